This design comes from an exercise in tuning for small area, a short achievable clock period and few clock cycles on the open sky130 flow, not from production work. At most, simulation tests tie the RTL to the original design; equivalence was not proved. Runs are listed by start time; runs that overlapped did not see each other's results, and the first one shown may already differ from the original design. Not every run is shown, and edits may drop behaviour that the tests do not exercise. The RTL of runs 2, 5 to 8 and 16 was laid out without a check of its function. No activity file was given, so power comes from the tool's default toggle rates.

==> flow/design.v <==
`timescale 1ns / 1ps
module conv1_dsp(
    input  wire signed [15:0] A,
    input  wire signed [15:0] B,
    output wire signed [31:0] P
);
    assign P = A * B;
endmodule
`timescale 1ns / 1ps
module conv1_weights_memory(
    input  wire                clk,
    input  wire                rst,
    input  wire                start,
    input  wire        [4: 0]  input_filter,
    output wire signed [15: 0] w0, w1,
    output wire signed [31: 0] b,
    output wire                done
);
    function signed [15:0] weights0_rom;
        input [4:0] i0;
        begin
            case (i0)
                5'd0: weights0_rom = -16'sd551;
                5'd1: weights0_rom = -16'sd35;
                5'd2: weights0_rom = -16'sd460;
                5'd3: weights0_rom = -16'sd1;
                5'd4: weights0_rom = -16'sd6;
                5'd5: weights0_rom = -16'sd4;
                5'd6: weights0_rom = -16'sd542;
                5'd7: weights0_rom = 16'sd267;
                5'd8: weights0_rom = -16'sd474;
                5'd9: weights0_rom = -16'sd637;
                5'd10: weights0_rom = -16'sd16;
                5'd11: weights0_rom = -16'sd485;
                5'd12: weights0_rom = 16'sd0;
                5'd13: weights0_rom = 16'sd978;
                5'd14: weights0_rom = -16'sd15;
                5'd15: weights0_rom = -16'sd497;
                5'd16: weights0_rom = 16'sd11;
                5'd17: weights0_rom = 16'sd395;
                5'd18: weights0_rom = -16'sd953;
                5'd19: weights0_rom = -16'sd647;
                default: weights0_rom = 16'sd0;
            endcase
        end
    endfunction
    function signed [15:0] weights1_rom;
        input [4:0] i0;
        begin
            case (i0)
                5'd0: weights1_rom = 16'sd577;
                5'd1: weights1_rom = 16'sd12;
                5'd2: weights1_rom = -16'sd737;
                5'd3: weights1_rom = -16'sd13;
                5'd4: weights1_rom = 16'sd590;
                5'd5: weights1_rom = 16'sd4;
                5'd6: weights1_rom = 16'sd609;
                5'd7: weights1_rom = -16'sd1219;
                5'd8: weights1_rom = -16'sd630;
                5'd9: weights1_rom = -16'sd460;
                5'd10: weights1_rom = -16'sd9;
                5'd11: weights1_rom = -16'sd1330;
                5'd12: weights1_rom = -16'sd12;
                5'd13: weights1_rom = -16'sd942;
                5'd14: weights1_rom = 16'sd18;
                5'd15: weights1_rom = -16'sd1270;
                5'd16: weights1_rom = 16'sd60;
                5'd17: weights1_rom = -16'sd1709;
                5'd18: weights1_rom = 16'sd70;
                5'd19: weights1_rom = 16'sd658;
                default: weights1_rom = 16'sd0;
            endcase
        end
    endfunction
    function signed [31:0] bias_rom;
        input [4:0] i0;
        begin
            case (i0)
                5'd0: bias_rom = 32'sd477383;
                5'd1: bias_rom = -32'sd808036;
                5'd2: bias_rom = -32'sd1332065;
                5'd3: bias_rom = -32'sd531149;
                5'd4: bias_rom = -32'sd1745857;
                5'd5: bias_rom = -32'sd74238;
                5'd6: bias_rom = 32'sd527788;
                5'd7: bias_rom = 32'sd747790;
                5'd8: bias_rom = 32'sd459118;
                5'd9: bias_rom = -32'sd1312600;
                5'd10: bias_rom = -32'sd272469;
                5'd11: bias_rom = 32'sd733043;
                5'd12: bias_rom = -32'sd234679;
                5'd13: bias_rom = -32'sd780901;
                5'd14: bias_rom = -32'sd340703;
                5'd15: bias_rom = 32'sd743281;
                5'd16: bias_rom = -32'sd272248;
                5'd17: bias_rom = 32'sd683411;
                5'd18: bias_rom = -32'sd805462;
                5'd19: bias_rom = -32'sd1882176;
                default: bias_rom = 32'sd0;
            endcase
        end
    endfunction
    assign w0   = weights0_rom(input_filter);
    assign w1   = weights1_rom(input_filter);
    assign b    = bias_rom(input_filter);
    assign done = (start == 1) ? 1 : 0;
endmodule
`timescale 1ns / 1ps
module conv1_input_buffer(
    input  wire               clk,
    input  wire               rst,
    input  wire               start,
    input  wire signed [15:0] idata,
    output reg  signed [15:0] x0, x1,
    output reg                done
);
    integer i;
    reg signed [15:0] buffer  [0:1]; 
    reg        [4:0]  addra;
    always @(posedge clk) begin
        if(rst) begin
            for(i=0; i<1; i=i+1) begin
                buffer[i] <= 0;
            end
        end else if(start) begin
            buffer[1] <= idata;
            for(i=0; i<1; i=i+1) begin
                buffer[i] <= buffer[i+1];
            end
        end
    end
    always @(posedge clk) begin
        if(rst) begin
            x0 <= 0; x1 <= 0;
            done <= 0;
        end else if(start) begin
            if((addra > 1) && (addra <= 23)) begin 
                x0 <= buffer[0];
                x1 <= buffer[1];
                done <= 1;
            end else begin 
                x0 <= x0;
                x1 <= x1;
                done <= 0;
            end
        end
    end
    always @(posedge clk) begin
        if(rst) begin
            addra <= 0;
        end else if(start) begin
            if(addra <= 23) begin
                addra <= addra + 1;
            end else begin
                addra <= addra;
            end
        end
    end
endmodule
`timescale  1ns / 1ps
module conv1_processing_element(
    input  wire               clk,
    input  wire               rst,
    input  wire               start,
    input  wire signed [15:0] x0, x1,
    input  wire signed [15:0] w0, w1,
    input  wire signed [31:0] b,
    output reg  signed [15:0] odata, 
    output reg                done
);
    reg adder_1_start;
    reg relu_start;
    reg quantify_start;
    wire signed [31:0] mult0, mult1;
    reg  signed [31:0] adder_0 [0:1];
    reg  signed [31:0] adder_1;
    reg  signed [31:0] relu;
    conv1_dsp conv1_dsp_0(.A(x0), .B(w0), .P(mult0));
    conv1_dsp conv1_dsp_1(.A(x1), .B(w1), .P(mult1));
    always @(posedge clk) begin
        if(rst) begin
            adder_0[0] <= 0;
            adder_0[1] <= 0;
            adder_1_start <= 0;
        end else if(start) begin
            adder_0[0] <= mult0 + mult1;
            adder_0[1] <= b;
            adder_1_start <= 1;
        end
    end
    always @(posedge clk) begin
        if(rst) begin
            adder_1 <= 0;
            relu_start <= 0;
        end else if(adder_1_start) begin
            adder_1 <= adder_0[0] + adder_0[1];
            relu_start <= 1;
        end
    end
    always @(posedge clk) begin
        if(rst) begin
            relu <= 0;
            quantify_start <= 0;
        end else if(relu_start) begin
            if(adder_1 > 0) begin
                relu <= adder_1;
            end else begin
                relu <= 0;
            end
            quantify_start <= 1;
        end
    end
    always @(posedge clk) begin
        if(rst) begin
            odata <= 0;
            done <= 0;
        end else if(quantify_start) begin
            odata <= relu / 1000;
            done <= 1;
        end
    end 
endmodule
`timescale 1ns / 1ps
module conv1_top#(
    parameter CONV_INPUT_SIZE = 23,
    parameter CONV_OUTPUT_SIZE = 22,
    parameter CONV_OUTPUT_FILTER = 20
)(
    input                     clk,
    input                     rst,
    input                     start,
    output reg         [4: 0] input_addra,
    input  wire signed [15:0] idata,
    output wire signed [15:0] odata,
    output reg         [4: 0] output_filter,
    output reg         [4: 0] output_addra,
    output reg                done
);
    reg [2:0] input_buffer_delay;
    reg [4:0] weights_memory_filter;
    reg [4:0] weights_memory_filter_counter;
    wire all_rst;
    wire input_buffer_start;
    wire input_buffer_done;
    wire weights_memory_start;
    wire weights_memory_done;
    wire pe_start;
    wire pe_done;
    wire signed [15: 0] x [0: 1];
    wire signed [15: 0] w [0: 1];
    wire signed [31: 0] b;
    conv1_input_buffer conv1_input_buffer1(
        .clk  (clk),
        .rst  (rst || all_rst),
        .start(input_buffer_start && input_buffer_delay == 2),
        .idata(idata),
        .x0   (x[0]), .x1(x[1]),
        .done (input_buffer_done)
    );
    assign input_buffer_start = start;
    conv1_weights_memory conv1_weights_memory_0(
        .clk         (clk), 
        .rst         (rst || all_rst), 
        .start       (start), 
        .input_filter(weights_memory_filter), 
        .w0          (w[0]), 
        .w1          (w[1]), 
        .b           (b), 
        .done        (weights_memory_done)
    );
    assign weights_memory_start = start;
    conv1_processing_element conv1_processing_element_0(
        .clk  (clk), 
        .rst  (rst || all_rst), 
        .start(pe_start), 
        .x0   (x[0]), 
        .x1   (x[1]), 
        .w0   (w[0]), 
        .w1   (w[1]), 
        .b    (b), 
        .odata(odata), 
        .done (pe_done)
    );
    assign pe_start = input_buffer_done && weights_memory_done;
    always @(posedge clk) begin
        if(rst || all_rst) begin
            input_buffer_delay <= 0;
        end else if(start) begin
            if(input_buffer_delay != 2) begin
                input_buffer_delay <= input_buffer_delay + 1;
            end else begin
                input_buffer_delay <= input_buffer_delay;
            end
        end
    end
    always @(posedge clk) begin
        if(rst || all_rst) begin
            input_addra <= 0;
        end else if(start) begin
            if(input_addra != CONV_INPUT_SIZE - 1) begin
                input_addra <= input_addra + 1;
            end else begin
                input_addra <= 0;
            end
        end
    end
    always @(posedge clk) begin
        if(rst) begin
            weights_memory_filter <= 0;
        end else if(start) begin
            if(weights_memory_filter != CONV_OUTPUT_FILTER - 1 && weights_memory_filter_counter == CONV_OUTPUT_SIZE - 1) begin
                weights_memory_filter <= weights_memory_filter + 1;
            end else begin
                weights_memory_filter <= weights_memory_filter;
            end
        end
    end
    always @(posedge clk) begin
        if(rst || all_rst) begin
            weights_memory_filter_counter <= 0;
        end else if(pe_start) begin
            if(weights_memory_filter_counter != CONV_INPUT_SIZE - 1) begin
                weights_memory_filter_counter <= weights_memory_filter_counter + 1;
            end else begin
                weights_memory_filter_counter <= 0;
            end
        end
    end
    always @(posedge clk) begin
        if(rst || all_rst) begin
            output_addra <= 0;
        end else if(pe_done) begin
            if(output_addra ==  CONV_OUTPUT_SIZE - 1) begin
                output_addra <= 0;
            end else begin
                output_addra <= output_addra + 1;
            end
        end
    end
    always @(posedge clk) begin
        if(rst) begin
            output_filter <= 0;
        end else if(output_addra == CONV_OUTPUT_SIZE - 1) begin
            if(output_filter !=  CONV_OUTPUT_FILTER - 1) begin
                output_filter <= output_filter + 1;
            end else begin
                output_filter <= output_filter;
            end
        end
    end
     always @(posedge clk) begin
        if(rst) begin
            done <= 0;
        end else if(output_filter == CONV_OUTPUT_FILTER - 1 && output_addra == CONV_OUTPUT_SIZE - 1) begin
            done <= 1;
        end
    end
    assign all_rst = (output_addra == CONV_OUTPUT_SIZE - 1)? 1 : 0;
endmodule
==> flow/run.sh <==
#!/bin/bash
# synth_recipe.tcl (not shown) runs the flow's synth.tcl, then flattens the netlist and writes it again
# the make line also repeats each setting of config.mk as NAME=value (left out here)
make -C /OpenROAD-flow-scripts/flow DESIGN_CONFIG=/design/flow/config.mk WORK_HOME=/design/flow/orfs CLKGATE_MAP_FILE= SYNTH_SCRIPT=/design/flow/synth_recipe.tcl finish
==> flow/config.mk <==
export PLATFORM = sky130hd
export DESIGN_NAME = conv1_top
export DESIGN_NICKNAME = conv1_top
export VERILOG_FILES = /design/flow/design.v
export SDC_FILE = /design/flow/constraint.sdc
export NUM_CORES = 8
export LEC_CHECK = 0
export CAP_MARGIN = 20
export CORE_MARGIN = 2
export CORE_UTILIZATION = 40
export SLEW_MARGIN = 20
==> flow/constraint.sdc <==
create_clock -name core_clock -period 30.0 [get_ports {clk}]
set_input_delay 6.0000 -clock core_clock [delete_from_list [all_inputs] [get_ports {clk}]]
set_output_delay 6.0000 -clock core_clock [all_outputs]
set_load 0.01 [all_outputs]
==> reports/results.tsv, run 1 <==
stage	metric	value	unit
outcome	outcome	complete, no violations	
routing	antenna_left	0	
synth	yosysSeqAreaShare	14.0	%
critical_path	critPathSlowestCell	xor2_1	
sta	fmax	50.3	MHz
job	drv_cap	0	
routing	totalWireLength	105000	µm
synth	syn_area_per_cell	8.65	µm²
critical_path	reg2reg_from	conv1_processing_element_0.relu[12]	
min_path	worstHoldPathType	register to register	
finish	drive_gt1_share	5.69	%
critical_path	crit_path_end	conv1_processing_element_0.odata[10]	
finish	fin_area	41100	µm²
placed_design	port_buffers	50	
power	pwr-share-seq	39.6	%
finish	fillers	9488	
floorplanning	rows	113	
global_routing	grtUsageTotal	21.4	%
floorplanning	coreArea	94900	µm²
floorplanning	io_pins	51	
clock_network	cts-hold-fix-buffers	0	
clock_network	clkSinkCount	260	
critical_path	worstPathMaxFanout	13	
synth	synth_most_common_cell	inv_1	
floorplanning	start_util	40.4	%
synth	syn_inst	4426	
sta	slew_viol_final	0	
critical_path	required	30.43	ns
critical_path	path_common_cell	mux2i_1	
routing	dr.pass1.iters	5	
routing	dr_total_vias	31000	
finish	area_delta_synth_final	7.32	%
finish	antenna_cells	0	
finish	final_util	43.3	%
global_routing	grt_pass1_wl	169000	µm
sta	fin_tns_setup	0	ns
critical_path	rrSetupSlack	10.13	ns
placed_design	dp.cells	5581	
global_routing	antenna_found_initial	0	
critical_path	worstPathArrival	20.30	ns
placed_design	detailed_place_hpwl	82900	µm
routing	drt-vias-per-instance	5.50	
routing	wire_per_inst	18.5	µm
critical_path	max_stage_delay	0.80	ns
synth	ys.flop_type	dfxtp_1	
clock_network	h-tree-depth	2	
synth	ys_top_cells_by_area	fa_1 30%, dfxtp_1 13%, ha_1 7.0%, inv_1 6.2%, nand2_1 5.6%	
synth	synth_area_leader_cell	fa_1	
routing	drtIter0Drc	2272	
critical_path	crit_type	register to register	
critical_path	r2r_cells	60	
critical_path	crit_path_start	conv1_processing_element_0.relu[12]	
sta	period_needed	19.87	ns
sta	hold_viol	0	
power	p_leak	18.3	nW
placed_design	routabilityCongestion	0.903	
placed_design	dpl_cell_area	39900	µm²
power	p_per_area	21.9	nW/µm²
power	p_sw_share	26.9	%
floorplanning	die_w	313	µm
floorplanning	die_area	98200	µm²
synth	synthArstFlopShare	0	%
synth	syn_area	38300	µm²
clock_network	clkLatencyLatePin	0.58	ns
synth	yosys_warnings	6	
global_routing	grt_pass1_vias	30900	
sta	relSlewSlack	25.1	%
floorplanning	die_h	313	µm
clock_network	clock_path_buffers	3	
power	power_switching	242	µW
clock_network	cts_buffers	35	
clock_network	cts_tree	built	
clock_network	post_cts.repair.setup_buffers	0	
clock_network	path_clk_slew	0.06	ns
finish	final_cells	5642	
power	peakVddDrop	43.0	µV
synth	syn-num-nets	5226	
power	power_frac_comb	12.4	%
sta	finalSetupViolations	0	
power	p_total	899	µW
sta	finalClockSkew	0.0367	ns
clock_network	cts_resized	0	
synth	yosysTopAreaCellShare	29.6	%
power	p_int	656	µW
clock_network	root_buffer	clkbuf_16	
power	clock_power_share	47.9	%
critical_path	end_kind	register	
sta	rsz0062_at_grt	false	
routing	drc_errors	0	
synth	synth-seq-cells	260	
synth	ys_top_cells_by_count	636 x inv_1, 576 x nand2_1, 566 x fa_1	
global_routing	grt_max_degree	65	
synth	synth_edf_count	16	
critical_path	crit_path_start_kind	register	
sta	tightestPinTransition	1.12	ns
sta	period_share	66.2	%
finish	fin_nets	5153	
synth	synthDistinctLibCells	139	
global_routing	gr-total-overflow	0	
critical_path	reg2reg_to	conv1_processing_element_0.odata[10]	
flip-flops by register name, indices dropped and copies added (netlist names), 3 cells and up:
name and flops:
conv1_processing_element_0.adder_0 54, conv1_input_buffer1.buffer 32, conv1_processing_element_0.adder_1 32, conv1_processing_element_0.relu 32
conv1_input_buffer1.x0 16, conv1_input_buffer1.x1 16, conv1_processing_element_0.odata 16, conv1_processing_element_0.conv1_dsp_1.B 12
conv1_processing_element_0.conv1_dsp_0.B 11, conv1_input_buffer1.addra 5, input_addra 5, output_addra 5
output_filter 5, weights_memory_filter 5, weights_memory_filter_counter 5, input_buffer_delay 3
worst min path at each step:
stage	from	endpoint	slack, ns	cells past startpoint
2_1_floorplan	conv1_input_buffer1.buffer[0][0]	conv1_input_buffer1.x0[0]	0.43	2
3_3_place_gp	conv1_input_buffer1.buffer[0][12]	conv1_input_buffer1.x0[12]	0.44	2
3_5_place_dp	conv1_processing_element_0.odata[7]	conv1_processing_element_0.odata[7]	0.44	2
4_1_cts	conv1_processing_element_0.odata[7]	conv1_processing_element_0.odata[7]	0.45	2
5_1_grt	conv1_input_buffer1.buffer[0][12]	conv1_input_buffer1.x0[12]	0.47	2
6_report	conv1_processing_element_0.odata[7]	conv1_processing_element_0.odata[7]	0.45	2
layer usage:
metal  global-route usage, %  part of all wire [%]
met3                    1.95                   5.1
met1                    29.2                    44
met5                       0                     0
met2                    36.6                    49
met4                    5.01                   2.2
worst max-delay path, delay by kind of cell (launching register included):
kind                       cells  cell delay [ns]
buffers and inverters          2             0.54
AOI/OAI and AO/OA             33            11.00
and+or+nand+nor               15             4.42
xor gates and xnor gates       4             1.84
adders and majority gates      1             0.22
DFF                            1             0.45
muxes                          5             1.24
through the flow:
step                      worst slack (ns)  hold slack (ns)
final                                10.13            0.446
after global routing                  8.28            0.467
after CTS                            10.14            0.450
after detailed placement             10.19            0.442
after global placement               10.69            0.439
after floorplan                      13.92            0.432
final cells by class:
type | instances | area, µm² | share of cell area [%]
multi-input combinational | 3320 | 29700 | 72.3
sequential | 260 | 5370 | 13.1
inverter | 639 | 2400 | 5.84
tap | 1265 | 1580 | 3.85
clock buffer | 43 | 957 | 2.33
timing repair buffer | 97 | 853 | 2.08
clock inverter | 18 | 215 | 0.524
power groups by stage:
stage | clock, mW | sequential (mW) | combinational [mW]
after global routing | 0.456 | 0.356 | 0.127
after detailed placement | 0 | 0.363 | 0.115
after global placement | 0 | 0.363 | 0.113
final | 0.431 | 0.356 | 0.112
after floorplan | 0 | 0.362 | 0.0846
after CTS | 0.443 | 0.356 | 0.115
placed cells by master (no fill, tap or decap), types with 18 or more instances in the layout:
master,instances
o21a_1,23
nor4_1,34
or3_1,19
o21ai_0,93
o21bai_1,51
xnor2_1,142
nand2b_1,36
nor2_1,248
o211ai_1,27
o31ai_1,21
nand2_1,575
fa_1,565
nor3_1,78
dfxtp_1,242
buf_4,47
clkbuf_16,36
and3_1,21
o21ai_1,19
inv_1,636
a31oi_1,40
ha_1,215
nand4_1,28
xor2_1,56
a22o_1,34
nand3_1,67
and2_1,146
clkdlybuf4s50_1,50
o2111ai_1,18
a211oi_1,28
a21oi_1,260
o22ai_1,26
a21o_1,35
mux2i_1,59
logic make-up after synthesis:
kind of cell	share of synthesized area, %
AO/OA/AOI/OAI	17.2
buffers and inverters	8.47
AND/OR/NAND/NOR	16.9
multiplexers	1.91
flip-flops	14.0
adder cells (fa/ha/maj)	36.8
XOR/XNOR	4.73
Testbench counts, summed over its fixed seeds: cycles 29,856.
==> run 2, diff against run 1 <==
==> flow/design.v (replaced) <==
`timescale 1ns / 1ps
module conv1_top #(
    parameter CONV_INPUT_SIZE = 23,
    parameter CONV_OUTPUT_SIZE = 22,
    parameter CONV_OUTPUT_FILTER = 20
)(
    input                     clk,
    input                     rst,
    input                     start,
    output reg         [4: 0] input_addra,
    input  wire signed [15:0] idata,
    output reg  signed [15:0] odata,
    output reg         [4: 0] output_filter,
    output reg         [4: 0] output_addra,
    output reg                done
);
    function [35:0] rom_ctl;
        input [4:0] i;
        begin
            case (i)
                5'd0: rom_ctl = 36'h38806aab1;
                5'd1: rom_ctl = 36'h2aa40068;
                5'd2: rom_ctl = 36'ha42146348;
                5'd3: rom_ctl = 36'h14014d;
                5'd4: rom_ctl = 36'h38918002e;
                5'd5: rom_ctl = 36'ha00008;
                5'd6: rom_ctl = 36'h39606a18e;
                5'd7: rom_ctl = 36'h41b6d229;
                5'd8: rom_ctl = 36'hab1b86396;
                5'd9: rom_ctl = 36'hab0346348;
                5'd10: rom_ctl = 36'h5540140;
                5'd11: rom_ctl = 36'h182b6da46;
                5'd12: rom_ctl = 36'h5200000;
                5'd13: rom_ctl = 36'h2293a824e;
                5'd14: rom_ctl = 36'h1380141;
                5'd15: rom_ctl = 36'h18116d06e;
                5'd16: rom_ctl = 36'h8a0006d;
                5'd17: rom_ctl = 36'hb1b7124d;
                5'd18: rom_ctl = 36'h85a8215;
                5'd19: rom_ctl = 36'ha50c4dc4e;
                default: rom_ctl = 36'h0;
            endcase
        end
    endfunction
    function [27:0] rom_k;
        input [4:0] i;
        begin
            case (i)
                5'd0: rom_k = 28'h55d4e0b;
                5'd1: rom_k = 28'h549abe4;
                5'd2: rom_k = 28'h541b1b0;
                5'd3: rom_k = 28'h54de545;
                5'd4: rom_k = 28'h53b5d45;
                5'd5: rom_k = 28'h554de06;
                5'd6: rom_k = 28'h55e12cd;
                5'd7: rom_k = 28'h5616e17;
                5'd8: rom_k = 28'h55d06c4;
                5'd9: rom_k = 28'h541fdf9;
                5'd10: rom_k = 28'h551d7cc;
                5'd11: rom_k = 28'h56135b9;
                5'd12: rom_k = 28'h5526b59;
                5'd13: rom_k = 28'h54a19dd;
                5'd14: rom_k = 28'h550cd32;
                5'd15: rom_k = 28'h5615d77;
                5'd16: rom_k = 28'h551d891;
                5'd17: rom_k = 28'h56071d9;
                5'd18: rom_k = 28'h549b9ac;
                5'd19: rom_k = 28'h5394d05;
                default: rom_k = 28'h0;
            endcase
        end
    endfunction
    reg idir;    
    always @(posedge clk) begin
        if (rst) begin
            input_addra <= 5'd0;
            idir <= 1'b0;
        end else if (start) begin
            if (!idir) begin
                if (input_addra == 5'd22) begin
                    input_addra <= 5'd21;
                    idir <= 1'b1;
                end else begin
                    input_addra <= input_addra + 5'd1;
                end
            end else begin
                if (input_addra == 5'd0) begin
                    input_addra <= 5'd1;
                    idir <= 1'b0;
                end else begin
                    input_addra <= input_addra - 5'd1;
                end
            end
        end
    end
    always @(posedge clk) begin
        if (rst) begin
            output_filter <= 5'd31;
            output_addra <= 5'd5;
        end else if (start) begin
            if (!output_filter[0]) begin
                if (output_addra == 5'd21) output_filter <= output_filter + 5'd1;
                else output_addra <= output_addra + 5'd1;
            end else begin
                if (output_addra == 5'd0) output_filter <= output_filter + 5'd1;
                else output_addra <= output_addra - 5'd1;
            end
        end
    end
    always @(posedge clk) begin
        if (rst) done <= 1'b0;
        else if (output_filter == 5'd19 && output_addra == 5'd0) done <= 1'b1;
    end
    reg signed [15:0] xn, xo;    
    always @(posedge clk) begin
        xn <= idata;
        xo <= xn;
    end
    wire near_end = output_filter[0] ? (output_addra <= 5'd1) : (output_addra >= 5'd20);
    wire [4:0] fidx = output_filter + {4'd0, near_end};
    wire [35:0] ctl = rom_ctl(fidx);
    wire [27:0] kc = rom_k(fidx);
    wire [16:0] m0 = ctl[0] ? {xo[15], xo} : (ctl[1] ? {xo, 1'b0} : 17'd0);
    wire [16:0] p0 = m0 ^ {17{ctl[2]}};
    wire [27:0] t0 = {{11{1'b0}}, ~p0[16], p0[15:0]} << 0;
    wire [16:0] m1 = ctl[3] ? {xo[15], xo} : (ctl[4] ? {xo, 1'b0} : 17'd0);
    wire [16:0] p1 = m1 ^ {17{ctl[5]}};
    wire [27:0] t1 = {{11{1'b0}}, ~p1[16], p1[15:0]} << 2;
    wire [16:0] m2 = ctl[6] ? {xo[15], xo} : (ctl[7] ? {xo, 1'b0} : 17'd0);
    wire [16:0] p2 = m2 ^ {17{ctl[8]}};
    wire [27:0] t2 = {{11{1'b0}}, ~p2[16], p2[15:0]} << 4;
    wire [16:0] m3 = ctl[9] ? {xo[15], xo} : (ctl[10] ? {xo, 1'b0} : 17'd0);
    wire [16:0] p3 = m3 ^ {17{ctl[11]}};
    wire [27:0] t3 = {{11{1'b0}}, ~p3[16], p3[15:0]} << 6;
    wire [16:0] m4 = ctl[12] ? {xo[15], xo} : (ctl[13] ? {xo, 1'b0} : 17'd0);
    wire [16:0] p4 = m4 ^ {17{ctl[14]}};
    wire [27:0] t4 = {{11{1'b0}}, ~p4[16], p4[15:0]} << 8;
    wire [16:0] m5 = ctl[15] ? {xo[15], xo} : (ctl[16] ? {xo, 1'b0} : 17'd0);
    wire [16:0] p5 = m5 ^ {17{ctl[17]}};
    wire [27:0] t5 = {{11{1'b0}}, ~p5[16], p5[15:0]} << 10;
    wire [16:0] m6 = ctl[18] ? {xn[15], xn} : (ctl[19] ? {xn, 1'b0} : 17'd0);
    wire [16:0] p6 = m6 ^ {17{ctl[20]}};
    wire [27:0] t6 = {{11{1'b0}}, ~p6[16], p6[15:0]} << 0;
    wire [16:0] m7 = ctl[21] ? {xn[15], xn} : (ctl[22] ? {xn, 1'b0} : 17'd0);
    wire [16:0] p7 = m7 ^ {17{ctl[23]}};
    wire [27:0] t7 = {{11{1'b0}}, ~p7[16], p7[15:0]} << 2;
    wire [16:0] m8 = ctl[24] ? {xn[15], xn} : (ctl[25] ? {xn, 1'b0} : 17'd0);
    wire [16:0] p8 = m8 ^ {17{ctl[26]}};
    wire [27:0] t8 = {{11{1'b0}}, ~p8[16], p8[15:0]} << 4;
    wire [16:0] m9 = ctl[27] ? {xn[15], xn} : (ctl[28] ? {xn, 1'b0} : 17'd0);
    wire [16:0] p9 = m9 ^ {17{ctl[29]}};
    wire [27:0] t9 = {{11{1'b0}}, ~p9[16], p9[15:0]} << 6;
    wire [16:0] m10 = ctl[30] ? {xn[15], xn} : (ctl[31] ? {xn, 1'b0} : 17'd0);
    wire [16:0] p10 = m10 ^ {17{ctl[32]}};
    wire [27:0] t10 = {{11{1'b0}}, ~p10[16], p10[15:0]} << 8;
    wire [16:0] m11 = ctl[33] ? {xn[15], xn} : (ctl[34] ? {xn, 1'b0} : 17'd0);
    wire [16:0] p11 = m11 ^ {17{ctl[35]}};
    wire [27:0] t11 = {{11{1'b0}}, ~p11[16], p11[15:0]} << 10;
    wire [27:0] s = t0 + t1 + t2 + t3 + t4 + t5 + t6 + t7 + t8 + t9 + t10 + t11 + kc;
    reg [23:0] sr;       
    reg        sneg;     
    always @(posedge clk) begin
        sr <= s[26:3];
        sneg <= s[27];
    end
    wire [26:0] srw = {3'd0, sr};
    wire [26:0] dsum = (srw >> 12) + (srw >> 10) + (srw >> 7) + (srw >> 1) + (srw << 4) - (srw >> 19) - (srw >> 15) - (srw >> 3) + 5;
    wire [15:0] q = dsum[26:11];
    always @(posedge clk) begin
        odata <= sneg ? 16'sd0 : q;
    end
endmodule
==> run 2 against run 1 <==
Effect of this change:
- utilization fell by 0.35 points
- synthesized cell count fell by 53%
- critical endpoint is now sr[23]
- non-clock buffer count decreased by 15
- clock-buffer cell count down 32
- global-route usage up 1.4 points
- cell area shrank 53%
- synthesized area decreased by 52%
- register-to-register slack better by 9.7 ns
- clock skew down 0.020 ns
- via count fell by 53%
- maximum frequency grew 95%
==> reports/results.tsv, run 2 <==
stage	metric	value	unit	change
outcome	outcome	complete, no violations		
placed_design	detailed_place_hpwl	41200	µm	-50%
synth	ys.flop_type	dfxtp_1		
synth	yosysSeqAreaShare	9.86	%	-4.2 points
finish	top_register	sr		
job	drv_cap	0		unchanged
synth	syn_inst	2083		-53%
floorplanning	io_pins	51		unchanged
clock_network	h-tree-depth	3		+1
sta	relSlewSlack	20.9	%	-4.1 points
routing	drc_errors	0		unchanged
clock_network	cts_resized	0		unchanged
finish	antenna_cells	0		unchanged
floorplanning	start_util	40.4	%	about the same
critical_path	reg2reg_to	sr[23]		
floorplanning	rows	78		-31%
routing	drt-vias-per-instance	5.51		+0.12%
clock_network	clkLatencyLatePin	0.39	ns	-0.19 ns
critical_path	path_common_cell	fa_1		
clock_network	clkSinkCount	90		-65%
critical_path	reg2reg_from	output_addra[2]		
clock_network	cts_tree	built		
global_routing	grt_pass1_wl	84000	µm	-50%
finish	area_delta_synth_final	6.45	%	
finish	final_common_cell	inv_1		
routing	dr.pass1.iters	6		+1
critical_path	crit_path_start_kind	register		
floorplanning	die_w	218	µm	-31%
critical_path	worstPathArrival	10.44	ns	-9.86 ns
floorplanning	die_area	47400	µm²	-52%
synth	ys_top_cells_by_count	302 x inv_1, 248 x fa_1, 144 x ha_1		
sta	finalClockSkew	0.0164	ns	-0.0204 ns
synth	syn_area_per_cell	8.77	µm²	+1.4%
clock_network	cts-hold-fix-buffers	0		unchanged
sta	slew_viol_final	0		unchanged
synth	synthArstFlopShare	0	%	unchanged
critical_path	crit_type	register to register		
routing	antenna_left	0		unchanged
clock_network	clock_path_buffers	2		-1
global_routing	antenna_found_initial	2		+2
placed_design	routabilityCongestion	0.937		+3.7%
synth	synth_area_leader_cell	fa_1		
critical_path	required	30.26	ns	-0.17 ns
synth	syn_area	18300	µm²	-52%
synth	synth_most_common_cell	inv_1		
clock_network	cts_buffers	9		-74%
finish	largest_reg_flops	24		-56%
synth	synth-seq-cells	90		-65%
sta	fin_tns_setup	0	ns	unchanged
critical_path	max_stage_delay	0.77	ns	-0.03 ns
floorplanning	coreArea	45300	µm²	-52%
routing	wire_per_inst	19.8	µm	+6.7%
finish	layout_common_cells	302 x inv_1, 248 x fa_1, 144 x ha_1		
sta	rsz0062_at_grt	false		
synth	ys_top_cells_by_area	fa_1 27%, dfxtp_1 9.9%, ha_1 9.9%, xnor2_1 6.6%, inv_1 6.2%		
sta	tightestPinTransition	1.17	ns	+0.0488 ns
finish	fin_nets	2457		-52%
sta	fmax	98.2	MHz	+95%
synth	synthDistinctLibCells	90		-35%
global_routing	gr-total-overflow	0		unchanged
critical_path	worstPathMaxFanout	32		+19
global_routing	grtUsageTotal	22.8	%	+1.4 points
global_routing	grt_max_degree	43		-34%
routing	dr_total_vias	14600		-53%
clock_network	path_clk_slew	0.07	ns	about the same
min_path	min_to	done		
placed_design	port_buffers	50		unchanged
critical_path	end_kind	register		
min_path	hold_start	done		
routing	drtIter0Drc	1221		-46%
critical_path	r2r_cells	30		-50%
synth	synth_edf_count	0		-16
clock_network	post_cts.repair.setup_buffers	0		unchanged
critical_path	rrSetupSlack	19.81	ns	+9.68 ns
sta	fin_ws	19.81	ns	+9.68 ns
finish	drive_gt1_share	4.83	%	-0.86 points
synth	yosys_warnings	1		-5
global_routing	grt_pass1_vias	14900		-52%
clock_network	root_buffer	clkbuf_16		
floorplanning	die_h	218	µm	-31%
sta	period_needed	10.19	ns	-9.68 ns
sta	hold_viol	0		unchanged
synth	yosysTopAreaCellShare	27.2	%	-2.4 points
sta	period_share	34.0	%	-32 points
critical_path	critPathSlowestCell	nor4_1		
routing	totalWireLength	52500	µm	-50%
min_path	worstHoldPathType	register to register		
synth	syn-num-nets	2494		-52%
finish	fillers	4558		-52%
placed_design	dp_slack	19.99	ns	+9.80 ns
min_path	hold_depth	2		unchanged
sta	finalSetupViolations	0		unchanged
run 2: cell count changes in the layout (fill, tap and decap cells not counted), sizes merged, moves of 71 or more:
cell,previous run,this run
fa,566,248
a21oi,272,127
nand2,577,98
dfxtp,244,90
ha,215,144
nor2,252,85
inv,642,305
and2,147,37
run 2: worst max path at each step:
stage | start | to | slack, ns | depth (start not counted)
floorplan | output_addra[1] | sr[23] | 21.79 | 35
global placement | output_addra[1] | sr[23] | 20.29 | 31
detailed placement | output_addra[2] | sr[23] | 19.99 | 27
CTS | output_addra[2] | sr[23] | 19.99 | 27
global route | output_addra[1] | sr[23] | 19.26 | 31
finish | output_addra[2] | sr[23] | 19.81 | 30
run 2: cells by family after synthesis:
family                   Yosys count  synth area share [%]
flip-flops                        90                  9.86
AO/OA/AOI/OAI                    449                  16.3
AND/OR/NAND/NOR                  416                  11.8
adder cells (fa/ha/maj)          392                  37.0
multiplexers                      51                  2.89
XOR/XNOR                         250                  12.2
buffers and inverters            435                  9.85
run 2: through the flow:
step           std cells  instance area (µm²)  hold WS [ns]  utilization (%)
6_report            2651                19500         0.498             43.0
3_3_place_gp        2635                19200         0.469             42.3
3_5_place_dp        2635                19200         0.474             42.3
4_1_cts             2651                19400         0.490             42.9
2_1_floorplan       2083                18300         0.342                -
5_1_grt             2651                19500         0.531             43.0
run 2: cell type report:
cell class	instances	area [µm²]	area share, %
multi-input cells	1558	14700	75.7
well taps	600	751	3.86
flip-flops and latches	90	1800	9.26
inverters	305	1140	5.88
repair buffers	82	741	3.81
clock inverters	5	38.8	0.199
clock buffers	11	243	1.25
run 2: routing by layer:
metal	vias to the layer above	track usage, %	part of all wire [%]
met5	-	0	0
met4	0	8.16	3.2
met3	96	3.32	6.5
met2	555	36.8	46
met1	7160	31.1	44
li1	6789	-	-
run 2: critical path, delay by kind of cell (launching register included):
| kind | cells | cell delay [ns] |
|---|---|---|
| AND/OR/NAND/NOR | 4 | 1.65 |
| buffers and inverters | 6 | 0.92 |
| XOR/XNOR | 3 | 0.44 |
| AO/OA/AOI/OAI | 8 | 2.17 |
| flip-flops | 1 | 0.39 |
| adder cells (fa/ha/maj) | 9 | 4.46 |
Power of run 2 is left out: the tool's default activity adds up to more than one toggle a clock period on the data nets, which glitch-free logic cannot reach.
==> run 3, diff against run 2 <==
==> flow/design.v (replaced) <==
`timescale 1ns / 1ps
module conv1_top #(
    parameter CONV_INPUT_SIZE = 23,
    parameter CONV_OUTPUT_SIZE = 22,
    parameter CONV_OUTPUT_FILTER = 20
)(
    input                     clk,
    input                     rst,
    input                     start,
    output reg         [4: 0] input_addra,
    input  wire signed [15:0] idata,
    output reg  signed [15:0] odata,
    output reg         [4: 0] output_filter,
    output reg         [4: 0] output_addra,
    output reg                done
);
    reg idir;    
    always @(posedge clk) begin
        if (rst) begin
            input_addra <= 5'd0;
            idir <= 1'b0;
        end else if (start) begin
            if (!idir) begin
                if (input_addra == 5'd22) begin
                    input_addra <= 5'd21;
                    idir <= 1'b1;
                end else begin
                    input_addra <= input_addra + 5'd1;
                end
            end else begin
                if (input_addra == 5'd0) begin
                    input_addra <= 5'd1;
                    idir <= 1'b0;
                end else begin
                    input_addra <= input_addra - 5'd1;
                end
            end
        end
    end
    always @(posedge clk) begin
        if (rst) begin
            output_filter <= 5'd31;
            output_addra <= 5'd5;
        end else if (start) begin
            if (!output_filter[0]) begin
                if (output_addra == 5'd21) output_filter <= output_filter + 5'd1;
                else output_addra <= output_addra + 5'd1;
            end else begin
                if (output_addra == 5'd0) output_filter <= output_filter + 5'd1;
                else output_addra <= output_addra - 5'd1;
            end
        end
    end
    always @(posedge clk) begin
        if (rst) done <= 1'b0;
        else if (output_filter == 5'd19 && output_addra == 5'd0) done <= 1'b1;
    end
    reg [4:0] fidx;
    wire near_end = output_filter[0] ? (output_addra <= 5'd2) : (output_addra >= 5'd19);
    always @(posedge clk) begin
        fidx <= output_filter + {4'd0, near_end};
    end
    reg signed [15:0] xn, xo;    
    always @(posedge clk) begin
        xn <= idata;
        xo <= xn;
    end
    wire [15:0] nxn = ~xn;
    wire [15:0] nxo = ~xo;
    wire [32:0] ctl;
    assign ctl[0] = (~fidx[1] & fidx[4]) | (~fidx[0] & fidx[4]) | (fidx[0] & fidx[1] & ~fidx[2] & ~fidx[3] & ~fidx[4]);
    assign ctl[1] = (fidx[0] & fidx[1] & fidx[2] & ~fidx[3]) | (~fidx[0] & fidx[1] & fidx[2] & fidx[3]) | (~fidx[0] & ~fidx[1] & ~fidx[2] & ~fidx[3] & ~fidx[4]);
    assign ctl[2] = (~fidx[0] & fidx[2] & ~fidx[3]) | (fidx[0] & fidx[1] & fidx[3]) | (fidx[0] & fidx[1] & fidx[4]) | (fidx[0] & fidx[2] & fidx[3]) | (~fidx[0] & ~fidx[1] & ~fidx[2] & fidx[3]);
    assign ctl[3] = (~fidx[0] & ~fidx[1] & fidx[4]) | (fidx[0] & fidx[1] & ~fidx[2] & fidx[3]) | (fidx[0] & fidx[1] & fidx[2] & ~fidx[3]) | (fidx[0] & ~fidx[1] & ~fidx[2] & ~fidx[3] & ~fidx[4]);
    assign ctl[4] = (~fidx[1] & ~fidx[2] & fidx[3]) | (fidx[1] & ~fidx[2] & ~fidx[3] & ~fidx[4]) | (fidx[0] & ~fidx[1] & fidx[4]) | (fidx[0] & ~fidx[1] & fidx[2] & ~fidx[3]);
    assign ctl[5] = (~fidx[0] & ~fidx[1] & ~fidx[3] & ~fidx[4]) | (~fidx[0] & fidx[1] & fidx[4]) | (fidx[0] & fidx[1] & fidx[2] & fidx[3]);
    assign ctl[6] = (~fidx[0] & fidx[1] & fidx[3]) | (fidx[1] & ~fidx[2] & ~fidx[3] & ~fidx[4]) | (~fidx[0] & ~fidx[1] & fidx[2] & ~fidx[3]) | (fidx[0] & ~fidx[1] & ~fidx[2] & fidx[3]);
    assign ctl[7] = (~fidx[1] & ~fidx[2] & ~fidx[3]) | (fidx[0] & fidx[4]) | (fidx[0] & fidx[1] & ~fidx[2] & fidx[3]) | (fidx[0] & ~fidx[1] & fidx[2] & fidx[3]);
    assign ctl[8] = (~fidx[0] & ~fidx[1] & ~fidx[2] & fidx[3]) | (~fidx[0] & fidx[1] & fidx[2] & ~fidx[3]);
    assign ctl[9] = (fidx[0] & fidx[1] & ~fidx[2] & fidx[3]) | (~fidx[0] & fidx[1] & fidx[2] & ~fidx[3]) | (~fidx[0] & ~fidx[1] & ~fidx[2] & ~fidx[3] & ~fidx[4]);
    assign ctl[10] = (fidx[0] & ~fidx[1] & fidx[3]) | (~fidx[0] & fidx[1] & ~fidx[2] & ~fidx[3]) | (fidx[0] & ~fidx[1] & fidx[4]) | (fidx[0] & fidx[1] & fidx[2] & ~fidx[3]);
    assign ctl[11] = (fidx[0] & fidx[1] & fidx[4]);
    assign ctl[12] = (fidx[0] & fidx[1] & fidx[2]) | (fidx[0] & fidx[1] & fidx[3]);
    assign ctl[13] = (fidx[0] & ~fidx[1] & fidx[4]);
    assign ctl[14] = (~fidx[1] & ~fidx[2] & fidx[3]) | (~fidx[0] & fidx[1] & ~fidx[3] & ~fidx[4]) | (fidx[0] & fidx[1] & fidx[4]) | (~fidx[0] & ~fidx[1] & ~fidx[2] & ~fidx[4]);
    assign ctl[15] = (fidx[0] & fidx[3]) | (~fidx[0] & fidx[1] & ~fidx[3]) | (~fidx[0] & ~fidx[1] & ~fidx[2] & ~fidx[4]) | (fidx[0] & fidx[1] & fidx[2]);
    assign ctl[16] = (fidx[0] & ~fidx[1] & fidx[4]);
    assign ctl[17] = (fidx[0] & fidx[1] & ~fidx[4]) | (fidx[1] & ~fidx[2] & ~fidx[4]) | (fidx[0] & ~fidx[2] & fidx[3]) | (fidx[0] & ~fidx[1] & fidx[4]);
    assign ctl[18] = (~fidx[1] & ~fidx[2] & ~fidx[3] & ~fidx[4]) | (fidx[0] & fidx[1] & fidx[4]) | (~fidx[0] & fidx[1] & fidx[2] & ~fidx[3]);
    assign ctl[19] = (~fidx[0] & fidx[1] & fidx[4]) | (~fidx[0] & ~fidx[1] & fidx[2] & ~fidx[3]) | (fidx[0] & ~fidx[1] & fidx[2] & fidx[3]) | (~fidx[0] & ~fidx[1] & ~fidx[2] & fidx[3]) | (~fidx[0] & fidx[1] & fidx[2] & fidx[3]);
    assign ctl[20] = (fidx[0] & ~fidx[1] & ~fidx[3]) | (~fidx[1] & fidx[4]) | (~fidx[1] & fidx[2] & ~fidx[3]) | (fidx[0] & fidx[2] & ~fidx[3]) | (fidx[0] & fidx[1] & ~fidx[2] & fidx[3]);
    assign ctl[21] = (~fidx[0] & fidx[1] & fidx[4]) | (~fidx[0] & ~fidx[1] & fidx[2] & fidx[3]) | (fidx[0] & ~fidx[1] & ~fidx[2] & fidx[3]);
    assign ctl[22] = (~fidx[0] & ~fidx[2] & fidx[3]) | (fidx[0] & fidx[1] & fidx[4]);
    assign ctl[23] = (fidx[0] & fidx[1] & fidx[4]) | (~fidx[0] & fidx[1] & ~fidx[2] & fidx[3]) | (~fidx[0] & ~fidx[1] & fidx[2] & fidx[3]);
    assign ctl[24] = (fidx[1] & fidx[2] & fidx[3]) | (fidx[0] & fidx[1] & fidx[2]) | (fidx[0] & ~fidx[1] & fidx[4]) | (fidx[0] & fidx[2] & fidx[3]) | (~fidx[0] & ~fidx[1] & fidx[2] & ~fidx[3]);
    assign ctl[25] = (~fidx[0] & fidx[1] & ~fidx[3] & ~fidx[4]) | (fidx[0] & fidx[1] & ~fidx[2] & fidx[3]) | (fidx[0] & ~fidx[1] & ~fidx[2] & ~fidx[3] & ~fidx[4]);
    assign ctl[26] = (fidx[0] & ~fidx[1] & fidx[2] & fidx[3]) | (fidx[0] & ~fidx[1] & ~fidx[2] & ~fidx[3] & ~fidx[4]);
    assign ctl[27] = (~fidx[0] & ~fidx[1] & ~fidx[3]) | (~fidx[0] & fidx[4]) | (~fidx[0] & fidx[2] & ~fidx[3]);
    assign ctl[28] = (fidx[0] & fidx[4]) | (~fidx[1] & ~fidx[2] & fidx[3]);
    assign ctl[29] = (fidx[0] & fidx[4]) | (~fidx[1] & ~fidx[2] & fidx[3]) | (fidx[0] & fidx[1] & fidx[2] & ~fidx[3]) | (~fidx[0] & fidx[1] & ~fidx[2] & ~fidx[3] & ~fidx[4]);
    assign ctl[30] = (~fidx[0] & fidx[2] & ~fidx[3]) | (fidx[0] & fidx[1] & fidx[3]) | (~fidx[0] & ~fidx[1] & ~fidx[3] & ~fidx[4]);
    assign ctl[31] = (~fidx[1] & ~fidx[2] & fidx[3]) | (fidx[0] & fidx[1] & fidx[3]) | (fidx[0] & fidx[1] & fidx[4]) | (~fidx[0] & fidx[1] & ~fidx[2] & ~fidx[3] & ~fidx[4]);
    assign ctl[32] = (fidx[0] & ~fidx[1] & fidx[2] & fidx[3]);
    wire [27:0] kn;
    assign kn[0] = (fidx[1] & ~fidx[2] & fidx[3]) | (~fidx[0] & fidx[1] & ~fidx[3] & ~fidx[4]) | (fidx[0] & ~fidx[1] & ~fidx[3] & ~fidx[4]) | (~fidx[0] & ~fidx[2] & fidx[3]) | (fidx[0] & fidx[1] & fidx[4]) | (fidx[0] & fidx[1] & fidx[3]);
    assign kn[1] = (fidx[0] & ~fidx[2]) | (~fidx[0] & fidx[1] & ~fidx[4]) | (~fidx[1] & fidx[4]) | (~fidx[0] & fidx[2] & fidx[3]);
    assign kn[2] = (fidx[4]) | (fidx[2] & fidx[3]) | (fidx[0] & ~fidx[1] & fidx[3]) | (~fidx[0] & ~fidx[1] & fidx[2]) | (~fidx[0] & fidx[1] & ~fidx[2] & ~fidx[3]);
    assign kn[3] = (~fidx[1] & ~fidx[3] & ~fidx[4]) | (fidx[0] & fidx[1] & ~fidx[3]) | (fidx[1] & fidx[2] & fidx[3]) | (~fidx[0] & ~fidx[1] & fidx[4]) | (~fidx[2] & ~fidx[3] & ~fidx[4]);
    assign kn[4] = (~fidx[0] & ~fidx[2] & fidx[3]) | (~fidx[1] & ~fidx[2] & ~fidx[3] & ~fidx[4]) | (~fidx[0] & fidx[1] & fidx[4]) | (fidx[0] & ~fidx[1] & fidx[2] & ~fidx[3]) | (~fidx[0] & fidx[1] & fidx[2] & ~fidx[3]) | (fidx[0] & ~fidx[2] & ~fidx[3] & ~fidx[4]);
    assign kn[5] = (~fidx[1] & fidx[2]) | (fidx[0] & fidx[1] & ~fidx[3]) | (~fidx[1] & fidx[4]) | (~fidx[0] & ~fidx[1] & ~fidx[3]) | (~fidx[0] & fidx[1] & ~fidx[2] & fidx[3]);
    assign kn[6] = (~fidx[0] & ~fidx[2] & ~fidx[3]) | (fidx[0] & ~fidx[2] & fidx[3]) | (fidx[0] & fidx[2] & ~fidx[3]) | (~fidx[1] & fidx[4]) | (~fidx[0] & fidx[1] & fidx[2] & fidx[3]);
    assign kn[7] = (~fidx[0] & ~fidx[1] & ~fidx[4]) | (fidx[1] & fidx[2] & fidx[3]) | (fidx[0] & fidx[2] & ~fidx[3]) | (fidx[0] & fidx[1] & ~fidx[3] & ~fidx[4]);
    assign kn[8] = (fidx[0] & ~fidx[2] & fidx[3]) | (fidx[0] & fidx[1] & fidx[2]) | (~fidx[1] & fidx[2] & ~fidx[3]) | (~fidx[0] & ~fidx[1] & fidx[4]) | (~fidx[0] & fidx[1] & ~fidx[2] & ~fidx[3] & ~fidx[4]);
    assign kn[9] = (~fidx[0] & ~fidx[3]) | (fidx[0] & fidx[3]) | (~fidx[1] & fidx[4]) | (~fidx[0] & ~fidx[1] & ~fidx[2]) | (fidx[1] & fidx[2] & fidx[3]) | (fidx[0] & fidx[1] & ~fidx[2] & ~fidx[4]);
    assign kn[10] = (fidx[4]) | (fidx[0] & fidx[3]) | (~fidx[1] & fidx[3]) | (fidx[0] & ~fidx[1] & ~fidx[2]) | (~fidx[0] & fidx[1] & fidx[2] & ~fidx[3]);
    assign kn[11] = (~fidx[0] & fidx[1] & ~fidx[3] & ~fidx[4]) | (fidx[0] & ~fidx[1] & fidx[4]) | (~fidx[0] & fidx[1] & ~fidx[2] & fidx[3]) | (fidx[1] & ~fidx[2] & ~fidx[3] & ~fidx[4]) | (fidx[0] & ~fidx[1] & ~fidx[2] & fidx[3]) | (fidx[0] & fidx[1] & fidx[2] & fidx[3]);
    assign kn[12] = (~fidx[1] & ~fidx[2] & ~fidx[4]) | (fidx[0] & fidx[1] & ~fidx[3]) | (fidx[1] & fidx[2] & fidx[3]) | (~fidx[0] & fidx[2] & fidx[3]);
    assign kn[13] = (~fidx[0] & ~fidx[1] & ~fidx[2]) | (~fidx[0] & fidx[1] & fidx[3]) | (~fidx[0] & fidx[2] & ~fidx[3]) | (fidx[0] & ~fidx[1] & fidx[2]) | (~fidx[1] & ~fidx[2] & fidx[3]) | (fidx[0] & fidx[1] & fidx[4]);
    assign kn[14] = (~fidx[0] & fidx[1] & ~fidx[3]) | (~fidx[1] & ~fidx[2] & fidx[3]) | (fidx[0] & ~fidx[2] & fidx[3]) | (fidx[0] & ~fidx[1] & fidx[3]) | (fidx[0] & ~fidx[1] & ~fidx[2] & ~fidx[4]);
    assign kn[15] = (fidx[0] & fidx[3]) | (~fidx[0] & ~fidx[1] & ~fidx[4]) | (fidx[0] & fidx[4]) | (fidx[1] & fidx[2] & ~fidx[3]);
    assign kn[16] = (~fidx[0] & fidx[2] & fidx[3]) | (fidx[0] & ~fidx[1] & fidx[3]) | (~fidx[0] & fidx[1] & fidx[2]) | (fidx[0] & ~fidx[1] & fidx[4]) | (fidx[0] & ~fidx[1] & fidx[2]);
    assign kn[17] = (~fidx[2] & ~fidx[3]) | (fidx[1] & fidx[3]) | (fidx[0] & ~fidx[3]) | (~fidx[0] & ~fidx[2]);
    assign kn[18] = (fidx[4]) | (fidx[1] & fidx[3]) | (fidx[2] & fidx[3]) | (fidx[0] & ~fidx[1] & ~fidx[2]) | (fidx[0] & fidx[1] & fidx[2]) | (~fidx[0] & fidx[1] & ~fidx[2]) | (~fidx[0] & ~fidx[1] & fidx[2]);
    assign kn[19] = (fidx[1] & fidx[3]) | (~fidx[1] & fidx[4]) | (fidx[0] & fidx[2] & ~fidx[3]) | (fidx[0] & ~fidx[2] & fidx[3]) | (~fidx[0] & fidx[2] & fidx[3]) | (~fidx[0] & fidx[1] & ~fidx[2] & ~fidx[4]);
    assign kn[20] = (fidx[0] & fidx[3]) | (fidx[0] & ~fidx[2] & ~fidx[4]) | (~fidx[0] & fidx[1] & ~fidx[2] & ~fidx[3]) | (fidx[0] & fidx[1] & fidx[2]) | (fidx[0] & ~fidx[1] & fidx[4]);
    assign kn[21] = (~fidx[0] & ~fidx[2]) | (fidx[0] & ~fidx[1] & ~fidx[4]) | (~fidx[0] & fidx[1]) | (~fidx[1] & fidx[3]) | (~fidx[2] & ~fidx[3] & ~fidx[4]);
    assign kn[22] = (fidx[0] & fidx[1] & fidx[4]) | (~fidx[0] & ~fidx[1] & fidx[2] & ~fidx[3]);
    assign kn[23] = 1'b1;
    assign kn[24] = 1'b0;
    assign kn[25] = 1'b1;
    assign kn[26] = 1'b0;
    assign kn[27] = 1'b1;
    wire pp0_0 = ~((ctl[0] & nxo[0]) | (ctl[1] & xo[0]));
    wire pp0_1 = ~((ctl[0] & nxo[1]) | (ctl[1] & xo[1]) | (ctl[2] & xo[0]));
    wire pp0_2 = ~((ctl[0] & nxo[2]) | (ctl[1] & xo[2]) | (ctl[2] & xo[1]));
    wire pp0_3 = ~((ctl[0] & nxo[3]) | (ctl[1] & xo[3]) | (ctl[2] & xo[2]));
    wire pp0_4 = ~((ctl[0] & nxo[4]) | (ctl[1] & xo[4]) | (ctl[2] & xo[3]));
    wire pp0_5 = ~((ctl[0] & nxo[5]) | (ctl[1] & xo[5]) | (ctl[2] & xo[4]));
    wire pp0_6 = ~((ctl[0] & nxo[6]) | (ctl[1] & xo[6]) | (ctl[2] & xo[5]));
    wire pp0_7 = ~((ctl[0] & nxo[7]) | (ctl[1] & xo[7]) | (ctl[2] & xo[6]));
    wire pp0_8 = ~((ctl[0] & nxo[8]) | (ctl[1] & xo[8]) | (ctl[2] & xo[7]));
    wire pp0_9 = ~((ctl[0] & nxo[9]) | (ctl[1] & xo[9]) | (ctl[2] & xo[8]));
    wire pp0_10 = ~((ctl[0] & nxo[10]) | (ctl[1] & xo[10]) | (ctl[2] & xo[9]));
    wire pp0_11 = ~((ctl[0] & nxo[11]) | (ctl[1] & xo[11]) | (ctl[2] & xo[10]));
    wire pp0_12 = ~((ctl[0] & nxo[12]) | (ctl[1] & xo[12]) | (ctl[2] & xo[11]));
    wire pp0_13 = ~((ctl[0] & nxo[13]) | (ctl[1] & xo[13]) | (ctl[2] & xo[12]));
    wire pp0_14 = ~((ctl[0] & nxo[14]) | (ctl[1] & xo[14]) | (ctl[2] & xo[13]));
    wire pp0_15 = ~((ctl[0] & nxo[15]) | (ctl[1] & xo[15]) | (ctl[2] & xo[14]));
    wire pp0_16 = (ctl[0] & nxo[15]) | (ctl[1] & xo[15]) | (ctl[2] & xo[15]);
    wire pp1_0 = ~((ctl[3] & nxo[0]) | (ctl[4] & xo[0]));
    wire pp1_1 = ~((ctl[3] & nxo[1]) | (ctl[4] & xo[1]) | (ctl[5] & xo[0]));
    wire pp1_2 = ~((ctl[3] & nxo[2]) | (ctl[4] & xo[2]) | (ctl[5] & xo[1]));
    wire pp1_3 = ~((ctl[3] & nxo[3]) | (ctl[4] & xo[3]) | (ctl[5] & xo[2]));
    wire pp1_4 = ~((ctl[3] & nxo[4]) | (ctl[4] & xo[4]) | (ctl[5] & xo[3]));
    wire pp1_5 = ~((ctl[3] & nxo[5]) | (ctl[4] & xo[5]) | (ctl[5] & xo[4]));
    wire pp1_6 = ~((ctl[3] & nxo[6]) | (ctl[4] & xo[6]) | (ctl[5] & xo[5]));
    wire pp1_7 = ~((ctl[3] & nxo[7]) | (ctl[4] & xo[7]) | (ctl[5] & xo[6]));
    wire pp1_8 = ~((ctl[3] & nxo[8]) | (ctl[4] & xo[8]) | (ctl[5] & xo[7]));
    wire pp1_9 = ~((ctl[3] & nxo[9]) | (ctl[4] & xo[9]) | (ctl[5] & xo[8]));
    wire pp1_10 = ~((ctl[3] & nxo[10]) | (ctl[4] & xo[10]) | (ctl[5] & xo[9]));
    wire pp1_11 = ~((ctl[3] & nxo[11]) | (ctl[4] & xo[11]) | (ctl[5] & xo[10]));
    wire pp1_12 = ~((ctl[3] & nxo[12]) | (ctl[4] & xo[12]) | (ctl[5] & xo[11]));
    wire pp1_13 = ~((ctl[3] & nxo[13]) | (ctl[4] & xo[13]) | (ctl[5] & xo[12]));
    wire pp1_14 = ~((ctl[3] & nxo[14]) | (ctl[4] & xo[14]) | (ctl[5] & xo[13]));
    wire pp1_15 = ~((ctl[3] & nxo[15]) | (ctl[4] & xo[15]) | (ctl[5] & xo[14]));
    wire pp1_16 = (ctl[3] & nxo[15]) | (ctl[4] & xo[15]) | (ctl[5] & xo[15]);
    wire pp2_0 = ~((ctl[6] & nxo[0]) | (ctl[7] & xo[0]));
    wire pp2_1 = ~((ctl[6] & nxo[1]) | (ctl[7] & xo[1]) | (ctl[8] & xo[0]));
    wire pp2_2 = ~((ctl[6] & nxo[2]) | (ctl[7] & xo[2]) | (ctl[8] & xo[1]));
    wire pp2_3 = ~((ctl[6] & nxo[3]) | (ctl[7] & xo[3]) | (ctl[8] & xo[2]));
    wire pp2_4 = ~((ctl[6] & nxo[4]) | (ctl[7] & xo[4]) | (ctl[8] & xo[3]));
    wire pp2_5 = ~((ctl[6] & nxo[5]) | (ctl[7] & xo[5]) | (ctl[8] & xo[4]));
    wire pp2_6 = ~((ctl[6] & nxo[6]) | (ctl[7] & xo[6]) | (ctl[8] & xo[5]));
    wire pp2_7 = ~((ctl[6] & nxo[7]) | (ctl[7] & xo[7]) | (ctl[8] & xo[6]));
    wire pp2_8 = ~((ctl[6] & nxo[8]) | (ctl[7] & xo[8]) | (ctl[8] & xo[7]));
    wire pp2_9 = ~((ctl[6] & nxo[9]) | (ctl[7] & xo[9]) | (ctl[8] & xo[8]));
    wire pp2_10 = ~((ctl[6] & nxo[10]) | (ctl[7] & xo[10]) | (ctl[8] & xo[9]));
    wire pp2_11 = ~((ctl[6] & nxo[11]) | (ctl[7] & xo[11]) | (ctl[8] & xo[10]));
    wire pp2_12 = ~((ctl[6] & nxo[12]) | (ctl[7] & xo[12]) | (ctl[8] & xo[11]));
    wire pp2_13 = ~((ctl[6] & nxo[13]) | (ctl[7] & xo[13]) | (ctl[8] & xo[12]));
    wire pp2_14 = ~((ctl[6] & nxo[14]) | (ctl[7] & xo[14]) | (ctl[8] & xo[13]));
    wire pp2_15 = ~((ctl[6] & nxo[15]) | (ctl[7] & xo[15]) | (ctl[8] & xo[14]));
    wire pp2_16 = (ctl[6] & nxo[15]) | (ctl[7] & xo[15]) | (ctl[8] & xo[15]);
    wire pp3_0 = ~((ctl[9] & nxo[0]) | (ctl[10] & xo[0]));
    wire pp3_1 = ~((ctl[9] & nxo[1]) | (ctl[10] & xo[1]) | (ctl[11] & xo[0]));
    wire pp3_2 = ~((ctl[9] & nxo[2]) | (ctl[10] & xo[2]) | (ctl[11] & xo[1]));
    wire pp3_3 = ~((ctl[9] & nxo[3]) | (ctl[10] & xo[3]) | (ctl[11] & xo[2]));
    wire pp3_4 = ~((ctl[9] & nxo[4]) | (ctl[10] & xo[4]) | (ctl[11] & xo[3]));
    wire pp3_5 = ~((ctl[9] & nxo[5]) | (ctl[10] & xo[5]) | (ctl[11] & xo[4]));
    wire pp3_6 = ~((ctl[9] & nxo[6]) | (ctl[10] & xo[6]) | (ctl[11] & xo[5]));
    wire pp3_7 = ~((ctl[9] & nxo[7]) | (ctl[10] & xo[7]) | (ctl[11] & xo[6]));
    wire pp3_8 = ~((ctl[9] & nxo[8]) | (ctl[10] & xo[8]) | (ctl[11] & xo[7]));
    wire pp3_9 = ~((ctl[9] & nxo[9]) | (ctl[10] & xo[9]) | (ctl[11] & xo[8]));
    wire pp3_10 = ~((ctl[9] & nxo[10]) | (ctl[10] & xo[10]) | (ctl[11] & xo[9]));
    wire pp3_11 = ~((ctl[9] & nxo[11]) | (ctl[10] & xo[11]) | (ctl[11] & xo[10]));
    wire pp3_12 = ~((ctl[9] & nxo[12]) | (ctl[10] & xo[12]) | (ctl[11] & xo[11]));
    wire pp3_13 = ~((ctl[9] & nxo[13]) | (ctl[10] & xo[13]) | (ctl[11] & xo[12]));
    wire pp3_14 = ~((ctl[9] & nxo[14]) | (ctl[10] & xo[14]) | (ctl[11] & xo[13]));
    wire pp3_15 = ~((ctl[9] & nxo[15]) | (ctl[10] & xo[15]) | (ctl[11] & xo[14]));
    wire pp3_16 = (ctl[9] & nxo[15]) | (ctl[10] & xo[15]) | (ctl[11] & xo[15]);
    wire pp4_0 = ~((ctl[12] & nxo[0]) | (ctl[13] & xo[0]));
    wire pp4_1 = ~((ctl[12] & nxo[1]) | (ctl[13] & xo[1]) | (ctl[14] & xo[0]));
    wire pp4_2 = ~((ctl[12] & nxo[2]) | (ctl[13] & xo[2]) | (ctl[14] & xo[1]));
    wire pp4_3 = ~((ctl[12] & nxo[3]) | (ctl[13] & xo[3]) | (ctl[14] & xo[2]));
    wire pp4_4 = ~((ctl[12] & nxo[4]) | (ctl[13] & xo[4]) | (ctl[14] & xo[3]));
    wire pp4_5 = ~((ctl[12] & nxo[5]) | (ctl[13] & xo[5]) | (ctl[14] & xo[4]));
    wire pp4_6 = ~((ctl[12] & nxo[6]) | (ctl[13] & xo[6]) | (ctl[14] & xo[5]));
    wire pp4_7 = ~((ctl[12] & nxo[7]) | (ctl[13] & xo[7]) | (ctl[14] & xo[6]));
    wire pp4_8 = ~((ctl[12] & nxo[8]) | (ctl[13] & xo[8]) | (ctl[14] & xo[7]));
    wire pp4_9 = ~((ctl[12] & nxo[9]) | (ctl[13] & xo[9]) | (ctl[14] & xo[8]));
    wire pp4_10 = ~((ctl[12] & nxo[10]) | (ctl[13] & xo[10]) | (ctl[14] & xo[9]));
    wire pp4_11 = ~((ctl[12] & nxo[11]) | (ctl[13] & xo[11]) | (ctl[14] & xo[10]));
    wire pp4_12 = ~((ctl[12] & nxo[12]) | (ctl[13] & xo[12]) | (ctl[14] & xo[11]));
    wire pp4_13 = ~((ctl[12] & nxo[13]) | (ctl[13] & xo[13]) | (ctl[14] & xo[12]));
    wire pp4_14 = ~((ctl[12] & nxo[14]) | (ctl[13] & xo[14]) | (ctl[14] & xo[13]));
    wire pp4_15 = ~((ctl[12] & nxo[15]) | (ctl[13] & xo[15]) | (ctl[14] & xo[14]));
    wire pp4_16 = (ctl[12] & nxo[15]) | (ctl[13] & xo[15]) | (ctl[14] & xo[15]);
    wire pp5_0 = ~((ctl[15] & nxo[0]) | ctl[16]);
    wire pp5_1 = ~((ctl[15] & nxo[1]) | (ctl[16] & nxo[0]));
    wire pp5_2 = ~((ctl[15] & nxo[2]) | (ctl[16] & nxo[1]));
    wire pp5_3 = ~((ctl[15] & nxo[3]) | (ctl[16] & nxo[2]));
    wire pp5_4 = ~((ctl[15] & nxo[4]) | (ctl[16] & nxo[3]));
    wire pp5_5 = ~((ctl[15] & nxo[5]) | (ctl[16] & nxo[4]));
    wire pp5_6 = ~((ctl[15] & nxo[6]) | (ctl[16] & nxo[5]));
    wire pp5_7 = ~((ctl[15] & nxo[7]) | (ctl[16] & nxo[6]));
    wire pp5_8 = ~((ctl[15] & nxo[8]) | (ctl[16] & nxo[7]));
    wire pp5_9 = ~((ctl[15] & nxo[9]) | (ctl[16] & nxo[8]));
    wire pp5_10 = ~((ctl[15] & nxo[10]) | (ctl[16] & nxo[9]));
    wire pp5_11 = ~((ctl[15] & nxo[11]) | (ctl[16] & nxo[10]));
    wire pp5_12 = ~((ctl[15] & nxo[12]) | (ctl[16] & nxo[11]));
    wire pp5_13 = ~((ctl[15] & nxo[13]) | (ctl[16] & nxo[12]));
    wire pp5_14 = ~((ctl[15] & nxo[14]) | (ctl[16] & nxo[13]));
    wire pp5_15 = ~((ctl[15] & nxo[15]) | (ctl[16] & nxo[14]));
    wire pp5_16 = (ctl[15] & nxo[15]) | (ctl[16] & nxo[15]);
    wire pp6_0 = ~((ctl[17] & nxn[0]) | (ctl[18] & xn[0]));
    wire pp6_1 = ~((ctl[17] & nxn[1]) | (ctl[18] & xn[1]) | (ctl[19] & xn[0]));
    wire pp6_2 = ~((ctl[17] & nxn[2]) | (ctl[18] & xn[2]) | (ctl[19] & xn[1]));
    wire pp6_3 = ~((ctl[17] & nxn[3]) | (ctl[18] & xn[3]) | (ctl[19] & xn[2]));
    wire pp6_4 = ~((ctl[17] & nxn[4]) | (ctl[18] & xn[4]) | (ctl[19] & xn[3]));
    wire pp6_5 = ~((ctl[17] & nxn[5]) | (ctl[18] & xn[5]) | (ctl[19] & xn[4]));
    wire pp6_6 = ~((ctl[17] & nxn[6]) | (ctl[18] & xn[6]) | (ctl[19] & xn[5]));
    wire pp6_7 = ~((ctl[17] & nxn[7]) | (ctl[18] & xn[7]) | (ctl[19] & xn[6]));
    wire pp6_8 = ~((ctl[17] & nxn[8]) | (ctl[18] & xn[8]) | (ctl[19] & xn[7]));
    wire pp6_9 = ~((ctl[17] & nxn[9]) | (ctl[18] & xn[9]) | (ctl[19] & xn[8]));
    wire pp6_10 = ~((ctl[17] & nxn[10]) | (ctl[18] & xn[10]) | (ctl[19] & xn[9]));
    wire pp6_11 = ~((ctl[17] & nxn[11]) | (ctl[18] & xn[11]) | (ctl[19] & xn[10]));
    wire pp6_12 = ~((ctl[17] & nxn[12]) | (ctl[18] & xn[12]) | (ctl[19] & xn[11]));
    wire pp6_13 = ~((ctl[17] & nxn[13]) | (ctl[18] & xn[13]) | (ctl[19] & xn[12]));
    wire pp6_14 = ~((ctl[17] & nxn[14]) | (ctl[18] & xn[14]) | (ctl[19] & xn[13]));
    wire pp6_15 = ~((ctl[17] & nxn[15]) | (ctl[18] & xn[15]) | (ctl[19] & xn[14]));
    wire pp6_16 = (ctl[17] & nxn[15]) | (ctl[18] & xn[15]) | (ctl[19] & xn[15]);
    wire pp7_0 = ~((ctl[20] & nxn[0]) | (ctl[21] & xn[0]));
    wire pp7_1 = ~((ctl[20] & nxn[1]) | (ctl[21] & xn[1]) | (ctl[22] & xn[0]));
    wire pp7_2 = ~((ctl[20] & nxn[2]) | (ctl[21] & xn[2]) | (ctl[22] & xn[1]));
    wire pp7_3 = ~((ctl[20] & nxn[3]) | (ctl[21] & xn[3]) | (ctl[22] & xn[2]));
    wire pp7_4 = ~((ctl[20] & nxn[4]) | (ctl[21] & xn[4]) | (ctl[22] & xn[3]));
    wire pp7_5 = ~((ctl[20] & nxn[5]) | (ctl[21] & xn[5]) | (ctl[22] & xn[4]));
    wire pp7_6 = ~((ctl[20] & nxn[6]) | (ctl[21] & xn[6]) | (ctl[22] & xn[5]));
    wire pp7_7 = ~((ctl[20] & nxn[7]) | (ctl[21] & xn[7]) | (ctl[22] & xn[6]));
    wire pp7_8 = ~((ctl[20] & nxn[8]) | (ctl[21] & xn[8]) | (ctl[22] & xn[7]));
    wire pp7_9 = ~((ctl[20] & nxn[9]) | (ctl[21] & xn[9]) | (ctl[22] & xn[8]));
    wire pp7_10 = ~((ctl[20] & nxn[10]) | (ctl[21] & xn[10]) | (ctl[22] & xn[9]));
    wire pp7_11 = ~((ctl[20] & nxn[11]) | (ctl[21] & xn[11]) | (ctl[22] & xn[10]));
    wire pp7_12 = ~((ctl[20] & nxn[12]) | (ctl[21] & xn[12]) | (ctl[22] & xn[11]));
    wire pp7_13 = ~((ctl[20] & nxn[13]) | (ctl[21] & xn[13]) | (ctl[22] & xn[12]));
    wire pp7_14 = ~((ctl[20] & nxn[14]) | (ctl[21] & xn[14]) | (ctl[22] & xn[13]));
    wire pp7_15 = ~((ctl[20] & nxn[15]) | (ctl[21] & xn[15]) | (ctl[22] & xn[14]));
    wire pp7_16 = (ctl[20] & nxn[15]) | (ctl[21] & xn[15]) | (ctl[22] & xn[15]);
    wire pp8_0 = ~((ctl[23] & nxn[0]) | (ctl[24] & xn[0]));
    wire pp8_1 = ~((ctl[23] & nxn[1]) | (ctl[24] & xn[1]) | (ctl[25] & xn[0]));
    wire pp8_2 = ~((ctl[23] & nxn[2]) | (ctl[24] & xn[2]) | (ctl[25] & xn[1]));
    wire pp8_3 = ~((ctl[23] & nxn[3]) | (ctl[24] & xn[3]) | (ctl[25] & xn[2]));
    wire pp8_4 = ~((ctl[23] & nxn[4]) | (ctl[24] & xn[4]) | (ctl[25] & xn[3]));
    wire pp8_5 = ~((ctl[23] & nxn[5]) | (ctl[24] & xn[5]) | (ctl[25] & xn[4]));
    wire pp8_6 = ~((ctl[23] & nxn[6]) | (ctl[24] & xn[6]) | (ctl[25] & xn[5]));
    wire pp8_7 = ~((ctl[23] & nxn[7]) | (ctl[24] & xn[7]) | (ctl[25] & xn[6]));
    wire pp8_8 = ~((ctl[23] & nxn[8]) | (ctl[24] & xn[8]) | (ctl[25] & xn[7]));
    wire pp8_9 = ~((ctl[23] & nxn[9]) | (ctl[24] & xn[9]) | (ctl[25] & xn[8]));
    wire pp8_10 = ~((ctl[23] & nxn[10]) | (ctl[24] & xn[10]) | (ctl[25] & xn[9]));
    wire pp8_11 = ~((ctl[23] & nxn[11]) | (ctl[24] & xn[11]) | (ctl[25] & xn[10]));
    wire pp8_12 = ~((ctl[23] & nxn[12]) | (ctl[24] & xn[12]) | (ctl[25] & xn[11]));
    wire pp8_13 = ~((ctl[23] & nxn[13]) | (ctl[24] & xn[13]) | (ctl[25] & xn[12]));
    wire pp8_14 = ~((ctl[23] & nxn[14]) | (ctl[24] & xn[14]) | (ctl[25] & xn[13]));
    wire pp8_15 = ~((ctl[23] & nxn[15]) | (ctl[24] & xn[15]) | (ctl[25] & xn[14]));
    wire pp8_16 = (ctl[23] & nxn[15]) | (ctl[24] & xn[15]) | (ctl[25] & xn[15]);
    wire pp9_0 = ~((ctl[26] & nxn[0]) | (ctl[27] & xn[0]));
    wire pp9_1 = ~((ctl[26] & nxn[1]) | (ctl[27] & xn[1]) | (ctl[28] & xn[0]));
    wire pp9_2 = ~((ctl[26] & nxn[2]) | (ctl[27] & xn[2]) | (ctl[28] & xn[1]));
    wire pp9_3 = ~((ctl[26] & nxn[3]) | (ctl[27] & xn[3]) | (ctl[28] & xn[2]));
    wire pp9_4 = ~((ctl[26] & nxn[4]) | (ctl[27] & xn[4]) | (ctl[28] & xn[3]));
    wire pp9_5 = ~((ctl[26] & nxn[5]) | (ctl[27] & xn[5]) | (ctl[28] & xn[4]));
    wire pp9_6 = ~((ctl[26] & nxn[6]) | (ctl[27] & xn[6]) | (ctl[28] & xn[5]));
    wire pp9_7 = ~((ctl[26] & nxn[7]) | (ctl[27] & xn[7]) | (ctl[28] & xn[6]));
    wire pp9_8 = ~((ctl[26] & nxn[8]) | (ctl[27] & xn[8]) | (ctl[28] & xn[7]));
    wire pp9_9 = ~((ctl[26] & nxn[9]) | (ctl[27] & xn[9]) | (ctl[28] & xn[8]));
    wire pp9_10 = ~((ctl[26] & nxn[10]) | (ctl[27] & xn[10]) | (ctl[28] & xn[9]));
    wire pp9_11 = ~((ctl[26] & nxn[11]) | (ctl[27] & xn[11]) | (ctl[28] & xn[10]));
    wire pp9_12 = ~((ctl[26] & nxn[12]) | (ctl[27] & xn[12]) | (ctl[28] & xn[11]));
    wire pp9_13 = ~((ctl[26] & nxn[13]) | (ctl[27] & xn[13]) | (ctl[28] & xn[12]));
    wire pp9_14 = ~((ctl[26] & nxn[14]) | (ctl[27] & xn[14]) | (ctl[28] & xn[13]));
    wire pp9_15 = ~((ctl[26] & nxn[15]) | (ctl[27] & xn[15]) | (ctl[28] & xn[14]));
    wire pp9_16 = (ctl[26] & nxn[15]) | (ctl[27] & xn[15]) | (ctl[28] & xn[15]);
    wire pp10_0 = ~((ctl[29] & xn[0]));
    wire pp10_1 = ~((ctl[29] & xn[1]) | (ctl[30] & xn[0]));
    wire pp10_2 = ~((ctl[29] & xn[2]) | (ctl[30] & xn[1]));
    wire pp10_3 = ~((ctl[29] & xn[3]) | (ctl[30] & xn[2]));
    wire pp10_4 = ~((ctl[29] & xn[4]) | (ctl[30] & xn[3]));
    wire pp10_5 = ~((ctl[29] & xn[5]) | (ctl[30] & xn[4]));
    wire pp10_6 = ~((ctl[29] & xn[6]) | (ctl[30] & xn[5]));
    wire pp10_7 = ~((ctl[29] & xn[7]) | (ctl[30] & xn[6]));
    wire pp10_8 = ~((ctl[29] & xn[8]) | (ctl[30] & xn[7]));
    wire pp10_9 = ~((ctl[29] & xn[9]) | (ctl[30] & xn[8]));
    wire pp10_10 = ~((ctl[29] & xn[10]) | (ctl[30] & xn[9]));
    wire pp10_11 = ~((ctl[29] & xn[11]) | (ctl[30] & xn[10]));
    wire pp10_12 = ~((ctl[29] & xn[12]) | (ctl[30] & xn[11]));
    wire pp10_13 = ~((ctl[29] & xn[13]) | (ctl[30] & xn[12]));
    wire pp10_14 = ~((ctl[29] & xn[14]) | (ctl[30] & xn[13]));
    wire pp10_15 = ~((ctl[29] & xn[15]) | (ctl[30] & xn[14]));
    wire pp10_16 = (ctl[29] & xn[15]) | (ctl[30] & xn[15]);
    wire pp11_0 = ~((ctl[31] & nxn[0]) | (ctl[32] & xn[0]));
    wire pp11_1 = ~((ctl[31] & nxn[1]) | (ctl[32] & xn[1]));
    wire pp11_2 = ~((ctl[31] & nxn[2]) | (ctl[32] & xn[2]));
    wire pp11_3 = ~((ctl[31] & nxn[3]) | (ctl[32] & xn[3]));
    wire pp11_4 = ~((ctl[31] & nxn[4]) | (ctl[32] & xn[4]));
    wire pp11_5 = ~((ctl[31] & nxn[5]) | (ctl[32] & xn[5]));
    wire pp11_6 = ~((ctl[31] & nxn[6]) | (ctl[32] & xn[6]));
    wire pp11_7 = ~((ctl[31] & nxn[7]) | (ctl[32] & xn[7]));
    wire pp11_8 = ~((ctl[31] & nxn[8]) | (ctl[32] & xn[8]));
    wire pp11_9 = ~((ctl[31] & nxn[9]) | (ctl[32] & xn[9]));
    wire pp11_10 = ~((ctl[31] & nxn[10]) | (ctl[32] & xn[10]));
    wire pp11_11 = ~((ctl[31] & nxn[11]) | (ctl[32] & xn[11]));
    wire pp11_12 = ~((ctl[31] & nxn[12]) | (ctl[32] & xn[12]));
    wire pp11_13 = ~((ctl[31] & nxn[13]) | (ctl[32] & xn[13]));
    wire pp11_14 = ~((ctl[31] & nxn[14]) | (ctl[32] & xn[14]));
    wire pp11_15 = ~((ctl[31] & nxn[15]) | (ctl[32] & xn[15]));
    wire pp11_16 = (ctl[31] & nxn[15]) | (ctl[32] & xn[15]);
    wire m0, m1;
    csa_fa u_m0 (.a(pp0_8), .b(pp1_6), .c(pp2_4), .s(m0), .co(m1));
    wire m2, m3;
    csa_fa u_m2 (.a(pp0_9), .b(pp1_7), .c(pp2_5), .s(m2), .co(m3));
    wire m4 = ~(pp3_3 ^ pp4_1);
    wire m5 = pp3_3 | pp4_1;
    wire m6, m7;
    csa_fa u_m6 (.a(pp0_10), .b(pp1_8), .c(pp2_6), .s(m6), .co(m7));
    wire m8, m9;
    csa_fa u_m8 (.a(pp3_4), .b(pp4_2), .c(pp5_0), .s(m8), .co(m9));
    wire m10, m11;
    csa_fa u_m10 (.a(pp6_10), .b(pp7_8), .c(pp8_6), .s(m10), .co(m11));
    wire m12, m13;
    csa_fa u_m12 (.a(pp0_11), .b(pp1_9), .c(pp2_7), .s(m12), .co(m13));
    wire m14, m15;
    csa_fa u_m14 (.a(pp3_5), .b(pp4_3), .c(pp5_1), .s(m14), .co(m15));
    wire m16, m17;
    csa_fa u_m16 (.a(pp6_11), .b(pp7_9), .c(pp8_7), .s(m16), .co(m17));
    wire m18 = ~(pp9_5 ^ pp10_3);
    wire m19 = pp9_5 | pp10_3;
    wire m20, m21;
    csa_fa u_m20 (.a(pp0_12), .b(pp1_10), .c(pp2_8), .s(m20), .co(m21));
    wire m22, m23;
    csa_fa u_m22 (.a(pp3_6), .b(pp4_4), .c(pp5_2), .s(m22), .co(m23));
    wire m24, m25;
    csa_fa u_m24 (.a(pp6_12), .b(pp7_10), .c(pp8_8), .s(m24), .co(m25));
    wire m26, m27;
    csa_fa u_m26 (.a(pp9_6), .b(pp10_4), .c(pp11_2), .s(m26), .co(m27));
    wire m28, m29;
    csa_fa u_m28 (.a(pp0_13), .b(pp1_11), .c(pp2_9), .s(m28), .co(m29));
    wire m30, m31;
    csa_fa u_m30 (.a(pp3_7), .b(pp4_5), .c(pp5_3), .s(m30), .co(m31));
    wire m32, m33;
    csa_fa u_m32 (.a(pp6_13), .b(pp7_11), .c(pp8_9), .s(m32), .co(m33));
    wire m34, m35;
    csa_fa u_m34 (.a(pp9_7), .b(pp10_5), .c(pp11_3), .s(m34), .co(m35));
    wire m36, m37;
    csa_fa u_m36 (.a(pp0_14), .b(pp1_12), .c(pp2_10), .s(m36), .co(m37));
    wire m38, m39;
    csa_fa u_m38 (.a(pp3_8), .b(pp4_6), .c(pp5_4), .s(m38), .co(m39));
    wire m40, m41;
    csa_fa u_m40 (.a(pp6_14), .b(pp7_12), .c(pp8_10), .s(m40), .co(m41));
    wire m42, m43;
    csa_fa u_m42 (.a(pp9_8), .b(pp10_6), .c(pp11_4), .s(m42), .co(m43));
    wire m44, m45;
    csa_fa u_m44 (.a(pp0_15), .b(pp1_13), .c(pp2_11), .s(m44), .co(m45));
    wire m46, m47;
    csa_fa u_m46 (.a(pp3_9), .b(pp4_7), .c(pp5_5), .s(m46), .co(m47));
    wire m48, m49;
    csa_fa u_m48 (.a(pp6_15), .b(pp7_13), .c(pp8_11), .s(m48), .co(m49));
    wire m50, m51;
    csa_fa u_m50 (.a(pp9_9), .b(pp10_7), .c(pp11_5), .s(m50), .co(m51));
    wire m52, m53;
    csa_fa u_m52 (.a(pp0_16), .b(pp1_14), .c(pp2_12), .s(m52), .co(m53));
    wire m54, m55;
    csa_fa u_m54 (.a(pp3_10), .b(pp4_8), .c(pp5_6), .s(m54), .co(m55));
    wire m56, m57;
    csa_fa u_m56 (.a(pp6_16), .b(pp7_14), .c(pp8_12), .s(m56), .co(m57));
    wire m58, m59;
    csa_fa u_m58 (.a(pp9_10), .b(pp10_8), .c(pp11_6), .s(m58), .co(m59));
    wire m60, m61;
    csa_fa u_m60 (.a(pp1_15), .b(pp2_13), .c(pp3_11), .s(m60), .co(m61));
    wire m62, m63;
    csa_fa u_m62 (.a(pp4_9), .b(pp5_7), .c(pp7_15), .s(m62), .co(m63));
    wire m64, m65;
    csa_fa u_m64 (.a(pp8_13), .b(pp9_11), .c(pp10_9), .s(m64), .co(m65));
    wire m66, m67;
    csa_fa u_m66 (.a(pp1_16), .b(pp2_14), .c(pp3_12), .s(m66), .co(m67));
    wire m68, m69;
    csa_fa u_m68 (.a(pp4_10), .b(pp5_8), .c(pp7_16), .s(m68), .co(m69));
    wire m70 = ~(pp8_14 ^ pp9_12);
    wire m71 = pp8_14 | pp9_12;
    wire m72, m73;
    csa_fa u_m72 (.a(pp2_15), .b(pp3_13), .c(pp4_11), .s(m72), .co(m73));
    wire m74 = ~(pp5_9 ^ pp8_15);
    wire m75 = pp5_9 | pp8_15;
    wire m76, m77;
    csa_fa u_m76 (.a(pp2_16), .b(pp3_14), .c(pp4_12), .s(m76), .co(m77));
    wire m78 = ~(pp0_4 ^ pp1_2);
    wire m79 = pp0_4 | pp1_2;
    wire m80, m81;
    csa_fa u_m80 (.a(pp0_5), .b(pp1_3), .c(pp2_1), .s(m80), .co(m81));
    wire m82, m83;
    csa_fa u_m82 (.a(pp0_6), .b(pp1_4), .c(pp2_2), .s(m82), .co(m83));
    wire m84, m85;
    csa_fa u_m84 (.a(pp3_0), .b(pp6_6), .c(pp7_4), .s(m84), .co(m85));
    wire m86, m87;
    csa_fa u_m86 (.a(pp0_7), .b(pp1_5), .c(pp2_3), .s(m86), .co(m87));
    wire m88, m89;
    csa_fa u_m88 (.a(pp3_1), .b(pp6_7), .c(pp7_5), .s(m88), .co(m89));
    wire m90 = ~(pp8_3 ^ pp9_1);
    wire m91 = pp8_3 | pp9_1;
    wire m92, m93;
    csa_fa u_m92 (.a(m0), .b(pp3_2), .c(pp4_0), .s(m92), .co(m93));
    wire m94, m95;
    csa_fa u_m94 (.a(pp6_8), .b(pp7_6), .c(pp8_4), .s(m94), .co(m95));
    wire m96, m97;
    csa_fa u_m96 (.a(pp9_2), .b(pp10_0), .c(kn[8]), .s(m96), .co(m97));
    wire m98, m99;
    csa_fa u_m98 (.a(m2), .b(m4), .c(pp6_9), .s(m98), .co(m99));
    wire m100, m101;
    csa_fa u_m100 (.a(pp7_7), .b(pp8_5), .c(pp9_3), .s(m100), .co(m101));
    wire m102, m103;
    csa_fa u_m102 (.a(pp10_1), .b(kn[9]), .c(m1), .s(m102), .co(m103));
    wire m104, m105;
    csa_fa u_m104 (.a(m6), .b(m8), .c(m10), .s(m104), .co(m105));
    wire m106, m107;
    csa_fa u_m106 (.a(pp9_4), .b(pp10_2), .c(pp11_0), .s(m106), .co(m107));
    wire m108, m109;
    csa_fa u_m108 (.a(kn[10]), .b(m3), .c(m5), .s(m108), .co(m109));
    wire m110, m111;
    csa_fa u_m110 (.a(m12), .b(m14), .c(m16), .s(m110), .co(m111));
    wire m112, m113;
    csa_fa u_m112 (.a(m18), .b(pp11_1), .c(kn[11]), .s(m112), .co(m113));
    wire m114, m115;
    csa_fa u_m114 (.a(m7), .b(m9), .c(m11), .s(m114), .co(m115));
    wire m116, m117;
    csa_fa u_m116 (.a(m20), .b(m22), .c(m24), .s(m116), .co(m117));
    wire m118, m119;
    csa_fa u_m118 (.a(m26), .b(kn[12]), .c(m13), .s(m118), .co(m119));
    wire m120, m121;
    csa_fa u_m120 (.a(m15), .b(m17), .c(m19), .s(m120), .co(m121));
    wire m122, m123;
    csa_fa u_m122 (.a(m28), .b(m30), .c(m32), .s(m122), .co(m123));
    wire m124, m125;
    csa_fa u_m124 (.a(m34), .b(kn[13]), .c(m21), .s(m124), .co(m125));
    wire m126, m127;
    csa_fa u_m126 (.a(m23), .b(m25), .c(m27), .s(m126), .co(m127));
    wire m128, m129;
    csa_fa u_m128 (.a(m36), .b(m38), .c(m40), .s(m128), .co(m129));
    wire m130, m131;
    csa_fa u_m130 (.a(m42), .b(kn[14]), .c(m29), .s(m130), .co(m131));
    wire m132, m133;
    csa_fa u_m132 (.a(m31), .b(m33), .c(m35), .s(m132), .co(m133));
    wire m134, m135;
    csa_fa u_m134 (.a(m44), .b(m46), .c(m48), .s(m134), .co(m135));
    wire m136, m137;
    csa_fa u_m136 (.a(m50), .b(kn[15]), .c(m37), .s(m136), .co(m137));
    wire m138, m139;
    csa_fa u_m138 (.a(m39), .b(m41), .c(m43), .s(m138), .co(m139));
    wire m140, m141;
    csa_fa u_m140 (.a(m52), .b(m54), .c(m56), .s(m140), .co(m141));
    wire m142, m143;
    csa_fa u_m142 (.a(m58), .b(kn[16]), .c(m45), .s(m142), .co(m143));
    wire m144, m145;
    csa_fa u_m144 (.a(m47), .b(m49), .c(m51), .s(m144), .co(m145));
    wire m146, m147;
    csa_fa u_m146 (.a(m60), .b(m62), .c(m64), .s(m146), .co(m147));
    wire m148, m149;
    csa_fa u_m148 (.a(pp11_7), .b(kn[17]), .c(m53), .s(m148), .co(m149));
    wire m150, m151;
    csa_fa u_m150 (.a(m55), .b(m57), .c(m59), .s(m150), .co(m151));
    wire m152, m153;
    csa_fa u_m152 (.a(m66), .b(m68), .c(m70), .s(m152), .co(m153));
    wire m154, m155;
    csa_fa u_m154 (.a(pp10_10), .b(pp11_8), .c(kn[18]), .s(m154), .co(m155));
    wire m156, m157;
    csa_fa u_m156 (.a(m61), .b(m63), .c(m65), .s(m156), .co(m157));
    wire m158, m159;
    csa_fa u_m158 (.a(m72), .b(m74), .c(pp9_13), .s(m158), .co(m159));
    wire m160, m161;
    csa_fa u_m160 (.a(pp10_11), .b(pp11_9), .c(kn[19]), .s(m160), .co(m161));
    wire m162, m163;
    csa_fa u_m162 (.a(m67), .b(m69), .c(m71), .s(m162), .co(m163));
    wire m164, m165;
    csa_fa u_m164 (.a(m76), .b(pp5_10), .c(pp8_16), .s(m164), .co(m165));
    wire m166, m167;
    csa_fa u_m166 (.a(pp9_14), .b(pp10_12), .c(pp11_10), .s(m166), .co(m167));
    wire m168, m169;
    csa_fa u_m168 (.a(kn[20]), .b(m73), .c(m75), .s(m168), .co(m169));
    wire m170, m171;
    csa_fa u_m170 (.a(pp3_15), .b(pp4_13), .c(pp5_11), .s(m170), .co(m171));
    wire m172, m173;
    csa_fa u_m172 (.a(pp9_15), .b(pp10_13), .c(pp11_11), .s(m172), .co(m173));
    wire m174 = ~(kn[21] ^ m77);
    wire m175 = kn[21] | m77;
    wire m176, m177;
    csa_fa u_m176 (.a(pp3_16), .b(pp4_14), .c(pp5_12), .s(m176), .co(m177));
    wire m178, m179;
    csa_fa u_m178 (.a(pp9_16), .b(pp10_14), .c(pp11_12), .s(m178), .co(m179));
    wire m180 = ~(pp0_2 ^ pp1_0);
    wire m181 = pp0_2 | pp1_0;
    wire m182, m183;
    csa_fa u_m182 (.a(pp0_3), .b(pp1_1), .c(pp6_3), .s(m182), .co(m183));
    wire m184, m185;
    csa_fa u_m184 (.a(m78), .b(pp2_0), .c(pp6_4), .s(m184), .co(m185));
    wire m186 = ~(pp7_2 ^ pp8_0);
    wire m187 = pp7_2 | pp8_0;
    wire m188, m189;
    csa_fa u_m188 (.a(m80), .b(pp6_5), .c(pp7_3), .s(m188), .co(m189));
    wire m190, m191;
    csa_fa u_m190 (.a(pp8_1), .b(kn[5]), .c(m79), .s(m190), .co(m191));
    wire m192, m193;
    csa_fa u_m192 (.a(m82), .b(m84), .c(pp8_2), .s(m192), .co(m193));
    wire m194, m195;
    csa_fa u_m194 (.a(pp9_0), .b(kn[6]), .c(m81), .s(m194), .co(m195));
    wire m196, m197;
    csa_fa u_m196 (.a(m86), .b(m88), .c(m90), .s(m196), .co(m197));
    wire m198, m199;
    csa_fa u_m198 (.a(kn[7]), .b(m83), .c(m85), .s(m198), .co(m199));
    wire m200, m201;
    csa_fa u_m200 (.a(m92), .b(m94), .c(m96), .s(m200), .co(m201));
    wire m202, m203;
    csa_fa u_m202 (.a(m87), .b(m89), .c(m91), .s(m202), .co(m203));
    wire m204, m205;
    csa_fa u_m204 (.a(m98), .b(m100), .c(m102), .s(m204), .co(m205));
    wire m206, m207;
    csa_fa u_m206 (.a(m93), .b(m95), .c(m97), .s(m206), .co(m207));
    wire m208, m209;
    csa_fa u_m208 (.a(m104), .b(m106), .c(m108), .s(m208), .co(m209));
    wire m210, m211;
    csa_fa u_m210 (.a(m99), .b(m101), .c(m103), .s(m210), .co(m211));
    wire m212, m213;
    csa_fa u_m212 (.a(m110), .b(m112), .c(m114), .s(m212), .co(m213));
    wire m214, m215;
    csa_fa u_m214 (.a(m105), .b(m107), .c(m109), .s(m214), .co(m215));
    wire m216, m217;
    csa_fa u_m216 (.a(m116), .b(m118), .c(m120), .s(m216), .co(m217));
    wire m218, m219;
    csa_fa u_m218 (.a(m111), .b(m113), .c(m115), .s(m218), .co(m219));
    wire m220, m221;
    csa_fa u_m220 (.a(m122), .b(m124), .c(m126), .s(m220), .co(m221));
    wire m222, m223;
    csa_fa u_m222 (.a(m117), .b(m119), .c(m121), .s(m222), .co(m223));
    wire m224, m225;
    csa_fa u_m224 (.a(m128), .b(m130), .c(m132), .s(m224), .co(m225));
    wire m226, m227;
    csa_fa u_m226 (.a(m123), .b(m125), .c(m127), .s(m226), .co(m227));
    wire m228, m229;
    csa_fa u_m228 (.a(m134), .b(m136), .c(m138), .s(m228), .co(m229));
    wire m230, m231;
    csa_fa u_m230 (.a(m129), .b(m131), .c(m133), .s(m230), .co(m231));
    wire m232, m233;
    csa_fa u_m232 (.a(m140), .b(m142), .c(m144), .s(m232), .co(m233));
    wire m234, m235;
    csa_fa u_m234 (.a(m135), .b(m137), .c(m139), .s(m234), .co(m235));
    wire m236, m237;
    csa_fa u_m236 (.a(m146), .b(m148), .c(m150), .s(m236), .co(m237));
    wire m238, m239;
    csa_fa u_m238 (.a(m141), .b(m143), .c(m145), .s(m238), .co(m239));
    wire m240, m241;
    csa_fa u_m240 (.a(m152), .b(m154), .c(m156), .s(m240), .co(m241));
    wire m242, m243;
    csa_fa u_m242 (.a(m147), .b(m149), .c(m151), .s(m242), .co(m243));
    wire m244, m245;
    csa_fa u_m244 (.a(m158), .b(m160), .c(m162), .s(m244), .co(m245));
    wire m246, m247;
    csa_fa u_m246 (.a(m153), .b(m155), .c(m157), .s(m246), .co(m247));
    wire m248, m249;
    csa_fa u_m248 (.a(m164), .b(m166), .c(m168), .s(m248), .co(m249));
    wire m250, m251;
    csa_fa u_m250 (.a(m159), .b(m161), .c(m163), .s(m250), .co(m251));
    wire m252, m253;
    csa_fa u_m252 (.a(m170), .b(m172), .c(m174), .s(m252), .co(m253));
    wire m254, m255;
    csa_fa u_m254 (.a(m165), .b(m167), .c(m169), .s(m254), .co(m255));
    wire m256, m257;
    csa_fa u_m256 (.a(m176), .b(m178), .c(kn[22]), .s(m256), .co(m257));
    wire m258, m259;
    csa_fa u_m258 (.a(m171), .b(m173), .c(m175), .s(m258), .co(m259));
    wire m260, m261;
    csa_fa u_m260 (.a(pp4_15), .b(pp5_13), .c(pp10_15), .s(m260), .co(m261));
    wire m262, m263;
    csa_fa u_m262 (.a(pp11_13), .b(m177), .c(m179), .s(m262), .co(m263));
    wire m264, m265;
    csa_ha u_m264 (.a(pp4_16), .b(pp5_14), .s(m264), .co(m265));
    wire m266 = ~(pp10_16 ^ pp11_14);
    wire m267 = pp10_16 | pp11_14;
    wire m268 = ~(m180 ^ pp6_2);
    wire m269 = m180 | pp6_2;
    wire m270, m271;
    csa_fa u_m270 (.a(m182), .b(pp7_1), .c(kn[3]), .s(m270), .co(m271));
    wire m272, m273;
    csa_fa u_m272 (.a(m184), .b(m186), .c(kn[4]), .s(m272), .co(m273));
    wire m274, m275;
    csa_fa u_m274 (.a(m188), .b(m190), .c(m185), .s(m274), .co(m275));
    wire m276, m277;
    csa_fa u_m276 (.a(m192), .b(m194), .c(m189), .s(m276), .co(m277));
    wire m278, m279;
    csa_fa u_m278 (.a(m196), .b(m198), .c(m193), .s(m278), .co(m279));
    wire m280, m281;
    csa_fa u_m280 (.a(m200), .b(m202), .c(m197), .s(m280), .co(m281));
    wire m282, m283;
    csa_fa u_m282 (.a(m204), .b(m206), .c(m201), .s(m282), .co(m283));
    wire m284, m285;
    csa_fa u_m284 (.a(m208), .b(m210), .c(m205), .s(m284), .co(m285));
    wire m286, m287;
    csa_fa u_m286 (.a(m212), .b(m214), .c(m209), .s(m286), .co(m287));
    wire m288, m289;
    csa_fa u_m288 (.a(m216), .b(m218), .c(m213), .s(m288), .co(m289));
    wire m290, m291;
    csa_fa u_m290 (.a(m220), .b(m222), .c(m217), .s(m290), .co(m291));
    wire m292, m293;
    csa_fa u_m292 (.a(m224), .b(m226), .c(m221), .s(m292), .co(m293));
    wire m294, m295;
    csa_fa u_m294 (.a(m228), .b(m230), .c(m225), .s(m294), .co(m295));
    wire m296, m297;
    csa_fa u_m296 (.a(m232), .b(m234), .c(m229), .s(m296), .co(m297));
    wire m298, m299;
    csa_fa u_m298 (.a(m236), .b(m238), .c(m233), .s(m298), .co(m299));
    wire m300, m301;
    csa_fa u_m300 (.a(m240), .b(m242), .c(m237), .s(m300), .co(m301));
    wire m302, m303;
    csa_fa u_m302 (.a(m244), .b(m246), .c(m241), .s(m302), .co(m303));
    wire m304, m305;
    csa_fa u_m304 (.a(m248), .b(m250), .c(m245), .s(m304), .co(m305));
    wire m306, m307;
    csa_fa u_m306 (.a(m252), .b(m254), .c(m249), .s(m306), .co(m307));
    wire m308, m309;
    csa_fa u_m308 (.a(m256), .b(m258), .c(m253), .s(m308), .co(m309));
    wire m310, m311;
    csa_fa u_m310 (.a(m260), .b(m262), .c(m257), .s(m310), .co(m311));
    wire m312, m313;
    csa_fa u_m312 (.a(m264), .b(m266), .c(m261), .s(m312), .co(m313));
    wire m314, m315;
    csa_fa u_m314 (.a(pp5_15), .b(pp11_15), .c(m265), .s(m314), .co(m315));
    wire m316 = ~pp5_16;
    wire m317 = ~(pp0_0 ^ pp6_0);
    wire m318 = pp0_0 | pp6_0;
    wire m319, m320;
    csa_fa u_m319 (.a(pp0_1), .b(pp6_1), .c(kn[1]), .s(m319), .co(m320));
    wire m321, m322;
    csa_fa u_m321 (.a(m268), .b(pp7_0), .c(kn[2]), .s(m321), .co(m322));
    wire m323, m324;
    csa_fa u_m323 (.a(m270), .b(m181), .c(m269), .s(m323), .co(m324));
    wire m325, m326;
    csa_fa u_m325 (.a(m272), .b(m183), .c(m271), .s(m325), .co(m326));
    wire m327, m328;
    csa_fa u_m327 (.a(m274), .b(m187), .c(m273), .s(m327), .co(m328));
    wire m329, m330;
    csa_fa u_m329 (.a(m276), .b(m191), .c(m275), .s(m329), .co(m330));
    wire m331, m332;
    csa_fa u_m331 (.a(m278), .b(m195), .c(m277), .s(m331), .co(m332));
    wire m333, m334;
    csa_fa u_m333 (.a(m280), .b(m199), .c(m279), .s(m333), .co(m334));
    wire m335, m336;
    csa_fa u_m335 (.a(m282), .b(m203), .c(m281), .s(m335), .co(m336));
    wire m337, m338;
    csa_fa u_m337 (.a(m284), .b(m207), .c(m283), .s(m337), .co(m338));
    wire m339, m340;
    csa_fa u_m339 (.a(m286), .b(m211), .c(m285), .s(m339), .co(m340));
    wire m341, m342;
    csa_fa u_m341 (.a(m288), .b(m215), .c(m287), .s(m341), .co(m342));
    wire m343, m344;
    csa_fa u_m343 (.a(m290), .b(m219), .c(m289), .s(m343), .co(m344));
    wire m345, m346;
    csa_fa u_m345 (.a(m292), .b(m223), .c(m291), .s(m345), .co(m346));
    wire m347, m348;
    csa_fa u_m347 (.a(m294), .b(m227), .c(m293), .s(m347), .co(m348));
    wire m349, m350;
    csa_fa u_m349 (.a(m296), .b(m231), .c(m295), .s(m349), .co(m350));
    wire m351, m352;
    csa_fa u_m351 (.a(m298), .b(m235), .c(m297), .s(m351), .co(m352));
    wire m353, m354;
    csa_fa u_m353 (.a(m300), .b(m239), .c(m299), .s(m353), .co(m354));
    wire m355, m356;
    csa_fa u_m355 (.a(m302), .b(m243), .c(m301), .s(m355), .co(m356));
    wire m357, m358;
    csa_fa u_m357 (.a(m304), .b(m247), .c(m303), .s(m357), .co(m358));
    wire m359, m360;
    csa_fa u_m359 (.a(m306), .b(m251), .c(m305), .s(m359), .co(m360));
    wire m361, m362;
    csa_fa u_m361 (.a(m308), .b(m255), .c(m307), .s(m361), .co(m362));
    wire m363, m364;
    csa_fa u_m363 (.a(m310), .b(m259), .c(m309), .s(m363), .co(m364));
    wire m365, m366;
    csa_fa u_m365 (.a(m312), .b(m263), .c(m311), .s(m365), .co(m366));
    wire m367, m368;
    csa_fa u_m367 (.a(m314), .b(m267), .c(m313), .s(m367), .co(m368));
    wire m369, m370;
    csa_fa u_m369 (.a(m316), .b(pp11_16), .c(m315), .s(m369), .co(m370));
    wire [27:0] ma = {pp5_16, m369, m367, m365, m363, m361, m359, m357, m355, m353, m351, m349, m347, m345, m343, m341, m339, m337, m335, m333, m331, m329, m327, m325, m323, m321, m319, m317};
    wire [27:0] mb = {m370, m368, m366, m364, m362, m360, m358, m356, m354, m352, m350, m348, m346, m344, m342, m340, m338, m336, m334, m332, m330, m328, m326, m324, m322, m320, m318, kn[0]};
    wire [27:0] sn = ma + mb + 1'b1;    
    reg [23:0] srn;      
    reg        spos;     
    always @(posedge clk) begin
        srn <= sn[26:3];
        spos <= sn[27];
    end
    wire [23:0] sr = ~srn;
    wire d0 = ~(sr[19] ^ sr[15]);
    wire d1 = sr[19] | sr[15];
    wire d2, d3;
    csa_fa u_d2 (.a(sr[20]), .b(sr[16]), .c(srn[13]), .s(d2), .co(d3));
    wire d4, d5;
    csa_fa u_d4 (.a(sr[21]), .b(sr[17]), .c(srn[14]), .s(d4), .co(d5));
    wire d6, d7;
    csa_ha u_d6 (.a(sr[22]), .b(sr[18]), .s(d6), .co(d7));
    wire d8 = ~(srn[15] ^ srn[13]);
    wire d9 = srn[15] | srn[13];
    wire d10, d11;
    csa_fa u_d10 (.a(sr[23]), .b(sr[19]), .c(srn[16]), .s(d10), .co(d11));
    wire d12, d13;
    csa_fa u_d12 (.a(srn[14]), .b(srn[11]), .c(sr[7]), .s(d12), .co(d13));
    wire d14, d15;
    csa_ha u_d14 (.a(sr[20]), .b(srn[17]), .s(d14), .co(d15));
    wire d16, d17;
    csa_fa u_d16 (.a(srn[15]), .b(srn[12]), .c(sr[8]), .s(d16), .co(d17));
    wire d18, d19;
    csa_ha u_d18 (.a(sr[21]), .b(srn[18]), .s(d18), .co(d19));
    wire d20, d21;
    csa_fa u_d20 (.a(srn[16]), .b(srn[13]), .c(sr[9]), .s(d20), .co(d21));
    wire d22, d23;
    csa_ha u_d22 (.a(sr[22]), .b(srn[19]), .s(d22), .co(d23));
    wire d24, d25;
    csa_fa u_d24 (.a(srn[17]), .b(srn[14]), .c(sr[10]), .s(d24), .co(d25));
    wire d26, d27;
    csa_ha u_d26 (.a(sr[23]), .b(srn[20]), .s(d26), .co(d27));
    wire d28, d29;
    csa_fa u_d28 (.a(srn[18]), .b(srn[15]), .c(sr[11]), .s(d28), .co(d29));
    wire d30, d31;
    csa_fa u_d30 (.a(srn[21]), .b(srn[19]), .c(srn[16]), .s(d30), .co(d31));
    wire d32, d33;
    csa_ha u_d32 (.a(srn[22]), .b(srn[20]), .s(d32), .co(d33));
    wire d34, d35;
    csa_ha u_d34 (.a(srn[23]), .b(srn[21]), .s(d34), .co(d35));
    wire d36 = ~srn[22];
    wire d37 = ~srn[23];
    wire d38, d39;
    csa_fa u_d38 (.a(d0), .b(srn[12]), .c(srn[10]), .s(d38), .co(d39));
    wire d40, d41;
    csa_fa u_d40 (.a(d2), .b(srn[11]), .c(srn[8]), .s(d40), .co(d41));
    wire d42 = ~(sr[4] ^ srn[2]);
    wire d43 = sr[4] | srn[2];
    wire d44, d45;
    csa_fa u_d44 (.a(d4), .b(srn[12]), .c(srn[9]), .s(d44), .co(d45));
    wire d46, d47;
    csa_fa u_d46 (.a(sr[5]), .b(srn[3]), .c(d3), .s(d46), .co(d47));
    wire d48, d49;
    csa_fa u_d48 (.a(d6), .b(d8), .c(srn[10]), .s(d48), .co(d49));
    wire d50, d51;
    csa_fa u_d50 (.a(sr[6]), .b(srn[4]), .c(d5), .s(d50), .co(d51));
    wire d52, d53;
    csa_fa u_d52 (.a(d10), .b(d12), .c(srn[5]), .s(d52), .co(d53));
    wire d54, d55;
    csa_fa u_d54 (.a(srn[0]), .b(d7), .c(d9), .s(d54), .co(d55));
    wire d56, d57;
    csa_fa u_d56 (.a(d14), .b(d16), .c(srn[6]), .s(d56), .co(d57));
    wire d58, d59;
    csa_fa u_d58 (.a(srn[1]), .b(d11), .c(d13), .s(d58), .co(d59));
    wire d60, d61;
    csa_fa u_d60 (.a(d18), .b(d20), .c(srn[7]), .s(d60), .co(d61));
    wire d62, d63;
    csa_fa u_d62 (.a(srn[2]), .b(d15), .c(d17), .s(d62), .co(d63));
    wire d64, d65;
    csa_fa u_d64 (.a(d22), .b(d24), .c(srn[8]), .s(d64), .co(d65));
    wire d66, d67;
    csa_fa u_d66 (.a(srn[3]), .b(d19), .c(d21), .s(d66), .co(d67));
    wire d68, d69;
    csa_fa u_d68 (.a(d26), .b(d28), .c(srn[9]), .s(d68), .co(d69));
    wire d70, d71;
    csa_fa u_d70 (.a(srn[4]), .b(d23), .c(d25), .s(d70), .co(d71));
    wire d72, d73;
    csa_fa u_d72 (.a(d30), .b(sr[12]), .c(srn[10]), .s(d72), .co(d73));
    wire d74, d75;
    csa_fa u_d74 (.a(srn[5]), .b(d27), .c(d29), .s(d74), .co(d75));
    wire d76, d77;
    csa_fa u_d76 (.a(d32), .b(srn[17]), .c(sr[13]), .s(d76), .co(d77));
    wire d78, d79;
    csa_fa u_d78 (.a(srn[11]), .b(srn[6]), .c(d31), .s(d78), .co(d79));
    wire d80, d81;
    csa_fa u_d80 (.a(d34), .b(srn[18]), .c(sr[14]), .s(d80), .co(d81));
    wire d82, d83;
    csa_fa u_d82 (.a(srn[12]), .b(srn[7]), .c(d33), .s(d82), .co(d83));
    wire d84, d85;
    csa_fa u_d84 (.a(d36), .b(srn[19]), .c(sr[15]), .s(d84), .co(d85));
    wire d86, d87;
    csa_fa u_d86 (.a(srn[13]), .b(srn[8]), .c(d35), .s(d86), .co(d87));
    wire d88, d89;
    csa_fa u_d88 (.a(d37), .b(srn[20]), .c(sr[16]), .s(d88), .co(d89));
    wire d90, d91;
    csa_fa u_d90 (.a(srn[14]), .b(srn[9]), .c(srn[22]), .s(d90), .co(d91));
    wire d92, d93;
    csa_ha u_d92 (.a(srn[21]), .b(sr[17]), .s(d92), .co(d93));
    wire d94, d95;
    csa_fa u_d94 (.a(srn[15]), .b(srn[10]), .c(srn[23]), .s(d94), .co(d95));
    wire d96, d97;
    csa_ha u_d96 (.a(srn[22]), .b(sr[18]), .s(d96), .co(d97));
    wire d98 = ~(srn[16] ^ srn[11]);
    wire d99 = srn[16] | srn[11];
    wire d100, d101;
    csa_ha u_d100 (.a(srn[23]), .b(sr[19]), .s(d100), .co(d101));
    wire d102 = ~(srn[17] ^ srn[12]);
    wire d103 = srn[17] | srn[12];
    wire d104, d105;
    csa_ha u_d104 (.a(sr[20]), .b(srn[18]), .s(d104), .co(d105));
    wire d106 = ~sr[21];
    wire d107 = ~sr[22];
    wire d108 = ~sr[23];
    wire d109 = ~(d38 ^ srn[7]);
    wire d110 = d38 | srn[7];
    wire d111, d112;
    csa_fa u_d111 (.a(d40), .b(d42), .c(d1), .s(d111), .co(d112));
    wire d113, d114;
    csa_fa u_d113 (.a(d44), .b(d46), .c(d41), .s(d113), .co(d114));
    wire d115, d116;
    csa_fa u_d115 (.a(d48), .b(d50), .c(d45), .s(d115), .co(d116));
    wire d117, d118;
    csa_fa u_d117 (.a(d52), .b(d54), .c(d49), .s(d117), .co(d118));
    wire d119, d120;
    csa_fa u_d119 (.a(d56), .b(d58), .c(d53), .s(d119), .co(d120));
    wire d121, d122;
    csa_fa u_d121 (.a(d60), .b(d62), .c(d57), .s(d121), .co(d122));
    wire d123, d124;
    csa_fa u_d123 (.a(d64), .b(d66), .c(d61), .s(d123), .co(d124));
    wire d125, d126;
    csa_fa u_d125 (.a(d68), .b(d70), .c(d65), .s(d125), .co(d126));
    wire d127, d128;
    csa_fa u_d127 (.a(d72), .b(d74), .c(d69), .s(d127), .co(d128));
    wire d129, d130;
    csa_fa u_d129 (.a(d76), .b(d78), .c(d73), .s(d129), .co(d130));
    wire d131, d132;
    csa_fa u_d131 (.a(d80), .b(d82), .c(d77), .s(d131), .co(d132));
    wire d133, d134;
    csa_fa u_d133 (.a(d84), .b(d86), .c(d81), .s(d133), .co(d134));
    wire d135, d136;
    csa_fa u_d135 (.a(d88), .b(d90), .c(d85), .s(d135), .co(d136));
    wire d137, d138;
    csa_fa u_d137 (.a(d92), .b(d94), .c(d89), .s(d137), .co(d138));
    wire d139, d140;
    csa_fa u_d139 (.a(d96), .b(d98), .c(d93), .s(d139), .co(d140));
    wire d141, d142;
    csa_fa u_d141 (.a(d100), .b(d102), .c(d97), .s(d141), .co(d142));
    wire d143, d144;
    csa_fa u_d143 (.a(d104), .b(srn[13]), .c(d101), .s(d143), .co(d144));
    wire d145, d146;
    csa_fa u_d145 (.a(d106), .b(srn[19]), .c(srn[14]), .s(d145), .co(d146));
    wire d147, d148;
    csa_fa u_d147 (.a(d107), .b(srn[20]), .c(srn[15]), .s(d147), .co(d148));
    wire d149, d150;
    csa_fa u_d149 (.a(d108), .b(srn[21]), .c(srn[16]), .s(d149), .co(d150));
    wire d151 = ~(srn[22] ^ srn[17]);
    wire d152 = srn[22] | srn[17];
    wire d153 = ~srn[23];
    wire d154 = ~(d109 ^ sr[3]);
    wire d155 = d109 | sr[3];
    wire d156, d157;
    csa_fa u_d156 (.a(d111), .b(d39), .c(d110), .s(d156), .co(d157));
    wire d158, d159;
    csa_fa u_d158 (.a(d113), .b(d43), .c(d112), .s(d158), .co(d159));
    wire d160, d161;
    csa_fa u_d160 (.a(d115), .b(d47), .c(d114), .s(d160), .co(d161));
    wire d162, d163;
    csa_fa u_d162 (.a(d117), .b(d51), .c(d116), .s(d162), .co(d163));
    wire d164, d165;
    csa_fa u_d164 (.a(d119), .b(d55), .c(d118), .s(d164), .co(d165));
    wire d166, d167;
    csa_fa u_d166 (.a(d121), .b(d59), .c(d120), .s(d166), .co(d167));
    wire d168, d169;
    csa_fa u_d168 (.a(d123), .b(d63), .c(d122), .s(d168), .co(d169));
    wire d170, d171;
    csa_fa u_d170 (.a(d125), .b(d67), .c(d124), .s(d170), .co(d171));
    wire d172, d173;
    csa_fa u_d172 (.a(d127), .b(d71), .c(d126), .s(d172), .co(d173));
    wire d174, d175;
    csa_fa u_d174 (.a(d129), .b(d75), .c(d128), .s(d174), .co(d175));
    wire d176, d177;
    csa_fa u_d176 (.a(d131), .b(d79), .c(d130), .s(d176), .co(d177));
    wire d178, d179;
    csa_fa u_d178 (.a(d133), .b(d83), .c(d132), .s(d178), .co(d179));
    wire d180, d181;
    csa_fa u_d180 (.a(d135), .b(d87), .c(d134), .s(d180), .co(d181));
    wire d182, d183;
    csa_fa u_d182 (.a(d137), .b(d91), .c(d136), .s(d182), .co(d183));
    wire d184, d185;
    csa_fa u_d184 (.a(d139), .b(d95), .c(d138), .s(d184), .co(d185));
    wire d186, d187;
    csa_fa u_d186 (.a(d141), .b(d99), .c(d140), .s(d186), .co(d187));
    wire d188, d189;
    csa_fa u_d188 (.a(d143), .b(d103), .c(d142), .s(d188), .co(d189));
    wire d190, d191;
    csa_fa u_d190 (.a(d145), .b(d105), .c(d144), .s(d190), .co(d191));
    wire d192, d193;
    csa_fa u_d192 (.a(d147), .b(sr[21]), .c(d146), .s(d192), .co(d193));
    wire d194, d195;
    csa_fa u_d194 (.a(d149), .b(sr[22]), .c(d148), .s(d194), .co(d195));
    wire d196, d197;
    csa_fa u_d196 (.a(d151), .b(sr[23]), .c(d150), .s(d196), .co(d197));
    wire d198, d199;
    csa_fa u_d198 (.a(d153), .b(srn[18]), .c(d152), .s(d198), .co(d199));
    wire d200, d201;
    csa_ha u_d200 (.a(srn[19]), .b(srn[23]), .s(d200), .co(d201));
    wire d202 = ~srn[20];
    wire d203 = ~srn[21];
    wire d204 = ~srn[22];
    wire [26:0] da = {d204, d203, d202, d200, d198, d196, d194, d192, d190, d188, d186, d184, d182, d180, d178, d176, d174, d172, d170, d168, d166, d164, d162, d160, d158, d156, d154};
    wire [26:0] db = {srn[21], srn[20], d201, d199, d197, d195, d193, d191, d189, d187, d185, d183, d181, d179, d177, d175, d173, d171, d169, d167, d165, d163, d161, d159, d157, d155, srn[1]};
    wire [26:0] dsumn = da + db + 1'b1;    
    wire [15:0] q = ~dsumn[26:11];
    always @(posedge clk) begin
        odata <= spos ? q : 16'sd0;
    end
endmodule
module csa_fa(input a, input b, input c, output s, output co);
    assign s = a ^ b ^ c;
    assign co = (a & b) | (a & c) | (b & c);
endmodule
module csa_ha(input a, input b, output s, output co);
    assign s = a ^ b;
    assign co = a & b;
endmodule
--- a/flow/config.mk
+++ b/flow/config.mk
@@ -9,3 +9,4 @@
 export CORE_MARGIN = 2
 export CORE_UTILIZATION = 40
 export SLEW_MARGIN = 20
+export SYNTH_HIERARCHICAL = 1
==> run 3 against run 2 <==
Effect of this change:
- still clean on timing, DRC and antenna
- register-to-register slack better by 2.4 ns
- clock skew is 0.0023 ns lower
- synthesized area shrank 19%
- sequential share of layout area grew 2.8 points
- via count shrank 13%
- flip-flop and latch count up 5
- first-iteration DRC count grew 29%
- critical path type unchanged
- critical endpoint is now srn[23]
==> reports/results.tsv, run 3 <==
stage	metric	value	unit	change
finish	drive_gt1_share	3.96	%	-0.86 points
routing	drt-vias-per-instance	6.22		+13%
floorplanning	die_w	196	µm	-10%
sta	slew_viol_final	0		unchanged
synth	synth_area_leader_cell	fa_1		
finish	fin_area	15700	µm²	-19%
clock_network	cts-hold-fix-buffers	0		unchanged
floorplanning	start_util	40.4	%	about the same
critical_path	critPathSlowestCell	nand2_1		
placed_design	routabilityCongestion	0.942		+0.52%
synth	yosys_warnings	7		+6
sta	period_share	25.9	%	-8.0 points
synth	synth-seq-cells	95		+5.6%
sta	fin_tns_setup	0	ns	unchanged
synth	syn_area	14700	µm²	-19%
routing	totalWireLength	45500	µm	-13%
sta	finalSetupViolations	0		unchanged
sta	fmax	129	MHz	+31%
clock_network	clock_path_buffers	2		unchanged
clock_network	cts_buffers	9		unchanged
global_routing	gr-total-overflow	0		unchanged
synth	yosysSeqAreaShare	12.9	%	+3.1 points
sta	hold_viol	0		unchanged
critical_path	worstPathMaxFanout	44		+38%
clock_network	cts_tree	built		
critical_path	max_stage_delay	0.78	ns	about the same
clock_network	post_cts.repair.setup_buffers	0		unchanged
global_routing	antenna_found_initial	1		-1
routing	dr.pass1.iters	6		unchanged
sta	tightestPinTransition	1.09	ns	-0.0766 ns
finish	top_register	srn		
synth	synthArstFlopShare	0	%	unchanged
job	drv_cap	0		unchanged
finish	antenna_cells	0		unchanged
synth	ys_top_cells_by_area	fa_1 34%, dfxtp_1 13%, ha_1 8.1%, a221oi_1 7.0%, nor2_1 5.3%		
synth	syn-num-nets	1979		-21%
floorplanning	die_area	38300	µm²	-19%
sta	period_needed	7.77	ns	-2.41 ns
routing	antenna_left	0		unchanged
finish	area_delta_synth_final	7.00	%	
synth	syn_area_per_cell	9.12	µm²	+3.9%
critical_path	path_cells	buf_4, clkinv_1, nor2_1, nand2_1, nand2_1, a21oi_1, fa_1, fa_1, fa_1, fa_1, fa_1, ha_1, and3_1, and2_1, a221oi_2, a21oi_4, o21ai_0, or4b_1		
global_routing	grt_pass1_wl	71300	µm	-15%
global_routing	grtUsageTotal	24.2	%	+1.4 points
synth	ys_top_cells_by_count	251 x fa_1, 207 x nor2_1, 118 x a221oi_1		
finish	fin_nets	1924		-22%
finish	final_common_cell	fa_1		
critical_path	crit_type	register to register		
clock_network	path_clk_slew	0.07	ns	about the same
clock_network	clkSinkCount	95		+5.6%
clock_network	clkLatencyLatePin	0.39	ns	about the same
placed_design	dpl_cell_area	15400	µm²	-19%
placed_design	port_buffers	50		unchanged
critical_path	crit_path_start_kind	register		
critical_path	end_kind	register		
routing	drc_errors	0		unchanged
sta	relSlewSlack	27.0	%	+6.1 points
clock_network	h-tree-depth	3		unchanged
synth	syn_inst	1614		-23%
critical_path	path_common_cell	fa_1		
synth	synth_edf_count	0		unchanged
floorplanning	io_pins	51		unchanged
routing	dr_total_vias	12600		-13%
synth	synthDistinctLibCells	75		-17%
finish	largest_reg_flops	24		unchanged
critical_path	required	30.26	ns	about the same
routing	drtIter0Drc	1573		+29%
sta	finalClockSkew	0.0141	ns	-0.00227 ns
finish	layout_common_cells	251 x fa_1, 205 x nor2_1, 118 x a221oi_1		
floorplanning	die_h	196	µm	-10%
placed_design	detailed_place_hpwl	34500	µm	-16%
clock_network	root_buffer	clkbuf_16		
floorplanning	coreArea	36400	µm²	-20%
global_routing	grt_max_degree	68		+58%
min_path	worstHoldPathType	register to register		
global_routing	grt_pass1_vias	12400		-16%
synth	synth_most_common_cell	fa_1		
outcome	outcome	complete, no violations		
routing	wire_per_inst	22.4	µm	+13%
synth	yosysTopAreaCellShare	34.1	%	+7.0 points
sta	rsz0062_at_grt	false		
critical_path	worstPathArrival	8.03	ns	-2.41 ns
synth	ys.flop_type	dfxtp_1		
clock_network	cts_resized	0		unchanged
floorplanning	rows	70		-10%
## run 3: cell count changes after synthesis, moves of 30 or more
cell and change:
a21oi_1 -37, a221oi_1 +116, and3_1 -45, clkbuf_1 +40
ha_1 -49, inv_1 -221, mux2i_1 -36, nor2_1 +124
nor2b_1 -30, o21ai_0 +32, xnor2_1 -116, xor2_1 -94
## run 3: cells by family (layout without fill, tap and decap cells)
family | Yosys count | in the layout | share of synthesized area, %
compound gates | 484 | 484 | 23.6
fa+ha+maj | 346 | 346 | 42.2
simple gates | 424 | 424 | 12.7
buf+inv | 219 | 169 | 5.75
xor+xnor | 35 | 35 | 2.08
mux | 11 | 11 | 0.757
flops | 95 | 95 | 12.9
## run 3: critical path: cells and delay by family (launching register included)
| kind | cells | cell delay [ns] |
|---|---|---|
| and+or+nand+nor | 6 | 2.56 |
| AOI/OAI and AO/OA | 4 | 0.89 |
| DFF | 1 | 0.31 |
| buffers and inverters | 2 | 0.91 |
| adders and majority gates | 6 | 2.95 |
## run 3: cell type report
class / instances / area (µm²)
multi-input cells: 1300 / 12000
fillers: 3604 / 20700
clock inverters: 6 / 68.8
inverters: 84 / 315
repair buffers: 69 / 643
flip-flops and latches: 95 / 1900
well taps: 468 / 586
clock buffers: 10 / 229
## run 3: routing by layer
layer  part of all wire, %  vias to the layer above  track usage, %
met5                 0.035                        -               0
met4                   4.7                        2            11.8
met3                   9.0                      153            5.09
met2                    46                      680            38.8
met1                    41                     6167            31.1
li1                      -                     5647               -
## run 3: through the flow
stage / hold slack [ns] / std cells / util, % / worst slack, ns
floorplan: 0.329 / 1614 / - / 22.80
detailed placement: 0.464 / 2016 / 42.4 / 22.06
global placement: 0.459 / 2016 / 42.4 / 22.04
CTS: 0.490 / 2032 / 43.2 / 22.34
global route: 0.509 / 2032 / 43.2 / 21.80
finish: 0.483 / 2032 / 43.2 / 22.23
## run 3: final timing paths
kind	from	endpoint	slack, ns	cells after the start
min reg2reg	done	done	0.48	2
max reg2reg	fidx[0]	srn[23]	22.23	18
min	done	done	0.48	2
max	fidx[0]	srn[23]	22.23	18
## run 3: modules after synthesis (local to each module, per instance)
module     cells  area (µm²)
conv1_top   1351        9550
csa_fa         1        20.0
csa_ha         1        12.5
Testbench counts for the RTL of run 3, summed over its fixed seeds: cycles 21,504.
Power of run 3 is left out for the same reason.
==> run 4, diff against run 3 <==
==> flow/flow/run.sh (new file) <==
#!/bin/bash
# Standard ORFS layout, with repair_timing asked for extra setup margin so
# that it sizes the critical paths for a shorter period than the clock's.
set -uo pipefail
MARGIN=$(cat "$(dirname "$0")/margin.txt")
bash standard.sh synth > synth.log 2>&1 || exit 1
bash standard.sh SETUP_SLACK_MARGIN=$MARGIN finish > layout.log 2>&1 || exit 1
==> flow/flow/margin.txt (new file) <==
22.5
==> flow/standard.sh (new file) <==
#!/bin/bash
# synth_recipe.tcl (not shown) runs the flow's synth.tcl, then flattens the netlist and writes it again
# the make line also repeats each setting of config.mk as NAME=value (left out here)
make -C /OpenROAD-flow-scripts/flow DESIGN_CONFIG=/design/flow/config.mk WORK_HOME=/design/flow/orfs CLKGATE_MAP_FILE= SYNTH_SCRIPT=/design/flow/synth_recipe.tcl "${@:-finish}"
removed: flow/run.sh
==> run 4 against run 3 <==
Effect of this change:
- critical endpoint is now output_filter[3]
- register-to-register slack gained 0.68 ns
- highest routed layer is now met4
- via count shrank 0.41%
- non-clock buffer count grew 4
- hold slack is essentially flat
- largest cell class unchanged
- cell count grew 0.20%
- sequential share of layout area is essentially flat
- synthesized cell count is the same
- first-iteration DRC count shrank 2.7%
- critical path depth shrank 17
- cell area grew 0.56%
- setup slack gained 0.31 ns
- critical path type is now register to primary output
- wire length grew 0.38%
==> reports/results.tsv, run 4 <==
stage	metric	value	unit	change
outcome	outcome	complete, no violations		
synth	synthDistinctLibCells	75		unchanged
global_routing	gr-total-overflow	0		unchanged
clock_network	cts-hold-fix-buffers	0		unchanged
finish	layout_common_cells	251 x fa_1, 204 x nor2_1, 118 x a221oi_1		
finish	largest_reg_flops	24		unchanged
synth	syn_area_per_cell	9.12	µm²	unchanged
clock_network	root_buffer	clkbuf_16		
placed_design	detailed_place_hpwl	34500	µm	unchanged
critical_path	path_cells	clkdlybuf4s50_1		
sta	period_needed	7.46	ns	-0.309 ns
sta	period_share	24.9	%	-1.0 points
clock_network	clock_path_buffers	2		unchanged
global_routing	antenna_found_initial	0		-1
sta	fin_ws	22.54	ns	+0.309 ns
finish	top_register	srn		
floorplanning	die_area	38300	µm²	unchanged
critical_path	worstPathMaxFanout	6		-86%
critical_path	worstPathArrival	1.46	ns	-6.57 ns
synth	synth_area_leader_cell	fa_1		
critical_path	max_stage_delay	0.60	ns	-0.18 ns
placed_design	dpl_cell_area	15400	µm²	unchanged
routing	drc_errors	0		unchanged
synth	synthArstFlopShare	0	%	unchanged
sta	rsz0062_at_grt	false		
finish	final_common_cell	fa_1		
sta	finalClockSkew	0.0140	ns	-0.0000572 ns
synth	syn_area	14700	µm²	unchanged
routing	dr.pass1.iters	9		+3
synth	ys_top_cells_by_area	fa_1 34%, dfxtp_1 13%, ha_1 8.1%, a221oi_1 7.0%, nor2_1 5.3%		
synth	yosysTopAreaCellShare	34.1	%	unchanged
floorplanning	die_h	196	µm	unchanged
min_path	hold_depth	2		unchanged
clock_network	clkSinkCount	95		unchanged
floorplanning	die_w	196	µm	unchanged
routing	drtIter0Drc	1530		-2.7%
sta	slew_viol_final	0		unchanged
synth	ys_top_cells_by_count	251 x fa_1, 207 x nor2_1, 118 x a221oi_1		
finish	fin_nets	1928		+0.21%
floorplanning	rows	70		unchanged
min_path	worstHoldPathType	register to register		
clock_network	path_clk_slew	0.06	ns	about the same
synth	yosys_warnings	7		unchanged
sta	fin_tns_setup	0	ns	unchanged
finish	seq_area	1920	µm²	+0.85%
clock_network	cts_tree	built		
critical_path	crit_type	register to primary output		
routing	dr_total_vias	12600		-0.41%
finish	fillers	3596		-0.22%
sta	relSlewSlack	30.1	%	+3.1 points
floorplanning	io_pins	51		unchanged
routing	drt-vias-per-instance	6.19		-0.61%
placed_design	routabilityCongestion	0.942		unchanged
global_routing	grt_pass1_vias	12400		-0.11%
clock_network	h-tree-depth	3		unchanged
global_routing	grt_pass1_wl	71400	µm	+0.11%
critical_path	critPathSlowestCell	clkdlybuf4s50_1		
critical_path	r2r_cells	18		unchanged
finish	area_delta_synth_final	7.60	%	
critical_path	end_kind	primary output		
finish	antenna_cells	0		unchanged
sta	tightestPinTransition	1.04	ns	-0.0592 ns
synth	yosysSeqAreaShare	12.9	%	unchanged
routing	totalWireLength	45700	µm	+0.38%
global_routing	grt_max_degree	68		unchanged
clock_network	cts_buffers	9		unchanged
critical_path	cp_top_family	buffers and inverters		
synth	synth_edf_count	0		unchanged
synth	syn_inst	1614		unchanged
sta	finalSetupViolations	0		unchanged
synth	synth_most_common_cell	fa_1		
synth	syn-num-nets	1979		unchanged
synth	synth-seq-cells	95		unchanged
routing	antenna_left	0		unchanged
sta	hold_viol	0		unchanged
clock_network	clkLatencyLatePin	0.39	ns	about the same
placed_design	dp_slack	22.06	ns	unchanged
floorplanning	start_util	40.4	%	unchanged
placed_design	port_buffers	50		unchanged
critical_path	crit_path_start_kind	register		
routing	wire_per_inst	22.4	µm	+0.18%
critical_path	rrSetupSlack	22.91	ns	+0.68 ns
finish	drive_gt1_share	5.36	%	+1.4 points
critical_path	critical_path_depth	1		-17
critical_path	required	24.00	ns	-6.26 ns
sta	hold_ws	0.483	ns	-0.000113 ns
critical_path	critPathBufInv	1		-1
floorplanning	coreArea	36400	µm²	unchanged
finish	multi_input_comb_area	12000	µm²	+0.30%
synth	ys.flop_type	dfxtp_1		
finish	fin_area	15800	µm²	+0.56%
global_routing	grtUsageTotal	24.2	%	+0.034 points
job	drv_cap	0		unchanged
sta	fmax	134	MHz	+4.1%
## run 4: area by class of cell
class / count / share of cell area [%]
sequential: 95 / 12.1
clock buffer: 10 / 1.45
tap: 468 / 3.70
inverter: 84 / 2.01
timing repair buffer: 73 / 4.27
multi-input combinational: 1300 / 76.0
clock inverter: 6 / 0.435
## run 4: metal layers
metal | up-vias | part of all wire, % | track usage (%)
met5 | - | 0 | 0
met2 | 632 | 46 | 39.0
met1 | 6179 | 41 | 31.1
met4 | 0 | 4.1 | 11.2
li1 | 5655 | - | -
met3 | 131 | 8.6 | 5.40
## run 4: path summary, 6_finish.rpt
check	from	to
worst max-delay path	output_filter[3]	output_filter[3]
worst min-delay path	done	done
worst max register to register	fidx[1]	srn[23]
worst min register to register	done	done
## run 4: cells by family (layout without fill, tap and decap cells)
group | after synthesis | after routing | synth area share, %
xor+xnor | 35 | 35 | 2.08
fa+ha+maj | 346 | 346 | 42.2
flops | 95 | 95 | 12.9
compound gates | 484 | 484 | 23.6
simple gates | 424 | 424 | 12.7
mux | 11 | 11 | 0.757
buf+inv | 219 | 173 | 5.75
## run 4: modules after synthesis, one instance, submodules excluded
module | flops+latches | cells | copies in the design | area, µm²
csa_fa | 0 | 1 | 250 | 20.0
csa_ha | 0 | 1 | 13 | 12.5
conv1_top | 95 | 1351 | 1 | 9550
## run 4: through the flow
step,cells,utilization [%]
after floorplan,1614,-
after global placement,2016,42.4
after detailed placement,2016,42.4
after CTS,2032,43.3
after global routing,2036,43.5
final,2036,43.5
## run 4: what timing repair did
| action | 4_1_cts | 5_1_grt |
|---|---|---|
| endpoints found under the setup margin | 11 | 20 |
| cloned | 0 | 0 |
| gates resized for setup | 12 | 12 |
| pin swaps | 0 | 1 |
| setup buffers | 0 | 4 |
Power of run 4 is left out for the same reason.
==> run 5, diff against run 4 <==
--- a/flow/design.v
+++ b/flow/design.v
@@ -920,10 +920,168 @@
     wire d202 = ~srn[20];
     wire d203 = ~srn[21];
     wire d204 = ~srn[22];
-    wire [26:0] da = {d204, d203, d202, d200, d198, d196, d194, d192, d190, d188, d186, d184, d182, d180, d178, d176, d174, d172, d170, d168, d166, d164, d162, d160, d158, d156, d154};
-    wire [26:0] db = {srn[21], srn[20], d201, d199, d197, d195, d193, d191, d189, d187, d185, d183, d181, d179, d177, d175, d173, d171, d169, d167, d165, d163, d161, d159, d157, d155, srn[1]};
-    wire [26:0] dsumn = da + db + 1'b1;    
-    wire [15:0] q = ~dsumn[26:11];
+    wire [26:0] da_p, da_g;
+    assign da_p[0] = d154 ^ srn[1];
+    assign da_g[0] = d154 & srn[1];
+    assign da_p[1] = d156 ^ d155;
+    assign da_g[1] = d156 & d155;
+    assign da_p[2] = d158 ^ d157;
+    assign da_g[2] = d158 & d157;
+    assign da_p[3] = d160 ^ d159;
+    assign da_g[3] = d160 & d159;
+    assign da_p[4] = d162 ^ d161;
+    assign da_g[4] = d162 & d161;
+    assign da_p[5] = d164 ^ d163;
+    assign da_g[5] = d164 & d163;
+    assign da_p[6] = d166 ^ d165;
+    assign da_g[6] = d166 & d165;
+    assign da_p[7] = d168 ^ d167;
+    assign da_g[7] = d168 & d167;
+    assign da_p[8] = d170 ^ d169;
+    assign da_g[8] = d170 & d169;
+    assign da_p[9] = d172 ^ d171;
+    assign da_g[9] = d172 & d171;
+    assign da_p[10] = d174 ^ d173;
+    assign da_g[10] = d174 & d173;
+    assign da_p[11] = d176 ^ d175;
+    assign da_g[11] = d176 & d175;
+    assign da_p[12] = d178 ^ d177;
+    assign da_g[12] = d178 & d177;
+    assign da_p[13] = d180 ^ d179;
+    assign da_g[13] = d180 & d179;
+    assign da_p[14] = d182 ^ d181;
+    assign da_g[14] = d182 & d181;
+    assign da_p[15] = d184 ^ d183;
+    assign da_g[15] = d184 & d183;
+    assign da_p[16] = d186 ^ d185;
+    assign da_g[16] = d186 & d185;
+    assign da_p[17] = d188 ^ d187;
+    assign da_g[17] = d188 & d187;
+    assign da_p[18] = d190 ^ d189;
+    assign da_g[18] = d190 & d189;
+    assign da_p[19] = d192 ^ d191;
+    assign da_g[19] = d192 & d191;
+    assign da_p[20] = d194 ^ d193;
+    assign da_g[20] = d194 & d193;
+    assign da_p[21] = d196 ^ d195;
+    assign da_g[21] = d196 & d195;
+    assign da_p[22] = d198 ^ d197;
+    assign da_g[22] = d198 & d197;
+    assign da_p[23] = d200 ^ d199;
+    assign da_g[23] = d200 & d199;
+    assign da_p[24] = d202 ^ d201;
+    assign da_g[24] = d202 & d201;
+    assign da_p[25] = d203 ^ srn[20];
+    assign da_g[25] = d203 & srn[20];
+    assign da_p[26] = d204 ^ srn[21];
+    assign da_g[26] = d204 & srn[21];
+    wire da_G0 = da_g[1] | (da_p[1] & (da_g[0] | da_p[0]));
+    wire da_P0 = da_p[1] & da_p[0];
+    wire da_G1 = da_g[3] | (da_p[3] & da_g[2]);
+    wire da_P1 = da_p[3] & da_p[2];
+    wire da_G2 = da_g[5] | (da_p[5] & da_g[4]);
+    wire da_P2 = da_p[5] & da_p[4];
+    wire da_G3 = da_g[7] | (da_p[7] & da_g[6]);
+    wire da_P3 = da_p[7] & da_p[6];
+    wire da_G4 = da_g[9] | (da_p[9] & da_g[8]);
+    wire da_P4 = da_p[9] & da_p[8];
+    wire da_G5 = da_g[11] | (da_p[11] & da_g[10]);
+    wire da_P5 = da_p[11] & da_p[10];
+    wire da_G6 = da_g[13] | (da_p[13] & da_g[12]);
+    wire da_P6 = da_p[13] & da_p[12];
+    wire da_G7 = da_g[15] | (da_p[15] & da_g[14]);
+    wire da_P7 = da_p[15] & da_p[14];
+    wire da_G8 = da_g[17] | (da_p[17] & da_g[16]);
+    wire da_P8 = da_p[17] & da_p[16];
+    wire da_G9 = da_g[19] | (da_p[19] & da_g[18]);
+    wire da_P9 = da_p[19] & da_p[18];
+    wire da_G10 = da_g[21] | (da_p[21] & da_g[20]);
+    wire da_P10 = da_p[21] & da_p[20];
+    wire da_G11 = da_g[23] | (da_p[23] & da_g[22]);
+    wire da_P11 = da_p[23] & da_p[22];
+    wire da_G12 = da_g[25] | (da_p[25] & da_g[24]);
+    wire da_P12 = da_p[25] & da_p[24];
+    wire da_G13 = da_G1 | (da_P1 & da_G0);
+    wire da_P13 = da_P1 & da_P0;
+    wire da_G14 = da_G3 | (da_P3 & da_G2);
+    wire da_P14 = da_P3 & da_P2;
+    wire da_G15 = da_G5 | (da_P5 & da_G4);
+    wire da_P15 = da_P5 & da_P4;
+    wire da_G16 = da_G7 | (da_P7 & da_G6);
+    wire da_P16 = da_P7 & da_P6;
+    wire da_G17 = da_G9 | (da_P9 & da_G8);
+    wire da_P17 = da_P9 & da_P8;
+    wire da_G18 = da_G11 | (da_P11 & da_G10);
+    wire da_P18 = da_P11 & da_P10;
+    wire da_G19 = da_G14 | (da_P14 & da_G13);
+    wire da_P19 = da_P14 & da_P13;
+    wire da_G20 = da_G16 | (da_P16 & da_G15);
+    wire da_P20 = da_P16 & da_P15;
+    wire da_G21 = da_G18 | (da_P18 & da_G17);
+    wire da_P21 = da_P18 & da_P17;
+    wire da_G22 = da_G20 | (da_P20 & da_G19);
+    wire da_P22 = da_P20 & da_P19;
+    wire da_G23 = da_G21 | (da_P21 & da_G22);
+    wire da_P23 = da_P21 & da_P22;
+    wire da_G24 = da_G15 | (da_P15 & da_G19);
+    wire da_P24 = da_P15 & da_P19;
+    wire da_G25 = da_G17 | (da_P17 & da_G22);
+    wire da_P25 = da_P17 & da_P22;
+    wire da_G26 = da_G2 | (da_P2 & da_G13);
+    wire da_P26 = da_P2 & da_P13;
+    wire da_G27 = da_G4 | (da_P4 & da_G19);
+    wire da_P27 = da_P4 & da_P19;
+    wire da_G28 = da_G6 | (da_P6 & da_G24);
+    wire da_P28 = da_P6 & da_P24;
+    wire da_G29 = da_G8 | (da_P8 & da_G22);
+    wire da_P29 = da_P8 & da_P22;
+    wire da_G30 = da_G10 | (da_P10 & da_G25);
+    wire da_P30 = da_P10 & da_P25;
+    wire da_G31 = da_G12 | (da_P12 & da_G23);
+    wire da_P31 = da_P12 & da_P23;
+    wire da_G32 = da_g[2] | (da_p[2] & da_G0);
+    wire da_P32 = da_p[2] & da_P0;
+    wire da_G33 = da_g[4] | (da_p[4] & da_G13);
+    wire da_P33 = da_p[4] & da_P13;
+    wire da_G34 = da_g[6] | (da_p[6] & da_G26);
+    wire da_P34 = da_p[6] & da_P26;
+    wire da_G35 = da_g[8] | (da_p[8] & da_G19);
+    wire da_P35 = da_p[8] & da_P19;
+    wire da_G36 = da_g[10] | (da_p[10] & da_G27);
+    wire da_P36 = da_p[10] & da_P27;
+    wire da_G37 = da_g[12] | (da_p[12] & da_G24);
+    wire da_P37 = da_p[12] & da_P24;
+    wire da_G38 = da_g[14] | (da_p[14] & da_G28);
+    wire da_P38 = da_p[14] & da_P28;
+    wire da_G39 = da_g[16] | (da_p[16] & da_G22);
+    wire da_P39 = da_p[16] & da_P22;
+    wire da_G40 = da_g[18] | (da_p[18] & da_G29);
+    wire da_P40 = da_p[18] & da_P29;
+    wire da_G41 = da_g[20] | (da_p[20] & da_G25);
+    wire da_P41 = da_p[20] & da_P25;
+    wire da_G42 = da_g[22] | (da_p[22] & da_G30);
+    wire da_P42 = da_p[22] & da_P30;
+    wire da_G43 = da_g[24] | (da_p[24] & da_G23);
+    wire da_P43 = da_p[24] & da_P23;
+    wire da_G44 = da_g[26] | (da_p[26] & da_G31);
+    wire da_P44 = da_p[26] & da_P31;
+    wire [15:0] q;
+    assign q[0] = ~(da_p[11] ^ da_G36);
+    assign q[1] = ~(da_p[12] ^ da_G24);
+    assign q[2] = ~(da_p[13] ^ da_G37);
+    assign q[3] = ~(da_p[14] ^ da_G28);
+    assign q[4] = ~(da_p[15] ^ da_G38);
+    assign q[5] = ~(da_p[16] ^ da_G22);
+    assign q[6] = ~(da_p[17] ^ da_G39);
+    assign q[7] = ~(da_p[18] ^ da_G29);
+    assign q[8] = ~(da_p[19] ^ da_G40);
+    assign q[9] = ~(da_p[20] ^ da_G25);
+    assign q[10] = ~(da_p[21] ^ da_G41);
+    assign q[11] = ~(da_p[22] ^ da_G30);
+    assign q[12] = ~(da_p[23] ^ da_G42);
+    assign q[13] = ~(da_p[24] ^ da_G23);
+    assign q[14] = ~(da_p[25] ^ da_G43);
+    assign q[15] = ~(da_p[26] ^ da_G31);
     always @(posedge clk) begin
         odata <= spos ? q : 16'sd0;
     end
==> flow/flow/margin.txt (replaced) <==
23.0
==> run 5 against run 4 <==
Effect of this change:
- still clean
- register-to-register slack improved by 0.38 ns
- non-clock buffer count up 46
- clock-buffer cell count unchanged
- first-iteration DRC count down 5.6%
- via count decreased by 4.3%
- die area shrank 3.3%
- flip-flop and latch count did not move
- critical path type unchanged
- largest cell class unchanged
==> reports/results.tsv, run 5 <==
stage	metric	value	unit	change
global_routing	antenna_found_initial	0		unchanged
synth	syn_inst	1520		-5.8%
floorplanning	rows	69		-1.4%
sta	slew_viol_final	0		unchanged
synth	yosys_warnings	7		unchanged
clock_network	cts-hold-fix-buffers	0		unchanged
critical_path	critPathSlowestCell	dfxtp_4		
critical_path	required	24.00	ns	about the same
routing	wire_per_inst	22.1	µm	-1.8%
global_routing	met1_usage	30.3	%	-0.75 points
finish	area_delta_synth_final	13.1	%	
routing	drtIter0Drc	1444		-5.6%
global_routing	met2_usage	39.2	%	+0.14 points
sta	hold_viol	0		unchanged
sta	fmax	144	MHz	+7.1%
critical_path	cp_top_family	flip-flops		
critical_path	crit_type	register to primary output		
sta	finalSetupViolations	0		unchanged
synth	yosysSeqAreaShare	13.4	%	+0.45 points
synth	synth_most_common_cell	fa_1		
synth	synth-seq-cells	95		unchanged
finish	largest_reg_flops	24		unchanged
global_routing	gr-total-overflow	0		unchanged
critical_path	worstPathArrival	0.97	ns	-0.49 ns
sta	relSlewSlack	22.4	%	-7.6 points
floorplanning	die_w	193	µm	-1.7%
global_routing	grt_max_degree	63		-7.4%
critical_path	crit_path_start_kind	register		
critical_path	max_stage_delay	0.36	ns	-0.24 ns
synth	synth_edf_count	0		unchanged
routing	drc_errors	0		unchanged
sta	finalClockSkew	0.0207	ns	+0.00670 ns
finish	fillers	3333		-7.3%
finish	seq_area	1960	µm²	+2.2%
sta	rsz0062_at_grt	false		
synth	synthDistinctLibCells	68		-9.3%
floorplanning	coreArea	35300	µm²	-3.1%
placed_design	routabilityCongestion	0.969		+2.9%
clock_network	root_buffer	clkbuf_16		
synth	synthArstFlopShare	0	%	unchanged
sta	fin_tns_setup	0	ns	unchanged
floorplanning	die_h	193	µm	-1.7%
finish	top_register	srn		
synth	synth_area_leader_cell	fa_1		
clock_network	h-tree-depth	3		unchanged
finish	multi_input_comb_area	11800	µm²	-1.8%
routing	dr_total_vias	12100		-4.3%
routing	drt-vias-per-instance	6.06		-2.1%
critical_path	critPathBufInv	1		unchanged
finish	fin_nets	1895		-1.7%
synth	yosysTopAreaCellShare	36.3	%	+2.2 points
synth	syn_area	14200	µm²	-3.4%
synth	ys.flop_type	dfxtp_1		
finish	layout_common_cells	258 x fa_1, 210 x nor2_1, 99 x a221oi_1		
sta	period_share	23.2	%	-1.7 points
critical_path	end_kind	primary output		
routing	antenna_left	0		unchanged
min_path	worstHoldPathType	register to register		
global_routing	grt_pass1_wl	67400	µm	-5.5%
synth	ys_top_cells_by_count	258 x fa_1, 217 x nor2_1, 117 x a221oi_1		
routing	dr.pass1.iters	6		-3
finish	antenna_cells	0		unchanged
min_path	hold_depth	2		unchanged
job	drv_cap	0		unchanged
clock_network	path_clk_slew	0.07	ns	about the same
clock_network	cts_tree	built		
synth	syn_area_per_cell	9.35	µm²	+2.6%
global_routing	grtUsageTotal	24.1	%	-0.098 points
clock_network	cts_buffers	9		unchanged
synth	syn-num-nets	1892		-4.4%
floorplanning	io_pins	51		unchanged
placed_design	port_buffers	50		unchanged
global_routing	grt_pass1_vias	11700		-5.6%
floorplanning	start_util	40.3	%	-0.13 points
sta	tightestPinTransition	1.15	ns	+0.113 ns
global_routing	grt_use_met3	6.42	%	+1.0 points
global_routing	grt_most_used_layer	met2		
critical_path	path_cells	clkdlybuf4s15_2		
clock_network	clkLatencyLatePin	0.39	ns	about the same
finish	final_common_cell	fa_1		
critical_path	worstPathMaxFanout	4		-2
synth	ys_top_cells_by_area	fa_1 36%, dfxtp_1 13%, ha_1 8.4%, a221oi_1 7.2%, nor2_1 5.7%		
critical_path	critical_path_depth	1		unchanged
outcome	outcome	complete, no violations		
routing	totalWireLength	43900	µm	-4.0%
finish	drive_gt1_share	12.6	%	+7.3 points
sta	period_needed	6.97	ns	-0.497 ns
floorplanning	die_area	37100	µm²	-3.3%
clock_network	clkSinkCount	95		unchanged
critical_path	r2r_cells	21		+3
clock_network	clock_path_buffers	2		unchanged
placed_design	detailed_place_hpwl	32800	µm	-4.8%
==> run 5: layer usage <==
layer  wire length (µm)  up-vias
met5                  0        -
met4               1780        0
met3               4180      126
met2              20600      689
met1              17300     5905
li1                   -     5333
==> run 5: worst paths after layout <==
check                                       from          endpoint  slack (ns)
worst max register to register           fidx[2]              spos       23.29
worst min-delay path                        done              done        0.49
worst max-delay path            output_filter[1]  output_filter[1]       23.03
worst min register to register              done              done        0.49
==> run 5: cells by family (layout without fill, tap and decap cells) <==
group                    count (synthesis)  count (layout)  share of synthesized area (%)
AO/OA/AOI/OAI                          419             419                           21.4
buffers and inverters                  220             228                           5.98
multiplexers                             5               5                          0.361
AND/OR/NAND/NOR                        387             387                           11.7
adder cells (fa/ha/maj)                353             353                           44.7
flip-flops                              95              95                           13.4
XOR/XNOR                                41              41                           2.53
==> run 5: cell type report <==
cell class | instances | area share [%]
repair buffers | 119 | 6.55
inverters | 93 | 2.29
multi-input cells | 1205 | 73.5
flip-flops and latches | 95 | 12.2
well taps | 461 | 3.59
clock inverters | 6 | 0.381
clock buffers | 10 | 1.49
==> run 5: tightest hold or removal path, stage by stage (launching register included) <==
cell and delay, ns:
dfxtp_1 0.34, a31oi_1 0.04, nor2_1 0.07
==> run 5: Yosys stat by module, one instance, submodules excluded <==
module | area [µm²] | times used
conv1_top | 9050 | 1
csa_fa | 20.0 | 250
csa_ha | 12.5 | 13
==> run 5: timing repair <==
item,in CTS,in global routing
buffers inserted,25,21
pin swaps,1,7
endpoints found under the setup margin,59,21
resized for setup,128,60
==> run 5: through the flow <==
step / utilization [%] / instance area (µm²) / cells / hold slack (ns) / setup WS [ns]
2_1_floorplan: - / 14200 / 1520 / 0.329 / 23.25
6_report: 45.5 / 16100 / 1989 / 0.486 / 23.03
5_1_grt: 45.5 / 16100 / 1989 / 0.532 / 22.97
3_3_place_gp: 42.5 / 15000 / 1927 / 0.460 / 22.18
4_1_cts: 44.4 / 15700 / 1968 / 0.479 / 22.99
3_5_place_dp: 42.5 / 15000 / 1927 / 0.459 / 22.00
Power of run 5 is left out for the same reason.
==> run 6, diff against run 5 <==
==> flow/flow/margin.txt (replaced) <==
24.0
==> run 6 against run 5 <==
Effect of this change:
- global-route usage rose by 4.4 points
- setup slack improved by 0.10 ns
- synthesized area did not move
- maximum frequency rose by 1.5%
- utilization rose by 9.1 points
- clock skew barely moved
- synthesized cell count did not move
- critical endpoint is now output_addra[0]
==> reports/results.tsv, run 6 <==
stage	metric	value	unit	change
sta	fmax	146	MHz	+1.5%
floorplanning	die_w	193	µm	unchanged
clock_network	h-tree-depth	3		unchanged
finish	top_register	srn		
finish	drive_gt1_share	32.0	%	+19 points
synth	ys_top_cells_by_area	fa_1 36%, dfxtp_1 13%, ha_1 8.4%, a221oi_1 7.2%, nor2_1 5.7%		
clock_network	path_clk_slew	0.08	ns	about the same
sta	slew_viol_final	0		unchanged
finish	final_cells	2133		+7.2%
synth	syn_area	14200	µm²	unchanged
sta	finalSetupViolations	0		unchanged
placed_design	dp_slack	22.36	ns	+0.352 ns
sta	fin_ws	23.14	ns	+0.102 ns
synth	yosysTopAreaCellShare	36.3	%	unchanged
clock_network	clock_path_buffers	2		unchanged
finish	area_delta_synth_final	35.7	%	
synth	synth_compound_gate_area_share	21.4	%	unchanged
min_path	worstHoldPathType	register to register		
sta	hold_viol	0		unchanged
synth	ys_top_cells_by_count	258 x fa_1, 217 x nor2_1, 117 x a221oi_1		
global_routing	gr-total-overflow	0		unchanged
routing	totalWireLength	52900	µm	+21%
routing	dr_total_vias	13500		+12%
placed_design	port_buffers	50		unchanged
routing	antenna_left	0		unchanged
global_routing	grtUsageTotal	28.6	%	+4.4 points
clock_network	cts_buffers	9		unchanged
critical_path	max_stage_delay	0.37	ns	about the same
placed_design	detailed_place_hpwl	33000	µm	+0.51%
synth	yosys_warnings	7		unchanged
critical_path	required	24.00	ns	about the same
synth	syn-num-nets	1892		unchanged
synth	ys.flop_type	dfxtp_1		
critical_path	end_kind	primary output		
clock_network	cts-hold-fix-buffers	0		unchanged
synth	synthAdderAreaFrac	44.7	%	unchanged
sta	period_share	22.9	%	-0.34 points
job	drv_cap	0		unchanged
synth	synthArstFlopShare	0	%	unchanged
finish	fin_nets	2039		+7.6%
routing	dr.pass1.iters	8		+2
global_routing	grt_pass1_vias	13600		+16%
sta	fin_tns_setup	0	ns	unchanged
outcome	outcome	complete, no violations		
clock_network	cts_tree	built		
floorplanning	rows	69		unchanged
sta	relSlewSlack	11.8	%	-11 points
floorplanning	start_util	40.3	%	unchanged
routing	drt-vias-per-instance	6.34		+4.6%
floorplanning	die_area	37100	µm²	unchanged
global_routing	antenna_found_initial	0		unchanged
finish	layout_common_cells	250 x fa_1, 184 x nor2_1, 150 x buf_4		
synth	yosysSeqAreaShare	13.4	%	unchanged
critical_path	worstPathMaxFanout	2		-2
floorplanning	io_pins	51		unchanged
sta	finalClockSkew	0.0205	ns	-0.000259 ns
critical_path	critPathSlowestCell	dfxtp_4		
floorplanning	coreArea	35300	µm²	unchanged
critical_path	path_cells	buf_6		
sta	tightestPinTransition	1.32	ns	+0.172 ns
routing	drc_errors	0		unchanged
global_routing	grt_max_degree	32		-49%
synth	synth.mux.area_fraction	0.361	%	unchanged
clock_network	root_buffer	clkbuf_16		
global_routing	grt_pass1_wl	79900	µm	+19%
sta	period_needed	6.86	ns	-0.102 ns
synth	syn_area_per_cell	9.35	µm²	unchanged
placed_design	routabilityCongestion	0.938		-3.3%
finish	final_common_cell	fa_1		
synth	synth_top_family_by_area	adder cells		
synth	synthDistinctLibCells	68		unchanged
synth	synthXorXnorAreaFrac	2.53	%	unchanged
critical_path	crit_type	register to primary output		
critical_path	critPathBufInv	1		unchanged
finish	largest_reg_flops	24		unchanged
sta	rsz0062_at_grt	true		
clock_network	clkLatencyLatePin	0.38	ns	about the same
finish	antenna_cells	0		unchanged
routing	drtIter0Drc	1894		+31%
critical_path	worstPathArrival	0.86	ns	-0.11 ns
placed_design	dp.cells	1916		-0.57%
synth	synth_area_leader_cell	fa_1		
critical_path	cp_top_family	flip-flops		
routing	wire_per_inst	24.8	µm	+12%
floorplanning	die_h	193	µm	unchanged
synth	yosys.area_share.simple	11.7	%	unchanged
synth	synth-seq-cells	95		unchanged
synth	syn_inst	1520		unchanged
synth	synth_edf_count	0		unchanged
clock_network	clkSinkCount	95		unchanged
finish	final_util	54.7	%	+9.1 points
critical_path	crit_path_start_kind	register		
synth	synth_most_common_cell	fa_1		
## run 6: layout make-up
class / instances / area [µm²]
flip-flops and latches: 95 / 2000
clock buffers: 9 / 225
repair buffers: 259 / 2850
multi-input cells: 1208 / 13200
well taps: 461 / 577
inverters: 93 / 397
repair inverters: 1 / 8.76
clock inverters: 7 / 87.6
fillers: 2925 / 16000
## run 6: what timing repair did
item / CTS / global route
pin swaps: 112 / 91
cloned: 17 / 2
setup endpoints to repair: 89 / 68
resized for setup: 415 / 92
setup buffers: 141 / 41
hold endpoints to repair: 0 / 0
## run 6: modules after synthesis (local to each module, per instance)
module,cell area (µm²),cells inside
csa_fa,20.0,1
conv1_top,9050,1257
csa_ha,12.5,1
## run 6: through the flow
step	hold WS [ns]	instance area [µm²]
6_report	0.582	19300
5_1_grt	0.610	19300
4_1_cts	0.582	18400
3_5_place_dp	0.469	15300
3_3_place_gp	0.459	15300
2_1_floorplan	0.329	14800
## run 6: final timing paths
path                                       from  slack [ns]  cells past startpoint               to
worst max-delay path            output_addra[0]       23.14                      1  output_addra[0]
worst min-delay path                       done        0.58                      3             done
worst max register to register          fidx[1]       23.62                     23          srn[22]
worst min register to register             done        0.58                      3             done
## run 6: layer usage
metal  routed length (µm)  GRT usage, %
met5                    0             0
met4                 3470          12.8
met2                23800          45.8
met3                 5850          6.84
met1                19700          36.6
## run 6: cells by family after synthesis
family | Yosys count
adder cells (fa/ha/maj) | 353
AND/OR/NAND/NOR | 387
AO/OA/AOI/OAI | 419
buffers and inverters | 220
multiplexers | 5
flip-flops | 95
XOR/XNOR | 41
## run 6: worst min-delay path, stage by stage (launching register included)
cell     delay [ns]
dfxtp_2        0.34
buf_4          0.10
a31oi_1        0.05
nor2_4         0.07
Power of run 6 is left out for the same reason.
==> run 7, diff against run 6 <==
==> flow/flow/margin.txt (replaced) <==
23.0
--- a/flow/config.mk
+++ b/flow/config.mk
@@ -8,5 +8,7 @@
 export CAP_MARGIN = 20
 export CORE_MARGIN = 2
 export CORE_UTILIZATION = 40
+export CTS_CLUSTER_DIAMETER = 300
+export CTS_CLUSTER_SIZE = 60
 export SLEW_MARGIN = 20
 export SYNTH_HIERARCHICAL = 1
==> run 7 against run 6 <==
Effect of this change:
- still clean
- via count down 11%
- clock skew about the same
- utilization shrank 9.1 points
==> reports/results.tsv, run 7 <==
stage	metric	value	unit	change
clock_network	h-tree-depth	3		unchanged
critical_path	critPathBufInv	1		unchanged
synth	syn-num-nets	1892		unchanged
placed_design	port_buffers	50		unchanged
global_routing	grt_pass1_wl	67400	µm	-16%
global_routing	grtUsageTotal	24.1	%	-4.4 points
global_routing	grt_max_degree	63		+97%
sta	period_share	23.2	%	+0.34 points
routing	drc_errors	0		unchanged
clock_network	root_buffer	clkbuf_16		
synth	syn_area	14200	µm²	unchanged
finish	drive_gt1_share	12.6	%	-19 points
synth	ys.flop_type	dfxtp_1		
clock_network	path_clk_slew	0.07	ns	about the same
synth	yosysSeqAreaShare	13.4	%	unchanged
critical_path	critPathSlowestCell	dfxtp_4		
min_path	worstHoldPathType	register to register		
critical_path	path_cells	clkdlybuf4s15_2		
routing	drtIter0Drc	1444		-24%
critical_path	worstPathArrival	0.97	ns	+0.11 ns
routing	totalWireLength	43900	µm	-17%
finish	area_delta_synth_final	13.1	%	
routing	drt-vias-per-instance	6.06		-4.4%
sta	relSlewSlack	22.4	%	+11 points
placed_design	detailed_place_hpwl	32800	µm	-0.51%
synth	ys_top_cells_by_area	fa_1 36%, dfxtp_1 13%, ha_1 8.4%, a221oi_1 7.2%, nor2_1 5.7%		
global_routing	antenna_found_initial	0		unchanged
global_routing	grt_pass1_vias	11700		-14%
floorplanning	die_w	193	µm	unchanged
finish	final_util	45.5	%	-9.1 points
critical_path	end_kind	primary output		
job	drv_cap	0		unchanged
clock_network	cts_tree	built		
sta	rsz0062_at_grt	false		
finish	top_register	srn		
floorplanning	io_pins	51		unchanged
routing	wire_per_inst	22.1	µm	-11%
finish	seq_area	1960	µm²	-2.0%
floorplanning	die_h	193	µm	unchanged
critical_path	critical_path_depth	1		unchanged
sta	fin_tns_setup	0	ns	unchanged
critical_path	max_stage_delay	0.36	ns	about the same
synth	ys_top_cells_by_count	258 x fa_1, 217 x nor2_1, 117 x a221oi_1		
routing	dr.pass1.iters	6		-2
finish	multi_input_comb_area	11800	µm²	-10%
sta	finalSetupViolations	0		unchanged
synth	synth_most_common_cell	fa_1		
synth	synth-seq-cells	95		unchanged
synth	syn_area_per_cell	9.35	µm²	unchanged
critical_path	crit_path_start_kind	register		
finish	layout_common_cells	258 x fa_1, 210 x nor2_1, 99 x a221oi_1		
sta	hold_viol	0		unchanged
finish	fin_nets	1895		-7.1%
synth	synth_area_leader_cell	fa_1		
synth	synthArstFlopShare	0	%	unchanged
global_routing	gr-total-overflow	0		unchanged
floorplanning	rows	69		unchanged
critical_path	rrSetupSlack	23.29	ns	-0.33 ns
synth	synthDistinctLibCells	68		unchanged
sta	period_needed	6.97	ns	+0.102 ns
critical_path	r2r_cells	21		-8.7%
finish	antenna_cells	0		unchanged
clock_network	clkLatencyLatePin	0.39	ns	about the same
finish	largest_reg_flops	24		unchanged
synth	yosysTopAreaCellShare	36.3	%	unchanged
routing	antenna_left	0		unchanged
synth	yosys_warnings	7		unchanged
outcome	outcome	complete, no violations		
min_path	hold_depth	2		-1
sta	finalClockSkew	0.0207	ns	+0.000259 ns
sta	fmax	144	MHz	-1.5%
routing	dr_total_vias	12100		-11%
sta	tightestPinTransition	1.15	ns	-0.172 ns
placed_design	routabilityCongestion	0.969		+3.4%
clock_network	clkSinkCount	95		unchanged
critical_path	cp_top_family	flip-flops		
synth	synth_edf_count	0		unchanged
critical_path	crit_type	register to primary output		
critical_path	required	24.00	ns	about the same
sta	slew_viol_final	0		unchanged
critical_path	worstPathMaxFanout	4		+2
clock_network	clock_path_buffers	2		unchanged
clock_network	cts_buffers	9		unchanged
finish	final_common_cell	fa_1		
finish	fillers	3333		+14%
synth	syn_inst	1520		unchanged
floorplanning	start_util	40.3	%	unchanged
floorplanning	coreArea	35300	µm²	unchanged
floorplanning	die_area	37100	µm²	unchanged
[run 7: cell counts after synthesis]
Identical to the previous run, type by type.
[run 7: modules after synthesis, one instance, submodules excluded]
module,copies in the design,flip-flops and latches
conv1_top,1,95
csa_ha,13,0
csa_fa,250,0
[run 7: logic make-up (layout without fill, tap and decap cells)]
logic type / count (synthesis) / in the layout / synth area share (%)
buffers and inverters: 220 / 228 / 5.98
AND/OR/NAND/NOR: 387 / 387 / 11.7
multiplexers: 5 / 5 / 0.361
adder cells (fa/ha/maj): 353 / 353 / 44.7
XOR/XNOR: 41 / 41 / 2.53
flip-flops: 95 / 95 / 13.4
AO/OA/AOI/OAI: 419 / 419 / 21.4
[run 7: final cells by class]
| type | count | share of cell area [%] |
|---|---|---|
| Timing Repair Buffer | 119 | 6.55 |
| Tap cell | 461 | 3.59 |
| Sequential cell | 95 | 12.2 |
| Clock inverter | 6 | 0.381 |
| Inverter | 93 | 2.29 |
| Clock buffer | 10 | 1.49 |
| Multi-Input combinational cell | 1205 | 73.5 |
[run 7: through the flow]
stage               hold WS, ns  cell area (µm²)  std cells  setup slack, ns
finish                    0.486            16100       1989            23.03
floorplan                 0.329            14200       1520            23.25
detailed placement        0.459            15000       1927            22.00
CTS                       0.479            15700       1968            22.99
global placement          0.460            15000       1927            22.18
global route              0.532            16100       1989            22.97
[run 7: what timing repair did]
item / in CTS / in global routing
endpoints found under the setup margin: 59 / 21
pin swaps: 1 / 7
gates cloned: 0 / 0
gates resized for setup: 128 / 60
hold buffers: 0 / 0
buffers inserted: 25 / 21
[run 7: final timing paths]
kind	to	from
setup / recovery	output_filter[1]	output_filter[1]
hold / removal	done	done
setup reg to reg	spos	fidx[2]
hold reg to reg	done	done
[run 7: per-layer routing]
layer	wire length [µm]	up-vias	track usage, %
met4	1780	0	10.2
met2	20600	689	39.2
met1	17300	5905	30.3
met5	0	-	0
li1	-	5333	-
met3	4180	126	6.42
[run 7: tightest hold or removal path: cells and delay by family (launching register included)]
family | cells | cell delay (ns)
AO/OA/AOI/OAI | 1 | 0.04
flip-flops | 1 | 0.34
AND/OR/NAND/NOR | 1 | 0.07
Power of run 7 is left out for the same reason.
==> run 8, diff against run 7 <==
==> flow/flow/margin.txt (replaced) <==
22.75
--- a/flow/config.mk
+++ b/flow/config.mk
@@ -8,7 +8,5 @@
 export CAP_MARGIN = 20
 export CORE_MARGIN = 2
 export CORE_UTILIZATION = 40
-export CTS_CLUSTER_DIAMETER = 300
-export CTS_CLUSTER_SIZE = 60
 export SLEW_MARGIN = 20
 export SYNTH_HIERARCHICAL = 1
==> run 8 against run 7 <==
Effect of this change:
- hold slack worse by 0.0060 ns
- synthesized area unchanged
- largest cell class unchanged
- global-route usage fell by 0.15 points
==> reports/results.tsv, run 8 <==
stage	metric	value	unit	change
outcome	outcome	complete, no violations		
synth	synthDistinctLibCells	68		unchanged
min_path	min_to	done		
critical_path	required	24.00	ns	about the same
critical_path	r2r_cells	21		unchanged
synth	synth_most_common_cell	fa_1		
finish	antenna_cells	0		unchanged
critical_path	worstPathArrival	1.14	ns	+0.17 ns
global_routing	grt_pass1_wl	67000	µm	-0.62%
global_routing	grtUsageTotal	24.0	%	-0.15 points
clock_network	root_buffer	clkbuf_16		
sta	fin_tns_setup	0	ns	unchanged
finish	fillers	3359		+0.78%
finish	largest_reg_flops	24		unchanged
synth	ys_top_cells_by_count	258 x fa_1, 217 x nor2_1, 117 x a221oi_1		
synth	synth-seq-cells	95		unchanged
critical_path	critPathBufInv	1		unchanged
synth	syn-num-nets	1892		unchanged
floorplanning	coreArea	35300	µm²	unchanged
placed_design	routabilityCongestion	0.969		unchanged
floorplanning	die_w	193	µm	unchanged
synth	syn_area_per_cell	9.35	µm²	unchanged
placed_design	port_buffers	50		unchanged
sta	relSlewSlack	27.8	%	+5.3 points
synth	ys.flop_type	dfxtp_1		
finish	layout_common_cells	258 x fa_1, 212 x nor2_1, 114 x a221oi_1		
routing	drt-vias-per-instance	6.07		+0.24%
floorplanning	start_util	40.3	%	unchanged
sta	period_share	23.8	%	+0.59 points
sta	period_needed	7.14	ns	+0.178 ns
placed_design	dp.cells	1927		unchanged
floorplanning	die_area	37100	µm²	unchanged
clock_network	clock_path_buffers	2		unchanged
min_path	hold_depth	2		unchanged
finish	final_cells	1970		-0.96%
finish	drive_gt1_share	8.95	%	-3.7 points
sta	fmax	140	MHz	-2.5%
critical_path	path_cells	dlygate4sd2_1		
clock_network	clkSinkCount	95		unchanged
min_path	hold_start	done		
critical_path	reg2reg_from	fidx[3]		
synth	synthArstFlopShare	0	%	unchanged
sta	rsz0062_at_grt	false		
finish	area_delta_synth_final	10.7	%	
job	drv_cap	0		unchanged
finish	fin_nets	1876		-1.0%
sta	tightestPinTransition	1.07	ns	-0.0786 ns
min_path	worstHoldPathType	register to register		
clock_network	h-tree-depth	3		unchanged
routing	dr.pass1.iters	6		unchanged
synth	syn_inst	1520		unchanged
sta	slew_viol_final	0		unchanged
sta	finalClockSkew	0.0200	ns	-0.000732 ns
critical_path	crit_path_start_kind	register		
sta	finalSetupViolations	0		unchanged
synth	yosys_warnings	7		unchanged
global_routing	grt_max_degree	63		unchanged
critical_path	rrSetupSlack	23.14	ns	-0.15 ns
placed_design	detailed_place_hpwl	32800	µm	unchanged
routing	drc_errors	0		unchanged
routing	drtIter0Drc	1414		-2.1%
floorplanning	io_pins	51		unchanged
routing	wire_per_inst	22.0	µm	about the same
synth	syn_area	14200	µm²	unchanged
finish	top_register	srn		
global_routing	antenna_found_initial	0		unchanged
floorplanning	rows	69		unchanged
clock_network	cts_tree	built		
global_routing	gr-total-overflow	0		unchanged
finish	final_common_cell	fa_1		
routing	dr_total_vias	12000		-0.71%
sta	hold_viol	0		unchanged
critical_path	critPathSlowestCell	dfxtp_2		
clock_network	path_clk_slew	0.07	ns	about the same
synth	yosysSeqAreaShare	13.4	%	unchanged
clock_network	cts-hold-fix-buffers	0		unchanged
synth	yosysTopAreaCellShare	36.3	%	unchanged
critical_path	end_kind	primary output		
synth	ys_top_cells_by_area	fa_1 36%, dfxtp_1 13%, ha_1 8.4%, a221oi_1 7.2%, nor2_1 5.7%		
routing	totalWireLength	43400	µm	-1.0%
clock_network	clkLatencyLatePin	0.39	ns	about the same
clock_network	cts_buffers	9		unchanged
critical_path	crit_type	register to primary output		
synth	synth_area_leader_cell	fa_1		
synth	synth_edf_count	0		unchanged
floorplanning	die_h	193	µm	unchanged
critical_path	max_stage_delay	0.43	ns	+0.07 ns
critical_path	worstPathMaxFanout	12		+8
routing	antenna_left	0		unchanged
critical_path	cp_top_family	flip-flops		
global_routing	grt_pass1_vias	11600		-1.4%
critical_path	reg2reg_to	spos		
[run 8: through the flow]
step | setup slack [ns] | instance area, µm² | utilization, % | hold WS [ns]
2_1_floorplan | 23.25 | 14200 | - | 0.329
3_3_place_gp | 22.18 | 15000 | 42.5 | 0.460
3_5_place_dp | 22.00 | 15000 | 42.5 | 0.459
4_1_cts | 22.74 | 15400 | 43.6 | 0.479
5_1_grt | 22.77 | 15700 | 44.6 | 0.518
6_report | 22.86 | 15700 | 44.6 | 0.480
[run 8: area by class of cell]
| class | instances | area (µm²) | area share, % |
|---|---|---|---|
| Timing Repair Buffer | 99 | 895 | 5.68 |
| Sequential cell | 95 | 1940 | 12.3 |
| Tap cell | 461 | 577 | 3.67 |
| Clock inverter | 6 | 61.3 | 0.390 |
| Multi-Input combinational cell | 1205 | 11700 | 74.1 |
| Timing Repair inverter | 1 | 5.00 | 0.0318 |
| Inverter | 93 | 364 | 2.31 |
| Clock buffer | 10 | 239 | 1.52 |
[run 8: kinds of logic (layout without fill, tap and decap cells)]
family                   after synthesis  in the layout  synth area share, %
AND/OR/NAND/NOR                      387            387                 11.7
multiplexers                           5              5                0.361
XOR/XNOR                              41             41                 2.53
buffers and inverters                220            209                 5.98
adder cells (fa/ha/maj)              353            353                 44.7
AO/OA/AOI/OAI                        419            419                 21.4
flip-flops                            95             95                 13.4
[run 8: worst max-delay path by stage]
stage | depth (start not counted) | slack (ns) | from | end
after floorplan | 4 | 23.25 | start | output_addra[4]
after global placement | 21 | 22.18 | fidx[3] | spos
after detailed placement | 21 | 22.00 | fidx[3] | spos
after CTS | 21 | 22.74 | fidx[2] | spos
after global routing | 22 | 22.77 | fidx[2] | spos
final | 1 | 22.86 | input_addra[2] | input_addra[2]
[run 8: per-module statistics from Yosys (local to each module, per instance)]
module     cells inside  flip-flops and latches
csa_fa                1                       0
conv1_top          1257                      95
csa_ha                1                       0
[run 8: per-layer routing]
metal / vias to the layer above / global-route usage, % / routed length [µm]
li1: 5289 / - / -
met1: 5914 / 30.7 / 17400
met2: 645 / 38.6 / 20200
met3: 119 / 6.07 / 3960
met4: 0 / 9.95 / 1860
met5: - / 0 / 0
[run 8: what timing repair did]
item,in CTS,in global routing
gates cloned,0,1
endpoints found under the setup margin,43,17
gates resized for setup,60,41
buffers inserted,4,22
pin swaps,0,3
Power of run 8 is left out for the same reason.
==> run 9, diff against run 8 <==
--- a/flow/design.v
+++ b/flow/design.v
@@ -131,89 +131,164 @@
     assign kn[26] = 1'b0;
     assign kn[27] = 1'b1;
     wire pp0_0 = ~((ctl[0] & nxo[0]) | (ctl[1] & xo[0]));
-    wire pp0_1 = ~((ctl[0] & nxo[1]) | (ctl[1] & xo[1]) | (ctl[2] & xo[0]));
-    wire pp0_2 = ~((ctl[0] & nxo[2]) | (ctl[1] & xo[2]) | (ctl[2] & xo[1]));
-    wire pp0_3 = ~((ctl[0] & nxo[3]) | (ctl[1] & xo[3]) | (ctl[2] & xo[2]));
-    wire pp0_4 = ~((ctl[0] & nxo[4]) | (ctl[1] & xo[4]) | (ctl[2] & xo[3]));
-    wire pp0_5 = ~((ctl[0] & nxo[5]) | (ctl[1] & xo[5]) | (ctl[2] & xo[4]));
-    wire pp0_6 = ~((ctl[0] & nxo[6]) | (ctl[1] & xo[6]) | (ctl[2] & xo[5]));
-    wire pp0_7 = ~((ctl[0] & nxo[7]) | (ctl[1] & xo[7]) | (ctl[2] & xo[6]));
-    wire pp0_8 = ~((ctl[0] & nxo[8]) | (ctl[1] & xo[8]) | (ctl[2] & xo[7]));
-    wire pp0_9 = ~((ctl[0] & nxo[9]) | (ctl[1] & xo[9]) | (ctl[2] & xo[8]));
-    wire pp0_10 = ~((ctl[0] & nxo[10]) | (ctl[1] & xo[10]) | (ctl[2] & xo[9]));
-    wire pp0_11 = ~((ctl[0] & nxo[11]) | (ctl[1] & xo[11]) | (ctl[2] & xo[10]));
-    wire pp0_12 = ~((ctl[0] & nxo[12]) | (ctl[1] & xo[12]) | (ctl[2] & xo[11]));
-    wire pp0_13 = ~((ctl[0] & nxo[13]) | (ctl[1] & xo[13]) | (ctl[2] & xo[12]));
-    wire pp0_14 = ~((ctl[0] & nxo[14]) | (ctl[1] & xo[14]) | (ctl[2] & xo[13]));
-    wire pp0_15 = ~((ctl[0] & nxo[15]) | (ctl[1] & xo[15]) | (ctl[2] & xo[14]));
+    wire pp0_1;
+    pp_aoi222 u_pp0_1 (.a1(ctl[0]), .a2(nxo[1]), .b1(ctl[1]), .b2(xo[1]), .c1(ctl[2]), .c2(xo[0]), .y(pp0_1));
+    wire pp0_2;
+    pp_aoi222 u_pp0_2 (.a1(ctl[0]), .a2(nxo[2]), .b1(ctl[1]), .b2(xo[2]), .c1(ctl[2]), .c2(xo[1]), .y(pp0_2));
+    wire pp0_3;
+    pp_aoi222 u_pp0_3 (.a1(ctl[0]), .a2(nxo[3]), .b1(ctl[1]), .b2(xo[3]), .c1(ctl[2]), .c2(xo[2]), .y(pp0_3));
+    wire pp0_4;
+    pp_aoi222 u_pp0_4 (.a1(ctl[0]), .a2(nxo[4]), .b1(ctl[1]), .b2(xo[4]), .c1(ctl[2]), .c2(xo[3]), .y(pp0_4));
+    wire pp0_5;
+    pp_aoi222 u_pp0_5 (.a1(ctl[0]), .a2(nxo[5]), .b1(ctl[1]), .b2(xo[5]), .c1(ctl[2]), .c2(xo[4]), .y(pp0_5));
+    wire pp0_6;
+    pp_aoi222 u_pp0_6 (.a1(ctl[0]), .a2(nxo[6]), .b1(ctl[1]), .b2(xo[6]), .c1(ctl[2]), .c2(xo[5]), .y(pp0_6));
+    wire pp0_7;
+    pp_aoi222 u_pp0_7 (.a1(ctl[0]), .a2(nxo[7]), .b1(ctl[1]), .b2(xo[7]), .c1(ctl[2]), .c2(xo[6]), .y(pp0_7));
+    wire pp0_8;
+    pp_aoi222 u_pp0_8 (.a1(ctl[0]), .a2(nxo[8]), .b1(ctl[1]), .b2(xo[8]), .c1(ctl[2]), .c2(xo[7]), .y(pp0_8));
+    wire pp0_9;
+    pp_aoi222 u_pp0_9 (.a1(ctl[0]), .a2(nxo[9]), .b1(ctl[1]), .b2(xo[9]), .c1(ctl[2]), .c2(xo[8]), .y(pp0_9));
+    wire pp0_10;
+    pp_aoi222 u_pp0_10 (.a1(ctl[0]), .a2(nxo[10]), .b1(ctl[1]), .b2(xo[10]), .c1(ctl[2]), .c2(xo[9]), .y(pp0_10));
+    wire pp0_11;
+    pp_aoi222 u_pp0_11 (.a1(ctl[0]), .a2(nxo[11]), .b1(ctl[1]), .b2(xo[11]), .c1(ctl[2]), .c2(xo[10]), .y(pp0_11));
+    wire pp0_12;
+    pp_aoi222 u_pp0_12 (.a1(ctl[0]), .a2(nxo[12]), .b1(ctl[1]), .b2(xo[12]), .c1(ctl[2]), .c2(xo[11]), .y(pp0_12));
+    wire pp0_13;
+    pp_aoi222 u_pp0_13 (.a1(ctl[0]), .a2(nxo[13]), .b1(ctl[1]), .b2(xo[13]), .c1(ctl[2]), .c2(xo[12]), .y(pp0_13));
+    wire pp0_14;
+    pp_aoi222 u_pp0_14 (.a1(ctl[0]), .a2(nxo[14]), .b1(ctl[1]), .b2(xo[14]), .c1(ctl[2]), .c2(xo[13]), .y(pp0_14));
+    wire pp0_15;
+    pp_aoi222 u_pp0_15 (.a1(ctl[0]), .a2(nxo[15]), .b1(ctl[1]), .b2(xo[15]), .c1(ctl[2]), .c2(xo[14]), .y(pp0_15));
     wire pp0_16 = (ctl[0] & nxo[15]) | (ctl[1] & xo[15]) | (ctl[2] & xo[15]);
     wire pp1_0 = ~((ctl[3] & nxo[0]) | (ctl[4] & xo[0]));
-    wire pp1_1 = ~((ctl[3] & nxo[1]) | (ctl[4] & xo[1]) | (ctl[5] & xo[0]));
-    wire pp1_2 = ~((ctl[3] & nxo[2]) | (ctl[4] & xo[2]) | (ctl[5] & xo[1]));
-    wire pp1_3 = ~((ctl[3] & nxo[3]) | (ctl[4] & xo[3]) | (ctl[5] & xo[2]));
-    wire pp1_4 = ~((ctl[3] & nxo[4]) | (ctl[4] & xo[4]) | (ctl[5] & xo[3]));
-    wire pp1_5 = ~((ctl[3] & nxo[5]) | (ctl[4] & xo[5]) | (ctl[5] & xo[4]));
-    wire pp1_6 = ~((ctl[3] & nxo[6]) | (ctl[4] & xo[6]) | (ctl[5] & xo[5]));
-    wire pp1_7 = ~((ctl[3] & nxo[7]) | (ctl[4] & xo[7]) | (ctl[5] & xo[6]));
-    wire pp1_8 = ~((ctl[3] & nxo[8]) | (ctl[4] & xo[8]) | (ctl[5] & xo[7]));
-    wire pp1_9 = ~((ctl[3] & nxo[9]) | (ctl[4] & xo[9]) | (ctl[5] & xo[8]));
-    wire pp1_10 = ~((ctl[3] & nxo[10]) | (ctl[4] & xo[10]) | (ctl[5] & xo[9]));
-    wire pp1_11 = ~((ctl[3] & nxo[11]) | (ctl[4] & xo[11]) | (ctl[5] & xo[10]));
-    wire pp1_12 = ~((ctl[3] & nxo[12]) | (ctl[4] & xo[12]) | (ctl[5] & xo[11]));
-    wire pp1_13 = ~((ctl[3] & nxo[13]) | (ctl[4] & xo[13]) | (ctl[5] & xo[12]));
-    wire pp1_14 = ~((ctl[3] & nxo[14]) | (ctl[4] & xo[14]) | (ctl[5] & xo[13]));
-    wire pp1_15 = ~((ctl[3] & nxo[15]) | (ctl[4] & xo[15]) | (ctl[5] & xo[14]));
+    wire pp1_1;
+    pp_aoi222 u_pp1_1 (.a1(ctl[3]), .a2(nxo[1]), .b1(ctl[4]), .b2(xo[1]), .c1(ctl[5]), .c2(xo[0]), .y(pp1_1));
+    wire pp1_2;
+    pp_aoi222 u_pp1_2 (.a1(ctl[3]), .a2(nxo[2]), .b1(ctl[4]), .b2(xo[2]), .c1(ctl[5]), .c2(xo[1]), .y(pp1_2));
+    wire pp1_3;
+    pp_aoi222 u_pp1_3 (.a1(ctl[3]), .a2(nxo[3]), .b1(ctl[4]), .b2(xo[3]), .c1(ctl[5]), .c2(xo[2]), .y(pp1_3));
+    wire pp1_4;
+    pp_aoi222 u_pp1_4 (.a1(ctl[3]), .a2(nxo[4]), .b1(ctl[4]), .b2(xo[4]), .c1(ctl[5]), .c2(xo[3]), .y(pp1_4));
+    wire pp1_5;
+    pp_aoi222 u_pp1_5 (.a1(ctl[3]), .a2(nxo[5]), .b1(ctl[4]), .b2(xo[5]), .c1(ctl[5]), .c2(xo[4]), .y(pp1_5));
+    wire pp1_6;
+    pp_aoi222 u_pp1_6 (.a1(ctl[3]), .a2(nxo[6]), .b1(ctl[4]), .b2(xo[6]), .c1(ctl[5]), .c2(xo[5]), .y(pp1_6));
+    wire pp1_7;
+    pp_aoi222 u_pp1_7 (.a1(ctl[3]), .a2(nxo[7]), .b1(ctl[4]), .b2(xo[7]), .c1(ctl[5]), .c2(xo[6]), .y(pp1_7));
+    wire pp1_8;
+    pp_aoi222 u_pp1_8 (.a1(ctl[3]), .a2(nxo[8]), .b1(ctl[4]), .b2(xo[8]), .c1(ctl[5]), .c2(xo[7]), .y(pp1_8));
+    wire pp1_9;
+    pp_aoi222 u_pp1_9 (.a1(ctl[3]), .a2(nxo[9]), .b1(ctl[4]), .b2(xo[9]), .c1(ctl[5]), .c2(xo[8]), .y(pp1_9));
+    wire pp1_10;
+    pp_aoi222 u_pp1_10 (.a1(ctl[3]), .a2(nxo[10]), .b1(ctl[4]), .b2(xo[10]), .c1(ctl[5]), .c2(xo[9]), .y(pp1_10));
+    wire pp1_11;
+    pp_aoi222 u_pp1_11 (.a1(ctl[3]), .a2(nxo[11]), .b1(ctl[4]), .b2(xo[11]), .c1(ctl[5]), .c2(xo[10]), .y(pp1_11));
+    wire pp1_12;
+    pp_aoi222 u_pp1_12 (.a1(ctl[3]), .a2(nxo[12]), .b1(ctl[4]), .b2(xo[12]), .c1(ctl[5]), .c2(xo[11]), .y(pp1_12));
+    wire pp1_13;
+    pp_aoi222 u_pp1_13 (.a1(ctl[3]), .a2(nxo[13]), .b1(ctl[4]), .b2(xo[13]), .c1(ctl[5]), .c2(xo[12]), .y(pp1_13));
+    wire pp1_14;
+    pp_aoi222 u_pp1_14 (.a1(ctl[3]), .a2(nxo[14]), .b1(ctl[4]), .b2(xo[14]), .c1(ctl[5]), .c2(xo[13]), .y(pp1_14));
+    wire pp1_15;
+    pp_aoi222 u_pp1_15 (.a1(ctl[3]), .a2(nxo[15]), .b1(ctl[4]), .b2(xo[15]), .c1(ctl[5]), .c2(xo[14]), .y(pp1_15));
     wire pp1_16 = (ctl[3] & nxo[15]) | (ctl[4] & xo[15]) | (ctl[5] & xo[15]);
     wire pp2_0 = ~((ctl[6] & nxo[0]) | (ctl[7] & xo[0]));
-    wire pp2_1 = ~((ctl[6] & nxo[1]) | (ctl[7] & xo[1]) | (ctl[8] & xo[0]));
-    wire pp2_2 = ~((ctl[6] & nxo[2]) | (ctl[7] & xo[2]) | (ctl[8] & xo[1]));
-    wire pp2_3 = ~((ctl[6] & nxo[3]) | (ctl[7] & xo[3]) | (ctl[8] & xo[2]));
-    wire pp2_4 = ~((ctl[6] & nxo[4]) | (ctl[7] & xo[4]) | (ctl[8] & xo[3]));
-    wire pp2_5 = ~((ctl[6] & nxo[5]) | (ctl[7] & xo[5]) | (ctl[8] & xo[4]));
-    wire pp2_6 = ~((ctl[6] & nxo[6]) | (ctl[7] & xo[6]) | (ctl[8] & xo[5]));
-    wire pp2_7 = ~((ctl[6] & nxo[7]) | (ctl[7] & xo[7]) | (ctl[8] & xo[6]));
-    wire pp2_8 = ~((ctl[6] & nxo[8]) | (ctl[7] & xo[8]) | (ctl[8] & xo[7]));
-    wire pp2_9 = ~((ctl[6] & nxo[9]) | (ctl[7] & xo[9]) | (ctl[8] & xo[8]));
-    wire pp2_10 = ~((ctl[6] & nxo[10]) | (ctl[7] & xo[10]) | (ctl[8] & xo[9]));
-    wire pp2_11 = ~((ctl[6] & nxo[11]) | (ctl[7] & xo[11]) | (ctl[8] & xo[10]));
-    wire pp2_12 = ~((ctl[6] & nxo[12]) | (ctl[7] & xo[12]) | (ctl[8] & xo[11]));
-    wire pp2_13 = ~((ctl[6] & nxo[13]) | (ctl[7] & xo[13]) | (ctl[8] & xo[12]));
-    wire pp2_14 = ~((ctl[6] & nxo[14]) | (ctl[7] & xo[14]) | (ctl[8] & xo[13]));
-    wire pp2_15 = ~((ctl[6] & nxo[15]) | (ctl[7] & xo[15]) | (ctl[8] & xo[14]));
+    wire pp2_1;
+    pp_aoi222 u_pp2_1 (.a1(ctl[6]), .a2(nxo[1]), .b1(ctl[7]), .b2(xo[1]), .c1(ctl[8]), .c2(xo[0]), .y(pp2_1));
+    wire pp2_2;
+    pp_aoi222 u_pp2_2 (.a1(ctl[6]), .a2(nxo[2]), .b1(ctl[7]), .b2(xo[2]), .c1(ctl[8]), .c2(xo[1]), .y(pp2_2));
+    wire pp2_3;
+    pp_aoi222 u_pp2_3 (.a1(ctl[6]), .a2(nxo[3]), .b1(ctl[7]), .b2(xo[3]), .c1(ctl[8]), .c2(xo[2]), .y(pp2_3));
+    wire pp2_4;
+    pp_aoi222 u_pp2_4 (.a1(ctl[6]), .a2(nxo[4]), .b1(ctl[7]), .b2(xo[4]), .c1(ctl[8]), .c2(xo[3]), .y(pp2_4));
+    wire pp2_5;
+    pp_aoi222 u_pp2_5 (.a1(ctl[6]), .a2(nxo[5]), .b1(ctl[7]), .b2(xo[5]), .c1(ctl[8]), .c2(xo[4]), .y(pp2_5));
+    wire pp2_6;
+    pp_aoi222 u_pp2_6 (.a1(ctl[6]), .a2(nxo[6]), .b1(ctl[7]), .b2(xo[6]), .c1(ctl[8]), .c2(xo[5]), .y(pp2_6));
+    wire pp2_7;
+    pp_aoi222 u_pp2_7 (.a1(ctl[6]), .a2(nxo[7]), .b1(ctl[7]), .b2(xo[7]), .c1(ctl[8]), .c2(xo[6]), .y(pp2_7));
+    wire pp2_8;
+    pp_aoi222 u_pp2_8 (.a1(ctl[6]), .a2(nxo[8]), .b1(ctl[7]), .b2(xo[8]), .c1(ctl[8]), .c2(xo[7]), .y(pp2_8));
+    wire pp2_9;
+    pp_aoi222 u_pp2_9 (.a1(ctl[6]), .a2(nxo[9]), .b1(ctl[7]), .b2(xo[9]), .c1(ctl[8]), .c2(xo[8]), .y(pp2_9));
+    wire pp2_10;
+    pp_aoi222 u_pp2_10 (.a1(ctl[6]), .a2(nxo[10]), .b1(ctl[7]), .b2(xo[10]), .c1(ctl[8]), .c2(xo[9]), .y(pp2_10));
+    wire pp2_11;
+    pp_aoi222 u_pp2_11 (.a1(ctl[6]), .a2(nxo[11]), .b1(ctl[7]), .b2(xo[11]), .c1(ctl[8]), .c2(xo[10]), .y(pp2_11));
+    wire pp2_12;
+    pp_aoi222 u_pp2_12 (.a1(ctl[6]), .a2(nxo[12]), .b1(ctl[7]), .b2(xo[12]), .c1(ctl[8]), .c2(xo[11]), .y(pp2_12));
+    wire pp2_13;
+    pp_aoi222 u_pp2_13 (.a1(ctl[6]), .a2(nxo[13]), .b1(ctl[7]), .b2(xo[13]), .c1(ctl[8]), .c2(xo[12]), .y(pp2_13));
+    wire pp2_14;
+    pp_aoi222 u_pp2_14 (.a1(ctl[6]), .a2(nxo[14]), .b1(ctl[7]), .b2(xo[14]), .c1(ctl[8]), .c2(xo[13]), .y(pp2_14));
+    wire pp2_15;
+    pp_aoi222 u_pp2_15 (.a1(ctl[6]), .a2(nxo[15]), .b1(ctl[7]), .b2(xo[15]), .c1(ctl[8]), .c2(xo[14]), .y(pp2_15));
     wire pp2_16 = (ctl[6] & nxo[15]) | (ctl[7] & xo[15]) | (ctl[8] & xo[15]);
     wire pp3_0 = ~((ctl[9] & nxo[0]) | (ctl[10] & xo[0]));
-    wire pp3_1 = ~((ctl[9] & nxo[1]) | (ctl[10] & xo[1]) | (ctl[11] & xo[0]));
-    wire pp3_2 = ~((ctl[9] & nxo[2]) | (ctl[10] & xo[2]) | (ctl[11] & xo[1]));
-    wire pp3_3 = ~((ctl[9] & nxo[3]) | (ctl[10] & xo[3]) | (ctl[11] & xo[2]));
-    wire pp3_4 = ~((ctl[9] & nxo[4]) | (ctl[10] & xo[4]) | (ctl[11] & xo[3]));
-    wire pp3_5 = ~((ctl[9] & nxo[5]) | (ctl[10] & xo[5]) | (ctl[11] & xo[4]));
-    wire pp3_6 = ~((ctl[9] & nxo[6]) | (ctl[10] & xo[6]) | (ctl[11] & xo[5]));
-    wire pp3_7 = ~((ctl[9] & nxo[7]) | (ctl[10] & xo[7]) | (ctl[11] & xo[6]));
-    wire pp3_8 = ~((ctl[9] & nxo[8]) | (ctl[10] & xo[8]) | (ctl[11] & xo[7]));
-    wire pp3_9 = ~((ctl[9] & nxo[9]) | (ctl[10] & xo[9]) | (ctl[11] & xo[8]));
-    wire pp3_10 = ~((ctl[9] & nxo[10]) | (ctl[10] & xo[10]) | (ctl[11] & xo[9]));
-    wire pp3_11 = ~((ctl[9] & nxo[11]) | (ctl[10] & xo[11]) | (ctl[11] & xo[10]));
-    wire pp3_12 = ~((ctl[9] & nxo[12]) | (ctl[10] & xo[12]) | (ctl[11] & xo[11]));
-    wire pp3_13 = ~((ctl[9] & nxo[13]) | (ctl[10] & xo[13]) | (ctl[11] & xo[12]));
-    wire pp3_14 = ~((ctl[9] & nxo[14]) | (ctl[10] & xo[14]) | (ctl[11] & xo[13]));
-    wire pp3_15 = ~((ctl[9] & nxo[15]) | (ctl[10] & xo[15]) | (ctl[11] & xo[14]));
+    wire pp3_1;
+    pp_aoi222 u_pp3_1 (.a1(ctl[9]), .a2(nxo[1]), .b1(ctl[10]), .b2(xo[1]), .c1(ctl[11]), .c2(xo[0]), .y(pp3_1));
+    wire pp3_2;
+    pp_aoi222 u_pp3_2 (.a1(ctl[9]), .a2(nxo[2]), .b1(ctl[10]), .b2(xo[2]), .c1(ctl[11]), .c2(xo[1]), .y(pp3_2));
+    wire pp3_3;
+    pp_aoi222 u_pp3_3 (.a1(ctl[9]), .a2(nxo[3]), .b1(ctl[10]), .b2(xo[3]), .c1(ctl[11]), .c2(xo[2]), .y(pp3_3));
+    wire pp3_4;
+    pp_aoi222 u_pp3_4 (.a1(ctl[9]), .a2(nxo[4]), .b1(ctl[10]), .b2(xo[4]), .c1(ctl[11]), .c2(xo[3]), .y(pp3_4));
+    wire pp3_5;
+    pp_aoi222 u_pp3_5 (.a1(ctl[9]), .a2(nxo[5]), .b1(ctl[10]), .b2(xo[5]), .c1(ctl[11]), .c2(xo[4]), .y(pp3_5));
+    wire pp3_6;
+    pp_aoi222 u_pp3_6 (.a1(ctl[9]), .a2(nxo[6]), .b1(ctl[10]), .b2(xo[6]), .c1(ctl[11]), .c2(xo[5]), .y(pp3_6));
+    wire pp3_7;
+    pp_aoi222 u_pp3_7 (.a1(ctl[9]), .a2(nxo[7]), .b1(ctl[10]), .b2(xo[7]), .c1(ctl[11]), .c2(xo[6]), .y(pp3_7));
+    wire pp3_8;
+    pp_aoi222 u_pp3_8 (.a1(ctl[9]), .a2(nxo[8]), .b1(ctl[10]), .b2(xo[8]), .c1(ctl[11]), .c2(xo[7]), .y(pp3_8));
+    wire pp3_9;
+    pp_aoi222 u_pp3_9 (.a1(ctl[9]), .a2(nxo[9]), .b1(ctl[10]), .b2(xo[9]), .c1(ctl[11]), .c2(xo[8]), .y(pp3_9));
+    wire pp3_10;
+    pp_aoi222 u_pp3_10 (.a1(ctl[9]), .a2(nxo[10]), .b1(ctl[10]), .b2(xo[10]), .c1(ctl[11]), .c2(xo[9]), .y(pp3_10));
+    wire pp3_11;
+    pp_aoi222 u_pp3_11 (.a1(ctl[9]), .a2(nxo[11]), .b1(ctl[10]), .b2(xo[11]), .c1(ctl[11]), .c2(xo[10]), .y(pp3_11));
+    wire pp3_12;
+    pp_aoi222 u_pp3_12 (.a1(ctl[9]), .a2(nxo[12]), .b1(ctl[10]), .b2(xo[12]), .c1(ctl[11]), .c2(xo[11]), .y(pp3_12));
+    wire pp3_13;
+    pp_aoi222 u_pp3_13 (.a1(ctl[9]), .a2(nxo[13]), .b1(ctl[10]), .b2(xo[13]), .c1(ctl[11]), .c2(xo[12]), .y(pp3_13));
+    wire pp3_14;
+    pp_aoi222 u_pp3_14 (.a1(ctl[9]), .a2(nxo[14]), .b1(ctl[10]), .b2(xo[14]), .c1(ctl[11]), .c2(xo[13]), .y(pp3_14));
+    wire pp3_15;
+    pp_aoi222 u_pp3_15 (.a1(ctl[9]), .a2(nxo[15]), .b1(ctl[10]), .b2(xo[15]), .c1(ctl[11]), .c2(xo[14]), .y(pp3_15));
     wire pp3_16 = (ctl[9] & nxo[15]) | (ctl[10] & xo[15]) | (ctl[11] & xo[15]);
     wire pp4_0 = ~((ctl[12] & nxo[0]) | (ctl[13] & xo[0]));
-    wire pp4_1 = ~((ctl[12] & nxo[1]) | (ctl[13] & xo[1]) | (ctl[14] & xo[0]));
-    wire pp4_2 = ~((ctl[12] & nxo[2]) | (ctl[13] & xo[2]) | (ctl[14] & xo[1]));
-    wire pp4_3 = ~((ctl[12] & nxo[3]) | (ctl[13] & xo[3]) | (ctl[14] & xo[2]));
-    wire pp4_4 = ~((ctl[12] & nxo[4]) | (ctl[13] & xo[4]) | (ctl[14] & xo[3]));
-    wire pp4_5 = ~((ctl[12] & nxo[5]) | (ctl[13] & xo[5]) | (ctl[14] & xo[4]));
-    wire pp4_6 = ~((ctl[12] & nxo[6]) | (ctl[13] & xo[6]) | (ctl[14] & xo[5]));
-    wire pp4_7 = ~((ctl[12] & nxo[7]) | (ctl[13] & xo[7]) | (ctl[14] & xo[6]));
-    wire pp4_8 = ~((ctl[12] & nxo[8]) | (ctl[13] & xo[8]) | (ctl[14] & xo[7]));
-    wire pp4_9 = ~((ctl[12] & nxo[9]) | (ctl[13] & xo[9]) | (ctl[14] & xo[8]));
-    wire pp4_10 = ~((ctl[12] & nxo[10]) | (ctl[13] & xo[10]) | (ctl[14] & xo[9]));
-    wire pp4_11 = ~((ctl[12] & nxo[11]) | (ctl[13] & xo[11]) | (ctl[14] & xo[10]));
-    wire pp4_12 = ~((ctl[12] & nxo[12]) | (ctl[13] & xo[12]) | (ctl[14] & xo[11]));
-    wire pp4_13 = ~((ctl[12] & nxo[13]) | (ctl[13] & xo[13]) | (ctl[14] & xo[12]));
-    wire pp4_14 = ~((ctl[12] & nxo[14]) | (ctl[13] & xo[14]) | (ctl[14] & xo[13]));
-    wire pp4_15 = ~((ctl[12] & nxo[15]) | (ctl[13] & xo[15]) | (ctl[14] & xo[14]));
+    wire pp4_1;
+    pp_aoi222 u_pp4_1 (.a1(ctl[12]), .a2(nxo[1]), .b1(ctl[13]), .b2(xo[1]), .c1(ctl[14]), .c2(xo[0]), .y(pp4_1));
+    wire pp4_2;
+    pp_aoi222 u_pp4_2 (.a1(ctl[12]), .a2(nxo[2]), .b1(ctl[13]), .b2(xo[2]), .c1(ctl[14]), .c2(xo[1]), .y(pp4_2));
+    wire pp4_3;
+    pp_aoi222 u_pp4_3 (.a1(ctl[12]), .a2(nxo[3]), .b1(ctl[13]), .b2(xo[3]), .c1(ctl[14]), .c2(xo[2]), .y(pp4_3));
+    wire pp4_4;
+    pp_aoi222 u_pp4_4 (.a1(ctl[12]), .a2(nxo[4]), .b1(ctl[13]), .b2(xo[4]), .c1(ctl[14]), .c2(xo[3]), .y(pp4_4));
+    wire pp4_5;
+    pp_aoi222 u_pp4_5 (.a1(ctl[12]), .a2(nxo[5]), .b1(ctl[13]), .b2(xo[5]), .c1(ctl[14]), .c2(xo[4]), .y(pp4_5));
+    wire pp4_6;
+    pp_aoi222 u_pp4_6 (.a1(ctl[12]), .a2(nxo[6]), .b1(ctl[13]), .b2(xo[6]), .c1(ctl[14]), .c2(xo[5]), .y(pp4_6));
+    wire pp4_7;
+    pp_aoi222 u_pp4_7 (.a1(ctl[12]), .a2(nxo[7]), .b1(ctl[13]), .b2(xo[7]), .c1(ctl[14]), .c2(xo[6]), .y(pp4_7));
+    wire pp4_8;
+    pp_aoi222 u_pp4_8 (.a1(ctl[12]), .a2(nxo[8]), .b1(ctl[13]), .b2(xo[8]), .c1(ctl[14]), .c2(xo[7]), .y(pp4_8));
+    wire pp4_9;
+    pp_aoi222 u_pp4_9 (.a1(ctl[12]), .a2(nxo[9]), .b1(ctl[13]), .b2(xo[9]), .c1(ctl[14]), .c2(xo[8]), .y(pp4_9));
+    wire pp4_10;
+    pp_aoi222 u_pp4_10 (.a1(ctl[12]), .a2(nxo[10]), .b1(ctl[13]), .b2(xo[10]), .c1(ctl[14]), .c2(xo[9]), .y(pp4_10));
+    wire pp4_11;
+    pp_aoi222 u_pp4_11 (.a1(ctl[12]), .a2(nxo[11]), .b1(ctl[13]), .b2(xo[11]), .c1(ctl[14]), .c2(xo[10]), .y(pp4_11));
+    wire pp4_12;
+    pp_aoi222 u_pp4_12 (.a1(ctl[12]), .a2(nxo[12]), .b1(ctl[13]), .b2(xo[12]), .c1(ctl[14]), .c2(xo[11]), .y(pp4_12));
+    wire pp4_13;
+    pp_aoi222 u_pp4_13 (.a1(ctl[12]), .a2(nxo[13]), .b1(ctl[13]), .b2(xo[13]), .c1(ctl[14]), .c2(xo[12]), .y(pp4_13));
+    wire pp4_14;
+    pp_aoi222 u_pp4_14 (.a1(ctl[12]), .a2(nxo[14]), .b1(ctl[13]), .b2(xo[14]), .c1(ctl[14]), .c2(xo[13]), .y(pp4_14));
+    wire pp4_15;
+    pp_aoi222 u_pp4_15 (.a1(ctl[12]), .a2(nxo[15]), .b1(ctl[13]), .b2(xo[15]), .c1(ctl[14]), .c2(xo[14]), .y(pp4_15));
     wire pp4_16 = (ctl[12] & nxo[15]) | (ctl[13] & xo[15]) | (ctl[14] & xo[15]);
     wire pp5_0 = ~((ctl[15] & nxo[0]) | ctl[16]);
     wire pp5_1 = ~((ctl[15] & nxo[1]) | (ctl[16] & nxo[0]));
@@ -233,72 +308,132 @@
     wire pp5_15 = ~((ctl[15] & nxo[15]) | (ctl[16] & nxo[14]));
     wire pp5_16 = (ctl[15] & nxo[15]) | (ctl[16] & nxo[15]);
     wire pp6_0 = ~((ctl[17] & nxn[0]) | (ctl[18] & xn[0]));
-    wire pp6_1 = ~((ctl[17] & nxn[1]) | (ctl[18] & xn[1]) | (ctl[19] & xn[0]));
-    wire pp6_2 = ~((ctl[17] & nxn[2]) | (ctl[18] & xn[2]) | (ctl[19] & xn[1]));
-    wire pp6_3 = ~((ctl[17] & nxn[3]) | (ctl[18] & xn[3]) | (ctl[19] & xn[2]));
-    wire pp6_4 = ~((ctl[17] & nxn[4]) | (ctl[18] & xn[4]) | (ctl[19] & xn[3]));
-    wire pp6_5 = ~((ctl[17] & nxn[5]) | (ctl[18] & xn[5]) | (ctl[19] & xn[4]));
-    wire pp6_6 = ~((ctl[17] & nxn[6]) | (ctl[18] & xn[6]) | (ctl[19] & xn[5]));
-    wire pp6_7 = ~((ctl[17] & nxn[7]) | (ctl[18] & xn[7]) | (ctl[19] & xn[6]));
-    wire pp6_8 = ~((ctl[17] & nxn[8]) | (ctl[18] & xn[8]) | (ctl[19] & xn[7]));
-    wire pp6_9 = ~((ctl[17] & nxn[9]) | (ctl[18] & xn[9]) | (ctl[19] & xn[8]));
-    wire pp6_10 = ~((ctl[17] & nxn[10]) | (ctl[18] & xn[10]) | (ctl[19] & xn[9]));
-    wire pp6_11 = ~((ctl[17] & nxn[11]) | (ctl[18] & xn[11]) | (ctl[19] & xn[10]));
-    wire pp6_12 = ~((ctl[17] & nxn[12]) | (ctl[18] & xn[12]) | (ctl[19] & xn[11]));
-    wire pp6_13 = ~((ctl[17] & nxn[13]) | (ctl[18] & xn[13]) | (ctl[19] & xn[12]));
-    wire pp6_14 = ~((ctl[17] & nxn[14]) | (ctl[18] & xn[14]) | (ctl[19] & xn[13]));
-    wire pp6_15 = ~((ctl[17] & nxn[15]) | (ctl[18] & xn[15]) | (ctl[19] & xn[14]));
+    wire pp6_1;
+    pp_aoi222 u_pp6_1 (.a1(ctl[17]), .a2(nxn[1]), .b1(ctl[18]), .b2(xn[1]), .c1(ctl[19]), .c2(xn[0]), .y(pp6_1));
+    wire pp6_2;
+    pp_aoi222 u_pp6_2 (.a1(ctl[17]), .a2(nxn[2]), .b1(ctl[18]), .b2(xn[2]), .c1(ctl[19]), .c2(xn[1]), .y(pp6_2));
+    wire pp6_3;
+    pp_aoi222 u_pp6_3 (.a1(ctl[17]), .a2(nxn[3]), .b1(ctl[18]), .b2(xn[3]), .c1(ctl[19]), .c2(xn[2]), .y(pp6_3));
+    wire pp6_4;
+    pp_aoi222 u_pp6_4 (.a1(ctl[17]), .a2(nxn[4]), .b1(ctl[18]), .b2(xn[4]), .c1(ctl[19]), .c2(xn[3]), .y(pp6_4));
+    wire pp6_5;
+    pp_aoi222 u_pp6_5 (.a1(ctl[17]), .a2(nxn[5]), .b1(ctl[18]), .b2(xn[5]), .c1(ctl[19]), .c2(xn[4]), .y(pp6_5));
+    wire pp6_6;
+    pp_aoi222 u_pp6_6 (.a1(ctl[17]), .a2(nxn[6]), .b1(ctl[18]), .b2(xn[6]), .c1(ctl[19]), .c2(xn[5]), .y(pp6_6));
+    wire pp6_7;
+    pp_aoi222 u_pp6_7 (.a1(ctl[17]), .a2(nxn[7]), .b1(ctl[18]), .b2(xn[7]), .c1(ctl[19]), .c2(xn[6]), .y(pp6_7));
+    wire pp6_8;
+    pp_aoi222 u_pp6_8 (.a1(ctl[17]), .a2(nxn[8]), .b1(ctl[18]), .b2(xn[8]), .c1(ctl[19]), .c2(xn[7]), .y(pp6_8));
+    wire pp6_9;
+    pp_aoi222 u_pp6_9 (.a1(ctl[17]), .a2(nxn[9]), .b1(ctl[18]), .b2(xn[9]), .c1(ctl[19]), .c2(xn[8]), .y(pp6_9));
+    wire pp6_10;
+    pp_aoi222 u_pp6_10 (.a1(ctl[17]), .a2(nxn[10]), .b1(ctl[18]), .b2(xn[10]), .c1(ctl[19]), .c2(xn[9]), .y(pp6_10));
+    wire pp6_11;
+    pp_aoi222 u_pp6_11 (.a1(ctl[17]), .a2(nxn[11]), .b1(ctl[18]), .b2(xn[11]), .c1(ctl[19]), .c2(xn[10]), .y(pp6_11));
+    wire pp6_12;
+    pp_aoi222 u_pp6_12 (.a1(ctl[17]), .a2(nxn[12]), .b1(ctl[18]), .b2(xn[12]), .c1(ctl[19]), .c2(xn[11]), .y(pp6_12));
+    wire pp6_13;
+    pp_aoi222 u_pp6_13 (.a1(ctl[17]), .a2(nxn[13]), .b1(ctl[18]), .b2(xn[13]), .c1(ctl[19]), .c2(xn[12]), .y(pp6_13));
+    wire pp6_14;
+    pp_aoi222 u_pp6_14 (.a1(ctl[17]), .a2(nxn[14]), .b1(ctl[18]), .b2(xn[14]), .c1(ctl[19]), .c2(xn[13]), .y(pp6_14));
+    wire pp6_15;
+    pp_aoi222 u_pp6_15 (.a1(ctl[17]), .a2(nxn[15]), .b1(ctl[18]), .b2(xn[15]), .c1(ctl[19]), .c2(xn[14]), .y(pp6_15));
     wire pp6_16 = (ctl[17] & nxn[15]) | (ctl[18] & xn[15]) | (ctl[19] & xn[15]);
     wire pp7_0 = ~((ctl[20] & nxn[0]) | (ctl[21] & xn[0]));
-    wire pp7_1 = ~((ctl[20] & nxn[1]) | (ctl[21] & xn[1]) | (ctl[22] & xn[0]));
-    wire pp7_2 = ~((ctl[20] & nxn[2]) | (ctl[21] & xn[2]) | (ctl[22] & xn[1]));
-    wire pp7_3 = ~((ctl[20] & nxn[3]) | (ctl[21] & xn[3]) | (ctl[22] & xn[2]));
-    wire pp7_4 = ~((ctl[20] & nxn[4]) | (ctl[21] & xn[4]) | (ctl[22] & xn[3]));
-    wire pp7_5 = ~((ctl[20] & nxn[5]) | (ctl[21] & xn[5]) | (ctl[22] & xn[4]));
-    wire pp7_6 = ~((ctl[20] & nxn[6]) | (ctl[21] & xn[6]) | (ctl[22] & xn[5]));
-    wire pp7_7 = ~((ctl[20] & nxn[7]) | (ctl[21] & xn[7]) | (ctl[22] & xn[6]));
-    wire pp7_8 = ~((ctl[20] & nxn[8]) | (ctl[21] & xn[8]) | (ctl[22] & xn[7]));
-    wire pp7_9 = ~((ctl[20] & nxn[9]) | (ctl[21] & xn[9]) | (ctl[22] & xn[8]));
-    wire pp7_10 = ~((ctl[20] & nxn[10]) | (ctl[21] & xn[10]) | (ctl[22] & xn[9]));
-    wire pp7_11 = ~((ctl[20] & nxn[11]) | (ctl[21] & xn[11]) | (ctl[22] & xn[10]));
-    wire pp7_12 = ~((ctl[20] & nxn[12]) | (ctl[21] & xn[12]) | (ctl[22] & xn[11]));
-    wire pp7_13 = ~((ctl[20] & nxn[13]) | (ctl[21] & xn[13]) | (ctl[22] & xn[12]));
-    wire pp7_14 = ~((ctl[20] & nxn[14]) | (ctl[21] & xn[14]) | (ctl[22] & xn[13]));
-    wire pp7_15 = ~((ctl[20] & nxn[15]) | (ctl[21] & xn[15]) | (ctl[22] & xn[14]));
+    wire pp7_1;
+    pp_aoi222 u_pp7_1 (.a1(ctl[20]), .a2(nxn[1]), .b1(ctl[21]), .b2(xn[1]), .c1(ctl[22]), .c2(xn[0]), .y(pp7_1));
+    wire pp7_2;
+    pp_aoi222 u_pp7_2 (.a1(ctl[20]), .a2(nxn[2]), .b1(ctl[21]), .b2(xn[2]), .c1(ctl[22]), .c2(xn[1]), .y(pp7_2));
+    wire pp7_3;
+    pp_aoi222 u_pp7_3 (.a1(ctl[20]), .a2(nxn[3]), .b1(ctl[21]), .b2(xn[3]), .c1(ctl[22]), .c2(xn[2]), .y(pp7_3));
+    wire pp7_4;
+    pp_aoi222 u_pp7_4 (.a1(ctl[20]), .a2(nxn[4]), .b1(ctl[21]), .b2(xn[4]), .c1(ctl[22]), .c2(xn[3]), .y(pp7_4));
+    wire pp7_5;
+    pp_aoi222 u_pp7_5 (.a1(ctl[20]), .a2(nxn[5]), .b1(ctl[21]), .b2(xn[5]), .c1(ctl[22]), .c2(xn[4]), .y(pp7_5));
+    wire pp7_6;
+    pp_aoi222 u_pp7_6 (.a1(ctl[20]), .a2(nxn[6]), .b1(ctl[21]), .b2(xn[6]), .c1(ctl[22]), .c2(xn[5]), .y(pp7_6));
+    wire pp7_7;
+    pp_aoi222 u_pp7_7 (.a1(ctl[20]), .a2(nxn[7]), .b1(ctl[21]), .b2(xn[7]), .c1(ctl[22]), .c2(xn[6]), .y(pp7_7));
+    wire pp7_8;
+    pp_aoi222 u_pp7_8 (.a1(ctl[20]), .a2(nxn[8]), .b1(ctl[21]), .b2(xn[8]), .c1(ctl[22]), .c2(xn[7]), .y(pp7_8));
+    wire pp7_9;
+    pp_aoi222 u_pp7_9 (.a1(ctl[20]), .a2(nxn[9]), .b1(ctl[21]), .b2(xn[9]), .c1(ctl[22]), .c2(xn[8]), .y(pp7_9));
+    wire pp7_10;
+    pp_aoi222 u_pp7_10 (.a1(ctl[20]), .a2(nxn[10]), .b1(ctl[21]), .b2(xn[10]), .c1(ctl[22]), .c2(xn[9]), .y(pp7_10));
+    wire pp7_11;
+    pp_aoi222 u_pp7_11 (.a1(ctl[20]), .a2(nxn[11]), .b1(ctl[21]), .b2(xn[11]), .c1(ctl[22]), .c2(xn[10]), .y(pp7_11));
+    wire pp7_12;
+    pp_aoi222 u_pp7_12 (.a1(ctl[20]), .a2(nxn[12]), .b1(ctl[21]), .b2(xn[12]), .c1(ctl[22]), .c2(xn[11]), .y(pp7_12));
+    wire pp7_13;
+    pp_aoi222 u_pp7_13 (.a1(ctl[20]), .a2(nxn[13]), .b1(ctl[21]), .b2(xn[13]), .c1(ctl[22]), .c2(xn[12]), .y(pp7_13));
+    wire pp7_14;
+    pp_aoi222 u_pp7_14 (.a1(ctl[20]), .a2(nxn[14]), .b1(ctl[21]), .b2(xn[14]), .c1(ctl[22]), .c2(xn[13]), .y(pp7_14));
+    wire pp7_15;
+    pp_aoi222 u_pp7_15 (.a1(ctl[20]), .a2(nxn[15]), .b1(ctl[21]), .b2(xn[15]), .c1(ctl[22]), .c2(xn[14]), .y(pp7_15));
     wire pp7_16 = (ctl[20] & nxn[15]) | (ctl[21] & xn[15]) | (ctl[22] & xn[15]);
     wire pp8_0 = ~((ctl[23] & nxn[0]) | (ctl[24] & xn[0]));
-    wire pp8_1 = ~((ctl[23] & nxn[1]) | (ctl[24] & xn[1]) | (ctl[25] & xn[0]));
-    wire pp8_2 = ~((ctl[23] & nxn[2]) | (ctl[24] & xn[2]) | (ctl[25] & xn[1]));
-    wire pp8_3 = ~((ctl[23] & nxn[3]) | (ctl[24] & xn[3]) | (ctl[25] & xn[2]));
-    wire pp8_4 = ~((ctl[23] & nxn[4]) | (ctl[24] & xn[4]) | (ctl[25] & xn[3]));
-    wire pp8_5 = ~((ctl[23] & nxn[5]) | (ctl[24] & xn[5]) | (ctl[25] & xn[4]));
-    wire pp8_6 = ~((ctl[23] & nxn[6]) | (ctl[24] & xn[6]) | (ctl[25] & xn[5]));
-    wire pp8_7 = ~((ctl[23] & nxn[7]) | (ctl[24] & xn[7]) | (ctl[25] & xn[6]));
-    wire pp8_8 = ~((ctl[23] & nxn[8]) | (ctl[24] & xn[8]) | (ctl[25] & xn[7]));
-    wire pp8_9 = ~((ctl[23] & nxn[9]) | (ctl[24] & xn[9]) | (ctl[25] & xn[8]));
-    wire pp8_10 = ~((ctl[23] & nxn[10]) | (ctl[24] & xn[10]) | (ctl[25] & xn[9]));
-    wire pp8_11 = ~((ctl[23] & nxn[11]) | (ctl[24] & xn[11]) | (ctl[25] & xn[10]));
-    wire pp8_12 = ~((ctl[23] & nxn[12]) | (ctl[24] & xn[12]) | (ctl[25] & xn[11]));
-    wire pp8_13 = ~((ctl[23] & nxn[13]) | (ctl[24] & xn[13]) | (ctl[25] & xn[12]));
-    wire pp8_14 = ~((ctl[23] & nxn[14]) | (ctl[24] & xn[14]) | (ctl[25] & xn[13]));
-    wire pp8_15 = ~((ctl[23] & nxn[15]) | (ctl[24] & xn[15]) | (ctl[25] & xn[14]));
+    wire pp8_1;
+    pp_aoi222 u_pp8_1 (.a1(ctl[23]), .a2(nxn[1]), .b1(ctl[24]), .b2(xn[1]), .c1(ctl[25]), .c2(xn[0]), .y(pp8_1));
+    wire pp8_2;
+    pp_aoi222 u_pp8_2 (.a1(ctl[23]), .a2(nxn[2]), .b1(ctl[24]), .b2(xn[2]), .c1(ctl[25]), .c2(xn[1]), .y(pp8_2));
+    wire pp8_3;
+    pp_aoi222 u_pp8_3 (.a1(ctl[23]), .a2(nxn[3]), .b1(ctl[24]), .b2(xn[3]), .c1(ctl[25]), .c2(xn[2]), .y(pp8_3));
+    wire pp8_4;
+    pp_aoi222 u_pp8_4 (.a1(ctl[23]), .a2(nxn[4]), .b1(ctl[24]), .b2(xn[4]), .c1(ctl[25]), .c2(xn[3]), .y(pp8_4));
+    wire pp8_5;
+    pp_aoi222 u_pp8_5 (.a1(ctl[23]), .a2(nxn[5]), .b1(ctl[24]), .b2(xn[5]), .c1(ctl[25]), .c2(xn[4]), .y(pp8_5));
+    wire pp8_6;
+    pp_aoi222 u_pp8_6 (.a1(ctl[23]), .a2(nxn[6]), .b1(ctl[24]), .b2(xn[6]), .c1(ctl[25]), .c2(xn[5]), .y(pp8_6));
+    wire pp8_7;
+    pp_aoi222 u_pp8_7 (.a1(ctl[23]), .a2(nxn[7]), .b1(ctl[24]), .b2(xn[7]), .c1(ctl[25]), .c2(xn[6]), .y(pp8_7));
+    wire pp8_8;
+    pp_aoi222 u_pp8_8 (.a1(ctl[23]), .a2(nxn[8]), .b1(ctl[24]), .b2(xn[8]), .c1(ctl[25]), .c2(xn[7]), .y(pp8_8));
+    wire pp8_9;
+    pp_aoi222 u_pp8_9 (.a1(ctl[23]), .a2(nxn[9]), .b1(ctl[24]), .b2(xn[9]), .c1(ctl[25]), .c2(xn[8]), .y(pp8_9));
+    wire pp8_10;
+    pp_aoi222 u_pp8_10 (.a1(ctl[23]), .a2(nxn[10]), .b1(ctl[24]), .b2(xn[10]), .c1(ctl[25]), .c2(xn[9]), .y(pp8_10));
+    wire pp8_11;
+    pp_aoi222 u_pp8_11 (.a1(ctl[23]), .a2(nxn[11]), .b1(ctl[24]), .b2(xn[11]), .c1(ctl[25]), .c2(xn[10]), .y(pp8_11));
+    wire pp8_12;
+    pp_aoi222 u_pp8_12 (.a1(ctl[23]), .a2(nxn[12]), .b1(ctl[24]), .b2(xn[12]), .c1(ctl[25]), .c2(xn[11]), .y(pp8_12));
+    wire pp8_13;
+    pp_aoi222 u_pp8_13 (.a1(ctl[23]), .a2(nxn[13]), .b1(ctl[24]), .b2(xn[13]), .c1(ctl[25]), .c2(xn[12]), .y(pp8_13));
+    wire pp8_14;
+    pp_aoi222 u_pp8_14 (.a1(ctl[23]), .a2(nxn[14]), .b1(ctl[24]), .b2(xn[14]), .c1(ctl[25]), .c2(xn[13]), .y(pp8_14));
+    wire pp8_15;
+    pp_aoi222 u_pp8_15 (.a1(ctl[23]), .a2(nxn[15]), .b1(ctl[24]), .b2(xn[15]), .c1(ctl[25]), .c2(xn[14]), .y(pp8_15));
     wire pp8_16 = (ctl[23] & nxn[15]) | (ctl[24] & xn[15]) | (ctl[25] & xn[15]);
     wire pp9_0 = ~((ctl[26] & nxn[0]) | (ctl[27] & xn[0]));
-    wire pp9_1 = ~((ctl[26] & nxn[1]) | (ctl[27] & xn[1]) | (ctl[28] & xn[0]));
-    wire pp9_2 = ~((ctl[26] & nxn[2]) | (ctl[27] & xn[2]) | (ctl[28] & xn[1]));
-    wire pp9_3 = ~((ctl[26] & nxn[3]) | (ctl[27] & xn[3]) | (ctl[28] & xn[2]));
-    wire pp9_4 = ~((ctl[26] & nxn[4]) | (ctl[27] & xn[4]) | (ctl[28] & xn[3]));
-    wire pp9_5 = ~((ctl[26] & nxn[5]) | (ctl[27] & xn[5]) | (ctl[28] & xn[4]));
-    wire pp9_6 = ~((ctl[26] & nxn[6]) | (ctl[27] & xn[6]) | (ctl[28] & xn[5]));
-    wire pp9_7 = ~((ctl[26] & nxn[7]) | (ctl[27] & xn[7]) | (ctl[28] & xn[6]));
-    wire pp9_8 = ~((ctl[26] & nxn[8]) | (ctl[27] & xn[8]) | (ctl[28] & xn[7]));
-    wire pp9_9 = ~((ctl[26] & nxn[9]) | (ctl[27] & xn[9]) | (ctl[28] & xn[8]));
-    wire pp9_10 = ~((ctl[26] & nxn[10]) | (ctl[27] & xn[10]) | (ctl[28] & xn[9]));
-    wire pp9_11 = ~((ctl[26] & nxn[11]) | (ctl[27] & xn[11]) | (ctl[28] & xn[10]));
-    wire pp9_12 = ~((ctl[26] & nxn[12]) | (ctl[27] & xn[12]) | (ctl[28] & xn[11]));
-    wire pp9_13 = ~((ctl[26] & nxn[13]) | (ctl[27] & xn[13]) | (ctl[28] & xn[12]));
-    wire pp9_14 = ~((ctl[26] & nxn[14]) | (ctl[27] & xn[14]) | (ctl[28] & xn[13]));
-    wire pp9_15 = ~((ctl[26] & nxn[15]) | (ctl[27] & xn[15]) | (ctl[28] & xn[14]));
+    wire pp9_1;
+    pp_aoi222 u_pp9_1 (.a1(ctl[26]), .a2(nxn[1]), .b1(ctl[27]), .b2(xn[1]), .c1(ctl[28]), .c2(xn[0]), .y(pp9_1));
+    wire pp9_2;
+    pp_aoi222 u_pp9_2 (.a1(ctl[26]), .a2(nxn[2]), .b1(ctl[27]), .b2(xn[2]), .c1(ctl[28]), .c2(xn[1]), .y(pp9_2));
+    wire pp9_3;
+    pp_aoi222 u_pp9_3 (.a1(ctl[26]), .a2(nxn[3]), .b1(ctl[27]), .b2(xn[3]), .c1(ctl[28]), .c2(xn[2]), .y(pp9_3));
+    wire pp9_4;
+    pp_aoi222 u_pp9_4 (.a1(ctl[26]), .a2(nxn[4]), .b1(ctl[27]), .b2(xn[4]), .c1(ctl[28]), .c2(xn[3]), .y(pp9_4));
+    wire pp9_5;
+    pp_aoi222 u_pp9_5 (.a1(ctl[26]), .a2(nxn[5]), .b1(ctl[27]), .b2(xn[5]), .c1(ctl[28]), .c2(xn[4]), .y(pp9_5));
+    wire pp9_6;
+    pp_aoi222 u_pp9_6 (.a1(ctl[26]), .a2(nxn[6]), .b1(ctl[27]), .b2(xn[6]), .c1(ctl[28]), .c2(xn[5]), .y(pp9_6));
+    wire pp9_7;
+    pp_aoi222 u_pp9_7 (.a1(ctl[26]), .a2(nxn[7]), .b1(ctl[27]), .b2(xn[7]), .c1(ctl[28]), .c2(xn[6]), .y(pp9_7));
+    wire pp9_8;
+    pp_aoi222 u_pp9_8 (.a1(ctl[26]), .a2(nxn[8]), .b1(ctl[27]), .b2(xn[8]), .c1(ctl[28]), .c2(xn[7]), .y(pp9_8));
+    wire pp9_9;
+    pp_aoi222 u_pp9_9 (.a1(ctl[26]), .a2(nxn[9]), .b1(ctl[27]), .b2(xn[9]), .c1(ctl[28]), .c2(xn[8]), .y(pp9_9));
+    wire pp9_10;
+    pp_aoi222 u_pp9_10 (.a1(ctl[26]), .a2(nxn[10]), .b1(ctl[27]), .b2(xn[10]), .c1(ctl[28]), .c2(xn[9]), .y(pp9_10));
+    wire pp9_11;
+    pp_aoi222 u_pp9_11 (.a1(ctl[26]), .a2(nxn[11]), .b1(ctl[27]), .b2(xn[11]), .c1(ctl[28]), .c2(xn[10]), .y(pp9_11));
+    wire pp9_12;
+    pp_aoi222 u_pp9_12 (.a1(ctl[26]), .a2(nxn[12]), .b1(ctl[27]), .b2(xn[12]), .c1(ctl[28]), .c2(xn[11]), .y(pp9_12));
+    wire pp9_13;
+    pp_aoi222 u_pp9_13 (.a1(ctl[26]), .a2(nxn[13]), .b1(ctl[27]), .b2(xn[13]), .c1(ctl[28]), .c2(xn[12]), .y(pp9_13));
+    wire pp9_14;
+    pp_aoi222 u_pp9_14 (.a1(ctl[26]), .a2(nxn[14]), .b1(ctl[27]), .b2(xn[14]), .c1(ctl[28]), .c2(xn[13]), .y(pp9_14));
+    wire pp9_15;
+    pp_aoi222 u_pp9_15 (.a1(ctl[26]), .a2(nxn[15]), .b1(ctl[27]), .b2(xn[15]), .c1(ctl[28]), .c2(xn[14]), .y(pp9_15));
     wire pp9_16 = (ctl[26] & nxn[15]) | (ctl[27] & xn[15]) | (ctl[28] & xn[15]);
     wire pp10_0 = ~((ctl[29] & xn[0]));
     wire pp10_1 = ~((ctl[29] & xn[1]) | (ctl[30] & xn[0]));
@@ -338,8 +473,9 @@
     csa_fa u_m0 (.a(pp0_8), .b(pp1_6), .c(pp2_4), .s(m0), .co(m1));
     wire m2, m3;
     csa_fa u_m2 (.a(pp0_9), .b(pp1_7), .c(pp2_5), .s(m2), .co(m3));
-    wire m4 = ~(pp3_3 ^ pp4_1);
-    wire m5 = pp3_3 | pp4_1;
+    wire m4, m5;
+    csa_xnor2 u_m4 (.a(pp3_3), .b(pp4_1), .y(m4));
+    csa_or2 u_m5 (.a(pp3_3), .b(pp4_1), .y(m5));
     wire m6, m7;
     csa_fa u_m6 (.a(pp0_10), .b(pp1_8), .c(pp2_6), .s(m6), .co(m7));
     wire m8, m9;
@@ -352,8 +488,9 @@
     csa_fa u_m14 (.a(pp3_5), .b(pp4_3), .c(pp5_1), .s(m14), .co(m15));
     wire m16, m17;
     csa_fa u_m16 (.a(pp6_11), .b(pp7_9), .c(pp8_7), .s(m16), .co(m17));
-    wire m18 = ~(pp9_5 ^ pp10_3);
-    wire m19 = pp9_5 | pp10_3;
+    wire m18, m19;
+    csa_xnor2 u_m18 (.a(pp9_5), .b(pp10_3), .y(m18));
+    csa_or2 u_m19 (.a(pp9_5), .b(pp10_3), .y(m19));
     wire m20, m21;
     csa_fa u_m20 (.a(pp0_12), .b(pp1_10), .c(pp2_8), .s(m20), .co(m21));
     wire m22, m23;
@@ -404,16 +541,19 @@
     csa_fa u_m66 (.a(pp1_16), .b(pp2_14), .c(pp3_12), .s(m66), .co(m67));
     wire m68, m69;
     csa_fa u_m68 (.a(pp4_10), .b(pp5_8), .c(pp7_16), .s(m68), .co(m69));
-    wire m70 = ~(pp8_14 ^ pp9_12);
-    wire m71 = pp8_14 | pp9_12;
+    wire m70, m71;
+    csa_xnor2 u_m70 (.a(pp8_14), .b(pp9_12), .y(m70));
+    csa_or2 u_m71 (.a(pp8_14), .b(pp9_12), .y(m71));
     wire m72, m73;
     csa_fa u_m72 (.a(pp2_15), .b(pp3_13), .c(pp4_11), .s(m72), .co(m73));
-    wire m74 = ~(pp5_9 ^ pp8_15);
-    wire m75 = pp5_9 | pp8_15;
+    wire m74, m75;
+    csa_xnor2 u_m74 (.a(pp5_9), .b(pp8_15), .y(m74));
+    csa_or2 u_m75 (.a(pp5_9), .b(pp8_15), .y(m75));
     wire m76, m77;
     csa_fa u_m76 (.a(pp2_16), .b(pp3_14), .c(pp4_12), .s(m76), .co(m77));
-    wire m78 = ~(pp0_4 ^ pp1_2);
-    wire m79 = pp0_4 | pp1_2;
+    wire m78, m79;
+    csa_xnor2 u_m78 (.a(pp0_4), .b(pp1_2), .y(m78));
+    csa_or2 u_m79 (.a(pp0_4), .b(pp1_2), .y(m79));
     wire m80, m81;
     csa_fa u_m80 (.a(pp0_5), .b(pp1_3), .c(pp2_1), .s(m80), .co(m81));
     wire m82, m83;
@@ -424,8 +564,9 @@
     csa_fa u_m86 (.a(pp0_7), .b(pp1_5), .c(pp2_3), .s(m86), .co(m87));
     wire m88, m89;
     csa_fa u_m88 (.a(pp3_1), .b(pp6_7), .c(pp7_5), .s(m88), .co(m89));
-    wire m90 = ~(pp8_3 ^ pp9_1);
-    wire m91 = pp8_3 | pp9_1;
+    wire m90, m91;
+    csa_xnor2 u_m90 (.a(pp8_3), .b(pp9_1), .y(m90));
+    csa_or2 u_m91 (.a(pp8_3), .b(pp9_1), .y(m91));
     wire m92, m93;
     csa_fa u_m92 (.a(m0), .b(pp3_2), .c(pp4_0), .s(m92), .co(m93));
     wire m94, m95;
@@ -508,20 +649,23 @@
     csa_fa u_m170 (.a(pp3_15), .b(pp4_13), .c(pp5_11), .s(m170), .co(m171));
     wire m172, m173;
     csa_fa u_m172 (.a(pp9_15), .b(pp10_13), .c(pp11_11), .s(m172), .co(m173));
-    wire m174 = ~(kn[21] ^ m77);
-    wire m175 = kn[21] | m77;
+    wire m174, m175;
+    csa_xnor2 u_m174 (.a(kn[21]), .b(m77), .y(m174));
+    csa_or2 u_m175 (.a(kn[21]), .b(m77), .y(m175));
     wire m176, m177;
     csa_fa u_m176 (.a(pp3_16), .b(pp4_14), .c(pp5_12), .s(m176), .co(m177));
     wire m178, m179;
     csa_fa u_m178 (.a(pp9_16), .b(pp10_14), .c(pp11_12), .s(m178), .co(m179));
-    wire m180 = ~(pp0_2 ^ pp1_0);
-    wire m181 = pp0_2 | pp1_0;
+    wire m180, m181;
+    csa_xnor2 u_m180 (.a(pp0_2), .b(pp1_0), .y(m180));
+    csa_or2 u_m181 (.a(pp0_2), .b(pp1_0), .y(m181));
     wire m182, m183;
     csa_fa u_m182 (.a(pp0_3), .b(pp1_1), .c(pp6_3), .s(m182), .co(m183));
     wire m184, m185;
     csa_fa u_m184 (.a(m78), .b(pp2_0), .c(pp6_4), .s(m184), .co(m185));
-    wire m186 = ~(pp7_2 ^ pp8_0);
-    wire m187 = pp7_2 | pp8_0;
+    wire m186, m187;
+    csa_xnor2 u_m186 (.a(pp7_2), .b(pp8_0), .y(m186));
+    csa_or2 u_m187 (.a(pp7_2), .b(pp8_0), .y(m187));
     wire m188, m189;
     csa_fa u_m188 (.a(m80), .b(pp6_5), .c(pp7_3), .s(m188), .co(m189));
     wire m190, m191;
@@ -600,10 +744,12 @@
     csa_fa u_m262 (.a(pp11_13), .b(m177), .c(m179), .s(m262), .co(m263));
     wire m264, m265;
     csa_ha u_m264 (.a(pp4_16), .b(pp5_14), .s(m264), .co(m265));
-    wire m266 = ~(pp10_16 ^ pp11_14);
-    wire m267 = pp10_16 | pp11_14;
-    wire m268 = ~(m180 ^ pp6_2);
-    wire m269 = m180 | pp6_2;
+    wire m266, m267;
+    csa_xnor2 u_m266 (.a(pp10_16), .b(pp11_14), .y(m266));
+    csa_or2 u_m267 (.a(pp10_16), .b(pp11_14), .y(m267));
+    wire m268, m269;
+    csa_xnor2 u_m268 (.a(m180), .b(pp6_2), .y(m268));
+    csa_or2 u_m269 (.a(m180), .b(pp6_2), .y(m269));
     wire m270, m271;
     csa_fa u_m270 (.a(m182), .b(pp7_1), .c(kn[3]), .s(m270), .co(m271));
     wire m272, m273;
@@ -651,8 +797,9 @@
     wire m314, m315;
     csa_fa u_m314 (.a(pp5_15), .b(pp11_15), .c(m265), .s(m314), .co(m315));
     wire m316 = ~pp5_16;
-    wire m317 = ~(pp0_0 ^ pp6_0);
-    wire m318 = pp0_0 | pp6_0;
+    wire m317, m318;
+    csa_xnor2 u_m317 (.a(pp0_0), .b(pp6_0), .y(m317));
+    csa_or2 u_m318 (.a(pp0_0), .b(pp6_0), .y(m318));
     wire m319, m320;
     csa_fa u_m319 (.a(pp0_1), .b(pp6_1), .c(kn[1]), .s(m319), .co(m320));
     wire m321, m322;
@@ -705,9 +852,218 @@
     csa_fa u_m367 (.a(m314), .b(m267), .c(m313), .s(m367), .co(m368));
     wire m369, m370;
     csa_fa u_m369 (.a(m316), .b(pp11_16), .c(m315), .s(m369), .co(m370));
-    wire [27:0] ma = {pp5_16, m369, m367, m365, m363, m361, m359, m357, m355, m353, m351, m349, m347, m345, m343, m341, m339, m337, m335, m333, m331, m329, m327, m325, m323, m321, m319, m317};
-    wire [27:0] mb = {m370, m368, m366, m364, m362, m360, m358, m356, m354, m352, m350, m348, m346, m344, m342, m340, m338, m336, m334, m332, m330, m328, m326, m324, m322, m320, m318, kn[0]};
-    wire [27:0] sn = ma + mb + 1'b1;    
+    wire [27:0] ma_p, ma_gn;
+    csa_xor2 u_ma_p0 (.a(m317), .b(kn[0]), .y(ma_p[0]));
+    csa_nand2 u_ma_g0 (.a(m317), .b(kn[0]), .y(ma_gn[0]));
+    csa_xor2 u_ma_p1 (.a(m319), .b(m318), .y(ma_p[1]));
+    csa_nand2 u_ma_g1 (.a(m319), .b(m318), .y(ma_gn[1]));
+    csa_xor2 u_ma_p2 (.a(m321), .b(m320), .y(ma_p[2]));
+    csa_nand2 u_ma_g2 (.a(m321), .b(m320), .y(ma_gn[2]));
+    csa_xor2 u_ma_p3 (.a(m323), .b(m322), .y(ma_p[3]));
+    csa_nand2 u_ma_g3 (.a(m323), .b(m322), .y(ma_gn[3]));
+    csa_xor2 u_ma_p4 (.a(m325), .b(m324), .y(ma_p[4]));
+    csa_nand2 u_ma_g4 (.a(m325), .b(m324), .y(ma_gn[4]));
+    csa_xor2 u_ma_p5 (.a(m327), .b(m326), .y(ma_p[5]));
+    csa_nand2 u_ma_g5 (.a(m327), .b(m326), .y(ma_gn[5]));
+    csa_xor2 u_ma_p6 (.a(m329), .b(m328), .y(ma_p[6]));
+    csa_nand2 u_ma_g6 (.a(m329), .b(m328), .y(ma_gn[6]));
+    csa_xor2 u_ma_p7 (.a(m331), .b(m330), .y(ma_p[7]));
+    csa_nand2 u_ma_g7 (.a(m331), .b(m330), .y(ma_gn[7]));
+    csa_xor2 u_ma_p8 (.a(m333), .b(m332), .y(ma_p[8]));
+    csa_nand2 u_ma_g8 (.a(m333), .b(m332), .y(ma_gn[8]));
+    csa_xor2 u_ma_p9 (.a(m335), .b(m334), .y(ma_p[9]));
+    csa_nand2 u_ma_g9 (.a(m335), .b(m334), .y(ma_gn[9]));
+    csa_xor2 u_ma_p10 (.a(m337), .b(m336), .y(ma_p[10]));
+    csa_nand2 u_ma_g10 (.a(m337), .b(m336), .y(ma_gn[10]));
+    csa_xor2 u_ma_p11 (.a(m339), .b(m338), .y(ma_p[11]));
+    csa_nand2 u_ma_g11 (.a(m339), .b(m338), .y(ma_gn[11]));
+    csa_xor2 u_ma_p12 (.a(m341), .b(m340), .y(ma_p[12]));
+    csa_nand2 u_ma_g12 (.a(m341), .b(m340), .y(ma_gn[12]));
+    csa_xor2 u_ma_p13 (.a(m343), .b(m342), .y(ma_p[13]));
+    csa_nand2 u_ma_g13 (.a(m343), .b(m342), .y(ma_gn[13]));
+    csa_xor2 u_ma_p14 (.a(m345), .b(m344), .y(ma_p[14]));
+    csa_nand2 u_ma_g14 (.a(m345), .b(m344), .y(ma_gn[14]));
+    csa_xor2 u_ma_p15 (.a(m347), .b(m346), .y(ma_p[15]));
+    csa_nand2 u_ma_g15 (.a(m347), .b(m346), .y(ma_gn[15]));
+    csa_xor2 u_ma_p16 (.a(m349), .b(m348), .y(ma_p[16]));
+    csa_nand2 u_ma_g16 (.a(m349), .b(m348), .y(ma_gn[16]));
+    csa_xor2 u_ma_p17 (.a(m351), .b(m350), .y(ma_p[17]));
+    csa_nand2 u_ma_g17 (.a(m351), .b(m350), .y(ma_gn[17]));
+    csa_xor2 u_ma_p18 (.a(m353), .b(m352), .y(ma_p[18]));
+    csa_nand2 u_ma_g18 (.a(m353), .b(m352), .y(ma_gn[18]));
+    csa_xor2 u_ma_p19 (.a(m355), .b(m354), .y(ma_p[19]));
+    csa_nand2 u_ma_g19 (.a(m355), .b(m354), .y(ma_gn[19]));
+    csa_xor2 u_ma_p20 (.a(m357), .b(m356), .y(ma_p[20]));
+    csa_nand2 u_ma_g20 (.a(m357), .b(m356), .y(ma_gn[20]));
+    csa_xor2 u_ma_p21 (.a(m359), .b(m358), .y(ma_p[21]));
+    csa_nand2 u_ma_g21 (.a(m359), .b(m358), .y(ma_gn[21]));
+    csa_xor2 u_ma_p22 (.a(m361), .b(m360), .y(ma_p[22]));
+    csa_nand2 u_ma_g22 (.a(m361), .b(m360), .y(ma_gn[22]));
+    csa_xor2 u_ma_p23 (.a(m363), .b(m362), .y(ma_p[23]));
+    csa_nand2 u_ma_g23 (.a(m363), .b(m362), .y(ma_gn[23]));
+    csa_xor2 u_ma_p24 (.a(m365), .b(m364), .y(ma_p[24]));
+    csa_nand2 u_ma_g24 (.a(m365), .b(m364), .y(ma_gn[24]));
+    csa_xor2 u_ma_p25 (.a(m367), .b(m366), .y(ma_p[25]));
+    csa_nand2 u_ma_g25 (.a(m367), .b(m366), .y(ma_gn[25]));
+    csa_xor2 u_ma_p26 (.a(m369), .b(m368), .y(ma_p[26]));
+    csa_nand2 u_ma_g26 (.a(m369), .b(m368), .y(ma_gn[26]));
+    csa_xor2 u_ma_p27 (.a(pp5_16), .b(m370), .y(ma_p[27]));
+    csa_nand2 u_ma_g27 (.a(pp5_16), .b(m370), .y(ma_gn[27]));
+    wire ma_G0 = ~ma_gn[1] | (ma_p[1] & (~ma_gn[0] | ma_p[0]));
+    wire ma_P0 = ma_p[1] & ma_p[0];
+    wire ma_G1 = ~ma_gn[3] | (ma_p[3] & ~ma_gn[2]);
+    wire ma_P1 = ma_p[3] & ma_p[2];
+    wire ma_G2 = ~ma_gn[5] | (ma_p[5] & ~ma_gn[4]);
+    wire ma_P2 = ma_p[5] & ma_p[4];
+    wire ma_G3 = ~ma_gn[7] | (ma_p[7] & ~ma_gn[6]);
+    wire ma_P3 = ma_p[7] & ma_p[6];
+    wire ma_G4 = ~ma_gn[9] | (ma_p[9] & ~ma_gn[8]);
+    wire ma_P4 = ma_p[9] & ma_p[8];
+    wire ma_G5 = ~ma_gn[11] | (ma_p[11] & ~ma_gn[10]);
+    wire ma_P5 = ma_p[11] & ma_p[10];
+    wire ma_G6 = ~ma_gn[13] | (ma_p[13] & ~ma_gn[12]);
+    wire ma_P6 = ma_p[13] & ma_p[12];
+    wire ma_G7 = ~ma_gn[15] | (ma_p[15] & ~ma_gn[14]);
+    wire ma_P7 = ma_p[15] & ma_p[14];
+    wire ma_G8 = ~ma_gn[17] | (ma_p[17] & ~ma_gn[16]);
+    wire ma_P8 = ma_p[17] & ma_p[16];
+    wire ma_G9 = ~ma_gn[19] | (ma_p[19] & ~ma_gn[18]);
+    wire ma_P9 = ma_p[19] & ma_p[18];
+    wire ma_G10 = ~ma_gn[21] | (ma_p[21] & ~ma_gn[20]);
+    wire ma_P10 = ma_p[21] & ma_p[20];
+    wire ma_G11 = ~ma_gn[23] | (ma_p[23] & ~ma_gn[22]);
+    wire ma_P11 = ma_p[23] & ma_p[22];
+    wire ma_G12 = ~ma_gn[25] | (ma_p[25] & ~ma_gn[24]);
+    wire ma_P12 = ma_p[25] & ma_p[24];
+    wire ma_G13 = ~ma_gn[27] | (ma_p[27] & ~ma_gn[26]);
+    wire ma_P13 = ma_p[27] & ma_p[26];
+    wire ma_G14 = ~ma_gn[2] | (ma_p[2] & ma_G0);
+    wire ma_P14 = ma_p[2] & ma_P0;
+    wire ma_G15 = ma_G1 | (ma_P1 & ma_G0);
+    wire ma_P15 = ma_P1 & ma_P0;
+    wire ma_G16 = ~ma_gn[6] | (ma_p[6] & ma_G2);
+    wire ma_P16 = ma_p[6] & ma_P2;
+    wire ma_G17 = ma_G3 | (ma_P3 & ma_G2);
+    wire ma_P17 = ma_P3 & ma_P2;
+    wire ma_G18 = ~ma_gn[10] | (ma_p[10] & ma_G4);
+    wire ma_P18 = ma_p[10] & ma_P4;
+    wire ma_G19 = ma_G5 | (ma_P5 & ma_G4);
+    wire ma_P19 = ma_P5 & ma_P4;
+    wire ma_G20 = ~ma_gn[14] | (ma_p[14] & ma_G6);
+    wire ma_P20 = ma_p[14] & ma_P6;
+    wire ma_G21 = ma_G7 | (ma_P7 & ma_G6);
+    wire ma_P21 = ma_P7 & ma_P6;
+    wire ma_G22 = ~ma_gn[18] | (ma_p[18] & ma_G8);
+    wire ma_P22 = ma_p[18] & ma_P8;
+    wire ma_G23 = ma_G9 | (ma_P9 & ma_G8);
+    wire ma_P23 = ma_P9 & ma_P8;
+    wire ma_G24 = ~ma_gn[22] | (ma_p[22] & ma_G10);
+    wire ma_P24 = ma_p[22] & ma_P10;
+    wire ma_G25 = ma_G11 | (ma_P11 & ma_G10);
+    wire ma_P25 = ma_P11 & ma_P10;
+    wire ma_G26 = ~ma_gn[26] | (ma_p[26] & ma_G12);
+    wire ma_P26 = ma_p[26] & ma_P12;
+    wire ma_G27 = ma_G13 | (ma_P13 & ma_G12);
+    wire ma_P27 = ma_P13 & ma_P12;
+    wire ma_G28 = ~ma_gn[4] | (ma_p[4] & ma_G15);
+    wire ma_P28 = ma_p[4] & ma_P15;
+    wire ma_G29 = ma_G2 | (ma_P2 & ma_G15);
+    wire ma_P29 = ma_P2 & ma_P15;
+    wire ma_G30 = ma_G16 | (ma_P16 & ma_G15);
+    wire ma_P30 = ma_P16 & ma_P15;
+    wire ma_G31 = ma_G17 | (ma_P17 & ma_G15);
+    wire ma_P31 = ma_P17 & ma_P15;
+    wire ma_G32 = ~ma_gn[12] | (ma_p[12] & ma_G19);
+    wire ma_P32 = ma_p[12] & ma_P19;
+    wire ma_G33 = ma_G6 | (ma_P6 & ma_G19);
+    wire ma_P33 = ma_P6 & ma_P19;
+    wire ma_G34 = ma_G20 | (ma_P20 & ma_G19);
+    wire ma_P34 = ma_P20 & ma_P19;
+    wire ma_G35 = ma_G21 | (ma_P21 & ma_G19);
+    wire ma_P35 = ma_P21 & ma_P19;
+    wire ma_G36 = ~ma_gn[20] | (ma_p[20] & ma_G23);
+    wire ma_P36 = ma_p[20] & ma_P23;
+    wire ma_G37 = ma_G10 | (ma_P10 & ma_G23);
+    wire ma_P37 = ma_P10 & ma_P23;
+    wire ma_G38 = ma_G24 | (ma_P24 & ma_G23);
+    wire ma_P38 = ma_P24 & ma_P23;
+    wire ma_G39 = ma_G25 | (ma_P25 & ma_G23);
+    wire ma_P39 = ma_P25 & ma_P23;
+    wire ma_G40 = ~ma_gn[8] | (ma_p[8] & ma_G31);
+    wire ma_P40 = ma_p[8] & ma_P31;
+    wire ma_G41 = ma_G4 | (ma_P4 & ma_G31);
+    wire ma_P41 = ma_P4 & ma_P31;
+    wire ma_G42 = ma_G18 | (ma_P18 & ma_G31);
+    wire ma_P42 = ma_P18 & ma_P31;
+    wire ma_G43 = ma_G19 | (ma_P19 & ma_G31);
+    wire ma_P43 = ma_P19 & ma_P31;
+    wire ma_G44 = ma_G32 | (ma_P32 & ma_G31);
+    wire ma_P44 = ma_P32 & ma_P31;
+    wire ma_G45 = ma_G33 | (ma_P33 & ma_G31);
+    wire ma_P45 = ma_P33 & ma_P31;
+    wire ma_G46 = ma_G34 | (ma_P34 & ma_G31);
+    wire ma_P46 = ma_P34 & ma_P31;
+    wire ma_G47 = ma_G35 | (ma_P35 & ma_G31);
+    wire ma_P47 = ma_P35 & ma_P31;
+    wire ma_G48 = ~ma_gn[24] | (ma_p[24] & ma_G39);
+    wire ma_P48 = ma_p[24] & ma_P39;
+    wire ma_G49 = ma_G12 | (ma_P12 & ma_G39);
+    wire ma_P49 = ma_P12 & ma_P39;
+    wire ma_G50 = ma_G26 | (ma_P26 & ma_G39);
+    wire ma_P50 = ma_P26 & ma_P39;
+    wire ma_G51 = ma_G27 | (ma_P27 & ma_G39);
+    wire ma_P51 = ma_P27 & ma_P39;
+    wire ma_G52 = ~ma_gn[16] | (ma_p[16] & ma_G47);
+    wire ma_P52 = ma_p[16] & ma_P47;
+    wire ma_G53 = ma_G8 | (ma_P8 & ma_G47);
+    wire ma_P53 = ma_P8 & ma_P47;
+    wire ma_G54 = ma_G22 | (ma_P22 & ma_G47);
+    wire ma_P54 = ma_P22 & ma_P47;
+    wire ma_G55 = ma_G23 | (ma_P23 & ma_G47);
+    wire ma_P55 = ma_P23 & ma_P47;
+    wire ma_G56 = ma_G36 | (ma_P36 & ma_G47);
+    wire ma_P56 = ma_P36 & ma_P47;
+    wire ma_G57 = ma_G37 | (ma_P37 & ma_G47);
+    wire ma_P57 = ma_P37 & ma_P47;
+    wire ma_G58 = ma_G38 | (ma_P38 & ma_G47);
+    wire ma_P58 = ma_P38 & ma_P47;
+    wire ma_G59 = ma_G39 | (ma_P39 & ma_G47);
+    wire ma_P59 = ma_P39 & ma_P47;
+    wire ma_G60 = ma_G48 | (ma_P48 & ma_G47);
+    wire ma_P60 = ma_P48 & ma_P47;
+    wire ma_G61 = ma_G49 | (ma_P49 & ma_G47);
+    wire ma_P61 = ma_P49 & ma_P47;
+    wire ma_G62 = ma_G50 | (ma_P50 & ma_G47);
+    wire ma_P62 = ma_P50 & ma_P47;
+    wire ma_G63 = ma_G51 | (ma_P51 & ma_G47);
+    wire ma_P63 = ma_P51 & ma_P47;
+    wire [27:0] sn;    
+    assign sn[2:0] = 3'd0;
+    assign sn[3] = (ma_p[3] ^ ma_G14);
+    assign sn[4] = (ma_p[4] ^ ma_G15);
+    assign sn[5] = (ma_p[5] ^ ma_G28);
+    assign sn[6] = (ma_p[6] ^ ma_G29);
+    assign sn[7] = (ma_p[7] ^ ma_G30);
+    assign sn[8] = (ma_p[8] ^ ma_G31);
+    assign sn[9] = (ma_p[9] ^ ma_G40);
+    assign sn[10] = (ma_p[10] ^ ma_G41);
+    assign sn[11] = (ma_p[11] ^ ma_G42);
+    assign sn[12] = (ma_p[12] ^ ma_G43);
+    assign sn[13] = (ma_p[13] ^ ma_G44);
+    assign sn[14] = (ma_p[14] ^ ma_G45);
+    assign sn[15] = (ma_p[15] ^ ma_G46);
+    assign sn[16] = (ma_p[16] ^ ma_G47);
+    assign sn[17] = (ma_p[17] ^ ma_G52);
+    assign sn[18] = (ma_p[18] ^ ma_G53);
+    assign sn[19] = (ma_p[19] ^ ma_G54);
+    assign sn[20] = (ma_p[20] ^ ma_G55);
+    assign sn[21] = (ma_p[21] ^ ma_G56);
+    assign sn[22] = (ma_p[22] ^ ma_G57);
+    assign sn[23] = (ma_p[23] ^ ma_G58);
+    assign sn[24] = (ma_p[24] ^ ma_G59);
+    assign sn[25] = (ma_p[25] ^ ma_G60);
+    assign sn[26] = (ma_p[26] ^ ma_G61);
+    assign sn[27] = (ma_p[27] ^ ma_G62);
     reg [23:0] srn;      
     reg        spos;     
     always @(posedge clk) begin
@@ -715,16 +1071,18 @@
         spos <= sn[27];
     end
     wire [23:0] sr = ~srn;
-    wire d0 = ~(sr[19] ^ sr[15]);
-    wire d1 = sr[19] | sr[15];
+    wire d0, d1;
+    csa_xnor2 u_d0 (.a(sr[19]), .b(sr[15]), .y(d0));
+    csa_or2 u_d1 (.a(sr[19]), .b(sr[15]), .y(d1));
     wire d2, d3;
     csa_fa u_d2 (.a(sr[20]), .b(sr[16]), .c(srn[13]), .s(d2), .co(d3));
     wire d4, d5;
     csa_fa u_d4 (.a(sr[21]), .b(sr[17]), .c(srn[14]), .s(d4), .co(d5));
     wire d6, d7;
     csa_ha u_d6 (.a(sr[22]), .b(sr[18]), .s(d6), .co(d7));
-    wire d8 = ~(srn[15] ^ srn[13]);
-    wire d9 = srn[15] | srn[13];
+    wire d8, d9;
+    csa_xnor2 u_d8 (.a(srn[15]), .b(srn[13]), .y(d8));
+    csa_or2 u_d9 (.a(srn[15]), .b(srn[13]), .y(d9));
     wire d10, d11;
     csa_fa u_d10 (.a(sr[23]), .b(sr[19]), .c(srn[16]), .s(d10), .co(d11));
     wire d12, d13;
@@ -757,8 +1115,9 @@
     csa_fa u_d38 (.a(d0), .b(srn[12]), .c(srn[10]), .s(d38), .co(d39));
     wire d40, d41;
     csa_fa u_d40 (.a(d2), .b(srn[11]), .c(srn[8]), .s(d40), .co(d41));
-    wire d42 = ~(sr[4] ^ srn[2]);
-    wire d43 = sr[4] | srn[2];
+    wire d42, d43;
+    csa_xnor2 u_d42 (.a(sr[4]), .b(srn[2]), .y(d42));
+    csa_or2 u_d43 (.a(sr[4]), .b(srn[2]), .y(d43));
     wire d44, d45;
     csa_fa u_d44 (.a(d4), .b(srn[12]), .c(srn[9]), .s(d44), .co(d45));
     wire d46, d47;
@@ -813,19 +1172,22 @@
     csa_fa u_d94 (.a(srn[15]), .b(srn[10]), .c(srn[23]), .s(d94), .co(d95));
     wire d96, d97;
     csa_ha u_d96 (.a(srn[22]), .b(sr[18]), .s(d96), .co(d97));
-    wire d98 = ~(srn[16] ^ srn[11]);
-    wire d99 = srn[16] | srn[11];
+    wire d98, d99;
+    csa_xnor2 u_d98 (.a(srn[16]), .b(srn[11]), .y(d98));
+    csa_or2 u_d99 (.a(srn[16]), .b(srn[11]), .y(d99));
     wire d100, d101;
     csa_ha u_d100 (.a(srn[23]), .b(sr[19]), .s(d100), .co(d101));
-    wire d102 = ~(srn[17] ^ srn[12]);
-    wire d103 = srn[17] | srn[12];
+    wire d102, d103;
+    csa_xnor2 u_d102 (.a(srn[17]), .b(srn[12]), .y(d102));
+    csa_or2 u_d103 (.a(srn[17]), .b(srn[12]), .y(d103));
     wire d104, d105;
     csa_ha u_d104 (.a(sr[20]), .b(srn[18]), .s(d104), .co(d105));
     wire d106 = ~sr[21];
     wire d107 = ~sr[22];
     wire d108 = ~sr[23];
-    wire d109 = ~(d38 ^ srn[7]);
-    wire d110 = d38 | srn[7];
+    wire d109, d110;
+    csa_xnor2 u_d109 (.a(d38), .b(srn[7]), .y(d109));
+    csa_or2 u_d110 (.a(d38), .b(srn[7]), .y(d110));
     wire d111, d112;
     csa_fa u_d111 (.a(d40), .b(d42), .c(d1), .s(d111), .co(d112));
     wire d113, d114;
@@ -866,11 +1228,13 @@
     csa_fa u_d147 (.a(d107), .b(srn[20]), .c(srn[15]), .s(d147), .co(d148));
     wire d149, d150;
     csa_fa u_d149 (.a(d108), .b(srn[21]), .c(srn[16]), .s(d149), .co(d150));
-    wire d151 = ~(srn[22] ^ srn[17]);
-    wire d152 = srn[22] | srn[17];
+    wire d151, d152;
+    csa_xnor2 u_d151 (.a(srn[22]), .b(srn[17]), .y(d151));
+    csa_or2 u_d152 (.a(srn[22]), .b(srn[17]), .y(d152));
     wire d153 = ~srn[23];
-    wire d154 = ~(d109 ^ sr[3]);
-    wire d155 = d109 | sr[3];
+    wire d154, d155;
+    csa_xnor2 u_d154 (.a(d109), .b(sr[3]), .y(d154));
+    csa_or2 u_d155 (.a(d109), .b(sr[3]), .y(d155));
     wire d156, d157;
     csa_fa u_d156 (.a(d111), .b(d39), .c(d110), .s(d156), .co(d157));
     wire d158, d159;
@@ -920,86 +1284,86 @@
     wire d202 = ~srn[20];
     wire d203 = ~srn[21];
     wire d204 = ~srn[22];
-    wire [26:0] da_p, da_g;
-    assign da_p[0] = d154 ^ srn[1];
-    assign da_g[0] = d154 & srn[1];
-    assign da_p[1] = d156 ^ d155;
-    assign da_g[1] = d156 & d155;
-    assign da_p[2] = d158 ^ d157;
-    assign da_g[2] = d158 & d157;
-    assign da_p[3] = d160 ^ d159;
-    assign da_g[3] = d160 & d159;
-    assign da_p[4] = d162 ^ d161;
-    assign da_g[4] = d162 & d161;
-    assign da_p[5] = d164 ^ d163;
-    assign da_g[5] = d164 & d163;
-    assign da_p[6] = d166 ^ d165;
-    assign da_g[6] = d166 & d165;
-    assign da_p[7] = d168 ^ d167;
-    assign da_g[7] = d168 & d167;
-    assign da_p[8] = d170 ^ d169;
-    assign da_g[8] = d170 & d169;
-    assign da_p[9] = d172 ^ d171;
-    assign da_g[9] = d172 & d171;
-    assign da_p[10] = d174 ^ d173;
-    assign da_g[10] = d174 & d173;
-    assign da_p[11] = d176 ^ d175;
-    assign da_g[11] = d176 & d175;
-    assign da_p[12] = d178 ^ d177;
-    assign da_g[12] = d178 & d177;
-    assign da_p[13] = d180 ^ d179;
-    assign da_g[13] = d180 & d179;
-    assign da_p[14] = d182 ^ d181;
-    assign da_g[14] = d182 & d181;
-    assign da_p[15] = d184 ^ d183;
-    assign da_g[15] = d184 & d183;
-    assign da_p[16] = d186 ^ d185;
-    assign da_g[16] = d186 & d185;
-    assign da_p[17] = d188 ^ d187;
-    assign da_g[17] = d188 & d187;
-    assign da_p[18] = d190 ^ d189;
-    assign da_g[18] = d190 & d189;
-    assign da_p[19] = d192 ^ d191;
-    assign da_g[19] = d192 & d191;
-    assign da_p[20] = d194 ^ d193;
-    assign da_g[20] = d194 & d193;
-    assign da_p[21] = d196 ^ d195;
-    assign da_g[21] = d196 & d195;
-    assign da_p[22] = d198 ^ d197;
-    assign da_g[22] = d198 & d197;
-    assign da_p[23] = d200 ^ d199;
-    assign da_g[23] = d200 & d199;
-    assign da_p[24] = d202 ^ d201;
-    assign da_g[24] = d202 & d201;
-    assign da_p[25] = d203 ^ srn[20];
-    assign da_g[25] = d203 & srn[20];
-    assign da_p[26] = d204 ^ srn[21];
-    assign da_g[26] = d204 & srn[21];
-    wire da_G0 = da_g[1] | (da_p[1] & (da_g[0] | da_p[0]));
+    wire [26:0] da_p, da_gn;
+    csa_xor2 u_da_p0 (.a(d154), .b(srn[1]), .y(da_p[0]));
+    csa_nand2 u_da_g0 (.a(d154), .b(srn[1]), .y(da_gn[0]));
+    csa_xor2 u_da_p1 (.a(d156), .b(d155), .y(da_p[1]));
+    csa_nand2 u_da_g1 (.a(d156), .b(d155), .y(da_gn[1]));
+    csa_xor2 u_da_p2 (.a(d158), .b(d157), .y(da_p[2]));
+    csa_nand2 u_da_g2 (.a(d158), .b(d157), .y(da_gn[2]));
+    csa_xor2 u_da_p3 (.a(d160), .b(d159), .y(da_p[3]));
+    csa_nand2 u_da_g3 (.a(d160), .b(d159), .y(da_gn[3]));
+    csa_xor2 u_da_p4 (.a(d162), .b(d161), .y(da_p[4]));
+    csa_nand2 u_da_g4 (.a(d162), .b(d161), .y(da_gn[4]));
+    csa_xor2 u_da_p5 (.a(d164), .b(d163), .y(da_p[5]));
+    csa_nand2 u_da_g5 (.a(d164), .b(d163), .y(da_gn[5]));
+    csa_xor2 u_da_p6 (.a(d166), .b(d165), .y(da_p[6]));
+    csa_nand2 u_da_g6 (.a(d166), .b(d165), .y(da_gn[6]));
+    csa_xor2 u_da_p7 (.a(d168), .b(d167), .y(da_p[7]));
+    csa_nand2 u_da_g7 (.a(d168), .b(d167), .y(da_gn[7]));
+    csa_xor2 u_da_p8 (.a(d170), .b(d169), .y(da_p[8]));
+    csa_nand2 u_da_g8 (.a(d170), .b(d169), .y(da_gn[8]));
+    csa_xor2 u_da_p9 (.a(d172), .b(d171), .y(da_p[9]));
+    csa_nand2 u_da_g9 (.a(d172), .b(d171), .y(da_gn[9]));
+    csa_xor2 u_da_p10 (.a(d174), .b(d173), .y(da_p[10]));
+    csa_nand2 u_da_g10 (.a(d174), .b(d173), .y(da_gn[10]));
+    csa_xor2 u_da_p11 (.a(d176), .b(d175), .y(da_p[11]));
+    csa_nand2 u_da_g11 (.a(d176), .b(d175), .y(da_gn[11]));
+    csa_xor2 u_da_p12 (.a(d178), .b(d177), .y(da_p[12]));
+    csa_nand2 u_da_g12 (.a(d178), .b(d177), .y(da_gn[12]));
+    csa_xor2 u_da_p13 (.a(d180), .b(d179), .y(da_p[13]));
+    csa_nand2 u_da_g13 (.a(d180), .b(d179), .y(da_gn[13]));
+    csa_xor2 u_da_p14 (.a(d182), .b(d181), .y(da_p[14]));
+    csa_nand2 u_da_g14 (.a(d182), .b(d181), .y(da_gn[14]));
+    csa_xor2 u_da_p15 (.a(d184), .b(d183), .y(da_p[15]));
+    csa_nand2 u_da_g15 (.a(d184), .b(d183), .y(da_gn[15]));
+    csa_xor2 u_da_p16 (.a(d186), .b(d185), .y(da_p[16]));
+    csa_nand2 u_da_g16 (.a(d186), .b(d185), .y(da_gn[16]));
+    csa_xor2 u_da_p17 (.a(d188), .b(d187), .y(da_p[17]));
+    csa_nand2 u_da_g17 (.a(d188), .b(d187), .y(da_gn[17]));
+    csa_xor2 u_da_p18 (.a(d190), .b(d189), .y(da_p[18]));
+    csa_nand2 u_da_g18 (.a(d190), .b(d189), .y(da_gn[18]));
+    csa_xor2 u_da_p19 (.a(d192), .b(d191), .y(da_p[19]));
+    csa_nand2 u_da_g19 (.a(d192), .b(d191), .y(da_gn[19]));
+    csa_xor2 u_da_p20 (.a(d194), .b(d193), .y(da_p[20]));
+    csa_nand2 u_da_g20 (.a(d194), .b(d193), .y(da_gn[20]));
+    csa_xor2 u_da_p21 (.a(d196), .b(d195), .y(da_p[21]));
+    csa_nand2 u_da_g21 (.a(d196), .b(d195), .y(da_gn[21]));
+    csa_xor2 u_da_p22 (.a(d198), .b(d197), .y(da_p[22]));
+    csa_nand2 u_da_g22 (.a(d198), .b(d197), .y(da_gn[22]));
+    csa_xor2 u_da_p23 (.a(d200), .b(d199), .y(da_p[23]));
+    csa_nand2 u_da_g23 (.a(d200), .b(d199), .y(da_gn[23]));
+    csa_xor2 u_da_p24 (.a(d202), .b(d201), .y(da_p[24]));
+    csa_nand2 u_da_g24 (.a(d202), .b(d201), .y(da_gn[24]));
+    csa_xor2 u_da_p25 (.a(d203), .b(srn[20]), .y(da_p[25]));
+    csa_nand2 u_da_g25 (.a(d203), .b(srn[20]), .y(da_gn[25]));
+    csa_xor2 u_da_p26 (.a(d204), .b(srn[21]), .y(da_p[26]));
+    csa_nand2 u_da_g26 (.a(d204), .b(srn[21]), .y(da_gn[26]));
+    wire da_G0 = ~da_gn[1] | (da_p[1] & (~da_gn[0] | da_p[0]));
     wire da_P0 = da_p[1] & da_p[0];
-    wire da_G1 = da_g[3] | (da_p[3] & da_g[2]);
+    wire da_G1 = ~da_gn[3] | (da_p[3] & ~da_gn[2]);
     wire da_P1 = da_p[3] & da_p[2];
-    wire da_G2 = da_g[5] | (da_p[5] & da_g[4]);
+    wire da_G2 = ~da_gn[5] | (da_p[5] & ~da_gn[4]);
     wire da_P2 = da_p[5] & da_p[4];
-    wire da_G3 = da_g[7] | (da_p[7] & da_g[6]);
+    wire da_G3 = ~da_gn[7] | (da_p[7] & ~da_gn[6]);
     wire da_P3 = da_p[7] & da_p[6];
-    wire da_G4 = da_g[9] | (da_p[9] & da_g[8]);
+    wire da_G4 = ~da_gn[9] | (da_p[9] & ~da_gn[8]);
     wire da_P4 = da_p[9] & da_p[8];
-    wire da_G5 = da_g[11] | (da_p[11] & da_g[10]);
+    wire da_G5 = ~da_gn[11] | (da_p[11] & ~da_gn[10]);
     wire da_P5 = da_p[11] & da_p[10];
-    wire da_G6 = da_g[13] | (da_p[13] & da_g[12]);
+    wire da_G6 = ~da_gn[13] | (da_p[13] & ~da_gn[12]);
     wire da_P6 = da_p[13] & da_p[12];
-    wire da_G7 = da_g[15] | (da_p[15] & da_g[14]);
+    wire da_G7 = ~da_gn[15] | (da_p[15] & ~da_gn[14]);
     wire da_P7 = da_p[15] & da_p[14];
-    wire da_G8 = da_g[17] | (da_p[17] & da_g[16]);
+    wire da_G8 = ~da_gn[17] | (da_p[17] & ~da_gn[16]);
     wire da_P8 = da_p[17] & da_p[16];
-    wire da_G9 = da_g[19] | (da_p[19] & da_g[18]);
+    wire da_G9 = ~da_gn[19] | (da_p[19] & ~da_gn[18]);
     wire da_P9 = da_p[19] & da_p[18];
-    wire da_G10 = da_g[21] | (da_p[21] & da_g[20]);
+    wire da_G10 = ~da_gn[21] | (da_p[21] & ~da_gn[20]);
     wire da_P10 = da_p[21] & da_p[20];
-    wire da_G11 = da_g[23] | (da_p[23] & da_g[22]);
+    wire da_G11 = ~da_gn[23] | (da_p[23] & ~da_gn[22]);
     wire da_P11 = da_p[23] & da_p[22];
-    wire da_G12 = da_g[25] | (da_p[25] & da_g[24]);
+    wire da_G12 = ~da_gn[25] | (da_p[25] & ~da_gn[24]);
     wire da_P12 = da_p[25] & da_p[24];
     wire da_G13 = da_G1 | (da_P1 & da_G0);
     wire da_P13 = da_P1 & da_P0;
@@ -1039,31 +1403,31 @@
     wire da_P30 = da_P10 & da_P25;
     wire da_G31 = da_G12 | (da_P12 & da_G23);
     wire da_P31 = da_P12 & da_P23;
-    wire da_G32 = da_g[2] | (da_p[2] & da_G0);
+    wire da_G32 = ~da_gn[2] | (da_p[2] & da_G0);
     wire da_P32 = da_p[2] & da_P0;
-    wire da_G33 = da_g[4] | (da_p[4] & da_G13);
+    wire da_G33 = ~da_gn[4] | (da_p[4] & da_G13);
     wire da_P33 = da_p[4] & da_P13;
-    wire da_G34 = da_g[6] | (da_p[6] & da_G26);
+    wire da_G34 = ~da_gn[6] | (da_p[6] & da_G26);
     wire da_P34 = da_p[6] & da_P26;
-    wire da_G35 = da_g[8] | (da_p[8] & da_G19);
+    wire da_G35 = ~da_gn[8] | (da_p[8] & da_G19);
     wire da_P35 = da_p[8] & da_P19;
-    wire da_G36 = da_g[10] | (da_p[10] & da_G27);
+    wire da_G36 = ~da_gn[10] | (da_p[10] & da_G27);
     wire da_P36 = da_p[10] & da_P27;
-    wire da_G37 = da_g[12] | (da_p[12] & da_G24);
+    wire da_G37 = ~da_gn[12] | (da_p[12] & da_G24);
     wire da_P37 = da_p[12] & da_P24;
-    wire da_G38 = da_g[14] | (da_p[14] & da_G28);
+    wire da_G38 = ~da_gn[14] | (da_p[14] & da_G28);
     wire da_P38 = da_p[14] & da_P28;
-    wire da_G39 = da_g[16] | (da_p[16] & da_G22);
+    wire da_G39 = ~da_gn[16] | (da_p[16] & da_G22);
     wire da_P39 = da_p[16] & da_P22;
-    wire da_G40 = da_g[18] | (da_p[18] & da_G29);
+    wire da_G40 = ~da_gn[18] | (da_p[18] & da_G29);
     wire da_P40 = da_p[18] & da_P29;
-    wire da_G41 = da_g[20] | (da_p[20] & da_G25);
+    wire da_G41 = ~da_gn[20] | (da_p[20] & da_G25);
     wire da_P41 = da_p[20] & da_P25;
-    wire da_G42 = da_g[22] | (da_p[22] & da_G30);
+    wire da_G42 = ~da_gn[22] | (da_p[22] & da_G30);
     wire da_P42 = da_p[22] & da_P30;
-    wire da_G43 = da_g[24] | (da_p[24] & da_G23);
+    wire da_G43 = ~da_gn[24] | (da_p[24] & da_G23);
     wire da_P43 = da_p[24] & da_P23;
-    wire da_G44 = da_g[26] | (da_p[26] & da_G31);
+    wire da_G44 = ~da_gn[26] | (da_p[26] & da_G31);
     wire da_P44 = da_p[26] & da_P31;
     wire [15:0] q;
     assign q[0] = ~(da_p[11] ^ da_G36);
@@ -1090,6 +1454,21 @@
     assign s = a ^ b ^ c;
     assign co = (a & b) | (a & c) | (b & c);
 endmodule
+module pp_aoi222(input a1, input a2, input b1, input b2, input c1, input c2, output y);
+    assign y = ~((a1 & a2) | (b1 & b2) | (c1 & c2));
+endmodule
+module csa_xnor2(input a, input b, output y);
+    assign y = ~(a ^ b);
+endmodule
+module csa_xor2(input a, input b, output y);
+    assign y = a ^ b;
+endmodule
+module csa_nand2(input a, input b, output y);
+    assign y = ~(a & b);
+endmodule
+module csa_or2(input a, input b, output y);
+    assign y = a | b;
+endmodule
 module csa_ha(input a, input b, output s, output co);
     assign s = a ^ b;
     assign co = a & b;
==> run 9 against run 8 <==
Effect of this change:
- via count about the same
- global-route usage grew 1.1 points
- register-to-register slack worse by 0.04 ns
- setup slack lost 0.053 ns
- maximum frequency fell by 0.74%
- synthesized area shrank 4.8%
- wire length decreased by 0.46%
- hold slack got worse by 0.00061 ns
- largest cell class unchanged
==> reports/results.tsv, run 9 <==
stage	metric	value	unit	change
global_routing	gr-total-overflow	0		unchanged
synth	syn_inst	1385		-8.9%
sta	finalSetupViolations	0		unchanged
sta	hold_ws	0.479	ns	-0.000607 ns
floorplanning	die_h	188	µm	-2.4%
critical_path	worstPathArrival	1.20	ns	+0.06 ns
floorplanning	io_pins	51		unchanged
placed_design	routabilityCongestion	0.938		-3.3%
synth	syn-num-nets	1689		-11%
finish	final_common_cell	fa_1		
sta	rsz0062_at_grt	false		
synth	syn_area	13500	µm²	-4.8%
synth	ys.flop_type	dfxtp_1		
clock_network	cts_buffers	9		unchanged
synth	ys_top_cells_by_count	251 x fa_1, 135 x a222oi_1, 135 x nand2_1		
finish	drive_gt1_share	7.79	%	-1.2 points
synth	synth_edf_count	0		unchanged
global_routing	grt_pass1_vias	12200		+5.8%
clock_network	cts_tree	built		
critical_path	required	24.00	ns	about the same
clock_network	root_buffer	clkbuf_16		
finish	layout_common_cells	251 x fa_1, 135 x a222oi_1, 130 x nand2_1		
routing	drtIter0Drc	2561		+81%
finish	fillers	3159		-6.0%
global_routing	grt_max_degree	58		-7.9%
global_routing	grtUsageTotal	25.0	%	+1.1 points
synth	synth-seq-cells	95		unchanged
critical_path	cp_top_family	buffers and inverters		
floorplanning	rows	67		-2.9%
finish	largest_reg_flops	24		unchanged
critical_path	critPathSlowestCell	clkdlybuf4s50_1		
critical_path	worstPathMaxFanout	1		-11
sta	period_needed	7.20	ns	+0.0529 ns
floorplanning	die_w	188	µm	-2.4%
sta	hold_viol	0		unchanged
outcome	outcome	complete, no violations		
sta	finalClockSkew	0.0185	ns	-0.00146 ns
routing	antenna_left	0		unchanged
floorplanning	start_util	40.4	%	+0.19 points
sta	fmax	139	MHz	-0.74%
global_routing	antenna_found_initial	0		unchanged
global_routing	grt_pass1_wl	68700	µm	+2.5%
floorplanning	coreArea	33400	µm²	-5.3%
routing	wire_per_inst	22.8	µm	+3.3%
sta	slew_viol_final	0		unchanged
clock_network	cts-hold-fix-buffers	0		unchanged
finish	fin_nets	1749		-6.8%
finish	antenna_cells	0		unchanged
routing	totalWireLength	43200	µm	-0.46%
sta	fin_ws	22.80	ns	-0.0529 ns
job	drv_cap	0		unchanged
synth	yosys_warnings	7		unchanged
finish	multi_input_comb_area	11300	µm²	-3.4%
sta	fin_tns_setup	0	ns	unchanged
placed_design	port_buffers	50		unchanged
sta	tightestPinTransition	0.786	ns	-0.284 ns
critical_path	crit_path_start_kind	register		
routing	drt-vias-per-instance	6.31		+3.9%
placed_design	dp_slack	22.12	ns	+0.119 ns
routing	dr_total_vias	12000		+0.092%
critical_path	max_stage_delay	0.54	ns	+0.11 ns
synth	synth_area_leader_cell	fa_1		
clock_network	path_clk_slew	0.07	ns	about the same
clock_network	h-tree-depth	3		unchanged
finish	seq_area	1940	µm²	about the same
min_path	worstHoldPathType	register to register		
synth	yosysSeqAreaShare	14.1	%	+0.68 points
critical_path	path_cells	clkdlybuf4s50_1		
placed_design	detailed_place_hpwl	32700	µm	-0.32%
critical_path	end_kind	primary output		
sta	relSlewSlack	47.0	%	+19 points
synth	ys_top_cells_by_area	fa_1 37%, dfxtp_1 14%, a222oi_1 10%, xor2_1 4.3%, nand2_1 3.7%		
synth	synthDistinctLibCells	64		-5.9%
synth	synthArstFlopShare	0	%	unchanged
sta	period_share	24.0	%	+0.18 points
clock_network	clock_path_buffers	2		unchanged
finish	area_delta_synth_final	13.0	%	
finish	top_register	srn		
synth	syn_area_per_cell	9.77	µm²	+4.4%
synth	yosysTopAreaCellShare	37.1	%	+0.81 points
routing	dr.pass1.iters	13		+7
critical_path	critPathBufInv	1		unchanged
routing	drc_errors	0		unchanged
clock_network	clkSinkCount	95		unchanged
synth	synth_most_common_cell	fa_1		
clock_network	clkLatencyLatePin	0.37	ns	-0.02 ns
critical_path	crit_type	register to primary output		
floorplanning	die_area	35300	µm²	-4.7%
-- run 9: changes by cell type in the layout (fill, tap and decap cells not counted), sizes merged, moves of 16 or more --
cell           change
clkdlybuf4s50     +16
a222oi           +135
nand2             +60
ha                -61
or2               +17
xor2              +52
a21o              -19
xnor2             +21
a221oi           -119
nor2             -126
-- run 9: final cells by class --
type,count,share of cell area [%]
Clock buffer,10,1.56
Multi-Input combinational cell,1154,73.7
Sequential cell,95,12.7
Tap cell,448,3.67
Timing Repair Buffer,88,5.31
Inverter,97,2.49
Clock inverter,6,0.638
-- run 9: final timing paths --
path	startpoint	end	slack [ns]	cells after the start
setup reg to reg	fidx[3]	spos	23.10	22
hold reg to reg	done	done	0.48	2
hold / removal	done	done	0.48	2
setup / recovery	odata[1]	odata[1]	22.80	1
-- run 9: routing by layer --
metal / vias up / global-route usage [%] / routed length [µm]
met3: 120 / 5.71 / 4440
li1: 5195 / - / -
met2: 763 / 39.7 / 19500
met4: 0 / 11.3 / 1910
met5: - / 0 / 0
met1: 5900 / 32.8 / 17300
-- run 9: what timing repair did --
| item | in CTS | in global routing |
|---|---|---|
| setup buffers | 0 | 15 |
| setup endpoints to repair | 29 | 14 |
| pin swaps | 0 | 4 |
| gates resized for setup | 45 | 28 |
-- run 9: worst min-delay path, stage by stage (launching register included) --
cell,delay (ns)
dfxtp_1,0.33
a31oi_1,0.04
nor2_1,0.07
-- run 9: per-stage QoR --
step	utilization [%]	cells	area, µm²
after floorplan	-	1385	13500
after global placement	43.8	1867	14700
after detailed placement	43.8	1867	14700
after CTS	44.9	1883	15000
after global routing	45.7	1898	15300
final	45.7	1898	15300
-- run 9: Yosys stat by module (local to each module, per instance) --
module / cell area, µm² / flops+latches
csa_xor2: 8.76 / 0
csa_or2: 6.26 / 0
csa_nand2: 3.75 / 0
csa_xnor2: 8.76 / 0
conv1_top: 6030 / 95
pp_aoi222: 10.0 / 0
csa_fa: 20.0 / 0
csa_ha: 12.5 / 0
-- run 9: cells by family after synthesis --
family / after synthesis / share of synthesized area [%]
AO/OA/AOI/OAI: 399 / 22.1
AND/OR/NAND/NOR: 348 / 11.8
adder cells (fa/ha/maj): 285 / 40.3
buffers and inverters: 136 / 3.81
XOR/XNOR: 114 / 7.38
flip-flops: 95 / 14.1
multiplexers: 8 / 0.601
Testbench counts for the RTL of run 9, summed over its fixed seeds: cycles 21,504.
Power of run 9 is left out for the same reason.
==> run 10, diff against run 9 <==
==> flow/flow/run.sh (replaced) <==
#!/bin/bash
# Standard ORFS layout (standard.sh), with extra ORFS settings from
# flow/make_args.txt (one NAME=value per line): repair_timing is asked for
# extra setup margin so that it sizes the critical paths for a shorter period
# than the clock's, and the port buffers are plain buffers.
set -uo pipefail
HERE="$(cd "$(dirname "$0")" && pwd)"
ARGS=()
while IFS= read -r line; do
    [[ -n "$line" && "$line" != \#* ]] && ARGS+=("$line")
done < "$HERE/make_args.txt"
bash standard.sh synth > synth.log 2>&1 || exit 1
bash standard.sh "${ARGS[@]}" finish > layout.log 2>&1 || exit 1
==> flow/flow/make_args.txt (new file) <==
SETUP_SLACK_MARGIN=23.0
BUFFER_PORTS_ARGS=-buffer_cell sky130_fd_sc_hd__buf_2
--- a/flow/config.mk
+++ b/flow/config.mk
@@ -6,7 +6,8 @@
 export NUM_CORES = 8
 export LEC_CHECK = 0
 export CAP_MARGIN = 20
+export CELL_PAD_IN_SITES_DETAIL_PLACEMENT = 1
 export CORE_MARGIN = 2
-export CORE_UTILIZATION = 40
+export CORE_UTILIZATION = 30
 export SLEW_MARGIN = 20
 export SYNTH_HIERARCHICAL = 1
removed: flow/flow/margin.txt
==> run 10 against run 9 <==
Effect of this change:
- clock skew down 0.0040 ns
- flip-flop and latch count unchanged
- maximum frequency up 3.4%
- cell count up 8.1%
- critical path depth unchanged
- cell area up 0.71%
- clock-buffer cell count up 1
- register-to-register slack better by 0.05 ns
- wire length up 14%
==> reports/results.tsv, run 10 <==
stage	metric	value	unit	change
synth	synth_edf_count	0		unchanged
synth	syn_inst	1385		unchanged
sta	period_needed	6.96	ns	-0.235 ns
synth	syn_area	13500	µm²	unchanged
critical_path	worstPathMaxFanout	4		+3
critical_path	max_stage_delay	0.41	ns	-0.13 ns
clock_network	clkLatencyLatePin	0.39	ns	+0.02 ns
sta	hold_viol	0		unchanged
floorplanning	io_pins	51		unchanged
global_routing	grt_use_met3	5.73	%	+0.018 points
sta	fmax	144	MHz	+3.4%
floorplanning	die_area	46800	µm²	+33%
global_routing	gr-total-overflow	0		unchanged
floorplanning	start_util	30.5	%	-10 points
synth	syn_area_per_cell	9.77	µm²	unchanged
clock_network	path_clk_slew	0.08	ns	about the same
synth	ys.flop_type	dfxtp_1		
synth	synth_most_common_cell	fa_1		
clock_network	clock_path_buffers	2		unchanged
sta	fin_ws	23.04	ns	+0.235 ns
critical_path	cp_top_family	flip-flops		
clock_network	cts_buffers	9		unchanged
clock_network	cts_tree	built		
global_routing	grt_most_used_layer	met2		
critical_path	r2r_cells	22		unchanged
global_routing	grt_max_degree	52		-10%
finish	final_common_cell	fa_1		
floorplanning	die_w	216	µm	+15%
critical_path	critPathBufInv	1		unchanged
finish	multi_input_comb_area	11400	µm²	+0.80%
critical_path	crit_path_end	output_filter[4]		
critical_path	worstPathArrival	0.96	ns	-0.24 ns
synth	synthArstFlopShare	0	%	unchanged
clock_network	root_buffer	clkbuf_16		
global_routing	met2_usage	34.9	%	-4.7 points
sta	slew_viol_final	0		unchanged
routing	dr_total_vias	12300		+2.3%
job	drv_cap	0		unchanged
routing	wire_per_inst	24.1	µm	+5.7%
routing	dr.pass1.iters	13		unchanged
clock_network	clkSinkCount	95		unchanged
critical_path	rrSetupSlack	23.15	ns	+0.05 ns
routing	totalWireLength	49400	µm	+14%
synth	syn-num-nets	1689		unchanged
finish	seq_area	1930	µm²	-0.19%
floorplanning	die_h	216	µm	+15%
global_routing	grt_pass1_vias	13200		+7.7%
synth	ys_top_cells_by_area	fa_1 37%, dfxtp_1 14%, a222oi_1 10%, xor2_1 4.3%, nand2_1 3.7%		
clock_network	h-tree-depth	3		unchanged
placed_design	detailed_place_hpwl	37100	µm	+13%
global_routing	antenna_found_initial	0		unchanged
finish	layout_common_cells	251 x fa_1, 135 x a222oi_1, 131 x nand2_1		
routing	antenna_left	0		unchanged
synth	ys_top_cells_by_count	251 x fa_1, 135 x a222oi_1, 135 x nand2_1		
critical_path	crit_type	register to primary output		
floorplanning	coreArea	44400	µm²	+33%
finish	fin_nets	1758		+0.51%
synth	synth-seq-cells	95		unchanged
finish	largest_reg_flops	24		unchanged
synth	synthDistinctLibCells	64		unchanged
sta	fin_tns_setup	0	ns	unchanged
finish	area_delta_synth_final	13.8	%	
critical_path	path_cells	buf_2		
finish	fillers	5064		+60%
synth	yosysSeqAreaShare	14.1	%	unchanged
min_path	worstHoldPathType	register to register		
floorplanning	rows	77		+15%
sta	period_share	23.2	%	-0.78 points
global_routing	grt_pass1_wl	76800	µm	+12%
sta	tightestPinTransition	0.908	ns	+0.122 ns
finish	final_util	34.7	%	-11 points
placed_design	port_buffers	50		unchanged
critical_path	end_kind	primary output		
placed_design	routabilityCongestion	0.907		-3.3%
global_routing	grtUsageTotal	21.2	%	-3.8 points
critical_path	required	24.00	ns	about the same
synth	yosys_warnings	7		unchanged
finish	antenna_cells	0		unchanged
routing	drt-vias-per-instance	5.97		-5.3%
sta	finalSetupViolations	0		unchanged
finish	top_register	srn		
finish	drive_gt1_share	12.7	%	+4.9 points
routing	drtIter0Drc	2344		-8.5%
clock_network	cts-hold-fix-buffers	0		unchanged
sta	relSlewSlack	38.8	%	-8.2 points
critical_path	reg2reg_to	spos		
placed_design	dp_slack	21.99	ns	-0.132 ns
sta	finalClockSkew	0.0145	ns	-0.00402 ns
critical_path	crit_path_start_kind	register		
critical_path	critPathSlowestCell	dfxtp_1		
critical_path	critical_path_depth	1		unchanged
routing	drc_errors	0		unchanged
critical_path	crit_path_start	output_filter[4]		
critical_path	reg2reg_from	fidx[2]		
synth	synth_area_leader_cell	fa_1		
global_routing	met1_usage	25.9	%	-6.9 points
sta	rsz0062_at_grt	true		
synth	yosysTopAreaCellShare	37.1	%	unchanged
outcome	outcome	complete, no violations		
run 10: changes by cell type in the layout (fill, tap and decap cells not counted), moves of 3 or more:
cell,delta
xor2_2,+6
clkdlybuf4s50_1,-33
buf_2,+50
xor2_1,-6
buf_4,+7
dlygate4sd2_1,-17
dfxtp_2,+3
run 10: routing by layer:
metal  vias to the layer above  wire length [µm]
li1                       5198                 -
met1                      6133             18400
met2                       775             23400
met3                       146              5230
met4                         0              2330
met5                         -                 0
run 10: cell type report:
cell class                 count  share of cell area (%)
clock buffer                  11                    1.64
clock inverter                 5                   0.455
inverter                      97                    2.49
multi-input combinational   1154                    73.7
sequential                    95                    12.6
tap                          592                    4.81
timing repair buffer          97                    4.32
run 10: metrics by stage:
step | hold WS [ns] | cell area (µm²) | instances
2_1_floorplan | 0.384 | 13500 | 1385
3_3_place_gp | 0.456 | 14600 | 2010
3_5_place_dp | 0.466 | 14600 | 2010
4_1_cts | 0.490 | 15200 | 2044
5_1_grt | 0.524 | 15400 | 2051
6_report | 0.479 | 15400 | 2051
run 10: how the worst min path moves through the flow:
stage	from	end	slack (ns)	depth (start not counted)
final	done	done	0.48	2
after global routing	done	done	0.52	2
after CTS	done	done	0.49	2
after detailed placement	done	done	0.47	2
after global placement	done	done	0.46	2
after floorplan	xn[15]	xo[15]	0.38	0
run 10: kinds of logic (layout without fill, tap and decap cells):
family	after synthesis	after routing	synth area share (%)
muxes	8	8	0.601
DFF	95	95	14.1
and+or+nand+nor	348	348	11.8
buffers and inverters	136	210	3.81
AOI/OAI and AO/OA	399	399	22.1
xor gates and xnor gates	114	114	7.38
adders and majority gates	285	285	40.3
run 10: timing repair:
item / 4_1_cts / 5_1_grt
endpoints found under the setup margin: 32 / 14
setup buffers: 18 / 7
gates resized for setup: 42 / 29
pin swaps: 2 / 8
run 10: modules after synthesis, one instance, submodules excluded:
module	copies in the design	cell area, µm²	flip-flops and latches
csa_nand2	53	3.75	0
conv1_top	1	6030	95
csa_xnor2	20	8.76	0
pp_aoi222	135	10.0	0
csa_ha	13	12.5	0
csa_xor2	55	8.76	0
csa_fa	250	20.0	0
csa_or2	20	6.26	0
Power of run 10 is left out for the same reason.
==> run 11, diff against run 10 <==
--- a/flow/design.v
+++ b/flow/design.v
@@ -14,41 +14,28 @@
     output reg         [4: 0] output_addra,
     output reg                done
 );
+    wire hold = rst | ~start;
     reg idir;    
+    wire iturn = idir ? (input_addra == 5'd0) : (input_addra == 5'd22);
+    wire idir_next = idir ^ iturn;
     always @(posedge clk) begin
-        if (rst) begin
+        if (hold) begin
             input_addra <= 5'd0;
             idir <= 1'b0;
-        end else if (start) begin
-            if (!idir) begin
-                if (input_addra == 5'd22) begin
-                    input_addra <= 5'd21;
-                    idir <= 1'b1;
-                end else begin
-                    input_addra <= input_addra + 5'd1;
-                end
-            end else begin
-                if (input_addra == 5'd0) begin
-                    input_addra <= 5'd1;
-                    idir <= 1'b0;
-                end else begin
-                    input_addra <= input_addra - 5'd1;
-                end
-            end
+        end else begin
+            input_addra <= idir_next ? input_addra - 5'd1 : input_addra + 5'd1;
+            idir <= idir_next;
         end
     end
+    wire oturn = output_filter[0] ? (output_addra == 5'd0) : (output_addra == 5'd21);
     always @(posedge clk) begin
-        if (rst) begin
+        if (hold) begin
             output_filter <= 5'd31;
             output_addra <= 5'd5;
-        end else if (start) begin
-            if (!output_filter[0]) begin
-                if (output_addra == 5'd21) output_filter <= output_filter + 5'd1;
-                else output_addra <= output_addra + 5'd1;
-            end else begin
-                if (output_addra == 5'd0) output_filter <= output_filter + 5'd1;
-                else output_addra <= output_addra - 5'd1;
-            end
+        end else if (oturn) begin
+            output_filter <= output_filter + 5'd1;
+        end else begin
+            output_addra <= output_filter[0] ? output_addra - 5'd1 : output_addra + 5'd1;
         end
     end
     always @(posedge clk) begin
@@ -104,9 +91,9 @@
     wire [27:0] kn;
     assign kn[0] = (fidx[1] & ~fidx[2] & fidx[3]) | (~fidx[0] & fidx[1] & ~fidx[3] & ~fidx[4]) | (fidx[0] & ~fidx[1] & ~fidx[3] & ~fidx[4]) | (~fidx[0] & ~fidx[2] & fidx[3]) | (fidx[0] & fidx[1] & fidx[4]) | (fidx[0] & fidx[1] & fidx[3]);
     assign kn[1] = (fidx[0] & ~fidx[2]) | (~fidx[0] & fidx[1] & ~fidx[4]) | (~fidx[1] & fidx[4]) | (~fidx[0] & fidx[2] & fidx[3]);
-    assign kn[2] = (fidx[4]) | (fidx[2] & fidx[3]) | (fidx[0] & ~fidx[1] & fidx[3]) | (~fidx[0] & ~fidx[1] & fidx[2]) | (~fidx[0] & fidx[1] & ~fidx[2] & ~fidx[3]);
-    assign kn[3] = (~fidx[1] & ~fidx[3] & ~fidx[4]) | (fidx[0] & fidx[1] & ~fidx[3]) | (fidx[1] & fidx[2] & fidx[3]) | (~fidx[0] & ~fidx[1] & fidx[4]) | (~fidx[2] & ~fidx[3] & ~fidx[4]);
-    assign kn[4] = (~fidx[0] & ~fidx[2] & fidx[3]) | (~fidx[1] & ~fidx[2] & ~fidx[3] & ~fidx[4]) | (~fidx[0] & fidx[1] & fidx[4]) | (fidx[0] & ~fidx[1] & fidx[2] & ~fidx[3]) | (~fidx[0] & fidx[1] & fidx[2] & ~fidx[3]) | (fidx[0] & ~fidx[2] & ~fidx[3] & ~fidx[4]);
+    assign kn[2] = (fidx[0] & ~fidx[3] & ~fidx[4]) | (fidx[1] & ~fidx[2] & fidx[3]) | (~fidx[0] & ~fidx[1] & ~fidx[2] & ~fidx[4]) | (fidx[1] & fidx[2] & ~fidx[3]);
+    assign kn[3] = (fidx[0] & ~fidx[1]) | (fidx[0] & ~fidx[3] & ~fidx[4]) | (~fidx[0] & fidx[1] & fidx[4]) | (~fidx[1] & fidx[2] & fidx[3]) | (~fidx[1] & ~fidx[2] & ~fidx[3] & ~fidx[4]);
+    assign kn[4] = (~fidx[0] & ~fidx[3]) | (~fidx[0] & fidx[1]) | (fidx[1] & ~fidx[2] & ~fidx[3]) | (~fidx[1] & ~fidx[3] & ~fidx[4]) | (~fidx[0] & ~fidx[2]) | (fidx[1] & fidx[2] & fidx[3]);
     assign kn[5] = (~fidx[1] & fidx[2]) | (fidx[0] & fidx[1] & ~fidx[3]) | (~fidx[1] & fidx[4]) | (~fidx[0] & ~fidx[1] & ~fidx[3]) | (~fidx[0] & fidx[1] & ~fidx[2] & fidx[3]);
     assign kn[6] = (~fidx[0] & ~fidx[2] & ~fidx[3]) | (fidx[0] & ~fidx[2] & fidx[3]) | (fidx[0] & fidx[2] & ~fidx[3]) | (~fidx[1] & fidx[4]) | (~fidx[0] & fidx[1] & fidx[2] & fidx[3]);
     assign kn[7] = (~fidx[0] & ~fidx[1] & ~fidx[4]) | (fidx[1] & fidx[2] & fidx[3]) | (fidx[0] & fidx[2] & ~fidx[3]) | (fidx[0] & fidx[1] & ~fidx[3] & ~fidx[4]);
@@ -120,11 +107,11 @@
     assign kn[15] = (fidx[0] & fidx[3]) | (~fidx[0] & ~fidx[1] & ~fidx[4]) | (fidx[0] & fidx[4]) | (fidx[1] & fidx[2] & ~fidx[3]);
     assign kn[16] = (~fidx[0] & fidx[2] & fidx[3]) | (fidx[0] & ~fidx[1] & fidx[3]) | (~fidx[0] & fidx[1] & fidx[2]) | (fidx[0] & ~fidx[1] & fidx[4]) | (fidx[0] & ~fidx[1] & fidx[2]);
     assign kn[17] = (~fidx[2] & ~fidx[3]) | (fidx[1] & fidx[3]) | (fidx[0] & ~fidx[3]) | (~fidx[0] & ~fidx[2]);
-    assign kn[18] = (fidx[4]) | (fidx[1] & fidx[3]) | (fidx[2] & fidx[3]) | (fidx[0] & ~fidx[1] & ~fidx[2]) | (fidx[0] & fidx[1] & fidx[2]) | (~fidx[0] & fidx[1] & ~fidx[2]) | (~fidx[0] & ~fidx[1] & fidx[2]);
-    assign kn[19] = (fidx[1] & fidx[3]) | (~fidx[1] & fidx[4]) | (fidx[0] & fidx[2] & ~fidx[3]) | (fidx[0] & ~fidx[2] & fidx[3]) | (~fidx[0] & fidx[2] & fidx[3]) | (~fidx[0] & fidx[1] & ~fidx[2] & ~fidx[4]);
-    assign kn[20] = (fidx[0] & fidx[3]) | (fidx[0] & ~fidx[2] & ~fidx[4]) | (~fidx[0] & fidx[1] & ~fidx[2] & ~fidx[3]) | (fidx[0] & fidx[1] & fidx[2]) | (fidx[0] & ~fidx[1] & fidx[4]);
-    assign kn[21] = (~fidx[0] & ~fidx[2]) | (fidx[0] & ~fidx[1] & ~fidx[4]) | (~fidx[0] & fidx[1]) | (~fidx[1] & fidx[3]) | (~fidx[2] & ~fidx[3] & ~fidx[4]);
-    assign kn[22] = (fidx[0] & fidx[1] & fidx[4]) | (~fidx[0] & ~fidx[1] & fidx[2] & ~fidx[3]);
+    assign kn[18] = (~fidx[0] & ~fidx[1] & ~fidx[2] & ~fidx[4]) | (fidx[0] & ~fidx[1] & fidx[2] & ~fidx[3]) | (~fidx[0] & fidx[1] & fidx[2] & ~fidx[3]) | (fidx[0] & fidx[1] & ~fidx[2] & ~fidx[3] & ~fidx[4]);
+    assign kn[19] = (fidx[1] & fidx[4]) | (~fidx[1] & fidx[2] & ~fidx[3]) | (fidx[0] & ~fidx[1] & fidx[2]) | (fidx[0] & ~fidx[1] & ~fidx[3] & ~fidx[4]);
+    assign kn[20] = (~fidx[0] & fidx[4]) | (~fidx[0] & fidx[1] & fidx[3]) | (~fidx[1] & fidx[2] & fidx[3]) | (fidx[0] & ~fidx[2] & ~fidx[3] & ~fidx[4]);
+    assign kn[21] = (fidx[0] & fidx[1] & fidx[4]) | (~fidx[0] & ~fidx[1] & fidx[2] & ~fidx[3]) | (fidx[0] & ~fidx[1] & ~fidx[2] & fidx[3]) | (~fidx[0] & fidx[1] & ~fidx[2] & ~fidx[3] & ~fidx[4]);
+    assign kn[22] = 1'b1;
     assign kn[23] = 1'b1;
     assign kn[24] = 1'b0;
     assign kn[25] = 1'b1;
@@ -538,12 +525,11 @@
     wire m64, m65;
     csa_fa u_m64 (.a(pp8_13), .b(pp9_11), .c(pp10_9), .s(m64), .co(m65));
     wire m66, m67;
-    csa_fa u_m66 (.a(pp1_16), .b(pp2_14), .c(pp3_12), .s(m66), .co(m67));
+    csa_ha u_m66 (.a(pp1_16), .b(pp2_14), .s(m66), .co(m67));
     wire m68, m69;
-    csa_fa u_m68 (.a(pp4_10), .b(pp5_8), .c(pp7_16), .s(m68), .co(m69));
+    csa_fa u_m68 (.a(pp3_12), .b(pp4_10), .c(pp5_8), .s(m68), .co(m69));
     wire m70, m71;
-    csa_xnor2 u_m70 (.a(pp8_14), .b(pp9_12), .y(m70));
-    csa_or2 u_m71 (.a(pp8_14), .b(pp9_12), .y(m71));
+    csa_fa u_m70 (.a(pp7_16), .b(pp8_14), .c(pp9_12), .s(m70), .co(m71));
     wire m72, m73;
     csa_fa u_m72 (.a(pp2_15), .b(pp3_13), .c(pp4_11), .s(m72), .co(m73));
     wire m74, m75;
@@ -568,234 +554,233 @@
     csa_xnor2 u_m90 (.a(pp8_3), .b(pp9_1), .y(m90));
     csa_or2 u_m91 (.a(pp8_3), .b(pp9_1), .y(m91));
     wire m92, m93;
-    csa_fa u_m92 (.a(m0), .b(pp3_2), .c(pp4_0), .s(m92), .co(m93));
+    csa_fa u_m92 (.a(pp3_2), .b(pp4_0), .c(pp6_8), .s(m92), .co(m93));
     wire m94, m95;
-    csa_fa u_m94 (.a(pp6_8), .b(pp7_6), .c(pp8_4), .s(m94), .co(m95));
+    csa_fa u_m94 (.a(pp7_6), .b(pp8_4), .c(pp9_2), .s(m94), .co(m95));
     wire m96, m97;
-    csa_fa u_m96 (.a(pp9_2), .b(pp10_0), .c(kn[8]), .s(m96), .co(m97));
+    csa_fa u_m96 (.a(pp10_0), .b(kn[8]), .c(m0), .s(m96), .co(m97));
     wire m98, m99;
-    csa_fa u_m98 (.a(m2), .b(m4), .c(pp6_9), .s(m98), .co(m99));
+    csa_fa u_m98 (.a(pp6_9), .b(pp7_7), .c(pp8_5), .s(m98), .co(m99));
     wire m100, m101;
-    csa_fa u_m100 (.a(pp7_7), .b(pp8_5), .c(pp9_3), .s(m100), .co(m101));
+    csa_fa u_m100 (.a(pp9_3), .b(pp10_1), .c(kn[9]), .s(m100), .co(m101));
     wire m102, m103;
-    csa_fa u_m102 (.a(pp10_1), .b(kn[9]), .c(m1), .s(m102), .co(m103));
+    csa_fa u_m102 (.a(m4), .b(m1), .c(m2), .s(m102), .co(m103));
     wire m104, m105;
-    csa_fa u_m104 (.a(m6), .b(m8), .c(m10), .s(m104), .co(m105));
+    csa_fa u_m104 (.a(pp9_4), .b(pp10_2), .c(pp11_0), .s(m104), .co(m105));
     wire m106, m107;
-    csa_fa u_m106 (.a(pp9_4), .b(pp10_2), .c(pp11_0), .s(m106), .co(m107));
+    csa_fa u_m106 (.a(kn[10]), .b(m5), .c(m3), .s(m106), .co(m107));
     wire m108, m109;
-    csa_fa u_m108 (.a(kn[10]), .b(m3), .c(m5), .s(m108), .co(m109));
+    csa_fa u_m108 (.a(m6), .b(m8), .c(m10), .s(m108), .co(m109));
     wire m110, m111;
-    csa_fa u_m110 (.a(m12), .b(m14), .c(m16), .s(m110), .co(m111));
+    csa_fa u_m110 (.a(pp11_1), .b(kn[11]), .c(m18), .s(m110), .co(m111));
     wire m112, m113;
-    csa_fa u_m112 (.a(m18), .b(pp11_1), .c(kn[11]), .s(m112), .co(m113));
+    csa_fa u_m112 (.a(m7), .b(m9), .c(m11), .s(m112), .co(m113));
     wire m114, m115;
-    csa_fa u_m114 (.a(m7), .b(m9), .c(m11), .s(m114), .co(m115));
+    csa_fa u_m114 (.a(m12), .b(m14), .c(m16), .s(m114), .co(m115));
     wire m116, m117;
-    csa_fa u_m116 (.a(m20), .b(m22), .c(m24), .s(m116), .co(m117));
+    csa_fa u_m116 (.a(kn[12]), .b(m19), .c(m13), .s(m116), .co(m117));
     wire m118, m119;
-    csa_fa u_m118 (.a(m26), .b(kn[12]), .c(m13), .s(m118), .co(m119));
+    csa_fa u_m118 (.a(m15), .b(m17), .c(m20), .s(m118), .co(m119));
     wire m120, m121;
-    csa_fa u_m120 (.a(m15), .b(m17), .c(m19), .s(m120), .co(m121));
+    csa_fa u_m120 (.a(m22), .b(m24), .c(m26), .s(m120), .co(m121));
     wire m122, m123;
-    csa_fa u_m122 (.a(m28), .b(m30), .c(m32), .s(m122), .co(m123));
+    csa_fa u_m122 (.a(kn[13]), .b(m21), .c(m23), .s(m122), .co(m123));
     wire m124, m125;
-    csa_fa u_m124 (.a(m34), .b(kn[13]), .c(m21), .s(m124), .co(m125));
+    csa_fa u_m124 (.a(m25), .b(m27), .c(m28), .s(m124), .co(m125));
     wire m126, m127;
-    csa_fa u_m126 (.a(m23), .b(m25), .c(m27), .s(m126), .co(m127));
+    csa_fa u_m126 (.a(m30), .b(m32), .c(m34), .s(m126), .co(m127));
     wire m128, m129;
-    csa_fa u_m128 (.a(m36), .b(m38), .c(m40), .s(m128), .co(m129));
+    csa_fa u_m128 (.a(kn[14]), .b(m29), .c(m31), .s(m128), .co(m129));
     wire m130, m131;
-    csa_fa u_m130 (.a(m42), .b(kn[14]), .c(m29), .s(m130), .co(m131));
+    csa_fa u_m130 (.a(m33), .b(m35), .c(m36), .s(m130), .co(m131));
     wire m132, m133;
-    csa_fa u_m132 (.a(m31), .b(m33), .c(m35), .s(m132), .co(m133));
+    csa_fa u_m132 (.a(m38), .b(m40), .c(m42), .s(m132), .co(m133));
     wire m134, m135;
-    csa_fa u_m134 (.a(m44), .b(m46), .c(m48), .s(m134), .co(m135));
+    csa_fa u_m134 (.a(kn[15]), .b(m37), .c(m39), .s(m134), .co(m135));
     wire m136, m137;
-    csa_fa u_m136 (.a(m50), .b(kn[15]), .c(m37), .s(m136), .co(m137));
+    csa_fa u_m136 (.a(m41), .b(m43), .c(m44), .s(m136), .co(m137));
     wire m138, m139;
-    csa_fa u_m138 (.a(m39), .b(m41), .c(m43), .s(m138), .co(m139));
+    csa_fa u_m138 (.a(m46), .b(m48), .c(m50), .s(m138), .co(m139));
     wire m140, m141;
-    csa_fa u_m140 (.a(m52), .b(m54), .c(m56), .s(m140), .co(m141));
+    csa_fa u_m140 (.a(kn[16]), .b(m45), .c(m47), .s(m140), .co(m141));
     wire m142, m143;
-    csa_fa u_m142 (.a(m58), .b(kn[16]), .c(m45), .s(m142), .co(m143));
+    csa_fa u_m142 (.a(m49), .b(m51), .c(m52), .s(m142), .co(m143));
     wire m144, m145;
-    csa_fa u_m144 (.a(m47), .b(m49), .c(m51), .s(m144), .co(m145));
+    csa_fa u_m144 (.a(m54), .b(m56), .c(m58), .s(m144), .co(m145));
     wire m146, m147;
-    csa_fa u_m146 (.a(m60), .b(m62), .c(m64), .s(m146), .co(m147));
+    csa_fa u_m146 (.a(pp11_7), .b(kn[17]), .c(m53), .s(m146), .co(m147));
     wire m148, m149;
-    csa_fa u_m148 (.a(pp11_7), .b(kn[17]), .c(m53), .s(m148), .co(m149));
+    csa_fa u_m148 (.a(m55), .b(m57), .c(m59), .s(m148), .co(m149));
     wire m150, m151;
-    csa_fa u_m150 (.a(m55), .b(m57), .c(m59), .s(m150), .co(m151));
+    csa_fa u_m150 (.a(m60), .b(m62), .c(m64), .s(m150), .co(m151));
     wire m152, m153;
-    csa_fa u_m152 (.a(m66), .b(m68), .c(m70), .s(m152), .co(m153));
+    csa_fa u_m152 (.a(pp10_10), .b(pp11_8), .c(kn[18]), .s(m152), .co(m153));
     wire m154, m155;
-    csa_fa u_m154 (.a(pp10_10), .b(pp11_8), .c(kn[18]), .s(m154), .co(m155));
+    csa_fa u_m154 (.a(m66), .b(m61), .c(m63), .s(m154), .co(m155));
     wire m156, m157;
-    csa_fa u_m156 (.a(m61), .b(m63), .c(m65), .s(m156), .co(m157));
+    csa_fa u_m156 (.a(m65), .b(m68), .c(m70), .s(m156), .co(m157));
     wire m158, m159;
-    csa_fa u_m158 (.a(m72), .b(m74), .c(pp9_13), .s(m158), .co(m159));
+    csa_fa u_m158 (.a(pp9_13), .b(pp10_11), .c(pp11_9), .s(m158), .co(m159));
     wire m160, m161;
-    csa_fa u_m160 (.a(pp10_11), .b(pp11_9), .c(kn[19]), .s(m160), .co(m161));
+    csa_fa u_m160 (.a(kn[19]), .b(m74), .c(m67), .s(m160), .co(m161));
     wire m162, m163;
-    csa_fa u_m162 (.a(m67), .b(m69), .c(m71), .s(m162), .co(m163));
+    csa_fa u_m162 (.a(m69), .b(m71), .c(m72), .s(m162), .co(m163));
     wire m164, m165;
-    csa_fa u_m164 (.a(m76), .b(pp5_10), .c(pp8_16), .s(m164), .co(m165));
+    csa_fa u_m164 (.a(pp5_10), .b(pp8_16), .c(pp9_14), .s(m164), .co(m165));
     wire m166, m167;
-    csa_fa u_m166 (.a(pp9_14), .b(pp10_12), .c(pp11_10), .s(m166), .co(m167));
+    csa_fa u_m166 (.a(pp10_12), .b(pp11_10), .c(kn[20]), .s(m166), .co(m167));
     wire m168, m169;
-    csa_fa u_m168 (.a(kn[20]), .b(m73), .c(m75), .s(m168), .co(m169));
+    csa_fa u_m168 (.a(m75), .b(m73), .c(m76), .s(m168), .co(m169));
     wire m170, m171;
-    csa_fa u_m170 (.a(pp3_15), .b(pp4_13), .c(pp5_11), .s(m170), .co(m171));
+    csa_ha u_m170 (.a(pp3_15), .b(pp4_13), .s(m170), .co(m171));
     wire m172, m173;
-    csa_fa u_m172 (.a(pp9_15), .b(pp10_13), .c(pp11_11), .s(m172), .co(m173));
+    csa_fa u_m172 (.a(pp5_11), .b(pp9_15), .c(pp10_13), .s(m172), .co(m173));
     wire m174, m175;
-    csa_xnor2 u_m174 (.a(kn[21]), .b(m77), .y(m174));
-    csa_or2 u_m175 (.a(kn[21]), .b(m77), .y(m175));
+    csa_fa u_m174 (.a(pp11_11), .b(kn[21]), .c(m77), .s(m174), .co(m175));
     wire m176, m177;
     csa_fa u_m176 (.a(pp3_16), .b(pp4_14), .c(pp5_12), .s(m176), .co(m177));
     wire m178, m179;
-    csa_fa u_m178 (.a(pp9_16), .b(pp10_14), .c(pp11_12), .s(m178), .co(m179));
+    csa_xnor2 u_m178 (.a(pp9_16), .b(pp10_14), .y(m178));
+    csa_or2 u_m179 (.a(pp9_16), .b(pp10_14), .y(m179));
     wire m180, m181;
-    csa_xnor2 u_m180 (.a(pp0_2), .b(pp1_0), .y(m180));
-    csa_or2 u_m181 (.a(pp0_2), .b(pp1_0), .y(m181));
+    csa_ha u_m180 (.a(pp0_2), .b(pp1_0), .s(m180), .co(m181));
     wire m182, m183;
     csa_fa u_m182 (.a(pp0_3), .b(pp1_1), .c(pp6_3), .s(m182), .co(m183));
     wire m184, m185;
-    csa_fa u_m184 (.a(m78), .b(pp2_0), .c(pp6_4), .s(m184), .co(m185));
+    csa_fa u_m184 (.a(pp2_0), .b(pp6_4), .c(pp7_2), .s(m184), .co(m185));
     wire m186, m187;
-    csa_xnor2 u_m186 (.a(pp7_2), .b(pp8_0), .y(m186));
-    csa_or2 u_m187 (.a(pp7_2), .b(pp8_0), .y(m187));
+    csa_xnor2 u_m186 (.a(pp8_0), .b(kn[4]), .y(m186));
+    csa_or2 u_m187 (.a(pp8_0), .b(kn[4]), .y(m187));
     wire m188, m189;
-    csa_fa u_m188 (.a(m80), .b(pp6_5), .c(pp7_3), .s(m188), .co(m189));
+    csa_fa u_m188 (.a(pp6_5), .b(pp7_3), .c(pp8_1), .s(m188), .co(m189));
     wire m190, m191;
-    csa_fa u_m190 (.a(pp8_1), .b(kn[5]), .c(m79), .s(m190), .co(m191));
+    csa_fa u_m190 (.a(kn[5]), .b(m79), .c(m80), .s(m190), .co(m191));
     wire m192, m193;
-    csa_fa u_m192 (.a(m82), .b(m84), .c(pp8_2), .s(m192), .co(m193));
+    csa_fa u_m192 (.a(pp8_2), .b(pp9_0), .c(kn[6]), .s(m192), .co(m193));
     wire m194, m195;
-    csa_fa u_m194 (.a(pp9_0), .b(kn[6]), .c(m81), .s(m194), .co(m195));
+    csa_fa u_m194 (.a(m81), .b(m82), .c(m84), .s(m194), .co(m195));
     wire m196, m197;
-    csa_fa u_m196 (.a(m86), .b(m88), .c(m90), .s(m196), .co(m197));
+    csa_fa u_m196 (.a(kn[7]), .b(m90), .c(m83), .s(m196), .co(m197));
     wire m198, m199;
-    csa_fa u_m198 (.a(kn[7]), .b(m83), .c(m85), .s(m198), .co(m199));
+    csa_fa u_m198 (.a(m85), .b(m86), .c(m88), .s(m198), .co(m199));
     wire m200, m201;
-    csa_fa u_m200 (.a(m92), .b(m94), .c(m96), .s(m200), .co(m201));
+    csa_fa u_m200 (.a(m91), .b(m87), .c(m89), .s(m200), .co(m201));
     wire m202, m203;
-    csa_fa u_m202 (.a(m87), .b(m89), .c(m91), .s(m202), .co(m203));
+    csa_fa u_m202 (.a(m92), .b(m94), .c(m96), .s(m202), .co(m203));
     wire m204, m205;
-    csa_fa u_m204 (.a(m98), .b(m100), .c(m102), .s(m204), .co(m205));
+    csa_fa u_m204 (.a(m93), .b(m95), .c(m98), .s(m204), .co(m205));
     wire m206, m207;
-    csa_fa u_m206 (.a(m93), .b(m95), .c(m97), .s(m206), .co(m207));
+    csa_fa u_m206 (.a(m100), .b(m97), .c(m102), .s(m206), .co(m207));
     wire m208, m209;
-    csa_fa u_m208 (.a(m104), .b(m106), .c(m108), .s(m208), .co(m209));
+    csa_fa u_m208 (.a(m99), .b(m101), .c(m104), .s(m208), .co(m209));
     wire m210, m211;
-    csa_fa u_m210 (.a(m99), .b(m101), .c(m103), .s(m210), .co(m211));
+    csa_fa u_m210 (.a(m106), .b(m103), .c(m108), .s(m210), .co(m211));
     wire m212, m213;
-    csa_fa u_m212 (.a(m110), .b(m112), .c(m114), .s(m212), .co(m213));
+    csa_fa u_m212 (.a(m105), .b(m110), .c(m107), .s(m212), .co(m213));
     wire m214, m215;
-    csa_fa u_m214 (.a(m105), .b(m107), .c(m109), .s(m214), .co(m215));
+    csa_fa u_m214 (.a(m112), .b(m109), .c(m114), .s(m214), .co(m215));
     wire m216, m217;
-    csa_fa u_m216 (.a(m116), .b(m118), .c(m120), .s(m216), .co(m217));
+    csa_fa u_m216 (.a(m111), .b(m113), .c(m116), .s(m216), .co(m217));
     wire m218, m219;
-    csa_fa u_m218 (.a(m111), .b(m113), .c(m115), .s(m218), .co(m219));
+    csa_fa u_m218 (.a(m115), .b(m118), .c(m120), .s(m218), .co(m219));
     wire m220, m221;
-    csa_fa u_m220 (.a(m122), .b(m124), .c(m126), .s(m220), .co(m221));
+    csa_fa u_m220 (.a(m117), .b(m122), .c(m119), .s(m220), .co(m221));
     wire m222, m223;
-    csa_fa u_m222 (.a(m117), .b(m119), .c(m121), .s(m222), .co(m223));
+    csa_fa u_m222 (.a(m121), .b(m124), .c(m126), .s(m222), .co(m223));
     wire m224, m225;
-    csa_fa u_m224 (.a(m128), .b(m130), .c(m132), .s(m224), .co(m225));
+    csa_fa u_m224 (.a(m123), .b(m128), .c(m125), .s(m224), .co(m225));
     wire m226, m227;
-    csa_fa u_m226 (.a(m123), .b(m125), .c(m127), .s(m226), .co(m227));
+    csa_fa u_m226 (.a(m127), .b(m130), .c(m132), .s(m226), .co(m227));
     wire m228, m229;
-    csa_fa u_m228 (.a(m134), .b(m136), .c(m138), .s(m228), .co(m229));
+    csa_fa u_m228 (.a(m129), .b(m134), .c(m131), .s(m228), .co(m229));
     wire m230, m231;
-    csa_fa u_m230 (.a(m129), .b(m131), .c(m133), .s(m230), .co(m231));
+    csa_fa u_m230 (.a(m133), .b(m136), .c(m138), .s(m230), .co(m231));
     wire m232, m233;
-    csa_fa u_m232 (.a(m140), .b(m142), .c(m144), .s(m232), .co(m233));
+    csa_fa u_m232 (.a(m135), .b(m140), .c(m137), .s(m232), .co(m233));
     wire m234, m235;
-    csa_fa u_m234 (.a(m135), .b(m137), .c(m139), .s(m234), .co(m235));
+    csa_fa u_m234 (.a(m139), .b(m142), .c(m144), .s(m234), .co(m235));
     wire m236, m237;
-    csa_fa u_m236 (.a(m146), .b(m148), .c(m150), .s(m236), .co(m237));
+    csa_fa u_m236 (.a(m141), .b(m146), .c(m148), .s(m236), .co(m237));
     wire m238, m239;
-    csa_fa u_m238 (.a(m141), .b(m143), .c(m145), .s(m238), .co(m239));
+    csa_fa u_m238 (.a(m143), .b(m145), .c(m150), .s(m238), .co(m239));
     wire m240, m241;
-    csa_fa u_m240 (.a(m152), .b(m154), .c(m156), .s(m240), .co(m241));
+    csa_fa u_m240 (.a(m152), .b(m147), .c(m149), .s(m240), .co(m241));
     wire m242, m243;
-    csa_fa u_m242 (.a(m147), .b(m149), .c(m151), .s(m242), .co(m243));
+    csa_fa u_m242 (.a(m154), .b(m151), .c(m156), .s(m242), .co(m243));
     wire m244, m245;
-    csa_fa u_m244 (.a(m158), .b(m160), .c(m162), .s(m244), .co(m245));
+    csa_fa u_m244 (.a(m153), .b(m158), .c(m160), .s(m244), .co(m245));
     wire m246, m247;
-    csa_fa u_m246 (.a(m153), .b(m155), .c(m157), .s(m246), .co(m247));
+    csa_fa u_m246 (.a(m155), .b(m157), .c(m162), .s(m246), .co(m247));
     wire m248, m249;
-    csa_fa u_m248 (.a(m164), .b(m166), .c(m168), .s(m248), .co(m249));
+    csa_fa u_m248 (.a(m159), .b(m164), .c(m166), .s(m248), .co(m249));
     wire m250, m251;
-    csa_fa u_m250 (.a(m159), .b(m161), .c(m163), .s(m250), .co(m251));
+    csa_fa u_m250 (.a(m161), .b(m163), .c(m168), .s(m250), .co(m251));
     wire m252, m253;
-    csa_fa u_m252 (.a(m170), .b(m172), .c(m174), .s(m252), .co(m253));
+    csa_fa u_m252 (.a(m170), .b(m165), .c(m167), .s(m252), .co(m253));
     wire m254, m255;
-    csa_fa u_m254 (.a(m165), .b(m167), .c(m169), .s(m254), .co(m255));
+    csa_fa u_m254 (.a(m172), .b(m174), .c(m169), .s(m254), .co(m255));
     wire m256, m257;
-    csa_fa u_m256 (.a(m176), .b(m178), .c(kn[22]), .s(m256), .co(m257));
+    csa_fa u_m256 (.a(pp11_12), .b(m178), .c(m171), .s(m256), .co(m257));
     wire m258, m259;
-    csa_fa u_m258 (.a(m171), .b(m173), .c(m175), .s(m258), .co(m259));
+    csa_fa u_m258 (.a(m173), .b(m176), .c(m175), .s(m258), .co(m259));
     wire m260, m261;
     csa_fa u_m260 (.a(pp4_15), .b(pp5_13), .c(pp10_15), .s(m260), .co(m261));
     wire m262, m263;
-    csa_fa u_m262 (.a(pp11_13), .b(m177), .c(m179), .s(m262), .co(m263));
+    csa_fa u_m262 (.a(pp11_13), .b(m179), .c(m177), .s(m262), .co(m263));
     wire m264, m265;
     csa_ha u_m264 (.a(pp4_16), .b(pp5_14), .s(m264), .co(m265));
     wire m266, m267;
     csa_xnor2 u_m266 (.a(pp10_16), .b(pp11_14), .y(m266));
     csa_or2 u_m267 (.a(pp10_16), .b(pp11_14), .y(m267));
     wire m268, m269;
-    csa_xnor2 u_m268 (.a(m180), .b(pp6_2), .y(m268));
-    csa_or2 u_m269 (.a(m180), .b(pp6_2), .y(m269));
+    csa_xnor2 u_m268 (.a(pp6_2), .b(pp7_0), .y(m268));
+    csa_or2 u_m269 (.a(pp6_2), .b(pp7_0), .y(m269));
     wire m270, m271;
-    csa_fa u_m270 (.a(m182), .b(pp7_1), .c(kn[3]), .s(m270), .co(m271));
+    csa_fa u_m270 (.a(pp7_1), .b(kn[3]), .c(m181), .s(m270), .co(m271));
     wire m272, m273;
-    csa_fa u_m272 (.a(m184), .b(m186), .c(kn[4]), .s(m272), .co(m273));
+    csa_fa u_m272 (.a(m186), .b(m78), .c(m183), .s(m272), .co(m273));
     wire m274, m275;
-    csa_fa u_m274 (.a(m188), .b(m190), .c(m185), .s(m274), .co(m275));
+    csa_fa u_m274 (.a(m187), .b(m185), .c(m188), .s(m274), .co(m275));
     wire m276, m277;
-    csa_fa u_m276 (.a(m192), .b(m194), .c(m189), .s(m276), .co(m277));
+    csa_fa u_m276 (.a(m189), .b(m192), .c(m191), .s(m276), .co(m277));
     wire m278, m279;
-    csa_fa u_m278 (.a(m196), .b(m198), .c(m193), .s(m278), .co(m279));
+    csa_fa u_m278 (.a(m193), .b(m196), .c(m195), .s(m278), .co(m279));
     wire m280, m281;
-    csa_fa u_m280 (.a(m200), .b(m202), .c(m197), .s(m280), .co(m281));
+    csa_fa u_m280 (.a(m197), .b(m200), .c(m199), .s(m280), .co(m281));
     wire m282, m283;
-    csa_fa u_m282 (.a(m204), .b(m206), .c(m201), .s(m282), .co(m283));
+    csa_fa u_m282 (.a(m201), .b(m204), .c(m203), .s(m282), .co(m283));
     wire m284, m285;
-    csa_fa u_m284 (.a(m208), .b(m210), .c(m205), .s(m284), .co(m285));
+    csa_fa u_m284 (.a(m205), .b(m208), .c(m207), .s(m284), .co(m285));
     wire m286, m287;
-    csa_fa u_m286 (.a(m212), .b(m214), .c(m209), .s(m286), .co(m287));
+    csa_fa u_m286 (.a(m209), .b(m212), .c(m211), .s(m286), .co(m287));
     wire m288, m289;
-    csa_fa u_m288 (.a(m216), .b(m218), .c(m213), .s(m288), .co(m289));
+    csa_fa u_m288 (.a(m213), .b(m216), .c(m215), .s(m288), .co(m289));
     wire m290, m291;
-    csa_fa u_m290 (.a(m220), .b(m222), .c(m217), .s(m290), .co(m291));
+    csa_fa u_m290 (.a(m217), .b(m220), .c(m219), .s(m290), .co(m291));
     wire m292, m293;
-    csa_fa u_m292 (.a(m224), .b(m226), .c(m221), .s(m292), .co(m293));
+    csa_fa u_m292 (.a(m221), .b(m224), .c(m223), .s(m292), .co(m293));
     wire m294, m295;
-    csa_fa u_m294 (.a(m228), .b(m230), .c(m225), .s(m294), .co(m295));
+    csa_fa u_m294 (.a(m225), .b(m228), .c(m227), .s(m294), .co(m295));
     wire m296, m297;
-    csa_fa u_m296 (.a(m232), .b(m234), .c(m229), .s(m296), .co(m297));
+    csa_fa u_m296 (.a(m229), .b(m232), .c(m231), .s(m296), .co(m297));
     wire m298, m299;
-    csa_fa u_m298 (.a(m236), .b(m238), .c(m233), .s(m298), .co(m299));
+    csa_fa u_m298 (.a(m233), .b(m236), .c(m235), .s(m298), .co(m299));
     wire m300, m301;
-    csa_fa u_m300 (.a(m240), .b(m242), .c(m237), .s(m300), .co(m301));
+    csa_fa u_m300 (.a(m240), .b(m237), .c(m239), .s(m300), .co(m301));
     wire m302, m303;
-    csa_fa u_m302 (.a(m244), .b(m246), .c(m241), .s(m302), .co(m303));
+    csa_fa u_m302 (.a(m241), .b(m244), .c(m243), .s(m302), .co(m303));
     wire m304, m305;
-    csa_fa u_m304 (.a(m248), .b(m250), .c(m245), .s(m304), .co(m305));
+    csa_fa u_m304 (.a(m248), .b(m245), .c(m247), .s(m304), .co(m305));
     wire m306, m307;
-    csa_fa u_m306 (.a(m252), .b(m254), .c(m249), .s(m306), .co(m307));
+    csa_fa u_m306 (.a(m252), .b(m249), .c(m254), .s(m306), .co(m307));
     wire m308, m309;
-    csa_fa u_m308 (.a(m256), .b(m258), .c(m253), .s(m308), .co(m309));
+    csa_fa u_m308 (.a(m256), .b(m253), .c(m258), .s(m308), .co(m309));
     wire m310, m311;
-    csa_fa u_m310 (.a(m260), .b(m262), .c(m257), .s(m310), .co(m311));
+    csa_fa u_m310 (.a(m260), .b(m257), .c(m262), .s(m310), .co(m311));
     wire m312, m313;
-    csa_fa u_m312 (.a(m264), .b(m266), .c(m261), .s(m312), .co(m313));
+    csa_fa u_m312 (.a(m266), .b(m264), .c(m261), .s(m312), .co(m313));
     wire m314, m315;
-    csa_fa u_m314 (.a(pp5_15), .b(pp11_15), .c(m265), .s(m314), .co(m315));
+    csa_fa u_m314 (.a(pp5_15), .b(pp11_15), .c(m267), .s(m314), .co(m315));
     wire m316 = ~pp5_16;
     wire m317, m318;
     csa_xnor2 u_m317 (.a(pp0_0), .b(pp6_0), .y(m317));
@@ -803,55 +788,55 @@
     wire m319, m320;
     csa_fa u_m319 (.a(pp0_1), .b(pp6_1), .c(kn[1]), .s(m319), .co(m320));
     wire m321, m322;
-    csa_fa u_m321 (.a(m268), .b(pp7_0), .c(kn[2]), .s(m321), .co(m322));
+    csa_fa u_m321 (.a(kn[2]), .b(m268), .c(m180), .s(m321), .co(m322));
     wire m323, m324;
-    csa_fa u_m323 (.a(m270), .b(m181), .c(m269), .s(m323), .co(m324));
+    csa_fa u_m323 (.a(m269), .b(m182), .c(m270), .s(m323), .co(m324));
     wire m325, m326;
-    csa_fa u_m325 (.a(m272), .b(m183), .c(m271), .s(m325), .co(m326));
+    csa_fa u_m325 (.a(m184), .b(m271), .c(m272), .s(m325), .co(m326));
     wire m327, m328;
-    csa_fa u_m327 (.a(m274), .b(m187), .c(m273), .s(m327), .co(m328));
+    csa_fa u_m327 (.a(m273), .b(m274), .c(m190), .s(m327), .co(m328));
     wire m329, m330;
-    csa_fa u_m329 (.a(m276), .b(m191), .c(m275), .s(m329), .co(m330));
+    csa_fa u_m329 (.a(m275), .b(m194), .c(m276), .s(m329), .co(m330));
     wire m331, m332;
-    csa_fa u_m331 (.a(m278), .b(m195), .c(m277), .s(m331), .co(m332));
+    csa_fa u_m331 (.a(m198), .b(m277), .c(m278), .s(m331), .co(m332));
     wire m333, m334;
-    csa_fa u_m333 (.a(m280), .b(m199), .c(m279), .s(m333), .co(m334));
+    csa_fa u_m333 (.a(m279), .b(m280), .c(m202), .s(m333), .co(m334));
     wire m335, m336;
-    csa_fa u_m335 (.a(m282), .b(m203), .c(m281), .s(m335), .co(m336));
+    csa_fa u_m335 (.a(m281), .b(m206), .c(m282), .s(m335), .co(m336));
     wire m337, m338;
-    csa_fa u_m337 (.a(m284), .b(m207), .c(m283), .s(m337), .co(m338));
+    csa_fa u_m337 (.a(m210), .b(m283), .c(m284), .s(m337), .co(m338));
     wire m339, m340;
-    csa_fa u_m339 (.a(m286), .b(m211), .c(m285), .s(m339), .co(m340));
+    csa_fa u_m339 (.a(m214), .b(m285), .c(m286), .s(m339), .co(m340));
     wire m341, m342;
-    csa_fa u_m341 (.a(m288), .b(m215), .c(m287), .s(m341), .co(m342));
+    csa_fa u_m341 (.a(m218), .b(m287), .c(m288), .s(m341), .co(m342));
     wire m343, m344;
-    csa_fa u_m343 (.a(m290), .b(m219), .c(m289), .s(m343), .co(m344));
+    csa_fa u_m343 (.a(m222), .b(m289), .c(m290), .s(m343), .co(m344));
     wire m345, m346;
-    csa_fa u_m345 (.a(m292), .b(m223), .c(m291), .s(m345), .co(m346));
+    csa_fa u_m345 (.a(m226), .b(m291), .c(m292), .s(m345), .co(m346));
     wire m347, m348;
-    csa_fa u_m347 (.a(m294), .b(m227), .c(m293), .s(m347), .co(m348));
+    csa_fa u_m347 (.a(m230), .b(m293), .c(m294), .s(m347), .co(m348));
     wire m349, m350;
-    csa_fa u_m349 (.a(m296), .b(m231), .c(m295), .s(m349), .co(m350));
+    csa_fa u_m349 (.a(m234), .b(m295), .c(m296), .s(m349), .co(m350));
     wire m351, m352;
-    csa_fa u_m351 (.a(m298), .b(m235), .c(m297), .s(m351), .co(m352));
+    csa_fa u_m351 (.a(m238), .b(m297), .c(m298), .s(m351), .co(m352));
     wire m353, m354;
-    csa_fa u_m353 (.a(m300), .b(m239), .c(m299), .s(m353), .co(m354));
+    csa_fa u_m353 (.a(m242), .b(m299), .c(m300), .s(m353), .co(m354));
     wire m355, m356;
-    csa_fa u_m355 (.a(m302), .b(m243), .c(m301), .s(m355), .co(m356));
+    csa_fa u_m355 (.a(m246), .b(m301), .c(m302), .s(m355), .co(m356));
     wire m357, m358;
-    csa_fa u_m357 (.a(m304), .b(m247), .c(m303), .s(m357), .co(m358));
+    csa_fa u_m357 (.a(m250), .b(m303), .c(m304), .s(m357), .co(m358));
     wire m359, m360;
-    csa_fa u_m359 (.a(m306), .b(m251), .c(m305), .s(m359), .co(m360));
+    csa_fa u_m359 (.a(m251), .b(m305), .c(m306), .s(m359), .co(m360));
     wire m361, m362;
-    csa_fa u_m361 (.a(m308), .b(m255), .c(m307), .s(m361), .co(m362));
+    csa_fa u_m361 (.a(m255), .b(m307), .c(m308), .s(m361), .co(m362));
     wire m363, m364;
-    csa_fa u_m363 (.a(m310), .b(m259), .c(m309), .s(m363), .co(m364));
+    csa_fa u_m363 (.a(m259), .b(m310), .c(m309), .s(m363), .co(m364));
     wire m365, m366;
-    csa_fa u_m365 (.a(m312), .b(m263), .c(m311), .s(m365), .co(m366));
+    csa_fa u_m365 (.a(m263), .b(m312), .c(m311), .s(m365), .co(m366));
     wire m367, m368;
-    csa_fa u_m367 (.a(m314), .b(m267), .c(m313), .s(m367), .co(m368));
+    csa_fa u_m367 (.a(m265), .b(m314), .c(m313), .s(m367), .co(m368));
     wire m369, m370;
-    csa_fa u_m369 (.a(m316), .b(pp11_16), .c(m315), .s(m369), .co(m370));
+    csa_fa u_m369 (.a(pp11_16), .b(m316), .c(m315), .s(m369), .co(m370));
     wire [27:0] ma_p, ma_gn;
     csa_xor2 u_ma_p0 (.a(m317), .b(kn[0]), .y(ma_p[0]));
     csa_nand2 u_ma_g0 (.a(m317), .b(kn[0]), .y(ma_gn[0]));
@@ -1072,8 +1057,7 @@
     end
     wire [23:0] sr = ~srn;
     wire d0, d1;
-    csa_xnor2 u_d0 (.a(sr[19]), .b(sr[15]), .y(d0));
-    csa_or2 u_d1 (.a(sr[19]), .b(sr[15]), .y(d1));
+    csa_ha u_d0 (.a(sr[19]), .b(sr[15]), .s(d0), .co(d1));
     wire d2, d3;
     csa_fa u_d2 (.a(sr[20]), .b(sr[16]), .c(srn[13]), .s(d2), .co(d3));
     wire d4, d5;
@@ -1112,60 +1096,60 @@
     wire d36 = ~srn[22];
     wire d37 = ~srn[23];
     wire d38, d39;
-    csa_fa u_d38 (.a(d0), .b(srn[12]), .c(srn[10]), .s(d38), .co(d39));
+    csa_fa u_d38 (.a(srn[12]), .b(srn[10]), .c(srn[7]), .s(d38), .co(d39));
     wire d40, d41;
-    csa_fa u_d40 (.a(d2), .b(srn[11]), .c(srn[8]), .s(d40), .co(d41));
+    csa_fa u_d40 (.a(srn[11]), .b(srn[8]), .c(sr[4]), .s(d40), .co(d41));
     wire d42, d43;
-    csa_xnor2 u_d42 (.a(sr[4]), .b(srn[2]), .y(d42));
-    csa_or2 u_d43 (.a(sr[4]), .b(srn[2]), .y(d43));
+    csa_xnor2 u_d42 (.a(srn[2]), .b(d1), .y(d42));
+    csa_or2 u_d43 (.a(srn[2]), .b(d1), .y(d43));
     wire d44, d45;
-    csa_fa u_d44 (.a(d4), .b(srn[12]), .c(srn[9]), .s(d44), .co(d45));
+    csa_fa u_d44 (.a(srn[12]), .b(srn[9]), .c(sr[5]), .s(d44), .co(d45));
     wire d46, d47;
-    csa_fa u_d46 (.a(sr[5]), .b(srn[3]), .c(d3), .s(d46), .co(d47));
+    csa_fa u_d46 (.a(srn[3]), .b(d3), .c(d4), .s(d46), .co(d47));
     wire d48, d49;
-    csa_fa u_d48 (.a(d6), .b(d8), .c(srn[10]), .s(d48), .co(d49));
+    csa_fa u_d48 (.a(srn[10]), .b(sr[6]), .c(srn[4]), .s(d48), .co(d49));
     wire d50, d51;
-    csa_fa u_d50 (.a(sr[6]), .b(srn[4]), .c(d5), .s(d50), .co(d51));
+    csa_fa u_d50 (.a(d8), .b(d6), .c(d5), .s(d50), .co(d51));
     wire d52, d53;
-    csa_fa u_d52 (.a(d10), .b(d12), .c(srn[5]), .s(d52), .co(d53));
+    csa_fa u_d52 (.a(srn[5]), .b(srn[0]), .c(d9), .s(d52), .co(d53));
     wire d54, d55;
-    csa_fa u_d54 (.a(srn[0]), .b(d7), .c(d9), .s(d54), .co(d55));
+    csa_fa u_d54 (.a(d7), .b(d10), .c(d12), .s(d54), .co(d55));
     wire d56, d57;
-    csa_fa u_d56 (.a(d14), .b(d16), .c(srn[6]), .s(d56), .co(d57));
+    csa_fa u_d56 (.a(srn[6]), .b(srn[1]), .c(d14), .s(d56), .co(d57));
     wire d58, d59;
-    csa_fa u_d58 (.a(srn[1]), .b(d11), .c(d13), .s(d58), .co(d59));
+    csa_fa u_d58 (.a(d11), .b(d13), .c(d16), .s(d58), .co(d59));
     wire d60, d61;
-    csa_fa u_d60 (.a(d18), .b(d20), .c(srn[7]), .s(d60), .co(d61));
+    csa_fa u_d60 (.a(srn[7]), .b(srn[2]), .c(d15), .s(d60), .co(d61));
     wire d62, d63;
-    csa_fa u_d62 (.a(srn[2]), .b(d15), .c(d17), .s(d62), .co(d63));
+    csa_fa u_d62 (.a(d18), .b(d17), .c(d20), .s(d62), .co(d63));
     wire d64, d65;
-    csa_fa u_d64 (.a(d22), .b(d24), .c(srn[8]), .s(d64), .co(d65));
+    csa_fa u_d64 (.a(srn[8]), .b(srn[3]), .c(d19), .s(d64), .co(d65));
     wire d66, d67;
-    csa_fa u_d66 (.a(srn[3]), .b(d19), .c(d21), .s(d66), .co(d67));
+    csa_fa u_d66 (.a(d22), .b(d21), .c(d24), .s(d66), .co(d67));
     wire d68, d69;
-    csa_fa u_d68 (.a(d26), .b(d28), .c(srn[9]), .s(d68), .co(d69));
+    csa_fa u_d68 (.a(srn[9]), .b(srn[4]), .c(d23), .s(d68), .co(d69));
     wire d70, d71;
-    csa_fa u_d70 (.a(srn[4]), .b(d23), .c(d25), .s(d70), .co(d71));
+    csa_fa u_d70 (.a(d26), .b(d25), .c(d28), .s(d70), .co(d71));
     wire d72, d73;
-    csa_fa u_d72 (.a(d30), .b(sr[12]), .c(srn[10]), .s(d72), .co(d73));
+    csa_fa u_d72 (.a(sr[12]), .b(srn[10]), .c(srn[5]), .s(d72), .co(d73));
     wire d74, d75;
-    csa_fa u_d74 (.a(srn[5]), .b(d27), .c(d29), .s(d74), .co(d75));
+    csa_fa u_d74 (.a(d27), .b(d29), .c(d30), .s(d74), .co(d75));
     wire d76, d77;
-    csa_fa u_d76 (.a(d32), .b(srn[17]), .c(sr[13]), .s(d76), .co(d77));
+    csa_fa u_d76 (.a(srn[17]), .b(sr[13]), .c(srn[11]), .s(d76), .co(d77));
     wire d78, d79;
-    csa_fa u_d78 (.a(srn[11]), .b(srn[6]), .c(d31), .s(d78), .co(d79));
+    csa_fa u_d78 (.a(srn[6]), .b(d32), .c(d31), .s(d78), .co(d79));
     wire d80, d81;
-    csa_fa u_d80 (.a(d34), .b(srn[18]), .c(sr[14]), .s(d80), .co(d81));
+    csa_fa u_d80 (.a(srn[18]), .b(sr[14]), .c(srn[12]), .s(d80), .co(d81));
     wire d82, d83;
-    csa_fa u_d82 (.a(srn[12]), .b(srn[7]), .c(d33), .s(d82), .co(d83));
+    csa_fa u_d82 (.a(srn[7]), .b(d33), .c(d34), .s(d82), .co(d83));
     wire d84, d85;
-    csa_fa u_d84 (.a(d36), .b(srn[19]), .c(sr[15]), .s(d84), .co(d85));
+    csa_fa u_d84 (.a(srn[19]), .b(sr[15]), .c(srn[13]), .s(d84), .co(d85));
     wire d86, d87;
-    csa_fa u_d86 (.a(srn[13]), .b(srn[8]), .c(d35), .s(d86), .co(d87));
+    csa_fa u_d86 (.a(srn[8]), .b(d36), .c(d35), .s(d86), .co(d87));
     wire d88, d89;
-    csa_fa u_d88 (.a(d37), .b(srn[20]), .c(sr[16]), .s(d88), .co(d89));
+    csa_fa u_d88 (.a(srn[20]), .b(sr[16]), .c(srn[14]), .s(d88), .co(d89));
     wire d90, d91;
-    csa_fa u_d90 (.a(srn[14]), .b(srn[9]), .c(srn[22]), .s(d90), .co(d91));
+    csa_fa u_d90 (.a(srn[9]), .b(srn[22]), .c(d37), .s(d90), .co(d91));
     wire d92, d93;
     csa_ha u_d92 (.a(srn[21]), .b(sr[17]), .s(d92), .co(d93));
     wire d94, d95;
@@ -1186,107 +1170,107 @@
     wire d107 = ~sr[22];
     wire d108 = ~sr[23];
     wire d109, d110;
-    csa_xnor2 u_d109 (.a(d38), .b(srn[7]), .y(d109));
-    csa_or2 u_d110 (.a(d38), .b(srn[7]), .y(d110));
+    csa_xnor2 u_d109 (.a(sr[3]), .b(srn[1]), .y(d109));
+    csa_or2 u_d110 (.a(sr[3]), .b(srn[1]), .y(d110));
     wire d111, d112;
-    csa_fa u_d111 (.a(d40), .b(d42), .c(d1), .s(d111), .co(d112));
+    csa_fa u_d111 (.a(d39), .b(d40), .c(d2), .s(d111), .co(d112));
     wire d113, d114;
-    csa_fa u_d113 (.a(d44), .b(d46), .c(d41), .s(d113), .co(d114));
+    csa_fa u_d113 (.a(d41), .b(d44), .c(d43), .s(d113), .co(d114));
     wire d115, d116;
-    csa_fa u_d115 (.a(d48), .b(d50), .c(d45), .s(d115), .co(d116));
+    csa_fa u_d115 (.a(d45), .b(d48), .c(d50), .s(d115), .co(d116));
     wire d117, d118;
-    csa_fa u_d117 (.a(d52), .b(d54), .c(d49), .s(d117), .co(d118));
+    csa_fa u_d117 (.a(d49), .b(d52), .c(d51), .s(d117), .co(d118));
     wire d119, d120;
-    csa_fa u_d119 (.a(d56), .b(d58), .c(d53), .s(d119), .co(d120));
+    csa_fa u_d119 (.a(d53), .b(d56), .c(d55), .s(d119), .co(d120));
     wire d121, d122;
-    csa_fa u_d121 (.a(d60), .b(d62), .c(d57), .s(d121), .co(d122));
+    csa_fa u_d121 (.a(d57), .b(d60), .c(d59), .s(d121), .co(d122));
     wire d123, d124;
-    csa_fa u_d123 (.a(d64), .b(d66), .c(d61), .s(d123), .co(d124));
+    csa_fa u_d123 (.a(d61), .b(d64), .c(d63), .s(d123), .co(d124));
     wire d125, d126;
-    csa_fa u_d125 (.a(d68), .b(d70), .c(d65), .s(d125), .co(d126));
+    csa_fa u_d125 (.a(d65), .b(d68), .c(d67), .s(d125), .co(d126));
     wire d127, d128;
-    csa_fa u_d127 (.a(d72), .b(d74), .c(d69), .s(d127), .co(d128));
+    csa_fa u_d127 (.a(d72), .b(d69), .c(d71), .s(d127), .co(d128));
     wire d129, d130;
-    csa_fa u_d129 (.a(d76), .b(d78), .c(d73), .s(d129), .co(d130));
+    csa_fa u_d129 (.a(d73), .b(d76), .c(d78), .s(d129), .co(d130));
     wire d131, d132;
-    csa_fa u_d131 (.a(d80), .b(d82), .c(d77), .s(d131), .co(d132));
+    csa_fa u_d131 (.a(d77), .b(d80), .c(d79), .s(d131), .co(d132));
     wire d133, d134;
-    csa_fa u_d133 (.a(d84), .b(d86), .c(d81), .s(d133), .co(d134));
+    csa_fa u_d133 (.a(d81), .b(d84), .c(d83), .s(d133), .co(d134));
     wire d135, d136;
-    csa_fa u_d135 (.a(d88), .b(d90), .c(d85), .s(d135), .co(d136));
+    csa_fa u_d135 (.a(d85), .b(d88), .c(d90), .s(d135), .co(d136));
     wire d137, d138;
-    csa_fa u_d137 (.a(d92), .b(d94), .c(d89), .s(d137), .co(d138));
+    csa_fa u_d137 (.a(d92), .b(d89), .c(d94), .s(d137), .co(d138));
     wire d139, d140;
-    csa_fa u_d139 (.a(d96), .b(d98), .c(d93), .s(d139), .co(d140));
+    csa_fa u_d139 (.a(d98), .b(d93), .c(d96), .s(d139), .co(d140));
     wire d141, d142;
-    csa_fa u_d141 (.a(d100), .b(d102), .c(d97), .s(d141), .co(d142));
+    csa_fa u_d141 (.a(d99), .b(d102), .c(d97), .s(d141), .co(d142));
     wire d143, d144;
-    csa_fa u_d143 (.a(d104), .b(srn[13]), .c(d101), .s(d143), .co(d144));
+    csa_fa u_d143 (.a(srn[13]), .b(d103), .c(d101), .s(d143), .co(d144));
     wire d145, d146;
-    csa_fa u_d145 (.a(d106), .b(srn[19]), .c(srn[14]), .s(d145), .co(d146));
+    csa_fa u_d145 (.a(srn[19]), .b(srn[14]), .c(d106), .s(d145), .co(d146));
     wire d147, d148;
-    csa_fa u_d147 (.a(d107), .b(srn[20]), .c(srn[15]), .s(d147), .co(d148));
+    csa_fa u_d147 (.a(srn[20]), .b(srn[15]), .c(sr[21]), .s(d147), .co(d148));
     wire d149, d150;
-    csa_fa u_d149 (.a(d108), .b(srn[21]), .c(srn[16]), .s(d149), .co(d150));
+    csa_fa u_d149 (.a(srn[21]), .b(srn[16]), .c(sr[22]), .s(d149), .co(d150));
     wire d151, d152;
     csa_xnor2 u_d151 (.a(srn[22]), .b(srn[17]), .y(d151));
     csa_or2 u_d152 (.a(srn[22]), .b(srn[17]), .y(d152));
     wire d153 = ~srn[23];
     wire d154, d155;
-    csa_xnor2 u_d154 (.a(d109), .b(sr[3]), .y(d154));
-    csa_or2 u_d155 (.a(d109), .b(sr[3]), .y(d155));
+    csa_xnor2 u_d154 (.a(d109), .b(d0), .y(d154));
+    csa_or2 u_d155 (.a(d109), .b(d0), .y(d155));
     wire d156, d157;
-    csa_fa u_d156 (.a(d111), .b(d39), .c(d110), .s(d156), .co(d157));
+    csa_fa u_d156 (.a(d110), .b(d42), .c(d111), .s(d156), .co(d157));
     wire d158, d159;
-    csa_fa u_d158 (.a(d113), .b(d43), .c(d112), .s(d158), .co(d159));
+    csa_fa u_d158 (.a(d112), .b(d46), .c(d113), .s(d158), .co(d159));
     wire d160, d161;
-    csa_fa u_d160 (.a(d115), .b(d47), .c(d114), .s(d160), .co(d161));
+    csa_fa u_d160 (.a(d47), .b(d114), .c(d115), .s(d160), .co(d161));
     wire d162, d163;
-    csa_fa u_d162 (.a(d117), .b(d51), .c(d116), .s(d162), .co(d163));
+    csa_fa u_d162 (.a(d54), .b(d117), .c(d116), .s(d162), .co(d163));
     wire d164, d165;
-    csa_fa u_d164 (.a(d119), .b(d55), .c(d118), .s(d164), .co(d165));
+    csa_fa u_d164 (.a(d58), .b(d118), .c(d119), .s(d164), .co(d165));
     wire d166, d167;
-    csa_fa u_d166 (.a(d121), .b(d59), .c(d120), .s(d166), .co(d167));
+    csa_fa u_d166 (.a(d62), .b(d120), .c(d121), .s(d166), .co(d167));
     wire d168, d169;
-    csa_fa u_d168 (.a(d123), .b(d63), .c(d122), .s(d168), .co(d169));
+    csa_fa u_d168 (.a(d66), .b(d122), .c(d123), .s(d168), .co(d169));
     wire d170, d171;
-    csa_fa u_d170 (.a(d125), .b(d67), .c(d124), .s(d170), .co(d171));
+    csa_fa u_d170 (.a(d70), .b(d124), .c(d125), .s(d170), .co(d171));
     wire d172, d173;
-    csa_fa u_d172 (.a(d127), .b(d71), .c(d126), .s(d172), .co(d173));
+    csa_fa u_d172 (.a(d74), .b(d126), .c(d127), .s(d172), .co(d173));
     wire d174, d175;
-    csa_fa u_d174 (.a(d129), .b(d75), .c(d128), .s(d174), .co(d175));
+    csa_fa u_d174 (.a(d75), .b(d128), .c(d129), .s(d174), .co(d175));
     wire d176, d177;
-    csa_fa u_d176 (.a(d131), .b(d79), .c(d130), .s(d176), .co(d177));
+    csa_fa u_d176 (.a(d82), .b(d131), .c(d130), .s(d176), .co(d177));
     wire d178, d179;
-    csa_fa u_d178 (.a(d133), .b(d83), .c(d132), .s(d178), .co(d179));
+    csa_fa u_d178 (.a(d86), .b(d132), .c(d133), .s(d178), .co(d179));
     wire d180, d181;
-    csa_fa u_d180 (.a(d135), .b(d87), .c(d134), .s(d180), .co(d181));
+    csa_fa u_d180 (.a(d87), .b(d135), .c(d134), .s(d180), .co(d181));
     wire d182, d183;
-    csa_fa u_d182 (.a(d137), .b(d91), .c(d136), .s(d182), .co(d183));
+    csa_fa u_d182 (.a(d91), .b(d137), .c(d136), .s(d182), .co(d183));
     wire d184, d185;
-    csa_fa u_d184 (.a(d139), .b(d95), .c(d138), .s(d184), .co(d185));
+    csa_fa u_d184 (.a(d95), .b(d139), .c(d138), .s(d184), .co(d185));
     wire d186, d187;
-    csa_fa u_d186 (.a(d141), .b(d99), .c(d140), .s(d186), .co(d187));
+    csa_fa u_d186 (.a(d100), .b(d140), .c(d141), .s(d186), .co(d187));
     wire d188, d189;
-    csa_fa u_d188 (.a(d143), .b(d103), .c(d142), .s(d188), .co(d189));
+    csa_fa u_d188 (.a(d104), .b(d142), .c(d143), .s(d188), .co(d189));
     wire d190, d191;
-    csa_fa u_d190 (.a(d145), .b(d105), .c(d144), .s(d190), .co(d191));
+    csa_fa u_d190 (.a(d105), .b(d145), .c(d144), .s(d190), .co(d191));
     wire d192, d193;
-    csa_fa u_d192 (.a(d147), .b(sr[21]), .c(d146), .s(d192), .co(d193));
+    csa_fa u_d192 (.a(d107), .b(d147), .c(d146), .s(d192), .co(d193));
     wire d194, d195;
-    csa_fa u_d194 (.a(d149), .b(sr[22]), .c(d148), .s(d194), .co(d195));
+    csa_fa u_d194 (.a(d108), .b(d148), .c(d149), .s(d194), .co(d195));
     wire d196, d197;
-    csa_fa u_d196 (.a(d151), .b(sr[23]), .c(d150), .s(d196), .co(d197));
+    csa_fa u_d196 (.a(sr[23]), .b(d151), .c(d150), .s(d196), .co(d197));
     wire d198, d199;
-    csa_fa u_d198 (.a(d153), .b(srn[18]), .c(d152), .s(d198), .co(d199));
+    csa_fa u_d198 (.a(srn[18]), .b(d153), .c(d152), .s(d198), .co(d199));
     wire d200, d201;
     csa_ha u_d200 (.a(srn[19]), .b(srn[23]), .s(d200), .co(d201));
     wire d202 = ~srn[20];
     wire d203 = ~srn[21];
     wire d204 = ~srn[22];
     wire [26:0] da_p, da_gn;
-    csa_xor2 u_da_p0 (.a(d154), .b(srn[1]), .y(da_p[0]));
-    csa_nand2 u_da_g0 (.a(d154), .b(srn[1]), .y(da_gn[0]));
+    csa_xor2 u_da_p0 (.a(d154), .b(d38), .y(da_p[0]));
+    csa_nand2 u_da_g0 (.a(d154), .b(d38), .y(da_gn[0]));
     csa_xor2 u_da_p1 (.a(d156), .b(d155), .y(da_p[1]));
     csa_nand2 u_da_g1 (.a(d156), .b(d155), .y(da_gn[1]));
     csa_xor2 u_da_p2 (.a(d158), .b(d157), .y(da_p[2]));
==> run 11 against run 10 <==
Effect of this change:
- register-to-register slack improved by 0.22 ns
- cell area decreased by 3.4%
- flip-flop and latch count unchanged
- non-clock buffer count decreased by 21
- maximum frequency increased by 0.13%
- critical endpoint is now input_addra[1]
- largest cell class unchanged
==> reports/results.tsv, run 11 <==
stage	metric	value	unit	change
finish	top_register	srn		
clock_network	cts_tree	built		
clock_network	root_buffer	clkbuf_16		
synth	synthDistinctLibCells	61		-4.7%
synth	ys_top_cells_by_area	fa_1 38%, dfxtp_1 14%, a222oi_1 10%, xor2_1 4.4%, nand2_1 4.1%		
synth	syn_area	13300	µm²	-1.5%
routing	drc_errors	0		unchanged
sta	tightestPinTransition	1.04	ns	+0.129 ns
synth	synth_area_leader_cell	fa_1		
clock_network	clock_path_buffers	2		unchanged
critical_path	worstPathArrival	0.95	ns	about the same
sta	hold_viol	0		unchanged
placed_design	dp_slack	22.58	ns	+0.586 ns
sta	period_share	23.2	%	-0.031 points
floorplanning	die_area	46100	µm²	-1.5%
floorplanning	rows	77		unchanged
critical_path	worstPathMaxFanout	6		+2
clock_network	clkSinkCount	95		unchanged
sta	finalClockSkew	0.0134	ns	-0.00115 ns
critical_path	required	24.00	ns	about the same
critical_path	end_kind	primary output		
clock_network	clkLatencyLatePin	0.40	ns	about the same
routing	dr_total_vias	11900		-3.1%
routing	antenna_left	0		unchanged
critical_path	max_stage_delay	0.40	ns	about the same
critical_path	crit_path_start_kind	register		
finish	final_common_cell	fa_1		
routing	wire_per_inst	23.6	µm	-1.8%
clock_network	cts_buffers	9		unchanged
critical_path	critPathBufInv	1		unchanged
floorplanning	coreArea	44000	µm²	-0.87%
placed_design	port_buffers	50		unchanged
routing	drt-vias-per-instance	5.94		-0.63%
finish	fin_nets	1712		-2.6%
global_routing	grtUsageTotal	20.7	%	-0.54 points
finish	drive_gt1_share	10.4	%	-2.2 points
placed_design	detailed_place_hpwl	36800	µm	-0.68%
clock_network	h-tree-depth	3		unchanged
sta	rsz0062_at_grt	true		
sta	fmax	144	MHz	+0.13%
synth	synthArstFlopShare	0	%	unchanged
synth	syn_area_per_cell	9.86	µm²	+0.89%
critical_path	rrSetupSlack	23.37	ns	+0.22 ns
critical_path	reg2reg_from	fidx[2]		
sta	period_needed	6.95	ns	-0.00920 ns
finish	area_delta_synth_final	11.6	%	
global_routing	antenna_found_initial	0		unchanged
finish	largest_reg_flops	24		unchanged
critical_path	crit_type	register to primary output		
floorplanning	start_util	30.3	%	-0.20 points
global_routing	gr-total-overflow	0		unchanged
critical_path	reg2reg_to	spos		
synth	ys_top_cells_by_count	251 x fa_1, 145 x nand2_1, 135 x a222oi_1		
placed_design	dpl_cell_area	14400	µm²	-1.4%
min_path	min_to	input_addra[0]		
floorplanning	io_pins	51		unchanged
synth	syn_inst	1352		-2.4%
finish	antenna_cells	0		unchanged
critical_path	path_cells	buf_2		
min_path	hold_depth	1		-1
placed_design	routabilityCongestion	0.958		+5.7%
synth	synth_edf_count	0		unchanged
finish	layout_common_cells	251 x fa_1, 140 x nand2_1, 135 x a222oi_1		
floorplanning	die_h	215	µm	-0.75%
sta	fin_tns_setup	0	ns	unchanged
global_routing	grt_pass1_wl	74200	µm	-3.4%
min_path	hold_start	input_addra[0]		
floorplanning	die_w	215	µm	-0.75%
synth	synth-seq-cells	95		unchanged
synth	syn-num-nets	1661		-1.7%
routing	totalWireLength	47300	µm	-4.2%
job	drv_cap	0		unchanged
min_path	worstHoldPathType	register to register		
global_routing	grt_pass1_vias	12800		-2.9%
critical_path	cp_top_family	flip-flops		
critical_path	critPathSlowestCell	dfxtp_2		
sta	slew_viol_final	0		unchanged
finish	fin_area	14900	µm²	-3.4%
synth	ys.flop_type	dfxtp_1		
synth	synth_most_common_cell	fa_1		
global_routing	grt_max_degree	57		+9.6%
synth	yosysSeqAreaShare	14.3	%	+0.22 points
routing	dr.pass1.iters	11		-2
routing	drtIter0Drc	2243		-4.3%
clock_network	path_clk_slew	0.08	ns	about the same
synth	yosysTopAreaCellShare	37.7	%	+0.57 points
critical_path	r2r_cells	21		-4.5%
outcome	outcome	complete, no violations		
sta	relSlewSlack	30.0	%	-8.8 points
sta	finalSetupViolations	0		unchanged
synth	yosys_warnings	7		unchanged
sta	fin_ws	23.05	ns	+0.00920 ns
[run 11: changes by cell type in the layout (fill, tap and decap cells not counted), moves of 5 or more]
cell / previous run / this run
xor2_1: 56 / 64
xor2_2: 10 / 3
nand2b_1: 14 / 9
ha_1: 34 / 39
nand2_1: 131 / 140
buf_4: 40 / 24
nor2_1: 85 / 79
a22oi_1: 21 / 15
[run 11: modules after synthesis, one instance, submodules excluded]
module	cells	copies in the design	area (µm²)	flops+latches
pp_aoi222	1	135	10.0	0
conv1_top	809	1	5840	95
csa_fa	1	249	20.0	0
csa_or2	1	17	6.26	0
csa_nand2	1	53	3.75	0
csa_xor2	1	55	8.76	0
csa_ha	1	17	12.5	0
csa_xnor2	1	17	8.76	0
[run 11: per-stage QoR]
| stage | cells | hold WS, ns | utilization, % |
|---|---|---|---|
| 3_3_place_gp | 1979 | 0.457 | 32.6 |
| 6_report | 2000 | 0.476 | 33.8 |
| 4_1_cts | 1997 | 0.484 | 33.5 |
| 2_1_floorplan | 1352 | 0.384 | - |
| 5_1_grt | 2000 | 0.507 | 33.8 |
| 3_5_place_dp | 1980 | 0.496 | 32.6 |
[run 11: cell families after synthesis]
| family | Yosys count | synth area share (%) |
|---|---|---|
| compound gates | 375 | 21.0 |
| xor+xnor | 113 | 7.43 |
| fa+ha+maj | 290 | 41.4 |
| buf+inv | 129 | 3.70 |
| flops | 95 | 14.3 |
| mux | 7 | 0.526 |
| simple gates | 343 | 11.7 |
[run 11: final cells by class]
cell class | count | area [µm²]
fillers | 5051 | 29200
multi-input cells | 1128 | 11000
flip-flops and latches | 95 | 1940
well taps | 592 | 741
repair buffers | 76 | 455
inverters | 93 | 355
clock buffers | 9 | 225
clock inverters | 7 | 114
[run 11: worst max path at each step]
stage          cells after the start  slack [ns]            from              end
3_3_place_gp                      19       22.57         fidx[3]             spos
6_report                           1       23.05  input_addra[1]   input_addra[1]
4_1_cts                           20       22.93         fidx[3]             spos
5_1_grt                           21       22.97         fidx[2]             spos
3_5_place_dp                      19       22.58         fidx[4]             spos
2_1_floorplan                      4       23.37             rst  output_addra[2]
[run 11: per-layer routing]
layer,track usage (%),routed length [µm]
met5,0,0
met4,9.68,1970
met3,5.24,4860
met2,34.4,22800
met1,25.1,17700
[run 11: repair_timing]
action | 4_1_cts | 5_1_grt
gates resized for setup | 19 | 32
hold buffers | 0 | 0
setup buffers | 1 | 3
pin swaps | 0 | 4
endpoints found under the setup margin | 20 | 18
Testbench counts for the RTL of run 11, summed over its fixed seeds: cycles 21,504.
Power of run 11 is left out for the same reason.
==> run 12, diff against run 11 <==
--- a/flow/design.v
+++ b/flow/design.v
@@ -43,9 +43,16 @@
         else if (output_filter == 5'd19 && output_addra == 5'd0) done <= 1'b1;
     end
     reg [4:0] fidx;
-    wire near_end = output_filter[0] ? (output_addra <= 5'd2) : (output_addra >= 5'd19);
+    wire ftrig = output_filter[0] ? (output_addra == 5'd2) : (output_addra == 5'd19);
+    wire [4:0] fsucc;
+    assign fsucc[0] = (fidx[1] & fidx[2] & ~fidx[4]) | (~fidx[2] & fidx[3] & fidx[4]) | (fidx[2] & ~fidx[3] & ~fidx[4]) | (fidx[0] & fidx[2] & ~fidx[3]) | (~fidx[0] & ~fidx[1] & ~fidx[2] & fidx[4]);
+    assign fsucc[1] = (~fidx[1] & ~fidx[3] & fidx[4]) | (~fidx[1] & ~fidx[2] & fidx[3] & ~fidx[4]) | (fidx[0] & ~fidx[3]) | (~fidx[0] & ~fidx[1] & fidx[3] & ~fidx[4]);
+    assign fsucc[2] = (~fidx[0] & fidx[1] & fidx[3]) | (~fidx[0] & ~fidx[1] & fidx[4]) | (~fidx[1] & fidx[2] & fidx[3]) | (fidx[1] & ~fidx[3] & ~fidx[4]) | (~fidx[2] & ~fidx[3] & ~fidx[4]);
+    assign fsucc[3] = (fidx[0] & ~fidx[1]) | (~fidx[3] & ~fidx[4]) | (fidx[0] & ~fidx[2]) | (~fidx[1] & fidx[2] & ~fidx[3]) | (~fidx[0] & fidx[1] & fidx[2] & ~fidx[4]);
+    assign fsucc[4] = (~fidx[0] & ~fidx[1] & ~fidx[4]) | (~fidx[0] & ~fidx[2] & fidx[3]) | (fidx[0] & ~fidx[2] & ~fidx[3]) | (fidx[1] & fidx[2] & fidx[4]) | (fidx[0] & fidx[1] & fidx[2] & fidx[3]);
     always @(posedge clk) begin
-        fidx <= output_filter + {4'd0, near_end};
+        if (hold) fidx <= 5'd17;
+        else if (ftrig) fidx <= fsucc;
     end
     reg signed [15:0] xn, xo;    
     always @(posedge clk) begin
@@ -55,62 +62,62 @@
     wire [15:0] nxn = ~xn;
     wire [15:0] nxo = ~xo;
     wire [32:0] ctl;
-    assign ctl[0] = (~fidx[1] & fidx[4]) | (~fidx[0] & fidx[4]) | (fidx[0] & fidx[1] & ~fidx[2] & ~fidx[3] & ~fidx[4]);
-    assign ctl[1] = (fidx[0] & fidx[1] & fidx[2] & ~fidx[3]) | (~fidx[0] & fidx[1] & fidx[2] & fidx[3]) | (~fidx[0] & ~fidx[1] & ~fidx[2] & ~fidx[3] & ~fidx[4]);
-    assign ctl[2] = (~fidx[0] & fidx[2] & ~fidx[3]) | (fidx[0] & fidx[1] & fidx[3]) | (fidx[0] & fidx[1] & fidx[4]) | (fidx[0] & fidx[2] & fidx[3]) | (~fidx[0] & ~fidx[1] & ~fidx[2] & fidx[3]);
-    assign ctl[3] = (~fidx[0] & ~fidx[1] & fidx[4]) | (fidx[0] & fidx[1] & ~fidx[2] & fidx[3]) | (fidx[0] & fidx[1] & fidx[2] & ~fidx[3]) | (fidx[0] & ~fidx[1] & ~fidx[2] & ~fidx[3] & ~fidx[4]);
-    assign ctl[4] = (~fidx[1] & ~fidx[2] & fidx[3]) | (fidx[1] & ~fidx[2] & ~fidx[3] & ~fidx[4]) | (fidx[0] & ~fidx[1] & fidx[4]) | (fidx[0] & ~fidx[1] & fidx[2] & ~fidx[3]);
-    assign ctl[5] = (~fidx[0] & ~fidx[1] & ~fidx[3] & ~fidx[4]) | (~fidx[0] & fidx[1] & fidx[4]) | (fidx[0] & fidx[1] & fidx[2] & fidx[3]);
-    assign ctl[6] = (~fidx[0] & fidx[1] & fidx[3]) | (fidx[1] & ~fidx[2] & ~fidx[3] & ~fidx[4]) | (~fidx[0] & ~fidx[1] & fidx[2] & ~fidx[3]) | (fidx[0] & ~fidx[1] & ~fidx[2] & fidx[3]);
-    assign ctl[7] = (~fidx[1] & ~fidx[2] & ~fidx[3]) | (fidx[0] & fidx[4]) | (fidx[0] & fidx[1] & ~fidx[2] & fidx[3]) | (fidx[0] & ~fidx[1] & fidx[2] & fidx[3]);
-    assign ctl[8] = (~fidx[0] & ~fidx[1] & ~fidx[2] & fidx[3]) | (~fidx[0] & fidx[1] & fidx[2] & ~fidx[3]);
-    assign ctl[9] = (fidx[0] & fidx[1] & ~fidx[2] & fidx[3]) | (~fidx[0] & fidx[1] & fidx[2] & ~fidx[3]) | (~fidx[0] & ~fidx[1] & ~fidx[2] & ~fidx[3] & ~fidx[4]);
-    assign ctl[10] = (fidx[0] & ~fidx[1] & fidx[3]) | (~fidx[0] & fidx[1] & ~fidx[2] & ~fidx[3]) | (fidx[0] & ~fidx[1] & fidx[4]) | (fidx[0] & fidx[1] & fidx[2] & ~fidx[3]);
-    assign ctl[11] = (fidx[0] & fidx[1] & fidx[4]);
-    assign ctl[12] = (fidx[0] & fidx[1] & fidx[2]) | (fidx[0] & fidx[1] & fidx[3]);
-    assign ctl[13] = (fidx[0] & ~fidx[1] & fidx[4]);
-    assign ctl[14] = (~fidx[1] & ~fidx[2] & fidx[3]) | (~fidx[0] & fidx[1] & ~fidx[3] & ~fidx[4]) | (fidx[0] & fidx[1] & fidx[4]) | (~fidx[0] & ~fidx[1] & ~fidx[2] & ~fidx[4]);
-    assign ctl[15] = (fidx[0] & fidx[3]) | (~fidx[0] & fidx[1] & ~fidx[3]) | (~fidx[0] & ~fidx[1] & ~fidx[2] & ~fidx[4]) | (fidx[0] & fidx[1] & fidx[2]);
-    assign ctl[16] = (fidx[0] & ~fidx[1] & fidx[4]);
-    assign ctl[17] = (fidx[0] & fidx[1] & ~fidx[4]) | (fidx[1] & ~fidx[2] & ~fidx[4]) | (fidx[0] & ~fidx[2] & fidx[3]) | (fidx[0] & ~fidx[1] & fidx[4]);
-    assign ctl[18] = (~fidx[1] & ~fidx[2] & ~fidx[3] & ~fidx[4]) | (fidx[0] & fidx[1] & fidx[4]) | (~fidx[0] & fidx[1] & fidx[2] & ~fidx[3]);
-    assign ctl[19] = (~fidx[0] & fidx[1] & fidx[4]) | (~fidx[0] & ~fidx[1] & fidx[2] & ~fidx[3]) | (fidx[0] & ~fidx[1] & fidx[2] & fidx[3]) | (~fidx[0] & ~fidx[1] & ~fidx[2] & fidx[3]) | (~fidx[0] & fidx[1] & fidx[2] & fidx[3]);
-    assign ctl[20] = (fidx[0] & ~fidx[1] & ~fidx[3]) | (~fidx[1] & fidx[4]) | (~fidx[1] & fidx[2] & ~fidx[3]) | (fidx[0] & fidx[2] & ~fidx[3]) | (fidx[0] & fidx[1] & ~fidx[2] & fidx[3]);
-    assign ctl[21] = (~fidx[0] & fidx[1] & fidx[4]) | (~fidx[0] & ~fidx[1] & fidx[2] & fidx[3]) | (fidx[0] & ~fidx[1] & ~fidx[2] & fidx[3]);
-    assign ctl[22] = (~fidx[0] & ~fidx[2] & fidx[3]) | (fidx[0] & fidx[1] & fidx[4]);
-    assign ctl[23] = (fidx[0] & fidx[1] & fidx[4]) | (~fidx[0] & fidx[1] & ~fidx[2] & fidx[3]) | (~fidx[0] & ~fidx[1] & fidx[2] & fidx[3]);
-    assign ctl[24] = (fidx[1] & fidx[2] & fidx[3]) | (fidx[0] & fidx[1] & fidx[2]) | (fidx[0] & ~fidx[1] & fidx[4]) | (fidx[0] & fidx[2] & fidx[3]) | (~fidx[0] & ~fidx[1] & fidx[2] & ~fidx[3]);
-    assign ctl[25] = (~fidx[0] & fidx[1] & ~fidx[3] & ~fidx[4]) | (fidx[0] & fidx[1] & ~fidx[2] & fidx[3]) | (fidx[0] & ~fidx[1] & ~fidx[2] & ~fidx[3] & ~fidx[4]);
-    assign ctl[26] = (fidx[0] & ~fidx[1] & fidx[2] & fidx[3]) | (fidx[0] & ~fidx[1] & ~fidx[2] & ~fidx[3] & ~fidx[4]);
-    assign ctl[27] = (~fidx[0] & ~fidx[1] & ~fidx[3]) | (~fidx[0] & fidx[4]) | (~fidx[0] & fidx[2] & ~fidx[3]);
-    assign ctl[28] = (fidx[0] & fidx[4]) | (~fidx[1] & ~fidx[2] & fidx[3]);
-    assign ctl[29] = (fidx[0] & fidx[4]) | (~fidx[1] & ~fidx[2] & fidx[3]) | (fidx[0] & fidx[1] & fidx[2] & ~fidx[3]) | (~fidx[0] & fidx[1] & ~fidx[2] & ~fidx[3] & ~fidx[4]);
-    assign ctl[30] = (~fidx[0] & fidx[2] & ~fidx[3]) | (fidx[0] & fidx[1] & fidx[3]) | (~fidx[0] & ~fidx[1] & ~fidx[3] & ~fidx[4]);
-    assign ctl[31] = (~fidx[1] & ~fidx[2] & fidx[3]) | (fidx[0] & fidx[1] & fidx[3]) | (fidx[0] & fidx[1] & fidx[4]) | (~fidx[0] & fidx[1] & ~fidx[2] & ~fidx[3] & ~fidx[4]);
-    assign ctl[32] = (fidx[0] & ~fidx[1] & fidx[2] & fidx[3]);
+    assign ctl[0] = (fidx[0] & fidx[1] & fidx[2]) | (~fidx[0] & ~fidx[1] & ~fidx[2] & fidx[3]) | (~fidx[0] & ~fidx[1] & ~fidx[2] & fidx[4]);
+    assign ctl[1] = (~fidx[0] & ~fidx[1] & fidx[2] & ~fidx[4]) | (fidx[1] & fidx[3] & fidx[4]);
+    assign ctl[2] = (~fidx[0] & fidx[2] & fidx[4]) | (fidx[0] & ~fidx[2] & fidx[4]) | (fidx[1] & ~fidx[2] & ~fidx[3]) | (fidx[0] & ~fidx[1] & fidx[2] & ~fidx[4]);
+    assign ctl[3] = (~fidx[1] & fidx[2] & ~fidx[3]) | (~fidx[0] & ~fidx[1] & ~fidx[3] & fidx[4]);
+    assign ctl[4] = (~fidx[1] & ~fidx[2] & fidx[3]) | (fidx[0] & ~fidx[2] & fidx[3]) | (fidx[1] & ~fidx[3] & ~fidx[4]) | (~fidx[1] & ~fidx[2] & ~fidx[4]);
+    assign ctl[5] = (fidx[1] & fidx[4]) | (fidx[0] & fidx[1] & fidx[2] & fidx[3]);
+    assign ctl[6] = (~fidx[2] & fidx[3] & ~fidx[4]) | (fidx[1] & ~fidx[2] & ~fidx[3]) | (~fidx[0] & ~fidx[1] & fidx[3] & ~fidx[4]);
+    assign ctl[7] = (~fidx[1] & ~fidx[3] & fidx[4]) | (fidx[0] & ~fidx[3]) | (fidx[0] & ~fidx[1] & fidx[2]) | (fidx[1] & fidx[3] & fidx[4]);
+    assign ctl[8] = (~fidx[1] & fidx[3] & fidx[4]);
+    assign ctl[9] = (~fidx[0] & fidx[3] & fidx[4]) | (~fidx[0] & ~fidx[1] & fidx[2] & fidx[4]);
+    assign ctl[10] = (fidx[0] & ~fidx[4]) | (fidx[2] & ~fidx[3] & ~fidx[4]);
+    assign ctl[11] = (fidx[0] & ~fidx[2] & ~fidx[3]);
+    assign ctl[12] = (~fidx[0] & fidx[2] & ~fidx[3]);
+    assign ctl[13] = (fidx[1] & ~fidx[3] & ~fidx[4]);
+    assign ctl[14] = (fidx[0] & ~fidx[2]) | (fidx[3] & fidx[4]);
+    assign ctl[15] = (fidx[0] & fidx[3]) | (~fidx[0] & fidx[2] & ~fidx[3]) | (fidx[3] & fidx[4]);
+    assign ctl[16] = (fidx[1] & ~fidx[3] & ~fidx[4]);
+    assign ctl[17] = (~fidx[2] & fidx[3] & ~fidx[4]) | (~fidx[0] & fidx[2] & ~fidx[3]) | (fidx[1] & ~fidx[3] & ~fidx[4]);
+    assign ctl[18] = (fidx[0] & ~fidx[1] & ~fidx[3]) | (~fidx[0] & fidx[3] & fidx[4]);
+    assign ctl[19] = (fidx[0] & fidx[2] & fidx[3]) | (fidx[1] & ~fidx[2] & ~fidx[3]) | (fidx[0] & fidx[3] & fidx[4]) | (~fidx[1] & fidx[2] & fidx[3] & ~fidx[4]);
+    assign ctl[20] = (~fidx[0] & ~fidx[1] & ~fidx[3]) | (fidx[0] & fidx[2] & ~fidx[3]) | (fidx[1] & ~fidx[2] & ~fidx[3]);
+    assign ctl[21] = (fidx[1] & fidx[2] & fidx[3]) | (fidx[0] & ~fidx[1] & ~fidx[2] & ~fidx[4]);
+    assign ctl[22] = (fidx[0] & ~fidx[2] & fidx[4]) | (~fidx[0] & fidx[1] & ~fidx[2] & ~fidx[4]);
+    assign ctl[23] = (~fidx[0] & fidx[1] & ~fidx[4]) | (fidx[0] & ~fidx[2] & ~fidx[3]);
+    assign ctl[24] = (fidx[1] & ~fidx[3]) | (~fidx[1] & fidx[2] & ~fidx[4]);
+    assign ctl[25] = (~fidx[1] & fidx[2] & fidx[4]) | (fidx[0] & fidx[1] & ~fidx[2]);
+    assign ctl[26] = (fidx[0] & ~fidx[1] & fidx[2]);
+    assign ctl[27] = (~fidx[0] & ~fidx[2] & fidx[4]) | (~fidx[0] & fidx[3] & fidx[4]) | (fidx[0] & fidx[1] & fidx[2] & fidx[3]);
+    assign ctl[28] = (fidx[0] & ~fidx[1] & ~fidx[2]) | (fidx[1] & ~fidx[3] & ~fidx[4]);
+    assign ctl[29] = (fidx[0] & ~fidx[2]) | (fidx[2] & ~fidx[3] & ~fidx[4]);
+    assign ctl[30] = (fidx[1] & fidx[4]) | (~fidx[0] & fidx[2] & fidx[4]);
+    assign ctl[31] = (fidx[0] & ~fidx[2]) | (~fidx[0] & fidx[2] & ~fidx[3] & fidx[4]);
+    assign ctl[32] = (fidx[0] & ~fidx[1] & fidx[2] & ~fidx[4]);
     wire [27:0] kn;
-    assign kn[0] = (fidx[1] & ~fidx[2] & fidx[3]) | (~fidx[0] & fidx[1] & ~fidx[3] & ~fidx[4]) | (fidx[0] & ~fidx[1] & ~fidx[3] & ~fidx[4]) | (~fidx[0] & ~fidx[2] & fidx[3]) | (fidx[0] & fidx[1] & fidx[4]) | (fidx[0] & fidx[1] & fidx[3]);
-    assign kn[1] = (fidx[0] & ~fidx[2]) | (~fidx[0] & fidx[1] & ~fidx[4]) | (~fidx[1] & fidx[4]) | (~fidx[0] & fidx[2] & fidx[3]);
-    assign kn[2] = (fidx[0] & ~fidx[3] & ~fidx[4]) | (fidx[1] & ~fidx[2] & fidx[3]) | (~fidx[0] & ~fidx[1] & ~fidx[2] & ~fidx[4]) | (fidx[1] & fidx[2] & ~fidx[3]);
-    assign kn[3] = (fidx[0] & ~fidx[1]) | (fidx[0] & ~fidx[3] & ~fidx[4]) | (~fidx[0] & fidx[1] & fidx[4]) | (~fidx[1] & fidx[2] & fidx[3]) | (~fidx[1] & ~fidx[2] & ~fidx[3] & ~fidx[4]);
-    assign kn[4] = (~fidx[0] & ~fidx[3]) | (~fidx[0] & fidx[1]) | (fidx[1] & ~fidx[2] & ~fidx[3]) | (~fidx[1] & ~fidx[3] & ~fidx[4]) | (~fidx[0] & ~fidx[2]) | (fidx[1] & fidx[2] & fidx[3]);
-    assign kn[5] = (~fidx[1] & fidx[2]) | (fidx[0] & fidx[1] & ~fidx[3]) | (~fidx[1] & fidx[4]) | (~fidx[0] & ~fidx[1] & ~fidx[3]) | (~fidx[0] & fidx[1] & ~fidx[2] & fidx[3]);
-    assign kn[6] = (~fidx[0] & ~fidx[2] & ~fidx[3]) | (fidx[0] & ~fidx[2] & fidx[3]) | (fidx[0] & fidx[2] & ~fidx[3]) | (~fidx[1] & fidx[4]) | (~fidx[0] & fidx[1] & fidx[2] & fidx[3]);
-    assign kn[7] = (~fidx[0] & ~fidx[1] & ~fidx[4]) | (fidx[1] & fidx[2] & fidx[3]) | (fidx[0] & fidx[2] & ~fidx[3]) | (fidx[0] & fidx[1] & ~fidx[3] & ~fidx[4]);
-    assign kn[8] = (fidx[0] & ~fidx[2] & fidx[3]) | (fidx[0] & fidx[1] & fidx[2]) | (~fidx[1] & fidx[2] & ~fidx[3]) | (~fidx[0] & ~fidx[1] & fidx[4]) | (~fidx[0] & fidx[1] & ~fidx[2] & ~fidx[3] & ~fidx[4]);
-    assign kn[9] = (~fidx[0] & ~fidx[3]) | (fidx[0] & fidx[3]) | (~fidx[1] & fidx[4]) | (~fidx[0] & ~fidx[1] & ~fidx[2]) | (fidx[1] & fidx[2] & fidx[3]) | (fidx[0] & fidx[1] & ~fidx[2] & ~fidx[4]);
-    assign kn[10] = (fidx[4]) | (fidx[0] & fidx[3]) | (~fidx[1] & fidx[3]) | (fidx[0] & ~fidx[1] & ~fidx[2]) | (~fidx[0] & fidx[1] & fidx[2] & ~fidx[3]);
-    assign kn[11] = (~fidx[0] & fidx[1] & ~fidx[3] & ~fidx[4]) | (fidx[0] & ~fidx[1] & fidx[4]) | (~fidx[0] & fidx[1] & ~fidx[2] & fidx[3]) | (fidx[1] & ~fidx[2] & ~fidx[3] & ~fidx[4]) | (fidx[0] & ~fidx[1] & ~fidx[2] & fidx[3]) | (fidx[0] & fidx[1] & fidx[2] & fidx[3]);
-    assign kn[12] = (~fidx[1] & ~fidx[2] & ~fidx[4]) | (fidx[0] & fidx[1] & ~fidx[3]) | (fidx[1] & fidx[2] & fidx[3]) | (~fidx[0] & fidx[2] & fidx[3]);
-    assign kn[13] = (~fidx[0] & ~fidx[1] & ~fidx[2]) | (~fidx[0] & fidx[1] & fidx[3]) | (~fidx[0] & fidx[2] & ~fidx[3]) | (fidx[0] & ~fidx[1] & fidx[2]) | (~fidx[1] & ~fidx[2] & fidx[3]) | (fidx[0] & fidx[1] & fidx[4]);
-    assign kn[14] = (~fidx[0] & fidx[1] & ~fidx[3]) | (~fidx[1] & ~fidx[2] & fidx[3]) | (fidx[0] & ~fidx[2] & fidx[3]) | (fidx[0] & ~fidx[1] & fidx[3]) | (fidx[0] & ~fidx[1] & ~fidx[2] & ~fidx[4]);
-    assign kn[15] = (fidx[0] & fidx[3]) | (~fidx[0] & ~fidx[1] & ~fidx[4]) | (fidx[0] & fidx[4]) | (fidx[1] & fidx[2] & ~fidx[3]);
-    assign kn[16] = (~fidx[0] & fidx[2] & fidx[3]) | (fidx[0] & ~fidx[1] & fidx[3]) | (~fidx[0] & fidx[1] & fidx[2]) | (fidx[0] & ~fidx[1] & fidx[4]) | (fidx[0] & ~fidx[1] & fidx[2]);
-    assign kn[17] = (~fidx[2] & ~fidx[3]) | (fidx[1] & fidx[3]) | (fidx[0] & ~fidx[3]) | (~fidx[0] & ~fidx[2]);
-    assign kn[18] = (~fidx[0] & ~fidx[1] & ~fidx[2] & ~fidx[4]) | (fidx[0] & ~fidx[1] & fidx[2] & ~fidx[3]) | (~fidx[0] & fidx[1] & fidx[2] & ~fidx[3]) | (fidx[0] & fidx[1] & ~fidx[2] & ~fidx[3] & ~fidx[4]);
-    assign kn[19] = (fidx[1] & fidx[4]) | (~fidx[1] & fidx[2] & ~fidx[3]) | (fidx[0] & ~fidx[1] & fidx[2]) | (fidx[0] & ~fidx[1] & ~fidx[3] & ~fidx[4]);
-    assign kn[20] = (~fidx[0] & fidx[4]) | (~fidx[0] & fidx[1] & fidx[3]) | (~fidx[1] & fidx[2] & fidx[3]) | (fidx[0] & ~fidx[2] & ~fidx[3] & ~fidx[4]);
-    assign kn[21] = (fidx[0] & fidx[1] & fidx[4]) | (~fidx[0] & ~fidx[1] & fidx[2] & ~fidx[3]) | (fidx[0] & ~fidx[1] & ~fidx[2] & fidx[3]) | (~fidx[0] & fidx[1] & ~fidx[2] & ~fidx[3] & ~fidx[4]);
+    assign kn[0] = (fidx[2] & fidx[4]) | (fidx[0] & fidx[4]) | (fidx[1] & ~fidx[2] & ~fidx[4]) | (~fidx[2] & ~fidx[3] & ~fidx[4]);
+    assign kn[1] = (~fidx[1] & ~fidx[3] & fidx[4]) | (~fidx[2] & fidx[3] & ~fidx[4]) | (~fidx[0] & fidx[2] & fidx[3]) | (fidx[0] & ~fidx[3]);
+    assign kn[2] = (fidx[3] & fidx[4]) | (~fidx[0] & ~fidx[2] & ~fidx[4]) | (~fidx[1] & fidx[2] & ~fidx[3]);
+    assign kn[3] = (fidx[0] & fidx[2]) | (~fidx[1] & ~fidx[2] & ~fidx[4]) | (~fidx[3] & ~fidx[4]) | (fidx[1] & fidx[2] & fidx[3]) | (fidx[1] & fidx[3] & fidx[4]);
+    assign kn[4] = (~fidx[0] & ~fidx[2]) | (fidx[0] & fidx[4]) | (fidx[0] & fidx[1] & fidx[3]) | (~fidx[0] & ~fidx[1] & fidx[3]) | (fidx[1] & fidx[4]);
+    assign kn[5] = (~fidx[0] & ~fidx[2]) | (~fidx[3] & ~fidx[4]) | (~fidx[2] & ~fidx[3]) | (~fidx[0] & fidx[1] & fidx[3]) | (fidx[0] & ~fidx[1] & fidx[2] & ~fidx[4]);
+    assign kn[6] = (~fidx[0] & ~fidx[1] & ~fidx[3]) | (fidx[0] & fidx[1]) | (fidx[0] & ~fidx[2] & ~fidx[4]) | (fidx[1] & fidx[3] & fidx[4]) | (~fidx[0] & ~fidx[1] & fidx[2] & ~fidx[4]);
+    assign kn[7] = (~fidx[0] & ~fidx[1] & ~fidx[4]) | (fidx[1] & fidx[4]) | (fidx[0] & fidx[3] & fidx[4]) | (~fidx[0] & fidx[1] & fidx[2]);
+    assign kn[8] = (~fidx[0] & ~fidx[3]) | (fidx[0] & ~fidx[2] & ~fidx[4]);
+    assign kn[9] = (~fidx[1] & fidx[3]) | (~fidx[0] & fidx[4]) | (fidx[0] & ~fidx[4]);
+    assign kn[10] = (~fidx[1] & fidx[4]) | (fidx[1] & fidx[2]) | (fidx[0] & ~fidx[1]);
+    assign kn[11] = (~fidx[2] & fidx[3] & ~fidx[4]) | (fidx[1] & fidx[2] & ~fidx[3]) | (fidx[2] & fidx[3] & fidx[4]);
+    assign kn[12] = (fidx[0] & fidx[4]) | (~fidx[0] & fidx[2] & ~fidx[4]) | (~fidx[1] & ~fidx[2] & fidx[3]) | (fidx[1] & fidx[3] & fidx[4]) | (fidx[1] & fidx[2] & fidx[4]);
+    assign kn[13] = (~fidx[2] & fidx[4]) | (~fidx[1] & fidx[2] & fidx[3]) | (~fidx[2] & ~fidx[3]) | (~fidx[0] & fidx[1] & ~fidx[2]) | (fidx[0] & ~fidx[1] & ~fidx[2]);
+    assign kn[14] = (fidx[0] & fidx[3]) | (~fidx[1] & fidx[2] & fidx[4]);
+    assign kn[15] = (fidx[1] & ~fidx[3]) | (fidx[3] & fidx[4]) | (~fidx[0] & fidx[2] & ~fidx[3]) | (fidx[0] & ~fidx[1] & ~fidx[2]) | (~fidx[0] & fidx[1] & fidx[2]) | (fidx[0] & ~fidx[1] & fidx[3]);
+    assign kn[16] = (~fidx[0] & fidx[2] & fidx[3]) | (fidx[0] & ~fidx[1] & ~fidx[4]) | (fidx[1] & ~fidx[3] & ~fidx[4]) | (~fidx[2] & ~fidx[3] & ~fidx[4]);
+    assign kn[17] = (~fidx[1] & ~fidx[3]) | (fidx[0] & fidx[1]) | (~fidx[0] & ~fidx[2] & fidx[3]) | (fidx[0] & fidx[4]) | (fidx[2] & ~fidx[3]) | (~fidx[0] & ~fidx[1] & ~fidx[4]);
+    assign kn[18] = (fidx[3] & fidx[4]) | (~fidx[0] & ~fidx[1] & ~fidx[2] & ~fidx[4]);
+    assign kn[19] = (fidx[0] & ~fidx[1] & ~fidx[3]) | (fidx[0] & fidx[2] & fidx[3]) | (fidx[1] & ~fidx[2] & ~fidx[3]) | (~fidx[2] & ~fidx[3] & ~fidx[4]);
+    assign kn[20] = (fidx[2] & fidx[3] & ~fidx[4]) | (~fidx[0] & fidx[3] & ~fidx[4]) | (fidx[0] & ~fidx[1] & fidx[2]) | (~fidx[0] & ~fidx[1] & ~fidx[2] & fidx[4]);
+    assign kn[21] = (fidx[0] & ~fidx[2] & ~fidx[4]) | (fidx[1] & ~fidx[2] & ~fidx[3]) | (fidx[0] & ~fidx[2] & ~fidx[3]);
     assign kn[22] = 1'b1;
     assign kn[23] = 1'b1;
     assign kn[24] = 1'b0;
==> flow/flow/make_args.txt (replaced) <==
SETUP_SLACK_MARGIN=23.1
BUFFER_PORTS_ARGS=-buffer_cell sky130_fd_sc_hd__buf_2
--- a/flow/config.mk
+++ b/flow/config.mk
@@ -8,6 +8,6 @@
 export CAP_MARGIN = 20
 export CELL_PAD_IN_SITES_DETAIL_PLACEMENT = 1
 export CORE_MARGIN = 2
-export CORE_UTILIZATION = 30
+export CORE_UTILIZATION = 40
 export SLEW_MARGIN = 20
 export SYNTH_HIERARCHICAL = 1
==> run 12 against run 11 <==
Effect of this change:
- synthesized area is 0.70% lower
- first-iteration DRC count decreased by 0.71%
- sequential share of layout area up 0.090 points
- setup slack better by 0.060 ns
- clock skew increased by 0.0079 ns
- maximum frequency rose by 0.87%
- global-route usage is 6.8 points higher
- highest routed layer unchanged
- cell count is 8.0% lower
- register-to-register slack worse by 0.09 ns
- hold slack improved by 0.011 ns
- cell area shrank 0.56%
- synthesized cell count is 1.6% lower
- largest cell class unchanged
==> reports/results.tsv, run 12 <==
stage	metric	value	unit	change
global_routing	met2_usage	44.9	%	+10 points
global_routing	grt_pass1_wl	71700	µm	-3.4%
synth	syn_area	13200	µm²	-0.70%
sta	hold_viol	0		unchanged
global_routing	grtUsageTotal	27.4	%	+6.8 points
synth	syn_area_per_cell	9.94	µm²	+0.86%
synth	synth-seq-cells	95		unchanged
finish	fillers	3695		-27%
floorplanning	rows	66		-14%
finish	final_common_cell	fa_1		
clock_network	cts_buffers	9		unchanged
floorplanning	die_area	34500	µm²	-25%
synth	ys_top_cells_by_area	fa_1 38%, dfxtp_1 14%, a222oi_1 10%, xor2_1 4.4%, nand2_1 3.6%		
clock_network	h-tree-depth	3		unchanged
placed_design	port_buffers	50		unchanged
synth	ys.flop_type	dfxtp_1		
global_routing	met1_usage	34.6	%	+9.6 points
floorplanning	die_h	186	µm	-13%
critical_path	critPathBufInv	1		unchanged
routing	totalWireLength	46300	µm	-2.1%
synth	yosysTopAreaCellShare	38.0	%	+0.27 points
synth	syn-num-nets	1635		-1.6%
synth	yosysSeqAreaShare	14.4	%	+0.10 points
critical_path	worstPathMaxFanout	3		-3
routing	dr_total_vias	11700		-1.3%
routing	dr.pass1.iters	14		+3
sta	rsz0062_at_grt	true		
routing	drt-vias-per-instance	6.37		+7.2%
global_routing	gr-total-overflow	0		unchanged
routing	antenna_left	0		unchanged
min_path	worstHoldPathType	register to register		
floorplanning	coreArea	32500	µm²	-26%
sta	fmax	145	MHz	+0.87%
synth	ys_top_cells_by_count	251 x fa_1, 135 x a222oi_1, 128 x nand2_1		
sta	fin_tns_setup	0	ns	unchanged
synth	synthArstFlopShare	0	%	unchanged
synth	synth_most_common_cell	fa_1		
placed_design	routabilityCongestion	0.973		+1.6%
clock_network	clkSinkCount	95		unchanged
routing	wire_per_inst	25.2	µm	+6.4%
synth	yosys_warnings	7		unchanged
synth	synth_area_leader_cell	fa_1		
sta	period_share	23.0	%	-0.20 points
finish	antenna_cells	0		unchanged
routing	drtIter0Drc	2227		-0.71%
finish	seq_area	1940	µm²	+0.13%
sta	finalSetupViolations	0		unchanged
routing	drc_errors	0		unchanged
floorplanning	die_w	186	µm	-13%
synth	synth_edf_count	0		unchanged
sta	tightestPinTransition	1.24	ns	+0.208 ns
critical_path	end_kind	primary output		
sta	hold_ws	0.487	ns	+0.0115 ns
clock_network	cts_tree	built		
critical_path	max_stage_delay	0.37	ns	-0.03 ns
placed_design	detailed_place_hpwl	35000	µm	-5.1%
clock_network	clock_path_buffers	2		unchanged
finish	layout_common_cells	251 x fa_1, 135 x a222oi_1, 124 x nand2_1		
sta	slew_viol_final	0		unchanged
critical_path	required	24.00	ns	about the same
clock_network	root_buffer	clkbuf_16		
global_routing	grt_max_degree	49		-14%
global_routing	grt_most_used_layer	met2		
finish	area_delta_synth_final	11.8	%	
critical_path	path_cells	buf_2		
finish	fin_nets	1698		-0.82%
sta	relSlewSlack	17.0	%	-13 points
clock_network	clkLatencyLatePin	0.39	ns	about the same
job	drv_cap	0		unchanged
global_routing	grt_pass1_vias	12600		-1.9%
synth	synthDistinctLibCells	64		+4.9%
finish	largest_reg_flops	24		unchanged
outcome	outcome	complete, no violations		
floorplanning	io_pins	51		unchanged
finish	drive_gt1_share	11.8	%	+1.4 points
global_routing	grt_use_met3	6.22	%	+0.98 points
critical_path	crit_path_start_kind	register		
sta	finalClockSkew	0.0213	ns	+0.00790 ns
floorplanning	start_util	40.7	%	+10 points
clock_network	path_clk_slew	0.07	ns	about the same
critical_path	critPathSlowestCell	dfxtp_2		
global_routing	antenna_found_initial	0		unchanged
synth	syn_inst	1331		-1.6%
critical_path	worstPathArrival	0.89	ns	-0.06 ns
finish	top_register	srn		
critical_path	cp_top_family	flip-flops		
critical_path	crit_type	register to primary output		
finish	multi_input_comb_area	11000	µm²	-0.60%
sta	period_needed	6.89	ns	-0.0601 ns
## run 12: changes by cell type in the layout (fill, tap and decap cells not counted), sizes merged, moves of 4 or more
cell | previous run | this run
a31oi | 17 | 13
nor3 | 19 | 15
clkinvlp | 1 | 6
buf | 75 | 90
o21ai | 85 | 80
xnor2 | 46 | 42
nor2b | 22 | 27
ha | 39 | 34
nand2 | 145 | 128
a21oi | 69 | 58
inv | 95 | 91
## run 12: worst reg2reg max path, stage by stage, from the launching register on
cell and delay (ns):
dfxtp_1 0.30, buf_4 0.25, nor2_1 0.19, nand2_1 0.13, a21oi_2 1.00, a222oi_1 0.28
fa_1 0.61, fa_1 0.45, fa_1 0.39, fa_1 0.47, fa_1 0.53, xor2_1 0.35
and2_1 0.22, nand3_1 0.10, nor4_1 0.20, nand2_1 0.13, a41o_1 0.35, a211oi_1 0.35
a31oi_1 0.15, xnor2_1 0.15
## run 12: metal layers
metal	routed length (µm)	part of all wire, %
met4	2430	5.2
met5	0	0
met3	4370	9.4
met1	17900	39
met2	21600	47
## run 12: final timing paths
path                            slack, ns                to  depth (start not counted)        startpoint
worst max-delay path                23.11  output_filter[4]                          1  output_filter[4]
worst min-delay path                 0.49    input_addra[0]                          1    input_addra[0]
worst max register to register      23.28              spos                         19           fidx[4]
worst min register to register       0.49    input_addra[0]                          1    input_addra[0]
## run 12: area by class of cell
type | instances | area share, %
Clock buffer | 10 | 1.62
Clock inverter | 6 | 0.651
Inverter | 91 | 2.40
Multi-Input combinational cell | 1105 | 74.2
Sequential cell | 95 | 13.1
Tap cell | 442 | 3.74
Timing Repair Buffer | 90 | 4.18
Timing Repair inverter | 2 | 0.0677
## run 12: per-module statistics from Yosys, one instance, submodules excluded
module	area, µm²	flip-flops and latches
conv1_top	5750	95
csa_xnor2	8.76	0
csa_xor2	8.76	0
csa_nand2	3.75	0
csa_fa	20.0	0
pp_aoi222	10.0	0
csa_or2	6.26	0
csa_ha	12.5	0
## run 12: metrics by stage
stage / util [%] / setup WS [ns] / instances / instance area, µm²
after floorplan: - / 23.45 / 1331 / 13200
after global routing: 45.5 / 23.03 / 1841 / 14800
after detailed placement: 43.3 / 22.44 / 1804 / 14100
after CTS: 44.6 / 23.05 / 1825 / 14500
after global placement: 43.3 / 22.70 / 1804 / 14100
final: 45.5 / 23.11 / 1841 / 14800
## run 12: logic make-up after synthesis
family / after synthesis / share of synthesized area (%)
simple gates: 337 / 11.8
fa+ha+maj: 285 / 41.2
mux: 9 / 0.681
buf+inv: 131 / 3.73
xor+xnor: 108 / 7.15
flops: 95 / 14.4
compound gates: 366 / 21.1
## run 12: what timing repair did
action / in CTS / in global routing
pin swaps: 0 / 6
setup endpoints to repair: 28 / 20
gates resized for setup: 30 / 29
cloned: 0 / 2
hold buffers: 0 / 0
buffers inserted: 5 / 14
Testbench counts for the RTL of run 12, summed over its fixed seeds: cycles 21,504.
Power of run 12 is left out for the same reason.
==> run 13, diff against run 12 <==
==> flow/flow/make_args.txt (replaced) <==
SETUP_SLACK_MARGIN=23.2
BUFFER_PORTS_ARGS=-buffer_cell sky130_fd_sc_hd__buf_2
--- a/flow/config.mk
+++ b/flow/config.mk
@@ -8,6 +8,6 @@
 export CAP_MARGIN = 20
 export CELL_PAD_IN_SITES_DETAIL_PLACEMENT = 1
 export CORE_MARGIN = 2
-export CORE_UTILIZATION = 40
+export CORE_UTILIZATION = 30
 export SLEW_MARGIN = 20
 export SYNTH_HIERARCHICAL = 1
==> run 13 against run 12 <==
Effect of this change:
- critical path type unchanged
- synthesized area unchanged
- still clean on timing, DRC and antenna
- die area increased by 33%
- highest routed layer unchanged
- register-to-register slack improved by 0.22 ns
- critical endpoint is now output_addra[4]
- via count increased by 0.68%
- critical path depth unchanged
- utilization decreased by 11 points
- cell area increased by 1.6%
- maximum frequency increased by 0.57%
- hold slack improved by 0.016 ns
- flip-flop and latch count unchanged
- sequential share of layout area decreased by 0.18 points
==> reports/results.tsv, run 13 <==
stage	metric	value	unit	change
outcome	outcome	complete, no violations		
synth	ys_top_cells_by_count	251 x fa_1, 135 x a222oi_1, 128 x nand2_1		
clock_network	cts-hold-fix-buffers	0		unchanged
synth	synthArstFlopShare	0	%	unchanged
floorplanning	io_pins	51		unchanged
critical_path	worstPathMaxFanout	2		-1
floorplanning	start_util	30.6	%	-10 points
routing	drc_errors	0		unchanged
finish	final_common_cell	fa_1		
global_routing	grt_pass1_vias	12800		+1.7%
critical_path	required	24.00	ns	about the same
clock_network	clock_path_buffers	2		unchanged
sta	rsz0062_at_grt	true		
clock_network	clkSinkCount	95		unchanged
global_routing	gr-total-overflow	0		unchanged
critical_path	crit_path_end	output_addra[4]		
finish	area_delta_synth_final	13.6	%	
finish	final_util	34.7	%	-11 points
critical_path	rrSetupSlack	23.50	ns	+0.22 ns
job	drv_cap	0		unchanged
routing	totalWireLength	45900	µm	-0.92%
synth	synth_most_common_cell	fa_1		
global_routing	grtUsageTotal	19.9	%	-7.5 points
critical_path	critPathSlowestCell	dfxtp_4		
clock_network	h-tree-depth	3		unchanged
floorplanning	coreArea	43300	µm²	+33%
finish	top_register	srn		
critical_path	r2r_cells	19		unchanged
synth	syn_inst	1331		unchanged
synth	yosys_warnings	7		unchanged
sta	period_needed	6.85	ns	-0.0387 ns
routing	drt-vias-per-instance	5.93		-6.9%
global_routing	grt_pass1_wl	71900	µm	+0.28%
sta	fmax	146	MHz	+0.57%
sta	fin_ws	23.15	ns	+0.0387 ns
critical_path	crit_type	register to primary output		
routing	drtIter0Drc	2202		-1.1%
floorplanning	die_h	214	µm	+15%
clock_network	root_buffer	clkbuf_16		
placed_design	port_buffers	50		unchanged
critical_path	worstPathArrival	0.85	ns	-0.04 ns
critical_path	reg2reg_from	fidx[0]		
synth	syn_area_per_cell	9.94	µm²	unchanged
critical_path	path_cells	buf_6		
placed_design	dp_slack	22.59	ns	+0.154 ns
floorplanning	die_area	45800	µm²	+33%
synth	ys.flop_type	dfxtp_1		
finish	largest_reg_flops	24		unchanged
sta	finalClockSkew	0.0121	ns	-0.00914 ns
critical_path	crit_path_start_kind	register		
min_path	worstHoldPathType	register to register		
synth	synthDistinctLibCells	64		unchanged
finish	layout_common_cells	251 x fa_1, 135 x a222oi_1, 124 x nand2_1		
global_routing	grt_max_degree	49		unchanged
routing	dr_total_vias	11800		+0.68%
sta	period_share	22.8	%	-0.13 points
synth	syn-num-nets	1635		unchanged
synth	syn_area	13200	µm²	unchanged
sta	hold_viol	0		unchanged
finish	antenna_cells	0		unchanged
clock_network	cts_tree	built		
synth	synth-seq-cells	95		unchanged
sta	tightestPinTransition	0.834	ns	-0.411 ns
critical_path	crit_path_start	output_addra[4]		
routing	antenna_left	0		unchanged
global_routing	antenna_found_initial	0		unchanged
placed_design	detailed_place_hpwl	35100	µm	+0.49%
synth	synth_edf_count	0		unchanged
critical_path	max_stage_delay	0.36	ns	about the same
sta	relSlewSlack	44.1	%	+27 points
clock_network	cts_buffers	9		unchanged
placed_design	routabilityCongestion	0.946		-2.8%
clock_network	clkLatencyLatePin	0.38	ns	about the same
synth	ys_top_cells_by_area	fa_1 38%, dfxtp_1 14%, a222oi_1 10%, xor2_1 4.4%, nand2_1 3.6%		
critical_path	reg2reg_to	spos		
synth	yosysSeqAreaShare	14.4	%	unchanged
sta	fin_tns_setup	0	ns	unchanged
synth	yosysTopAreaCellShare	38.0	%	unchanged
finish	fin_nets	1705		+0.41%
routing	dr.pass1.iters	14		unchanged
synth	synth_area_leader_cell	fa_1		
clock_network	path_clk_slew	0.08	ns	about the same
floorplanning	die_w	214	µm	+15%
finish	drive_gt1_share	12.5	%	+0.72 points
critical_path	cp_top_family	flip-flops		
sta	finalSetupViolations	0		unchanged
routing	wire_per_inst	23.0	µm	-8.4%
critical_path	critical_path_depth	1		unchanged
critical_path	end_kind	primary output		
floorplanning	rows	76		+15%
critical_path	critPathBufInv	1		unchanged
sta	slew_viol_final	0		unchanged
run 13: metrics by stage:
stage / area (µm²) / std cells / hold WS (ns)
CTS: 14900 / 1982 / 0.502
floorplan: 13200 / 1331 / 0.384
global route: 15000 / 1991 / 0.522
finish: 15000 / 1991 / 0.504
detailed placement: 14300 / 1951 / 0.482
global placement: 14300 / 1951 / 0.462
run 13: how the worst min path moves through the flow:
stage	cells past startpoint	endpoint	slack [ns]	from
after detailed placement	2	done	0.48	done
after CTS	2	done	0.50	done
after global placement	2	done	0.46	done
final	2	done	0.50	done
after global routing	2	done	0.52	done
after floorplan	0	xo[0]	0.38	xn[0]
run 13: cell families after synthesis:
family / synth area share (%)
and+or+nand+nor: 11.8
adders and majority gates: 41.2
AOI/OAI and AO/OA: 21.1
buffers and inverters: 3.73
DFF: 14.4
muxes: 0.681
xor gates and xnor gates: 7.15
run 13: timing repair:
| item | in CTS | in global routing |
|---|---|---|
| setup endpoints to repair | 47 | 47 |
| resized for setup | 50 | 34 |
| cloned | 0 | 1 |
| pin swaps | 0 | 8 |
| buffers inserted | 15 | 8 |
run 13: cell type report:
cell class	count	area [µm²]
multi-input cells	1105	10900
flip-flops and latches	95	1950
fillers	4991	28200
well taps	585	732
clock buffers	9	225
repair inverters	1	5.00
inverters	91	355
repair buffers	98	752
clock inverters	7	78.8
run 13: Yosys stat by module, one instance, submodules excluded:
module | copies in the design | cells
conv1_top | 1 | 788
csa_fa | 249 | 1
csa_ha | 17 | 1
csa_nand2 | 53 | 1
csa_or2 | 17 | 1
csa_xnor2 | 17 | 1
csa_xor2 | 55 | 1
pp_aoi222 | 135 | 1
run 13: routing by layer:
| metal | vias up | wire (µm) | GRT usage, % |
|---|---|---|---|
| met2 | 725 | 21700 | 32.7 |
| met5 | - | 0 | 0 |
| li1 | 5004 | - | - |
| met4 | 0 | 2650 | 11.3 |
| met1 | 5917 | 17400 | 24.6 |
| met3 | 152 | 4090 | 3.62 |
Power of run 13 is left out for the same reason.
==> run 14, diff against run 13 <==
==> flow/flow/make_args.txt (replaced) <==
SETUP_SLACK_MARGIN=23.1
BUFFER_PORTS_ARGS=-buffer_cell sky130_fd_sc_hd__buf_2
==> run 14 against run 13 <==
Effect of this change:
- maximum frequency decreased by 0.21%
- sequential share of layout area increased by 0.17 points
- via count about the same
- synthesized area unchanged
- critical path type unchanged
- critical endpoint is now output_filter[3]
- highest routed layer unchanged
==> reports/results.tsv, run 14 <==
stage	metric	value	unit	change
sta	finalSetupViolations	0		unchanged
critical_path	critPathBufInv	1		unchanged
synth	syn_area_per_cell	9.94	µm²	unchanged
synth	yosysSeqAreaShare	14.4	%	unchanged
finish	drive_gt1_share	11.4	%	-1.1 points
clock_network	cts-hold-fix-buffers	0		unchanged
critical_path	max_stage_delay	0.36	ns	about the same
sta	period_needed	6.87	ns	+0.0145 ns
sta	relSlewSlack	43.0	%	-1.0 points
critical_path	crit_type	register to primary output		
routing	antenna_left	0		unchanged
global_routing	antenna_found_initial	0		unchanged
clock_network	path_clk_slew	0.07	ns	about the same
synth	ys_top_cells_by_count	251 x fa_1, 135 x a222oi_1, 128 x nand2_1		
synth	synth-seq-cells	95		unchanged
sta	fin_ws	23.13	ns	-0.0145 ns
finish	fin_nets	1696		-0.53%
global_routing	grt_pass1_wl	71200	µm	-0.99%
synth	syn_area	13200	µm²	unchanged
placed_design	detailed_place_hpwl	35100	µm	unchanged
clock_network	h-tree-depth	3		unchanged
synth	synth_area_leader_cell	fa_1		
placed_design	port_buffers	50		unchanged
finish	final_common_cell	fa_1		
global_routing	met1_usage	24.5	%	-0.13 points
synth	syn_inst	1331		unchanged
finish	final_cells	1982		-0.45%
sta	rsz0062_at_grt	true		
min_path	hold_start	done		
clock_network	cts_buffers	9		unchanged
finish	layout_common_cells	251 x fa_1, 135 x a222oi_1, 124 x nand2_1		
routing	totalWireLength	45500	µm	-0.83%
global_routing	grt_most_used_layer	met2		
floorplanning	die_area	45800	µm²	unchanged
clock_network	cts_tree	built		
synth	syn-num-nets	1635		unchanged
sta	tightestPinTransition	0.849	ns	+0.0153 ns
critical_path	required	24.00	ns	about the same
critical_path	path_cells	buf_2		
critical_path	crit_path_start_kind	register		
critical_path	end_kind	primary output		
synth	ys.flop_type	dfxtp_1		
floorplanning	die_w	214	µm	unchanged
synth	ys_top_cells_by_area	fa_1 38%, dfxtp_1 14%, a222oi_1 10%, xor2_1 4.4%, nand2_1 3.6%		
synth	yosys_warnings	7		unchanged
global_routing	grt_max_degree	49		unchanged
sta	period_share	22.9	%	+0.048 points
floorplanning	start_util	30.6	%	unchanged
finish	fin_area	14800	µm²	-1.4%
critical_path	worstPathArrival	0.87	ns	+0.02 ns
critical_path	critPathSlowestCell	dfxtp_2		
sta	slew_viol_final	0		unchanged
synth	synth_most_common_cell	fa_1		
clock_network	root_buffer	clkbuf_16		
finish	area_delta_synth_final	12.0	%	
finish	top_register	srn		
clock_network	clkSinkCount	95		unchanged
sta	fmax	146	MHz	-0.21%
routing	drtIter0Drc	2313		+5.0%
clock_network	clock_path_buffers	2		unchanged
routing	dr_total_vias	11800		-0.068%
routing	wire_per_inst	23.0	µm	-0.38%
sta	fin_tns_setup	0	ns	unchanged
min_path	worstHoldPathType	register to register		
critical_path	cp_top_family	flip-flops		
critical_path	reg2reg_from	fidx[4]		
global_routing	gr-total-overflow	0		unchanged
global_routing	grt_use_met3	3.56	%	-0.057 points
job	drv_cap	0		unchanged
synth	yosysTopAreaCellShare	38.0	%	unchanged
floorplanning	rows	76		unchanged
global_routing	met2_usage	32.2	%	-0.50 points
sta	hold_viol	0		unchanged
global_routing	grt_pass1_vias	12600		-1.3%
floorplanning	coreArea	43300	µm²	unchanged
synth	synthDistinctLibCells	64		unchanged
critical_path	crit_path_start	output_filter[3]		
routing	dr.pass1.iters	15		+1
floorplanning	io_pins	51		unchanged
critical_path	worstPathMaxFanout	4		+2
placed_design	dpl_cell_area	14300	µm²	unchanged
clock_network	clkLatencyLatePin	0.38	ns	about the same
sta	finalClockSkew	0.0135	ns	+0.00140 ns
routing	drt-vias-per-instance	5.95		+0.39%
finish	antenna_cells	0		unchanged
placed_design	dp.cells	1951		unchanged
outcome	outcome	complete, no violations		
synth	synthArstFlopShare	0	%	unchanged
finish	largest_reg_flops	24		unchanged
floorplanning	die_h	214	µm	unchanged
placed_design	routabilityCongestion	0.946		unchanged
routing	drc_errors	0		unchanged
global_routing	grtUsageTotal	19.7	%	-0.20 points
placed_design	dp_slack	22.59	ns	unchanged
synth	synth_edf_count	0		unchanged
[run 14: changes by cell type in the layout (fill, tap and decap cells not counted), moves of 2 or more]
cell | before | now
buf_6 | 23 | 3
buf_2 | 31 | 49
buf_4 | 43 | 37
dfxtp_2 | 11 | 6
dfxtp_1 | 76 | 80
nor2b_1 | 25 | 27
nor2b_2 | 2 | 0
[run 14: cells by family (layout without fill, tap and decap cells)]
group,after synthesis,count (layout),synth area share [%]
AOI/OAI and AO/OA,366,366,21.1
and+or+nand+nor,337,337,11.8
adders and majority gates,285,285,41.2
buffers and inverters,131,197,3.73
xor gates and xnor gates,108,108,7.15
DFF,95,95,14.4
muxes,9,9,0.681
[run 14: layout make-up]
| cell class | instances | area [µm²] |
|---|---|---|
| Fill cell | 4994 | 28400 |
| Multi-Input combinational cell | 1105 | 10900 |
| Sequential cell | 95 | 1940 |
| Tap cell | 585 | 732 |
| Timing Repair Buffer | 89 | 557 |
| Inverter | 91 | 355 |
| Clock buffer | 9 | 225 |
| Clock inverter | 7 | 78.8 |
| Timing Repair inverter | 1 | 5.00 |
[run 14: path summary, 6_finish.rpt]
check / depth (start not counted) / end / slack [ns]
worst max-delay path: 1 / output_filter[3] / 23.13
worst min-delay path: 2 / done / 0.50
worst max register to register: 21 / spos / 23.43
worst min register to register: 2 / done / 0.50
[run 14: per-module statistics from Yosys, one instance, submodules excluded]
module,times used,cell area [µm²],cells inside
csa_or2,17,6.26,1
csa_ha,17,12.5,1
csa_xor2,55,8.76,1
conv1_top,1,5750,788
csa_fa,249,20.0,1
csa_nand2,53,3.75,1
csa_xnor2,17,8.76,1
pp_aoi222,135,10.0,1
[run 14: stage by stage]
stage	util, %	hold slack, ns
after detailed placement	33.0	0.482
after global placement	33.0	0.462
after CTS	33.9	0.497
after floorplan	-	0.384
final	34.3	0.500
after global routing	34.3	0.520
[run 14: repair_timing]
item | 4_1_cts | 5_1_grt
setup endpoints to repair | 28 | 18
pin swaps | 0 | 7
endpoints found under the hold margin | 0 | 0
resized for setup | 26 | 28
gates cloned | 0 | 1
setup buffers | 7 | 7
[run 14: routing by layer]
| metal | share of wire [%] | wire (µm) |
|---|---|---|
| met3 | 8.4 | 3820 |
| met1 | 39 | 17600 |
| met5 | 0 | 0 |
| met2 | 47 | 21500 |
| met4 | 5.6 | 2560 |
Power of run 14 is left out for the same reason.
==> run 15, diff against run 14 <==
--- a/flow/config.mk
+++ b/flow/config.mk
@@ -8,6 +8,6 @@
 export CAP_MARGIN = 20
 export CELL_PAD_IN_SITES_DETAIL_PLACEMENT = 1
 export CORE_MARGIN = 2
-export CORE_UTILIZATION = 30
+export CORE_UTILIZATION = 25
 export SLEW_MARGIN = 20
 export SYNTH_HIERARCHICAL = 1
==> run 15 against run 14 <==
Effect of this change:
- die area up 20%
- wire length up 2.1%
- largest cell class unchanged
- synthesized area unchanged
- flip-flop and latch count unchanged
- maximum frequency about the same
- cell count up 5.5%
- non-clock buffer count up 6
- critical path depth unchanged
- critical endpoint is now output_filter[4]
- synthesized cell count unchanged
==> reports/results.tsv, run 15 <==
stage	metric	value	unit	change
global_routing	grt_pass1_wl	71600	µm	+0.58%
critical_path	critPathBufInv	1		unchanged
synth	synth_most_common_cell	fa_1		
finish	top_register	srn		
routing	drtIter0Drc	2338		+1.1%
global_routing	gr-total-overflow	0		unchanged
floorplanning	coreArea	52400	µm²	+21%
clock_network	cts_buffers	9		unchanged
placed_design	port_buffers	50		unchanged
routing	drc_errors	0		unchanged
floorplanning	io_pins	51		unchanged
synth	yosysTopAreaCellShare	38.0	%	unchanged
synth	synthDistinctLibCells	64		unchanged
critical_path	max_stage_delay	0.35	ns	about the same
critical_path	required	24.00	ns	about the same
sta	rsz0062_at_grt	false		
critical_path	cp_top_family	flip-flops		
routing	antenna_left	0		unchanged
clock_network	cts-hold-fix-buffers	0		unchanged
finish	largest_reg_flops	24		unchanged
synth	syn-num-nets	1635		unchanged
synth	synthArstFlopShare	0	%	unchanged
critical_path	crit_type	register to primary output		
floorplanning	die_h	234	µm	+9.4%
routing	totalWireLength	46500	µm	+2.1%
routing	drt-vias-per-instance	5.57		-6.3%
floorplanning	rows	84		+11%
synth	ys.flop_type	dfxtp_1		
finish	layout_common_cells	251 x fa_1, 135 x a222oi_1, 124 x nand2_1		
finish	area_delta_synth_final	14.3	%	
clock_network	clock_path_buffers	2		unchanged
critical_path	worstPathArrival	0.87	ns	about the same
outcome	outcome	complete, no violations		
critical_path	critPathSlowestCell	dfxtp_2		
critical_path	worstPathMaxFanout	3		-1
finish	drive_gt1_share	12.3	%	+0.87 points
sta	fin_tns_setup	0	ns	unchanged
finish	final_common_cell	fa_1		
global_routing	grtUsageTotal	17.2	%	-2.6 points
floorplanning	start_util	25.2	%	-5.4 points
synth	synth_area_leader_cell	fa_1		
routing	wire_per_inst	22.2	µm	-3.2%
synth	syn_area_per_cell	9.94	µm²	unchanged
sta	slew_viol_final	0		unchanged
floorplanning	die_w	234	µm	+9.4%
critical_path	r2r_cells	20		-4.8%
placed_design	detailed_place_hpwl	35700	µm	+1.6%
critical_path	crit_path_start_kind	register		
critical_path	critical_path_depth	1		unchanged
critical_path	end_kind	primary output		
sta	fmax	146	MHz	about the same
finish	fin_nets	1703		+0.41%
sta	period_needed	6.87	ns	+0.000200 ns
clock_network	cts_tree	built		
synth	yosys_warnings	7		unchanged
sta	tightestPinTransition	1.17	ns	+0.319 ns
critical_path	reg2reg_from	fidx[2]		
clock_network	h-tree-depth	3		unchanged
critical_path	crit_path_end	output_filter[4]		
critical_path	rrSetupSlack	23.32	ns	-0.11 ns
clock_network	clkSinkCount	95		unchanged
clock_network	clkLatencyLatePin	0.39	ns	about the same
synth	ys_top_cells_by_count	251 x fa_1, 135 x a222oi_1, 128 x nand2_1		
clock_network	root_buffer	clkbuf_16		
sta	relSlewSlack	22.1	%	-21 points
clock_network	path_clk_slew	0.07	ns	about the same
min_path	worstHoldPathType	register to register		
sta	finalClockSkew	0.0143	ns	+0.000777 ns
placed_design	routabilityCongestion	0.945		about the same
critical_path	reg2reg_to	spos		
sta	hold_viol	0		unchanged
global_routing	grt_pass1_vias	12400		-1.9%
sta	finalSetupViolations	0		unchanged
synth	syn_area	13200	µm²	unchanged
critical_path	crit_path_start	output_filter[4]		
critical_path	path_cells	buf_2		
routing	dr.pass1.iters	17		+2
global_routing	grt_max_degree	49		unchanged
sta	period_share	22.9	%	about the same
synth	ys_top_cells_by_area	fa_1 38%, dfxtp_1 14%, a222oi_1 10%, xor2_1 4.4%, nand2_1 3.6%		
routing	dr_total_vias	11700		-1.1%
global_routing	antenna_found_initial	0		unchanged
finish	antenna_cells	0		unchanged
floorplanning	die_area	54800	µm²	+20%
synth	synth_edf_count	0		unchanged
synth	syn_inst	1331		unchanged
synth	synth-seq-cells	95		unchanged
synth	yosysSeqAreaShare	14.4	%	unchanged
job	drv_cap	0		unchanged
[run 15: how the worst min path moves through the flow]
| stage | cells past startpoint | from | endpoint | slack [ns] |
|---|---|---|---|---|
| 2_1_floorplan | 0 | xn[0] | xo[0] | 0.38 |
| 3_3_place_gp | 2 | done | done | 0.46 |
| 3_5_place_dp | 2 | done | done | 0.48 |
| 4_1_cts | 2 | done | done | 0.50 |
| 5_1_grt | 2 | done | done | 0.53 |
| 6_report | 2 | done | done | 0.49 |
[run 15: metrics by stage]
step	cells	instance area [µm²]	setup WS [ns]	utilization, %	hold slack, ns
CTS	2079	14900	23.06	28.5	0.495
global route	2092	15100	23.09	28.8	0.528
finish	2092	15100	23.13	28.8	0.487
detailed placement	2049	14400	22.32	27.4	0.478
floorplan	1331	13200	23.45	-	0.384
global placement	2049	14400	22.61	27.4	0.463
[run 15: area by class of cell]
cell class	instances	area (µm²)
Fill cell	5956	37300
Tap cell	688	861
Inverter	91	359
Clock buffer	10	229
Sequential cell	95	1950
Multi-Input combinational cell	1105	11000
Timing Repair inverter	2	10.0
Timing Repair Buffer	95	664
Clock inverter	6	90.1
[run 15: cells by family after synthesis]
kind of cell               after synthesis  synth area share (%)
xor gates and xnor gates               108                  7.15
buffers and inverters                  131                  3.73
muxes                                    9                 0.681
and+or+nand+nor                        337                  11.8
adders and majority gates              285                  41.2
DFF                                     95                  14.4
AOI/OAI and AO/OA                      366                  21.1
[run 15: Yosys stat by module (local to each module, per instance)]
module | cell area [µm²] | flops+latches | cells | copies in the design
conv1_top | 5750 | 95 | 788 | 1
csa_fa | 20.0 | 0 | 1 | 249
csa_ha | 12.5 | 0 | 1 | 17
pp_aoi222 | 10.0 | 0 | 1 | 135
csa_xnor2 | 8.76 | 0 | 1 | 17
csa_xor2 | 8.76 | 0 | 1 | 55
csa_or2 | 6.26 | 0 | 1 | 17
csa_nand2 | 3.75 | 0 | 1 | 53
[run 15: what timing repair did]
action	4_1_cts	5_1_grt
gates cloned	0	2
setup endpoints to repair	30	15
buffers inserted	14	11
resized for setup	41	23
pin swaps	1	5
[run 15: per-layer routing]
| layer | GRT usage (%) | wire, µm | part of all wire (%) | up-vias |
|---|---|---|---|---|
| met1 | 20.9 | 17600 | 38 | 5887 |
| met3 | 4.37 | 4380 | 9.4 | 133 |
| li1 | - | - | - | 4995 |
| met5 | 0 | 0 | 0 | - |
| met2 | 27.7 | 21800 | 47 | 645 |
| met4 | 9.51 | 2730 | 5.9 | 0 |
Power of run 15 is left out for the same reason.
==> run 16, diff against run 15 <==
--- a/flow/design.v
+++ b/flow/design.v
@@ -929,133 +929,101 @@
     wire ma_P12 = ma_p[25] & ma_p[24];
     wire ma_G13 = ~ma_gn[27] | (ma_p[27] & ~ma_gn[26]);
     wire ma_P13 = ma_p[27] & ma_p[26];
-    wire ma_G14 = ~ma_gn[2] | (ma_p[2] & ma_G0);
-    wire ma_P14 = ma_p[2] & ma_P0;
-    wire ma_G15 = ma_G1 | (ma_P1 & ma_G0);
-    wire ma_P15 = ma_P1 & ma_P0;
-    wire ma_G16 = ~ma_gn[6] | (ma_p[6] & ma_G2);
-    wire ma_P16 = ma_p[6] & ma_P2;
-    wire ma_G17 = ma_G3 | (ma_P3 & ma_G2);
-    wire ma_P17 = ma_P3 & ma_P2;
-    wire ma_G18 = ~ma_gn[10] | (ma_p[10] & ma_G4);
-    wire ma_P18 = ma_p[10] & ma_P4;
-    wire ma_G19 = ma_G5 | (ma_P5 & ma_G4);
-    wire ma_P19 = ma_P5 & ma_P4;
-    wire ma_G20 = ~ma_gn[14] | (ma_p[14] & ma_G6);
-    wire ma_P20 = ma_p[14] & ma_P6;
-    wire ma_G21 = ma_G7 | (ma_P7 & ma_G6);
-    wire ma_P21 = ma_P7 & ma_P6;
-    wire ma_G22 = ~ma_gn[18] | (ma_p[18] & ma_G8);
-    wire ma_P22 = ma_p[18] & ma_P8;
-    wire ma_G23 = ma_G9 | (ma_P9 & ma_G8);
-    wire ma_P23 = ma_P9 & ma_P8;
-    wire ma_G24 = ~ma_gn[22] | (ma_p[22] & ma_G10);
-    wire ma_P24 = ma_p[22] & ma_P10;
-    wire ma_G25 = ma_G11 | (ma_P11 & ma_G10);
-    wire ma_P25 = ma_P11 & ma_P10;
-    wire ma_G26 = ~ma_gn[26] | (ma_p[26] & ma_G12);
-    wire ma_P26 = ma_p[26] & ma_P12;
-    wire ma_G27 = ma_G13 | (ma_P13 & ma_G12);
-    wire ma_P27 = ma_P13 & ma_P12;
-    wire ma_G28 = ~ma_gn[4] | (ma_p[4] & ma_G15);
-    wire ma_P28 = ma_p[4] & ma_P15;
-    wire ma_G29 = ma_G2 | (ma_P2 & ma_G15);
-    wire ma_P29 = ma_P2 & ma_P15;
-    wire ma_G30 = ma_G16 | (ma_P16 & ma_G15);
-    wire ma_P30 = ma_P16 & ma_P15;
-    wire ma_G31 = ma_G17 | (ma_P17 & ma_G15);
-    wire ma_P31 = ma_P17 & ma_P15;
-    wire ma_G32 = ~ma_gn[12] | (ma_p[12] & ma_G19);
-    wire ma_P32 = ma_p[12] & ma_P19;
-    wire ma_G33 = ma_G6 | (ma_P6 & ma_G19);
-    wire ma_P33 = ma_P6 & ma_P19;
-    wire ma_G34 = ma_G20 | (ma_P20 & ma_G19);
-    wire ma_P34 = ma_P20 & ma_P19;
-    wire ma_G35 = ma_G21 | (ma_P21 & ma_G19);
-    wire ma_P35 = ma_P21 & ma_P19;
-    wire ma_G36 = ~ma_gn[20] | (ma_p[20] & ma_G23);
-    wire ma_P36 = ma_p[20] & ma_P23;
-    wire ma_G37 = ma_G10 | (ma_P10 & ma_G23);
-    wire ma_P37 = ma_P10 & ma_P23;
-    wire ma_G38 = ma_G24 | (ma_P24 & ma_G23);
-    wire ma_P38 = ma_P24 & ma_P23;
-    wire ma_G39 = ma_G25 | (ma_P25 & ma_G23);
-    wire ma_P39 = ma_P25 & ma_P23;
-    wire ma_G40 = ~ma_gn[8] | (ma_p[8] & ma_G31);
-    wire ma_P40 = ma_p[8] & ma_P31;
-    wire ma_G41 = ma_G4 | (ma_P4 & ma_G31);
-    wire ma_P41 = ma_P4 & ma_P31;
-    wire ma_G42 = ma_G18 | (ma_P18 & ma_G31);
-    wire ma_P42 = ma_P18 & ma_P31;
-    wire ma_G43 = ma_G19 | (ma_P19 & ma_G31);
-    wire ma_P43 = ma_P19 & ma_P31;
-    wire ma_G44 = ma_G32 | (ma_P32 & ma_G31);
-    wire ma_P44 = ma_P32 & ma_P31;
-    wire ma_G45 = ma_G33 | (ma_P33 & ma_G31);
-    wire ma_P45 = ma_P33 & ma_P31;
-    wire ma_G46 = ma_G34 | (ma_P34 & ma_G31);
-    wire ma_P46 = ma_P34 & ma_P31;
-    wire ma_G47 = ma_G35 | (ma_P35 & ma_G31);
-    wire ma_P47 = ma_P35 & ma_P31;
-    wire ma_G48 = ~ma_gn[24] | (ma_p[24] & ma_G39);
-    wire ma_P48 = ma_p[24] & ma_P39;
-    wire ma_G49 = ma_G12 | (ma_P12 & ma_G39);
-    wire ma_P49 = ma_P12 & ma_P39;
-    wire ma_G50 = ma_G26 | (ma_P26 & ma_G39);
-    wire ma_P50 = ma_P26 & ma_P39;
-    wire ma_G51 = ma_G27 | (ma_P27 & ma_G39);
-    wire ma_P51 = ma_P27 & ma_P39;
-    wire ma_G52 = ~ma_gn[16] | (ma_p[16] & ma_G47);
-    wire ma_P52 = ma_p[16] & ma_P47;
-    wire ma_G53 = ma_G8 | (ma_P8 & ma_G47);
-    wire ma_P53 = ma_P8 & ma_P47;
-    wire ma_G54 = ma_G22 | (ma_P22 & ma_G47);
-    wire ma_P54 = ma_P22 & ma_P47;
-    wire ma_G55 = ma_G23 | (ma_P23 & ma_G47);
-    wire ma_P55 = ma_P23 & ma_P47;
-    wire ma_G56 = ma_G36 | (ma_P36 & ma_G47);
-    wire ma_P56 = ma_P36 & ma_P47;
-    wire ma_G57 = ma_G37 | (ma_P37 & ma_G47);
-    wire ma_P57 = ma_P37 & ma_P47;
-    wire ma_G58 = ma_G38 | (ma_P38 & ma_G47);
-    wire ma_P58 = ma_P38 & ma_P47;
-    wire ma_G59 = ma_G39 | (ma_P39 & ma_G47);
-    wire ma_P59 = ma_P39 & ma_P47;
-    wire ma_G60 = ma_G48 | (ma_P48 & ma_G47);
-    wire ma_P60 = ma_P48 & ma_P47;
-    wire ma_G61 = ma_G49 | (ma_P49 & ma_G47);
-    wire ma_P61 = ma_P49 & ma_P47;
-    wire ma_G62 = ma_G50 | (ma_P50 & ma_G47);
-    wire ma_P62 = ma_P50 & ma_P47;
-    wire ma_G63 = ma_G51 | (ma_P51 & ma_G47);
-    wire ma_P63 = ma_P51 & ma_P47;
+    wire ma_G14 = ma_G1 | (ma_P1 & ma_G0);
+    wire ma_P14 = ma_P1 & ma_P0;
+    wire ma_G15 = ma_G3 | (ma_P3 & ma_G2);
+    wire ma_P15 = ma_P3 & ma_P2;
+    wire ma_G16 = ma_G5 | (ma_P5 & ma_G4);
+    wire ma_P16 = ma_P5 & ma_P4;
+    wire ma_G17 = ma_G7 | (ma_P7 & ma_G6);
+    wire ma_P17 = ma_P7 & ma_P6;
+    wire ma_G18 = ma_G9 | (ma_P9 & ma_G8);
+    wire ma_P18 = ma_P9 & ma_P8;
+    wire ma_G19 = ma_G11 | (ma_P11 & ma_G10);
+    wire ma_P19 = ma_P11 & ma_P10;
+    wire ma_G20 = ma_G13 | (ma_P13 & ma_G12);
+    wire ma_P20 = ma_P13 & ma_P12;
+    wire ma_G21 = ma_G15 | (ma_P15 & ma_G14);
+    wire ma_P21 = ma_P15 & ma_P14;
+    wire ma_G22 = ma_G17 | (ma_P17 & ma_G16);
+    wire ma_P22 = ma_P17 & ma_P16;
+    wire ma_G23 = ma_G19 | (ma_P19 & ma_G18);
+    wire ma_P23 = ma_P19 & ma_P18;
+    wire ma_G24 = ma_G22 | (ma_P22 & ma_G21);
+    wire ma_P24 = ma_P22 & ma_P21;
+    wire ma_G25 = ma_G23 | (ma_P23 & ma_G24);
+    wire ma_P25 = ma_P23 & ma_P24;
+    wire ma_G26 = ma_G16 | (ma_P16 & ma_G21);
+    wire ma_P26 = ma_P16 & ma_P21;
+    wire ma_G27 = ma_G18 | (ma_P18 & ma_G24);
+    wire ma_P27 = ma_P18 & ma_P24;
+    wire ma_G28 = ma_G20 | (ma_P20 & ma_G25);
+    wire ma_P28 = ma_P20 & ma_P25;
+    wire ma_G29 = ma_G2 | (ma_P2 & ma_G14);
+    wire ma_P29 = ma_P2 & ma_P14;
+    wire ma_G30 = ma_G4 | (ma_P4 & ma_G21);
+    wire ma_P30 = ma_P4 & ma_P21;
+    wire ma_G31 = ma_G6 | (ma_P6 & ma_G26);
+    wire ma_P31 = ma_P6 & ma_P26;
+    wire ma_G32 = ma_G8 | (ma_P8 & ma_G24);
+    wire ma_P32 = ma_P8 & ma_P24;
+    wire ma_G33 = ma_G10 | (ma_P10 & ma_G27);
+    wire ma_P33 = ma_P10 & ma_P27;
+    wire ma_G34 = ma_G12 | (ma_P12 & ma_G25);
+    wire ma_P34 = ma_P12 & ma_P25;
+    wire ma_G35 = ~ma_gn[2] | (ma_p[2] & ma_G0);
+    wire ma_P35 = ma_p[2] & ma_P0;
+    wire ma_G36 = ~ma_gn[4] | (ma_p[4] & ma_G14);
+    wire ma_P36 = ma_p[4] & ma_P14;
+    wire ma_G37 = ~ma_gn[6] | (ma_p[6] & ma_G29);
+    wire ma_P37 = ma_p[6] & ma_P29;
+    wire ma_G38 = ~ma_gn[8] | (ma_p[8] & ma_G21);
+    wire ma_P38 = ma_p[8] & ma_P21;
+    wire ma_G39 = ~ma_gn[10] | (ma_p[10] & ma_G30);
+    wire ma_P39 = ma_p[10] & ma_P30;
+    wire ma_G40 = ~ma_gn[12] | (ma_p[12] & ma_G26);
+    wire ma_P40 = ma_p[12] & ma_P26;
+    wire ma_G41 = ~ma_gn[14] | (ma_p[14] & ma_G31);
+    wire ma_P41 = ma_p[14] & ma_P31;
+    wire ma_G42 = ~ma_gn[16] | (ma_p[16] & ma_G24);
+    wire ma_P42 = ma_p[16] & ma_P24;
+    wire ma_G43 = ~ma_gn[18] | (ma_p[18] & ma_G32);
+    wire ma_P43 = ma_p[18] & ma_P32;
+    wire ma_G44 = ~ma_gn[20] | (ma_p[20] & ma_G27);
+    wire ma_P44 = ma_p[20] & ma_P27;
+    wire ma_G45 = ~ma_gn[22] | (ma_p[22] & ma_G33);
+    wire ma_P45 = ma_p[22] & ma_P33;
+    wire ma_G46 = ~ma_gn[24] | (ma_p[24] & ma_G25);
+    wire ma_P46 = ma_p[24] & ma_P25;
+    wire ma_G47 = ~ma_gn[26] | (ma_p[26] & ma_G34);
+    wire ma_P47 = ma_p[26] & ma_P34;
     wire [27:0] sn;    
     assign sn[2:0] = 3'd0;
-    assign sn[3] = (ma_p[3] ^ ma_G14);
-    assign sn[4] = (ma_p[4] ^ ma_G15);
-    assign sn[5] = (ma_p[5] ^ ma_G28);
+    assign sn[3] = (ma_p[3] ^ ma_G35);
+    assign sn[4] = (ma_p[4] ^ ma_G14);
+    assign sn[5] = (ma_p[5] ^ ma_G36);
     assign sn[6] = (ma_p[6] ^ ma_G29);
-    assign sn[7] = (ma_p[7] ^ ma_G30);
-    assign sn[8] = (ma_p[8] ^ ma_G31);
-    assign sn[9] = (ma_p[9] ^ ma_G40);
-    assign sn[10] = (ma_p[10] ^ ma_G41);
-    assign sn[11] = (ma_p[11] ^ ma_G42);
-    assign sn[12] = (ma_p[12] ^ ma_G43);
-    assign sn[13] = (ma_p[13] ^ ma_G44);
-    assign sn[14] = (ma_p[14] ^ ma_G45);
-    assign sn[15] = (ma_p[15] ^ ma_G46);
-    assign sn[16] = (ma_p[16] ^ ma_G47);
-    assign sn[17] = (ma_p[17] ^ ma_G52);
-    assign sn[18] = (ma_p[18] ^ ma_G53);
-    assign sn[19] = (ma_p[19] ^ ma_G54);
-    assign sn[20] = (ma_p[20] ^ ma_G55);
-    assign sn[21] = (ma_p[21] ^ ma_G56);
-    assign sn[22] = (ma_p[22] ^ ma_G57);
-    assign sn[23] = (ma_p[23] ^ ma_G58);
-    assign sn[24] = (ma_p[24] ^ ma_G59);
-    assign sn[25] = (ma_p[25] ^ ma_G60);
-    assign sn[26] = (ma_p[26] ^ ma_G61);
-    assign sn[27] = (ma_p[27] ^ ma_G62);
+    assign sn[7] = (ma_p[7] ^ ma_G37);
+    assign sn[8] = (ma_p[8] ^ ma_G21);
+    assign sn[9] = (ma_p[9] ^ ma_G38);
+    assign sn[10] = (ma_p[10] ^ ma_G30);
+    assign sn[11] = (ma_p[11] ^ ma_G39);
+    assign sn[12] = (ma_p[12] ^ ma_G26);
+    assign sn[13] = (ma_p[13] ^ ma_G40);
+    assign sn[14] = (ma_p[14] ^ ma_G31);
+    assign sn[15] = (ma_p[15] ^ ma_G41);
+    assign sn[16] = (ma_p[16] ^ ma_G24);
+    assign sn[17] = (ma_p[17] ^ ma_G42);
+    assign sn[18] = (ma_p[18] ^ ma_G32);
+    assign sn[19] = (ma_p[19] ^ ma_G43);
+    assign sn[20] = (ma_p[20] ^ ma_G27);
+    assign sn[21] = (ma_p[21] ^ ma_G44);
+    assign sn[22] = (ma_p[22] ^ ma_G33);
+    assign sn[23] = (ma_p[23] ^ ma_G45);
+    assign sn[24] = (ma_p[24] ^ ma_G25);
+    assign sn[25] = (ma_p[25] ^ ma_G46);
+    assign sn[26] = (ma_p[26] ^ ma_G34);
+    assign sn[27] = (ma_p[27] ^ ma_G47);
     reg [23:0] srn;      
     reg        spos;     
     always @(posedge clk) begin
--- a/flow/config.mk
+++ b/flow/config.mk
@@ -8,6 +8,6 @@
 export CAP_MARGIN = 20
 export CELL_PAD_IN_SITES_DETAIL_PLACEMENT = 1
 export CORE_MARGIN = 2
-export CORE_UTILIZATION = 25
+export CORE_UTILIZATION = 30
 export SLEW_MARGIN = 20
 export SYNTH_HIERARCHICAL = 1
==> run 16 against run 15 <==
Effect of this change:
- clock skew shrank 0.0041 ns
- maximum frequency shrank 0.19%
- flip-flop and latch count is the same
- non-clock buffer count grew 3
- wire length is essentially flat
- cell area shrank 1.3%
- sequential share of layout area grew 0.22 points
- register-to-register slack lost 0.02 ns
- synthesized area shrank 0.16%
- utilization grew 5.7 points
- hold slack gained 0.024 ns
- first-iteration DRC count shrank 7.0%
- largest cell class unchanged
==> reports/results.tsv, run 16 <==
stage	metric	value	unit	change
floorplanning	start_util	30.5	%	+5.3 points
clock_network	clkLatencyLatePin	0.38	ns	about the same
placed_design	dp.cells	1940		-5.3%
routing	drt-vias-per-instance	5.94		+6.5%
finish	final_cells	1980		-5.4%
global_routing	grtUsageTotal	21.0	%	+3.8 points
critical_path	crit_path_start_kind	register		
floorplanning	rows	76		-9.5%
routing	totalWireLength	46500	µm	about the same
finish	final_util	34.5	%	+5.7 points
global_routing	grt_max_degree	50		+2.0%
finish	layout_common_cells	251 x fa_1, 135 x a222oi_1, 124 x nand2_1		
floorplanning	die_area	45700	µm²	-17%
synth	syn_area_per_cell	10.0	µm²	+0.82%
synth	ys.flop_type	dfxtp_1		
routing	dr_total_vias	11800		+0.81%
clock_network	clkSinkCount	95		unchanged
synth	syn-num-nets	1631		-0.24%
sta	fin_tns_setup	0	ns	unchanged
sta	finalSetupViolations	0		unchanged
synth	syn_area	13200	µm²	-0.16%
sta	rsz0062_at_grt	true		
global_routing	grt_pass1_wl	73300	µm	+2.3%
synth	synth_most_common_cell	fa_1		
synth	yosysSeqAreaShare	14.4	%	+0.023 points
clock_network	cts_tree	built		
synth	synthDistinctLibCells	62		-3.1%
synth	synthArstFlopShare	0	%	unchanged
critical_path	max_stage_delay	0.37	ns	+0.02 ns
critical_path	cp_top_family	flip-flops		
sta	slew_viol_final	0		unchanged
routing	drtIter0Drc	2174		-7.0%
critical_path	end_kind	primary output		
routing	wire_per_inst	23.5	µm	+5.6%
finish	drive_gt1_share	11.9	%	-0.35 points
critical_path	worstPathArrival	0.88	ns	about the same
floorplanning	io_pins	51		unchanged
finish	antenna_cells	0		unchanged
finish	fillers	4930		-17%
clock_network	path_clk_slew	0.07	ns	about the same
routing	dr.pass1.iters	16		-1
placed_design	routabilityCongestion	0.938		-0.74%
min_path	worstHoldPathType	register to register		
synth	yosysTopAreaCellShare	38.0	%	+0.061 points
synth	ys_top_cells_by_count	251 x fa_1, 135 x a222oi_1, 128 x nand2_1		
critical_path	worstPathMaxFanout	3		unchanged
finish	top_register	srn		
synth	yosys_warnings	7		unchanged
sta	tightestPinTransition	1.06	ns	-0.112 ns
critical_path	critPathSlowestCell	dfxtp_2		
clock_network	cts-hold-fix-buffers	0		unchanged
synth	syn_inst	1318		-0.98%
sta	period_needed	6.88	ns	+0.0131 ns
synth	synth_area_leader_cell	fa_1		
floorplanning	die_w	214	µm	-8.6%
finish	fin_nets	1703		unchanged
finish	largest_reg_flops	24		unchanged
sta	relSlewSlack	29.6	%	+7.4 points
clock_network	h-tree-depth	3		unchanged
global_routing	gr-total-overflow	0		unchanged
sta	fmax	145	MHz	-0.19%
finish	final_common_cell	fa_1		
critical_path	required	24.00	ns	about the same
clock_network	clock_path_buffers	2		unchanged
synth	synth_edf_count	0		unchanged
placed_design	port_buffers	50		unchanged
synth	synth-seq-cells	95		unchanged
critical_path	path_cells	buf_2		
global_routing	grt_pass1_vias	12800		+3.6%
routing	antenna_left	0		unchanged
clock_network	root_buffer	clkbuf_16		
critical_path	crit_type	register to primary output		
floorplanning	coreArea	43300	µm²	-18%
finish	area_delta_synth_final	13.0	%	
clock_network	cts_buffers	9		unchanged
floorplanning	die_h	214	µm	-8.6%
sta	hold_ws	0.511	ns	+0.0240 ns
placed_design	detailed_place_hpwl	35000	µm	-1.9%
routing	drc_errors	0		unchanged
job	drv_cap	0		unchanged
critical_path	critPathBufInv	1		unchanged
outcome	outcome	complete, no violations		
global_routing	antenna_found_initial	0		unchanged
sta	finalClockSkew	0.0102	ns	-0.00409 ns
sta	period_share	22.9	%	+0.044 points
synth	ys_top_cells_by_area	fa_1 38%, dfxtp_1 14%, a222oi_1 10%, ha_1 4.1%, xor2_1 4.0%		
sta	hold_viol	0		unchanged
## run 16: layout make-up
class | count | area [µm²] | share of cell area, %
Inverter | 88 | 352 | 2.36
Tap cell | 585 | 732 | 4.90
Sequential cell | 95 | 1950 | 13.1
Multi-Input combinational cell | 1098 | 10900 | 73.3
Timing Repair Buffer | 98 | 643 | 4.31
Clock buffer | 12 | 256 | 1.72
Clock inverter | 4 | 52.6 | 0.352
## run 16: Yosys stat by module (local to each module, per instance), excerpt
module     times used  flip-flops and latches
conv1_top           1                      95
csa_xor2           55                       0
csa_nand2          53                       0
csa_ha             17                       0
csa_fa            249                       0
csa_xnor2          17                       0
pp_aoi222         135                       0
## run 16: what timing repair did
| action | CTS | global route |
|---|---|---|
| buffers inserted | 8 | 16 |
| pin swaps | 1 | 4 |
| endpoints found under the setup margin | 29 | 17 |
| resized for setup | 32 | 31 |
## run 16: worst reg2reg max path, cell delays in order (launching register included)
cell and delay, ns:
dfxtp_1 0.33, buf_6 0.26, clkinvlp_4 0.25, nor2_1 0.31, nand3_4 0.30, nand3_4 0.28, a222oi_1 0.15, fa_1 0.62
fa_1 0.44, fa_1 0.40, fa_1 0.47, fa_1 0.54, xor2_1 0.31, and4_1 0.26, and4_1 0.20, nand4_1 0.12
nand4_2 0.22, or3b_1 0.46, a21oi_2 0.20, o31a_1 0.15, ha_1 0.14, nor2b_1 0.05, xnor2_1 0.11
## run 16: metrics by stage
stage               setup slack [ns]  area (µm²)
global placement               22.63       14300
global route                   23.05       14900
detailed placement             22.39       14300
floorplan                      23.31       13200
finish                         23.12       14900
CTS                            23.10       14700
## run 16: cells by family (layout without fill, tap and decap cells)
logic type | after synthesis | in the layout | share of synthesized area, %
and+or+nand+nor | 338 | 338 | 11.9
AOI/OAI and AO/OA | 359 | 359 | 20.8
DFF | 95 | 95 | 14.4
muxes | 9 | 9 | 0.682
buffers and inverters | 125 | 202 | 3.60
adders and majority gates | 294 | 294 | 42.1
xor gates and xnor gates | 98 | 98 | 6.50
## run 16: layer usage
layer / share of wire, % / wire, µm / GRT usage, %
met1: 39 / 18100 / 26.1
met2: 48 / 22200 / 35.0
met3: 8.2 / 3790 / 3.49
met4: 5.1 / 2360 / 11.2
met5: 0 / 0 / 0
## run 16: final timing paths
path                                       start                to  slack (ns)  depth (start not counted)
worst max-delay path            output_filter[4]  output_filter[4]       23.12                          1
worst min-delay path                        done              done        0.51                          2
worst max register to register           fidx[2]              spos       23.30                         22
worst min register to register              done              done        0.51                          2
Power of run 16 is left out for the same reason.
==> run 17, diff against run 16 <==
==> flow/design.v: back to that of run 12 <==
--- a/flow/config.mk
+++ b/flow/config.mk
@@ -9,5 +9,6 @@
 export CELL_PAD_IN_SITES_DETAIL_PLACEMENT = 1
 export CORE_MARGIN = 2
 export CORE_UTILIZATION = 30
+export CTS_BUF_LIST = sky130_fd_sc_hd__clkbuf_8 sky130_fd_sc_hd__clkbuf_16
 export SLEW_MARGIN = 20
 export SYNTH_HIERARCHICAL = 1
==> run 17 against run 16 <==
Effect of this change:
- global-route usage decreased by 1.3 points
- critical path depth unchanged
- setup slack improved by 0.013 ns
- synthesized area increased by 0.16%
- sequential share of layout area about the same
- hold slack got worse by 0.011 ns
- critical endpoint is now output_filter[3]
- largest cell class unchanged
==> reports/results.tsv, run 17 <==
stage	metric	value	unit	change
routing	totalWireLength	45500	µm	-2.1%
synth	synthXorXnorAreaFrac	7.15	%	+0.65 points
synth	ys_top_cells_by_area	fa_1 38%, dfxtp_1 14%, a222oi_1 10%, xor2_1 4.4%, nand2_1 3.6%		
critical_path	crit_path_start_kind	register		
synth	syn-num-nets	1635		+0.25%
finish	largest_reg_flops	24		unchanged
critical_path	path_cells	buf_2		
sta	fmax	146	MHz	+0.19%
finish	final_common_cell	fa_1		
synth	synth_area_leader_cell	fa_1		
routing	dr.pass1.iters	15		-1
routing	antenna_left	0		unchanged
placed_design	routabilityCongestion	0.946		+0.82%
floorplanning	die_area	45800	µm²	+0.16%
global_routing	gr-total-overflow	0		unchanged
clock_network	path_clk_slew	0.07	ns	about the same
clock_network	clkSinkCount	95		unchanged
finish	final_cells	1982		+0.10%
sta	tightestPinTransition	0.849	ns	-0.207 ns
synth	syn_area_per_cell	9.94	µm²	-0.82%
sta	period_needed	6.87	ns	-0.0133 ns
clock_network	cts_tree	built		
clock_network	cts_buffers	9		unchanged
synth	synth_top_family_by_area	adder cells		
job	drv_cap	0		unchanged
sta	period_share	22.9	%	-0.044 points
synth	ys.flop_type	dfxtp_1		
critical_path	cp_top_family	flip-flops		
finish	fillers	4994		+1.3%
synth	synthArstFlopShare	0	%	unchanged
synth	synth-seq-cells	95		unchanged
sta	relSlewSlack	43.0	%	+13 points
sta	rsz0062_at_grt	true		
critical_path	worstPathArrival	0.87	ns	about the same
routing	drc_errors	0		unchanged
critical_path	required	24.00	ns	about the same
critical_path	critPathSlowestCell	dfxtp_2		
sta	slew_viol_final	0		unchanged
critical_path	max_stage_delay	0.36	ns	about the same
finish	area_delta_synth_final	12.0	%	
sta	fin_ws	23.13	ns	+0.0133 ns
synth	yosysSeqAreaShare	14.4	%	-0.023 points
routing	drtIter0Drc	2313		+6.4%
synth	yosysTopAreaCellShare	38.0	%	-0.061 points
synth	yosys.area_share.simple	11.8	%	-0.076 points
min_path	worstHoldPathType	register to register		
sta	fin_tns_setup	0	ns	unchanged
clock_network	clock_path_buffers	2		unchanged
global_routing	grt_max_degree	49		-2.0%
placed_design	detailed_place_hpwl	35100	µm	+0.40%
sta	finalClockSkew	0.0135	ns	+0.00331 ns
finish	layout_common_cells	251 x fa_1, 135 x a222oi_1, 124 x nand2_1		
sta	hold_viol	0		unchanged
placed_design	dp.cells	1951		+0.57%
clock_network	h-tree-depth	3		unchanged
clock_network	root_buffer	clkbuf_16		
synth	synth_edf_count	0		unchanged
synth	synth.mux.area_fraction	0.681	%	-0.0011 points
critical_path	crit_type	register to primary output		
synth	ys_top_cells_by_count	251 x fa_1, 135 x a222oi_1, 128 x nand2_1		
floorplanning	rows	76		unchanged
routing	drt-vias-per-instance	5.95		+0.20%
outcome	outcome	complete, no violations		
synth	synth_most_common_cell	fa_1		
finish	fin_nets	1696		-0.41%
finish	drive_gt1_share	11.4	%	-0.52 points
floorplanning	die_h	214	µm	about the same
clock_network	cts-hold-fix-buffers	0		unchanged
synth	synthAdderAreaFrac	41.2	%	-0.92 points
placed_design	dp_slack	22.59	ns	+0.201 ns
critical_path	end_kind	primary output		
global_routing	grt_pass1_vias	12600		-1.6%
global_routing	antenna_found_initial	0		unchanged
floorplanning	coreArea	43300	µm²	unchanged
synth	synthDistinctLibCells	64		+3.2%
sta	finalSetupViolations	0		unchanged
global_routing	grtUsageTotal	19.7	%	-1.3 points
finish	antenna_cells	0		unchanged
clock_network	clkLatencyLatePin	0.38	ns	about the same
floorplanning	io_pins	51		unchanged
critical_path	worstPathMaxFanout	4		+1
routing	wire_per_inst	23.0	µm	-2.2%
routing	dr_total_vias	11800		+0.30%
synth	syn_inst	1331		+0.99%
synth	synth_compound_gate_area_share	21.1	%	+0.24 points
floorplanning	start_util	30.6	%	+0.049 points
synth	yosys_warnings	7		unchanged
global_routing	grt_pass1_wl	71200	µm	-2.8%
critical_path	critPathBufInv	1		unchanged
placed_design	port_buffers	50		unchanged
finish	top_register	srn		
synth	syn_area	13200	µm²	+0.16%
floorplanning	die_w	214	µm	about the same
-- run 17: cells by family after synthesis --
logic type / after synthesis
and+or+nand+nor: 337
buffers and inverters: 131
DFF: 95
adders and majority gates: 285
xor gates and xnor gates: 108
muxes: 9
AOI/OAI and AO/OA: 366
-- run 17: final cells by class --
class / instances / area (µm²) / area share [%]
Multi-Input combinational cell: 1105 / 10900 / 73.7
Sequential cell: 95 / 1940 / 13.1
Tap cell: 585 / 732 / 4.94
Timing Repair Buffer: 89 / 557 / 3.76
Inverter: 91 / 355 / 2.40
Clock buffer: 9 / 225 / 1.52
Clock inverter: 7 / 78.8 / 0.532
Timing Repair inverter: 1 / 5.00 / 0.0338
-- run 17: Yosys stat by module (local to each module, per instance) --
module / area, µm² / cells / flops+latches
csa_fa: 20.0 / 1 / 0
csa_nand2: 3.75 / 1 / 0
conv1_top: 5750 / 788 / 95
csa_or2: 6.26 / 1 / 0
csa_xnor2: 8.76 / 1 / 0
csa_ha: 12.5 / 1 / 0
pp_aoi222: 10.0 / 1 / 0
csa_xor2: 8.76 / 1 / 0
-- run 17: worst paths after layout --
check                         from  cells past startpoint  slack, ns                to
setup / recovery  output_filter[3]                      1      23.13  output_filter[3]
hold / removal                done                      2       0.50              done
setup reg to reg           fidx[4]                     21      23.43              spos
hold reg to reg               done                      2       0.50              done
-- run 17: through the flow --
step	utilization, %	cell area, µm²	hold WS (ns)
2_1_floorplan	-	13200	0.384
3_3_place_gp	33.0	14300	0.462
3_5_place_dp	33.0	14300	0.482
4_1_cts	33.9	14700	0.497
5_1_grt	34.3	14800	0.520
6_report	34.3	14800	0.500
-- run 17: repair_timing --
item	CTS	global route
gates resized for setup	26	28
cloned	0	1
buffers inserted	7	7
endpoints found under the setup margin	28	18
pin swaps	0	7
-- run 17: per-layer routing --
metal | vias to the layer above | wire (µm) | global-route usage, %
li1 | 4990 | - | -
met1 | 5969 | 17600 | 24.5
met2 | 680 | 21500 | 32.2
met3 | 151 | 3820 | 3.56
met4 | 0 | 2560 | 11.3
met5 | - | 0 | 0
Testbench counts for the RTL of run 17, summed over its fixed seeds: cycles 21,504.
Power of run 17 is left out for the same reason.
==> run 18, diff against run 17 <==
--- a/flow/config.mk
+++ b/flow/config.mk
@@ -9,6 +9,6 @@
 export CELL_PAD_IN_SITES_DETAIL_PLACEMENT = 1
 export CORE_MARGIN = 2
 export CORE_UTILIZATION = 30
-export CTS_BUF_LIST = sky130_fd_sc_hd__clkbuf_8 sky130_fd_sc_hd__clkbuf_16
+export GPL_ROUTABILITY_DRIVEN = 0
 export SLEW_MARGIN = 20
 export SYNTH_HIERARCHICAL = 1
==> run 18 against run 17 <==
Effect of this change:
- clock-buffer cell count rose by 1
- synthesized cell count did not move
- synthesized area did not move
- hold slack got worse by 0.013 ns
- first-iteration DRC count rose by 1.6%
- critical path type unchanged
- cell count rose by 0.20%
- setup slack barely moved
- highest routed layer unchanged
- maximum frequency barely moved
- via count fell by 0.42%
- largest cell class unchanged
==> reports/results.tsv, run 18 <==
stage	metric	value	unit	change
outcome	outcome	complete, no violations		
sta	finalClockSkew	0.0141	ns	+0.000610 ns
clock_network	clock_path_buffers	2		unchanged
critical_path	reg2reg_from	fidx[4]		
sta	tightestPinTransition	0.939	ns	+0.0898 ns
finish	area_delta_synth_final	12.3	%	
routing	drc_errors	0		unchanged
finish	final_cells	1986		+0.20%
synth	synth_most_common_cell	fa_1		
synth	synth-seq-cells	95		unchanged
synth	synthArstFlopShare	0	%	unchanged
sta	rsz0062_at_grt	true		
clock_network	root_buffer	clkbuf_16		
critical_path	crit_path_start_kind	register		
routing	totalWireLength	45400	µm	-0.31%
sta	fin_tns_setup	0	ns	unchanged
routing	antenna_left	0		unchanged
sta	relSlewSlack	37.4	%	-5.6 points
routing	wire_per_inst	22.8	µm	-0.51%
critical_path	end_kind	primary output		
finish	fin_nets	1701		+0.29%
min_path	min_to	done		
synth	yosys_warnings	7		unchanged
synth	ys.flop_type	dfxtp_1		
global_routing	grt_max_degree	49		unchanged
critical_path	required	24.00	ns	about the same
placed_design	dp_slack	22.49	ns	-0.105 ns
finish	antenna_cells	0		unchanged
placed_design	dpl_cell_area	14300	µm²	about the same
job	drv_cap	0		unchanged
finish	top_register	srn		
critical_path	max_stage_delay	0.35	ns	about the same
critical_path	cp_top_family	flip-flops		
placed_design	detailed_place_hpwl	35200	µm	+0.12%
global_routing	grt_pass1_wl	71900	µm	+1.0%
clock_network	cts_buffers	9		unchanged
placed_design	port_buffers	50		unchanged
floorplanning	die_w	214	µm	unchanged
synth	synth_edf_count	0		unchanged
floorplanning	die_area	45800	µm²	unchanged
finish	layout_common_cells	251 x fa_1, 135 x a222oi_1, 125 x nand2_1		
sta	fin_ws	23.13	ns	+0.000100 ns
synth	syn_area_per_cell	9.94	µm²	unchanged
finish	largest_reg_flops	24		unchanged
placed_design	dp.cells	1951		unchanged
routing	drtIter0Drc	2349		+1.6%
synth	synthDistinctLibCells	64		unchanged
critical_path	critPathBufInv	1		unchanged
critical_path	critPathSlowestCell	dfxtp_4		
global_routing	grtUsageTotal	19.9	%	+0.23 points
floorplanning	rows	76		unchanged
global_routing	gr-total-overflow	0		unchanged
critical_path	r2r_cells	19		-9.5%
synth	yosysTopAreaCellShare	38.0	%	unchanged
sta	period_needed	6.87	ns	-0.000100 ns
sta	slew_viol_final	0		unchanged
critical_path	worstPathArrival	0.87	ns	about the same
synth	ys_top_cells_by_count	251 x fa_1, 135 x a222oi_1, 128 x nand2_1		
min_path	hold_start	done		
floorplanning	io_pins	51		unchanged
critical_path	critical_path_depth	1		unchanged
clock_network	h-tree-depth	3		unchanged
synth	syn_area	13200	µm²	unchanged
synth	synth_area_leader_cell	fa_1		
finish	fillers	4946		-0.96%
floorplanning	die_h	214	µm	unchanged
floorplanning	coreArea	43300	µm²	unchanged
min_path	worstHoldPathType	register to register		
clock_network	clkSinkCount	95		unchanged
synth	ys_top_cells_by_area	fa_1 38%, dfxtp_1 14%, a222oi_1 10%, xor2_1 4.4%, nand2_1 3.6%		
routing	dr.pass1.iters	15		unchanged
finish	drive_gt1_share	11.7	%	+0.32 points
clock_network	path_clk_slew	0.07	ns	about the same
finish	final_common_cell	fa_1		
sta	hold_viol	0		unchanged
routing	dr_total_vias	11700		-0.42%
sta	fmax	146	MHz	about the same
sta	period_share	22.9	%	about the same
finish	fin_area	14900	µm²	+0.25%
finish	seq_area	1940	µm²	-0.13%
finish	multi_input_comb_area	10900	µm²	about the same
sta	finalSetupViolations	0		unchanged
critical_path	path_cells	buf_2		
critical_path	worstPathMaxFanout	2		-2
global_routing	antenna_found_initial	0		unchanged
clock_network	cts_tree	built		
floorplanning	start_util	30.6	%	unchanged
synth	syn_inst	1331		unchanged
clock_network	clkLatencyLatePin	0.38	ns	about the same
global_routing	grt_pass1_vias	12800		+1.4%
synth	syn-num-nets	1635		unchanged
min_path	hold_depth	2		unchanged
critical_path	reg2reg_to	spos		
critical_path	rrSetupSlack	23.39	ns	-0.04 ns
routing	drt-vias-per-instance	5.91		-0.62%
synth	yosysSeqAreaShare	14.4	%	unchanged
critical_path	crit_type	register to primary output		
-- run 18: cell counts after synthesis --
No cell type changed its count.
-- run 18: final cells by class --
class	instances	area share [%]
Clock buffer	10	1.54
Clock inverter	5	0.396
Inverter	91	2.42
Multi-Input combinational cell	1105	73.6
Sequential cell	95	13.1
Tap cell	585	4.93
Timing Repair Buffer	94	4.04
Timing Repair inverter	1	0.0337
-- run 18: worst max-delay path by stage --
stage / startpoint / endpoint
final: output_filter[2] / output_filter[2]
after CTS: fidx[2] / spos
after global routing: fidx[2] / spos
after global placement: fidx[4] / spos
after floorplan: rst / fidx[1]
after detailed placement: fidx[4] / spos
-- run 18: Yosys stat by module (local to each module, per instance) --
module / times used / cell area, µm² / cells inside / flip-flops and latches
csa_nand2: 53 / 3.75 / 1 / 0
csa_xor2: 55 / 8.76 / 1 / 0
pp_aoi222: 135 / 10.0 / 1 / 0
csa_xnor2: 17 / 8.76 / 1 / 0
conv1_top: 1 / 5750 / 788 / 95
csa_or2: 17 / 6.26 / 1 / 0
csa_ha: 17 / 12.5 / 1 / 0
csa_fa: 249 / 20.0 / 1 / 0
-- run 18: metal layers --
| layer | wire length, µm | global-route usage [%] | vias to the layer above |
|---|---|---|---|
| met5 | 0 | 0 | - |
| met4 | 2980 | 12.1 | 0 |
| met3 | 4060 | 3.91 | 161 |
| met2 | 21100 | 32.7 | 728 |
| met1 | 17200 | 24.2 | 5862 |
| li1 | - | - | 4990 |
-- run 18: cells by family after synthesis --
kind of cell	count (synthesis)	synth area share, %
AOI/OAI and AO/OA	366	21.1
and+or+nand+nor	337	11.8
adders and majority gates	285	41.2
buffers and inverters	131	3.73
xor gates and xnor gates	108	7.15
DFF	95	14.4
muxes	9	0.681
-- run 18: per-stage QoR --
step	util (%)	hold WS, ns
CTS	33.9	0.492
finish	34.3	0.487
detailed placement	33.0	0.477
floorplan	-	0.384
global route	34.3	0.520
global placement	33.0	0.462
-- run 18: timing repair --
| action | 4_1_cts | 5_1_grt |
|---|---|---|
| gates cloned | 0 | 1 |
| gates resized for setup | 26 | 27 |
| endpoints found under the setup margin | 28 | 15 |
| pin swaps | 0 | 2 |
| buffers inserted | 10 | 9 |
| hold buffers | 0 | 0 |
Power of run 18 is left out for the same reason.
==> run 19, diff against run 18 <==
==> flow/run.sh (new file) <==
#!/bin/bash
# synth_recipe.tcl (not shown) runs the flow's synth.tcl, then flattens the netlist and writes it again
# the make line also repeats each setting of config.mk as NAME=value (left out here)
make -C /OpenROAD-flow-scripts/flow DESIGN_CONFIG=/design/flow/config.mk WORK_HOME=/design/flow/orfs CLKGATE_MAP_FILE= SYNTH_SCRIPT=/design/flow/synth_recipe.tcl finish
--- a/flow/config.mk
+++ b/flow/config.mk
@@ -9,6 +9,6 @@
 export CELL_PAD_IN_SITES_DETAIL_PLACEMENT = 1
 export CORE_MARGIN = 2
 export CORE_UTILIZATION = 30
-export GPL_ROUTABILITY_DRIVEN = 0
+export SETUP_SLACK_MARGIN = 5
 export SLEW_MARGIN = 20
 export SYNTH_HIERARCHICAL = 1
removed: flow/flow/run.sh
removed: flow/flow/make_args.txt
removed: flow/standard.sh
==> run 19 against run 18 <==
Effect of this change:
- still clean on timing, DRC and antenna
- hold slack gained 0.015 ns
- cell count shrank 0.96%
- clock skew shrank 0.0021 ns
- die area is the same
- first-iteration DRC count shrank 11%
- non-clock buffer count shrank 19
- synthesized cell count is the same
- cell area shrank 0.15%
- sequential share of layout area shrank 0.24 points
- wire length shrank 1.9%
- maximum frequency shrank 11%
- synthesized area is the same
- critical endpoint is now spos
- largest cell class unchanged
==> reports/results.tsv, run 19 <==
stage	metric	value	unit	change
finish	fin_nets	1681		-1.2%
routing	totalWireLength	44500	µm	-1.9%
global_routing	grtUsageTotal	19.5	%	-0.44 points
clock_network	h-tree-depth	3		unchanged
sta	finalSetupViolations	0		unchanged
min_path	worstHoldPathType	register to register		
sta	fin_ws	22.29	ns	-0.844 ns
global_routing	gr-total-overflow	0		unchanged
synth	synth_edf_count	0		unchanged
critical_path	crit_path_start_kind	register		
clock_network	clkLatencyLatePin	0.39	ns	about the same
floorplanning	die_h	214	µm	unchanged
synth	yosys_warnings	7		unchanged
global_routing	grt_max_degree	49		unchanged
finish	drive_gt1_share	4.34	%	-7.4 points
synth	syn-num-nets	1635		unchanged
finish	final_common_cell	fa_1		
placed_design	dp_slack	22.38	ns	-0.108 ns
sta	fmax	130	MHz	-11%
routing	antenna_left	0		unchanged
global_routing	grt_pass1_wl	70200	µm	-2.3%
synth	syn_area	13200	µm²	unchanged
routing	drt-vias-per-instance	5.90		-0.25%
synth	synth_most_common_cell	fa_1		
job	drv_cap	0		unchanged
clock_network	cts_buffers	9		unchanged
finish	seq_area	1900	µm²	-2.0%
floorplanning	coreArea	43300	µm²	unchanged
placed_design	port_buffers	50		unchanged
critical_path	worstPathArrival	7.99	ns	+7.12 ns
routing	drtIter0Drc	2093		-11%
placed_design	detailed_place_hpwl	34700	µm	-1.4%
global_routing	grt_pass1_vias	12500		-1.9%
global_routing	antenna_found_initial	0		unchanged
clock_network	path_clk_slew	0.08	ns	about the same
finish	antenna_cells	0		unchanged
finish	top_register	srn		
clock_network	cts-hold-fix-buffers	0		unchanged
routing	dr.pass1.iters	13		-2
sta	slew_viol_final	0		unchanged
floorplanning	die_area	45800	µm²	unchanged
clock_network	clkSinkCount	95		unchanged
synth	ys.flop_type	dfxtp_1		
critical_path	crit_type	register to register		
synth	synthArstFlopShare	0	%	unchanged
sta	period_needed	7.71	ns	+0.844 ns
synth	synthDistinctLibCells	64		unchanged
synth	yosysSeqAreaShare	14.4	%	unchanged
floorplanning	die_w	214	µm	unchanged
synth	syn_area_per_cell	9.94	µm²	unchanged
clock_network	post_cts.repair.setup_buffers	0		-10
routing	drc_errors	0		unchanged
clock_network	cts_tree	built		
floorplanning	start_util	30.6	%	unchanged
clock_network	root_buffer	clkbuf_16		
floorplanning	rows	76		unchanged
critical_path	required	30.27	ns	+6.27 ns
sta	relSlewSlack	31.4	%	-6.0 points
synth	syn_inst	1331		unchanged
finish	largest_reg_flops	24		unchanged
finish	area_delta_synth_final	12.1	%	
placed_design	dpl_cell_area	14500	µm²	+1.7%
sta	period_share	25.7	%	+2.8 points
finish	fillers	4914		-0.65%
critical_path	end_kind	register		
sta	rsz0062_at_grt	false		
routing	dr_total_vias	11600		-1.2%
floorplanning	io_pins	51		unchanged
finish	layout_common_cells	251 x fa_1, 135 x a222oi_1, 128 x nand2_1		
synth	synth_area_leader_cell	fa_1		
finish	multi_input_comb_area	10900	µm²	-0.72%
outcome	outcome	complete, no violations		
sta	hold_viol	0		unchanged
critical_path	worstPathMaxFanout	35		+33
clock_network	clock_path_buffers	2		unchanged
synth	yosysTopAreaCellShare	38.0	%	unchanged
synth	ys_top_cells_by_count	251 x fa_1, 135 x a222oi_1, 128 x nand2_1		
sta	finalClockSkew	0.0121	ns	-0.00205 ns
synth	synth-seq-cells	95		unchanged
finish	fin_area	14800	µm²	-0.15%
sta	tightestPinTransition	1.02	ns	+0.0797 ns
routing	wire_per_inst	22.6	µm	-0.98%
placed_design	routabilityCongestion	0.919		
synth	ys_top_cells_by_area	fa_1 38%, dfxtp_1 14%, a222oi_1 10%, xor2_1 4.4%, nand2_1 3.6%		
sta	fin_tns_setup	0	ns	unchanged
clock_network	cts_resized	0		-100%
run 19: cell counts after synthesis:
No cell type changed its count.
run 19: routing by layer:
metal  wire, µm  vias up  GRT usage [%]  part of all wire (%)
met5          0        -              0                     0
met4       2340        0           10.0                   5.3
met3       3840      134           3.42                   8.6
met2      21300      628           32.6                    48
met1      17000     5877           24.2                    38
li1           -     4961              -                     -
run 19: through the flow:
step / hold slack (ns) / utilization [%] / instances
6_report: 0.502 / 34.3 / 1967
3_5_place_dp: 0.486 / 33.5 / 1950
5_1_grt: 0.533 / 34.3 / 1967
4_1_cts: 0.508 / 34.3 / 1966
3_3_place_gp: 0.474 / 33.5 / 1950
2_1_floorplan: 0.384 / - / 1331
run 19: area by class of cell:
class | instances | share of cell area, %
timing repair buffer | 75 | 4.69
tap | 585 | 4.93
inverter | 91 | 2.30
clock inverter | 7 | 0.574
sequential | 95 | 12.8
multi-input combinational | 1105 | 73.2
clock buffer | 9 | 1.52
run 19: path summary, 6_finish.rpt:
kind,startpoint,endpoint,slack [ns],depth (start not counted)
worst min-delay path,done,done,0.50,2
worst min register to register,done,done,0.50,2
worst max register to register,fidx[4],spos,22.29,19
worst max-delay path,fidx[4],spos,22.29,19
run 19: per-module statistics from Yosys, one instance, submodules excluded:
module	cells	copies in the design
csa_xnor2	1	17
csa_ha	1	17
pp_aoi222	1	135
csa_or2	1	17
conv1_top	788	1
csa_xor2	1	55
csa_nand2	1	53
csa_fa	1	249
run 19: cells by family (layout without fill, tap and decap cells):
family / after synthesis / after routing / share of synthesized area (%)
buf+inv: 131 / 182 / 3.73
fa+ha+maj: 285 / 285 / 41.2
compound gates: 366 / 366 / 21.1
simple gates: 337 / 337 / 11.8
flops: 95 / 95 / 14.4
mux: 9 / 9 / 0.681
xor+xnor: 108 / 108 / 7.15
run 19: worst max-delay path, cell delays in order (launching register included):
cell      delay (ns)
dfxtp_1         0.32
buf_4           0.32
inv_1           0.40
nand3_1         0.67
nand3_1         0.81
a222oi_1        0.69
fa_1            0.50
fa_1            0.39
fa_1            0.52
fa_1            0.43
fa_1            0.53
xor2_1          0.34
and2_1          0.21
nand3_1         0.12
nor4_1          0.22
nand2_1         0.15
a41o_1          0.30
a211oi_1        0.32
a31oi_1         0.16
xnor2_1         0.15
Power of run 19 is left out for the same reason.

[separate check: timing with driven ports]
The results above use ideal ports. As a check the final layouts listed here were re-extracted and re-timed, cells and wires unchanged. Step 1, drivers: a clkbuf_16 drives clk and a buf_2 each remaining input, both assumed. Step 2 adds t to the input delays and takes it off the output delays; t is the mean of the earliest and latest rising clock arrival at the registers after step 1. Input paths then give back, and output paths get back, about the clock's delay inside the block. a / b / c = no drivers / after step 1 / after step 2; a / b = the first two.
run | t, ns | setup WS [ns] | worst setup path at the end | worst slew at a driven data input, ns
run 1 | 0.618 | 10.131 / 10.131 / 10.131 | register to register | 0.06
run 2 | 0.439 | 19.815 / 19.815 / 19.815 | register to register | 0.03
run 3 | 0.439 | 22.229 / 22.229 / 22.038 | input to register | 0.05
run 4 | 0.441 | 22.537 / 22.483 / 22.303 | input to register | 0.05
run 5 | 0.433 | 23.034 / 22.982 / 22.749 | input to register | 0.06
run 6 | 0.423 | 23.136 / 23.087 / 23.248 | input to register | 0.10
run 7 | 0.433 | 23.034 / 22.982 / 22.749 | input to register | 0.06
run 8 | 0.433 | 22.856 / 22.802 / 22.507 | input to register | 0.06
run 9 | 0.412 | 22.803 / 22.753 / 22.583 | input to register | 0.05
run 10 | 0.437 | 23.038 / 22.989 / 22.815 | input to register | 0.03
run 11 | 0.447 | 23.047 / 22.992 / 23.094 | input to register | 0.05
run 12 | 0.433 | 23.107 / 23.054 / 22.872 | input to register | 0.03
run 13 | 0.423 | 23.146 / 23.098 / 22.931 | input to register | 0.04
run 14 | 0.421 | 23.132 / 23.084 / 22.907 | input to register | 0.04
run 15 | 0.430 | 23.131 / 23.085 / 22.916 | input to register | 0.04
run 16 | 0.423 | 23.118 / 23.071 / 23.079 | input to register | 0.04
run 17 | 0.421 | 23.132 / 23.084 / 22.907 | input to register | 0.04
run 18 | 0.426 | 23.132 / 23.082 / 22.955 | input to register | 0.05
run 19 | 0.423 | 22.287 / 22.287 / 22.287 | register to register | 0.04
After both steps every run listed still meets setup and hold. The setup slack of run 8, which loses most, moves by -0.054 ns with the drivers and by -0.349 ns with both steps.
